From an optimization exercise on the open Yosys and OpenROAD flow, aimed at small area; shortcuts taken in it are not production practice.
RTL that was checked went through simulation tests only; none was proved equivalent to the original.
Order is by start time. A run may have started before the one above it ended, and the first run may already hold edits.
Not every run is shown, and edits may drop behaviour that the tests do not exercise.
No functional check of the RTL was part of runs 2, 14 and 16.

--- flow/run.sh ---
#!/bin/bash
# synth_recipe.tcl (not shown) runs the flow's synth.tcl, then flattens the netlist and writes it again
# the make line also repeats each setting of config.mk as NAME=value (left out here)
make -C /OpenROAD-flow-scripts/flow DESIGN_CONFIG=/design/flow/config.mk WORK_HOME=/design/flow/orfs CLKGATE_MAP_FILE= SYNTH_SCRIPT=/design/flow/synth_recipe.tcl finish
--- flow/config.mk ---
export PLATFORM = sky130hd
export DESIGN_NAME = filter
export DESIGN_NICKNAME = filter
export VERILOG_FILES = /design/flow/design.v
export SDC_FILE = /design/flow/constraint.sdc
export NUM_CORES = 4
export LEC_CHECK = 0
export CAP_MARGIN = 20
export CORE_MARGIN = 2
export CORE_UTILIZATION = 40
export SLEW_MARGIN = 20
--- flow/constraint.sdc ---
create_clock -name core_clock -period 14.0 [get_ports {clk}]
set_input_delay 2.8000 -clock core_clock [delete_from_list [all_inputs] [get_ports {clk}]]
set_output_delay 2.8000 -clock core_clock [all_outputs]
set_load 0.01 [all_outputs]
--- flow/design.v ---
module dff #(
    parameter DATA_WIDTH = 33
) (
    input clk,
    input rst_n,
    input [DATA_WIDTH-1:0] d,
    output reg [DATA_WIDTH-1:0] q
);
always @(posedge clk or negedge rst_n) begin
    if (!rst_n) begin
        q <= 0;
    end else begin
        q <= d;
    end
end
endmodule
module filter #(
    parameter DATA_WIDTH = 16
) 
(
    input                               clk,
    input                               rst_n,
    input   signed [DATA_WIDTH-1:0]     FilterIn,
    input                               ValidIn,
    output reg signed [32:0]           data_out,
    output reg                         ValidOut
);
localparam signed [16:0] h1     =   17'b00000001010110111; 
localparam signed [16:0] h2     =   17'b00000000011111101;
localparam signed [16:0] h3     =   17'b11111101100110010;
localparam signed [16:0] h4     =   17'b11111010111110110;
localparam signed [16:0] h5     =   17'b11111100100110101;
localparam signed [16:0] h6     =   17'b00000101000001001;
localparam signed [16:0] h7     =   17'b00010010100001000;
localparam signed [16:0] h8     =   17'b00011111001011110;
localparam signed [16:0] h9     =   17'b00100100010111110;
localparam signed [16:0] h10    =   17'b00011111001011110;
localparam signed [16:0] h11    =   17'b00010010100001000;
localparam signed [16:0] h12    =   17'b00000101000001001;
localparam signed [16:0] h13    =   17'b11111100100110101;
localparam signed [16:0] h14    =   17'b11111010111110110;
localparam signed [16:0] h15    =   17'b11111101100110010; 
localparam signed [16:0] h16    =   17'b00000000011111101;
localparam signed [16:0] h17    =   17'b00000001010110111;
reg signed [15:0] data_in_0;
wire signed [15:0] data_in_delay_0_0;
wire signed [32:0] data_in_delay_1;
wire signed [32:0] data_in_delay_2;
wire signed [32:0] data_in_delay_3;
wire signed [32:0] data_in_delay_4;
wire signed [32:0] data_in_delay_5;
wire signed [32:0] data_in_delay_6;
wire signed [32:0] data_in_delay_7;
wire signed [32:0] data_in_delay_8;
wire signed [32:0] data_in_delay_9;
wire signed [32:0] data_in_delay_10;
wire signed [32:0] data_in_delay_11;
wire signed [32:0] data_in_delay_12;
wire signed [32:0] data_in_delay_13;
wire signed [32:0] data_in_delay_14;
wire signed [32:0] data_in_delay_15;
wire signed [32:0] data_in_delay_16;
wire signed [32:0] mul1;
wire signed [32:0] mul2;
wire signed [32:0] mul3;    
wire signed [32:0] mul4;
wire signed [32:0] mul5;
wire signed [32:0] mul6;    
wire signed [32:0] mul7;
wire signed [32:0] mul8;
wire signed [32:0] mul9;
wire signed [32:0] mul10;
wire signed [32:0] mul11;
wire signed [32:0] mul12;
wire signed [32:0] mul13;
wire signed [32:0] mul14;
wire signed [32:0] mul15;
wire signed [32:0] mul16;
wire signed [32:0] mul17;
wire signed [32:0] add1;
wire signed [32:0] add2;
wire signed [32:0] add3;
wire signed [32:0] add4;
wire signed [32:0] add5;
wire signed [32:0] add6;
wire signed [32:0] add7;
wire signed [32:0] add8;
wire signed [32:0] add9;
wire signed [32:0] add10;
wire signed [32:0] add11;
wire signed [32:0] add12;
wire signed [32:0] add13;
wire signed [32:0] add14;
wire signed [32:0] add15;
wire signed [32:0] add16;
reg [4:0] num_taps_and_delay;
always @(*) begin
    if (ValidIn) begin
        data_in_0 = FilterIn;
    end else begin
        data_in_0 = 0;
    end
end
always @(posedge clk or negedge rst_n) begin
    if (!rst_n) begin
        ValidOut <= 0;
        data_out <= 0;
        num_taps_and_delay <= 0;
    end else if (ValidIn) begin
        ValidOut <= 1;
        data_out <= add16;
        num_taps_and_delay <= 5'd17;
    end else if (num_taps_and_delay > 1) begin
        num_taps_and_delay <= num_taps_and_delay - 1;
        ValidOut <= 1;
        data_out <= add16;
    end else begin
        ValidOut <= 0;
        data_out <= 0;
    end
end
dff dff_0 (.clk(clk), .rst_n(rst_n), .d(mul1), .q(data_in_delay_1));
dff dff_1 (.clk(clk), .rst_n(rst_n), .d(add1), .q(data_in_delay_2));
dff dff_2 (.clk(clk), .rst_n(rst_n), .d(add2), .q(data_in_delay_3));
dff dff_3 (.clk(clk), .rst_n(rst_n), .d(add3), .q(data_in_delay_4));
dff dff_4 (.clk(clk), .rst_n(rst_n), .d(add4), .q(data_in_delay_5));
dff dff_5 (.clk(clk), .rst_n(rst_n), .d(add5), .q(data_in_delay_6));
dff dff_6 (.clk(clk), .rst_n(rst_n), .d(add6), .q(data_in_delay_7));
dff dff_7 (.clk(clk), .rst_n(rst_n), .d(add7), .q(data_in_delay_8));
dff dff_8 (.clk(clk), .rst_n(rst_n), .d(add8), .q(data_in_delay_9));
dff dff_9 (.clk(clk), .rst_n(rst_n), .d(add9), .q(data_in_delay_10));
dff dff_10 (.clk(clk), .rst_n(rst_n), .d(add10), .q(data_in_delay_11));
dff dff_11 (.clk(clk), .rst_n(rst_n), .d(add11), .q(data_in_delay_12));
dff dff_12 (.clk(clk), .rst_n(rst_n), .d(add12), .q(data_in_delay_13));
dff dff_13 (.clk(clk), .rst_n(rst_n), .d(add13), .q(data_in_delay_14));
dff dff_14 (.clk(clk), .rst_n(rst_n), .d(add14), .q(data_in_delay_15));
dff dff_15 (.clk(clk), .rst_n(rst_n), .d(add15), .q(data_in_delay_16));
assign mul1     = data_in_0 * h17; 
assign mul2     = data_in_0 * h16;
assign mul3     = data_in_0 * h15;
assign mul4     = data_in_0 * h14;
assign mul5     = data_in_0 * h13;
assign mul6     = data_in_0 * h12; 
assign mul7     = data_in_0 * h11;
assign mul8     = data_in_0 * h10;
assign mul9     = data_in_0 * h9;
assign mul10    = data_in_0 * h8;
assign mul11    = data_in_0 * h7; 
assign mul12    = data_in_0 * h6;
assign mul13    = data_in_0 * h5;
assign mul14    = data_in_0 * h4;
assign mul15    = data_in_0 * h3;
assign mul16    = data_in_0 * h2;
assign mul17    = data_in_0 * h1;
assign add1 = data_in_delay_1 + mul2;
assign add2 = data_in_delay_2 + mul3;
assign add3 = data_in_delay_3 + mul4;
assign add4 = data_in_delay_4 + mul5;
assign add5 = data_in_delay_5 + mul6;
assign add6 = data_in_delay_6 + mul7;
assign add7 = data_in_delay_7 + mul8;
assign add8 = data_in_delay_8 + mul9;
assign add9 = data_in_delay_9 + mul10;
assign add10 = data_in_delay_10 + mul11;
assign add11 = data_in_delay_11 + mul12;
assign add12 = data_in_delay_12 + mul13;
assign add13 = data_in_delay_13 + mul14;
assign add14 = data_in_delay_14 + mul15;
assign add15 = data_in_delay_15 + mul16;
assign add16 = data_in_delay_16 + mul17;
endmodule
==> results.cfg, run 1 <==
[clock_tree]
cts_tree = built
cts_buffer_depth = 3
root_buffer = clkbuf_16
cts_setup_buffers = 0
clk_latency_ns = 0.71
cts.clk_slew.worst_paths_ns = 0.06
cts.sinks = 556
cts_resized = 0
cts_buffers = 72
htreeDepth = 3
holdBufCountCts = 0

[die]
die_w_um = 410
rows = 148
coreArea_um2 = 163000
ios = 53
dieArea_um2 = 168000
start_util_pct = 40.4
die_h_um = 410

[routing]
routed_wirelength_mm = 230
first_iter_violations = 3882
drc = 0
via_per_inst = 5.52
wl_met1_mm = 102
wl_per_cell_um = 24.3
drtPass1Iterations = 6
ant_nets = 0
route.vias.total = 52300
routed-wl-met2_mm = 106
topRoutingLayerUsed = met5
route.met3.wl_mm = 10.5

[final_layout]
area_growth_pct = 9.16
fillers = 15800
multi_input_area_um2 = 47800
nets = 8763
drive_gt1_share_pct = 4.06
regArea_um2 = 13900

[synthesis]
syn_nets = 8641
netlist_area_um2 = 65800
synth-seq-cells = 556
ys.warnings.count = 2
yosys_most_used_dff = dfrtp_1
async_reset_ff_share_pct = 100
yosys.area_share.xor_xnor_pct = 10.4
synth_fa_ha_area_share_pct = 34.3
ys_seq_area_share_pct = 21.1
syn_avg_cell_area_um2 = 9.25
synth_top_family_by_area = adder cells
synth_cell_types = 95
synth.area.top_cells = dfrtp_1, ha_1, fa_1, xnor2_1, inv_1
synthSimpleGateAreaFrac_pct = 10.2
synth-edff-count = 0
synthCells = 7120
synth_mux_area_share_pct = 0.184
yosys.area.top_type = dfrtp_1
synth_common_cells = inv_1, ha_1, xnor2_1
synth_most_common_cell = inv_1
synth_compound_area_share_pct = 17.5
synth_top_area_share_pct = 21.1

[timing]
fin_skew_ns = 0.0453
slew_viol_final = 0
hold_violations = 0
min_period_ns = 11.90
max_freq_ghz = 0.0841
rsz0062_at_grt = no
relSlewSlack_pct = 24.7
fin_tns_setup_ns = 0
finalCritPeriodShare_pct = 85.0
setup_viol = 0
tightest_slew_ns = 1.13

[critical_path]
start_kind = input port
path_buf_inv = 9
cp_data_required_time_ns = 14.62
critical-path-top-delay-family = adder cells
crit_fanout = 9
crit_path_top_delay_cell = clkdlybuf4s50_1
crit_path_max_incr_delay_ns = 0.67
crit_top_cell = inv_1
arrival_ns = 12.51
cp-end-kind = flop
critPathKind = input port to flop

[job]
timing.max_cap.violations = 0

[placed_design]
numPortBuffers = 52
gp_congestion = 1.02
hpwl_mm = 190

[global_route]
grt_pass1_wl_mm = 342
grt_max_degree = 152
grt_pass1_vias = 53500
grt_use_total_pct = 27.3
overflow = 0
antenna_found_initial = 7

[run_status]
outcome = complete, no violations

[hold_path]
hp-class = flop to flop
-- layout by cell type (no fill, tap or decap), types with 27 or more instances in the layout --
cell type / instances
dfrtp_1: 556
buf_4: 83
a21oi_1: 554
and2_1: 48
nor2b_1: 72
nor3_1: 95
a21o_1: 309
o21ai_0: 284
o211ai_1: 30
nand2_1: 348
and3_1: 90
o21a_1: 88
inv_1: 1000
a21boi_0: 28
clkbuf_16: 74
nand3_1: 112
a31oi_1: 53
nor2_1: 412
fa_1: 504
nand4_1: 40
ha_1: 998
xnor2_1: 592
clkdlybuf4s50_1: 48
xor2_1: 183
a211oi_1: 41
nand2b_1: 94
o31ai_1: 27
o21bai_1: 98
-- flip-flops by register name, indices dropped and copies added (netlist names) --
| register | cells |
|---|---|
| num_taps_and_delay | 5 |
| dff_7.q | 33 |
| ValidOut | 1 |
| dff_15.q | 33 |
| dff_11.q | 33 |
| dff_2.q | 33 |
| dff_3.q | 33 |
| data_out | 33 |
| dff_5.q | 33 |
| dff_12.q | 33 |
| dff_0.q | 27 |
| dff_14.q | 33 |
| dff_4.q | 33 |
| dff_6.q | 33 |
| dff_9.q | 33 |
| dff_10.q | 33 |
| dff_8.q | 33 |
| dff_1.q | 28 |
| dff_13.q | 33 |
-- kinds of logic after synthesis --
kind of cell	count (synthesis)
AOI/OAI and AO/OA	1769
adders and majority gates	1502
and+or+nand+nor	1405
buffers and inverters	1098
xor gates and xnor gates	778
DFF	556
muxes	12
-- final timing paths --
path / slack, ns / start / cells past startpoint / end
max: 2.10 / FilterIn[10] / 34 / dff_8.q[29]$_DFF_PN0_
max reg2reg: 9.97 / dff_8.q[1]$_DFF_PN0_ / 13 / dff_9.q[31]$_DFF_PN0_
min: 0.34 / dff_9.q[0]$_DFF_PN0_ / 0 / dff_10.q[0]$_DFF_PN0_
max in group asynchronous: 9.72 / rst_n / 3 / dff_10.q[14]$_DFF_PN0_
min reg2reg: 0.34 / dff_9.q[0]$_DFF_PN0_ / 0 / dff_10.q[0]$_DFF_PN0_
min in group asynchronous: 2.08 / rst_n / 1 / ValidOut$_DFF_PN0_
-- area by class of cell --
class,count,share of cell area (%)
inverter,1010,5.27
timing repair buffer,136,1.63
sequential,556,19.4
clock buffer,91,2.75
clock inverter,39,0.721
antenna,3,0.0104
multi-input combinational,5466,66.5
tap,2175,3.79
-- metrics by stage --
stage          instance area [um^2]  instances  utilization [%]  hold slack [ns]  setup slack [ns]
2_1_floorplan                 65800       7120                -            0.331             0.271
3_3_place_gp                  69400       9343             42.5            0.332              1.61
3_5_place_dp                  69400       9343             42.5            0.335              1.58
4_1_cts                       71900       9473             44.1            0.329              2.25
5_1_grt                       71900       9474             44.1            0.348              1.84
6_report                      71900       9476             44.1            0.338              2.10
-- routing by layer --
layer | track usage (%) | up-vias
li1 | - | 24500
met1 | 36.4 | 25900
met2 | 44.9 | 1438
met3 | 3.00 | 355
met4 | 12.0 | 2
met5 | 0 | -
Power of run 1 is not shown: default switching activity piles up to over one toggle a cycle in this logic, so the estimate is an artifact.
==> inputs of run 2 (changes only) <==
==> flow/design.v (replaced) <==
module dff #(
    parameter DATA_WIDTH = 33
) (
    input clk,
    input rst_n,
    input [DATA_WIDTH-1:0] d,
    output reg [DATA_WIDTH-1:0] q
);
always @(posedge clk or negedge rst_n) begin
    if (!rst_n) begin
        q <= 0;
    end else begin
        q <= d;
    end
end
endmodule
module filter #(
    parameter DATA_WIDTH = 16
)
(
    input                               clk,
    input                               rst_n,
    input   signed [DATA_WIDTH-1:0]     FilterIn,
    input                               ValidIn,
    output      signed [32:0]           data_out,
    output                              ValidOut
);
wire [15:0] xin = ValidIn ? FilterIn : 16'd0;
reg [15:0] d1;
reg [15:0] d2;
reg [15:0] d3;
reg [15:0] d4;
reg [15:0] d5;
reg [15:0] d6;
reg [15:0] d7;
reg [15:0] d8;
reg [15:0] d9;
reg [15:0] d10;
reg [15:0] d11;
reg [15:0] d12;
reg [15:0] d13;
reg [15:0] d14;
reg [15:0] d15;
reg [15:0] d16;
reg [4:0] cnt;
reg [13:0] lo_q;
reg [29:0] up_q;
assign ValidOut = |cnt;
always @(posedge clk or negedge rst_n) begin
    if (!rst_n) begin
        cnt <= 5'd0;
        d1 <= 16'd0;
        d2 <= 16'd0;
        d3 <= 16'd0;
        d4 <= 16'd0;
        d5 <= 16'd0;
        d6 <= 16'd0;
        d7 <= 16'd0;
        d8 <= 16'd0;
        d9 <= 16'd0;
        d10 <= 16'd0;
        d11 <= 16'd0;
        d12 <= 16'd0;
        d13 <= 16'd0;
        d14 <= 16'd0;
        d15 <= 16'd0;
        d16 <= 16'd0;
    end else begin
        cnt <= ValidIn ? 5'd17 : (cnt != 5'd0 ? cnt - 5'd1 : 5'd0);
        d1 <= xin;
        d2 <= d1;
        d3 <= d2;
        d4 <= d3;
        d5 <= d4;
        d6 <= d5;
        d7 <= d6;
        d8 <= d7;
        d9 <= d8;
        d10 <= d9;
        d11 <= d10;
        d12 <= d11;
        d13 <= d12;
        d14 <= d13;
        d15 <= d14;
        d16 <= d15;
    end
end
wire c2, c4, c6, c8, c10, c12, c14, c16, c18, c20, c22, c24, c26, c28, c30, c33, c35, c37, c39, c41, c43, c45, c47, c49, c51, c53, c55, c57, c59, c61, c63, c66, c68, c70, c72, c74, c76, c78, c80, c82, c84, c86, c88, c90, c92, c94, c96, c99, c101, c103, c105, c107, c109, c111, c113, c115, c117, c119, c121, c123, c125, c127, c129, c132, c134, c136, c138, c140, c142, c144, c146, c148, c150, c152, c154, c156, c158, c160, c162, c165, c167, c169, c171, c173, c175, c177, c179, c181, c183, c185, c187, c189, c191, c193, c195, c198, c200, c202, c204, c206, c208, c210, c212, c214, c216, c218, c220, c222, c224, c226, c228, c231, c233, c235, c237, c239, c241, c243, c245, c247, c249, c251, c253, c255, c257, c259, c261, c264, c266, c269, c271, c273, c275, c277, c280, c282, c284, c286, c288, c290, c292, c295, c297, c299, c301, c303, c305, c307, c309, c311, c313, c316, c318, c320, c322, c324, c326, c328, c330, c332, c334, c336, c338, c340, c343, c345, c347, c349, c351, c353, c355, c357, c359, c361, c363, c365, c367, c369, c371, c373, c375, c377, c379, c381, c383, c385, c387, c389, c391, c393, c395, c397, c399, c401, c403, c405, c407, c409, c411, c413, c415, c417, c419, c421, c423, c425, c427, c429, c431, c433, c435, c437, c439, c441, c443, c445, c447, c449, c451, c453, c455, c457, c459, c461, c463, c465, c467, c469, c471, c473, c475, c477, c479, c481, c483, c485, c487, c490, c492, c494, c496, c498, c500, c502, c504, c506, c508, c510, c512, c514, c516, c518, c520, c522, c524, c526, c528, c530, c532, c534, c536, c538, c540, c542, c545, c547, c549, c551, c553, c555, c557, c559, c561, c563, c565, c567, c569, c571, c573, c575, c577, c579, c581, c583, c585, c587, c589, c591, c593, c595, c597, c599, c601, c603, c606, c608, c610, c612, c614, c616, c618, c620, c622, c624, c626, c628, c630, c632, c634, c636, c638, c640, c642, c644, c646, c648, c650, c652, c654, c656, c658, c660, c662, c664, c666, c668, c670, c672, c675, c677, c679, c681, c683, c685, c687, c689, c691, c693, c695, c697, c699, c701, c703, c705, c707, c709, c711, c713, c715, c717, c719, c721, c723, c725, c727, c729, c731, c733, c735, c737, c739, c741, c743, c745, c748, c750, c752, c754, c756, c758, c760, c762, c764, c766, c768, c770, c772, c774, c776, c778, c780, c782, c784, c786, c788, c790, c792, c794, c796, c798, c800, c802, c804, c806, c808, c810, c812, c814, c816, c818, c820, c823, c825, c827, c829, c831, c833, c835, c837, c839, c841, c843, c845, c847, c849, c851, c853, c855, c857, c859, c861, c863, c865, c867, c869, c871, c873, c875, c877, c879, c881, c883, c885, c887, c889, c891, c893, c895, c897, c899, c901, c903, c905, c907, c909, c911, c913, c915, c917, c919, c921, c923, c925, c927, c929, c931, c933, c935, c937, c939, c941, c943, c945, c947, c949, c951, c953, c955, c957, c959, c961, c963, c965, c967, c969, c971, c973, c975, c978, c980, c982, c984, c986, c988, c990, c992, c994, c996, c998, c1000, c1002, c1004, c1006, c1008, c1010, c1012, c1014, c1016, c1018, c1020, c1022, c1024, c1026, c1028, c1030, c1032, c1034, c1036, c1038, c1040, c1042, c1044, c1046, c1048, c1050, c1052, c1054, c1056, c1059, c1061, c1063, c1065, c1067, c1069, c1071, c1073, c1075, c1077, c1079, c1081, c1083, c1085, c1087, c1089, c1091, c1093, c1095, c1097, c1099, c1101, c1103, c1105, c1107, c1109, c1111, c1113, c1115, c1117, c1119, c1121, c1123, c1125, c1127, c1129, c1131, c1133, c1135, c1137, c1139, c1141, c1143, c1145, c1147, c1149, c1151, c1153, c1155, c1157, c1159, c1161, c1163, c1165, c1167, c1169, c1171, c1173, c1175, c1177, c1179, c1181, c1183, c1185, c1187, c1189, c1191, c1193, c1195, c1197, c1199, c1201, c1204, c1206, c1208, c1210, c1212, c1214, c1216, c1218, c1220, c1222, c1224, c1226, c1228, c1230, c1232, c1234, c1236, c1238, c1240, c1242, c1244, c1246, c1248, c1250, c1252, c1254, c1256, c1258, c1260, c1262, c1264, c1266, c1268, c1271, c1273, c1275, c1277, c1279, c1281, c1283, c1285, c1287, c1289, c1291, c1293, c1295, c1297, c1299, c1301, c1303, c1305, c1307, c1309, c1311, c1313, c1315, c1317, c1319, c1321, c1323, c1325, c1327, c1329, c1331, c1333, c1335, c1337, c1339, c1341, c1343, c1345, c1347, c1349, c1351, c1353, c1355, c1357, c1359, c1361, c1363, c1365, c1367, c1369, c1371, c1373, c1375, c1377, c1379, c1381, c1384, c1386, c1388, c1390, c1392, c1394, c1396, c1398, c1400, c1402, c1404, c1406, c1408, c1410, c1412, c1414, c1416, c1418, c1420, c1422, c1424, c1426, c1428, c1430, c1433, c1435, c1437, c1439, c1441, c1443, c1445, c1447, c1449, c1451, c1453, c1455, c1457, c1459, c1461, c1463, c1465, c1467, c1469, c1471, c1473, c1475, c1477, c1479, c1481, c1483, c1485, c1487, c1489, c1491, c1493, c1495, c1497, c1499, c1501, c1503, c1505, c1507, c1509, c1511, c1513, c1515, c1517, c1519, c1521, c1523, c1525, c1527, c1529, c1531, c1533, c1535, c1537, c1539, c1541, c1543, c1545, c1548, c1550, c1552, c1554, c1556, c1558, c1560, c1562, c1564, c1566, c1568, c1570, c1572, c1574, c1576, c1578, c1580, c1582, c1584, c1586, c1588, c1590, c1592, c1594, c1596, c1598, c1601, c1603, c1605, c1608, c1610, c1613, c1616, c1618, c1621, c1624, c1627, c1629, c1631, c1633, c1635, c1637, c1639, c1642, c1644, c1646, c1649, c1651, c1653, c1656, c1658, c1661, c1664, c1667, c1670, c1673, c1676, c1679, c1682, c1685, c1688, i31, i64, i97, i130, i163, i196, i229, i262, i267, i278, i293, i314, i341, i488, i543, i604, i673, i746, i821, i976, i1057, i1202, i1269, i1382, i1431, i1546, i1599, i1606, i1611, i1614, i1619, i1622, i1625, i1640, i1647, i1654, i1659, i1662, i1665, i1668, i1671, i1674, i1677, i1680, i1683, i1686, s1, s3, s5, s7, s9, s11, s13, s15, s17, s19, s21, s23, s25, s27, s29, s32, s34, s36, s38, s40, s42, s44, s46, s48, s50, s52, s54, s56, s58, s60, s62, s65, s67, s69, s71, s73, s75, s77, s79, s81, s83, s85, s87, s89, s91, s93, s95, s98, s100, s102, s104, s106, s108, s110, s112, s114, s116, s118, s120, s122, s124, s126, s128, s131, s133, s135, s137, s139, s141, s143, s145, s147, s149, s151, s153, s155, s157, s159, s161, s164, s166, s168, s170, s172, s174, s176, s178, s180, s182, s184, s186, s188, s190, s192, s194, s197, s199, s201, s203, s205, s207, s209, s211, s213, s215, s217, s219, s221, s223, s225, s227, s230, s232, s234, s236, s238, s240, s242, s244, s246, s248, s250, s252, s254, s256, s258, s260, s263, s265, s268, s270, s272, s274, s276, s279, s281, s283, s285, s287, s289, s291, s294, s296, s298, s300, s302, s304, s306, s308, s310, s312, s315, s317, s319, s321, s323, s325, s327, s329, s331, s333, s335, s337, s339, s342, s344, s346, s348, s350, s352, s354, s356, s358, s360, s362, s364, s366, s368, s370, s372, s374, s376, s378, s380, s382, s384, s386, s388, s390, s392, s394, s396, s398, s400, s402, s404, s406, s408, s410, s412, s414, s416, s418, s420, s422, s424, s426, s428, s430, s432, s434, s436, s438, s440, s442, s444, s446, s448, s450, s452, s454, s456, s458, s460, s462, s464, s466, s468, s470, s472, s474, s476, s478, s480, s482, s484, s486, s489, s491, s493, s495, s497, s499, s501, s503, s505, s507, s509, s511, s513, s515, s517, s519, s521, s523, s525, s527, s529, s531, s533, s535, s537, s539, s541, s544, s546, s548, s550, s552, s554, s556, s558, s560, s562, s564, s566, s568, s570, s572, s574, s576, s578, s580, s582, s584, s586, s588, s590, s592, s594, s596, s598, s600, s602, s605, s607, s609, s611, s613, s615, s617, s619, s621, s623, s625, s627, s629, s631, s633, s635, s637, s639, s641, s643, s645, s647, s649, s651, s653, s655, s657, s659, s661, s663, s665, s667, s669, s671, s674, s676, s678, s680, s682, s684, s686, s688, s690, s692, s694, s696, s698, s700, s702, s704, s706, s708, s710, s712, s714, s716, s718, s720, s722, s724, s726, s728, s730, s732, s734, s736, s738, s740, s742, s744, s747, s749, s751, s753, s755, s757, s759, s761, s763, s765, s767, s769, s771, s773, s775, s777, s779, s781, s783, s785, s787, s789, s791, s793, s795, s797, s799, s801, s803, s805, s807, s809, s811, s813, s815, s817, s819, s822, s824, s826, s828, s830, s832, s834, s836, s838, s840, s842, s844, s846, s848, s850, s852, s854, s856, s858, s860, s862, s864, s866, s868, s870, s872, s874, s876, s878, s880, s882, s884, s886, s888, s890, s892, s894, s896, s898, s900, s902, s904, s906, s908, s910, s912, s914, s916, s918, s920, s922, s924, s926, s928, s930, s932, s934, s936, s938, s940, s942, s944, s946, s948, s950, s952, s954, s956, s958, s960, s962, s964, s966, s968, s970, s972, s974, s977, s979, s981, s983, s985, s987, s989, s991, s993, s995, s997, s999, s1001, s1003, s1005, s1007, s1009, s1011, s1013, s1015, s1017, s1019, s1021, s1023, s1025, s1027, s1029, s1031, s1033, s1035, s1037, s1039, s1041, s1043, s1045, s1047, s1049, s1051, s1053, s1055, s1058, s1060, s1062, s1064, s1066, s1068, s1070, s1072, s1074, s1076, s1078, s1080, s1082, s1084, s1086, s1088, s1090, s1092, s1094, s1096, s1098, s1100, s1102, s1104, s1106, s1108, s1110, s1112, s1114, s1116, s1118, s1120, s1122, s1124, s1126, s1128, s1130, s1132, s1134, s1136, s1138, s1140, s1142, s1144, s1146, s1148, s1150, s1152, s1154, s1156, s1158, s1160, s1162, s1164, s1166, s1168, s1170, s1172, s1174, s1176, s1178, s1180, s1182, s1184, s1186, s1188, s1190, s1192, s1194, s1196, s1198, s1200, s1203, s1205, s1207, s1209, s1211, s1213, s1215, s1217, s1219, s1221, s1223, s1225, s1227, s1229, s1231, s1233, s1235, s1237, s1239, s1241, s1243, s1245, s1247, s1249, s1251, s1253, s1255, s1257, s1259, s1261, s1263, s1265, s1267, s1270, s1272, s1274, s1276, s1278, s1280, s1282, s1284, s1286, s1288, s1290, s1292, s1294, s1296, s1298, s1300, s1302, s1304, s1306, s1308, s1310, s1312, s1314, s1316, s1318, s1320, s1322, s1324, s1326, s1328, s1330, s1332, s1334, s1336, s1338, s1340, s1342, s1344, s1346, s1348, s1350, s1352, s1354, s1356, s1358, s1360, s1362, s1364, s1366, s1368, s1370, s1372, s1374, s1376, s1378, s1380, s1383, s1385, s1387, s1389, s1391, s1393, s1395, s1397, s1399, s1401, s1403, s1405, s1407, s1409, s1411, s1413, s1415, s1417, s1419, s1421, s1423, s1425, s1427, s1429, s1432, s1434, s1436, s1438, s1440, s1442, s1444, s1446, s1448, s1450, s1452, s1454, s1456, s1458, s1460, s1462, s1464, s1466, s1468, s1470, s1472, s1474, s1476, s1478, s1480, s1482, s1484, s1486, s1488, s1490, s1492, s1494, s1496, s1498, s1500, s1502, s1504, s1506, s1508, s1510, s1512, s1514, s1516, s1518, s1520, s1522, s1524, s1526, s1528, s1530, s1532, s1534, s1536, s1538, s1540, s1542, s1544, s1547, s1549, s1551, s1553, s1555, s1557, s1559, s1561, s1563, s1565, s1567, s1569, s1571, s1573, s1575, s1577, s1579, s1581, s1583, s1585, s1587, s1589, s1591, s1593, s1595, s1597, s1600, s1602, s1604, s1607, s1609, s1612, s1615, s1617, s1620, s1623, s1626, s1628, s1630, s1632, s1634, s1636, s1638, s1641, s1643, s1645, s1648, s1650, s1652, s1655, s1657, s1660, s1663, s1666, s1669, s1672, s1675, s1678, s1681, s1684, s1687;
ha us1 (.a(xin[0]), .b(d16[0]), .s(s1), .co(c2));
fa us3 (.a(xin[1]), .b(d16[1]), .c(c2), .s(s3), .co(c4));
fa us5 (.a(xin[2]), .b(d16[2]), .c(c4), .s(s5), .co(c6));
fa us7 (.a(xin[3]), .b(d16[3]), .c(c6), .s(s7), .co(c8));
fa us9 (.a(xin[4]), .b(d16[4]), .c(c8), .s(s9), .co(c10));
fa us11 (.a(xin[5]), .b(d16[5]), .c(c10), .s(s11), .co(c12));
fa us13 (.a(xin[6]), .b(d16[6]), .c(c12), .s(s13), .co(c14));
fa us15 (.a(xin[7]), .b(d16[7]), .c(c14), .s(s15), .co(c16));
fa us17 (.a(xin[8]), .b(d16[8]), .c(c16), .s(s17), .co(c18));
fa us19 (.a(xin[9]), .b(d16[9]), .c(c18), .s(s19), .co(c20));
fa us21 (.a(xin[10]), .b(d16[10]), .c(c20), .s(s21), .co(c22));
fa us23 (.a(xin[11]), .b(d16[11]), .c(c22), .s(s23), .co(c24));
fa us25 (.a(xin[12]), .b(d16[12]), .c(c24), .s(s25), .co(c26));
fa us27 (.a(xin[13]), .b(d16[13]), .c(c26), .s(s27), .co(c28));
fa us29 (.a(xin[14]), .b(d16[14]), .c(c28), .s(s29), .co(c30));
assign i31 = ~c30;
fa us32 (.a(xin[15]), .b(d16[15]), .c(i31), .s(s32), .co(c33));
ha us34 (.a(d1[0]), .b(d15[0]), .s(s34), .co(c35));
fa us36 (.a(d1[1]), .b(d15[1]), .c(c35), .s(s36), .co(c37));
fa us38 (.a(d1[2]), .b(d15[2]), .c(c37), .s(s38), .co(c39));
fa us40 (.a(d1[3]), .b(d15[3]), .c(c39), .s(s40), .co(c41));
fa us42 (.a(d1[4]), .b(d15[4]), .c(c41), .s(s42), .co(c43));
fa us44 (.a(d1[5]), .b(d15[5]), .c(c43), .s(s44), .co(c45));
fa us46 (.a(d1[6]), .b(d15[6]), .c(c45), .s(s46), .co(c47));
fa us48 (.a(d1[7]), .b(d15[7]), .c(c47), .s(s48), .co(c49));
fa us50 (.a(d1[8]), .b(d15[8]), .c(c49), .s(s50), .co(c51));
fa us52 (.a(d1[9]), .b(d15[9]), .c(c51), .s(s52), .co(c53));
fa us54 (.a(d1[10]), .b(d15[10]), .c(c53), .s(s54), .co(c55));
fa us56 (.a(d1[11]), .b(d15[11]), .c(c55), .s(s56), .co(c57));
fa us58 (.a(d1[12]), .b(d15[12]), .c(c57), .s(s58), .co(c59));
fa us60 (.a(d1[13]), .b(d15[13]), .c(c59), .s(s60), .co(c61));
fa us62 (.a(d1[14]), .b(d15[14]), .c(c61), .s(s62), .co(c63));
assign i64 = ~c63;
fa us65 (.a(d1[15]), .b(d15[15]), .c(i64), .s(s65), .co(c66));
ha us67 (.a(d2[0]), .b(d14[0]), .s(s67), .co(c68));
fa us69 (.a(d2[1]), .b(d14[1]), .c(c68), .s(s69), .co(c70));
fa us71 (.a(d2[2]), .b(d14[2]), .c(c70), .s(s71), .co(c72));
fa us73 (.a(d2[3]), .b(d14[3]), .c(c72), .s(s73), .co(c74));
fa us75 (.a(d2[4]), .b(d14[4]), .c(c74), .s(s75), .co(c76));
fa us77 (.a(d2[5]), .b(d14[5]), .c(c76), .s(s77), .co(c78));
fa us79 (.a(d2[6]), .b(d14[6]), .c(c78), .s(s79), .co(c80));
fa us81 (.a(d2[7]), .b(d14[7]), .c(c80), .s(s81), .co(c82));
fa us83 (.a(d2[8]), .b(d14[8]), .c(c82), .s(s83), .co(c84));
fa us85 (.a(d2[9]), .b(d14[9]), .c(c84), .s(s85), .co(c86));
fa us87 (.a(d2[10]), .b(d14[10]), .c(c86), .s(s87), .co(c88));
fa us89 (.a(d2[11]), .b(d14[11]), .c(c88), .s(s89), .co(c90));
fa us91 (.a(d2[12]), .b(d14[12]), .c(c90), .s(s91), .co(c92));
fa us93 (.a(d2[13]), .b(d14[13]), .c(c92), .s(s93), .co(c94));
fa us95 (.a(d2[14]), .b(d14[14]), .c(c94), .s(s95), .co(c96));
assign i97 = ~c96;
fa us98 (.a(d2[15]), .b(d14[15]), .c(i97), .s(s98), .co(c99));
ha us100 (.a(d3[0]), .b(d13[0]), .s(s100), .co(c101));
fa us102 (.a(d3[1]), .b(d13[1]), .c(c101), .s(s102), .co(c103));
fa us104 (.a(d3[2]), .b(d13[2]), .c(c103), .s(s104), .co(c105));
fa us106 (.a(d3[3]), .b(d13[3]), .c(c105), .s(s106), .co(c107));
fa us108 (.a(d3[4]), .b(d13[4]), .c(c107), .s(s108), .co(c109));
fa us110 (.a(d3[5]), .b(d13[5]), .c(c109), .s(s110), .co(c111));
fa us112 (.a(d3[6]), .b(d13[6]), .c(c111), .s(s112), .co(c113));
fa us114 (.a(d3[7]), .b(d13[7]), .c(c113), .s(s114), .co(c115));
fa us116 (.a(d3[8]), .b(d13[8]), .c(c115), .s(s116), .co(c117));
fa us118 (.a(d3[9]), .b(d13[9]), .c(c117), .s(s118), .co(c119));
fa us120 (.a(d3[10]), .b(d13[10]), .c(c119), .s(s120), .co(c121));
fa us122 (.a(d3[11]), .b(d13[11]), .c(c121), .s(s122), .co(c123));
fa us124 (.a(d3[12]), .b(d13[12]), .c(c123), .s(s124), .co(c125));
fa us126 (.a(d3[13]), .b(d13[13]), .c(c125), .s(s126), .co(c127));
fa us128 (.a(d3[14]), .b(d13[14]), .c(c127), .s(s128), .co(c129));
assign i130 = ~c129;
fa us131 (.a(d3[15]), .b(d13[15]), .c(i130), .s(s131), .co(c132));
ha us133 (.a(d4[0]), .b(d12[0]), .s(s133), .co(c134));
fa us135 (.a(d4[1]), .b(d12[1]), .c(c134), .s(s135), .co(c136));
fa us137 (.a(d4[2]), .b(d12[2]), .c(c136), .s(s137), .co(c138));
fa us139 (.a(d4[3]), .b(d12[3]), .c(c138), .s(s139), .co(c140));
fa us141 (.a(d4[4]), .b(d12[4]), .c(c140), .s(s141), .co(c142));
fa us143 (.a(d4[5]), .b(d12[5]), .c(c142), .s(s143), .co(c144));
fa us145 (.a(d4[6]), .b(d12[6]), .c(c144), .s(s145), .co(c146));
fa us147 (.a(d4[7]), .b(d12[7]), .c(c146), .s(s147), .co(c148));
fa us149 (.a(d4[8]), .b(d12[8]), .c(c148), .s(s149), .co(c150));
fa us151 (.a(d4[9]), .b(d12[9]), .c(c150), .s(s151), .co(c152));
fa us153 (.a(d4[10]), .b(d12[10]), .c(c152), .s(s153), .co(c154));
fa us155 (.a(d4[11]), .b(d12[11]), .c(c154), .s(s155), .co(c156));
fa us157 (.a(d4[12]), .b(d12[12]), .c(c156), .s(s157), .co(c158));
fa us159 (.a(d4[13]), .b(d12[13]), .c(c158), .s(s159), .co(c160));
fa us161 (.a(d4[14]), .b(d12[14]), .c(c160), .s(s161), .co(c162));
assign i163 = ~c162;
fa us164 (.a(d4[15]), .b(d12[15]), .c(i163), .s(s164), .co(c165));
ha us166 (.a(d5[0]), .b(d11[0]), .s(s166), .co(c167));
fa us168 (.a(d5[1]), .b(d11[1]), .c(c167), .s(s168), .co(c169));
fa us170 (.a(d5[2]), .b(d11[2]), .c(c169), .s(s170), .co(c171));
fa us172 (.a(d5[3]), .b(d11[3]), .c(c171), .s(s172), .co(c173));
fa us174 (.a(d5[4]), .b(d11[4]), .c(c173), .s(s174), .co(c175));
fa us176 (.a(d5[5]), .b(d11[5]), .c(c175), .s(s176), .co(c177));
fa us178 (.a(d5[6]), .b(d11[6]), .c(c177), .s(s178), .co(c179));
fa us180 (.a(d5[7]), .b(d11[7]), .c(c179), .s(s180), .co(c181));
fa us182 (.a(d5[8]), .b(d11[8]), .c(c181), .s(s182), .co(c183));
fa us184 (.a(d5[9]), .b(d11[9]), .c(c183), .s(s184), .co(c185));
fa us186 (.a(d5[10]), .b(d11[10]), .c(c185), .s(s186), .co(c187));
fa us188 (.a(d5[11]), .b(d11[11]), .c(c187), .s(s188), .co(c189));
fa us190 (.a(d5[12]), .b(d11[12]), .c(c189), .s(s190), .co(c191));
fa us192 (.a(d5[13]), .b(d11[13]), .c(c191), .s(s192), .co(c193));
fa us194 (.a(d5[14]), .b(d11[14]), .c(c193), .s(s194), .co(c195));
assign i196 = ~c195;
fa us197 (.a(d5[15]), .b(d11[15]), .c(i196), .s(s197), .co(c198));
ha us199 (.a(d6[0]), .b(d10[0]), .s(s199), .co(c200));
fa us201 (.a(d6[1]), .b(d10[1]), .c(c200), .s(s201), .co(c202));
fa us203 (.a(d6[2]), .b(d10[2]), .c(c202), .s(s203), .co(c204));
fa us205 (.a(d6[3]), .b(d10[3]), .c(c204), .s(s205), .co(c206));
fa us207 (.a(d6[4]), .b(d10[4]), .c(c206), .s(s207), .co(c208));
fa us209 (.a(d6[5]), .b(d10[5]), .c(c208), .s(s209), .co(c210));
fa us211 (.a(d6[6]), .b(d10[6]), .c(c210), .s(s211), .co(c212));
fa us213 (.a(d6[7]), .b(d10[7]), .c(c212), .s(s213), .co(c214));
fa us215 (.a(d6[8]), .b(d10[8]), .c(c214), .s(s215), .co(c216));
fa us217 (.a(d6[9]), .b(d10[9]), .c(c216), .s(s217), .co(c218));
fa us219 (.a(d6[10]), .b(d10[10]), .c(c218), .s(s219), .co(c220));
fa us221 (.a(d6[11]), .b(d10[11]), .c(c220), .s(s221), .co(c222));
fa us223 (.a(d6[12]), .b(d10[12]), .c(c222), .s(s223), .co(c224));
fa us225 (.a(d6[13]), .b(d10[13]), .c(c224), .s(s225), .co(c226));
fa us227 (.a(d6[14]), .b(d10[14]), .c(c226), .s(s227), .co(c228));
assign i229 = ~c228;
fa us230 (.a(d6[15]), .b(d10[15]), .c(i229), .s(s230), .co(c231));
ha us232 (.a(d7[0]), .b(d9[0]), .s(s232), .co(c233));
fa us234 (.a(d7[1]), .b(d9[1]), .c(c233), .s(s234), .co(c235));
fa us236 (.a(d7[2]), .b(d9[2]), .c(c235), .s(s236), .co(c237));
fa us238 (.a(d7[3]), .b(d9[3]), .c(c237), .s(s238), .co(c239));
fa us240 (.a(d7[4]), .b(d9[4]), .c(c239), .s(s240), .co(c241));
fa us242 (.a(d7[5]), .b(d9[5]), .c(c241), .s(s242), .co(c243));
fa us244 (.a(d7[6]), .b(d9[6]), .c(c243), .s(s244), .co(c245));
fa us246 (.a(d7[7]), .b(d9[7]), .c(c245), .s(s246), .co(c247));
fa us248 (.a(d7[8]), .b(d9[8]), .c(c247), .s(s248), .co(c249));
fa us250 (.a(d7[9]), .b(d9[9]), .c(c249), .s(s250), .co(c251));
fa us252 (.a(d7[10]), .b(d9[10]), .c(c251), .s(s252), .co(c253));
fa us254 (.a(d7[11]), .b(d9[11]), .c(c253), .s(s254), .co(c255));
fa us256 (.a(d7[12]), .b(d9[12]), .c(c255), .s(s256), .co(c257));
fa us258 (.a(d7[13]), .b(d9[13]), .c(c257), .s(s258), .co(c259));
fa us260 (.a(d7[14]), .b(d9[14]), .c(c259), .s(s260), .co(c261));
assign i262 = ~c261;
fa us263 (.a(d7[15]), .b(d9[15]), .c(i262), .s(s263), .co(c264));
fa us265 (.a(s34), .b(s133), .c(s166), .s(s265), .co(c266));
assign i267 = ~s265;
ha us268 (.a(i267), .b(s1), .s(s268), .co(c269));
ha us270 (.a(d8[0]), .b(s100), .s(s270), .co(c271));
fa us272 (.a(s67), .b(c266), .c(s36), .s(s272), .co(c273));
fa us274 (.a(s135), .b(s168), .c(s272), .s(s274), .co(c275));
fa us276 (.a(s232), .b(s270), .c(c269), .s(s276), .co(c277));
assign i278 = ~s274;
fa us279 (.a(i278), .b(s3), .c(s276), .s(s279), .co(c280));
fa us281 (.a(d8[1]), .b(s34), .c(c271), .s(s281), .co(c282));
fa us283 (.a(s102), .b(s234), .c(s281), .s(s283), .co(c284));
fa us285 (.a(s133), .b(s69), .c(c273), .s(s285), .co(c286));
fa us287 (.a(s38), .b(s137), .c(s170), .s(s287), .co(c288));
fa us289 (.a(c275), .b(s285), .c(s287), .s(s289), .co(c290));
fa us291 (.a(s283), .b(c277), .c(s5), .s(s291), .co(c292));
assign i293 = ~s289;
fa us294 (.a(i293), .b(c280), .c(s291), .s(s294), .co(c295));
ha us296 (.a(d8[2]), .b(s100), .s(s296), .co(c297));
fa us298 (.a(s166), .b(s199), .c(s135), .s(s298), .co(c299));
fa us300 (.a(s296), .b(s36), .c(c282), .s(s300), .co(c301));
fa us302 (.a(s104), .b(s236), .c(c284), .s(s302), .co(c303));
fa us304 (.a(s71), .b(s298), .c(c286), .s(s304), .co(c305));
fa us306 (.a(s40), .b(s139), .c(s172), .s(s306), .co(c307));
fa us308 (.a(c288), .b(c290), .c(s304), .s(s308), .co(c309));
fa us310 (.a(s300), .b(s302), .c(s1), .s(s310), .co(c311));
fa us312 (.a(s310), .b(s7), .c(c292), .s(s312), .co(c313));
assign i314 = ~c295;
fa us315 (.a(s306), .b(s308), .c(i314), .s(s315), .co(c316));
ha us317 (.a(d8[3]), .b(s67), .s(s317), .co(c318));
fa us319 (.a(s133), .b(c297), .c(s317), .s(s319), .co(c320));
fa us321 (.a(s168), .b(s201), .c(c299), .s(s321), .co(c322));
fa us323 (.a(s102), .b(s319), .c(s38), .s(s323), .co(c324));
fa us325 (.a(c301), .b(s106), .c(s238), .s(s325), .co(c326));
fa us327 (.a(s137), .b(s73), .c(s321), .s(s327), .co(c328));
fa us329 (.a(c305), .b(s42), .c(s141), .s(s329), .co(c330));
fa us331 (.a(s323), .b(c303), .c(s325), .s(s331), .co(c332));
fa us333 (.a(s174), .b(c307), .c(s327), .s(s333), .co(c334));
fa us335 (.a(c309), .b(s329), .c(s333), .s(s335), .co(c336));
fa us337 (.a(s331), .b(c311), .c(s3), .s(s337), .co(c338));
fa us339 (.a(s337), .b(s9), .c(c313), .s(s339), .co(c340));
assign i341 = ~s339;
fa us342 (.a(s335), .b(i341), .c(c316), .s(s342), .co(c343));
fa us344 (.a(d8[4]), .b(s232), .c(c318), .s(s344), .co(c345));
fa us346 (.a(s69), .b(s135), .c(c320), .s(s346), .co(c347));
fa us348 (.a(s344), .b(s104), .c(s346), .s(s348), .co(c349));
fa us350 (.a(s170), .b(s203), .c(c322), .s(s350), .co(c351));
fa us352 (.a(s40), .b(c324), .c(s108), .s(s352), .co(c353));
fa us354 (.a(s240), .b(c326), .c(s348), .s(s354), .co(c355));
fa us356 (.a(s139), .b(s75), .c(c328), .s(s356), .co(c357));
fa us358 (.a(s350), .b(s44), .c(s143), .s(s358), .co(c359));
fa us360 (.a(c332), .b(s352), .c(s354), .s(s360), .co(c361));
fa us362 (.a(s176), .b(c330), .c(c334), .s(s362), .co(c363));
fa us364 (.a(s356), .b(s358), .c(c336), .s(s364), .co(c365));
fa us366 (.a(s360), .b(s5), .c(c338), .s(s366), .co(c367));
fa us368 (.a(s366), .b(s11), .c(c340), .s(s368), .co(c369));
fa us370 (.a(s362), .b(s364), .c(c343), .s(s370), .co(c371));
ha us372 (.a(d8[5]), .b(d8[0]), .s(s372), .co(c373));
fa us374 (.a(s372), .b(s234), .c(c345), .s(s374), .co(c375));
fa us376 (.a(s71), .b(s137), .c(c347), .s(s376), .co(c377));
fa us378 (.a(s67), .b(s133), .c(s172), .s(s378), .co(c379));
fa us380 (.a(s374), .b(s106), .c(c349), .s(s380), .co(c381));
fa us382 (.a(s205), .b(c351), .c(s141), .s(s382), .co(c383));
fa us384 (.a(s376), .b(s42), .c(s110), .s(s384), .co(c385));
fa us386 (.a(s242), .b(c353), .c(c355), .s(s386), .co(c387));
fa us388 (.a(s378), .b(s77), .c(c357), .s(s388), .co(c389));
fa us390 (.a(s382), .b(s46), .c(s145), .s(s390), .co(c391));
fa us392 (.a(s380), .b(s384), .c(c361), .s(s392), .co(c393));
fa us394 (.a(s178), .b(c359), .c(c363), .s(s394), .co(c395));
fa us396 (.a(s386), .b(s1), .c(s392), .s(s396), .co(c397));
fa us398 (.a(s388), .b(s390), .c(c365), .s(s398), .co(c399));
fa us400 (.a(s396), .b(s7), .c(c367), .s(s400), .co(c401));
fa us402 (.a(s400), .b(s13), .c(c369), .s(s402), .co(c403));
fa us404 (.a(s394), .b(s398), .c(c371), .s(s404), .co(c405));
ha us406 (.a(d8[6]), .b(d8[1]), .s(s406), .co(c407));
fa us408 (.a(s232), .b(s69), .c(s135), .s(s408), .co(c409));
fa us410 (.a(c373), .b(s406), .c(s236), .s(s410), .co(c411));
fa us412 (.a(c375), .b(s73), .c(s139), .s(s412), .co(c413));
fa us414 (.a(s408), .b(s174), .c(s207), .s(s414), .co(c415));
fa us416 (.a(s410), .b(c377), .c(s108), .s(s416), .co(c417));
fa us418 (.a(c379), .b(s143), .c(c383), .s(s418), .co(c419));
fa us420 (.a(s412), .b(c381), .c(s44), .s(s420), .co(c421));
fa us422 (.a(s416), .b(s112), .c(s244), .s(s422), .co(c423));
fa us424 (.a(s414), .b(s79), .c(c389), .s(s424), .co(c425));
fa us426 (.a(c385), .b(c387), .c(s420), .s(s426), .co(c427));
fa us428 (.a(s418), .b(s48), .c(s147), .s(s428), .co(c429));
fa us430 (.a(s180), .b(c391), .c(c395), .s(s430), .co(c431));
fa us432 (.a(s422), .b(c393), .c(s426), .s(s432), .co(c433));
fa us434 (.a(s424), .b(s428), .c(c399), .s(s434), .co(c435));
fa us436 (.a(s3), .b(c397), .c(s432), .s(s436), .co(c437));
fa us438 (.a(s436), .b(s9), .c(c401), .s(s438), .co(c439));
fa us440 (.a(s438), .b(s15), .c(c403), .s(s440), .co(c441));
fa us442 (.a(s430), .b(s434), .c(c405), .s(s442), .co(c443));
fa us444 (.a(d8[7]), .b(d8[2]), .c(c407), .s(s444), .co(c445));
fa us446 (.a(d8[0]), .b(s34), .c(s133), .s(s446), .co(c447));
fa us448 (.a(s199), .b(s234), .c(s446), .s(s448), .co(c449));
fa us450 (.a(c409), .b(s71), .c(s137), .s(s450), .co(c451));
fa us452 (.a(s67), .b(s444), .c(s238), .s(s452), .co(c453));
fa us454 (.a(c411), .b(s75), .c(s141), .s(s454), .co(c455));
fa us456 (.a(s448), .b(s450), .c(s176), .s(s456), .co(c457));
fa us458 (.a(c413), .b(s452), .c(s110), .s(s458), .co(c459));
fa us460 (.a(s209), .b(c415), .c(s145), .s(s460), .co(c461));
fa us462 (.a(c417), .b(s454), .c(s46), .s(s462), .co(c463));
fa us464 (.a(c421), .b(s458), .c(s1), .s(s464), .co(c465));
fa us466 (.a(c419), .b(s456), .c(s81), .s(s466), .co(c467));
fa us468 (.a(s114), .b(s246), .c(c423), .s(s468), .co(c469));
fa us470 (.a(c427), .b(s462), .c(s464), .s(s470), .co(c471));
fa us472 (.a(c425), .b(s460), .c(s50), .s(s472), .co(c473));
fa us474 (.a(s149), .b(s182), .c(c429), .s(s474), .co(c475));
fa us476 (.a(s468), .b(c433), .c(s5), .s(s476), .co(c477));
fa us478 (.a(s466), .b(c431), .c(s472), .s(s478), .co(c479));
fa us480 (.a(s470), .b(c437), .c(s476), .s(s480), .co(c481));
fa us482 (.a(s474), .b(c435), .c(s478), .s(s482), .co(c483));
fa us484 (.a(s480), .b(s11), .c(c439), .s(s484), .co(c485));
fa us486 (.a(s484), .b(s17), .c(c441), .s(s486), .co(c487));
assign i488 = ~s486;
fa us489 (.a(s482), .b(i488), .c(c443), .s(s489), .co(c490));
ha us491 (.a(d8[8]), .b(d8[3]), .s(s491), .co(c492));
fa us493 (.a(s100), .b(s232), .c(s491), .s(s493), .co(c494));
fa us495 (.a(d8[1]), .b(s166), .c(c447), .s(s495), .co(c496));
fa us497 (.a(s36), .b(s135), .c(s201), .s(s497), .co(c498));
fa us499 (.a(c445), .b(s69), .c(s493), .s(s499), .co(c500));
fa us501 (.a(s236), .b(c449), .c(s495), .s(s501), .co(c502));
fa us503 (.a(s497), .b(s73), .c(s139), .s(s503), .co(c504));
fa us505 (.a(s499), .b(s240), .c(c453), .s(s505), .co(c506));
fa us507 (.a(c451), .b(s501), .c(s503), .s(s507), .co(c508));
fa us509 (.a(s77), .b(s143), .c(c455), .s(s509), .co(c510));
fa us511 (.a(s507), .b(s178), .c(s211), .s(s511), .co(c512));
fa us513 (.a(s505), .b(s112), .c(c459), .s(s513), .co(c514));
fa us515 (.a(c457), .b(s147), .c(c461), .s(s515), .co(c516));
fa us517 (.a(s509), .b(s48), .c(c463), .s(s517), .co(c518));
fa us519 (.a(s513), .b(c465), .c(s3), .s(s519), .co(c520));
fa us521 (.a(s511), .b(s83), .c(c467), .s(s521), .co(c522));
fa us523 (.a(s116), .b(s248), .c(c469), .s(s523), .co(c524));
fa us525 (.a(s515), .b(s52), .c(s151), .s(s525), .co(c526));
fa us527 (.a(s184), .b(c473), .c(c475), .s(s527), .co(c528));
fa us529 (.a(s517), .b(c471), .c(s519), .s(s529), .co(c530));
fa us531 (.a(s523), .b(s7), .c(c477), .s(s531), .co(c532));
fa us533 (.a(s521), .b(c479), .c(s525), .s(s533), .co(c534));
fa us535 (.a(s529), .b(c481), .c(s531), .s(s535), .co(c536));
fa us537 (.a(s527), .b(c483), .c(s533), .s(s537), .co(c538));
fa us539 (.a(s535), .b(s13), .c(c485), .s(s539), .co(c540));
fa us541 (.a(s539), .b(s19), .c(c487), .s(s541), .co(c542));
assign i543 = ~s541;
fa us544 (.a(s537), .b(i543), .c(c490), .s(s544), .co(c545));
fa us546 (.a(d8[9]), .b(d8[4]), .c(c492), .s(s546), .co(c547));
fa us548 (.a(d8[2]), .b(s199), .c(s168), .s(s548), .co(c549));
fa us550 (.a(s67), .b(c494), .c(s102), .s(s550), .co(c551));
fa us552 (.a(c496), .b(c498), .c(s38), .s(s552), .co(c553));
fa us554 (.a(s234), .b(s546), .c(s71), .s(s554), .co(c555));
fa us556 (.a(s137), .b(s203), .c(s548), .s(s556), .co(c557));
fa us558 (.a(s238), .b(c502), .c(s552), .s(s558), .co(c559));
fa us560 (.a(c500), .b(s550), .c(s554), .s(s560), .co(c561));
fa us562 (.a(s556), .b(s75), .c(s141), .s(s562), .co(c563));
fa us564 (.a(s560), .b(s242), .c(c506), .s(s564), .co(c565));
fa us566 (.a(c504), .b(s558), .c(c508), .s(s566), .co(c567));
fa us568 (.a(s79), .b(s145), .c(c510), .s(s568), .co(c569));
fa us570 (.a(s562), .b(s566), .c(s1), .s(s570), .co(c571));
fa us572 (.a(s180), .b(s213), .c(c512), .s(s572), .co(c573));
fa us574 (.a(s564), .b(s114), .c(c514), .s(s574), .co(c575));
fa us576 (.a(s570), .b(s149), .c(c516), .s(s576), .co(c577));
fa us578 (.a(s568), .b(s50), .c(c518), .s(s578), .co(c579));
fa us580 (.a(s574), .b(s5), .c(c520), .s(s580), .co(c581));
fa us582 (.a(s572), .b(s85), .c(c522), .s(s582), .co(c583));
fa us584 (.a(s118), .b(s250), .c(c524), .s(s584), .co(c585));
fa us586 (.a(s576), .b(s54), .c(s153), .s(s586), .co(c587));
fa us588 (.a(s186), .b(c526), .c(c528), .s(s588), .co(c589));
fa us590 (.a(s578), .b(c530), .c(s580), .s(s590), .co(c591));
fa us592 (.a(s584), .b(s9), .c(c532), .s(s592), .co(c593));
fa us594 (.a(s582), .b(c534), .c(s586), .s(s594), .co(c595));
fa us596 (.a(s590), .b(c536), .c(s592), .s(s596), .co(c597));
fa us598 (.a(s588), .b(c538), .c(s594), .s(s598), .co(c599));
fa us600 (.a(s596), .b(s15), .c(c540), .s(s600), .co(c601));
fa us602 (.a(s600), .b(s21), .c(c542), .s(s602), .co(c603));
assign i604 = ~s602;
fa us605 (.a(s598), .b(i604), .c(c545), .s(s605), .co(c606));
ha us607 (.a(d8[10]), .b(d8[5]), .s(s607), .co(c608));
fa us609 (.a(d8[3]), .b(d8[0]), .c(s166), .s(s609), .co(c610));
fa us611 (.a(s100), .b(s133), .c(s607), .s(s611), .co(c612));
fa us613 (.a(c547), .b(s69), .c(s611), .s(s613), .co(c614));
fa us615 (.a(s201), .b(s609), .c(c549), .s(s615), .co(c616));
fa us617 (.a(c551), .b(s104), .c(s236), .s(s617), .co(c618));
fa us619 (.a(s170), .b(s40), .c(s139), .s(s619), .co(c620));
fa us621 (.a(s613), .b(s73), .c(c555), .s(s621), .co(c622));
fa us623 (.a(s205), .b(c553), .c(c557), .s(s623), .co(c624));
fa us625 (.a(s615), .b(s240), .c(c559), .s(s625), .co(c626));
fa us627 (.a(s617), .b(c561), .c(s621), .s(s627), .co(c628));
fa us629 (.a(s619), .b(s623), .c(s77), .s(s629), .co(c630));
fa us631 (.a(s143), .b(c563), .c(s625), .s(s631), .co(c632));
fa us633 (.a(s627), .b(s244), .c(c565), .s(s633), .co(c634));
fa us635 (.a(c567), .b(s629), .c(s631), .s(s635), .co(c636));
fa us637 (.a(s81), .b(s147), .c(c569), .s(s637), .co(c638));
fa us639 (.a(c571), .b(s3), .c(s182), .s(s639), .co(c640));
fa us641 (.a(s215), .b(c573), .c(s635), .s(s641), .co(c642));
fa us643 (.a(s633), .b(s116), .c(c575), .s(s643), .co(c644));
fa us645 (.a(s637), .b(s52), .c(c579), .s(s645), .co(c646));
fa us647 (.a(s151), .b(c577), .c(s639), .s(s647), .co(c648));
fa us649 (.a(s643), .b(s7), .c(c581), .s(s649), .co(c650));
fa us651 (.a(s641), .b(s87), .c(c583), .s(s651), .co(c652));
fa us653 (.a(s120), .b(s252), .c(c585), .s(s653), .co(c654));
fa us655 (.a(s647), .b(s56), .c(s155), .s(s655), .co(c656));
fa us657 (.a(s188), .b(c587), .c(c589), .s(s657), .co(c658));
fa us659 (.a(s645), .b(c591), .c(s649), .s(s659), .co(c660));
fa us661 (.a(s653), .b(s11), .c(c593), .s(s661), .co(c662));
fa us663 (.a(s651), .b(c595), .c(s655), .s(s663), .co(c664));
fa us665 (.a(s659), .b(c597), .c(s661), .s(s665), .co(c666));
fa us667 (.a(s657), .b(c599), .c(s663), .s(s667), .co(c668));
fa us669 (.a(s665), .b(s17), .c(c601), .s(s669), .co(c670));
fa us671 (.a(s669), .b(s23), .c(c603), .s(s671), .co(c672));
assign i673 = ~s671;
fa us674 (.a(s667), .b(i673), .c(c606), .s(s674), .co(c675));
ha us676 (.a(d8[11]), .b(d8[6]), .s(s676), .co(c677));
fa us678 (.a(d8[4]), .b(d8[1]), .c(c610), .s(s678), .co(c679));
fa us680 (.a(c608), .b(s676), .c(c612), .s(s680), .co(c681));
fa us682 (.a(s102), .b(s135), .c(s71), .s(s682), .co(c683));
fa us684 (.a(s168), .b(s203), .c(s678), .s(s684), .co(c685));
fa us686 (.a(c614), .b(s680), .c(s106), .s(s686), .co(c687));
fa us688 (.a(s238), .b(c618), .c(s682), .s(s688), .co(c689));
fa us690 (.a(c616), .b(s172), .c(s684), .s(s690), .co(c691));
fa us692 (.a(s42), .b(s141), .c(s207), .s(s692), .co(c693));
fa us694 (.a(s75), .b(c622), .c(s686), .s(s694), .co(c695));
fa us696 (.a(c620), .b(c624), .c(s690), .s(s696), .co(c697));
fa us698 (.a(s242), .b(c626), .c(s692), .s(s698), .co(c699));
fa us700 (.a(s688), .b(c628), .c(s694), .s(s700), .co(c701));
fa us702 (.a(s696), .b(s79), .c(s145), .s(s702), .co(c703));
fa us704 (.a(c630), .b(c632), .c(s698), .s(s704), .co(c705));
fa us706 (.a(s700), .b(s246), .c(c634), .s(s706), .co(c707));
fa us708 (.a(s702), .b(c636), .c(s704), .s(s708), .co(c709));
fa us710 (.a(s83), .b(s149), .c(c638), .s(s710), .co(c711));
fa us712 (.a(s5), .b(s184), .c(s217), .s(s712), .co(c713));
fa us714 (.a(c640), .b(c642), .c(s708), .s(s714), .co(c715));
fa us716 (.a(s706), .b(s118), .c(c644), .s(s716), .co(c717));
fa us718 (.a(s710), .b(s54), .c(c646), .s(s718), .co(c719));
fa us720 (.a(s153), .b(c648), .c(s712), .s(s720), .co(c721));
fa us722 (.a(s716), .b(s9), .c(c650), .s(s722), .co(c723));
fa us724 (.a(s714), .b(s89), .c(c652), .s(s724), .co(c725));
fa us726 (.a(s122), .b(s254), .c(c654), .s(s726), .co(c727));
fa us728 (.a(s720), .b(s58), .c(s157), .s(s728), .co(c729));
fa us730 (.a(s190), .b(c656), .c(c658), .s(s730), .co(c731));
fa us732 (.a(s718), .b(c660), .c(s722), .s(s732), .co(c733));
fa us734 (.a(s726), .b(s13), .c(c662), .s(s734), .co(c735));
fa us736 (.a(s724), .b(c664), .c(s728), .s(s736), .co(c737));
fa us738 (.a(s732), .b(c666), .c(s734), .s(s738), .co(c739));
fa us740 (.a(s730), .b(c668), .c(s736), .s(s740), .co(c741));
fa us742 (.a(s738), .b(s19), .c(c670), .s(s742), .co(c743));
fa us744 (.a(s742), .b(s25), .c(c672), .s(s744), .co(c745));
assign i746 = ~s744;
fa us747 (.a(s740), .b(i746), .c(c675), .s(s747), .co(c748));
fa us749 (.a(d8[12]), .b(d8[7]), .c(c677), .s(s749), .co(c750));
fa us751 (.a(d8[5]), .b(d8[2]), .c(s199), .s(s751), .co(c752));
fa us753 (.a(s751), .b(c679), .c(s170), .s(s753), .co(c754));
fa us755 (.a(s749), .b(c681), .c(s104), .s(s755), .co(c756));
fa us757 (.a(s137), .b(s73), .c(c683), .s(s757), .co(c758));
fa us759 (.a(s205), .b(c685), .c(s753), .s(s759), .co(c760));
fa us761 (.a(s755), .b(s108), .c(s240), .s(s761), .co(c762));
fa us763 (.a(c687), .b(c689), .c(s757), .s(s763), .co(c764));
fa us765 (.a(s174), .b(c691), .c(s759), .s(s765), .co(c766));
fa us767 (.a(s44), .b(s143), .c(s209), .s(s767), .co(c768));
fa us769 (.a(s77), .b(c695), .c(s761), .s(s769), .co(c770));
fa us771 (.a(c693), .b(c697), .c(s765), .s(s771), .co(c772));
fa us773 (.a(s244), .b(c699), .c(s767), .s(s773), .co(c774));
fa us775 (.a(s763), .b(c701), .c(s769), .s(s775), .co(c776));
fa us777 (.a(s81), .b(s147), .c(c703), .s(s777), .co(c778));
fa us779 (.a(s771), .b(c705), .c(s773), .s(s779), .co(c780));
fa us781 (.a(s775), .b(s248), .c(c707), .s(s781), .co(c782));
fa us783 (.a(s777), .b(c709), .c(s779), .s(s783), .co(c784));
fa us785 (.a(s85), .b(s151), .c(c711), .s(s785), .co(c786));
fa us787 (.a(s7), .b(s186), .c(s219), .s(s787), .co(c788));
fa us789 (.a(c713), .b(c715), .c(s783), .s(s789), .co(c790));
fa us791 (.a(s781), .b(s120), .c(c717), .s(s791), .co(c792));
fa us793 (.a(s785), .b(s56), .c(c719), .s(s793), .co(c794));
fa us795 (.a(s155), .b(c721), .c(s787), .s(s795), .co(c796));
fa us797 (.a(s791), .b(s11), .c(c723), .s(s797), .co(c798));
fa us799 (.a(s789), .b(s91), .c(c725), .s(s799), .co(c800));
fa us801 (.a(s124), .b(s256), .c(c727), .s(s801), .co(c802));
fa us803 (.a(s795), .b(s60), .c(s159), .s(s803), .co(c804));
fa us805 (.a(s192), .b(c729), .c(c731), .s(s805), .co(c806));
fa us807 (.a(s793), .b(c733), .c(s797), .s(s807), .co(c808));
fa us809 (.a(s801), .b(s15), .c(c735), .s(s809), .co(c810));
fa us811 (.a(s799), .b(c737), .c(s803), .s(s811), .co(c812));
fa us813 (.a(s807), .b(c739), .c(s809), .s(s813), .co(c814));
fa us815 (.a(s805), .b(c741), .c(s811), .s(s815), .co(c816));
fa us817 (.a(s813), .b(s21), .c(c743), .s(s817), .co(c818));
fa us819 (.a(s817), .b(s27), .c(c745), .s(s819), .co(c820));
assign i821 = ~s819;
fa us822 (.a(s815), .b(i821), .c(c748), .s(s822), .co(c823));
fa us824 (.a(d8[6]), .b(d8[3]), .c(d8[0]), .s(s824), .co(c825));
fa us826 (.a(d8[13]), .b(d8[8]), .c(c750), .s(s826), .co(c827));
fa us828 (.a(s232), .b(s824), .c(c752), .s(s828), .co(c829));
fa us830 (.a(s201), .b(s828), .c(s172), .s(s830), .co(c831));
fa us832 (.a(s826), .b(s106), .c(s139), .s(s832), .co(c833));
fa us834 (.a(c756), .b(s75), .c(c758), .s(s834), .co(c835));
fa us836 (.a(c754), .b(s207), .c(c760), .s(s836), .co(c837));
fa us838 (.a(s832), .b(s110), .c(s242), .s(s838), .co(c839));
fa us840 (.a(c762), .b(c764), .c(s834), .s(s840), .co(c841));
fa us842 (.a(s830), .b(s176), .c(c766), .s(s842), .co(c843));
fa us844 (.a(s836), .b(s46), .c(s145), .s(s844), .co(c845));
fa us846 (.a(s79), .b(c770), .c(s838), .s(s846), .co(c847));
fa us848 (.a(s211), .b(c768), .c(c772), .s(s848), .co(c849));
fa us850 (.a(s842), .b(s246), .c(c774), .s(s850), .co(c851));
fa us852 (.a(s840), .b(c776), .c(s846), .s(s852), .co(c853));
fa us854 (.a(s844), .b(s83), .c(s149), .s(s854), .co(c855));
fa us856 (.a(c778), .b(s848), .c(c780), .s(s856), .co(c857));
fa us858 (.a(s852), .b(s250), .c(c782), .s(s858), .co(c859));
fa us860 (.a(s850), .b(s854), .c(c784), .s(s860), .co(c861));
fa us862 (.a(s87), .b(s153), .c(c786), .s(s862), .co(c863));
fa us864 (.a(s856), .b(s9), .c(s188), .s(s864), .co(c865));
fa us866 (.a(s221), .b(c788), .c(c790), .s(s866), .co(c867));
fa us868 (.a(s858), .b(s122), .c(c792), .s(s868), .co(c869));
fa us870 (.a(s862), .b(s58), .c(c794), .s(s870), .co(c871));
fa us872 (.a(s860), .b(s157), .c(c796), .s(s872), .co(c873));
fa us874 (.a(s868), .b(s13), .c(c798), .s(s874), .co(c875));
fa us876 (.a(s864), .b(s866), .c(s93), .s(s876), .co(c877));
fa us878 (.a(s126), .b(s258), .c(c802), .s(s878), .co(c879));
fa us880 (.a(c800), .b(s872), .c(s62), .s(s880), .co(c881));
fa us882 (.a(s161), .b(s194), .c(c804), .s(s882), .co(c883));
fa us884 (.a(s870), .b(c808), .c(s874), .s(s884), .co(c885));
fa us886 (.a(s878), .b(s17), .c(c810), .s(s886), .co(c887));
fa us888 (.a(c806), .b(s876), .c(c812), .s(s888), .co(c889));
fa us890 (.a(s884), .b(c814), .c(s886), .s(s890), .co(c891));
fa us892 (.a(s880), .b(s882), .c(c816), .s(s892), .co(c893));
fa us894 (.a(s890), .b(s23), .c(c818), .s(s894), .co(c895));
fa us896 (.a(s894), .b(s29), .c(c820), .s(s896), .co(c897));
fa us898 (.a(s888), .b(s892), .c(c823), .s(s898), .co(c899));
fa us900 (.a(d8[7]), .b(d8[4]), .c(d8[1]), .s(s900), .co(c901));
fa us902 (.a(c825), .b(s900), .c(s234), .s(s902), .co(c903));
fa us904 (.a(d8[14]), .b(d8[9]), .c(c827), .s(s904), .co(c905));
fa us906 (.a(c829), .b(s203), .c(s902), .s(s906), .co(c907));
fa us908 (.a(s906), .b(s174), .c(c831), .s(s908), .co(c909));
fa us910 (.a(s904), .b(s108), .c(s141), .s(s910), .co(c911));
fa us912 (.a(c833), .b(s77), .c(c835), .s(s912), .co(c913));
fa us914 (.a(s209), .b(c837), .c(s908), .s(s914), .co(c915));
fa us916 (.a(s910), .b(s112), .c(s244), .s(s916), .co(c917));
fa us918 (.a(c839), .b(c841), .c(s912), .s(s918), .co(c919));
fa us920 (.a(s178), .b(c843), .c(s914), .s(s920), .co(c921));
fa us922 (.a(s48), .b(s147), .c(s213), .s(s922), .co(c923));
fa us924 (.a(s81), .b(c847), .c(s916), .s(s924), .co(c925));
fa us926 (.a(c845), .b(c849), .c(s920), .s(s926), .co(c927));
fa us928 (.a(s248), .b(c851), .c(s922), .s(s928), .co(c929));
fa us930 (.a(s918), .b(c853), .c(s924), .s(s930), .co(c931));
fa us932 (.a(s85), .b(s151), .c(c855), .s(s932), .co(c933));
fa us934 (.a(s926), .b(s928), .c(c857), .s(s934), .co(c935));
fa us936 (.a(s930), .b(s252), .c(c859), .s(s936), .co(c937));
fa us938 (.a(s932), .b(c861), .c(s934), .s(s938), .co(c939));
fa us940 (.a(s89), .b(s155), .c(c863), .s(s940), .co(c941));
fa us942 (.a(s11), .b(s190), .c(s223), .s(s942), .co(c943));
fa us944 (.a(c865), .b(c867), .c(s938), .s(s944), .co(c945));
fa us946 (.a(s936), .b(s124), .c(c869), .s(s946), .co(c947));
fa us948 (.a(s940), .b(s60), .c(c871), .s(s948), .co(c949));
fa us950 (.a(s159), .b(c873), .c(s942), .s(s950), .co(c951));
fa us952 (.a(s946), .b(s15), .c(c875), .s(s952), .co(c953));
fa us954 (.a(s944), .b(s95), .c(c877), .s(s954), .co(c955));
fa us956 (.a(s128), .b(s260), .c(c879), .s(s956), .co(c957));
fa us958 (.a(s950), .b(c881), .c(c883), .s(s958), .co(c959));
fa us960 (.a(s948), .b(c885), .c(s952), .s(s960), .co(c961));
fa us962 (.a(s65), .b(s164), .c(s197), .s(s962), .co(c963));
fa us964 (.a(s956), .b(s19), .c(c887), .s(s964), .co(c965));
fa us966 (.a(s954), .b(c889), .c(s958), .s(s966), .co(c967));
fa us968 (.a(s960), .b(s962), .c(c891), .s(s968), .co(c969));
fa us970 (.a(s964), .b(s968), .c(s25), .s(s970), .co(c971));
fa us972 (.a(c895), .b(s970), .c(c897), .s(s972), .co(c973));
fa us974 (.a(c893), .b(s966), .c(s32), .s(s974), .co(c975));
assign i976 = ~s972;
fa us977 (.a(i976), .b(c899), .c(s974), .s(s977), .co(c978));
fa us979 (.a(d8[15]), .b(d8[8]), .c(d8[5]), .s(s979), .co(c980));
fa us981 (.a(d8[2]), .b(c901), .c(s979), .s(s981), .co(c982));
fa us983 (.a(s981), .b(c903), .c(s236), .s(s983), .co(c984));
ha us985 (.a(d8[10]), .b(c905), .s(s985), .co(c986));
fa us987 (.a(s205), .b(c907), .c(s983), .s(s987), .co(c988));
fa us989 (.a(s987), .b(s176), .c(c909), .s(s989), .co(c990));
fa us991 (.a(s985), .b(s110), .c(s143), .s(s991), .co(c992));
fa us993 (.a(c911), .b(s79), .c(c913), .s(s993), .co(c994));
fa us995 (.a(s211), .b(c915), .c(s989), .s(s995), .co(c996));
fa us997 (.a(s991), .b(s114), .c(s246), .s(s997), .co(c998));
fa us999 (.a(c917), .b(c919), .c(s993), .s(s999), .co(c1000));
fa us1001 (.a(s180), .b(c921), .c(s995), .s(s1001), .co(c1002));
fa us1003 (.a(s50), .b(s149), .c(s215), .s(s1003), .co(c1004));
fa us1005 (.a(s83), .b(c925), .c(s997), .s(s1005), .co(c1006));
fa us1007 (.a(c923), .b(c927), .c(s1001), .s(s1007), .co(c1008));
fa us1009 (.a(s250), .b(s1003), .c(c929), .s(s1009), .co(c1010));
fa us1011 (.a(s999), .b(s1005), .c(c931), .s(s1011), .co(c1012));
fa us1013 (.a(s87), .b(s153), .c(c933), .s(s1013), .co(c1014));
fa us1015 (.a(s1007), .b(s1009), .c(c935), .s(s1015), .co(c1016));
fa us1017 (.a(s1011), .b(s254), .c(c937), .s(s1017), .co(c1018));
fa us1019 (.a(s1013), .b(c939), .c(s1015), .s(s1019), .co(c1020));
fa us1021 (.a(s91), .b(s157), .c(c941), .s(s1021), .co(c1022));
fa us1023 (.a(s13), .b(s192), .c(s225), .s(s1023), .co(c1024));
fa us1025 (.a(c943), .b(c945), .c(s1019), .s(s1025), .co(c1026));
fa us1027 (.a(s1017), .b(s126), .c(c947), .s(s1027), .co(c1028));
fa us1029 (.a(s1021), .b(s62), .c(c949), .s(s1029), .co(c1030));
fa us1031 (.a(s161), .b(c951), .c(s1023), .s(s1031), .co(c1032));
fa us1033 (.a(s1027), .b(s17), .c(c953), .s(s1033), .co(c1034));
fa us1035 (.a(c66), .b(c165), .c(c198), .s(s1035), .co(c1036));
fa us1037 (.a(s1025), .b(c955), .c(s131), .s(s1037), .co(c1038));
fa us1039 (.a(c957), .b(s98), .c(s1029), .s(s1039), .co(c1040));
fa us1041 (.a(s263), .b(s1031), .c(c959), .s(s1041), .co(c1042));
fa us1043 (.a(c961), .b(s1033), .c(c963), .s(s1043), .co(c1044));
fa us1045 (.a(s1035), .b(s1039), .c(s21), .s(s1045), .co(c1046));
fa us1047 (.a(s1037), .b(c967), .c(s1041), .s(s1047), .co(c1048));
fa us1049 (.a(c965), .b(s1043), .c(c969), .s(s1049), .co(c1050));
fa us1051 (.a(s1045), .b(s1049), .c(s27), .s(s1051), .co(c1052));
fa us1053 (.a(c971), .b(s1051), .c(c973), .s(s1053), .co(c1054));
fa us1055 (.a(s1047), .b(c33), .c(c975), .s(s1055), .co(c1056));
assign i1057 = ~s1053;
fa us1058 (.a(i1057), .b(c978), .c(s1055), .s(s1058), .co(c1059));
fa us1060 (.a(d8[9]), .b(d8[6]), .c(d8[3]), .s(s1060), .co(c1061));
fa us1062 (.a(c980), .b(s1060), .c(c982), .s(s1062), .co(c1063));
fa us1064 (.a(s1062), .b(s238), .c(c984), .s(s1064), .co(c1065));
fa us1066 (.a(s207), .b(c988), .c(s1064), .s(s1066), .co(c1067));
fa us1068 (.a(s1066), .b(s178), .c(c990), .s(s1068), .co(c1069));
fa us1070 (.a(d8[11]), .b(c986), .c(s112), .s(s1070), .co(c1071));
fa us1072 (.a(s145), .b(c992), .c(s81), .s(s1072), .co(c1073));
fa us1074 (.a(s213), .b(c996), .c(s1068), .s(s1074), .co(c1075));
fa us1076 (.a(c994), .b(s1070), .c(s116), .s(s1076), .co(c1077));
fa us1078 (.a(s248), .b(c998), .c(c1000), .s(s1078), .co(c1079));
fa us1080 (.a(s182), .b(c1002), .c(s1074), .s(s1080), .co(c1081));
fa us1082 (.a(s52), .b(s151), .c(s217), .s(s1082), .co(c1083));
fa us1084 (.a(s1072), .b(s85), .c(s1076), .s(s1084), .co(c1085));
fa us1086 (.a(c1004), .b(c1008), .c(s1080), .s(s1086), .co(c1087));
fa us1088 (.a(s252), .b(s1082), .c(c1010), .s(s1088), .co(c1089));
fa us1090 (.a(c1006), .b(s1078), .c(s1084), .s(s1090), .co(c1091));
fa us1092 (.a(s89), .b(s155), .c(c1014), .s(s1092), .co(c1093));
fa us1094 (.a(s1086), .b(s1088), .c(c1016), .s(s1094), .co(c1095));
fa us1096 (.a(c1012), .b(s1090), .c(s256), .s(s1096), .co(c1097));
fa us1098 (.a(s1092), .b(c1020), .c(s1094), .s(s1098), .co(c1099));
fa us1100 (.a(c1018), .b(s93), .c(s159), .s(s1100), .co(c1101));
fa us1102 (.a(s15), .b(s194), .c(s227), .s(s1102), .co(c1103));
fa us1104 (.a(c1024), .b(c1026), .c(s1098), .s(s1104), .co(c1105));
fa us1106 (.a(c1022), .b(s1096), .c(s128), .s(s1106), .co(c1107));
fa us1108 (.a(c1028), .b(s1100), .c(c99), .s(s1108), .co(c1109));
fa us1110 (.a(c132), .b(c264), .c(s65), .s(s1110), .co(c1111));
fa us1112 (.a(c1032), .b(s1102), .c(s1104), .s(s1112), .co(c1113));
fa us1114 (.a(c1030), .b(s164), .c(s1106), .s(s1114), .co(c1115));
fa us1116 (.a(s19), .b(c1034), .c(c1036), .s(s1116), .co(c1117));
fa us1118 (.a(c1038), .b(s1110), .c(s1112), .s(s1118), .co(c1119));
fa us1120 (.a(s1108), .b(c1040), .c(s1114), .s(s1120), .co(c1121));
fa us1122 (.a(c1044), .b(s1116), .c(s1120), .s(s1122), .co(c1123));
fa us1124 (.a(c1042), .b(s1118), .c(c1048), .s(s1124), .co(c1125));
fa us1126 (.a(s23), .b(c1046), .c(s1122), .s(s1126), .co(c1127));
fa us1128 (.a(c1050), .b(s1126), .c(s29), .s(s1128), .co(c1129));
fa us1130 (.a(c1052), .b(s1128), .c(c1054), .s(s1130), .co(c1131));
fa us1132 (.a(s1124), .b(c1056), .c(c1059), .s(s1132), .co(c1133));
fa us1134 (.a(d8[10]), .b(d8[7]), .c(d8[4]), .s(s1134), .co(c1135));
fa us1136 (.a(c1061), .b(s1134), .c(c1063), .s(s1136), .co(c1137));
fa us1138 (.a(s1136), .b(s240), .c(c1065), .s(s1138), .co(c1139));
fa us1140 (.a(s209), .b(c1067), .c(s1138), .s(s1140), .co(c1141));
fa us1142 (.a(s1140), .b(s180), .c(c1069), .s(s1142), .co(c1143));
ha us1144 (.a(d8[12]), .b(s114), .s(s1144), .co(c1145));
fa us1146 (.a(s147), .b(c1071), .c(s1144), .s(s1146), .co(c1147));
fa us1148 (.a(s215), .b(c1075), .c(s1142), .s(s1148), .co(c1149));
fa us1150 (.a(s83), .b(c1073), .c(s118), .s(s1150), .co(c1151));
fa us1152 (.a(s250), .b(c1077), .c(s1146), .s(s1152), .co(c1153));
fa us1154 (.a(s184), .b(s1148), .c(c1081), .s(s1154), .co(c1155));
fa us1156 (.a(s54), .b(s153), .c(s219), .s(s1156), .co(c1157));
fa us1158 (.a(c1079), .b(s87), .c(c1085), .s(s1158), .co(c1159));
fa us1160 (.a(c1083), .b(c1087), .c(s1154), .s(s1160), .co(c1161));
fa us1162 (.a(s254), .b(s1156), .c(c1089), .s(s1162), .co(c1163));
fa us1164 (.a(s1150), .b(s1152), .c(c1091), .s(s1164), .co(c1165));
fa us1166 (.a(s91), .b(s157), .c(c1093), .s(s1166), .co(c1167));
fa us1168 (.a(s1160), .b(s1162), .c(c1095), .s(s1168), .co(c1169));
fa us1170 (.a(s1158), .b(s1164), .c(s258), .s(s1170), .co(c1171));
fa us1172 (.a(s1166), .b(c1099), .c(s1168), .s(s1172), .co(c1173));
fa us1174 (.a(c1097), .b(s95), .c(s161), .s(s1174), .co(c1175));
fa us1176 (.a(c1101), .b(s1170), .c(c165), .s(s1176), .co(c1177));
fa us1178 (.a(s17), .b(c66), .c(c1103), .s(s1178), .co(c1179));
fa us1180 (.a(c1105), .b(s1172), .c(s131), .s(s1180), .co(c1181));
fa us1182 (.a(c1107), .b(s197), .c(s230), .s(s1182), .co(c1183));
fa us1184 (.a(s1174), .b(c1109), .c(s1176), .s(s1184), .co(c1185));
fa us1186 (.a(c1111), .b(c1113), .c(s1178), .s(s1186), .co(c1187));
fa us1188 (.a(c1115), .b(s1182), .c(s21), .s(s1188), .co(c1189));
fa us1190 (.a(s1180), .b(c1119), .c(s1186), .s(s1190), .co(c1191));
fa us1192 (.a(c1117), .b(s1184), .c(c1121), .s(s1192), .co(c1193));
fa us1194 (.a(s1188), .b(c1123), .c(s1192), .s(s1194), .co(c1195));
fa us1196 (.a(s25), .b(c1127), .c(s1194), .s(s1196), .co(c1197));
fa us1198 (.a(s1190), .b(c1125), .c(s32), .s(s1198), .co(c1199));
fa us1200 (.a(s1196), .b(c1129), .c(c1131), .s(s1200), .co(c1201));
assign i1202 = ~s1200;
fa us1203 (.a(s1198), .b(i1202), .c(c1133), .s(s1203), .co(c1204));
fa us1205 (.a(d8[11]), .b(d8[8]), .c(d8[5]), .s(s1205), .co(c1206));
fa us1207 (.a(c1135), .b(s1205), .c(c1137), .s(s1207), .co(c1208));
fa us1209 (.a(s1207), .b(s242), .c(c1139), .s(s1209), .co(c1210));
fa us1211 (.a(s211), .b(c1141), .c(s1209), .s(s1211), .co(c1212));
ha us1213 (.a(d8[13]), .b(c1145), .s(s1213), .co(c1214));
fa us1215 (.a(s1211), .b(s182), .c(c1143), .s(s1215), .co(c1216));
fa us1217 (.a(s116), .b(s149), .c(s1213), .s(s1217), .co(c1218));
fa us1219 (.a(s217), .b(s1215), .c(c1149), .s(s1219), .co(c1220));
fa us1221 (.a(c1147), .b(s85), .c(s1217), .s(s1221), .co(c1222));
fa us1223 (.a(s120), .b(s252), .c(c1151), .s(s1223), .co(c1224));
fa us1225 (.a(s186), .b(s1219), .c(c1155), .s(s1225), .co(c1226));
fa us1227 (.a(s56), .b(s155), .c(s221), .s(s1227), .co(c1228));
fa us1229 (.a(c1153), .b(s1221), .c(s89), .s(s1229), .co(c1230));
fa us1231 (.a(c1157), .b(c1161), .c(s1225), .s(s1231), .co(c1232));
fa us1233 (.a(c1159), .b(s1223), .c(s1229), .s(s1233), .co(c1234));
fa us1235 (.a(s256), .b(s1227), .c(c1163), .s(s1235), .co(c1236));
fa us1237 (.a(s93), .b(s159), .c(c1167), .s(s1237), .co(c1238));
fa us1239 (.a(s1231), .b(s1235), .c(c1169), .s(s1239), .co(c1240));
fa us1241 (.a(c1165), .b(s1233), .c(s260), .s(s1241), .co(c1242));
fa us1243 (.a(s1237), .b(c1173), .c(s1239), .s(s1243), .co(c1244));
fa us1245 (.a(c1171), .b(c198), .c(c231), .s(s1245), .co(c1246));
fa us1247 (.a(c132), .b(s98), .c(s164), .s(s1247), .co(c1248));
fa us1249 (.a(c1175), .b(s1241), .c(c1177), .s(s1249), .co(c1250));
fa us1251 (.a(s19), .b(c1179), .c(s1243), .s(s1251), .co(c1252));
fa us1253 (.a(c1183), .b(s1245), .c(c1185), .s(s1253), .co(c1254));
fa us1255 (.a(c1181), .b(s1247), .c(c1187), .s(s1255), .co(c1256));
fa us1257 (.a(s1249), .b(s23), .c(c1189), .s(s1257), .co(c1258));
fa us1259 (.a(s1251), .b(c1191), .c(s1255), .s(s1259), .co(c1260));
fa us1261 (.a(s1253), .b(c1193), .c(s1257), .s(s1261), .co(c1262));
fa us1263 (.a(c1195), .b(s27), .c(s1261), .s(s1263), .co(c1264));
fa us1265 (.a(s1259), .b(c33), .c(c1199), .s(s1265), .co(c1266));
fa us1267 (.a(c1197), .b(s1263), .c(c1201), .s(s1267), .co(c1268));
assign i1269 = ~s1267;
fa us1270 (.a(s1265), .b(i1269), .c(c1204), .s(s1270), .co(c1271));
fa us1272 (.a(d8[12]), .b(d8[9]), .c(d8[6]), .s(s1272), .co(c1273));
fa us1274 (.a(c1206), .b(s1272), .c(c1208), .s(s1274), .co(c1275));
fa us1276 (.a(s1274), .b(s244), .c(c1210), .s(s1276), .co(c1277));
fa us1278 (.a(s213), .b(c1212), .c(s1276), .s(s1278), .co(c1279));
fa us1280 (.a(s1278), .b(s184), .c(c1216), .s(s1280), .co(c1281));
fa us1282 (.a(d8[14]), .b(c1214), .c(s118), .s(s1282), .co(c1283));
fa us1284 (.a(s151), .b(c1218), .c(s87), .s(s1284), .co(c1285));
fa us1286 (.a(s219), .b(s1280), .c(c1220), .s(s1286), .co(c1287));
fa us1288 (.a(s1282), .b(c1222), .c(s122), .s(s1288), .co(c1289));
fa us1290 (.a(s254), .b(c1224), .c(s1284), .s(s1290), .co(c1291));
fa us1292 (.a(s188), .b(s1286), .c(c1226), .s(s1292), .co(c1293));
fa us1294 (.a(s58), .b(s157), .c(s223), .s(s1294), .co(c1295));
fa us1296 (.a(s91), .b(c1230), .c(s1288), .s(s1296), .co(c1297));
fa us1298 (.a(c1228), .b(c1232), .c(s1292), .s(s1298), .co(c1299));
fa us1300 (.a(s258), .b(s1294), .c(c1236), .s(s1300), .co(c1301));
fa us1302 (.a(s1290), .b(c1234), .c(s1296), .s(s1302), .co(c1303));
fa us1304 (.a(s95), .b(s161), .c(c1238), .s(s1304), .co(c1305));
fa us1306 (.a(s1298), .b(s1300), .c(c1240), .s(s1306), .co(c1307));
fa us1308 (.a(c99), .b(c165), .c(s263), .s(s1308), .co(c1309));
fa us1310 (.a(s1304), .b(c1244), .c(s1306), .s(s1310), .co(c1311));
fa us1312 (.a(s1302), .b(c1242), .c(c1246), .s(s1312), .co(c1313));
fa us1314 (.a(c1248), .b(s1308), .c(s21), .s(s1314), .co(c1315));
fa us1316 (.a(c1252), .b(s1310), .c(s1314), .s(s1316), .co(c1317));
fa us1318 (.a(c1250), .b(s1312), .c(c1254), .s(s1318), .co(c1319));
fa us1320 (.a(s25), .b(c1258), .c(s1318), .s(s1320), .co(c1321));
fa us1322 (.a(c1256), .b(s1316), .c(c1260), .s(s1322), .co(c1323));
fa us1324 (.a(c1262), .b(s1320), .c(s29), .s(s1324), .co(c1325));
fa us1326 (.a(c1264), .b(s1324), .c(c1268), .s(s1326), .co(c1327));
fa us1328 (.a(s1322), .b(c1266), .c(c1271), .s(s1328), .co(c1329));
fa us1330 (.a(d8[15]), .b(d8[13]), .c(d8[10]), .s(s1330), .co(c1331));
fa us1332 (.a(d8[7]), .b(c1273), .c(s1330), .s(s1332), .co(c1333));
fa us1334 (.a(s1332), .b(c1275), .c(s246), .s(s1334), .co(c1335));
fa us1336 (.a(c1277), .b(s215), .c(c1279), .s(s1336), .co(c1337));
fa us1338 (.a(s1334), .b(s1336), .c(s186), .s(s1338), .co(c1339));
ha us1340 (.a(s120), .b(s153), .s(s1340), .co(c1341));
fa us1342 (.a(c1283), .b(s1340), .c(s89), .s(s1342), .co(c1343));
fa us1344 (.a(c1281), .b(s221), .c(s1338), .s(s1344), .co(c1345));
fa us1346 (.a(c1285), .b(s124), .c(s256), .s(s1346), .co(c1347));
fa us1348 (.a(c1289), .b(c1291), .c(s1342), .s(s1348), .co(c1349));
fa us1350 (.a(c1287), .b(s190), .c(s1344), .s(s1350), .co(c1351));
fa us1352 (.a(c1293), .b(s60), .c(s159), .s(s1352), .co(c1353));
fa us1354 (.a(s93), .b(c1297), .c(s1346), .s(s1354), .co(c1355));
fa us1356 (.a(s225), .b(c1295), .c(s1350), .s(s1356), .co(c1357));
fa us1358 (.a(c1299), .b(s260), .c(s1352), .s(s1358), .co(c1359));
fa us1360 (.a(s1348), .b(c1303), .c(s1354), .s(s1360), .co(c1361));
fa us1362 (.a(c1301), .b(c264), .c(s1356), .s(s1362), .co(c1363));
fa us1364 (.a(c1305), .b(s1358), .c(c1307), .s(s1364), .co(c1365));
fa us1366 (.a(s98), .b(s164), .c(s1360), .s(s1366), .co(c1367));
fa us1368 (.a(c1309), .b(s1362), .c(c1311), .s(s1368), .co(c1369));
fa us1370 (.a(s1364), .b(s23), .c(c1315), .s(s1370), .co(c1371));
fa us1372 (.a(s1368), .b(c1317), .c(s1370), .s(s1372), .co(c1373));
fa us1374 (.a(c1313), .b(s1366), .c(c1319), .s(s1374), .co(c1375));
fa us1376 (.a(s27), .b(c1321), .c(s1374), .s(s1376), .co(c1377));
fa us1378 (.a(s1372), .b(c1323), .c(s32), .s(s1378), .co(c1379));
fa us1380 (.a(s1376), .b(c1325), .c(c1327), .s(s1380), .co(c1381));
assign i1382 = ~s1380;
fa us1383 (.a(s1378), .b(i1382), .c(c1329), .s(s1383), .co(c1384));
fa us1385 (.a(d8[14]), .b(d8[11]), .c(d8[8]), .s(s1385), .co(c1386));
fa us1387 (.a(c1331), .b(s1385), .c(c1333), .s(s1387), .co(c1388));
fa us1389 (.a(s1387), .b(s248), .c(c1335), .s(s1389), .co(c1390));
fa us1391 (.a(s217), .b(s1389), .c(c1337), .s(s1391), .co(c1392));
fa us1393 (.a(s1391), .b(s188), .c(c1339), .s(s1393), .co(c1394));
fa us1395 (.a(c1341), .b(s122), .c(s155), .s(s1395), .co(c1396));
fa us1397 (.a(s223), .b(c1345), .c(s1393), .s(s1397), .co(c1398));
fa us1399 (.a(s91), .b(c1343), .c(s1395), .s(s1399), .co(c1400));
fa us1401 (.a(s126), .b(s258), .c(c1347), .s(s1401), .co(c1402));
fa us1403 (.a(s192), .b(c1351), .c(s1397), .s(s1403), .co(c1404));
fa us1405 (.a(s62), .b(s161), .c(s227), .s(s1405), .co(c1406));
fa us1407 (.a(c1349), .b(s1399), .c(s95), .s(s1407), .co(c1408));
fa us1409 (.a(c1353), .b(c1357), .c(s1403), .s(s1409), .co(c1410));
fa us1411 (.a(c1355), .b(s1401), .c(c99), .s(s1411), .co(c1412));
fa us1413 (.a(c165), .b(s263), .c(s1407), .s(s1413), .co(c1414));
fa us1415 (.a(c1359), .b(s1405), .c(c1363), .s(s1415), .co(c1416));
fa us1417 (.a(c1361), .b(s1411), .c(s1413), .s(s1417), .co(c1418));
fa us1419 (.a(s1409), .b(c1365), .c(s1415), .s(s1419), .co(c1420));
fa us1421 (.a(c1369), .b(s1419), .c(s25), .s(s1421), .co(c1422));
fa us1423 (.a(c1371), .b(c1373), .c(s1421), .s(s1423), .co(c1424));
fa us1425 (.a(c1367), .b(s1417), .c(c1375), .s(s1425), .co(c1426));
fa us1427 (.a(s29), .b(c1377), .c(s1425), .s(s1427), .co(c1428));
fa us1429 (.a(s1423), .b(c33), .c(c1379), .s(s1429), .co(c1430));
assign i1431 = ~s1429;
fa us1432 (.a(s1427), .b(i1431), .c(c1381), .s(s1432), .co(c1433));
fa us1434 (.a(d8[12]), .b(d8[9]), .c(c1386), .s(s1434), .co(c1435));
fa us1436 (.a(s1434), .b(c1388), .c(s250), .s(s1436), .co(c1437));
fa us1438 (.a(c1390), .b(s219), .c(s1436), .s(s1438), .co(c1439));
fa us1440 (.a(c1392), .b(s1438), .c(s190), .s(s1440), .co(c1441));
ha us1442 (.a(d8[15]), .b(s124), .s(s1442), .co(c1443));
fa us1444 (.a(s157), .b(c1396), .c(s1442), .s(s1444), .co(c1445));
fa us1446 (.a(c1394), .b(s225), .c(c1398), .s(s1446), .co(c1447));
fa us1448 (.a(s93), .b(c1400), .c(s1444), .s(s1448), .co(c1449));
fa us1450 (.a(s128), .b(s260), .c(c1402), .s(s1450), .co(c1451));
fa us1452 (.a(s1440), .b(s194), .c(c1404), .s(s1452), .co(c1453));
fa us1454 (.a(s1446), .b(c1406), .c(s98), .s(s1454), .co(c1455));
fa us1456 (.a(c264), .b(c1408), .c(s65), .s(s1456), .co(c1457));
fa us1458 (.a(s164), .b(s230), .c(s1448), .s(s1458), .co(c1459));
fa us1460 (.a(s1450), .b(c1412), .c(c1414), .s(s1460), .co(c1461));
fa us1462 (.a(c1410), .b(s1452), .c(s1454), .s(s1462), .co(c1463));
fa us1464 (.a(s1456), .b(s1458), .c(c1418), .s(s1464), .co(c1465));
fa us1466 (.a(c1416), .b(s1462), .c(c1420), .s(s1466), .co(c1467));
fa us1468 (.a(s1466), .b(s27), .c(c1422), .s(s1468), .co(c1469));
fa us1470 (.a(s1460), .b(s1464), .c(c1426), .s(s1470), .co(c1471));
fa us1472 (.a(c1424), .b(s1468), .c(s32), .s(s1472), .co(c1473));
fa us1474 (.a(c1428), .b(s1470), .c(c1433), .s(s1474), .co(c1475));
ha us1476 (.a(s1472), .b(c1430), .s(s1476), .co(c1477));
fa us1478 (.a(d8[13]), .b(d8[10]), .c(c1435), .s(s1478), .co(c1479));
fa us1480 (.a(s1478), .b(s252), .c(c1437), .s(s1480), .co(c1481));
fa us1482 (.a(s221), .b(c1439), .c(s1480), .s(s1482), .co(c1483));
fa us1484 (.a(s1482), .b(s192), .c(c1441), .s(s1484), .co(c1485));
fa us1486 (.a(c1443), .b(s126), .c(s159), .s(s1486), .co(c1487));
fa us1488 (.a(s227), .b(c1447), .c(s1484), .s(s1488), .co(c1489));
fa us1490 (.a(c1445), .b(s95), .c(s1486), .s(s1490), .co(c1491));
fa us1492 (.a(c66), .b(c165), .c(c231), .s(s1492), .co(c1493));
fa us1494 (.a(c99), .b(s131), .c(s263), .s(s1494), .co(c1495));
fa us1496 (.a(c1449), .b(c1451), .c(s197), .s(s1496), .co(c1497));
fa us1498 (.a(c1453), .b(s1488), .c(c1455), .s(s1498), .co(c1499));
fa us1500 (.a(s1490), .b(c1457), .c(s1492), .s(s1500), .co(c1501));
fa us1502 (.a(c1459), .b(s1496), .c(c1461), .s(s1502), .co(c1503));
fa us1504 (.a(s1494), .b(c1463), .c(s1498), .s(s1504), .co(c1505));
fa us1506 (.a(s1500), .b(c1465), .c(s1502), .s(s1506), .co(c1507));
fa us1508 (.a(s1504), .b(c1467), .c(s29), .s(s1508), .co(c1509));
fa us1510 (.a(c1469), .b(c33), .c(s1508), .s(s1510), .co(c1511));
fa us1512 (.a(c1473), .b(s1510), .c(c1477), .s(s1512), .co(c1513));
fa us1514 (.a(s1506), .b(c1471), .c(c1475), .s(s1514), .co(c1515));
fa us1516 (.a(d8[14]), .b(d8[11]), .c(c1479), .s(s1516), .co(c1517));
fa us1518 (.a(s1516), .b(s254), .c(c1481), .s(s1518), .co(c1519));
fa us1520 (.a(s223), .b(c1483), .c(s1518), .s(s1520), .co(c1521));
fa us1522 (.a(s1520), .b(s194), .c(c1485), .s(s1522), .co(c1523));
ha us1524 (.a(s128), .b(s161), .s(s1524), .co(c1525));
fa us1526 (.a(c1487), .b(s1524), .c(c198), .s(s1526), .co(c1527));
fa us1528 (.a(c132), .b(c264), .c(s98), .s(s1528), .co(c1529));
fa us1530 (.a(s230), .b(c1491), .c(c1493), .s(s1530), .co(c1531));
fa us1532 (.a(c1489), .b(s1522), .c(c1495), .s(s1532), .co(c1533));
fa us1534 (.a(c1497), .b(s1526), .c(c1501), .s(s1534), .co(c1535));
fa us1536 (.a(s1528), .b(c1499), .c(s1532), .s(s1536), .co(c1537));
fa us1538 (.a(s1530), .b(c1503), .c(s1534), .s(s1538), .co(c1539));
fa us1540 (.a(c1505), .b(s1536), .c(c1509), .s(s1540), .co(c1541));
fa us1542 (.a(c1507), .b(s1538), .c(s32), .s(s1542), .co(c1543));
fa us1544 (.a(c1511), .b(s1540), .c(c1513), .s(s1544), .co(c1545));
assign i1546 = ~s1544;
fa us1547 (.a(s1542), .b(i1546), .c(c1515), .s(s1547), .co(c1548));
fa us1549 (.a(d8[12]), .b(c1517), .c(s256), .s(s1549), .co(c1550));
fa us1551 (.a(c1519), .b(s225), .c(c1521), .s(s1551), .co(c1552));
fa us1553 (.a(s1549), .b(s1551), .c(c99), .s(s1553), .co(c1554));
fa us1555 (.a(d8[15]), .b(c1525), .c(c231), .s(s1555), .co(c1556));
fa us1557 (.a(c1523), .b(s131), .c(s164), .s(s1557), .co(c1558));
fa us1559 (.a(s197), .b(c1527), .c(s1555), .s(s1559), .co(c1560));
fa us1561 (.a(c1529), .b(s1553), .c(s1557), .s(s1561), .co(c1562));
fa us1563 (.a(c1531), .b(s1559), .c(c1535), .s(s1563), .co(c1564));
fa us1565 (.a(c1533), .b(s1561), .c(c1537), .s(s1565), .co(c1566));
fa us1567 (.a(c1539), .b(s1563), .c(c33), .s(s1567), .co(c1568));
fa us1569 (.a(s1565), .b(c1541), .c(c1545), .s(s1569), .co(c1570));
fa us1571 (.a(c1543), .b(s1567), .c(c1548), .s(s1571), .co(c1572));
fa us1573 (.a(d8[13]), .b(s258), .c(c1550), .s(s1573), .co(c1574));
fa us1575 (.a(s227), .b(c1552), .c(s1573), .s(s1575), .co(c1576));
fa us1577 (.a(c132), .b(c165), .c(s1575), .s(s1577), .co(c1578));
ha us1579 (.a(c198), .b(c1556), .s(s1579), .co(c1580));
fa us1581 (.a(c1554), .b(c1558), .c(s1577), .s(s1581), .co(c1582));
fa us1583 (.a(s1579), .b(c1560), .c(c1564), .s(s1583), .co(c1584));
fa us1585 (.a(c1562), .b(s1581), .c(c1566), .s(s1585), .co(c1586));
fa us1587 (.a(s1583), .b(c1568), .c(c1572), .s(s1587), .co(c1588));
ha us1589 (.a(s1585), .b(c1570), .s(s1589), .co(c1590));
fa us1591 (.a(d8[14]), .b(s260), .c(c1574), .s(s1591), .co(c1592));
fa us1593 (.a(c1576), .b(s1591), .c(c1578), .s(s1593), .co(c1594));
fa us1595 (.a(s230), .b(c1580), .c(c1584), .s(s1595), .co(c1596));
fa us1597 (.a(c1582), .b(s1593), .c(c1586), .s(s1597), .co(c1598));
assign i1599 = ~s1595;
fa us1600 (.a(i1599), .b(s1597), .c(c1590), .s(s1600), .co(c1601));
fa us1602 (.a(d8[15]), .b(c231), .c(s263), .s(s1602), .co(c1603));
fa us1604 (.a(c1592), .b(c1594), .c(c1598), .s(s1604), .co(c1605));
assign i1606 = ~s1604;
fa us1607 (.a(s1602), .b(c1596), .c(i1606), .s(s1607), .co(c1608));
ha us1609 (.a(c264), .b(c1603), .s(s1609), .co(c1610));
assign i1611 = ~c1605;
fa us1612 (.a(s1609), .b(i1611), .c(c1608), .s(s1612), .co(c1613));
assign i1614 = ~s312;
ha us1615 (.a(i1614), .b(s315), .s(s1615), .co(c1616));
ha us1617 (.a(s342), .b(c1616), .s(s1617), .co(c1618));
assign i1619 = ~s368;
fa us1620 (.a(i1619), .b(s370), .c(c1618), .s(s1620), .co(c1621));
assign i1622 = ~s402;
fa us1623 (.a(i1622), .b(s404), .c(c1621), .s(s1623), .co(c1624));
assign i1625 = ~s440;
fa us1626 (.a(i1625), .b(s442), .c(c1624), .s(s1626), .co(c1627));
ha us1628 (.a(s489), .b(c1627), .s(s1628), .co(c1629));
ha us1630 (.a(s544), .b(c1629), .s(s1630), .co(c1631));
ha us1632 (.a(s605), .b(c1631), .s(s1632), .co(c1633));
ha us1634 (.a(s674), .b(c1633), .s(s1634), .co(c1635));
ha us1636 (.a(s747), .b(c1635), .s(s1636), .co(c1637));
ha us1638 (.a(s822), .b(c1637), .s(s1638), .co(c1639));
assign i1640 = ~up_q[1];
fa us1641 (.a(i1640), .b(up_q[2]), .c(up_q[0]), .s(s1641), .co(c1642));
ha us1643 (.a(up_q[3]), .b(c1642), .s(s1643), .co(c1644));
ha us1645 (.a(up_q[4]), .b(c1644), .s(s1645), .co(c1646));
assign i1647 = ~up_q[5];
fa us1648 (.a(i1647), .b(up_q[6]), .c(c1646), .s(s1648), .co(c1649));
ha us1650 (.a(up_q[7]), .b(c1649), .s(s1650), .co(c1651));
ha us1652 (.a(up_q[8]), .b(c1651), .s(s1652), .co(c1653));
assign i1654 = ~up_q[9];
fa us1655 (.a(i1654), .b(up_q[10]), .c(c1653), .s(s1655), .co(c1656));
ha us1657 (.a(up_q[11]), .b(c1656), .s(s1657), .co(c1658));
assign i1659 = ~up_q[13];
fa us1660 (.a(up_q[12]), .b(i1659), .c(c1658), .s(s1660), .co(c1661));
assign i1662 = ~up_q[14];
fa us1663 (.a(i1662), .b(up_q[15]), .c(c1661), .s(s1663), .co(c1664));
assign i1665 = ~up_q[17];
fa us1666 (.a(up_q[16]), .b(i1665), .c(c1664), .s(s1666), .co(c1667));
assign i1668 = ~up_q[18];
ha us1669 (.a(i1668), .b(c1667), .s(s1669), .co(c1670));
assign i1671 = ~up_q[20];
fa us1672 (.a(up_q[19]), .b(i1671), .c(c1670), .s(s1672), .co(c1673));
assign i1674 = ~up_q[21];
fa us1675 (.a(i1674), .b(up_q[22]), .c(c1673), .s(s1675), .co(c1676));
assign i1677 = ~up_q[23];
fa us1678 (.a(i1677), .b(up_q[24]), .c(c1676), .s(s1678), .co(c1679));
assign i1680 = ~up_q[26];
fa us1681 (.a(up_q[25]), .b(i1680), .c(c1679), .s(s1681), .co(c1682));
assign i1683 = ~up_q[27];
ha us1684 (.a(i1683), .b(c1682), .s(s1684), .co(c1685));
assign i1686 = ~c1685;
fa us1687 (.a(up_q[28]), .b(up_q[29]), .c(i1686), .s(s1687), .co(c1688));
always @(posedge clk) begin
    lo_q[0] <= s268;
    lo_q[1] <= s279;
    lo_q[2] <= s294;
    lo_q[3] <= s1615;
    lo_q[4] <= s1617;
    lo_q[5] <= s1620;
    lo_q[6] <= s1623;
    lo_q[7] <= s1626;
    lo_q[8] <= s1628;
    lo_q[9] <= s1630;
    lo_q[10] <= s1632;
    lo_q[11] <= s1634;
    lo_q[12] <= s1636;
    lo_q[13] <= s1638;
    up_q[0] <= c1639;
    up_q[1] <= s896;
    up_q[2] <= s898;
    up_q[3] <= s977;
    up_q[4] <= s1058;
    up_q[5] <= s1130;
    up_q[6] <= s1132;
    up_q[7] <= s1203;
    up_q[8] <= s1270;
    up_q[9] <= s1326;
    up_q[10] <= s1328;
    up_q[11] <= s1383;
    up_q[12] <= c1384;
    up_q[13] <= s1432;
    up_q[14] <= s1474;
    up_q[15] <= s1476;
    up_q[16] <= s1512;
    up_q[17] <= s1514;
    up_q[18] <= s1547;
    up_q[19] <= s1569;
    up_q[20] <= s1571;
    up_q[21] <= s1587;
    up_q[22] <= s1589;
    up_q[23] <= c1588;
    up_q[24] <= s1600;
    up_q[25] <= c1601;
    up_q[26] <= s1607;
    up_q[27] <= s1612;
    up_q[28] <= c1610;
    up_q[29] <= c1613;
end
assign data_out = {c1688, ~s1687, s1684, s1681, s1678, s1675, s1672, s1669, s1666, s1663, s1660, s1657, s1655, s1652, s1650, s1648, s1645, s1643, s1641, lo_q[13], lo_q[12], lo_q[11], lo_q[10], lo_q[9], lo_q[8], lo_q[7], lo_q[6], lo_q[5], lo_q[4], lo_q[3], ~lo_q[2], ~lo_q[1], ~lo_q[0]};
endmodule
module fa (input a, input b, input c, output s, output co);
assign s = a ^ b ^ c;
assign co = (a & b) | (a & c) | (b & c);
endmodule
module ha (input a, input b, output s, output co);
assign s = a ^ b;
assign co = a & b;
endmodule
--- a/flow/config.mk
+++ b/flow/config.mk
@@ -9,3 +9,5 @@
 export CORE_MARGIN = 2
 export CORE_UTILIZATION = 40
 export SLEW_MARGIN = 20
+export SYNTH_HIERARCHICAL = 1
+export SYNTH_MINIMUM_KEEP_SIZE = 0
==> run 2 against run 1 <==
  * Still clean on timing, DRC and antenna
  * First-iteration DRC count shrank 80%
  * Core utilization grew 2.1 points
  * Cell area shrank 61%
  * Area after synthesis shrank 63%
  * Cell count shrank 77%
  * Clock-buffer cell count shrank 46
  * Clock skew grew 0.0014 ns
  * Worst setup slack lost 1.9 ns
  * Register-to-register slack lost 9.6 ns
  * Worst hold slack gained 0.043 ns
  * Largest cell class unchanged
==> results.cfg, run 2 <==
[run_status]
outcome = complete, no violations

[global_route]
grt_pass1_wl_mm = 91.4
overflow = 0
grt_use_total_pct = 20.9
grt_pass1_vias = 14100
antenna_found_initial = 0
grt_max_degree = 167

[critical_path]
cp_data_required_time_ns = 14.45
r2r-end = up_q[21]$_DFF_P_
crit_top_cell = fa_1
reg2reg_slack_ns = 0.33
start_kind = input port
crit_path_max_incr_delay_ns = 0.48
ff2ff_path_depth = 32
cp.depth = 31
critPathKind = input port to flop
cp-startpoint = ValidIn
crit_path_top_delay_cell = fa_1
crit_fanout = 7
path_buf_inv = 3
endpoint = up_q[21]$_DFF_P_
arrival_ns = 14.21
timing.rr.start = d7[0]$_DFF_PN0_
critical-path-top-delay-family = adder cells
cp-end-kind = flop

[final_layout]
area_growth_pct = 14.8
num_antenna_cells = 0
final_area_um2 = 27700
layout_commonest_cell = fa_1
drive_gt1_share_pct = 15.0
largest_reg_flops = 30
nets = 2251
top_register = up_q
layout_common_cells = fa_1, dfrtp_1, buf_4

[synthesis]
yosys_most_used_dff = dfrtp_1
syn_nets = 2078
synthCells = 1237
async_reset_ff_share_pct = 85.6
synth_common_cells = fa_1, dfrtp_1, inv_1
syn_avg_cell_area_um2 = 19.5
synth_compound_area_share_pct = 0.124
yosys.area.top_type = fa_1
synth_most_common_cell = fa_1
ys.warnings.count = 7
synth_cell_types = 17
synth-edff-count = 0
synth_top_family_by_area = adder cells
netlist_area_um2 = 24100
yosys.area_share.xor_xnor_pct = 0.0363
ys_seq_area_share_pct = 30.7
synthSimpleGateAreaFrac_pct = 0.560
synth-seq-cells = 305
synth_top_area_share_pct = 64.6
synth.area.top_cells = fa_1, dfrtp_1, dfxtp_1, ha_1, buf_4
synth_mux_area_share_pct = 0
synth_fa_ha_area_share_pct = 66.8

[timing]
hold_violations = 0
fin_skew_ns = 0.0468
rsz0062_at_grt = no
finalCritPeriodShare_pct = 98.2
max_freq_ghz = 0.0727
min_period_ns = 13.75
relSlewSlack_pct = 31.2
tightest_slew_ns = 1.03
setup_viol = 0
slew_viol_final = 0

[job]
timing.max_cap.violations = 0

[routing]
first_iter_violations = 758
wl_per_cell_um = 27.2
drtPass1Iterations = 4
route.vias.total = 11000
drc = 0
via_per_inst = 4.94
ant_nets = 0
routed_wirelength_mm = 60.4

[die]
coreArea_um2 = 60000
dieArea_um2 = 62300
start_util_pct = 40.2
die_h_um = 250
die_w_um = 250
ios = 53
rows = 90

[clock_tree]
clk_latency_ns = 0.59
cts_tree = built
cts_setup_buffers = 0
cts.clk_slew.worst_paths_ns = 0.07
root_buffer = clkbuf_16
cts_buffer_depth = 3
cts_buffers = 37
cts.sinks = 305
htreeDepth = 2

[hold_path]
hp-class = flop to flop

[placed_design]
place_area_um2 = 26400
hpwl_mm = 54.3
numPortBuffers = 52
gp_congestion = 0.910
-- run 2: repair_timing --
item                       CTS  global route
cloned                       0             0
hold endpoints to repair     0             0
pin swaps                    1             4
resized for setup            4            10
hold buffers                 0             0
setup endpoints to repair    2             2
-- run 2: how the worst min path moves through the flow --
stage	from	end	slack, ns	depth (start not counted)
6_report	d15[6]$_DFF_PN0_	d16[6]$_DFF_PN0_	0.38	0
3_3_place_gp	d13[0]$_DFF_PN0_	d14[0]$_DFF_PN0_	0.36	0
5_1_grt	d9[0]$_DFF_PN0_	d10[0]$_DFF_PN0_	0.40	0
3_5_place_dp	d8[13]$_DFF_PN0_	d9[13]$_DFF_PN0_	0.37	0
4_1_cts	d11[7]$_DFF_PN0_	d12[7]$_DFF_PN0_	0.39	0
2_1_floorplan	d9[0]$_DFF_PN0_	d10[0]$_DFF_PN0_	0.36	0
-- run 2: layout make-up --
class | instances | area (um^2)
clock buffers | 45 | 996
clock inverters | 22 | 329
fillers | 5071 | 32300
inverters | 53 | 199
multi-input cells | 848 | 16400
flip-flops and latches | 305 | 7410
well taps | 782 | 978
repair buffers | 165 | 1400
-- run 2: cell families (layout without fill, tap and decap cells) --
family / Yosys count / count (layout)
flip-flops: 305 / 305
buffers and inverters: 84 / 285
XOR/XNOR: 1 / 1
AND/OR/NAND/NOR: 21 / 21
AO/OA/AOI/OAI: 4 / 4
adder cells (fa/ha/maj): 822 / 822
-- run 2: worst register-to-register path: cells and delay by family, from the launching register on --
kind	cells	cell delay (ns)
adder cells (fa/ha/maj)	32	13.18
flip-flops	1	0.39
-- run 2: through the flow --
step / instances / worst slack [ns] / util [%] / hold slack [ns] / TNS (ns)
after global placement: 2153 / -0.727 / 43.9 / 0.364 / -1.85
after detailed placement: 2153 / -0.798 / 43.9 / 0.368 / -2.09
after CTS: 2220 / 0.0230 / 46.1 / 0.387 / 0
after floorplan: 1237 / 0.0386 / - / 0.357 / 0
after global routing: 2220 / 0.00881 / 46.2 / 0.402 / 0
final: 2220 / 0.248 / 46.2 / 0.382 / 0
-- run 2: modules after synthesis (local to each module, per instance) --
module / copies in the design / cells inside
fa: 779 / 1
filter: 1 / 416
ha: 42 / 1
-- run 2: layer usage --
layer / track usage, % / wire, um
met1: 31.0 / 27100
met2: 31.1 / 27800
met3: 5.62 / 4260
met4: 4.89 / 1270
met5: 0 / 0
Power of run 2 is left out for the same reason.
==> run 3: too many edits to list; what changed since run 2 <==
flow/design.v: 1011 -> 951 lines; modules unchanged: 3
  filter: edited, 987 -> 927 lines, shown in part
==> module filter as of run 3, first 71 of 927 lines <==
module filter #(
    parameter DATA_WIDTH = 16
)
(
    input                               clk,
    input                               rst_n,
    input   signed [DATA_WIDTH-1:0]     FilterIn,
    input                               ValidIn,
    output      signed [32:0]           data_out,
    output                              ValidOut
);
wire [15:0] xin = ValidIn ? FilterIn : 16'd0;
reg [15:0] d1;
reg [15:0] d2;
reg [15:0] d3;
reg [15:0] d4;
reg [15:0] d5;
reg [15:0] d6;
reg [15:0] d7;
reg [15:0] d8;
reg [15:0] d9;
reg [15:0] d10;
reg [15:0] d11;
reg [15:0] d12;
reg [15:0] d13;
reg [15:0] d14;
reg [15:0] d15;
reg [15:0] d16;
reg [4:0] cnt;
reg [13:0] lo_q;
reg [36:0] up_q;
assign ValidOut = |cnt;
always @(posedge clk or negedge rst_n) begin
    if (!rst_n) begin
        cnt <= 5'd0;
        d1 <= 16'd0;
        d2 <= 16'd0;
        d3 <= 16'd0;
        d4 <= 16'd0;
        d5 <= 16'd0;
        d6 <= 16'd0;
        d7 <= 16'd0;
        d8 <= 16'd0;
        d9 <= 16'd0;
        d10 <= 16'd0;
        d11 <= 16'd0;
        d12 <= 16'd0;
        d13 <= 16'd0;
        d14 <= 16'd0;
        d15 <= 16'd0;
        d16 <= 16'd0;
    end else begin
        cnt <= ValidIn ? 5'd17 : (cnt != 5'd0 ? cnt - 5'd1 : 5'd0);
        d1 <= xin;
        d2 <= d1;
        d3 <= d2;
        d4 <= d3;
        d5 <= d4;
        d6 <= d5;
        d7 <= d6;
        d8 <= d7;
        d9 <= d8;
        d10 <= d9;
        d11 <= d10;
        d12 <= d11;
        d13 <= d12;
        d14 <= d13;
        d15 <= d14;
        d16 <= d15;
    end
end
--- a/flow/config.mk
+++ b/flow/config.mk
@@ -7,7 +7,9 @@
 export LEC_CHECK = 0
 export CAP_MARGIN = 20
 export CORE_MARGIN = 2
-export CORE_UTILIZATION = 40
+export CORE_UTILIZATION = 65
+export CTS_BUF_LIST = sky130_fd_sc_hd__clkbuf_4 sky130_fd_sc_hd__clkbuf_8
+export GPL_TIMING_DRIVEN = 0
 export SLEW_MARGIN = 20
 export SYNTH_HIERARCHICAL = 1
 export SYNTH_MINIMUM_KEEP_SIZE = 0
==> run 3 against run 2 <==
  * Synthesized cell count decreased by 5.7%
  * Worst setup slack improved by 1.3 ns
  * Die area decreased by 44%
  * Cell count decreased by 21%
  * Register-to-register slack improved by 1.2 ns
  * Wire length decreased by 22%
  * Maximum frequency increased by 11%
  * Critical path depth decreased by 2
  * Global-route usage increased by 9.4 points
  * Clock skew decreased by 0.0087 ns
  * Flip-flop and latch count increased by 7
==> results.cfg, run 3 <==
[final_layout]
top_register = up_q
nets = 1979
drive_gt1_share_pct = 9.60
layout_commonest_cell = fa_1
finalNonFillerCells = 1755
layout_common_cells = fa_1, dfrtp_1, inv_1
final_area_um2 = 24000
largest_reg_flops = 37
num_antenna_cells = 0
area_growth_pct = 10.7

[routing]
first_iter_violations = 700
drtPass1Iterations = 6
routed-wl-met2_mm = 21.4
via_per_inst = 5.54
route.vias.total = 9721
ant_nets = 0
wl_met1_mm = 20.6
routed_wirelength_mm = 47.3
drc = 0
route.met3.wl_mm = 4.66
wl_per_cell_um = 27.0
topRoutingLayerUsed = met4

[critical_path]
cp-startpoint = d2[0]$_DFF_PN0_
arrival_ns = 12.93
crit_fanout = 2
crit_path_top_delay_cell = fa_1
critPathKind = flop to flop
start_kind = flop
crit_path_max_incr_delay_ns = 0.59
crit_top_cell = fa_1
endpoint = up_q[22]$_DFF_P_
r2r-end = up_q[22]$_DFF_P_
ff2ff_path_depth = 29
reg2reg_slack_ns = 1.57
cp-end-kind = flop
cp_data_required_time_ns = 14.50
timing.rr.start = d2[0]$_DFF_PN0_

[global_route]
grt_pass1_wl_mm = 73.1
grt_pass1_vias = 12100
grt_use_total_pct = 30.3
antenna_found_initial = 0
grt_max_degree = 97
overflow = 0

[synthesis]
synth_common_cells = fa_1, dfrtp_1, inv_1
synth_cell_types = 21
synth_top_area_share_pct = 57.6
ys.warnings.count = 7
synth-seq-cells = 312
synth-edff-count = 0
syn_avg_cell_area_um2 = 18.6
synthCells = 1167
yosys.area.top_type = fa_1
syn_nets = 1872
synth.area.top_cells = fa_1, dfrtp_1, dfxtp_1, ha_1, inv_1
synth_most_common_cell = fa_1
yosys_most_used_dff = dfrtp_1
ys_seq_area_share_pct = 34.8
netlist_area_um2 = 21700
async_reset_ff_share_pct = 83.7

[clock_tree]
cts_setup_buffers = 0
holdBufCountCts = 0
cts_buffer_depth = 3
cts_buffers = 50
cts.clk_slew.worst_paths_ns = 0.06
cts.sinks = 312
cts_tree = built
htreeDepth = 2
cts_resized = 0
clk_latency_ns = 0.65
root_buffer = clkbuf_8

[placed_design]
hpwl_mm = 41.0
gp_congestion = 0.925
place_inst = 1664
place_area_um2 = 22800
numPortBuffers = 52

[die]
start_util_pct = 66.3
dieArea_um2 = 34800
die_h_um = 187
rows = 66
ios = 53
die_w_um = 187
coreArea_um2 = 32700

[hold_path]
hp-class = flop to flop
min_from = d7[0]$_DFF_PN0_

[timing]
slew_viol_final = 0
rsz0062_at_grt = no
setup_viol = 0
tightest_slew_ns = 0.811
fin_skew_ns = 0.0381
hold_violations = 0
finalCritPeriodShare_pct = 88.8
min_period_ns = 12.43
relSlewSlack_pct = 45.9
max_freq_ghz = 0.0804

[run_status]
outcome = complete, no violations

[job]
timing.max_cap.violations = 0
## run 3: changes by cell type in the layout (fill, tap and decap cells not counted), sizes merged, moves of 3 or more
cell / change
ha: +20
bufinv: -3
clkbuf: +35
dfxtp: +7
clkinv: -3
fa: -156
mux2: +8
inv: +58
buf: -91
## run 3: routing by layer
| layer | up-vias | GRT usage (%) |
|---|---|---|
| met5 | - | 0 |
| met4 | 0 | 5.53 |
| met1 | 5658 | 46.9 |
| met2 | 285 | 43.1 |
| li1 | 3732 | - |
| met3 | 46 | 11.1 |
## run 3: worst max-delay path, delay by kind of cell, from the launching register on
family / cells / cell delay [ns]
DFF: 1 / 0.38
buffers and inverters: 1 / 0.07
adders and majority gates: 28 / 11.83
## run 3: how the worst min path moves through the flow
| stage | end | slack (ns) | depth (start not counted) |
|---|---|---|---|
| finish | d8[0]$_DFF_PN0_ | 0.38 | 0 |
| CTS | d6[10]$_DFF_PN0_ | 0.38 | 0 |
| floorplan | d10[0]$_DFF_PN0_ | 0.36 | 0 |
| detailed placement | d2[0]$_DFF_PN0_ | 0.37 | 0 |
| global route | d6[10]$_DFF_PN0_ | 0.39 | 0 |
| global placement | d2[0]$_DFF_PN0_ | 0.36 | 0 |
## run 3: stage by stage
step	setup TNS (ns)	hold WS, ns	util (%)	setup WS [ns]
3_5_place_dp	0	0.365	69.8	1.20
2_1_floorplan	0	0.357	-	2.32
4_1_cts	0	0.380	73.3	1.49
3_3_place_gp	-34.35	0.365	69.6	-0.160
5_1_grt	0	0.388	73.3	1.15
6_report	0	0.381	73.3	1.57
## run 3: logic make-up (layout without fill, tap and decap cells)
kind of cell | after synthesis | count (layout) | share of synthesized area (%)
compound gates | 4 | 4 | 0.162
xor+xnor | 1 | 1 | 0.0404
fa+ha+maj | 686 | 686 | 61.2
buf+inv | 134 | 280 | 2.64
flops | 312 | 312 | 34.8
mux | 9 | 9 | 0.462
simple gates | 21 | 21 | 0.658
## run 3: area by class of cell
type                       count  area [um^2]
buffer                        21          148
multi-input combinational    721        13600
sequential                   312         7550
fill                        2087         8720
timing repair buffer          55          592
tap                          442          553
clock buffer                  78          967
inverter                     113          424
clock inverter                13          193
## run 3: per-module statistics from Yosys (local to each module, per instance)
| module | flops+latches | times used | cell area, um^2 |
|---|---|---|---|
| ha | 0 | 61 | 12.5 |
| fa | 0 | 623 | 20.0 |
| filter | 312 | 1 | 8440 |
Power of run 3 is left out for the same reason.
==> inputs of run 4 (changes only) <==
--- a/flow/config.mk
+++ b/flow/config.mk
@@ -7,8 +7,7 @@
 export LEC_CHECK = 0
 export CAP_MARGIN = 20
 export CORE_MARGIN = 2
-export CORE_UTILIZATION = 65
-export CTS_BUF_LIST = sky130_fd_sc_hd__clkbuf_4 sky130_fd_sc_hd__clkbuf_8
+export CORE_UTILIZATION = 40
 export GPL_TIMING_DRIVEN = 0
 export SLEW_MARGIN = 20
 export SYNTH_HIERARCHICAL = 1
==> run 4 against run 3 <==
  * Still clean on timing, DRC and antenna
  * Cell area is 1.5% higher
  * Global-route usage is 12 points lower
  * Worst hold slack better by 0.00077 ns
  * Wire length is 0.20% higher
  * Area after synthesis stayed put
  * Cell count is 13% higher
  * Sequential share of layout area is 0.47 points lower
  * Critical path depth stayed put
  * Register-to-register slack worse by 0.04 ns
  * First-iteration DRC count is 6.4% lower
  * Core utilization is 28 points lower
==> results.cfg, run 4 <==
[placed_design]
hpwl_mm = 41.9
place_inst = 1918
gp_congestion = 0.891
pre_cts_ws_ns = 0.885
numPortBuffers = 52

[timing]
max_freq_ghz = 0.0802
final.setup.worst_slack_ns = 1.53
finalCritPeriodShare_pct = 89.1
relSlewSlack_pct = 48.9
fin_skew_ns = 0.0448
min_period_ns = 12.47
tightest_slew_ns = 0.765
slew_viol_final = 0
rsz0062_at_grt = no
hold_violations = 0
setup_viol = 0

[clock_tree]
cts_buffer_depth = 3
holdBufCountCts = 0
cts.clk_slew.worst_paths_ns = 0.07
htreeDepth = 2
cts_resized = 0
cts_tree = built
root_buffer = clkbuf_16
cts_setup_buffers = 0
cts.sinks = 312
clk_latency_ns = 0.56
cts_buffers = 35

[synthesis]
syn_avg_cell_area_um2 = 18.6
synth_mux_area_share_pct = 0.462
yosys.area_share.xor_xnor_pct = 0.0404
syn_nets = 1872
async_reset_ff_share_pct = 83.7
synth_cell_types = 21
synth-edff-count = 0
yosys.area.top_type = fa_1
ys.warnings.count = 7
netlist_area_um2 = 21700
synth_fa_ha_area_share_pct = 61.2
synth_common_cells = fa_1, dfrtp_1, inv_1
ys_seq_area_share_pct = 34.8
synth_most_common_cell = fa_1
synth_compound_area_share_pct = 0.162
synth_top_area_share_pct = 57.6
synthCells = 1167
synth-seq-cells = 312
synth.area.top_cells = fa_1, dfrtp_1, dfxtp_1, ha_1, inv_1
synth_top_family_by_area = adder cells
yosys_most_used_dff = dfrtp_1
synthSimpleGateAreaFrac_pct = 0.658

[routing]
drc = 0
via_per_inst = 4.71
route.vias.total = 9327
wl_per_cell_um = 23.9
drtPass1Iterations = 4
routed_wirelength_mm = 47.4
first_iter_violations = 655
ant_nets = 0

[run_status]
outcome = complete, no violations

[final_layout]
largest_reg_flops = 37
layout_commonest_cell = fa_1
fillers = 4604
num_antenna_cells = 0
finalNonFillerCells = 1981
layout_common_cells = fa_1, dfrtp_1, inv_1
nets = 1964
top_register = up_q
drive_gt1_share_pct = 7.24
area_growth_pct = 12.3

[critical_path]
arrival_ns = 12.90
cp_data_required_time_ns = 14.43
crit_path_max_incr_delay_ns = 0.58
start_kind = flop
reg2reg_slack_ns = 1.53
critPathKind = flop to flop
crit_path_top_delay_cell = fa_1
cp.depth = 29
r2r-end = up_q[22]$_DFF_P_
ff2ff_path_depth = 29
crit_top_cell = fa_1
critical-path-top-delay-family = adder cells
timing.rr.start = d2[0]$_DFF_PN0_
crit_fanout = 2
path_buf_inv = 1
cp-end-kind = flop

[hold_path]
min_from = d3[0]$_DFF_PN0_
worstHoldPathCells = 0
holdPathEnd = d4[0]$_DFF_PN0_
hp-class = flop to flop

[global_route]
grt_pass1_vias = 11900
overflow = 0
antenna_found_initial = 0
grt_use_total_pct = 18.2
grt_max_degree = 111
grt_pass1_wl_mm = 72.0

[die]
die_w_um = 237
rows = 85
dieArea_um2 = 56100
start_util_pct = 40.3
ios = 53
coreArea_um2 = 53700
die_h_um = 237

[job]
timing.max_cap.violations = 0
==> run 4: cell types whose count changed in the layout (fill, tap and decap cells not counted), moves of 2 or more <==
cell and change:
clkinv_4 +2, clkbuf_1 +5, clkbuf_4 -17, clkbuf_8 -53, inv_6 +3, clkbuf_16 +35
==> run 4: per-module statistics from Yosys, one instance, submodules excluded <==
module | copies in the design | area, um^2 | flops+latches | cells inside
ha | 61 | 12.5 | 0 | 1
filter | 1 | 8440 | 312 | 483
fa | 623 | 20.0 | 0 | 1
==> run 4: worst reg2reg max path: cells and delay by family (launching register included) <==
kind	cells	cell delay, ns
adders and majority gates	28	11.87
DFF	1	0.40
buffers and inverters	1	0.06
==> run 4: layout make-up <==
class,instances,area [um^2],share of cell area (%)
plain buffers,21,148,0.606
clock inverters,15,200,0.822
flip-flops and latches,312,7550,31.0
clock buffers,48,1000,4.13
repair buffers,55,596,2.45
well taps,696,871,3.58
multi-input cells,721,13600,55.7
inverters,113,424,1.74
==> run 4: worst max path at each step <==
stage                          from                 to  slack [ns]
global route        d1[0]$_DFF_PN0_   up_q[22]$_DFF_P_        1.20
global placement              rst_n  d16[15]$_DFF_PN0_       -0.05
detailed placement          ValidIn   up_q[22]$_DFF_P_        0.88
floorplan                   ValidIn   up_q[22]$_DFF_P_        2.32
CTS                 d2[0]$_DFF_PN0_   up_q[22]$_DFF_P_        1.43
finish              d2[0]$_DFF_PN0_   up_q[22]$_DFF_P_        1.53
==> run 4: kinds of logic after synthesis <==
logic type | Yosys count
DFF | 312
AOI/OAI and AO/OA | 4
adders and majority gates | 686
and+or+nand+nor | 21
muxes | 9
buffers and inverters | 134
xor gates and xnor gates | 1
==> run 4: per-stage QoR <==
stage	hold WS (ns)	cell area, um^2	TNS, ns	utilization [%]
2_1_floorplan	0.357	21700	0	-
3_3_place_gp	0.363	23100	-5.65	42.9
3_5_place_dp	0.373	23100	0	43.1
4_1_cts	0.384	24300	0	45.3
5_1_grt	0.395	24300	0	45.3
6_report	0.382	24300	0	45.3
==> run 4: metal layers <==
metal | track usage, % | up-vias | part of all wire, %
met4 | 3.59 | 0 | 1.4
met5 | 0 | - | 0
met3 | 3.57 | 39 | 6.6
met1 | 27.1 | 5421 | 44
li1 | - | 3691 | -
met2 | 28.2 | 176 | 48
Power of run 4 is left out for the same reason.
==> inputs of run 5 (changes only) <==
--- a/flow/config.mk
+++ b/flow/config.mk
@@ -7,7 +7,9 @@
 export LEC_CHECK = 0
 export CAP_MARGIN = 20
 export CORE_MARGIN = 2
-export CORE_UTILIZATION = 40
+export CORE_UTILIZATION = 65
+export CTS_CLUSTER_DIAMETER = 100
+export CTS_CLUSTER_SIZE = 26
 export GPL_TIMING_DRIVEN = 0
 export SLEW_MARGIN = 20
 export SYNTH_HIERARCHICAL = 1
==> run 5 against run 4 <==
  * Largest cell class unchanged
  * Synthesized cell count unchanged
  * Global-route usage up 11 points
  * Worst setup slack better by 0.036 ns
  * Critical endpoint unchanged
  * First-iteration DRC count up 6.4%
==> results.cfg, run 5 <==
[global_route]
grt_pass1_wl_mm = 71.4
grt_max_degree = 97
grt_use_total_pct = 29.3
grt_pass1_vias = 11800
antenna_found_initial = 0
overflow = 0

[critical_path]
arrival_ns = 12.83
crit_fanout = 2
timing.rr.start = d2[0]$_DFF_PN0_
crit_top_cell = fa_1
cp-startpoint = d2[0]$_DFF_PN0_
crit_path_top_delay_cell = fa_1
crit_path_max_incr_delay_ns = 0.58
critical-path-top-delay-family = adder cells
path_buf_inv = 1
critPathKind = flop to flop
start_kind = flop
cp_data_required_time_ns = 14.40
cp-end-kind = flop

[clock_tree]
cts.sinks = 312
htreeDepth = 1
cts_buffers = 17
cts_tree = built
cts_buffer_depth = 3
cts_resized = 0
cts.clk_slew.worst_paths_ns = 0.10
cts_setup_buffers = 0
holdBufCountCts = 0
clk_latency_ns = 0.53
root_buffer = clkbuf_16

[synthesis]
synth_most_common_cell = fa_1
synth-edff-count = 0
ys.warnings.count = 7
synth.area.top_cells = fa_1, dfrtp_1, dfxtp_1, ha_1, inv_1
syn_avg_cell_area_um2 = 18.6
yosys_most_used_dff = dfrtp_1
synth_top_area_share_pct = 57.6
synthCells = 1167
synth_cell_types = 21
syn_nets = 1872
ys_seq_area_share_pct = 34.8
yosys.area.top_type = fa_1
synth_common_cells = fa_1, dfrtp_1, inv_1
netlist_area_um2 = 21700
async_reset_ff_share_pct = 83.7
synth-seq-cells = 312

[die]
coreArea_um2 = 32700
die_w_um = 187
start_util_pct = 66.3
die_h_um = 187
ios = 53
dieArea_um2 = 34800
rows = 66

[final_layout]
nets = 1946
drive_gt1_share_pct = 4.65
top_register = up_q
multi_input_area_um2 = 13600
layout_common_cells = fa_1, dfrtp_1, inv_1
layout_commonest_cell = fa_1
num_antenna_cells = 0
largest_reg_flops = 37
fillers = 2153
regArea_um2 = 7550
area_growth_pct = 7.73

[routing]
wl_per_cell_um = 27.3
drtPass1Iterations = 4
via_per_inst = 5.61
drc = 0
ant_nets = 0
first_iter_violations = 697
routed_wirelength_mm = 46.1
route.vias.total = 9478

[timing]
final.setup.worst_slack_ns = 1.57
rsz0062_at_grt = no
setup_viol = 0
slew_viol_final = 0
fin_skew_ns = 0.0272
min_period_ns = 12.43
finalCritPeriodShare_pct = 88.8
tightest_slew_ns = 0.799
relSlewSlack_pct = 46.7
hold_violations = 0
max_freq_ghz = 0.0804

[placed_design]
hpwl_mm = 41.0
pre_cts_ws_ns = 1.20
gp_congestion = 0.925
numPortBuffers = 52

[hold_path]
min_from = d7[0]$_DFF_PN0_
hp-class = flop to flop

[job]
timing.max_cap.violations = 0

[run_status]
outcome = complete, no violations
run 5: cell counts after synthesis:
No cell type changed its count.
run 5: per-stage QoR:
stage,hold slack (ns),util (%),cells,setup TNS (ns),cell area [um^2]
2_1_floorplan,0.357,-,1167,0,21700
5_1_grt,0.407,71.4,1689,0,23300
3_3_place_gp,0.365,69.6,1661,-34.35,22700
4_1_cts,0.391,71.4,1689,0,23300
3_5_place_dp,0.365,69.8,1664,0,22800
6_report,0.390,71.4,1689,0,23300
run 5: cell families (layout without fill, tap and decap cells):
| logic type | count (synthesis) | count (layout) | share of synthesized area, % |
|---|---|---|---|
| DFF | 312 | 312 | 34.8 |
| muxes | 9 | 9 | 0.462 |
| xor gates and xnor gates | 1 | 1 | 0.0404 |
| buffers and inverters | 134 | 214 | 2.64 |
| AOI/OAI and AO/OA | 4 | 4 | 0.162 |
| adders and majority gates | 686 | 686 | 61.2 |
| and+or+nand+nor | 21 | 21 | 0.658 |
run 5: layer usage:
layer	vias to the layer above	wire, um	track usage [%]
li1	3631	-	-
met1	5545	20600	46.9
met2	264	20800	42.3
met3	38	4110	8.93
met4	0	618	4.06
met5	-	0	0
run 5: final cells by class:
type / count / share of cell area (%)
sequential: 312 / 32.4
timing repair buffer: 55 / 2.54
buffer: 21 / 0.632
clock buffer: 19 / 1.85
multi-input combinational: 721 / 58.0
tap: 442 / 2.37
inverter: 113 / 1.82
clock inverter: 6 / 0.397
run 5: final timing paths:
kind,to,slack [ns],cells after the start
max,up_q[22]$_DFF_P_,1.57,29
min,d8[0]$_DFF_PN0_,0.39,0
max reg2reg,up_q[22]$_DFF_P_,1.57,29
min reg2reg,d8[0]$_DFF_PN0_,0.39,0
max in group asynchronous,d4[15]$_DFF_PN0_,10.93,2
min in group asynchronous,cnt[1]$_DFF_PN0_,2.22,1
run 5: worst reg2reg max path, delay by kind of cell, from the launching register on:
family / cells / cell delay [ns]
flops: 1 / 0.40
fa+ha+maj: 28 / 11.84
buf+inv: 1 / 0.07
run 5: per-module statistics from Yosys, one instance, submodules excluded:
module  times used  cells  area, um^2
ha              61      1        12.5
filter           1    483        8440
fa             623      1        20.0
Power of run 5 is left out for the same reason.
## Run 6: large edit since run 5, in outline
flow/design.v: 951 -> 924 lines; modules unchanged: 3
  filter: edited, 927 -> 900 lines, shown in part
==> module filter as of run 6, first 71 of 900 lines <==
module filter #(
    parameter DATA_WIDTH = 16
)
(
    input                               clk,
    input                               rst_n,
    input   signed [DATA_WIDTH-1:0]     FilterIn,
    input                               ValidIn,
    output      signed [32:0]           data_out,
    output                              ValidOut
);
wire [15:0] xin = ValidIn ? FilterIn : 16'd0;
reg [15:0] d1;
reg [15:0] d2;
reg [15:0] d3;
reg [15:0] d4;
reg [15:0] d5;
reg [15:0] d6;
reg [15:0] d7;
reg [15:0] d8;
reg [15:0] d9;
reg [15:0] d10;
reg [15:0] d11;
reg [15:0] d12;
reg [15:0] d13;
reg [15:0] d14;
reg [15:0] d15;
reg [15:0] d16;
reg [4:0] cnt;
reg [19:0] lo_q;
reg [24:0] up_q;
assign ValidOut = |cnt;
always @(posedge clk or negedge rst_n) begin
    if (!rst_n) begin
        cnt <= 5'd0;
        d1 <= 16'd0;
        d2 <= 16'd0;
        d3 <= 16'd0;
        d4 <= 16'd0;
        d5 <= 16'd0;
        d6 <= 16'd0;
        d7 <= 16'd0;
        d8 <= 16'd0;
        d9 <= 16'd0;
        d10 <= 16'd0;
        d11 <= 16'd0;
        d12 <= 16'd0;
        d13 <= 16'd0;
        d14 <= 16'd0;
        d15 <= 16'd0;
        d16 <= 16'd0;
    end else begin
        cnt <= ValidIn ? 5'd17 : (cnt != 5'd0 ? cnt - 5'd1 : 5'd0);
        d1 <= xin;
        d2 <= d1;
        d3 <= d2;
        d4 <= d3;
        d5 <= d4;
        d6 <= d5;
        d7 <= d6;
        d8 <= d7;
        d9 <= d8;
        d10 <= d9;
        d11 <= d10;
        d12 <= d11;
        d13 <= d12;
        d14 <= d13;
        d15 <= d14;
        d16 <= d15;
    end
end
--- a/flow/config.mk
+++ b/flow/config.mk
@@ -8,8 +8,8 @@
 export CAP_MARGIN = 20
 export CORE_MARGIN = 2
 export CORE_UTILIZATION = 65
-export CTS_CLUSTER_DIAMETER = 100
-export CTS_CLUSTER_SIZE = 26
+export CTS_CLUSTER_DIAMETER = 120
+export CTS_CLUSTER_SIZE = 32
 export GPL_TIMING_DRIVEN = 0
 export SLEW_MARGIN = 20
 export SYNTH_HIERARCHICAL = 1
==> run 6 against run 5 <==
  * Register-to-register slack worse by 0.69 ns
  * Worst hold slack improved by 0.0072 ns
  * Critical path type is now input port to flop
  * Sequential share of layout area up 0.27 points
  * Synthesized cell count fell by 3.2%
  * Area after synthesis shrank 2.1%
  * Critical endpoint is now up_q[10]$_DFF_P_
  * Worst setup slack worse by 0.92 ns
  * Cell area down 2.4%
  * Clock-buffer cell count is 4 lower
  * Via count down 3.7%
  * Still clean
  * Cell count fell by 2.6%
  * Wire length is 2.4% lower
  * Flip-flop and latch count shrank 6
==> results.cfg, run 6 <==
[synthesis]
synth.area.top_cells = fa_1, dfrtp_1, dfxtp_1, ha_1, inv_1
synth-seq-cells = 306
ys.warnings.count = 7
yosys.area.top_type = fa_1
syn_avg_cell_area_um2 = 18.8
syn_nets = 1827
synth_cell_types = 17
synth-edff-count = 0
synthCells = 1130
yosys_most_used_dff = dfrtp_1
ys_seq_area_share_pct = 35.0
netlist_area_um2 = 21200
synth_common_cells = fa_1, dfrtp_1, inv_1
synth_most_common_cell = fa_1
async_reset_ff_share_pct = 85.3
synth_top_area_share_pct = 58.2

[hold_path]
holdPathEnd = d2[0]$_DFF_PN0_
hp-class = flop to flop
worstHoldPathCells = 0
min_from = d1[0]$_DFF_PN0_

[critical_path]
ff2ff_path_depth = 29
cp-end-kind = flop
reg2reg_slack_ns = 0.88
start_kind = input port
arrival_ns = 13.74
crit_path_max_incr_delay_ns = 0.63
timing.rr.start = d7[0]$_DFF_PN0_
r2r-end = up_q[10]$_DFF_P_
critPathKind = input port to flop
crit_path_top_delay_cell = fa_1
crit_top_cell = fa_1
crit_fanout = 10
cp_data_required_time_ns = 14.38

[global_route]
antenna_found_initial = 0
grt_pass1_wl_mm = 68.8
grt_max_degree = 109
overflow = 0
grt_use_total_pct = 29.6
grt_pass1_vias = 11300

[timing]
relSlewSlack_pct = 47.7
max_freq_ghz = 0.0749
slew_viol_final = 0
setup_viol = 0
rsz0062_at_grt = no
hold_slack_ns = 0.398
min_period_ns = 13.35
tightest_slew_ns = 0.774
finalCritPeriodShare_pct = 95.4
hold_violations = 0
fin_skew_ns = 0.0314

[final_layout]
num_antenna_cells = 0
multi_input_area_um2 = 13300
nets = 1897
layout_common_cells = fa_1, dfrtp_1, inv_1
drive_gt1_share_pct = 2.91
top_regs = up_q (25), lo_q (20)
layout_commonest_cell = fa_1
largest_reg_flops = 25
fillers = 2174
top_register = up_q
area_growth_pct = 7.38
regArea_um2 = 7430

[clock_tree]
cts_setup_buffers = 0
clk_latency_ns = 0.52
holdBufCountCts = 0
cts.clk_slew.worst_paths_ns = 0.11
cts.sinks = 306
root_buffer = clkbuf_16
cts_tree = built
cts_resized = 0
htreeDepth = 1
cts_buffers = 14
cts_buffer_depth = 3

[die]
start_util_pct = 65.5
coreArea_um2 = 32400
rows = 66
die_w_um = 185
ios = 53
dieArea_um2 = 34100
die_h_um = 185

[routing]
first_iter_violations = 731
ant_nets = 0
routed_wirelength_mm = 45.0
route.vias.total = 9130
via_per_inst = 5.55
wl_per_cell_um = 27.4
drtPass1Iterations = 5
drc = 0

[placed_design]
numPortBuffers = 52
gp_congestion = 0.932
hpwl_mm = 39.9

[run_status]
outcome = complete, no violations

[job]
timing.max_cap.violations = 0
[run 6: changes by cell type after synthesis, sizes merged]
cell,previous run,this run
ha,63,61
buf,19,12
mux2,8,0
fa,623,617
inv,113,106
and2,15,16
nand2,1,0
mux2i,1,0
dfxtp,51,45
[run 6: layout make-up]
cell class	instances	area share (%)
buffer	14	0.428
clock buffer	15	1.65
clock inverter	4	0.247
inverter	106	1.75
multi-input combinational	704	58.3
sequential	306	32.6
tap	442	2.43
timing repair buffer	54	2.55
[run 6: kinds of logic after synthesis]
kind of cell / after synthesis / share of synthesized area [%]
simple gates: 21 / 0.637
buf+inv: 120 / 2.34
flops: 306 / 35.0
compound gates: 4 / 0.142
xor+xnor: 1 / 0.0413
fa+ha+maj: 678 / 61.8
[run 6: worst max path at each step]
| stage | slack [ns] | cells after the start | end | startpoint |
|---|---|---|---|---|
| detailed placement | 0.07 | 29 | up_q[10]$_DFF_P_ | ValidIn |
| floorplan | 1.46 | 28 | up_q[10]$_DFF_P_ | ValidIn |
| global placement | -0.18 | 1 | d15[15]$_DFF_PN0_ | rst_n |
| CTS | 0.58 | 29 | up_q[10]$_DFF_P_ | ValidIn |
| global route | 0.25 | 29 | up_q[10]$_DFF_P_ | ValidIn |
| finish | 0.65 | 29 | up_q[10]$_DFF_P_ | ValidIn |
[run 6: metrics by stage]
stage | util (%) | instances | setup WS, ns | cell area (um^2) | TNS, ns
finish | 70.4 | 1645 | 0.645 | 22800 | 0
global route | 70.4 | 1645 | 0.249 | 22800 | 0
CTS | 70.4 | 1645 | 0.584 | 22800 | 0
detailed placement | 69.0 | 1626 | 0.0686 | 22400 | 0
global placement | 68.9 | 1624 | -0.183 | 22300 | -37.33
floorplan | - | 1130 | 1.46 | 21200 | 0
[run 6: worst max-delay path, delay by kind of cell]
kind | cells | cell delay, ns
buffers and inverters | 4 | 0.80
AND/OR/NAND/NOR | 1 | 0.21
adder cells (fa/ha/maj) | 24 | 9.91
[run 6: Yosys stat by module (local to each module, per instance)]
| module | cells inside | flops+latches |
|---|---|---|
| filter | 453 | 306 |
| ha | 1 | 0 |
| fa | 1 | 0 |
[run 6: metal layers]
layer  global-route usage [%]  vias to the layer above  wire length [um]  share of wire, %
met4                     4.16                        0               570               1.3
met3                     8.56                       41              3840               8.5
met1                     47.9                     5336             20300                45
li1                         -                     3511                 -                 -
met2                     42.3                      242             20300                45
met5                        0                        -                 0                 0
Power of run 6 is left out for the same reason.
==> inputs of run 7 (changes only) <==
--- a/flow/config.mk
+++ b/flow/config.mk
@@ -8,8 +8,8 @@
 export CAP_MARGIN = 20
 export CORE_MARGIN = 2
 export CORE_UTILIZATION = 65
-export CTS_CLUSTER_DIAMETER = 120
-export CTS_CLUSTER_SIZE = 32
+export CTS_CLUSTER_DIAMETER = 100
+export CTS_CLUSTER_SIZE = 26
 export GPL_TIMING_DRIVEN = 0
 export SLEW_MARGIN = 20
 export SYNTH_HIERARCHICAL = 1
==> run 7 against run 6 <==
  * Critical path type unchanged
  * Maximum frequency is 0.21% higher
  * Sequential share of layout area is 0.073 points lower
  * Wire length hardly changed
  * Cell area is 0.23% higher
  * Still clean
  * Clock-buffer cell count is 1 higher
  * Worst hold slack worse by 0.00074 ns
  * Core utilization is 0.16 points higher
==> results.cfg, run 7 <==
[synthesis]
synthCells = 1130
synth_top_area_share_pct = 58.2
synth-seq-cells = 306
ys.warnings.count = 7
async_reset_ff_share_pct = 85.3
synth_common_cells = fa_1, dfrtp_1, inv_1
synth.area.top_cells = fa_1, dfrtp_1, dfxtp_1, ha_1, inv_1
yosys_most_used_dff = dfrtp_1
syn_avg_cell_area_um2 = 18.8
syn_nets = 1827
netlist_area_um2 = 21200
ys_seq_area_share_pct = 35.0
synth_cell_types = 17
yosys.area.top_type = fa_1
synth-edff-count = 0
synth_most_common_cell = fa_1

[timing]
setup_viol = 0
rsz0062_at_grt = no
min_period_ns = 13.33
relSlewSlack_pct = 47.7
slew_viol_final = 0
fin_skew_ns = 0.0177
max_freq_ghz = 0.0750
finalCritPeriodShare_pct = 95.2
tightest_slew_ns = 0.774
hold_violations = 0
fin_tns_setup_ns = 0

[critical_path]
arrival_ns = 13.74
reg2reg_slack_ns = 0.89
r2r-end = up_q[10]$_DFF_P_
ff2ff_path_depth = 29
cp_data_required_time_ns = 14.41
critPathKind = input port to flop
crit_fanout = 10
timing.rr.start = d7[0]$_DFF_PN0_
crit_path_max_incr_delay_ns = 0.63
crit_path_top_delay_cell = fa_1
start_kind = input port
cp-end-kind = flop
crit_top_cell = fa_1

[global_route]
grt_pass1_vias = 11300
overflow = 0
grtUsageMet1_pct = 48.3
grt_use_total_pct = 29.5
grt_busiest_layer = met1
met3_usage_pct = 8.65
grt_pass1_wl_mm = 68.6
antenna_found_initial = 0
grt_max_degree = 109
grtUsageMet2_pct = 41.5

[die]
rows = 66
die_h_um = 185
die_w_um = 185
dieArea_um2 = 34100
coreArea_um2 = 32400
ios = 53
start_util_pct = 65.5

[placed_design]
gp_congestion = 0.932
place_area_um2 = 22400
numPortBuffers = 52
place_inst = 1626
hpwl_mm = 39.9

[final_layout]
num_antenna_cells = 0
largest_reg_flops = 25
area_growth_pct = 7.62
final_core_util_pct = 70.5
layout_commonest_cell = fa_1
finalNonFillerCells = 1648
fillers = 2167
nets = 1899
layout_common_cells = fa_1, dfrtp_1, inv_1
top_register = up_q
final_area_um2 = 22800
top_regs = up_q (25), lo_q (20)
drive_gt1_share_pct = 3.15

[clock_tree]
cts_setup_buffers = 0
cts.clk_slew.worst_paths_ns = 0.09
cts_tree = built
cts.sinks = 306
clk_latency_ns = 0.53
htreeDepth = 1
cts_buffers = 16
holdBufCountCts = 0
root_buffer = clkbuf_16
cts_buffer_depth = 3
cts_resized = 0

[routing]
route.vias.total = 9171
routed_wirelength_mm = 45.0
first_iter_violations = 617
drc = 0
ant_nets = 0
wl_per_cell_um = 27.3
via_per_inst = 5.56
drtPass1Iterations = 5

[hold_path]
hp-class = flop to flop
min_from = d1[0]$_DFF_PN0_
worstHoldPathCells = 0
holdPathEnd = d2[0]$_DFF_PN0_

[run_status]
outcome = complete, no violations

[job]
timing.max_cap.violations = 0
[run 7: how the worst max path moves through the flow]
stage | from | cells past startpoint | slack [ns] | end
finish | ValidIn | 29 | 0.67 | up_q[10]$_DFF_P_
CTS | ValidIn | 29 | 0.62 | up_q[10]$_DFF_P_
floorplan | ValidIn | 28 | 1.46 | up_q[10]$_DFF_P_
global route | ValidIn | 29 | 0.30 | up_q[10]$_DFF_P_
detailed placement | ValidIn | 29 | 0.07 | up_q[10]$_DFF_P_
global placement | rst_n | 1 | -0.18 | d15[15]$_DFF_PN0_
[run 7: routing by layer]
metal / up-vias / part of all wire, %
met3: 38 / 8.9
met2: 261 / 45
met5: - / 0
met1: 5352 / 45
li1: 3520 / -
met4: 0 / 1.5
[run 7: cell families after synthesis]
group | count (synthesis) | share of synthesized area (%)
adders and majority gates | 678 | 61.8
DFF | 306 | 35.0
xor gates and xnor gates | 1 | 0.0413
and+or+nand+nor | 21 | 0.637
AOI/OAI and AO/OA | 4 | 0.142
buffers and inverters | 120 | 2.34
[run 7: critical path, delay by kind of cell]
| kind | cells | cell delay [ns] |
|---|---|---|
| adders and majority gates | 24 | 9.91 |
| buffers and inverters | 4 | 0.80 |
| and+or+nand+nor | 1 | 0.21 |
[run 7: final cells by class]
cell class / instances / area [um^2] / share of cell area (%)
inverters: 106 / 398 / 1.74
multi-input cells: 704 / 13300 / 58.2
clock inverters: 6 / 82.6 / 0.362
clock buffers: 16 / 400 / 1.75
flip-flops and latches: 306 / 7430 / 32.5
well taps: 442 / 553 / 2.42
repair buffers: 54 / 581 / 2.54
plain buffers: 14 / 97.6 / 0.427
[run 7: Yosys stat by module (local to each module, per instance)]
module | flip-flops and latches | area [um^2] | cells inside | copies in the design
filter | 306 | 8110 | 453 | 1
ha | 0 | 12.5 | 1 | 60
fa | 0 | 20.0 | 1 | 617
[run 7: stage by stage]
| stage | worst slack (ns) | hold slack [ns] |
|---|---|---|
| after floorplan | 1.46 | 0.357 |
| after global placement | -0.183 | 0.367 |
| after detailed placement | 0.0686 | 0.375 |
| after CTS | 0.621 | 0.396 |
| after global routing | 0.305 | 0.406 |
| final | 0.673 | 0.397 |
Power of run 7 is left out for the same reason.
## Run 8: large edit since run 7, in outline
flow/design.v: 924 -> 924 lines; modules unchanged: 3
  filter: edited, 900 -> 900 lines, shown in part
==> module filter as of run 8, first 71 of 900 lines <==
module filter #(
    parameter DATA_WIDTH = 16
)
(
    input                               clk,
    input                               rst_n,
    input   signed [DATA_WIDTH-1:0]     FilterIn,
    input                               ValidIn,
    output      signed [32:0]           data_out,
    output                              ValidOut
);
wire [15:0] xin = ValidIn ? FilterIn : 16'd0;
reg [15:0] d1;
reg [15:0] d2;
reg [15:0] d3;
reg [15:0] d4;
reg [15:0] d5;
reg [15:0] d6;
reg [15:0] d7;
reg [15:0] d8;
reg [15:0] d9;
reg [15:0] d10;
reg [15:0] d11;
reg [15:0] d12;
reg [15:0] d13;
reg [15:0] d14;
reg [15:0] d15;
reg [15:0] d16;
reg [4:0] cnt;
reg [19:0] lo_q;
reg [26:0] up_q;
assign ValidOut = |cnt;
always @(posedge clk or negedge rst_n) begin
    if (!rst_n) begin
        cnt <= 5'd0;
        d1 <= 16'd0;
        d2 <= 16'd0;
        d3 <= 16'd0;
        d4 <= 16'd0;
        d5 <= 16'd0;
        d6 <= 16'd0;
        d7 <= 16'd0;
        d8 <= 16'd0;
        d9 <= 16'd0;
        d10 <= 16'd0;
        d11 <= 16'd0;
        d12 <= 16'd0;
        d13 <= 16'd0;
        d14 <= 16'd0;
        d15 <= 16'd0;
        d16 <= 16'd0;
    end else begin
        cnt <= ValidIn ? 5'd17 : (cnt != 5'd0 ? cnt - 5'd1 : 5'd0);
        d1 <= xin;
        d2 <= d1;
        d3 <= d2;
        d4 <= d3;
        d5 <= d4;
        d6 <= d5;
        d7 <= d6;
        d8 <= d7;
        d9 <= d8;
        d10 <= d9;
        d11 <= d10;
        d12 <= d11;
        d13 <= d12;
        d14 <= d13;
        d15 <= d14;
        d16 <= d15;
    end
end
==> run 8 against run 7 <==
  * Still clean on timing, DRC and antenna
  * Cell count shrank 2.1%
  * Global-route usage shrank 0.82 points
  * Worst hold slack lost 0.0090 ns
  * Non-clock buffer count grew 1
  * First-iteration DRC count grew 5.2%
  * Critical endpoint is now up_q[19]$_DFF_P_
==> results.cfg, run 8 <==
[run_status]
outcome = complete, no violations

[synthesis]
syn_nets = 1789
yosys.area.top_type = fa_1
synthCells = 1130
ys_seq_area_share_pct = 36.3
synth_cell_types = 17
synth-edff-count = 0
synth_common_cells = fa_1, dfrtp_1, inv_1
syn_avg_cell_area_um2 = 18.2
async_reset_ff_share_pct = 84.7
synth.area.top_cells = fa_1, dfrtp_1, dfxtp_1, ha_1, inv_1
ys.warnings.count = 7
synth_most_common_cell = fa_1
yosys_most_used_dff = dfrtp_1
netlist_area_um2 = 20600
synth_top_area_share_pct = 55.4
synth-seq-cells = 308

[placed_design]
numPortBuffers = 52
hpwl_mm = 38.4
place_inst = 1586
gp_congestion = 0.911

[routing]
via_per_inst = 5.57
wl_per_cell_um = 26.5
first_iter_violations = 649
drc = 0
route.vias.total = 8990
ant_nets = 0
drtPass1Iterations = 7
routed_wirelength_mm = 42.8

[final_layout]
num_antenna_cells = 0
top_regs = up_q (27), lo_q (20)
top_register = up_q
drive_gt1_share_pct = 3.05
finalNonFillerCells = 1614
largest_reg_flops = 27
nets = 1861
layout_commonest_cell = fa_1
area_growth_pct = 7.67
layout_common_cells = fa_1, dfrtp_1, inv_1

[hold_path]
worstHoldPathCells = 0
hp-class = flop to flop

[timing]
finalCritPeriodShare_pct = 97.3
slew_viol_final = 0
setup_viol = 0
hold_slack_ns = 0.388
hold_violations = 0
fin_skew_ns = 0.0183
tightest_slew_ns = 0.789
rsz0062_at_grt = no
relSlewSlack_pct = 46.7
max_freq_ghz = 0.0734
min_period_ns = 13.62

[global_route]
grt_use_total_pct = 28.7
overflow = 0
grt_pass1_vias = 10800
grt_max_degree = 107
grt_pass1_wl_mm = 66.2
antenna_found_initial = 0

[critical_path]
cp-end-kind = flop
crit_path_max_incr_delay_ns = 0.83
ff2ff_path_depth = 33
crit_path_top_delay_cell = fa_1
arrival_ns = 14.01
cp_data_required_time_ns = 14.39
crit_fanout = 10
critPathKind = input port to flop
start_kind = input port
crit_top_cell = fa_1

[clock_tree]
cts_buffer_depth = 3
holdBufCountCts = 0
htreeDepth = 1
root_buffer = clkbuf_16
cts_tree = built
clk_latency_ns = 0.52
cts_buffers = 16
cts.sinks = 308
cts_resized = 0
cts.clk_slew.worst_paths_ns = 0.09
cts_setup_buffers = 0

[die]
dieArea_um2 = 33100
die_h_um = 182
die_w_um = 182
ios = 53
coreArea_um2 = 31300
start_util_pct = 65.7
rows = 65

[job]
timing.max_cap.violations = 0
[run 8: cell types whose count changed in the layout (fill, tap and decap cells not counted), moves of 2 or more]
cell / previous run / this run
fa_1: 617 / 569
dfxtp_1: 45 / 47
clkinvlp_4: 2 / 0
ha_1: 61 / 71
inv_1: 106 / 141
clkbuf_1: 2 / 10
[run 8: metrics by stage]
step	area, um^2	setup TNS [ns]	setup slack [ns]	utilization (%)
global placement	21600	-144.78	-0.607	68.9
floorplan	20600	0	1.35	-
global route	22100	0	0.00507	70.7
CTS	22100	0	0.389	70.7
finish	22100	0	0.378	70.7
detailed placement	21600	-0.138	-0.138	69.1
[run 8: worst max-delay path: cells and delay by family]
family	cells	cell delay [ns]
simple gates	1	0.25
fa+ha+maj	24	10.08
buf+inv	4	0.87
[run 8: path summary, 6_finish.rpt]
kind	to	from	slack, ns
worst min-delay path	d8[0]$_DFF_PN0_	d7[0]$_DFF_PN0_	0.39
min in group asynchronous	d8[15]$_DFF_PN0_	rst_n	2.20
worst max-delay path	up_q[19]$_DFF_P_	ValidIn	0.38
max in group asynchronous	d8[1]$_DFF_PN0_	rst_n	10.41
worst max register to register	up_q[19]$_DFF_P_	d4[0]$_DFF_PN0_	1.12
worst min register to register	d8[0]$_DFF_PN0_	d7[0]$_DFF_PN0_	0.39
[run 8: Yosys stat by module, one instance, submodules excluded]
| module | cells inside | flops+latches |
|---|---|---|
| filter | 491 | 308 |
| fa | 1 | 0 |
| ha | 1 | 0 |
[run 8: cell families after synthesis]
group | Yosys count | synth area share (%)
compound gates | 4 | 0.146
xor+xnor | 1 | 0.0426
fa+ha+maj | 640 | 59.7
buf+inv | 156 | 3.09
flops | 308 | 36.3
simple gates | 21 | 0.657
[run 8: layout make-up]
| class | instances | area (um^2) |
|---|---|---|
| plain buffers | 15 | 105 |
| clock buffers | 25 | 455 |
| clock inverters | 3 | 37.5 |
| fillers | 2022 | 9180 |
| inverters | 141 | 529 |
| multi-input cells | 666 | 12500 |
| flip-flops and latches | 308 | 7470 |
| well taps | 402 | 503 |
| repair buffers | 54 | 581 |
[run 8: per-layer routing]
metal | vias to the layer above | global-route usage [%] | wire length (um)
met1 | 5136 | 47.3 | 19600
li1 | 3503 | - | -
met2 | 318 | 39.4 | 18400
met5 | - | 0 | 0
met3 | 33 | 9.43 | 4320
met4 | 0 | 4.06 | 505
Power of run 8 is left out for the same reason.
==> inputs of run 9 (changes only) <==
==> flow/flow/run.sh (new file) <==
#!/bin/bash
export BUFFER_PORTS_ARGS="-buffer_cell sky130_fd_sc_hd__buf_1"
export PRE_GLOBAL_PLACE_TCL="$PWD/flow/pre_gpl.tcl"
bash standard.sh > standard.log 2>&1
==> flow/flow/pre_gpl.tcl (new file) <==
remove_buffers
==> flow/standard.sh (new file) <==
#!/bin/bash
# synth_recipe.tcl (not shown) runs the flow's synth.tcl, then flattens the netlist and writes it again
# the make line also repeats each setting of config.mk as NAME=value (left out here)
make -C /OpenROAD-flow-scripts/flow DESIGN_CONFIG=/design/flow/config.mk WORK_HOME=/design/flow/orfs CLKGATE_MAP_FILE= SYNTH_SCRIPT=/design/flow/synth_recipe.tcl "${@:-finish}"
removed: flow/run.sh
==> run 9 against run 8 <==
  * Still clean on timing, DRC and antenna
  * Global-route usage grew 0.13 points
  * Clock skew grew 0.013 ns
  * First-iteration DRC count grew 5.5%
  * Worst setup slack gained 0.27 ns
  * Synthesized cell count is the same
  * Clock-buffer cell count is the same
  * Wire length grew 0.96%
  * Via count shrank 0.29%
  * Cell area shrank 1.1%
  * Area after synthesis is the same
  * Critical path type unchanged
==> results.cfg, run 9 <==
[critical_path]
cp-end-kind = flop
start_kind = input port
crit_fanout = 21
cp_data_required_time_ns = 14.39
arrival_ns = 13.74
critPathKind = input port to flop

[timing]
rsz0062_at_grt = no
setup_viol = 0
max_freq_ghz = 0.0749
hold_violations = 0
finalCritPeriodShare_pct = 95.3
slew_viol_final = 0
tightest_slew_ns = 0.890
relSlewSlack_pct = 40.7
fin_skew_ns = 0.0308
fin_tns_setup_ns = 0
min_period_ns = 13.35

[synthesis]
yosys.area.top_type = fa_1
synthCells = 1130
synth_compound_area_share_pct = 0.146
synth_mux_area_share_pct = 0
synth_top_area_share_pct = 55.4
synth.area.top_cells = fa_1, dfrtp_1, dfxtp_1, ha_1, inv_1
syn_nets = 1789
ys_seq_area_share_pct = 36.3
async_reset_ff_share_pct = 84.7
synth-seq-cells = 308
netlist_area_um2 = 20600
yosys_most_used_dff = dfrtp_1
yosys.area_share.xor_xnor_pct = 0.0426
syn_avg_cell_area_um2 = 18.2
synth-edff-count = 0
synth_most_common_cell = fa_1
synthSimpleGateAreaFrac_pct = 0.657
synth_top_family_by_area = adder cells
synth_fa_ha_area_share_pct = 59.7
ys.warnings.count = 7
synth_cell_types = 17
synth_common_cells = fa_1, dfrtp_1, inv_1

[final_layout]
nets = 1853
largest_reg_flops = 27
layout_commonest_cell = fa_1
num_antenna_cells = 0
layout_common_cells = fa_1, dfrtp_1, inv_1
top_register = up_q
top_regs = up_q (27), lo_q (20)
area_growth_pct = 6.46
drive_gt1_share_pct = 2.66

[die]
dieArea_um2 = 33100
die_h_um = 182
coreArea_um2 = 31300
start_util_pct = 65.7
ios = 53
rows = 65
die_w_um = 182

[hold_path]
hp-class = flop to flop

[clock_tree]
cts.sinks = 308
cts_setup_buffers = 0
cts_resized = 0
cts.clk_slew.worst_paths_ns = 0.09
clk_latency_ns = 0.52
cts_tree = built
holdBufCountCts = 0
root_buffer = clkbuf_16
cts_buffers = 16
htreeDepth = 1
cts_buffer_depth = 3

[global_route]
grt_busiest_layer = met1
grt_pass1_wl_mm = 66.3
overflow = 0
antenna_found_initial = 0
grt_pass1_vias = 10700
grt_max_degree = 35
grtUsageMet1_pct = 47.8
met3_usage_pct = 8.66
grt_use_total_pct = 28.8
grtUsageMet2_pct = 39.7

[routing]
via_per_inst = 5.58
drc = 0
wl_per_cell_um = 26.9
route.vias.total = 8964
first_iter_violations = 685
routed_wirelength_mm = 43.2
drtPass1Iterations = 5
ant_nets = 0

[run_status]
outcome = complete, no violations

[placed_design]
hpwl_mm = 38.9
numPortBuffers = 52
gp_congestion = 0.907

[job]
timing.max_cap.violations = 0
==> run 9: cell counts after synthesis <==
Identical to the previous run, type by type.
==> run 9: cells by family (layout without fill, tap and decap cells) <==
kind of cell | count (synthesis) | in the layout
adders and majority gates | 640 | 640
and+or+nand+nor | 21 | 21
buffers and inverters | 156 | 230
AOI/OAI and AO/OA | 4 | 4
DFF | 308 | 308
xor gates and xnor gates | 1 | 1
==> run 9: per-stage QoR <==
step                      cells  hold slack [ns]  utilization, %  setup WS (ns)  instance area [um^2]
after floorplan            1130            0.357               -           1.35                 20600
after global placement     1569            0.365            67.6          -2.31                 21200
after detailed placement   1578            0.367            68.2         0.0653                 21300
after CTS                  1606            0.389            69.9          0.591                 21900
after global routing       1606            0.403            69.9          0.238                 21900
final                      1606            0.386            69.9          0.651                 21900
==> run 9: layout make-up <==
cell class,instances,area (um^2)
repair buffers,61,384
clock inverters,3,80.1
flip-flops and latches,308,7470
well taps,402,503
fillers,2065,9420
multi-input cells,666,12500
inverters,141,529
clock buffers,25,465
==> run 9: final timing paths <==
kind,startpoint,to,slack [ns],cells after the start
max,ValidIn,up_q[19]$_DFF_P_,0.65,28
min,d1[0]$_DFF_PN0_,d2[0]$_DFF_PN0_,0.39,0
max reg2reg,d4[0]$_DFF_PN0_,up_q[19]$_DFF_P_,0.97,33
min reg2reg,d1[0]$_DFF_PN0_,d2[0]$_DFF_PN0_,0.39,0
max in group asynchronous,rst_n,d9[1]$_DFF_PN0_,10.20,8
min in group asynchronous,rst_n,d9[15]$_DFF_PN0_,2.23,2
==> run 9: critical path: stages <==
cell    delay, ns
buf_1        0.37
and2_1       0.32
ha_1         0.22
fa_1         0.40
fa_1         0.44
fa_1         0.41
fa_1         0.40
fa_1         0.40
fa_1         0.40
fa_1         0.41
fa_1         0.41
fa_1         0.41
fa_1         0.41
fa_1         0.40
fa_1         0.41
fa_1         0.75
fa_1         0.57
fa_1         0.48
fa_1         0.40
fa_1         0.39
fa_1         0.39
fa_1         0.52
fa_1         0.44
fa_1         0.39
inv_1        0.07
fa_1         0.40
inv_1        0.06
ha_1         0.24
==> run 9: Yosys stat by module, one instance, submodules excluded <==
module  flops+latches  copies in the design  area, um^2
filter            308                     1        8290
fa                  0                   569        20.0
ha                  0                    70        12.5
==> run 9: metal layers <==
| metal | share of wire (%) | wire, um |
|---|---|---|
| met1 | 47 | 20100 |
| met2 | 43 | 18500 |
| met3 | 9.2 | 3980 |
| met4 | 1.5 | 650 |
| met5 | 0 | 0 |
Power of run 9 is left out for the same reason.
==> inputs of run 10 (changes only) <==
==> flow/flow/run.sh (replaced) <==
#!/bin/bash
export BUFFER_PORTS_ARGS="-buffer_cell sky130_fd_sc_hd__buf_1"
export PRE_GLOBAL_PLACE_TCL="$PWD/flow/pre_gpl.tcl"
export CTS_ARGS="-sink_clustering_enable -repair_clock_nets -sink_clustering_size 26 -sink_clustering_max_diameter 100 -dont_use_dummy_load"
bash standard.sh > standard.log 2>&1
==> run 10 against run 9 <==
  * Sequential share of layout area rose by 0.23 points
  * First-iteration DRC count fell by 2.6%
  * Worst hold slack improved by 0.0021 ns
  * Cell area fell by 0.66%
  * Non-clock buffer count did not move
  * Critical endpoint unchanged
  * Critical path depth did not move
  * Synthesized cell count did not move
  * Die area did not move
  * Worst setup slack got worse by 0.0064 ns
  * Cell count fell by 0.75%
  * Wire length fell by 0.31%
  * Register-to-register slack improved by 0.03 ns
==> results.cfg, run 10 <==
[run_status]
outcome = complete, no violations

[critical_path]
arrival_ns = 13.74
critPathKind = input port to flop
cp-end-kind = flop
crit_fanout = 21
crit_top_cell = fa_1
crit_path_top_delay_cell = fa_1
start_kind = input port
crit_path_max_incr_delay_ns = 0.81
cp_data_required_time_ns = 14.39

[synthesis]
synth_cell_types = 17
synth_top_family_by_area = adder cells
synth_top_area_share_pct = 55.4
synth_mux_area_share_pct = 0
syn_avg_cell_area_um2 = 18.2
synth.area.top_cells = fa_1, dfrtp_1, dfxtp_1, ha_1, inv_1
synth_most_common_cell = fa_1
yosys.area.top_type = fa_1
ys.warnings.count = 7
synth_compound_area_share_pct = 0.146
synth-seq-cells = 308
syn_nets = 1789
async_reset_ff_share_pct = 84.7
synthSimpleGateAreaFrac_pct = 0.657
synth_common_cells = fa_1, dfrtp_1, inv_1
synth-edff-count = 0
ys_seq_area_share_pct = 36.3
synthCells = 1130
netlist_area_um2 = 20600
yosys.area_share.xor_xnor_pct = 0.0426
synth_fa_ha_area_share_pct = 59.7
yosys_most_used_dff = dfrtp_1

[die]
rows = 65
die_w_um = 182
coreArea_um2 = 31300
die_h_um = 182
dieArea_um2 = 33100
ios = 53
start_util_pct = 65.7

[timing]
relSlewSlack_pct = 39.0
finalCritPeriodShare_pct = 95.4
slew_viol_final = 0
hold_slack_ns = 0.388
tightest_slew_ns = 0.915
rsz0062_at_grt = no
max_freq_ghz = 0.0749
fin_tns_setup_ns = 0
hold_violations = 0
min_period_ns = 13.36
fin_skew_ns = 0.0630
setup_viol = 0

[global_route]
grt_use_total_pct = 28.7
grt_pass1_vias = 10600
grtUsageMet2_pct = 39.6
grt_max_degree = 35
grt_busiest_layer = met1
met3_usage_pct = 8.86
grt_pass1_wl_mm = 66.1
overflow = 0
grtUsageMet1_pct = 47.5
antenna_found_initial = 0

[routing]
drtPass1Iterations = 5
wl_per_cell_um = 27.0
via_per_inst = 5.62
routed_wirelength_mm = 43.1
ant_nets = 0
first_iter_violations = 667
drc = 0
route.vias.total = 8957

[final_layout]
top_regs = up_q (27), lo_q (20)
area_growth_pct = 5.75
num_antenna_cells = 0
nets = 1853
layout_commonest_cell = fa_1
drive_gt1_share_pct = 2.27
layout_common_cells = fa_1, dfrtp_1, inv_1
top_register = up_q
largest_reg_flops = 27
final_area_um2 = 21700

[placed_design]
gp_congestion = 0.907
place_area_um2 = 21300
hpwl_mm = 38.9
numPortBuffers = 52

[job]
timing.max_cap.violations = 0

[clock_tree]
cts.clk_slew.worst_paths_ns = 0.09
cts_buffer_depth = 3
cts.sinks = 308
cts_setup_buffers = 0
holdBufCountCts = 0
root_buffer = clkbuf_16
cts_tree = built
cts_buffers = 16
htreeDepth = 1
clk_latency_ns = 0.52
cts_resized = 0

[hold_path]
hp-class = flop to flop
[run 10: cell counts after synthesis]
No cell type changed its count.
[run 10: cell families (layout without fill, tap and decap cells)]
logic type / after synthesis / count (layout)
AND/OR/NAND/NOR: 21 / 21
adder cells (fa/ha/maj): 640 / 640
XOR/XNOR: 1 / 1
flip-flops: 308 / 308
buffers and inverters: 156 / 218
AO/OA/AOI/OAI: 4 / 4
[run 10: through the flow]
stage / worst slack [ns] / cells / util, %
4_1_cts: 0.585 / 1594 / 69.4
3_5_place_dp: 0.0653 / 1578 / 68.2
3_3_place_gp: -2.31 / 1569 / 67.6
2_1_floorplan: 1.35 / 1130 / -
6_report: 0.645 / 1594 / 69.4
5_1_grt: 0.242 / 1594 / 69.4
[run 10: cell type report]
cell class              instances  area, um^2
inverters                     141         529
fillers                      2076        9570
flip-flops and latches        308        7470
clock buffers                  16         400
multi-input cells             666       12500
repair buffers                 61         384
well taps                     402         503
[run 10: metal layers]
layer  wire length, um  up-vias
li1                  -     3474
met1             20100     5159
met2             18400      283
met3              3890       41
met4               674        0
met5                 0        -
[run 10: worst max-delay path: cells and delay by family]
family | cells | cell delay [ns]
buffers and inverters | 3 | 0.51
AND/OR/NAND/NOR | 1 | 0.32
adder cells (fa/ha/maj) | 24 | 10.09
[run 10: worst paths after layout]
path | to | start | slack [ns] | cells past startpoint
max | up_q[19]$_DFF_P_ | ValidIn | 0.64 | 28
min | d2[0]$_DFF_PN0_ | d1[0]$_DFF_PN0_ | 0.39 | 0
min in group asynchronous | d9[15]$_DFF_PN0_ | rst_n | 2.24 | 2
max reg2reg | up_q[19]$_DFF_P_ | d4[0]$_DFF_PN0_ | 1.00 | 33
min reg2reg | d2[0]$_DFF_PN0_ | d1[0]$_DFF_PN0_ | 0.39 | 0
max in group asynchronous | d9[1]$_DFF_PN0_ | rst_n | 10.18 | 8
[run 10: modules after synthesis, one instance, submodules excluded]
| module | cell area, um^2 | flip-flops and latches |
|---|---|---|
| filter | 8290 | 308 |
| ha | 12.5 | 0 |
| fa | 20.0 | 0 |
Power of run 10 is left out for the same reason.
==> inputs of run 11 (changes only) <==
==> flow/flow/run.sh (replaced) <==
#!/bin/bash
export BUFFER_PORTS_ARGS="-buffer_cell sky130_fd_sc_hd__buf_1"
export PRE_GLOBAL_PLACE_TCL="$PWD/flow/pre_gpl.tcl"
bash standard.sh > standard.log 2>&1
--- a/flow/config.mk
+++ b/flow/config.mk
@@ -8,8 +8,9 @@
 export CAP_MARGIN = 20
 export CORE_MARGIN = 2
 export CORE_UTILIZATION = 65
-export CTS_CLUSTER_DIAMETER = 100
-export CTS_CLUSTER_SIZE = 26
+export CTS_BUF_LIST = sky130_fd_sc_hd__clkbuf_8
+export CTS_CLUSTER_DIAMETER = 80
+export CTS_CLUSTER_SIZE = 15
 export GPL_TIMING_DRIVEN = 0
 export SLEW_MARGIN = 20
 export SYNTH_HIERARCHICAL = 1
==> run 11 against run 10 <==
  * Maximum frequency increased by 1.0%
  * Area after synthesis is the same
  * Clock-buffer cell count up 9
  * Worst setup slack improved by 0.14 ns
  * Sequential share of layout area about the same
  * Flip-flop and latch count is the same
  * Cell area rose by 0.13%
  * Synthesized cell count stayed put
==> results.cfg, run 11 <==
[critical_path]
critPathKind = input port to flop
cp_data_required_time_ns = 14.52
crit_fanout = 21
ff2ff_path_depth = 33
start_kind = input port
cp-end-kind = flop
arrival_ns = 13.74
timing.rr.start = d4[0]$_DFF_PN0_
path_buf_inv = 3
crit_top_cell = fa_1
r2r-end = up_q[19]$_DFF_P_
crit_path_top_delay_cell = fa_1
critical-path-top-delay-family = adder cells
crit_path_max_incr_delay_ns = 0.80
reg2reg_slack_ns = 1.03

[synthesis]
async_reset_ff_share_pct = 84.7
synth_most_common_cell = fa_1
ys.warnings.count = 7
synth-edff-count = 0
synth_top_area_share_pct = 55.4
yosys_most_used_dff = dfrtp_1
synth_cell_types = 17
synthCells = 1130
yosys.area.top_type = fa_1
ys_seq_area_share_pct = 36.3
netlist_area_um2 = 20600
syn_nets = 1789
synth.area.top_cells = fa_1, dfrtp_1, dfxtp_1, ha_1, inv_1
synth-seq-cells = 308
synth_common_cells = fa_1, dfrtp_1, inv_1
syn_avg_cell_area_um2 = 18.2

[timing]
min_period_ns = 13.22
fin_tns_setup_ns = 0
fin_skew_ns = 0.0652
hold_slack_ns = 0.354
max_freq_ghz = 0.0756
relSlewSlack_pct = 36.6
finalCritPeriodShare_pct = 94.4
rsz0062_at_grt = no
setup_viol = 0
hold_violations = 0
tightest_slew_ns = 0.951
slew_viol_final = 0

[clock_tree]
cts_resized = 0
cts.clk_slew.worst_paths_ns = 0.10
htreeDepth = 1
holdBufCountCts = 0
cts.sinks = 308
root_buffer = clkbuf_8
cts_setup_buffers = 0
cts_buffers = 25
cts_buffer_depth = 3
clk_latency_ns = 0.65
cts_tree = built

[global_route]
grt_use_total_pct = 29.0
grt_pass1_vias = 10700
overflow = 0
antenna_found_initial = 0
grt_pass1_wl_mm = 66.4
grt_max_degree = 35

[placed_design]
numPortBuffers = 52
gp_congestion = 0.907
hpwl_mm = 38.9

[final_layout]
final_core_util_pct = 69.5
num_antenna_cells = 0
top_register = up_q
drive_gt1_share_pct = 3.31
largest_reg_flops = 27
area_growth_pct = 5.89
layout_commonest_cell = fa_1
top_regs = up_q (27), lo_q (20)
layout_common_cells = fa_1, dfrtp_1, inv_1
nets = 1862

[die]
die_h_um = 182
dieArea_um2 = 33100
ios = 53
coreArea_um2 = 31300
rows = 65
start_util_pct = 65.7
die_w_um = 182

[hold_path]
holdPathEnd = d5[2]$_DFF_PN0_
worstHoldPathCells = 0
hp-class = flop to flop
min_from = d4[2]$_DFF_PN0_

[routing]
first_iter_violations = 634
route.vias.total = 8970
drc = 0
ant_nets = 0
via_per_inst = 5.56
drtPass1Iterations = 5
routed_wirelength_mm = 43.2
wl_per_cell_um = 26.8

[job]
timing.max_cap.violations = 0

[run_status]
outcome = complete, no violations
## run 11: cell counts after synthesis
No cell type changed its count.
## run 11: modules after synthesis (local to each module, per instance)
module / flops+latches / cells
filter: 308 / 491
fa: 0 / 1
ha: 0 / 1
## run 11: how the worst max path moves through the flow
stage | startpoint | cells past startpoint | to
3_5_place_dp | ValidIn | 28 | up_q[19]$_DFF_P_
6_report | ValidIn | 28 | up_q[19]$_DFF_P_
3_3_place_gp | rst_n | 1 | d10[1]$_DFF_PN0_
5_1_grt | ValidIn | 28 | up_q[19]$_DFF_P_
2_1_floorplan | ValidIn | 28 | up_q[19]$_DFF_P_
4_1_cts | ValidIn | 28 | up_q[19]$_DFF_P_
## run 11: final cells by class
cell class | count | area [um^2]
inverter | 141 | 529
clock buffer | 25 | 344
tap | 402 | 503
clock inverter | 9 | 85.1
sequential | 308 | 7470
fill | 2071 | 9540
timing repair buffer | 61 | 384
multi-input combinational | 666 | 12500
## run 11: logic make-up after synthesis
kind of cell | Yosys count | synth area share [%]
xor gates and xnor gates | 1 | 0.0426
buffers and inverters | 156 | 3.09
AOI/OAI and AO/OA | 4 | 0.146
adders and majority gates | 640 | 59.7
DFF | 308 | 36.3
and+or+nand+nor | 21 | 0.657
## run 11: metrics by stage
| stage | std cells | instance area (um^2) | worst slack, ns |
|---|---|---|---|
| floorplan | 1130 | 20600 | 1.35 |
| global placement | 1569 | 21200 | -2.31 |
| detailed placement | 1578 | 21300 | 0.0653 |
| CTS | 1612 | 21800 | 0.749 |
| global route | 1612 | 21800 | 0.408 |
| finish | 1612 | 21800 | 0.780 |
## run 11: per-layer routing
layer | vias to the layer above | track usage, % | routed length, um
met5 | - | 0 | 0
met4 | 0 | 4.55 | 737
met3 | 45 | 10.0 | 4130
met2 | 290 | 39.5 | 18300
met1 | 5137 | 47.6 | 20100
li1 | 3498 | - | -
Power of run 11 is left out for the same reason.
==> inputs of run 12 (changes only) <==
==> flow/flow/run.sh (replaced) <==
#!/bin/bash
export BUFFER_PORTS_ARGS="-buffer_cell sky130_fd_sc_hd__buf_1"
export PRE_GLOBAL_PLACE_TCL="$PWD/flow/pre_gpl.tcl"
export CTS_ARGS="-sink_clustering_enable -repair_clock_nets -sink_clustering_size 26 -sink_clustering_max_diameter 100 -dont_use_dummy_load"
bash standard.sh > standard.log 2>&1
==> flow/config.mk (replaced) <==
export PLATFORM = sky130hd
export DESIGN_NAME = filter
export DESIGN_NICKNAME = filter
export VERILOG_FILES = /design/flow/design.v
export SDC_FILE = /design/flow/constraint.sdc
export NUM_CORES = 4
export LEC_CHECK = 0
export CAP_MARGIN = 5
export CORE_MARGIN = 2
export CORE_UTILIZATION = 65
export CTS_CLUSTER_DIAMETER = 100
export CTS_CLUSTER_SIZE = 26
export GPL_TIMING_DRIVEN = 0
export SLEW_MARGIN = 5
export SYNTH_HIERARCHICAL = 1
export SYNTH_MINIMUM_KEEP_SIZE = 0
==> run 12 against run 11 <==
  * Wire length decreased by 0.46%
  * Maximum frequency is 1.6% lower
  * Global-route usage is 0.36 points lower
  * Non-clock buffer count shrank 2
  * Worst hold slack improved by 0.034 ns
  * Critical path depth unchanged
  * Highest routed layer unchanged
==> results.cfg, run 12 <==
[placed_design]
gp_congestion = 0.907
hpwl_mm = 38.8
numPortBuffers = 52

[final_layout]
largest_reg_flops = 27
top_regs = up_q (27), lo_q (20)
drive_gt1_share_pct = 2.10
layout_commonest_cell = fa_1
area_growth_pct = 5.52
nets = 1851
num_antenna_cells = 0
top_register = up_q
layout_common_cells = fa_1, dfrtp_1, inv_1
fillers = 2068

[routing]
drc = 0
drtPass1Iterations = 5
first_iter_violations = 621
routed_wirelength_mm = 43.0
wl_per_cell_um = 27.0
via_per_inst = 5.58
route.vias.total = 8877
ant_nets = 0

[timing]
rsz0062_at_grt = no
hold_violations = 0
tightest_slew_ns = 0.916
relSlewSlack_pct = 39.0
setup_viol = 0
min_period_ns = 13.44
fin_skew_ns = 0.0635
max_freq_ghz = 0.0744
fin_tns_setup_ns = 0
finalCritPeriodShare_pct = 96.0
slew_viol_final = 0

[critical_path]
critPathKind = input port to flop
crit_fanout = 21
cp_data_required_time_ns = 14.35
timing.rr.start = d4[0]$_DFF_PN0_
critical-path-top-delay-family = adder cells
ff2ff_path_depth = 33
cp-end-kind = flop
start_kind = input port
arrival_ns = 13.79
path_buf_inv = 3
r2r-end = up_q[19]$_DFF_P_
crit_path_top_delay_cell = fa_1
crit_top_cell = fa_1
crit_path_max_incr_delay_ns = 0.83
reg2reg_slack_ns = 1.02

[global_route]
grt_use_total_pct = 28.6
grt_max_degree = 42
grt_pass1_wl_mm = 65.7
grt_pass1_vias = 10500
overflow = 0
antenna_found_initial = 0

[hold_path]
min_from = d5[0]$_DFF_PN0_
hp-class = flop to flop
worstHoldPathCells = 0
holdPathEnd = d6[0]$_DFF_PN0_

[synthesis]
syn_nets = 1789
yosys.area.top_type = fa_1
synth-edff-count = 0
synth_top_area_share_pct = 55.4
ys.warnings.count = 7
syn_avg_cell_area_um2 = 18.2
synth_common_cells = fa_1, dfrtp_1, inv_1
synth.area.top_cells = fa_1, dfrtp_1, dfxtp_1, ha_1, inv_1
synth-seq-cells = 308
async_reset_ff_share_pct = 84.7
netlist_area_um2 = 20600
synthCells = 1130
synth_cell_types = 17
yosys_most_used_dff = dfrtp_1
ys_seq_area_share_pct = 36.3
synth_most_common_cell = fa_1

[die]
dieArea_um2 = 33100
die_w_um = 182
start_util_pct = 65.7
ios = 53
coreArea_um2 = 31300
rows = 65
die_h_um = 182

[clock_tree]
cts.clk_slew.worst_paths_ns = 0.10
cts_buffer_depth = 3
root_buffer = clkbuf_16
cts_tree = built
clk_latency_ns = 0.53
cts_buffers = 16
holdBufCountCts = 0
cts_setup_buffers = 0
cts_resized = 0
cts.sinks = 308
htreeDepth = 1

[run_status]
outcome = complete, no violations

[job]
timing.max_cap.violations = 0
==> run 12: cell counts after synthesis <==
No cell type changed its count.
==> run 12: final cells by class <==
cell class / instances / area (um^2) / share of cell area [%]
timing repair buffer: 59 / 337 / 1.55
inverter: 141 / 529 / 2.44
clock buffer: 16 / 400 / 1.85
sequential: 308 / 7470 / 34.4
tap: 402 / 503 / 2.32
multi-input combinational: 666 / 12500 / 57.4
==> run 12: worst max path at each step <==
stage | from | to | slack (ns) | depth (start not counted)
floorplan | ValidIn | up_q[19]$_DFF_P_ | 1.35 | 28
global placement | rst_n | d10[1]$_DFF_PN0_ | -2.31 | 1
detailed placement | ValidIn | up_q[19]$_DFF_P_ | 0.08 | 28
CTS | ValidIn | up_q[19]$_DFF_P_ | 0.55 | 28
global route | ValidIn | up_q[19]$_DFF_P_ | 0.28 | 28
finish | ValidIn | up_q[19]$_DFF_P_ | 0.56 | 28
==> run 12: per-module statistics from Yosys, one instance, submodules excluded <==
module | cells inside | times used | area, um^2 | flops+latches
fa | 1 | 569 | 20.0 | 0
ha | 1 | 70 | 12.5 | 0
filter | 491 | 1 | 8290 | 308
==> run 12: per-stage QoR <==
step	setup WS, ns	util, %	cell area [um^2]	hold slack [ns]	cells
2_1_floorplan	1.35	-	20600	0.357	1130
3_3_place_gp	-2.31	67.6	21200	0.365	1569
3_5_place_dp	0.0755	68.0	21300	0.366	1576
4_1_cts	0.553	69.3	21700	0.390	1592
5_1_grt	0.280	69.3	21700	0.401	1592
6_report	0.559	69.3	21700	0.388	1592
==> run 12: metal layers <==
layer  part of all wire (%)  up-vias  track usage, %
met1                     47     5110            47.9
met4                    1.7        0            4.48
li1                       -     3466               -
met2                     43      268            39.3
met3                    8.2       33            8.36
met5                      0        -               0
==> run 12: kinds of logic after synthesis <==
group,Yosys count,synth area share [%]
AOI/OAI and AO/OA,4,0.146
DFF,308,36.3
xor gates and xnor gates,1,0.0426
and+or+nand+nor,21,0.657
buffers and inverters,156,3.09
adders and majority gates,640,59.7
==> run 12: worst register-to-register path, delay by kind of cell, from the launching register on <==
kind	cells	cell delay (ns)
buffers and inverters	4	0.30
adders and majority gates	29	12.15
DFF	1	0.39
Power of run 12 is left out for the same reason.
==> inputs of run 13 (changes only) <==
==> flow/flow/run.sh (replaced) <==
#!/bin/bash
export BUFFER_PORTS_ARGS="-buffer_cell sky130_fd_sc_hd__buf_1"
export PRE_GLOBAL_PLACE_TCL="$PWD/flow/pre_gpl.tcl"
export CTS_ARGS="-sink_clustering_enable -repair_clock_nets -sink_clustering_size 18 -sink_clustering_max_diameter 90 -buf_list sky130_fd_sc_hd__clkbuf_8 -dont_use_dummy_load"
bash standard.sh > standard.log 2>&1
--- a/flow/config.mk
+++ b/flow/config.mk
@@ -5,12 +5,12 @@
 export SDC_FILE = /design/flow/constraint.sdc
 export NUM_CORES = 4
 export LEC_CHECK = 0
-export CAP_MARGIN = 5
+export CAP_MARGIN = 20
 export CORE_MARGIN = 2
 export CORE_UTILIZATION = 65
 export CTS_CLUSTER_DIAMETER = 100
 export CTS_CLUSTER_SIZE = 26
 export GPL_TIMING_DRIVEN = 0
-export SLEW_MARGIN = 5
+export SLEW_MARGIN = 20
 export SYNTH_HIERARCHICAL = 1
 export SYNTH_MINIMUM_KEEP_SIZE = 0
==> run 13 against run 12 <==
  * Clock skew hardly changed
  * Critical endpoint unchanged
  * Via count is 0.30% higher
  * Still clean on timing, DRC and antenna
  * Register-to-register slack worse by 0.02 ns
  * Clock-buffer cell count is 5 higher
  * Critical path type unchanged
  * Synthesized cell count stayed put
  * Cell area is 0.29% lower
  * Die area stayed put
==> results.cfg, run 13 <==
[timing]
hold_violations = 0
final.setup.worst_slack_ns = 0.755
tightest_slew_ns = 0.882
max_freq_ghz = 0.0755
fin_skew_ns = 0.0636
rsz0062_at_grt = no
setup_viol = 0
finalCritPeriodShare_pct = 94.6
relSlewSlack_pct = 41.2
min_period_ns = 13.24
slew_viol_final = 0

[critical_path]
crit_path_max_incr_delay_ns = 0.75
r2r-end = up_q[19]$_DFF_P_
critical-path-top-delay-family = adder cells
critPathKind = input port to flop
cp.depth = 28
crit_top_cell = fa_1
reg2reg_slack_ns = 1.00
start_kind = input port
cp-startpoint = ValidIn
crit_path_top_delay_cell = fa_1
ff2ff_path_depth = 33
arrival_ns = 13.72
crit_fanout = 21
cp_data_required_time_ns = 14.47
cp-end-kind = flop
timing.rr.start = d12[0]$_DFF_PN0_
path_buf_inv = 3
endpoint = up_q[19]$_DFF_P_

[global_route]
grt_use_total_pct = 28.7
overflow = 0
grt_max_degree = 35
antenna_found_initial = 0
grt_pass1_vias = 10600
grt_pass1_wl_mm = 65.9

[routing]
drc = 0
drtPass1Iterations = 5
via_per_inst = 5.57
wl_per_cell_um = 27.0
routed_wirelength_mm = 43.1
route.vias.total = 8904
first_iter_violations = 555
ant_nets = 0

[placed_design]
pre_cts_ws_ns = 0.0653
numPortBuffers = 52
place_inst = 1578
place_area_um2 = 21300
gp_congestion = 0.907
hpwl_mm = 38.9

[die]
die_w_um = 182
die_h_um = 182
coreArea_um2 = 31300
ios = 53
rows = 65
dieArea_um2 = 33100
start_util_pct = 65.7

[final_layout]
layout_common_cells = fa_1, dfrtp_1, inv_1
top_register = up_q
final_area_um2 = 21600
drive_gt1_share_pct = 2.67
area_growth_pct = 5.21
top_regs = up_q (27), lo_q (20)
finalNonFillerCells = 1599
nets = 1858
layout_commonest_cell = fa_1
largest_reg_flops = 27
num_antenna_cells = 0
final_core_util_pct = 69.1

[clock_tree]
cts_tree = built
cts_setup_buffers = 0
cts_resized = 0
root_buffer = clkbuf_8
htreeDepth = 1
holdBufCountCts = 0
cts.clk_slew.worst_paths_ns = 0.10
cts.sinks = 308
cts_buffers = 21
cts_buffer_depth = 3
clk_latency_ns = 0.59

[synthesis]
yosys_most_used_dff = dfrtp_1
syn_nets = 1789
synth_cell_types = 17
synth-seq-cells = 308
synth_common_cells = fa_1, dfrtp_1, inv_1
yosys.area.top_type = fa_1
synth.area.top_cells = fa_1, dfrtp_1, dfxtp_1, ha_1, inv_1
ys_seq_area_share_pct = 36.3
synth_top_area_share_pct = 55.4
synth-edff-count = 0
synthCells = 1130
syn_avg_cell_area_um2 = 18.2
ys.warnings.count = 7
async_reset_ff_share_pct = 84.7
netlist_area_um2 = 20600
synth_most_common_cell = fa_1

[run_status]
outcome = complete, no violations

[job]
timing.max_cap.violations = 0

[hold_path]
hp-class = flop to flop
min_from = d3[14]$_DFF_PN0_
run 13: cell count changes in the layout (fill, tap and decap cells not counted):
cell and delta:
clkbuf_16 -16, buf_12 +1, buf_16 +1, clkbuf_8 +21
run 13: cell type report:
cell class / instances / area (um^2)
Multi-Input combinational cell: 666 / 12500
Fill cell: 2084 / 9680
Sequential cell: 308 / 7470
Inverter: 141 / 529
Tap cell: 402 / 503
Timing Repair Buffer: 61 / 384
Clock buffer: 21 / 289
run 13: worst reg2reg max path: cells and delay by family, from the launching register on:
family,cells,cell delay (ns)
buffers and inverters,4,0.29
adder cells (fa/ha/maj),29,12.14
flip-flops,1,0.41
run 13: kinds of logic (layout without fill, tap and decap cells):
family | Yosys count | after routing | share of synthesized area [%]
AO/OA/AOI/OAI | 4 | 4 | 0.146
buffers and inverters | 156 | 223 | 3.09
XOR/XNOR | 1 | 1 | 0.0426
adder cells (fa/ha/maj) | 640 | 640 | 59.7
flip-flops | 308 | 308 | 36.3
AND/OR/NAND/NOR | 21 | 21 | 0.657
run 13: modules after synthesis (local to each module, per instance):
| module | flip-flops and latches | cells |
|---|---|---|
| filter | 308 | 491 |
| ha | 0 | 1 |
| fa | 0 | 1 |
run 13: through the flow:
step           hold slack [ns]  TNS [ns]
2_1_floorplan            0.357         0
6_report                 0.355         0
5_1_grt                  0.361         0
3_5_place_dp             0.367         0
4_1_cts                  0.361         0
3_3_place_gp             0.365   -591.75
run 13: layer usage:
layer / GRT usage (%) / wire, um
met1: 47.6 / 20200
met2: 38.9 / 18200
met3: 8.92 / 3770
met4: 5.77 / 964
met5: 0 / 0
run 13: how the worst min path moves through the flow:
stage	end	slack [ns]	cells after the start
final	d4[14]$_DFF_PN0_	0.36	0
after global routing	d4[14]$_DFF_PN0_	0.36	0
after CTS	d4[14]$_DFF_PN0_	0.36	0
after detailed placement	d6[0]$_DFF_PN0_	0.37	0
after global placement	d5[0]$_DFF_PN0_	0.36	0
after floorplan	d10[0]$_DFF_PN0_	0.36	0
Power of run 13 is left out for the same reason.
--- run 14: outline of the changes from run 13 ---
flow/design.v: 924 -> 921 lines; modules unchanged: 3
  filter: edited, 900 -> 897 lines, shown in part
==> module filter as of run 14, first 56 of 897 lines <==
module filter #(
    parameter DATA_WIDTH = 16
)
(
    input                               clk,
    input                               rst_n,
    input   signed [DATA_WIDTH-1:0]     FilterIn,
    input                               ValidIn,
    output      signed [32:0]           data_out,
    output                              ValidOut
);
wire [15:0] xin = ValidIn ? FilterIn : 16'd0;
reg [15:0] d1;
reg [15:0] d2;
reg [15:0] d3;
reg [15:0] d4;
reg [15:0] d5;
reg [15:0] d6;
reg [15:0] d7;
reg [15:0] d8;
reg [15:0] d9;
reg [15:0] d10;
reg [15:0] d11;
reg [15:0] d12;
reg [15:0] d13;
reg [15:0] d14;
reg [15:0] d15;
reg [15:0] d16;
reg [4:0] cnt;
reg [19:0] lo_q;
reg [26:0] up_q;
assign ValidOut = |cnt;
always @(posedge clk or negedge rst_n) begin
    if (!rst_n) cnt <= 5'd0;
    else cnt <= ValidIn ? 5'd17 : (cnt != 5'd0 ? cnt - 5'd1 : 5'd0);
end
wire [15:0] rmask = {16{rst_n}};
wire [15:0] rset = ~rmask;
always @(posedge clk) begin
    d1 <= ~(xin & rmask);
    d2 <= ~(d1 | rset);
    d3 <= ~(d2 & rmask);
    d4 <= ~(d3 | rset);
    d5 <= ~(d4 & rmask);
    d6 <= ~(d5 | rset);
    d7 <= ~(d6 & rmask);
    d8 <= ~(d7 | rset);
    d9 <= ~(d8 & rmask);
    d10 <= ~(d9 | rset);
    d11 <= ~(d10 & rmask);
    d12 <= ~(d11 | rset);
    d13 <= ~(d12 & rmask);
    d14 <= ~(d13 | rset);
    d15 <= ~(d14 & rmask);
    d16 <= ~(d15 | rset);
end
==> flow/config.mk (replaced) <==
export PLATFORM = sky130hd
export DESIGN_NAME = filter
export DESIGN_NICKNAME = filter
export VERILOG_FILES = /design/flow/design.v
export SDC_FILE = /design/flow/constraint.sdc
export NUM_CORES = 4
export LEC_CHECK = 0
export ABC_AREA = 1
export CAP_MARGIN = 5
export CORE_MARGIN = 2
export CORE_UTILIZATION = 65
export GPL_TIMING_DRIVEN = 0
export SLEW_MARGIN = 5
export SYNTH_HIERARCHICAL = 1
export SYNTH_MINIMUM_KEEP_SIZE = 0
==> run 14 against run 13 <==
  * Worst hold slack improved by 0.048 ns
  * Still clean
  * Via count increased by 14%
  * Flip-flop and latch count unchanged
  * Non-clock buffer count decreased by 5
  * Worst setup slack got worse by 0.20 ns
  * Sequential share of layout area decreased by 5.5 points
  * Register-to-register slack got worse by 0.20 ns
  * Cell count increased by 18%
  * Clock-buffer cell count unchanged
==> results.cfg, run 14 <==
[run_status]
outcome = complete, no violations

[synthesis]
synth-edff-count = 0
yosys_most_used_dff = dfxtp_1
synth_top_area_share_pct = 55.7
yosys.area.top_type = fa_1
synth-seq-cells = 308
synth_cell_types = 12
synth_most_common_cell = fa_1
syn_avg_cell_area_um2 = 14.1
async_reset_ff_share_pct = 1.62
synthCells = 1452
ys.warnings.count = 7
synth.area.top_cells = fa_1, dfxtp_1, ha_1, inv_1, nand2_1
syn_nets = 2111
synth_common_cells = fa_1, dfxtp_1, inv_1
ys_seq_area_share_pct = 30.3
netlist_area_um2 = 20500

[timing]
fin_tns_setup_ns = 0
finalCritPeriodShare_pct = 96.0
max_freq_ghz = 0.0744
hold_slack_ns = 0.403
min_period_ns = 13.45
setup_viol = 0
tightest_slew_ns = 0.527
fin_skew_ns = 0.0605
slew_viol_final = 0
hold_violations = 0
rsz0062_at_grt = no
relSlewSlack_pct = 64.8

[die]
rows = 64
coreArea_um2 = 30800
ios = 53
dieArea_um2 = 32900
start_util_pct = 66.4
die_w_um = 181
die_h_um = 181

[critical_path]
start_kind = input port
ff2ff_path_depth = 32
timing.rr.start = d4[0]$_DFF_P_
critPathKind = input port to flop
cp_data_required_time_ns = 14.46
crit_path_top_delay_cell = fa_1
endpoint = up_q[19]$_DFF_P_
crit_path_max_incr_delay_ns = 0.81
crit_top_cell = fa_1
reg2reg_slack_ns = 0.80
arrival_ns = 13.91
cp-startpoint = ValidIn
crit_fanout = 17
r2r-end = up_q[19]$_DFF_P_
cp-end-kind = flop

[routing]
drc = 0
wl_per_cell_um = 23.5
ant_nets = 0
wl_met1_mm = 20.6
first_iter_violations = 733
drtPass1Iterations = 7
route.met3.wl_mm = 4.87
routed_wirelength_mm = 44.2
topRoutingLayerUsed = met4
routed-wl-met2_mm = 18.3
via_per_inst = 5.41
route.vias.total = 10200

[clock_tree]
cts.clk_slew.worst_paths_ns = 0.12
cts_buffer_depth = 3
cts_tree = built
cts.sinks = 308
cts_resized = 0
root_buffer = clkbuf_8
clk_latency_ns = 0.58
holdBufCountCts = 0
htreeDepth = 1
cts_setup_buffers = 0
cts_buffers = 21

[global_route]
overflow = 0
grt_pass1_vias = 11700
antenna_found_initial = 0
grt_pass1_wl_mm = 68.9
grt_use_total_pct = 29.3
grt_max_degree = 102

[placed_design]
hpwl_mm = 38.9
gp_congestion = 0.930
numPortBuffers = 52

[final_layout]
area_growth_pct = 4.07
fillers = 2182
layout_common_cells = fa_1, dfxtp_1, inv_1
top_register = up_q
drive_gt1_share_pct = 2.09
largest_reg_flops = 27
top_regs = up_q (27), lo_q (20)
layout_commonest_cell = fa_1
final_core_util_pct = 69.1
regArea_um2 = 6190
num_antenna_cells = 0
nets = 2147
multi_input_area_um2 = 13400

[hold_path]
worstHoldPathCells = 1
hp-class = flop to flop

[job]
timing.max_cap.violations = 0
run 14: cell families after synthesis:
| logic type | count (synthesis) | share of synthesized area [%] |
|---|---|---|
| fa+ha+maj | 640 | 60.0 |
| flops | 308 | 30.3 |
| simple gates | 287 | 5.28 |
| buf+inv | 215 | 4.38 |
| compound gates | 1 | 0.0244 |
| xor+xnor | 1 | 0.0428 |
run 14: per-module statistics from Yosys (local to each module, per instance):
module | flip-flops and latches | times used | cells inside | cell area, um^2
fa | 0 | 569 | 1 | 20.0
filter | 308 | 1 | 813 | 8190
ha | 0 | 70 | 1 | 12.5
run 14: worst min-delay path by stage:
| stage | from | to | slack, ns |
|---|---|---|---|
| floorplan | d10[0]$_DFF_P_ | d11[0]$_DFF_P_ | 0.37 |
| global placement | d6[0]$_DFF_P_ | d7[0]$_DFF_P_ | 0.38 |
| detailed placement | d2[0]$_DFF_P_ | d3[0]$_DFF_P_ | 0.38 |
| CTS | d2[10]$_DFF_P_ | d3[10]$_DFF_P_ | 0.39 |
| global route | d10[0]$_DFF_P_ | d11[0]$_DFF_P_ | 0.43 |
| finish | d2[15]$_DFF_P_ | d3[15]$_DFF_P_ | 0.40 |
run 14: final cells by class:
type                       count  share of cell area, %
clock buffer                  21                   1.36
tap                          396                   2.33
inverter                     172                   3.06
sequential                   308                   29.1
multi-input combinational    929                   62.8
timing repair buffer          56                   1.34
run 14: metal layers:
| layer | vias to the layer above | track usage [%] |
|---|---|---|
| met5 | - | 0 |
| met2 | 335 | 39.8 |
| li1 | 4306 | - |
| met3 | 34 | 10.8 |
| met1 | 5504 | 47.3 |
| met4 | 0 | 3.74 |
run 14: stage by stage:
stage | instance area, um^2 | instances | setup WS (ns)
6_report | 21300 | 1882 | 0.554
5_1_grt | 21300 | 1882 | 0.246
4_1_cts | 21300 | 1882 | 0.331
3_5_place_dp | 21000 | 1861 | -0.264
3_3_place_gp | 20900 | 1857 | -0.181
2_1_floorplan | 20500 | 1452 | 0.920
run 14: worst max-delay path, delay by kind of cell:
| family | cells | cell delay, ns |
|---|---|---|
| buffers and inverters | 4 | 0.40 |
| adder cells (fa/ha/maj) | 25 | 10.58 |
| AND/OR/NAND/NOR | 1 | 0.13 |
Power of run 14 is not shown: the default activity estimate is doubtful for this run.
==> inputs of run 15 (changes only) <==
==> flow/design.v: back to that of run 8 <==
--- a/flow/config.mk
+++ b/flow/config.mk
@@ -5,7 +5,6 @@
 export SDC_FILE = /design/flow/constraint.sdc
 export NUM_CORES = 4
 export LEC_CHECK = 0
-export ABC_AREA = 1
 export CAP_MARGIN = 5
 export CORE_MARGIN = 2
 export CORE_UTILIZATION = 65
==> run 15 against run 14 <==
  * Still clean
  * Worst setup slack better by 0.18 ns
  * Register-to-register slack gained 0.28 ns
  * Non-clock buffer count is 3 higher
  * Cell area up 1.4%
  * Synthesized cell count decreased by 22%
  * Global-route usage decreased by 0.50 points
  * Cell count decreased by 15%
  * Critical path type unchanged
  * Largest cell class unchanged
  * Highest routed layer unchanged
==> results.cfg, run 15 <==
[run_status]
outcome = complete, no violations

[final_layout]
multi_input_area_um2 = 12500
regArea_um2 = 7470
largest_reg_flops = 27
fillers = 2093
area_growth_pct = 4.98
final_area_um2 = 21600
top_register = up_q
layout_commonest_cell = fa_1
drive_gt1_share_pct = 2.51
nets = 1856
top_regs = up_q (27), lo_q (20)
num_antenna_cells = 0
final_core_util_pct = 68.9
layout_common_cells = fa_1, dfrtp_1, inv_1

[global_route]
grt_max_degree = 42
grt_pass1_wl_mm = 66.0
grt_pass1_vias = 10500
grt_use_total_pct = 28.8
antenna_found_initial = 0
overflow = 0

[critical_path]
ff2ff_path_depth = 33
crit_path_max_incr_delay_ns = 0.81
arrival_ns = 13.76
cp_data_required_time_ns = 14.50
crit_top_cell = fa_1
crit_fanout = 21
r2r-end = up_q[19]$_DFF_P_
cp-end-kind = flop
timing.rr.start = d12[0]$_DFF_PN0_
critPathKind = input port to flop
crit_path_top_delay_cell = fa_1
reg2reg_slack_ns = 1.08
start_kind = input port

[routing]
wl_per_cell_um = 27.0
drtPass1Iterations = 5
ant_nets = 0
first_iter_violations = 608
drc = 0
route.vias.total = 8949
routed_wirelength_mm = 43.1
via_per_inst = 5.60

[clock_tree]
cts_setup_buffers = 0
cts.sinks = 308
clk_latency_ns = 0.60
cts.clk_slew.worst_paths_ns = 0.11
cts_resized = 0
cts_buffer_depth = 3
htreeDepth = 1
cts_buffers = 21
cts_tree = built
holdBufCountCts = 0
root_buffer = clkbuf_8

[die]
dieArea_um2 = 33100
start_util_pct = 65.7
rows = 65
ios = 53
coreArea_um2 = 31300
die_h_um = 182
die_w_um = 182

[timing]
fin_skew_ns = 0.0952
tightest_slew_ns = 0.916
max_freq_ghz = 0.0754
setup_viol = 0
min_period_ns = 13.26
relSlewSlack_pct = 38.9
rsz0062_at_grt = no
slew_viol_final = 0
fin_tns_setup_ns = 0
hold_violations = 0
finalCritPeriodShare_pct = 94.7

[synthesis]
synth_most_common_cell = fa_1
synth-seq-cells = 308
syn_avg_cell_area_um2 = 18.2
yosys.area.top_type = fa_1
synth_common_cells = fa_1, dfrtp_1, inv_1
yosys_most_used_dff = dfrtp_1
synth.area.top_cells = fa_1, dfrtp_1, dfxtp_1, ha_1, inv_1
synthCells = 1130
synth_cell_types = 17
syn_nets = 1789
async_reset_ff_share_pct = 84.7
synth_top_area_share_pct = 55.4
netlist_area_um2 = 20600
ys.warnings.count = 7
synth-edff-count = 0
ys_seq_area_share_pct = 36.3

[placed_design]
hpwl_mm = 38.8
numPortBuffers = 52
gp_congestion = 0.907
place_area_um2 = 21300

[hold_path]
holdPathEnd = d2[14]$_DFF_PN0_
min_from = d1[14]$_DFF_PN0_
worstHoldPathCells = 0
hp-class = flop to flop

[job]
timing.max_cap.violations = 0
-- run 15: cell types whose count changed in the layout (fill, tap and decap cells not counted), sizes merged, moves of 2 or more --
cell | before | now
dfxtp | 303 | 47
nand2 | 152 | 0
nor2 | 133 | 0
dfrtp | 5 | 261
and2 | 0 | 16
nor3 | 0 | 2
inv | 172 | 141
buf | 55 | 59
nand3 | 2 | 0
-- run 15: Yosys stat by module, one instance, submodules excluded --
module,cells,copies in the design
filter,491,1
ha,1,70
fa,1,569
-- run 15: worst max path at each step --
stage	end	cells after the start	slack (ns)	from
detailed placement	up_q[19]$_DFF_P_	28	0.08	ValidIn
CTS	up_q[19]$_DFF_P_	28	0.74	ValidIn
finish	up_q[19]$_DFF_P_	28	0.74	ValidIn
global placement	d10[1]$_DFF_PN0_	1	-2.31	rst_n
floorplan	up_q[19]$_DFF_P_	28	1.35	ValidIn
global route	up_q[19]$_DFF_P_	28	0.45	ValidIn
-- run 15: cell type report --
class | instances | area share (%)
clock buffers | 21 | 1.34
inverters | 141 | 2.45
multi-input cells | 666 | 57.7
flip-flops and latches | 308 | 34.6
well taps | 402 | 2.33
repair buffers | 59 | 1.56
-- run 15: metrics by stage --
step | hold WS [ns] | instances | setup WS, ns
2_1_floorplan | 0.357 | 1130 | 1.35
3_3_place_gp | 0.365 | 1569 | -2.31
3_5_place_dp | 0.366 | 1576 | 0.0755
4_1_cts | 0.346 | 1597 | 0.743
5_1_grt | 0.339 | 1597 | 0.453
6_report | 0.344 | 1597 | 0.739
-- run 15: critical path, delay by kind of cell --
kind | cells | cell delay [ns]
and+or+nand+nor | 1 | 0.32
adders and majority gates | 24 | 10.09
buffers and inverters | 3 | 0.52
-- run 15: metal layers --
| metal | global-route usage [%] | vias up | routed length (um) |
|---|---|---|---|
| li1 | - | 3474 | - |
| met1 | 48.0 | 5144 | 20400 |
| met2 | 39.1 | 291 | 18200 |
| met3 | 8.76 | 40 | 3680 |
| met4 | 5.19 | 0 | 794 |
| met5 | 0 | - | 0 |
-- run 15: cells by family after synthesis --
group,synth area share [%]
fa+ha+maj,59.7
flops,36.3
buf+inv,3.09
simple gates,0.657
compound gates,0.146
xor+xnor,0.0426
Power of run 15 is not shown: default switching activity piles up to over one toggle a cycle in this logic, so the estimate is an artifact.
==> inputs of run 16 (changes only) <==
==> flow/design.v (replaced) <==
module dff #(
    parameter DATA_WIDTH = 33
) (
    input clk,
    input rst_n,
    input [DATA_WIDTH-1:0] d,
    output reg [DATA_WIDTH-1:0] q
);
always @(posedge clk or negedge rst_n) begin
    if (!rst_n) begin
        q <= 0;
    end else begin
        q <= d;
    end
end
endmodule
module filter #(
    parameter DATA_WIDTH = 16
)
(
    input                               clk,
    input                               rst_n,
    input   signed [DATA_WIDTH-1:0]     FilterIn,
    input                               ValidIn,
    output      signed [32:0]           data_out,
    output                              ValidOut
);
wire [15:0] xin = ValidIn ? FilterIn : 16'd0;
reg [15:0] d1;
reg [15:0] d2;
reg [15:0] d3;
reg [15:0] d4;
reg [15:0] d5;
reg [15:0] d6;
reg [15:0] d7;
reg [15:0] d8;
reg [15:0] d9;
reg [15:0] d10;
reg [15:0] d11;
reg [15:0] d12;
reg [15:0] d13;
reg [15:0] d14;
reg [15:0] d15;
reg [15:0] d16;
reg [4:0] cnt;
reg [19:0] lo_q;
reg [25:0] up_q;
assign ValidOut = |cnt;
always @(posedge clk or negedge rst_n) begin
    if (!rst_n) begin
        cnt <= 5'd0;
        d1 <= 16'd0;
        d2 <= 16'd0;
        d3 <= 16'd0;
        d4 <= 16'd0;
        d5 <= 16'd0;
        d6 <= 16'd0;
        d7 <= 16'd0;
        d8 <= 16'd0;
        d9 <= 16'd0;
        d10 <= 16'd0;
        d11 <= 16'd0;
        d12 <= 16'd0;
        d13 <= 16'd0;
        d14 <= 16'd0;
        d15 <= 16'd0;
        d16 <= 16'd0;
    end else begin
        cnt <= ValidIn ? 5'd17 : (cnt != 5'd0 ? cnt - 5'd1 : 5'd0);
        d1 <= xin;
        d2 <= d1;
        d3 <= d2;
        d4 <= d3;
        d5 <= d4;
        d6 <= d5;
        d7 <= d6;
        d8 <= d7;
        d9 <= d8;
        d10 <= d9;
        d11 <= d10;
        d12 <= d11;
        d13 <= d12;
        d14 <= d13;
        d15 <= d14;
        d16 <= d15;
    end
end
wire c2, c4, c6, c8, c10, c12, c14, c16, c18, c20, c22, c24, c26, c28, c30, c33, c35, c37, c39, c41, c43, c45, c47, c49, c51, c53, c55, c57, c59, c61, c63, c66, c68, c70, c72, c74, c76, c78, c80, c82, c84, c86, c88, c90, c92, c94, c96, c99, c101, c103, c105, c107, c109, c111, c113, c115, c117, c119, c121, c123, c125, c127, c129, c132, c134, c136, c138, c140, c142, c144, c146, c148, c150, c152, c154, c156, c158, c160, c162, c165, c167, c169, c171, c173, c175, c177, c179, c181, c183, c185, c187, c189, c191, c193, c195, c198, c200, c202, c204, c206, c208, c210, c212, c214, c216, c218, c220, c222, c224, c226, c228, c231, c233, c235, c237, c239, c241, c243, c245, c247, c249, c251, c253, c255, c257, c259, c261, c264, c267, c270, c273, c276, c279, c282, c285, c288, c291, c294, c297, c300, c303, c306, c309, c312, c315, c318, c321, c324, c327, c330, c333, c336, c339, c342, c345, c348, c351, c354, c356, c360, c362, c364, c367, c370, c373, c376, c379, c382, c385, c388, c391, c394, c397, c400, c403, c406, c408, c411, c413, c415, c417, c419, c421, c423, c425, c427, c429, c431, c433, c435, c437, c439, c441, c443, c446, c448, c451, c454, c456, c458, c460, c462, c464, c466, c468, c470, c472, c474, c476, c478, c480, c482, c484, c487, c489, c491, c493, c495, c497, c499, c501, c503, c505, c507, c509, c511, c513, c515, c518, c521, c523, c525, c527, c529, c531, c533, c535, c537, c539, c541, c543, c545, c547, c549, c551, c553, c555, c557, c559, c562, c565, c568, c571, c574, c577, c580, c583, c586, c589, c592, c595, c598, c601, c604, c607, c610, c612, c614, c618, c620, c622, c624, c626, c628, c630, c632, c634, c636, c638, c640, c642, c645, c647, c649, c652, c655, c658, c660, c662, c664, c666, c668, c670, c672, c675, c678, c680, c682, c684, c686, c688, c690, c693, c695, c697, c699, c701, c703, c705, c707, c710, c712, c714, c716, c718, c720, c722, c724, c727, c729, c731, c733, c735, c737, c739, c741, c743, c746, c749, c751, c753, c755, c757, c759, c761, c763, c765, c767, c769, c772, c774, c776, c778, c780, c782, c784, c786, c788, c790, c792, c794, c797, c799, c801, c803, c805, c807, c809, c811, c813, c815, c817, c819, c822, c825, c827, c829, c831, c833, c835, c837, c839, c841, c843, c845, c847, c849, c851, c853, c855, c857, c859, c861, c863, c865, c867, c869, c871, c873, c875, c877, c879, c881, c883, c885, c887, c889, c891, c893, c895, c897, c899, c901, c903, c905, c907, c909, c911, c913, c915, c917, c919, c921, c923, c925, c927, c929, c931, c933, c935, c937, c939, c941, c943, c946, c948, c950, c952, c954, c956, c958, c960, c962, c964, c966, c968, c970, c972, c974, c976, c979, c982, c984, c986, c988, c990, c992, c994, c996, c998, c1000, c1002, c1004, c1006, c1008, c1010, c1012, c1014, c1016, c1018, c1020, c1022, c1024, c1026, c1028, c1030, c1032, c1034, c1036, c1038, c1040, c1042, c1044, c1046, c1049, c1052, c1054, c1056, c1058, c1060, c1062, c1064, c1066, c1068, c1070, c1072, c1074, c1076, c1078, c1080, c1083, c1086, c1088, c1090, c1092, c1094, c1096, c1098, c1100, c1102, c1104, c1106, c1108, c1110, c1112, c1115, c1118, c1120, c1122, c1124, c1126, c1128, c1130, c1132, c1134, c1136, c1138, c1140, c1142, c1145, c1148, c1150, c1152, c1154, c1156, c1158, c1160, c1162, c1164, c1166, c1168, c1170, c1172, c1175, c1177, c1179, c1181, c1183, c1185, c1187, c1189, c1191, c1193, c1195, c1198, c1201, c1203, c1205, c1207, c1209, c1211, c1213, c1215, c1217, c1219, c1221, c1224, c1226, c1228, c1230, c1232, c1234, c1236, c1238, c1240, c1242, c1244, c1246, c1248, c1250, c1252, c1254, c1256, c1259, c1261, c1263, c1265, c1267, c1269, c1271, c1274, c1276, c1278, c1280, c1282, c1284, c1286, c1289, c1291, c1293, c1295, c1297, c1299, c1301, c1303, c1305, c1308, c1310, c1312, c1315, c1317, c1320, c1322, c1325, c1328, c1331, c1334, c1336, c1339, c1341, c1343, c1345, c1347, c1350, c1353, c1356, c1358, c1360, c1363, c1365, c1367, c1369, c1371, c1373, c1375, c1377, c1380, c1382, c1385, c1388, c1391, c1394, c1397, c1400, c1403, c1407, i31, i64, i97, i130, i163, i196, i229, i262, i265, i268, i271, i274, i277, i280, i283, i286, i289, i292, i295, i298, i301, i304, i307, i310, i313, i316, i319, i322, i325, i328, i331, i334, i337, i340, i343, i346, i349, i352, i357, i358, i365, i368, i371, i374, i377, i380, i383, i386, i389, i392, i395, i398, i401, i404, i409, i444, i449, i452, i485, i516, i519, i560, i563, i566, i569, i572, i575, i578, i581, i584, i587, i590, i593, i596, i599, i602, i605, i608, i615, i616, i643, i650, i653, i656, i673, i676, i691, i708, i725, i744, i747, i770, i795, i820, i823, i944, i977, i980, i1047, i1050, i1081, i1084, i1113, i1116, i1143, i1146, i1173, i1196, i1199, i1222, i1257, i1272, i1287, i1306, i1313, i1318, i1323, i1326, i1329, i1332, i1337, i1348, i1351, i1354, i1361, i1378, i1383, i1386, i1389, i1392, i1395, i1398, i1401, i1404, i1405, s1, s3, s5, s7, s9, s11, s13, s15, s17, s19, s21, s23, s25, s27, s29, s32, s34, s36, s38, s40, s42, s44, s46, s48, s50, s52, s54, s56, s58, s60, s62, s65, s67, s69, s71, s73, s75, s77, s79, s81, s83, s85, s87, s89, s91, s93, s95, s98, s100, s102, s104, s106, s108, s110, s112, s114, s116, s118, s120, s122, s124, s126, s128, s131, s133, s135, s137, s139, s141, s143, s145, s147, s149, s151, s153, s155, s157, s159, s161, s164, s166, s168, s170, s172, s174, s176, s178, s180, s182, s184, s186, s188, s190, s192, s194, s197, s199, s201, s203, s205, s207, s209, s211, s213, s215, s217, s219, s221, s223, s225, s227, s230, s232, s234, s236, s238, s240, s242, s244, s246, s248, s250, s252, s254, s256, s258, s260, s263, s266, s269, s272, s275, s278, s281, s284, s287, s290, s293, s296, s299, s302, s305, s308, s311, s314, s317, s320, s323, s326, s329, s332, s335, s338, s341, s344, s347, s350, s353, s355, s359, s361, s363, s366, s369, s372, s375, s378, s381, s384, s387, s390, s393, s396, s399, s402, s405, s407, s410, s412, s414, s416, s418, s420, s422, s424, s426, s428, s430, s432, s434, s436, s438, s440, s442, s445, s447, s450, s453, s455, s457, s459, s461, s463, s465, s467, s469, s471, s473, s475, s477, s479, s481, s483, s486, s488, s490, s492, s494, s496, s498, s500, s502, s504, s506, s508, s510, s512, s514, s517, s520, s522, s524, s526, s528, s530, s532, s534, s536, s538, s540, s542, s544, s546, s548, s550, s552, s554, s556, s558, s561, s564, s567, s570, s573, s576, s579, s582, s585, s588, s591, s594, s597, s600, s603, s606, s609, s611, s613, s617, s619, s621, s623, s625, s627, s629, s631, s633, s635, s637, s639, s641, s644, s646, s648, s651, s654, s657, s659, s661, s663, s665, s667, s669, s671, s674, s677, s679, s681, s683, s685, s687, s689, s692, s694, s696, s698, s700, s702, s704, s706, s709, s711, s713, s715, s717, s719, s721, s723, s726, s728, s730, s732, s734, s736, s738, s740, s742, s745, s748, s750, s752, s754, s756, s758, s760, s762, s764, s766, s768, s771, s773, s775, s777, s779, s781, s783, s785, s787, s789, s791, s793, s796, s798, s800, s802, s804, s806, s808, s810, s812, s814, s816, s818, s821, s824, s826, s828, s830, s832, s834, s836, s838, s840, s842, s844, s846, s848, s850, s852, s854, s856, s858, s860, s862, s864, s866, s868, s870, s872, s874, s876, s878, s880, s882, s884, s886, s888, s890, s892, s894, s896, s898, s900, s902, s904, s906, s908, s910, s912, s914, s916, s918, s920, s922, s924, s926, s928, s930, s932, s934, s936, s938, s940, s942, s945, s947, s949, s951, s953, s955, s957, s959, s961, s963, s965, s967, s969, s971, s973, s975, s978, s981, s983, s985, s987, s989, s991, s993, s995, s997, s999, s1001, s1003, s1005, s1007, s1009, s1011, s1013, s1015, s1017, s1019, s1021, s1023, s1025, s1027, s1029, s1031, s1033, s1035, s1037, s1039, s1041, s1043, s1045, s1048, s1051, s1053, s1055, s1057, s1059, s1061, s1063, s1065, s1067, s1069, s1071, s1073, s1075, s1077, s1079, s1082, s1085, s1087, s1089, s1091, s1093, s1095, s1097, s1099, s1101, s1103, s1105, s1107, s1109, s1111, s1114, s1117, s1119, s1121, s1123, s1125, s1127, s1129, s1131, s1133, s1135, s1137, s1139, s1141, s1144, s1147, s1149, s1151, s1153, s1155, s1157, s1159, s1161, s1163, s1165, s1167, s1169, s1171, s1174, s1176, s1178, s1180, s1182, s1184, s1186, s1188, s1190, s1192, s1194, s1197, s1200, s1202, s1204, s1206, s1208, s1210, s1212, s1214, s1216, s1218, s1220, s1223, s1225, s1227, s1229, s1231, s1233, s1235, s1237, s1239, s1241, s1243, s1245, s1247, s1249, s1251, s1253, s1255, s1258, s1260, s1262, s1264, s1266, s1268, s1270, s1273, s1275, s1277, s1279, s1281, s1283, s1285, s1288, s1290, s1292, s1294, s1296, s1298, s1300, s1302, s1304, s1307, s1309, s1311, s1314, s1316, s1319, s1321, s1324, s1327, s1330, s1333, s1335, s1338, s1340, s1342, s1344, s1346, s1349, s1352, s1355, s1357, s1359, s1362, s1364, s1366, s1368, s1370, s1372, s1374, s1376, s1379, s1381, s1384, s1387, s1390, s1393, s1396, s1399, s1402, s1406;
ha us1 (.a(xin[0]), .b(d16[0]), .s(s1), .co(c2));
fa us3 (.a(xin[1]), .b(d16[1]), .c(c2), .s(s3), .co(c4));
fa us5 (.a(xin[2]), .b(d16[2]), .c(c4), .s(s5), .co(c6));
fa us7 (.a(xin[3]), .b(d16[3]), .c(c6), .s(s7), .co(c8));
fa us9 (.a(xin[4]), .b(d16[4]), .c(c8), .s(s9), .co(c10));
fa us11 (.a(xin[5]), .b(d16[5]), .c(c10), .s(s11), .co(c12));
fa us13 (.a(xin[6]), .b(d16[6]), .c(c12), .s(s13), .co(c14));
fa us15 (.a(xin[7]), .b(d16[7]), .c(c14), .s(s15), .co(c16));
fa us17 (.a(xin[8]), .b(d16[8]), .c(c16), .s(s17), .co(c18));
fa us19 (.a(xin[9]), .b(d16[9]), .c(c18), .s(s19), .co(c20));
fa us21 (.a(xin[10]), .b(d16[10]), .c(c20), .s(s21), .co(c22));
fa us23 (.a(xin[11]), .b(d16[11]), .c(c22), .s(s23), .co(c24));
fa us25 (.a(xin[12]), .b(d16[12]), .c(c24), .s(s25), .co(c26));
fa us27 (.a(xin[13]), .b(d16[13]), .c(c26), .s(s27), .co(c28));
fa us29 (.a(xin[14]), .b(d16[14]), .c(c28), .s(s29), .co(c30));
assign i31 = ~c30;
fa us32 (.a(xin[15]), .b(d16[15]), .c(i31), .s(s32), .co(c33));
ha us34 (.a(d1[0]), .b(d15[0]), .s(s34), .co(c35));
fa us36 (.a(d1[1]), .b(d15[1]), .c(c35), .s(s36), .co(c37));
fa us38 (.a(d1[2]), .b(d15[2]), .c(c37), .s(s38), .co(c39));
fa us40 (.a(d1[3]), .b(d15[3]), .c(c39), .s(s40), .co(c41));
fa us42 (.a(d1[4]), .b(d15[4]), .c(c41), .s(s42), .co(c43));
fa us44 (.a(d1[5]), .b(d15[5]), .c(c43), .s(s44), .co(c45));
fa us46 (.a(d1[6]), .b(d15[6]), .c(c45), .s(s46), .co(c47));
fa us48 (.a(d1[7]), .b(d15[7]), .c(c47), .s(s48), .co(c49));
fa us50 (.a(d1[8]), .b(d15[8]), .c(c49), .s(s50), .co(c51));
fa us52 (.a(d1[9]), .b(d15[9]), .c(c51), .s(s52), .co(c53));
fa us54 (.a(d1[10]), .b(d15[10]), .c(c53), .s(s54), .co(c55));
fa us56 (.a(d1[11]), .b(d15[11]), .c(c55), .s(s56), .co(c57));
fa us58 (.a(d1[12]), .b(d15[12]), .c(c57), .s(s58), .co(c59));
fa us60 (.a(d1[13]), .b(d15[13]), .c(c59), .s(s60), .co(c61));
fa us62 (.a(d1[14]), .b(d15[14]), .c(c61), .s(s62), .co(c63));
assign i64 = ~c63;
fa us65 (.a(d1[15]), .b(d15[15]), .c(i64), .s(s65), .co(c66));
ha us67 (.a(d2[0]), .b(d14[0]), .s(s67), .co(c68));
fa us69 (.a(d2[1]), .b(d14[1]), .c(c68), .s(s69), .co(c70));
fa us71 (.a(d2[2]), .b(d14[2]), .c(c70), .s(s71), .co(c72));
fa us73 (.a(d2[3]), .b(d14[3]), .c(c72), .s(s73), .co(c74));
fa us75 (.a(d2[4]), .b(d14[4]), .c(c74), .s(s75), .co(c76));
fa us77 (.a(d2[5]), .b(d14[5]), .c(c76), .s(s77), .co(c78));
fa us79 (.a(d2[6]), .b(d14[6]), .c(c78), .s(s79), .co(c80));
fa us81 (.a(d2[7]), .b(d14[7]), .c(c80), .s(s81), .co(c82));
fa us83 (.a(d2[8]), .b(d14[8]), .c(c82), .s(s83), .co(c84));
fa us85 (.a(d2[9]), .b(d14[9]), .c(c84), .s(s85), .co(c86));
fa us87 (.a(d2[10]), .b(d14[10]), .c(c86), .s(s87), .co(c88));
fa us89 (.a(d2[11]), .b(d14[11]), .c(c88), .s(s89), .co(c90));
fa us91 (.a(d2[12]), .b(d14[12]), .c(c90), .s(s91), .co(c92));
fa us93 (.a(d2[13]), .b(d14[13]), .c(c92), .s(s93), .co(c94));
fa us95 (.a(d2[14]), .b(d14[14]), .c(c94), .s(s95), .co(c96));
assign i97 = ~c96;
fa us98 (.a(d2[15]), .b(d14[15]), .c(i97), .s(s98), .co(c99));
ha us100 (.a(d3[0]), .b(d13[0]), .s(s100), .co(c101));
fa us102 (.a(d3[1]), .b(d13[1]), .c(c101), .s(s102), .co(c103));
fa us104 (.a(d3[2]), .b(d13[2]), .c(c103), .s(s104), .co(c105));
fa us106 (.a(d3[3]), .b(d13[3]), .c(c105), .s(s106), .co(c107));
fa us108 (.a(d3[4]), .b(d13[4]), .c(c107), .s(s108), .co(c109));
fa us110 (.a(d3[5]), .b(d13[5]), .c(c109), .s(s110), .co(c111));
fa us112 (.a(d3[6]), .b(d13[6]), .c(c111), .s(s112), .co(c113));
fa us114 (.a(d3[7]), .b(d13[7]), .c(c113), .s(s114), .co(c115));
fa us116 (.a(d3[8]), .b(d13[8]), .c(c115), .s(s116), .co(c117));
fa us118 (.a(d3[9]), .b(d13[9]), .c(c117), .s(s118), .co(c119));
fa us120 (.a(d3[10]), .b(d13[10]), .c(c119), .s(s120), .co(c121));
fa us122 (.a(d3[11]), .b(d13[11]), .c(c121), .s(s122), .co(c123));
fa us124 (.a(d3[12]), .b(d13[12]), .c(c123), .s(s124), .co(c125));
fa us126 (.a(d3[13]), .b(d13[13]), .c(c125), .s(s126), .co(c127));
fa us128 (.a(d3[14]), .b(d13[14]), .c(c127), .s(s128), .co(c129));
assign i130 = ~c129;
fa us131 (.a(d3[15]), .b(d13[15]), .c(i130), .s(s131), .co(c132));
ha us133 (.a(d4[0]), .b(d12[0]), .s(s133), .co(c134));
fa us135 (.a(d4[1]), .b(d12[1]), .c(c134), .s(s135), .co(c136));
fa us137 (.a(d4[2]), .b(d12[2]), .c(c136), .s(s137), .co(c138));
fa us139 (.a(d4[3]), .b(d12[3]), .c(c138), .s(s139), .co(c140));
fa us141 (.a(d4[4]), .b(d12[4]), .c(c140), .s(s141), .co(c142));
fa us143 (.a(d4[5]), .b(d12[5]), .c(c142), .s(s143), .co(c144));
fa us145 (.a(d4[6]), .b(d12[6]), .c(c144), .s(s145), .co(c146));
fa us147 (.a(d4[7]), .b(d12[7]), .c(c146), .s(s147), .co(c148));
fa us149 (.a(d4[8]), .b(d12[8]), .c(c148), .s(s149), .co(c150));
fa us151 (.a(d4[9]), .b(d12[9]), .c(c150), .s(s151), .co(c152));
fa us153 (.a(d4[10]), .b(d12[10]), .c(c152), .s(s153), .co(c154));
fa us155 (.a(d4[11]), .b(d12[11]), .c(c154), .s(s155), .co(c156));
fa us157 (.a(d4[12]), .b(d12[12]), .c(c156), .s(s157), .co(c158));
fa us159 (.a(d4[13]), .b(d12[13]), .c(c158), .s(s159), .co(c160));
fa us161 (.a(d4[14]), .b(d12[14]), .c(c160), .s(s161), .co(c162));
assign i163 = ~c162;
fa us164 (.a(d4[15]), .b(d12[15]), .c(i163), .s(s164), .co(c165));
ha us166 (.a(d5[0]), .b(d11[0]), .s(s166), .co(c167));
fa us168 (.a(d5[1]), .b(d11[1]), .c(c167), .s(s168), .co(c169));
fa us170 (.a(d5[2]), .b(d11[2]), .c(c169), .s(s170), .co(c171));
fa us172 (.a(d5[3]), .b(d11[3]), .c(c171), .s(s172), .co(c173));
fa us174 (.a(d5[4]), .b(d11[4]), .c(c173), .s(s174), .co(c175));
fa us176 (.a(d5[5]), .b(d11[5]), .c(c175), .s(s176), .co(c177));
fa us178 (.a(d5[6]), .b(d11[6]), .c(c177), .s(s178), .co(c179));
fa us180 (.a(d5[7]), .b(d11[7]), .c(c179), .s(s180), .co(c181));
fa us182 (.a(d5[8]), .b(d11[8]), .c(c181), .s(s182), .co(c183));
fa us184 (.a(d5[9]), .b(d11[9]), .c(c183), .s(s184), .co(c185));
fa us186 (.a(d5[10]), .b(d11[10]), .c(c185), .s(s186), .co(c187));
fa us188 (.a(d5[11]), .b(d11[11]), .c(c187), .s(s188), .co(c189));
fa us190 (.a(d5[12]), .b(d11[12]), .c(c189), .s(s190), .co(c191));
fa us192 (.a(d5[13]), .b(d11[13]), .c(c191), .s(s192), .co(c193));
fa us194 (.a(d5[14]), .b(d11[14]), .c(c193), .s(s194), .co(c195));
assign i196 = ~c195;
fa us197 (.a(d5[15]), .b(d11[15]), .c(i196), .s(s197), .co(c198));
ha us199 (.a(d6[0]), .b(d10[0]), .s(s199), .co(c200));
fa us201 (.a(d6[1]), .b(d10[1]), .c(c200), .s(s201), .co(c202));
fa us203 (.a(d6[2]), .b(d10[2]), .c(c202), .s(s203), .co(c204));
fa us205 (.a(d6[3]), .b(d10[3]), .c(c204), .s(s205), .co(c206));
fa us207 (.a(d6[4]), .b(d10[4]), .c(c206), .s(s207), .co(c208));
fa us209 (.a(d6[5]), .b(d10[5]), .c(c208), .s(s209), .co(c210));
fa us211 (.a(d6[6]), .b(d10[6]), .c(c210), .s(s211), .co(c212));
fa us213 (.a(d6[7]), .b(d10[7]), .c(c212), .s(s213), .co(c214));
fa us215 (.a(d6[8]), .b(d10[8]), .c(c214), .s(s215), .co(c216));
fa us217 (.a(d6[9]), .b(d10[9]), .c(c216), .s(s217), .co(c218));
fa us219 (.a(d6[10]), .b(d10[10]), .c(c218), .s(s219), .co(c220));
fa us221 (.a(d6[11]), .b(d10[11]), .c(c220), .s(s221), .co(c222));
fa us223 (.a(d6[12]), .b(d10[12]), .c(c222), .s(s223), .co(c224));
fa us225 (.a(d6[13]), .b(d10[13]), .c(c224), .s(s225), .co(c226));
fa us227 (.a(d6[14]), .b(d10[14]), .c(c226), .s(s227), .co(c228));
assign i229 = ~c228;
fa us230 (.a(d6[15]), .b(d10[15]), .c(i229), .s(s230), .co(c231));
ha us232 (.a(d7[0]), .b(d9[0]), .s(s232), .co(c233));
fa us234 (.a(d7[1]), .b(d9[1]), .c(c233), .s(s234), .co(c235));
fa us236 (.a(d7[2]), .b(d9[2]), .c(c235), .s(s236), .co(c237));
fa us238 (.a(d7[3]), .b(d9[3]), .c(c237), .s(s238), .co(c239));
fa us240 (.a(d7[4]), .b(d9[4]), .c(c239), .s(s240), .co(c241));
fa us242 (.a(d7[5]), .b(d9[5]), .c(c241), .s(s242), .co(c243));
fa us244 (.a(d7[6]), .b(d9[6]), .c(c243), .s(s244), .co(c245));
fa us246 (.a(d7[7]), .b(d9[7]), .c(c245), .s(s246), .co(c247));
fa us248 (.a(d7[8]), .b(d9[8]), .c(c247), .s(s248), .co(c249));
fa us250 (.a(d7[9]), .b(d9[9]), .c(c249), .s(s250), .co(c251));
fa us252 (.a(d7[10]), .b(d9[10]), .c(c251), .s(s252), .co(c253));
fa us254 (.a(d7[11]), .b(d9[11]), .c(c253), .s(s254), .co(c255));
fa us256 (.a(d7[12]), .b(d9[12]), .c(c255), .s(s256), .co(c257));
fa us258 (.a(d7[13]), .b(d9[13]), .c(c257), .s(s258), .co(c259));
fa us260 (.a(d7[14]), .b(d9[14]), .c(c259), .s(s260), .co(c261));
assign i262 = ~c261;
fa us263 (.a(d7[15]), .b(d9[15]), .c(i262), .s(s263), .co(c264));
assign i265 = ~s166;
ha us266 (.a(s100), .b(i265), .s(s266), .co(c267));
assign i268 = ~s168;
fa us269 (.a(s102), .b(i268), .c(c267), .s(s269), .co(c270));
assign i271 = ~s170;
fa us272 (.a(s104), .b(i271), .c(c270), .s(s272), .co(c273));
assign i274 = ~s172;
fa us275 (.a(s106), .b(i274), .c(c273), .s(s275), .co(c276));
assign i277 = ~s174;
fa us278 (.a(s108), .b(i277), .c(c276), .s(s278), .co(c279));
assign i280 = ~s176;
fa us281 (.a(s110), .b(i280), .c(c279), .s(s281), .co(c282));
assign i283 = ~s178;
fa us284 (.a(s112), .b(i283), .c(c282), .s(s284), .co(c285));
assign i286 = ~s180;
fa us287 (.a(s114), .b(i286), .c(c285), .s(s287), .co(c288));
assign i289 = ~s182;
fa us290 (.a(s116), .b(i289), .c(c288), .s(s290), .co(c291));
assign i292 = ~s184;
fa us293 (.a(s118), .b(i292), .c(c291), .s(s293), .co(c294));
assign i295 = ~s186;
fa us296 (.a(s120), .b(i295), .c(c294), .s(s296), .co(c297));
assign i298 = ~s188;
fa us299 (.a(s122), .b(i298), .c(c297), .s(s299), .co(c300));
assign i301 = ~s190;
fa us302 (.a(s124), .b(i301), .c(c300), .s(s302), .co(c303));
assign i304 = ~s192;
fa us305 (.a(s126), .b(i304), .c(c303), .s(s305), .co(c306));
assign i307 = ~s194;
fa us308 (.a(s128), .b(i307), .c(c306), .s(s308), .co(c309));
assign i310 = ~s131;
fa us311 (.a(i310), .b(s197), .c(c309), .s(s311), .co(c312));
assign i313 = ~c132;
fa us314 (.a(i313), .b(c198), .c(c312), .s(s314), .co(c315));
assign i316 = ~s232;
ha us317 (.a(s139), .b(i316), .s(s317), .co(c318));
assign i319 = ~s234;
fa us320 (.a(s141), .b(i319), .c(c318), .s(s320), .co(c321));
assign i322 = ~s236;
fa us323 (.a(s143), .b(i322), .c(c321), .s(s323), .co(c324));
assign i325 = ~s238;
fa us326 (.a(s145), .b(i325), .c(c324), .s(s326), .co(c327));
assign i328 = ~s240;
fa us329 (.a(s147), .b(i328), .c(c327), .s(s329), .co(c330));
assign i331 = ~s242;
fa us332 (.a(s149), .b(i331), .c(c330), .s(s332), .co(c333));
assign i334 = ~s244;
fa us335 (.a(s151), .b(i334), .c(c333), .s(s335), .co(c336));
assign i337 = ~s246;
fa us338 (.a(s153), .b(i337), .c(c336), .s(s338), .co(c339));
assign i340 = ~s248;
fa us341 (.a(s155), .b(i340), .c(c339), .s(s341), .co(c342));
assign i343 = ~s250;
fa us344 (.a(s157), .b(i343), .c(c342), .s(s344), .co(c345));
assign i346 = ~s252;
fa us347 (.a(s159), .b(i346), .c(c345), .s(s347), .co(c348));
assign i349 = ~s254;
fa us350 (.a(s161), .b(i349), .c(c348), .s(s350), .co(c351));
assign i352 = ~c351;
fa us353 (.a(s164), .b(s256), .c(i352), .s(s353), .co(c354));
fa us355 (.a(c165), .b(s258), .c(c354), .s(s355), .co(c356));
assign i357 = ~s260;
assign i358 = ~c356;
ha us359 (.a(i357), .b(i358), .s(s359), .co(c360));
ha us361 (.a(s263), .b(c360), .s(s361), .co(c362));
ha us363 (.a(c264), .b(c362), .s(s363), .co(c364));
assign i365 = ~s67;
ha us366 (.a(s137), .b(i365), .s(s366), .co(c367));
assign i368 = ~s69;
fa us369 (.a(s317), .b(i368), .c(c367), .s(s369), .co(c370));
assign i371 = ~s71;
fa us372 (.a(s320), .b(i371), .c(c370), .s(s372), .co(c373));
assign i374 = ~s73;
fa us375 (.a(s323), .b(i374), .c(c373), .s(s375), .co(c376));
assign i377 = ~s75;
fa us378 (.a(s326), .b(i377), .c(c376), .s(s378), .co(c379));
assign i380 = ~s77;
fa us381 (.a(s329), .b(i380), .c(c379), .s(s381), .co(c382));
assign i383 = ~s79;
fa us384 (.a(s332), .b(i383), .c(c382), .s(s384), .co(c385));
assign i386 = ~s81;
fa us387 (.a(s335), .b(i386), .c(c385), .s(s387), .co(c388));
assign i389 = ~s83;
fa us390 (.a(s338), .b(i389), .c(c388), .s(s390), .co(c391));
assign i392 = ~s85;
fa us393 (.a(s341), .b(i392), .c(c391), .s(s393), .co(c394));
assign i395 = ~s87;
fa us396 (.a(s344), .b(i395), .c(c394), .s(s396), .co(c397));
assign i398 = ~s89;
fa us399 (.a(s347), .b(i398), .c(c397), .s(s399), .co(c400));
assign i401 = ~s91;
fa us402 (.a(s350), .b(i401), .c(c400), .s(s402), .co(c403));
assign i404 = ~c403;
fa us405 (.a(s353), .b(s93), .c(i404), .s(s405), .co(c406));
fa us407 (.a(s355), .b(s95), .c(c406), .s(s407), .co(c408));
assign i409 = ~c408;
fa us410 (.a(s359), .b(s98), .c(i409), .s(s410), .co(c411));
fa us412 (.a(s361), .b(c99), .c(c411), .s(s412), .co(c413));
ha us414 (.a(s363), .b(c413), .s(s414), .co(c415));
ha us416 (.a(c364), .b(c415), .s(s416), .co(c417));
ha us418 (.a(d8[2]), .b(s1), .s(s418), .co(c419));
fa us420 (.a(d8[3]), .b(s3), .c(c419), .s(s420), .co(c421));
fa us422 (.a(d8[4]), .b(s5), .c(c421), .s(s422), .co(c423));
fa us424 (.a(d8[5]), .b(s7), .c(c423), .s(s424), .co(c425));
fa us426 (.a(d8[6]), .b(s9), .c(c425), .s(s426), .co(c427));
fa us428 (.a(d8[7]), .b(s11), .c(c427), .s(s428), .co(c429));
fa us430 (.a(d8[8]), .b(s13), .c(c429), .s(s430), .co(c431));
fa us432 (.a(d8[9]), .b(s15), .c(c431), .s(s432), .co(c433));
fa us434 (.a(d8[10]), .b(s17), .c(c433), .s(s434), .co(c435));
fa us436 (.a(d8[11]), .b(s19), .c(c435), .s(s436), .co(c437));
fa us438 (.a(d8[12]), .b(s21), .c(c437), .s(s438), .co(c439));
fa us440 (.a(d8[13]), .b(s23), .c(c439), .s(s440), .co(c441));
fa us442 (.a(d8[14]), .b(s25), .c(c441), .s(s442), .co(c443));
assign i444 = ~d8[15];
fa us445 (.a(i444), .b(s27), .c(c443), .s(s445), .co(c446));
ha us447 (.a(s29), .b(c446), .s(s447), .co(c448));
assign i449 = ~s32;
ha us450 (.a(i449), .b(c448), .s(s450), .co(c451));
assign i452 = ~c33;
ha us453 (.a(i452), .b(c451), .s(s453), .co(c454));
ha us455 (.a(s34), .b(s133), .s(s455), .co(c456));
fa us457 (.a(s36), .b(s135), .c(c456), .s(s457), .co(c458));
fa us459 (.a(s38), .b(s137), .c(c458), .s(s459), .co(c460));
fa us461 (.a(s40), .b(s139), .c(c460), .s(s461), .co(c462));
fa us463 (.a(s42), .b(s141), .c(c462), .s(s463), .co(c464));
fa us465 (.a(s44), .b(s143), .c(c464), .s(s465), .co(c466));
fa us467 (.a(s46), .b(s145), .c(c466), .s(s467), .co(c468));
fa us469 (.a(s48), .b(s147), .c(c468), .s(s469), .co(c470));
fa us471 (.a(s50), .b(s149), .c(c470), .s(s471), .co(c472));
fa us473 (.a(s52), .b(s151), .c(c472), .s(s473), .co(c474));
fa us475 (.a(s54), .b(s153), .c(c474), .s(s475), .co(c476));
fa us477 (.a(s56), .b(s155), .c(c476), .s(s477), .co(c478));
fa us479 (.a(s58), .b(s157), .c(c478), .s(s479), .co(c480));
fa us481 (.a(s60), .b(s159), .c(c480), .s(s481), .co(c482));
fa us483 (.a(s62), .b(s161), .c(c482), .s(s483), .co(c484));
assign i485 = ~c484;
fa us486 (.a(s65), .b(s164), .c(i485), .s(s486), .co(c487));
fa us488 (.a(c66), .b(c165), .c(c487), .s(s488), .co(c489));
ha us490 (.a(s366), .b(d8[0]), .s(s490), .co(c491));
fa us492 (.a(s369), .b(d8[1]), .c(c491), .s(s492), .co(c493));
fa us494 (.a(s372), .b(s418), .c(c493), .s(s494), .co(c495));
fa us496 (.a(s375), .b(s420), .c(c495), .s(s496), .co(c497));
fa us498 (.a(s378), .b(s422), .c(c497), .s(s498), .co(c499));
fa us500 (.a(s381), .b(s424), .c(c499), .s(s500), .co(c501));
fa us502 (.a(s384), .b(s426), .c(c501), .s(s502), .co(c503));
fa us504 (.a(s387), .b(s428), .c(c503), .s(s504), .co(c505));
fa us506 (.a(s390), .b(s430), .c(c505), .s(s506), .co(c507));
fa us508 (.a(s393), .b(s432), .c(c507), .s(s508), .co(c509));
fa us510 (.a(s396), .b(s434), .c(c509), .s(s510), .co(c511));
fa us512 (.a(s399), .b(s436), .c(c511), .s(s512), .co(c513));
fa us514 (.a(s402), .b(s438), .c(c513), .s(s514), .co(c515));
assign i516 = ~s405;
fa us517 (.a(i516), .b(s440), .c(c515), .s(s517), .co(c518));
assign i519 = ~s407;
fa us520 (.a(i519), .b(s442), .c(c518), .s(s520), .co(c521));
fa us522 (.a(s410), .b(s445), .c(c521), .s(s522), .co(c523));
fa us524 (.a(s412), .b(s447), .c(c523), .s(s524), .co(c525));
fa us526 (.a(s414), .b(s450), .c(c525), .s(s526), .co(c527));
fa us528 (.a(s416), .b(s453), .c(c527), .s(s528), .co(c529));
fa us530 (.a(c417), .b(c454), .c(c529), .s(s530), .co(c531));
ha us532 (.a(s201), .b(d8[0]), .s(s532), .co(c533));
fa us534 (.a(s203), .b(d8[1]), .c(c533), .s(s534), .co(c535));
fa us536 (.a(s205), .b(d8[2]), .c(c535), .s(s536), .co(c537));
fa us538 (.a(s207), .b(d8[3]), .c(c537), .s(s538), .co(c539));
fa us540 (.a(s209), .b(d8[4]), .c(c539), .s(s540), .co(c541));
fa us542 (.a(s211), .b(d8[5]), .c(c541), .s(s542), .co(c543));
fa us544 (.a(s213), .b(d8[6]), .c(c543), .s(s544), .co(c545));
fa us546 (.a(s215), .b(d8[7]), .c(c545), .s(s546), .co(c547));
fa us548 (.a(s217), .b(d8[8]), .c(c547), .s(s548), .co(c549));
fa us550 (.a(s219), .b(d8[9]), .c(c549), .s(s550), .co(c551));
fa us552 (.a(s221), .b(d8[10]), .c(c551), .s(s552), .co(c553));
fa us554 (.a(s223), .b(d8[11]), .c(c553), .s(s554), .co(c555));
fa us556 (.a(s225), .b(d8[12]), .c(c555), .s(s556), .co(c557));
fa us558 (.a(s227), .b(d8[13]), .c(c557), .s(s558), .co(c559));
assign i560 = ~s230;
fa us561 (.a(i560), .b(d8[14]), .c(c559), .s(s561), .co(c562));
assign i563 = ~c562;
fa us564 (.a(c231), .b(d8[15]), .c(i563), .s(s564), .co(c565));
assign i566 = ~s266;
ha us567 (.a(s457), .b(i566), .s(s567), .co(c568));
assign i569 = ~s269;
fa us570 (.a(s459), .b(i569), .c(c568), .s(s570), .co(c571));
assign i572 = ~s272;
fa us573 (.a(s461), .b(i572), .c(c571), .s(s573), .co(c574));
assign i575 = ~s275;
fa us576 (.a(s463), .b(i575), .c(c574), .s(s576), .co(c577));
assign i578 = ~s278;
fa us579 (.a(s465), .b(i578), .c(c577), .s(s579), .co(c580));
assign i581 = ~s281;
fa us582 (.a(s467), .b(i581), .c(c580), .s(s582), .co(c583));
assign i584 = ~s284;
fa us585 (.a(s469), .b(i584), .c(c583), .s(s585), .co(c586));
assign i587 = ~s287;
fa us588 (.a(s471), .b(i587), .c(c586), .s(s588), .co(c589));
assign i590 = ~s290;
fa us591 (.a(s473), .b(i590), .c(c589), .s(s591), .co(c592));
assign i593 = ~s293;
fa us594 (.a(s475), .b(i593), .c(c592), .s(s594), .co(c595));
assign i596 = ~s296;
fa us597 (.a(s477), .b(i596), .c(c595), .s(s597), .co(c598));
assign i599 = ~s299;
fa us600 (.a(s479), .b(i599), .c(c598), .s(s600), .co(c601));
assign i602 = ~s302;
fa us603 (.a(s481), .b(i602), .c(c601), .s(s603), .co(c604));
assign i605 = ~s305;
fa us606 (.a(s483), .b(i605), .c(c604), .s(s606), .co(c607));
assign i608 = ~c607;
fa us609 (.a(s486), .b(s308), .c(i608), .s(s609), .co(c610));
fa us611 (.a(s488), .b(s311), .c(c610), .s(s611), .co(c612));
fa us613 (.a(c489), .b(s314), .c(c612), .s(s613), .co(c614));
assign i615 = ~c315;
assign i616 = ~c614;
ha us617 (.a(i615), .b(i616), .s(s617), .co(c618));
ha us619 (.a(s573), .b(i566), .s(s619), .co(c620));
fa us621 (.a(s576), .b(i569), .c(c620), .s(s621), .co(c622));
fa us623 (.a(s579), .b(i572), .c(c622), .s(s623), .co(c624));
fa us625 (.a(s582), .b(i575), .c(c624), .s(s625), .co(c626));
fa us627 (.a(s585), .b(i578), .c(c626), .s(s627), .co(c628));
fa us629 (.a(s588), .b(i581), .c(c628), .s(s629), .co(c630));
fa us631 (.a(s591), .b(i584), .c(c630), .s(s631), .co(c632));
fa us633 (.a(s594), .b(i587), .c(c632), .s(s633), .co(c634));
fa us635 (.a(s597), .b(i590), .c(c634), .s(s635), .co(c636));
fa us637 (.a(s600), .b(i593), .c(c636), .s(s637), .co(c638));
fa us639 (.a(s603), .b(i596), .c(c638), .s(s639), .co(c640));
fa us641 (.a(s606), .b(i599), .c(c640), .s(s641), .co(c642));
assign i643 = ~c642;
fa us644 (.a(s609), .b(s302), .c(i643), .s(s644), .co(c645));
fa us646 (.a(s611), .b(s305), .c(c645), .s(s646), .co(c647));
fa us648 (.a(s613), .b(s308), .c(c647), .s(s648), .co(c649));
assign i650 = ~s617;
fa us651 (.a(i650), .b(s311), .c(c649), .s(s651), .co(c652));
assign i653 = ~c618;
fa us654 (.a(i653), .b(s314), .c(c652), .s(s654), .co(c655));
assign i656 = ~c655;
ha us657 (.a(i615), .b(i656), .s(s657), .co(c658));
ha us659 (.a(i265), .b(s455), .s(s659), .co(c660));
ha us661 (.a(d8[0]), .b(s232), .s(s661), .co(c662));
fa us663 (.a(s67), .b(c660), .c(s567), .s(s663), .co(c664));
fa us665 (.a(s661), .b(s168), .c(s3), .s(s665), .co(c666));
fa us667 (.a(d8[1]), .b(s34), .c(c662), .s(s667), .co(c668));
fa us669 (.a(s234), .b(s667), .c(s170), .s(s669), .co(c670));
fa us671 (.a(s133), .b(s69), .c(c664), .s(s671), .co(c672));
assign i673 = ~s669;
fa us674 (.a(i673), .b(s570), .c(s671), .s(s674), .co(c675));
assign i676 = ~c666;
ha us677 (.a(i676), .b(s674), .s(s677), .co(c678));
ha us679 (.a(s36), .b(c668), .s(s679), .co(c680));
fa us681 (.a(s199), .b(s135), .c(s71), .s(s681), .co(c682));
fa us683 (.a(s236), .b(s679), .c(s172), .s(s683), .co(c684));
fa us685 (.a(s681), .b(c672), .c(s619), .s(s685), .co(c686));
fa us687 (.a(c670), .b(s683), .c(s418), .s(s687), .co(c688));
fa us689 (.a(c675), .b(s685), .c(c678), .s(s689), .co(c690));
assign i691 = ~s687;
ha us692 (.a(i691), .b(s689), .s(s692), .co(c693));
fa us694 (.a(s133), .b(s38), .c(c680), .s(s694), .co(c695));
fa us696 (.a(s201), .b(s366), .c(s73), .s(s696), .co(c697));
fa us698 (.a(s238), .b(s694), .c(s174), .s(s698), .co(c699));
fa us700 (.a(c682), .b(s696), .c(c686), .s(s700), .co(c701));
fa us702 (.a(c684), .b(s698), .c(c688), .s(s702), .co(c703));
fa us704 (.a(s621), .b(s700), .c(c690), .s(s704), .co(c705));
fa us706 (.a(s420), .b(s702), .c(s9), .s(s706), .co(c707));
assign i708 = ~s706;
ha us709 (.a(s704), .b(i708), .s(s709), .co(c710));
fa us711 (.a(s135), .b(s40), .c(c695), .s(s711), .co(c712));
fa us713 (.a(s203), .b(s75), .c(c697), .s(s713), .co(c714));
fa us715 (.a(s240), .b(s711), .c(s176), .s(s715), .co(c716));
fa us717 (.a(s369), .b(s713), .c(c701), .s(s717), .co(c718));
fa us719 (.a(c699), .b(s715), .c(c703), .s(s719), .co(c720));
fa us721 (.a(s623), .b(s717), .c(c705), .s(s721), .co(c722));
fa us723 (.a(s422), .b(s719), .c(s11), .s(s723), .co(c724));
assign i725 = ~c707;
fa us726 (.a(i725), .b(c710), .c(s721), .s(s726), .co(c727));
ha us728 (.a(s490), .b(s42), .s(s728), .co(c729));
fa us730 (.a(s133), .b(s205), .c(s77), .s(s730), .co(c731));
fa us732 (.a(c712), .b(s728), .c(s242), .s(s732), .co(c733));
fa us734 (.a(s178), .b(c716), .c(s732), .s(s734), .co(c735));
fa us736 (.a(c714), .b(s730), .c(s372), .s(s736), .co(c737));
fa us738 (.a(s736), .b(c718), .c(s625), .s(s738), .co(c739));
fa us740 (.a(s1), .b(s734), .c(c720), .s(s740), .co(c741));
fa us742 (.a(s424), .b(s740), .c(s13), .s(s742), .co(c743));
assign i744 = ~c724;
fa us745 (.a(s738), .b(c722), .c(i744), .s(s745), .co(c746));
assign i747 = ~s742;
ha us748 (.a(i747), .b(s745), .s(s748), .co(c749));
ha us750 (.a(c729), .b(s44), .s(s750), .co(c751));
fa us752 (.a(s135), .b(s207), .c(s79), .s(s752), .co(c753));
fa us754 (.a(s750), .b(s244), .c(c733), .s(s754), .co(c755));
fa us756 (.a(s492), .b(s180), .c(c735), .s(s756), .co(c757));
fa us758 (.a(c731), .b(s752), .c(s375), .s(s758), .co(c759));
fa us760 (.a(s754), .b(s3), .c(s756), .s(s760), .co(c761));
fa us762 (.a(c737), .b(s758), .c(s627), .s(s762), .co(c763));
fa us764 (.a(s760), .b(c741), .c(s426), .s(s764), .co(c765));
fa us766 (.a(s764), .b(s15), .c(c743), .s(s766), .co(c767));
fa us768 (.a(c739), .b(s762), .c(c746), .s(s768), .co(c769));
assign i770 = ~s766;
ha us771 (.a(i770), .b(s768), .s(s771), .co(c772));
fa us773 (.a(s199), .b(s455), .c(s490), .s(s773), .co(c774));
fa us775 (.a(s773), .b(s209), .c(s81), .s(s775), .co(c776));
fa us777 (.a(c751), .b(s46), .c(s246), .s(s777), .co(c778));
fa us779 (.a(c755), .b(s182), .c(c757), .s(s779), .co(c780));
fa us781 (.a(c753), .b(s775), .c(s378), .s(s781), .co(c782));
fa us783 (.a(s777), .b(s494), .c(s5), .s(s783), .co(c784));
fa us785 (.a(s779), .b(c761), .c(s783), .s(s785), .co(c786));
fa us787 (.a(c759), .b(s781), .c(s629), .s(s787), .co(c788));
fa us789 (.a(s785), .b(s428), .c(c765), .s(s789), .co(c790));
fa us791 (.a(s789), .b(s17), .c(c767), .s(s791), .co(c792));
fa us793 (.a(c763), .b(s787), .c(c769), .s(s793), .co(c794));
assign i795 = ~s791;
ha us796 (.a(i795), .b(s793), .s(s796), .co(c797));
fa us798 (.a(s201), .b(s567), .c(c774), .s(s798), .co(c799));
fa us800 (.a(s798), .b(s211), .c(s492), .s(s800), .co(c801));
fa us802 (.a(s800), .b(s83), .c(c776), .s(s802), .co(c803));
ha us804 (.a(s48), .b(s248), .s(s804), .co(c805));
fa us806 (.a(c778), .b(s804), .c(s184), .s(s806), .co(c807));
fa us808 (.a(s802), .b(s381), .c(c782), .s(s808), .co(c809));
fa us810 (.a(c780), .b(s7), .c(c784), .s(s810), .co(c811));
fa us812 (.a(s496), .b(s806), .c(c786), .s(s812), .co(c813));
fa us814 (.a(s808), .b(s631), .c(c788), .s(s814), .co(c815));
fa us816 (.a(s810), .b(s812), .c(s430), .s(s816), .co(c817));
fa us818 (.a(c790), .b(s816), .c(s19), .s(s818), .co(c819));
assign i820 = ~c792;
fa us821 (.a(s814), .b(i820), .c(c794), .s(s821), .co(c822));
assign i823 = ~s818;
ha us824 (.a(i823), .b(s821), .s(s824), .co(c825));
fa us826 (.a(s199), .b(s203), .c(s570), .s(s826), .co(c827));
fa us828 (.a(c799), .b(s826), .c(s213), .s(s828), .co(c829));
ha us830 (.a(s67), .b(s50), .s(s830), .co(c831));
fa us832 (.a(c801), .b(s828), .c(s494), .s(s832), .co(c833));
fa us834 (.a(c805), .b(s830), .c(s250), .s(s834), .co(c835));
fa us836 (.a(s85), .b(c803), .c(s832), .s(s836), .co(c837));
fa us838 (.a(s186), .b(c807), .c(s834), .s(s838), .co(c839));
fa us840 (.a(s384), .b(c809), .c(s836), .s(s840), .co(c841));
fa us842 (.a(s9), .b(c811), .c(s498), .s(s842), .co(c843));
fa us844 (.a(s838), .b(c813), .c(s842), .s(s844), .co(c845));
fa us846 (.a(s840), .b(s633), .c(c815), .s(s846), .co(c847));
fa us848 (.a(s844), .b(s432), .c(c817), .s(s848), .co(c849));
fa us850 (.a(s848), .b(s21), .c(c819), .s(s850), .co(c851));
fa us852 (.a(s846), .b(c822), .c(c825), .s(s852), .co(c853));
ha us854 (.a(s133), .b(s69), .s(s854), .co(c855));
fa us856 (.a(s532), .b(s205), .c(c827), .s(s856), .co(c857));
fa us858 (.a(s619), .b(s856), .c(s215), .s(s858), .co(c859));
fa us860 (.a(s854), .b(c831), .c(s52), .s(s860), .co(c861));
fa us862 (.a(c829), .b(s858), .c(c833), .s(s862), .co(c863));
fa us864 (.a(s252), .b(c835), .c(s860), .s(s864), .co(c865));
fa us866 (.a(s87), .b(s496), .c(c837), .s(s866), .co(c867));
fa us868 (.a(s188), .b(c839), .c(s864), .s(s868), .co(c869));
fa us870 (.a(s862), .b(s387), .c(c841), .s(s870), .co(c871));
fa us872 (.a(s11), .b(s500), .c(c843), .s(s872), .co(c873));
fa us874 (.a(s868), .b(c845), .c(s872), .s(s874), .co(c875));
fa us876 (.a(s866), .b(s870), .c(s635), .s(s876), .co(c877));
fa us878 (.a(s874), .b(s434), .c(c849), .s(s878), .co(c879));
fa us880 (.a(s878), .b(s23), .c(c851), .s(s880), .co(c881));
fa us882 (.a(c847), .b(s876), .c(c853), .s(s882), .co(c883));
fa us884 (.a(s135), .b(c855), .c(s71), .s(s884), .co(c885));
fa us886 (.a(s534), .b(s207), .c(c857), .s(s886), .co(c887));
fa us888 (.a(s886), .b(s621), .c(s217), .s(s888), .co(c889));
fa us890 (.a(s884), .b(s54), .c(c861), .s(s890), .co(c891));
fa us892 (.a(c859), .b(s888), .c(c863), .s(s892), .co(c893));
fa us894 (.a(s254), .b(c865), .c(s890), .s(s894), .co(c895));
fa us896 (.a(s89), .b(s498), .c(c867), .s(s896), .co(c897));
fa us898 (.a(s190), .b(c869), .c(s894), .s(s898), .co(c899));
fa us900 (.a(s892), .b(s390), .c(c871), .s(s900), .co(c901));
fa us902 (.a(s13), .b(s502), .c(c873), .s(s902), .co(c903));
fa us904 (.a(s898), .b(c875), .c(s902), .s(s904), .co(c905));
fa us906 (.a(s896), .b(s900), .c(s637), .s(s906), .co(c907));
fa us908 (.a(s904), .b(s436), .c(c879), .s(s908), .co(c909));
fa us910 (.a(s908), .b(s25), .c(c881), .s(s910), .co(c911));
fa us912 (.a(c877), .b(s906), .c(c883), .s(s912), .co(c913));
fa us914 (.a(s137), .b(s73), .c(c885), .s(s914), .co(c915));
fa us916 (.a(s199), .b(s536), .c(s209), .s(s916), .co(c917));
fa us918 (.a(s916), .b(c887), .c(s623), .s(s918), .co(c919));
fa us920 (.a(s219), .b(c889), .c(s918), .s(s920), .co(c921));
fa us922 (.a(s914), .b(s56), .c(c891), .s(s922), .co(c923));
fa us924 (.a(s920), .b(c893), .c(s91), .s(s924), .co(c925));
fa us926 (.a(s256), .b(c895), .c(s922), .s(s926), .co(c927));
fa us928 (.a(s500), .b(c897), .c(s924), .s(s928), .co(c929));
fa us930 (.a(s192), .b(c899), .c(s926), .s(s930), .co(c931));
fa us932 (.a(s15), .b(s504), .c(c903), .s(s932), .co(c933));
fa us934 (.a(s393), .b(c901), .c(s928), .s(s934), .co(c935));
fa us936 (.a(s930), .b(c905), .c(s932), .s(s936), .co(c937));
fa us938 (.a(s934), .b(s639), .c(c907), .s(s938), .co(c939));
fa us940 (.a(s936), .b(s438), .c(c909), .s(s940), .co(c941));
fa us942 (.a(s940), .b(s27), .c(c911), .s(s942), .co(c943));
assign i944 = ~s942;
ha us945 (.a(s938), .b(i944), .s(s945), .co(c946));
ha us947 (.a(s317), .b(s75), .s(s947), .co(c948));
fa us949 (.a(s532), .b(s538), .c(s211), .s(s949), .co(c950));
fa us951 (.a(c917), .b(s949), .c(s625), .s(s951), .co(c952));
fa us953 (.a(c919), .b(s221), .c(c921), .s(s953), .co(c954));
fa us955 (.a(c915), .b(s947), .c(s58), .s(s955), .co(c956));
fa us957 (.a(s951), .b(s953), .c(s93), .s(s957), .co(c958));
fa us959 (.a(c923), .b(s258), .c(c927), .s(s959), .co(c960));
fa us961 (.a(c925), .b(s502), .c(c929), .s(s961), .co(c962));
fa us963 (.a(s955), .b(s194), .c(c931), .s(s963), .co(c964));
fa us965 (.a(s959), .b(s17), .c(s506), .s(s965), .co(c966));
fa us967 (.a(s957), .b(s396), .c(c935), .s(s967), .co(c968));
fa us969 (.a(c933), .b(s963), .c(c937), .s(s969), .co(c970));
fa us971 (.a(s961), .b(s967), .c(s641), .s(s971), .co(c972));
fa us973 (.a(s965), .b(s969), .c(s440), .s(s973), .co(c974));
fa us975 (.a(c941), .b(s973), .c(s29), .s(s975), .co(c976));
assign i977 = ~c943;
fa us978 (.a(c939), .b(s971), .c(i977), .s(s978), .co(c979));
assign i980 = ~s975;
ha us981 (.a(i980), .b(s978), .s(s981), .co(c982));
ha us983 (.a(c948), .b(s77), .s(s983), .co(c984));
fa us985 (.a(s534), .b(s540), .c(s213), .s(s985), .co(c986));
fa us987 (.a(c950), .b(s985), .c(s627), .s(s987), .co(c988));
fa us989 (.a(c952), .b(s223), .c(c954), .s(s989), .co(c990));
fa us991 (.a(s320), .b(s983), .c(s60), .s(s991), .co(c992));
fa us993 (.a(s987), .b(s989), .c(s95), .s(s993), .co(c994));
fa us995 (.a(c956), .b(s260), .c(c960), .s(s995), .co(c996));
fa us997 (.a(c958), .b(s504), .c(s197), .s(s997), .co(c998));
fa us999 (.a(s991), .b(c964), .c(s995), .s(s999), .co(c1000));
fa us1001 (.a(c962), .b(s993), .c(s399), .s(s1001), .co(c1002));
fa us1003 (.a(s19), .b(s508), .c(c966), .s(s1003), .co(c1004));
fa us1005 (.a(s997), .b(c968), .c(s1001), .s(s1005), .co(c1006));
fa us1007 (.a(s999), .b(c970), .c(s1003), .s(s1007), .co(c1008));
fa us1009 (.a(s1007), .b(s644), .c(s442), .s(s1009), .co(c1010));
fa us1011 (.a(c974), .b(s1009), .c(c976), .s(s1011), .co(c1012));
fa us1013 (.a(s1005), .b(c972), .c(s32), .s(s1013), .co(c1014));
fa us1015 (.a(c979), .b(c982), .c(s1013), .s(s1015), .co(c1016));
fa us1017 (.a(c984), .b(s79), .c(s323), .s(s1017), .co(c1018));
fa us1019 (.a(s536), .b(s542), .c(s215), .s(s1019), .co(c1020));
fa us1021 (.a(c986), .b(s1019), .c(s629), .s(s1021), .co(c1022));
fa us1023 (.a(c988), .b(s225), .c(c990), .s(s1023), .co(c1024));
fa us1025 (.a(s1017), .b(s62), .c(c992), .s(s1025), .co(c1026));
fa us1027 (.a(s1021), .b(s1023), .c(c198), .s(s1027), .co(c1028));
fa us1029 (.a(c994), .b(s263), .c(s506), .s(s1029), .co(c1030));
fa us1031 (.a(s98), .b(c996), .c(s1025), .s(s1031), .co(c1032));
fa us1033 (.a(c998), .b(s1027), .c(s1029), .s(s1033), .co(c1034));
fa us1035 (.a(c1000), .b(s1031), .c(s21), .s(s1035), .co(c1036));
fa us1037 (.a(s402), .b(c1002), .c(s1033), .s(s1037), .co(c1038));
fa us1039 (.a(s510), .b(c1004), .c(s1035), .s(s1039), .co(c1040));
fa us1041 (.a(c1008), .b(s1039), .c(s646), .s(s1041), .co(c1042));
fa us1043 (.a(s445), .b(c1010), .c(s1041), .s(s1043), .co(c1044));
fa us1045 (.a(c1006), .b(s1037), .c(c33), .s(s1045), .co(c1046));
assign i1047 = ~c1014;
fa us1048 (.a(s1043), .b(c1012), .c(i1047), .s(s1048), .co(c1049));
assign i1050 = ~s1048;
ha us1051 (.a(s1045), .b(i1050), .s(s1051), .co(c1052));
fa us1053 (.a(s81), .b(s326), .c(c1018), .s(s1053), .co(c1054));
fa us1055 (.a(s538), .b(s544), .c(s217), .s(s1055), .co(c1056));
fa us1057 (.a(c1020), .b(s1055), .c(s631), .s(s1057), .co(c1058));
fa us1059 (.a(c1022), .b(s227), .c(c1024), .s(s1059), .co(c1060));
fa us1061 (.a(s1053), .b(c99), .c(c1026), .s(s1061), .co(c1062));
fa us1063 (.a(s1057), .b(c264), .c(s65), .s(s1063), .co(c1064));
fa us1065 (.a(s1059), .b(c1028), .c(s508), .s(s1065), .co(c1066));
fa us1067 (.a(c1030), .b(s1063), .c(c1034), .s(s1067), .co(c1068));
fa us1069 (.a(c1032), .b(s1061), .c(s405), .s(s1069), .co(c1070));
fa us1071 (.a(s23), .b(c1036), .c(s512), .s(s1071), .co(c1072));
fa us1073 (.a(s1065), .b(c1038), .c(s1067), .s(s1073), .co(c1074));
fa us1075 (.a(s1069), .b(c1040), .c(s1071), .s(s1075), .co(c1076));
fa us1077 (.a(s1075), .b(s648), .c(c1042), .s(s1077), .co(c1078));
fa us1079 (.a(s447), .b(c1044), .c(s1077), .s(s1079), .co(c1080));
assign i1081 = ~s1079;
fa us1082 (.a(s1073), .b(c1046), .c(i1081), .s(s1082), .co(c1083));
assign i1084 = ~c1049;
ha us1085 (.a(i1084), .b(s1082), .s(s1085), .co(c1086));
ha us1087 (.a(s83), .b(s329), .s(s1087), .co(c1088));
fa us1089 (.a(s540), .b(s546), .c(s219), .s(s1089), .co(c1090));
fa us1091 (.a(c1056), .b(s1089), .c(s633), .s(s1091), .co(c1092));
fa us1093 (.a(c1058), .b(c66), .c(c1060), .s(s1093), .co(c1094));
fa us1095 (.a(c1054), .b(s1087), .c(s230), .s(s1095), .co(c1096));
fa us1097 (.a(s1091), .b(c1064), .c(s1093), .s(s1097), .co(c1098));
fa us1099 (.a(s510), .b(c1066), .c(s1097), .s(s1099), .co(c1100));
fa us1101 (.a(c1062), .b(s1095), .c(c1070), .s(s1101), .co(c1102));
fa us1103 (.a(s407), .b(s25), .c(s514), .s(s1103), .co(c1104));
fa us1105 (.a(c1068), .b(s1099), .c(c1074), .s(s1105), .co(c1106));
fa us1107 (.a(c1072), .b(s1101), .c(c1076), .s(s1107), .co(c1108));
fa us1109 (.a(s1103), .b(s1107), .c(s651), .s(s1109), .co(c1110));
fa us1111 (.a(c1078), .b(s450), .c(c1080), .s(s1111), .co(c1112));
assign i1113 = ~s1105;
fa us1114 (.a(i1113), .b(s1109), .c(s1111), .s(s1114), .co(c1115));
assign i1116 = ~s1114;
ha us1117 (.a(c1083), .b(i1116), .s(s1117), .co(c1118));
ha us1119 (.a(c1088), .b(s85), .s(s1119), .co(c1120));
fa us1121 (.a(s542), .b(s548), .c(s221), .s(s1121), .co(c1122));
fa us1123 (.a(c1090), .b(s1121), .c(s635), .s(s1123), .co(c1124));
fa us1125 (.a(s332), .b(s1119), .c(c231), .s(s1125), .co(c1126));
fa us1127 (.a(c1092), .b(c1094), .c(s1123), .s(s1127), .co(c1128));
fa us1129 (.a(c1098), .b(s1127), .c(s512), .s(s1129), .co(c1130));
fa us1131 (.a(c1096), .b(s1125), .c(c1102), .s(s1131), .co(c1132));
fa us1133 (.a(c1100), .b(s1129), .c(s410), .s(s1133), .co(c1134));
fa us1135 (.a(s27), .b(s517), .c(c1104), .s(s1135), .co(c1136));
fa us1137 (.a(s1131), .b(c1108), .c(s1135), .s(s1137), .co(c1138));
fa us1139 (.a(s1137), .b(s654), .c(c1110), .s(s1139), .co(c1140));
fa us1141 (.a(s453), .b(c1112), .c(s1139), .s(s1141), .co(c1142));
assign i1143 = ~c1115;
fa us1144 (.a(c1106), .b(s1133), .c(i1143), .s(s1144), .co(c1145));
assign i1146 = ~s1141;
ha us1147 (.a(i1146), .b(s1144), .s(s1147), .co(c1148));
ha us1149 (.a(c1120), .b(s87), .s(s1149), .co(c1150));
fa us1151 (.a(s544), .b(s550), .c(s223), .s(s1151), .co(c1152));
fa us1153 (.a(c1122), .b(s1151), .c(s637), .s(s1153), .co(c1154));
fa us1155 (.a(s335), .b(s1149), .c(c1126), .s(s1155), .co(c1156));
fa us1157 (.a(c1124), .b(c1128), .c(s1153), .s(s1157), .co(c1158));
fa us1159 (.a(s1157), .b(s514), .c(c1130), .s(s1159), .co(c1160));
fa us1161 (.a(s1155), .b(c1132), .c(s29), .s(s1161), .co(c1162));
fa us1163 (.a(s1159), .b(s412), .c(c1134), .s(s1163), .co(c1164));
fa us1165 (.a(s520), .b(c1136), .c(s1161), .s(s1165), .co(c1166));
fa us1167 (.a(c1138), .b(s1165), .c(c454), .s(s1167), .co(c1168));
fa us1169 (.a(c1140), .b(s1167), .c(c1142), .s(s1169), .co(c1170));
fa us1171 (.a(s1163), .b(s657), .c(c1145), .s(s1171), .co(c1172));
assign i1173 = ~s1169;
ha us1174 (.a(i1173), .b(s1171), .s(s1174), .co(c1175));
ha us1176 (.a(c1150), .b(s89), .s(s1176), .co(c1177));
fa us1178 (.a(s546), .b(s552), .c(s225), .s(s1178), .co(c1179));
fa us1180 (.a(c1152), .b(s1178), .c(s639), .s(s1180), .co(c1181));
fa us1182 (.a(s338), .b(s1176), .c(c1156), .s(s1182), .co(c1183));
fa us1184 (.a(c1154), .b(c1158), .c(s1180), .s(s1184), .co(c1185));
fa us1186 (.a(s1184), .b(s517), .c(c1160), .s(s1186), .co(c1187));
fa us1188 (.a(s414), .b(s1186), .c(c1164), .s(s1188), .co(c1189));
fa us1190 (.a(s1182), .b(c1162), .c(s522), .s(s1190), .co(c1191));
fa us1192 (.a(s32), .b(s1188), .c(c658), .s(s1192), .co(c1193));
fa us1194 (.a(c1166), .b(s1190), .c(c1168), .s(s1194), .co(c1195));
assign i1196 = ~s1192;
fa us1197 (.a(i1196), .b(s1194), .c(c1170), .s(s1197), .co(c1198));
assign i1199 = ~s1197;
ha us1200 (.a(c1172), .b(i1199), .s(s1200), .co(c1201));
ha us1202 (.a(c1177), .b(s91), .s(s1202), .co(c1203));
fa us1204 (.a(s548), .b(s554), .c(s227), .s(s1204), .co(c1205));
fa us1206 (.a(c1179), .b(s1204), .c(s641), .s(s1206), .co(c1207));
fa us1208 (.a(s341), .b(s1202), .c(c1183), .s(s1208), .co(c1209));
fa us1210 (.a(c1181), .b(c1185), .c(s1206), .s(s1210), .co(c1211));
fa us1212 (.a(s1210), .b(s520), .c(c1187), .s(s1212), .co(c1213));
fa us1214 (.a(c33), .b(s416), .c(s1212), .s(s1214), .co(c1215));
fa us1216 (.a(s1208), .b(s524), .c(c1191), .s(s1216), .co(c1217));
fa us1218 (.a(c1189), .b(s1214), .c(c1193), .s(s1218), .co(c1219));
fa us1220 (.a(s1216), .b(c1195), .c(c1198), .s(s1220), .co(c1221));
assign i1222 = ~s1220;
ha us1223 (.a(s1218), .b(i1222), .s(s1223), .co(c1224));
fa us1225 (.a(c1203), .b(s93), .c(s344), .s(s1225), .co(c1226));
fa us1227 (.a(s550), .b(s556), .c(c1205), .s(s1227), .co(c1228));
fa us1229 (.a(s1225), .b(s230), .c(s644), .s(s1229), .co(c1230));
fa us1231 (.a(s1227), .b(c1207), .c(c1211), .s(s1231), .co(c1232));
fa us1233 (.a(s1231), .b(c417), .c(s522), .s(s1233), .co(c1234));
fa us1235 (.a(c1213), .b(c1215), .c(s1233), .s(s1235), .co(c1236));
fa us1237 (.a(c1209), .b(s1229), .c(s526), .s(s1237), .co(c1238));
fa us1239 (.a(c1217), .b(s1237), .c(c1221), .s(s1239), .co(c1240));
fa us1241 (.a(s1235), .b(c1219), .c(c1224), .s(s1241), .co(c1242));
fa us1243 (.a(s95), .b(s347), .c(c1226), .s(s1243), .co(c1244));
fa us1245 (.a(s552), .b(s558), .c(c1228), .s(s1245), .co(c1246));
fa us1247 (.a(c231), .b(s1243), .c(s646), .s(s1247), .co(c1248));
fa us1249 (.a(s1245), .b(c1232), .c(s524), .s(s1249), .co(c1250));
fa us1251 (.a(c1234), .b(c1236), .c(s1249), .s(s1251), .co(c1252));
fa us1253 (.a(c1230), .b(s1247), .c(s528), .s(s1253), .co(c1254));
fa us1255 (.a(c1238), .b(s1253), .c(c1240), .s(s1255), .co(c1256));
assign i1257 = ~s1255;
ha us1258 (.a(s1251), .b(i1257), .s(s1258), .co(c1259));
ha us1260 (.a(s350), .b(c1244), .s(s1260), .co(c1261));
fa us1262 (.a(s554), .b(s98), .c(s561), .s(s1262), .co(c1263));
fa us1264 (.a(s1260), .b(s648), .c(c1248), .s(s1264), .co(c1265));
fa us1266 (.a(c1246), .b(s1262), .c(s526), .s(s1266), .co(c1267));
fa us1268 (.a(c1250), .b(c1252), .c(s1266), .s(s1268), .co(c1269));
fa us1270 (.a(s1264), .b(s530), .c(c1254), .s(s1270), .co(c1271));
assign i1272 = ~s1268;
fa us1273 (.a(i1272), .b(s1270), .c(c1256), .s(s1273), .co(c1274));
fa us1275 (.a(s556), .b(c99), .c(s353), .s(s1275), .co(c1276));
ha us1277 (.a(c1261), .b(s564), .s(s1277), .co(c1278));
fa us1279 (.a(s1277), .b(s651), .c(c1265), .s(s1279), .co(c1280));
fa us1281 (.a(c1263), .b(s1275), .c(s528), .s(s1281), .co(c1282));
fa us1283 (.a(c1267), .b(c1269), .c(s1281), .s(s1283), .co(c1284));
fa us1285 (.a(s1279), .b(c531), .c(c1271), .s(s1285), .co(c1286));
assign i1287 = ~s1285;
ha us1288 (.a(s1283), .b(i1287), .s(s1288), .co(c1289));
fa us1290 (.a(s558), .b(s355), .c(c1276), .s(s1290), .co(c1291));
fa us1292 (.a(c565), .b(c1278), .c(s654), .s(s1292), .co(c1293));
fa us1294 (.a(s1290), .b(s530), .c(c1282), .s(s1294), .co(c1295));
fa us1296 (.a(c1280), .b(s1292), .c(c1286), .s(s1296), .co(c1297));
fa us1298 (.a(c1284), .b(s1294), .c(c1289), .s(s1298), .co(c1299));
fa us1300 (.a(s561), .b(c1291), .c(s657), .s(s1300), .co(c1301));
ha us1302 (.a(s359), .b(c1293), .s(s1302), .co(c1303));
fa us1304 (.a(s1300), .b(c531), .c(c1295), .s(s1304), .co(c1305));
assign i1306 = ~s1304;
fa us1307 (.a(s1302), .b(i1306), .c(c1297), .s(s1307), .co(c1308));
fa us1309 (.a(s564), .b(s361), .c(c1303), .s(s1309), .co(c1310));
fa us1311 (.a(c658), .b(c1301), .c(c1305), .s(s1311), .co(c1312));
assign i1313 = ~s1309;
ha us1314 (.a(i1313), .b(s1311), .s(s1314), .co(c1315));
ha us1316 (.a(c565), .b(s363), .s(s1316), .co(c1317));
assign i1318 = ~c1312;
fa us1319 (.a(s1316), .b(c1310), .c(i1318), .s(s1319), .co(c1320));
ha us1321 (.a(c364), .b(c1317), .s(s1321), .co(c1322));
assign i1323 = ~s1;
ha us1324 (.a(s659), .b(i1323), .s(s1324), .co(c1325));
assign i1326 = ~s665;
fa us1327 (.a(s663), .b(i1326), .c(c1325), .s(s1327), .co(c1328));
assign i1329 = ~s5;
fa us1330 (.a(s677), .b(i1329), .c(c1328), .s(s1330), .co(c1331));
assign i1332 = ~s7;
fa us1333 (.a(s692), .b(i1332), .c(c1331), .s(s1333), .co(c1334));
fa us1335 (.a(s709), .b(c693), .c(c1334), .s(s1335), .co(c1336));
assign i1337 = ~s723;
fa us1338 (.a(i1337), .b(s726), .c(c1336), .s(s1338), .co(c1339));
fa us1340 (.a(s748), .b(c727), .c(c1339), .s(s1340), .co(c1341));
fa us1342 (.a(s771), .b(c749), .c(c1341), .s(s1342), .co(c1343));
fa us1344 (.a(s796), .b(c772), .c(c1343), .s(s1344), .co(c1345));
fa us1346 (.a(s824), .b(c797), .c(c1345), .s(s1346), .co(c1347));
assign i1348 = ~s850;
fa us1349 (.a(i1348), .b(s852), .c(c1347), .s(s1349), .co(c1350));
assign i1351 = ~s880;
fa us1352 (.a(i1351), .b(s882), .c(c1350), .s(s1352), .co(c1353));
assign i1354 = ~s910;
fa us1355 (.a(i1354), .b(s912), .c(c1353), .s(s1355), .co(c1356));
fa us1357 (.a(s945), .b(c913), .c(c1356), .s(s1357), .co(c1358));
fa us1359 (.a(s981), .b(c946), .c(c1358), .s(s1359), .co(c1360));
assign i1361 = ~s1011;
fa us1362 (.a(i1361), .b(s1015), .c(c1360), .s(s1362), .co(c1363));
fa us1364 (.a(s1051), .b(c1016), .c(c1363), .s(s1364), .co(c1365));
fa us1366 (.a(s1085), .b(c1052), .c(c1365), .s(s1366), .co(c1367));
fa us1368 (.a(s1117), .b(c1086), .c(c1367), .s(s1368), .co(c1369));
fa us1370 (.a(s1147), .b(c1118), .c(c1369), .s(s1370), .co(c1371));
fa us1372 (.a(up_q[1]), .b(up_q[2]), .c(up_q[0]), .s(s1372), .co(c1373));
fa us1374 (.a(up_q[3]), .b(up_q[4]), .c(c1373), .s(s1374), .co(c1375));
fa us1376 (.a(up_q[5]), .b(up_q[6]), .c(c1375), .s(s1376), .co(c1377));
assign i1378 = ~up_q[7];
fa us1379 (.a(i1378), .b(up_q[8]), .c(c1377), .s(s1379), .co(c1380));
fa us1381 (.a(up_q[9]), .b(up_q[10]), .c(c1380), .s(s1381), .co(c1382));
assign i1383 = ~up_q[12];
fa us1384 (.a(up_q[11]), .b(i1383), .c(c1382), .s(s1384), .co(c1385));
assign i1386 = ~up_q[14];
fa us1387 (.a(up_q[13]), .b(i1386), .c(c1385), .s(s1387), .co(c1388));
assign i1389 = ~up_q[15];
fa us1390 (.a(i1389), .b(up_q[16]), .c(c1388), .s(s1390), .co(c1391));
assign i1392 = ~up_q[18];
fa us1393 (.a(up_q[17]), .b(i1392), .c(c1391), .s(s1393), .co(c1394));
assign i1395 = ~up_q[20];
fa us1396 (.a(up_q[19]), .b(i1395), .c(c1394), .s(s1396), .co(c1397));
assign i1398 = ~up_q[22];
fa us1399 (.a(up_q[21]), .b(i1398), .c(c1397), .s(s1399), .co(c1400));
assign i1401 = ~c1400;
fa us1402 (.a(up_q[23]), .b(up_q[24]), .c(i1401), .s(s1402), .co(c1403));
assign i1404 = ~up_q[25];
assign i1405 = ~c1403;
ha us1406 (.a(i1404), .b(i1405), .s(s1406), .co(c1407));
always @(posedge clk) begin
    lo_q[0] <= s1324;
    lo_q[1] <= s1327;
    lo_q[2] <= s1330;
    lo_q[3] <= s1333;
    lo_q[4] <= s1335;
    lo_q[5] <= s1338;
    lo_q[6] <= s1340;
    lo_q[7] <= s1342;
    lo_q[8] <= s1344;
    lo_q[9] <= s1346;
    lo_q[10] <= s1349;
    lo_q[11] <= s1352;
    lo_q[12] <= s1355;
    lo_q[13] <= s1357;
    lo_q[14] <= s1359;
    lo_q[15] <= s1362;
    lo_q[16] <= s1364;
    lo_q[17] <= s1366;
    lo_q[18] <= s1368;
    lo_q[19] <= s1370;
    up_q[0] <= c1371;
    up_q[1] <= s1174;
    up_q[2] <= c1148;
    up_q[3] <= s1200;
    up_q[4] <= c1175;
    up_q[5] <= s1223;
    up_q[6] <= c1201;
    up_q[7] <= s1239;
    up_q[8] <= s1241;
    up_q[9] <= s1258;
    up_q[10] <= c1242;
    up_q[11] <= c1259;
    up_q[12] <= s1273;
    up_q[13] <= s1288;
    up_q[14] <= c1274;
    up_q[15] <= s1296;
    up_q[16] <= s1298;
    up_q[17] <= c1299;
    up_q[18] <= s1307;
    up_q[19] <= s1314;
    up_q[20] <= c1308;
    up_q[21] <= c1315;
    up_q[22] <= s1319;
    up_q[23] <= c1320;
    up_q[24] <= s1321;
    up_q[25] <= c1322;
end
assign data_out = {s1406, ~s1402, s1399, s1396, s1393, s1390, s1387, s1384, s1381, s1379, s1376, s1374, s1372, lo_q[19], lo_q[18], lo_q[17], lo_q[16], lo_q[15], lo_q[14], lo_q[13], lo_q[12], lo_q[11], lo_q[10], lo_q[9], lo_q[8], lo_q[7], lo_q[6], lo_q[5], lo_q[4], lo_q[3], lo_q[2], lo_q[1], lo_q[0]};
endmodule
module fa (input a, input b, input c, output s, output co);
assign s = a ^ b ^ c;
assign co = (a & b) | (a & c) | (b & c);
endmodule
module ha (input a, input b, output s, output co);
assign s = a ^ b;
assign co = a & b;
endmodule
==> run 16 against run 15 <==
  * Maximum frequency is 3.1% lower
  * Via count shrank 0.49%
  * Critical path depth decreased by 1
  * Wire length decreased by 1.1%
  * Register-to-register slack got worse by 0.73 ns
  * Worst setup slack got worse by 0.42 ns
  * Critical path type unchanged
  * Largest cell class unchanged
==> results.cfg, run 16 <==
[global_route]
grt_busiest_layer = met1
met3_usage_pct = 8.62
grtUsageMet1_pct = 48.2
overflow = 0
grt_max_degree = 41
grtUsageMet2_pct = 38.9
antenna_found_initial = 0
grt_pass1_vias = 10500
grt_use_total_pct = 28.5
grt_pass1_wl_mm = 65.6

[final_layout]
num_antenna_cells = 0
top_register = up_q
drive_gt1_share_pct = 4.61
largest_reg_flops = 26
final_area_um2 = 21600
layout_commonest_cell = fa_1
top_regs = up_q (26), lo_q (20)
finalNonFillerCells = 1589
nets = 1851
layout_common_cells = fa_1, dfrtp_1, inv_1
area_growth_pct = 5.40

[timing]
finalCritPeriodShare_pct = 97.8
tightest_slew_ns = 0.996
hold_violations = 0
fin_skew_ns = 0.0405
slew_viol_final = 0
setup_viol = 0
rsz0062_at_grt = no
max_freq_ghz = 0.0731
relSlewSlack_pct = 33.6
min_period_ns = 13.69
fin_tns_setup_ns = 0

[clock_tree]
cts_buffers = 21
clk_latency_ns = 0.58
cts.sinks = 307
cts_buffer_depth = 3
holdBufCountCts = 0
root_buffer = clkbuf_8
cts.clk_slew.worst_paths_ns = 0.11
cts_tree = built
htreeDepth = 1

[synthesis]
synth-edff-count = 0
synth_cell_types = 17
netlist_area_um2 = 20500
syn_avg_cell_area_um2 = 18.2
synth-seq-cells = 307
synth_fa_ha_area_share_pct = 59.7
synth_common_cells = fa_1, dfrtp_1, inv_1
yosys_most_used_dff = dfrtp_1
syn_nets = 1779
async_reset_ff_share_pct = 85.0
synth_top_family_by_area = adder cells
synth_compound_area_share_pct = 0.147
ys.warnings.count = 7
synthSimpleGateAreaFrac_pct = 0.660
yosys.area_share.xor_xnor_pct = 0.0428
yosys.area.top_type = fa_1
synth_top_area_share_pct = 55.5
ys_seq_area_share_pct = 36.4
synthCells = 1123
synth.area.top_cells = fa_1, dfrtp_1, dfxtp_1, ha_1, inv_1
synth_mux_area_share_pct = 0
synth_most_common_cell = fa_1

[run_status]
outcome = complete, no violations

[critical_path]
critPathKind = input port to flop
cp_data_required_time_ns = 14.46
start_kind = input port
arrival_ns = 14.15
crit_fanout = 21
cp-end-kind = flop

[routing]
first_iter_violations = 662
routed_wirelength_mm = 42.6
drtPass1Iterations = 5
route.vias.total = 8905
drc = 0
wl_per_cell_um = 26.8
ant_nets = 0
via_per_inst = 5.60

[die]
die_h_um = 182
dieArea_um2 = 32900
coreArea_um2 = 30800
start_util_pct = 66.4
ios = 53
rows = 64
die_w_um = 182

[placed_design]
place_area_um2 = 21200
numPortBuffers = 52
place_inst = 1564
gp_congestion = 0.939
hpwl_mm = 38.1

[hold_path]
hp-class = flop to flop

[job]
timing.max_cap.violations = 0
## run 16: cell type report
class                      instances  area [um^2]
clock buffer                      21          289
fill                            2040         9240
inverter                         139          522
multi-input combinational        663        12500
sequential                       307         7450
tap                              396          495
timing repair buffer              63          367
## run 16: cells by family after synthesis
family,Yosys count
flip-flops,307
AO/OA/AOI/OAI,4
buffers and inverters,153
XOR/XNOR,1
AND/OR/NAND/NOR,21
adder cells (fa/ha/maj),637
## run 16: worst paths after layout
| path | start | to | slack [ns] | cells after the start |
|---|---|---|---|---|
| min reg2reg | d3[14]$_DFF_PN0_ | d4[14]$_DFF_PN0_ | 0.36 | 0 |
| min in group asynchronous | rst_n | d9[15]$_DFF_PN0_ | 2.18 | 2 |
| min | d3[14]$_DFF_PN0_ | d4[14]$_DFF_PN0_ | 0.36 | 0 |
| max | ValidIn | up_q[12]$_DFF_P_ | 0.31 | 27 |
| max in group asynchronous | rst_n | d11[1]$_DFF_PN0_ | 10.54 | 6 |
| max reg2reg | d12[0]$_DFF_PN0_ | up_q[12]$_DFF_P_ | 0.35 | 32 |
## run 16: worst max-delay path, cell delays in order
cell    delay, ns
buf_1        0.41
and2_1       0.32
ha_1         0.21
fa_1         0.41
fa_1         0.45
fa_1         0.40
fa_1         0.39
fa_1         0.41
fa_1         0.41
fa_1         0.41
fa_1         0.41
fa_1         0.40
fa_1         0.40
fa_1         0.40
fa_1         0.81
fa_1         0.58
fa_1         0.44
fa_1         0.43
fa_1         0.42
fa_2         0.39
fa_1         0.42
fa_1         0.38
fa_1         0.40
fa_1         0.39
fa_1         0.40
fa_1         0.40
fa_1         0.43
## run 16: repair_timing
item                                    CTS  global route
endpoints found under the setup margin    0             4
gates resized for setup                   0            21
setup buffers                             0             4
hold endpoints to repair                  0             0
## run 16: through the flow
stage	hold slack, ns	utilization [%]	setup WS [ns]
3_3_place_gp	0.365	68.4	-2.39
2_1_floorplan	0.357	-	0.955
3_5_place_dp	0.368	68.8	-0.382
5_1_grt	0.394	70.0	0.00946
6_report	0.364	70.0	0.315
4_1_cts	0.371	69.7	0.147
## run 16: modules after synthesis (local to each module, per instance)
| module | cells inside | area (um^2) | copies in the design | flip-flops and latches |
|---|---|---|---|---|
| ha | 1 | 12.5 | 68 | 0 |
| fa | 1 | 20.0 | 568 | 0 |
| filter | 487 | 8260 | 1 | 307 |
## run 16: layer usage
metal  part of all wire (%)  vias to the layer above
met5                      0                        -
met4                    1.2                        0
met3                     10                       32
met2                     43                      328
met1                     46                     5073
li1                       -                     3472
Power of run 16 is left out for the same reason.
==> inputs of run 17 (changes only) <==
==> flow/design.v (replaced) <==
module dff #(
    parameter DATA_WIDTH = 33
) (
    input clk,
    input rst_n,
    input [DATA_WIDTH-1:0] d,
    output reg [DATA_WIDTH-1:0] q
);
always @(posedge clk or negedge rst_n) begin
    if (!rst_n) begin
        q <= 0;
    end else begin
        q <= d;
    end
end
endmodule
module filter #(
    parameter DATA_WIDTH = 16
)
(
    input                               clk,
    input                               rst_n,
    input   signed [DATA_WIDTH-1:0]     FilterIn,
    input                               ValidIn,
    output      signed [32:0]           data_out,
    output                              ValidOut
);
wire [15:0] xin = ValidIn ? FilterIn : 16'd0;
reg [15:0] d1;
reg [15:0] d2;
reg [15:0] d3;
reg [15:0] d4;
reg [15:0] d5;
reg [15:0] d6;
reg [15:0] d7;
reg [15:0] d8;
reg [15:0] d9;
reg [15:0] d10;
reg [15:0] d11;
reg [15:0] d12;
reg [15:0] d13;
reg [15:0] d14;
reg [15:0] d15;
reg [15:0] d16;
reg [4:0] cnt;
reg [19:0] lo_q;
reg [25:0] up_q;
assign ValidOut = |cnt;
always @(posedge clk or negedge rst_n) begin
    if (!rst_n) cnt <= 5'd0;
    else cnt <= ValidIn ? 5'd17 : (cnt != 5'd0 ? cnt - 5'd1 : 5'd0);
end
wire [15:0] rmask = {16{rst_n}};
wire [15:0] rset = ~rmask;
always @(posedge clk) begin
    d1 <= ~(xin & rmask);
    d2 <= ~(d1 | rset);
    d3 <= ~(d2 & rmask);
    d4 <= ~(d3 | rset);
    d5 <= ~(d4 & rmask);
    d6 <= ~(d5 | rset);
    d7 <= ~(d6 & rmask);
    d8 <= ~(d7 | rset);
    d9 <= ~(d8 & rmask);
    d10 <= ~(d9 | rset);
    d11 <= ~(d10 & rmask);
    d12 <= ~(d11 | rset);
    d13 <= ~(d12 & rmask);
    d14 <= ~(d13 | rset);
    d15 <= ~(d14 & rmask);
    d16 <= ~(d15 | rset);
end
wire c2, c4, c6, c8, c10, c12, c14, c16, c18, c20, c22, c24, c26, c28, c30, c33, c37, c40, c42, c44, c46, c48, c50, c52, c54, c56, c58, c60, c62, c64, c66, c69, c71, c73, c75, c77, c79, c81, c83, c85, c87, c89, c91, c93, c95, c97, c99, c102, c106, c109, c111, c113, c115, c117, c119, c121, c123, c125, c127, c129, c131, c133, c135, c138, c140, c142, c144, c146, c148, c150, c152, c154, c156, c158, c160, c162, c164, c166, c168, c171, c175, c178, c180, c182, c184, c186, c188, c190, c192, c194, c196, c198, c200, c202, c204, c207, c209, c211, c213, c215, c217, c219, c221, c223, c225, c227, c229, c231, c233, c235, c237, c240, c244, c247, c249, c251, c253, c255, c257, c259, c261, c263, c265, c267, c269, c271, c273, c276, c279, c282, c285, c288, c291, c294, c297, c300, c303, c306, c309, c312, c315, c318, c321, c324, c327, c330, c332, c334, c336, c338, c340, c342, c344, c346, c348, c350, c352, c355, c358, c360, c363, c366, c369, c372, c375, c378, c381, c384, c387, c390, c393, c396, c399, c402, c405, c408, c411, c414, c417, c420, c423, c426, c429, c432, c435, c438, c441, c444, c447, c450, c453, c456, c459, c462, c464, c466, c468, c471, c474, c477, c480, c483, c486, c489, c492, c495, c498, c501, c504, c507, c510, c512, c514, c516, c518, c520, c522, c524, c526, c528, c530, c532, c534, c536, c538, c540, c542, c544, c546, c548, c550, c552, c554, c556, c558, c560, c562, c564, c566, c568, c570, c572, c574, c576, c579, c582, c584, c586, c588, c590, c592, c594, c596, c598, c600, c602, c604, c606, c608, c610, c612, c614, c617, c619, c621, c623, c625, c627, c629, c631, c633, c635, c637, c639, c641, c643, c646, c649, c651, c653, c655, c657, c659, c661, c663, c665, c668, c670, c672, c674, c676, c679, c681, c683, c685, c687, c689, c692, c694, c696, c698, c700, c702, c704, c706, c708, c710, c712, c714, c716, c718, c720, c723, c725, c727, c729, c731, c733, c735, c737, c739, c742, c744, c746, c748, c750, c752, c754, c756, c758, c761, c764, c766, c768, c770, c772, c774, c776, c778, c780, c782, c784, c787, c790, c792, c794, c796, c798, c800, c802, c804, c806, c808, c810, c812, c815, c817, c819, c821, c823, c825, c827, c829, c831, c833, c835, c837, c839, c842, c844, c846, c848, c850, c852, c854, c856, c858, c860, c862, c864, c866, c868, c870, c872, c874, c876, c878, c880, c882, c884, c886, c888, c890, c892, c894, c896, c899, c902, c904, c906, c908, c910, c912, c914, c916, c918, c920, c922, c924, c926, c928, c930, c933, c936, c938, c940, c942, c944, c946, c948, c950, c952, c954, c956, c958, c960, c962, c964, c966, c968, c971, c973, c975, c977, c979, c981, c983, c985, c987, c989, c991, c993, c995, c997, c999, c1001, c1003, c1005, c1007, c1009, c1011, c1013, c1015, c1017, c1019, c1021, c1023, c1025, c1027, c1029, c1031, c1033, c1035, c1038, c1041, c1043, c1045, c1047, c1049, c1051, c1053, c1055, c1057, c1059, c1061, c1063, c1065, c1067, c1069, c1071, c1074, c1076, c1078, c1080, c1082, c1084, c1086, c1088, c1090, c1092, c1094, c1096, c1098, c1100, c1102, c1104, c1106, c1108, c1110, c1112, c1114, c1116, c1118, c1120, c1122, c1124, c1126, c1128, c1131, c1134, c1136, c1138, c1140, c1142, c1144, c1146, c1148, c1150, c1152, c1154, c1156, c1158, c1161, c1163, c1165, c1167, c1169, c1171, c1173, c1175, c1177, c1179, c1181, c1183, c1186, c1188, c1190, c1192, c1194, c1196, c1198, c1200, c1202, c1204, c1206, c1209, c1211, c1213, c1215, c1217, c1219, c1221, c1223, c1225, c1228, c1231, c1233, c1235, c1237, c1239, c1241, c1243, c1245, c1247, c1250, c1253, c1255, c1257, c1259, c1261, c1263, c1265, c1267, c1269, c1272, c1274, c1276, c1278, c1280, c1282, c1284, c1286, c1289, c1291, c1293, c1295, c1297, c1299, c1302, c1304, c1306, c1308, c1310, c1312, c1314, c1316, c1320, c1322, c1324, c1326, c1328, c1331, c1334, c1337, c1340, c1342, c1344, c1347, c1350, c1353, c1355, c1357, c1359, c1362, c1364, c1367, c1370, c1373, c1375, c1378, c1381, c1383, c1385, c1387, c1390, c1393, c1396, c1399, c1402, c1405, c1408, i31, i34, i35, i38, i67, i100, i103, i104, i107, i136, i169, i172, i173, i176, i205, i238, i241, i242, i245, i274, i277, i280, i283, i286, i289, i292, i295, i298, i301, i304, i307, i310, i313, i316, i319, i322, i325, i328, i353, i356, i361, i364, i367, i370, i373, i376, i379, i382, i385, i388, i391, i394, i397, i400, i403, i406, i409, i412, i415, i418, i421, i424, i427, i430, i433, i436, i439, i442, i445, i448, i451, i454, i457, i460, i469, i472, i475, i478, i481, i484, i487, i490, i493, i496, i499, i502, i505, i508, i577, i580, i615, i644, i647, i666, i677, i690, i721, i740, i759, i762, i785, i788, i813, i840, i897, i900, i931, i934, i969, i1036, i1039, i1072, i1129, i1132, i1159, i1184, i1207, i1226, i1229, i1248, i1251, i1270, i1287, i1300, i1317, i1318, i1329, i1332, i1335, i1338, i1345, i1348, i1351, i1360, i1365, i1368, i1371, i1376, i1379, i1388, i1391, i1394, i1397, i1400, i1403, i1406, s1, s3, s5, s7, s9, s11, s13, s15, s17, s19, s21, s23, s25, s27, s29, s32, s36, s39, s41, s43, s45, s47, s49, s51, s53, s55, s57, s59, s61, s63, s65, s68, s70, s72, s74, s76, s78, s80, s82, s84, s86, s88, s90, s92, s94, s96, s98, s101, s105, s108, s110, s112, s114, s116, s118, s120, s122, s124, s126, s128, s130, s132, s134, s137, s139, s141, s143, s145, s147, s149, s151, s153, s155, s157, s159, s161, s163, s165, s167, s170, s174, s177, s179, s181, s183, s185, s187, s189, s191, s193, s195, s197, s199, s201, s203, s206, s208, s210, s212, s214, s216, s218, s220, s222, s224, s226, s228, s230, s232, s234, s236, s239, s243, s246, s248, s250, s252, s254, s256, s258, s260, s262, s264, s266, s268, s270, s272, s275, s278, s281, s284, s287, s290, s293, s296, s299, s302, s305, s308, s311, s314, s317, s320, s323, s326, s329, s331, s333, s335, s337, s339, s341, s343, s345, s347, s349, s351, s354, s357, s359, s362, s365, s368, s371, s374, s377, s380, s383, s386, s389, s392, s395, s398, s401, s404, s407, s410, s413, s416, s419, s422, s425, s428, s431, s434, s437, s440, s443, s446, s449, s452, s455, s458, s461, s463, s465, s467, s470, s473, s476, s479, s482, s485, s488, s491, s494, s497, s500, s503, s506, s509, s511, s513, s515, s517, s519, s521, s523, s525, s527, s529, s531, s533, s535, s537, s539, s541, s543, s545, s547, s549, s551, s553, s555, s557, s559, s561, s563, s565, s567, s569, s571, s573, s575, s578, s581, s583, s585, s587, s589, s591, s593, s595, s597, s599, s601, s603, s605, s607, s609, s611, s613, s616, s618, s620, s622, s624, s626, s628, s630, s632, s634, s636, s638, s640, s642, s645, s648, s650, s652, s654, s656, s658, s660, s662, s664, s667, s669, s671, s673, s675, s678, s680, s682, s684, s686, s688, s691, s693, s695, s697, s699, s701, s703, s705, s707, s709, s711, s713, s715, s717, s719, s722, s724, s726, s728, s730, s732, s734, s736, s738, s741, s743, s745, s747, s749, s751, s753, s755, s757, s760, s763, s765, s767, s769, s771, s773, s775, s777, s779, s781, s783, s786, s789, s791, s793, s795, s797, s799, s801, s803, s805, s807, s809, s811, s814, s816, s818, s820, s822, s824, s826, s828, s830, s832, s834, s836, s838, s841, s843, s845, s847, s849, s851, s853, s855, s857, s859, s861, s863, s865, s867, s869, s871, s873, s875, s877, s879, s881, s883, s885, s887, s889, s891, s893, s895, s898, s901, s903, s905, s907, s909, s911, s913, s915, s917, s919, s921, s923, s925, s927, s929, s932, s935, s937, s939, s941, s943, s945, s947, s949, s951, s953, s955, s957, s959, s961, s963, s965, s967, s970, s972, s974, s976, s978, s980, s982, s984, s986, s988, s990, s992, s994, s996, s998, s1000, s1002, s1004, s1006, s1008, s1010, s1012, s1014, s1016, s1018, s1020, s1022, s1024, s1026, s1028, s1030, s1032, s1034, s1037, s1040, s1042, s1044, s1046, s1048, s1050, s1052, s1054, s1056, s1058, s1060, s1062, s1064, s1066, s1068, s1070, s1073, s1075, s1077, s1079, s1081, s1083, s1085, s1087, s1089, s1091, s1093, s1095, s1097, s1099, s1101, s1103, s1105, s1107, s1109, s1111, s1113, s1115, s1117, s1119, s1121, s1123, s1125, s1127, s1130, s1133, s1135, s1137, s1139, s1141, s1143, s1145, s1147, s1149, s1151, s1153, s1155, s1157, s1160, s1162, s1164, s1166, s1168, s1170, s1172, s1174, s1176, s1178, s1180, s1182, s1185, s1187, s1189, s1191, s1193, s1195, s1197, s1199, s1201, s1203, s1205, s1208, s1210, s1212, s1214, s1216, s1218, s1220, s1222, s1224, s1227, s1230, s1232, s1234, s1236, s1238, s1240, s1242, s1244, s1246, s1249, s1252, s1254, s1256, s1258, s1260, s1262, s1264, s1266, s1268, s1271, s1273, s1275, s1277, s1279, s1281, s1283, s1285, s1288, s1290, s1292, s1294, s1296, s1298, s1301, s1303, s1305, s1307, s1309, s1311, s1313, s1315, s1319, s1321, s1323, s1325, s1327, s1330, s1333, s1336, s1339, s1341, s1343, s1346, s1349, s1352, s1354, s1356, s1358, s1361, s1363, s1366, s1369, s1372, s1374, s1377, s1380, s1382, s1384, s1386, s1389, s1392, s1395, s1398, s1401, s1404, s1407;
ha us1 (.a(xin[0]), .b(d16[0]), .s(s1), .co(c2));
fa us3 (.a(xin[1]), .b(d16[1]), .c(c2), .s(s3), .co(c4));
fa us5 (.a(xin[2]), .b(d16[2]), .c(c4), .s(s5), .co(c6));
fa us7 (.a(xin[3]), .b(d16[3]), .c(c6), .s(s7), .co(c8));
fa us9 (.a(xin[4]), .b(d16[4]), .c(c8), .s(s9), .co(c10));
fa us11 (.a(xin[5]), .b(d16[5]), .c(c10), .s(s11), .co(c12));
fa us13 (.a(xin[6]), .b(d16[6]), .c(c12), .s(s13), .co(c14));
fa us15 (.a(xin[7]), .b(d16[7]), .c(c14), .s(s15), .co(c16));
fa us17 (.a(xin[8]), .b(d16[8]), .c(c16), .s(s17), .co(c18));
fa us19 (.a(xin[9]), .b(d16[9]), .c(c18), .s(s19), .co(c20));
fa us21 (.a(xin[10]), .b(d16[10]), .c(c20), .s(s21), .co(c22));
fa us23 (.a(xin[11]), .b(d16[11]), .c(c22), .s(s23), .co(c24));
fa us25 (.a(xin[12]), .b(d16[12]), .c(c24), .s(s25), .co(c26));
fa us27 (.a(xin[13]), .b(d16[13]), .c(c26), .s(s27), .co(c28));
fa us29 (.a(xin[14]), .b(d16[14]), .c(c28), .s(s29), .co(c30));
assign i31 = ~c30;
fa us32 (.a(xin[15]), .b(d16[15]), .c(i31), .s(s32), .co(c33));
assign i34 = ~d1[0];
assign i35 = ~d15[0];
ha us36 (.a(i34), .b(i35), .s(s36), .co(c37));
assign i38 = ~c37;
fa us39 (.a(d1[1]), .b(d15[1]), .c(i38), .s(s39), .co(c40));
fa us41 (.a(d1[2]), .b(d15[2]), .c(c40), .s(s41), .co(c42));
fa us43 (.a(d1[3]), .b(d15[3]), .c(c42), .s(s43), .co(c44));
fa us45 (.a(d1[4]), .b(d15[4]), .c(c44), .s(s45), .co(c46));
fa us47 (.a(d1[5]), .b(d15[5]), .c(c46), .s(s47), .co(c48));
fa us49 (.a(d1[6]), .b(d15[6]), .c(c48), .s(s49), .co(c50));
fa us51 (.a(d1[7]), .b(d15[7]), .c(c50), .s(s51), .co(c52));
fa us53 (.a(d1[8]), .b(d15[8]), .c(c52), .s(s53), .co(c54));
fa us55 (.a(d1[9]), .b(d15[9]), .c(c54), .s(s55), .co(c56));
fa us57 (.a(d1[10]), .b(d15[10]), .c(c56), .s(s57), .co(c58));
fa us59 (.a(d1[11]), .b(d15[11]), .c(c58), .s(s59), .co(c60));
fa us61 (.a(d1[12]), .b(d15[12]), .c(c60), .s(s61), .co(c62));
fa us63 (.a(d1[13]), .b(d15[13]), .c(c62), .s(s63), .co(c64));
fa us65 (.a(d1[14]), .b(d15[14]), .c(c64), .s(s65), .co(c66));
assign i67 = ~c66;
fa us68 (.a(d1[15]), .b(d15[15]), .c(i67), .s(s68), .co(c69));
ha us70 (.a(d2[0]), .b(d14[0]), .s(s70), .co(c71));
fa us72 (.a(d2[1]), .b(d14[1]), .c(c71), .s(s72), .co(c73));
fa us74 (.a(d2[2]), .b(d14[2]), .c(c73), .s(s74), .co(c75));
fa us76 (.a(d2[3]), .b(d14[3]), .c(c75), .s(s76), .co(c77));
fa us78 (.a(d2[4]), .b(d14[4]), .c(c77), .s(s78), .co(c79));
fa us80 (.a(d2[5]), .b(d14[5]), .c(c79), .s(s80), .co(c81));
fa us82 (.a(d2[6]), .b(d14[6]), .c(c81), .s(s82), .co(c83));
fa us84 (.a(d2[7]), .b(d14[7]), .c(c83), .s(s84), .co(c85));
fa us86 (.a(d2[8]), .b(d14[8]), .c(c85), .s(s86), .co(c87));
fa us88 (.a(d2[9]), .b(d14[9]), .c(c87), .s(s88), .co(c89));
fa us90 (.a(d2[10]), .b(d14[10]), .c(c89), .s(s90), .co(c91));
fa us92 (.a(d2[11]), .b(d14[11]), .c(c91), .s(s92), .co(c93));
fa us94 (.a(d2[12]), .b(d14[12]), .c(c93), .s(s94), .co(c95));
fa us96 (.a(d2[13]), .b(d14[13]), .c(c95), .s(s96), .co(c97));
fa us98 (.a(d2[14]), .b(d14[14]), .c(c97), .s(s98), .co(c99));
assign i100 = ~c99;
fa us101 (.a(d2[15]), .b(d14[15]), .c(i100), .s(s101), .co(c102));
assign i103 = ~d3[0];
assign i104 = ~d13[0];
ha us105 (.a(i103), .b(i104), .s(s105), .co(c106));
assign i107 = ~c106;
fa us108 (.a(d3[1]), .b(d13[1]), .c(i107), .s(s108), .co(c109));
fa us110 (.a(d3[2]), .b(d13[2]), .c(c109), .s(s110), .co(c111));
fa us112 (.a(d3[3]), .b(d13[3]), .c(c111), .s(s112), .co(c113));
fa us114 (.a(d3[4]), .b(d13[4]), .c(c113), .s(s114), .co(c115));
fa us116 (.a(d3[5]), .b(d13[5]), .c(c115), .s(s116), .co(c117));
fa us118 (.a(d3[6]), .b(d13[6]), .c(c117), .s(s118), .co(c119));
fa us120 (.a(d3[7]), .b(d13[7]), .c(c119), .s(s120), .co(c121));
fa us122 (.a(d3[8]), .b(d13[8]), .c(c121), .s(s122), .co(c123));
fa us124 (.a(d3[9]), .b(d13[9]), .c(c123), .s(s124), .co(c125));
fa us126 (.a(d3[10]), .b(d13[10]), .c(c125), .s(s126), .co(c127));
fa us128 (.a(d3[11]), .b(d13[11]), .c(c127), .s(s128), .co(c129));
fa us130 (.a(d3[12]), .b(d13[12]), .c(c129), .s(s130), .co(c131));
fa us132 (.a(d3[13]), .b(d13[13]), .c(c131), .s(s132), .co(c133));
fa us134 (.a(d3[14]), .b(d13[14]), .c(c133), .s(s134), .co(c135));
assign i136 = ~c135;
fa us137 (.a(d3[15]), .b(d13[15]), .c(i136), .s(s137), .co(c138));
ha us139 (.a(d4[0]), .b(d12[0]), .s(s139), .co(c140));
fa us141 (.a(d4[1]), .b(d12[1]), .c(c140), .s(s141), .co(c142));
fa us143 (.a(d4[2]), .b(d12[2]), .c(c142), .s(s143), .co(c144));
fa us145 (.a(d4[3]), .b(d12[3]), .c(c144), .s(s145), .co(c146));
fa us147 (.a(d4[4]), .b(d12[4]), .c(c146), .s(s147), .co(c148));
fa us149 (.a(d4[5]), .b(d12[5]), .c(c148), .s(s149), .co(c150));
fa us151 (.a(d4[6]), .b(d12[6]), .c(c150), .s(s151), .co(c152));
fa us153 (.a(d4[7]), .b(d12[7]), .c(c152), .s(s153), .co(c154));
fa us155 (.a(d4[8]), .b(d12[8]), .c(c154), .s(s155), .co(c156));
fa us157 (.a(d4[9]), .b(d12[9]), .c(c156), .s(s157), .co(c158));
fa us159 (.a(d4[10]), .b(d12[10]), .c(c158), .s(s159), .co(c160));
fa us161 (.a(d4[11]), .b(d12[11]), .c(c160), .s(s161), .co(c162));
fa us163 (.a(d4[12]), .b(d12[12]), .c(c162), .s(s163), .co(c164));
fa us165 (.a(d4[13]), .b(d12[13]), .c(c164), .s(s165), .co(c166));
fa us167 (.a(d4[14]), .b(d12[14]), .c(c166), .s(s167), .co(c168));
assign i169 = ~c168;
fa us170 (.a(d4[15]), .b(d12[15]), .c(i169), .s(s170), .co(c171));
assign i172 = ~d5[0];
assign i173 = ~d11[0];
ha us174 (.a(i172), .b(i173), .s(s174), .co(c175));
assign i176 = ~c175;
fa us177 (.a(d5[1]), .b(d11[1]), .c(i176), .s(s177), .co(c178));
fa us179 (.a(d5[2]), .b(d11[2]), .c(c178), .s(s179), .co(c180));
fa us181 (.a(d5[3]), .b(d11[3]), .c(c180), .s(s181), .co(c182));
fa us183 (.a(d5[4]), .b(d11[4]), .c(c182), .s(s183), .co(c184));
fa us185 (.a(d5[5]), .b(d11[5]), .c(c184), .s(s185), .co(c186));
fa us187 (.a(d5[6]), .b(d11[6]), .c(c186), .s(s187), .co(c188));
fa us189 (.a(d5[7]), .b(d11[7]), .c(c188), .s(s189), .co(c190));
fa us191 (.a(d5[8]), .b(d11[8]), .c(c190), .s(s191), .co(c192));
fa us193 (.a(d5[9]), .b(d11[9]), .c(c192), .s(s193), .co(c194));
fa us195 (.a(d5[10]), .b(d11[10]), .c(c194), .s(s195), .co(c196));
fa us197 (.a(d5[11]), .b(d11[11]), .c(c196), .s(s197), .co(c198));
fa us199 (.a(d5[12]), .b(d11[12]), .c(c198), .s(s199), .co(c200));
fa us201 (.a(d5[13]), .b(d11[13]), .c(c200), .s(s201), .co(c202));
fa us203 (.a(d5[14]), .b(d11[14]), .c(c202), .s(s203), .co(c204));
assign i205 = ~c204;
fa us206 (.a(d5[15]), .b(d11[15]), .c(i205), .s(s206), .co(c207));
ha us208 (.a(d6[0]), .b(d10[0]), .s(s208), .co(c209));
fa us210 (.a(d6[1]), .b(d10[1]), .c(c209), .s(s210), .co(c211));
fa us212 (.a(d6[2]), .b(d10[2]), .c(c211), .s(s212), .co(c213));
fa us214 (.a(d6[3]), .b(d10[3]), .c(c213), .s(s214), .co(c215));
fa us216 (.a(d6[4]), .b(d10[4]), .c(c215), .s(s216), .co(c217));
fa us218 (.a(d6[5]), .b(d10[5]), .c(c217), .s(s218), .co(c219));
fa us220 (.a(d6[6]), .b(d10[6]), .c(c219), .s(s220), .co(c221));
fa us222 (.a(d6[7]), .b(d10[7]), .c(c221), .s(s222), .co(c223));
fa us224 (.a(d6[8]), .b(d10[8]), .c(c223), .s(s224), .co(c225));
fa us226 (.a(d6[9]), .b(d10[9]), .c(c225), .s(s226), .co(c227));
fa us228 (.a(d6[10]), .b(d10[10]), .c(c227), .s(s228), .co(c229));
fa us230 (.a(d6[11]), .b(d10[11]), .c(c229), .s(s230), .co(c231));
fa us232 (.a(d6[12]), .b(d10[12]), .c(c231), .s(s232), .co(c233));
fa us234 (.a(d6[13]), .b(d10[13]), .c(c233), .s(s234), .co(c235));
fa us236 (.a(d6[14]), .b(d10[14]), .c(c235), .s(s236), .co(c237));
assign i238 = ~c237;
fa us239 (.a(d6[15]), .b(d10[15]), .c(i238), .s(s239), .co(c240));
assign i241 = ~d7[0];
assign i242 = ~d9[0];
ha us243 (.a(i241), .b(i242), .s(s243), .co(c244));
assign i245 = ~c244;
fa us246 (.a(d7[1]), .b(d9[1]), .c(i245), .s(s246), .co(c247));
fa us248 (.a(d7[2]), .b(d9[2]), .c(c247), .s(s248), .co(c249));
fa us250 (.a(d7[3]), .b(d9[3]), .c(c249), .s(s250), .co(c251));
fa us252 (.a(d7[4]), .b(d9[4]), .c(c251), .s(s252), .co(c253));
fa us254 (.a(d7[5]), .b(d9[5]), .c(c253), .s(s254), .co(c255));
fa us256 (.a(d7[6]), .b(d9[6]), .c(c255), .s(s256), .co(c257));
fa us258 (.a(d7[7]), .b(d9[7]), .c(c257), .s(s258), .co(c259));
fa us260 (.a(d7[8]), .b(d9[8]), .c(c259), .s(s260), .co(c261));
fa us262 (.a(d7[9]), .b(d9[9]), .c(c261), .s(s262), .co(c263));
fa us264 (.a(d7[10]), .b(d9[10]), .c(c263), .s(s264), .co(c265));
fa us266 (.a(d7[11]), .b(d9[11]), .c(c265), .s(s266), .co(c267));
fa us268 (.a(d7[12]), .b(d9[12]), .c(c267), .s(s268), .co(c269));
fa us270 (.a(d7[13]), .b(d9[13]), .c(c269), .s(s270), .co(c271));
fa us272 (.a(d7[14]), .b(d9[14]), .c(c271), .s(s272), .co(c273));
assign i274 = ~c273;
fa us275 (.a(d7[15]), .b(d9[15]), .c(i274), .s(s275), .co(c276));
assign i277 = ~s174;
ha us278 (.a(s105), .b(i277), .s(s278), .co(c279));
assign i280 = ~s108;
fa us281 (.a(i280), .b(s177), .c(c279), .s(s281), .co(c282));
assign i283 = ~s110;
fa us284 (.a(i283), .b(s179), .c(c282), .s(s284), .co(c285));
assign i286 = ~s112;
fa us287 (.a(i286), .b(s181), .c(c285), .s(s287), .co(c288));
assign i289 = ~s114;
fa us290 (.a(i289), .b(s183), .c(c288), .s(s290), .co(c291));
assign i292 = ~s116;
fa us293 (.a(i292), .b(s185), .c(c291), .s(s293), .co(c294));
assign i295 = ~s118;
fa us296 (.a(i295), .b(s187), .c(c294), .s(s296), .co(c297));
assign i298 = ~s120;
fa us299 (.a(i298), .b(s189), .c(c297), .s(s299), .co(c300));
assign i301 = ~s122;
fa us302 (.a(i301), .b(s191), .c(c300), .s(s302), .co(c303));
assign i304 = ~s124;
fa us305 (.a(i304), .b(s193), .c(c303), .s(s305), .co(c306));
assign i307 = ~s126;
fa us308 (.a(i307), .b(s195), .c(c306), .s(s308), .co(c309));
assign i310 = ~s128;
fa us311 (.a(i310), .b(s197), .c(c309), .s(s311), .co(c312));
assign i313 = ~s130;
fa us314 (.a(i313), .b(s199), .c(c312), .s(s314), .co(c315));
assign i316 = ~s132;
fa us317 (.a(i316), .b(s201), .c(c315), .s(s317), .co(c318));
assign i319 = ~s134;
fa us320 (.a(i319), .b(s203), .c(c318), .s(s320), .co(c321));
assign i322 = ~s206;
fa us323 (.a(s137), .b(i322), .c(c321), .s(s323), .co(c324));
assign i325 = ~c207;
fa us326 (.a(c138), .b(i325), .c(c324), .s(s326), .co(c327));
assign i328 = ~s243;
ha us329 (.a(s145), .b(i328), .s(s329), .co(c330));
fa us331 (.a(s147), .b(s246), .c(c330), .s(s331), .co(c332));
fa us333 (.a(s149), .b(s248), .c(c332), .s(s333), .co(c334));
fa us335 (.a(s151), .b(s250), .c(c334), .s(s335), .co(c336));
fa us337 (.a(s153), .b(s252), .c(c336), .s(s337), .co(c338));
fa us339 (.a(s155), .b(s254), .c(c338), .s(s339), .co(c340));
fa us341 (.a(s157), .b(s256), .c(c340), .s(s341), .co(c342));
fa us343 (.a(s159), .b(s258), .c(c342), .s(s343), .co(c344));
fa us345 (.a(s161), .b(s260), .c(c344), .s(s345), .co(c346));
fa us347 (.a(s163), .b(s262), .c(c346), .s(s347), .co(c348));
fa us349 (.a(s165), .b(s264), .c(c348), .s(s349), .co(c350));
fa us351 (.a(s167), .b(s266), .c(c350), .s(s351), .co(c352));
assign i353 = ~s170;
fa us354 (.a(i353), .b(s268), .c(c352), .s(s354), .co(c355));
assign i356 = ~c171;
fa us357 (.a(i356), .b(s270), .c(c355), .s(s357), .co(c358));
ha us359 (.a(s272), .b(c358), .s(s359), .co(c360));
assign i361 = ~s275;
ha us362 (.a(i361), .b(c360), .s(s362), .co(c363));
assign i364 = ~c276;
ha us365 (.a(i364), .b(c363), .s(s365), .co(c366));
assign i367 = ~d8[0];
ha us368 (.a(s70), .b(i367), .s(s368), .co(c369));
assign i370 = ~d8[1];
fa us371 (.a(s72), .b(i370), .c(c369), .s(s371), .co(c372));
assign i373 = ~d8[2];
fa us374 (.a(s74), .b(i373), .c(c372), .s(s374), .co(c375));
assign i376 = ~d8[3];
fa us377 (.a(s76), .b(i376), .c(c375), .s(s377), .co(c378));
assign i379 = ~d8[4];
fa us380 (.a(s78), .b(i379), .c(c378), .s(s380), .co(c381));
assign i382 = ~d8[5];
fa us383 (.a(s80), .b(i382), .c(c381), .s(s383), .co(c384));
assign i385 = ~d8[6];
fa us386 (.a(s82), .b(i385), .c(c384), .s(s386), .co(c387));
assign i388 = ~d8[7];
fa us389 (.a(s84), .b(i388), .c(c387), .s(s389), .co(c390));
assign i391 = ~d8[8];
fa us392 (.a(s86), .b(i391), .c(c390), .s(s392), .co(c393));
assign i394 = ~d8[9];
fa us395 (.a(s88), .b(i394), .c(c393), .s(s395), .co(c396));
assign i397 = ~d8[10];
fa us398 (.a(s90), .b(i397), .c(c396), .s(s398), .co(c399));
assign i400 = ~d8[11];
fa us401 (.a(s92), .b(i400), .c(c399), .s(s401), .co(c402));
assign i403 = ~d8[12];
fa us404 (.a(s94), .b(i403), .c(c402), .s(s404), .co(c405));
assign i406 = ~d8[13];
fa us407 (.a(s96), .b(i406), .c(c405), .s(s407), .co(c408));
assign i409 = ~d8[14];
fa us410 (.a(s98), .b(i409), .c(c408), .s(s410), .co(c411));
assign i412 = ~s101;
fa us413 (.a(i412), .b(d8[15]), .c(c411), .s(s413), .co(c414));
assign i415 = ~c102;
ha us416 (.a(i415), .b(c414), .s(s416), .co(c417));
assign i418 = ~s1;
ha us419 (.a(s374), .b(i418), .s(s419), .co(c420));
assign i421 = ~s3;
fa us422 (.a(s377), .b(i421), .c(c420), .s(s422), .co(c423));
assign i424 = ~s5;
fa us425 (.a(s380), .b(i424), .c(c423), .s(s425), .co(c426));
assign i427 = ~s7;
fa us428 (.a(s383), .b(i427), .c(c426), .s(s428), .co(c429));
assign i430 = ~s9;
fa us431 (.a(s386), .b(i430), .c(c429), .s(s431), .co(c432));
assign i433 = ~s11;
fa us434 (.a(s389), .b(i433), .c(c432), .s(s434), .co(c435));
assign i436 = ~s13;
fa us437 (.a(s392), .b(i436), .c(c435), .s(s437), .co(c438));
assign i439 = ~s15;
fa us440 (.a(s395), .b(i439), .c(c438), .s(s440), .co(c441));
assign i442 = ~s17;
fa us443 (.a(s398), .b(i442), .c(c441), .s(s443), .co(c444));
assign i445 = ~s19;
fa us446 (.a(s401), .b(i445), .c(c444), .s(s446), .co(c447));
assign i448 = ~s21;
fa us449 (.a(s404), .b(i448), .c(c447), .s(s449), .co(c450));
assign i451 = ~s23;
fa us452 (.a(s407), .b(i451), .c(c450), .s(s452), .co(c453));
assign i454 = ~s25;
fa us455 (.a(s410), .b(i454), .c(c453), .s(s455), .co(c456));
assign i457 = ~s27;
fa us458 (.a(s413), .b(i457), .c(c456), .s(s458), .co(c459));
assign i460 = ~s29;
fa us461 (.a(s416), .b(i460), .c(c459), .s(s461), .co(c462));
fa us463 (.a(c417), .b(s32), .c(c462), .s(s463), .co(c464));
ha us465 (.a(c33), .b(c464), .s(s465), .co(c466));
ha us467 (.a(s36), .b(s139), .s(s467), .co(c468));
assign i469 = ~s39;
fa us470 (.a(i469), .b(s141), .c(c468), .s(s470), .co(c471));
assign i472 = ~s41;
fa us473 (.a(i472), .b(s143), .c(c471), .s(s473), .co(c474));
assign i475 = ~s43;
fa us476 (.a(i475), .b(s145), .c(c474), .s(s476), .co(c477));
assign i478 = ~s45;
fa us479 (.a(i478), .b(s147), .c(c477), .s(s479), .co(c480));
assign i481 = ~s47;
fa us482 (.a(i481), .b(s149), .c(c480), .s(s482), .co(c483));
assign i484 = ~s49;
fa us485 (.a(i484), .b(s151), .c(c483), .s(s485), .co(c486));
assign i487 = ~s51;
fa us488 (.a(i487), .b(s153), .c(c486), .s(s488), .co(c489));
assign i490 = ~s53;
fa us491 (.a(i490), .b(s155), .c(c489), .s(s491), .co(c492));
assign i493 = ~s55;
fa us494 (.a(i493), .b(s157), .c(c492), .s(s494), .co(c495));
assign i496 = ~s57;
fa us497 (.a(i496), .b(s159), .c(c495), .s(s497), .co(c498));
assign i499 = ~s59;
fa us500 (.a(i499), .b(s161), .c(c498), .s(s500), .co(c501));
assign i502 = ~s61;
fa us503 (.a(i502), .b(s163), .c(c501), .s(s503), .co(c504));
assign i505 = ~s63;
fa us506 (.a(i505), .b(s165), .c(c504), .s(s506), .co(c507));
assign i508 = ~s65;
fa us509 (.a(i508), .b(s167), .c(c507), .s(s509), .co(c510));
fa us511 (.a(s68), .b(i353), .c(c510), .s(s511), .co(c512));
fa us513 (.a(c69), .b(i356), .c(c512), .s(s513), .co(c514));
ha us515 (.a(s281), .b(s70), .s(s515), .co(c516));
fa us517 (.a(s284), .b(s72), .c(c516), .s(s517), .co(c518));
fa us519 (.a(s287), .b(s74), .c(c518), .s(s519), .co(c520));
fa us521 (.a(s290), .b(s76), .c(c520), .s(s521), .co(c522));
fa us523 (.a(s293), .b(s78), .c(c522), .s(s523), .co(c524));
fa us525 (.a(s296), .b(s80), .c(c524), .s(s525), .co(c526));
fa us527 (.a(s299), .b(s82), .c(c526), .s(s527), .co(c528));
fa us529 (.a(s302), .b(s84), .c(c528), .s(s529), .co(c530));
fa us531 (.a(s305), .b(s86), .c(c530), .s(s531), .co(c532));
fa us533 (.a(s308), .b(s88), .c(c532), .s(s533), .co(c534));
fa us535 (.a(s311), .b(s90), .c(c534), .s(s535), .co(c536));
fa us537 (.a(s314), .b(s92), .c(c536), .s(s537), .co(c538));
fa us539 (.a(s317), .b(s94), .c(c538), .s(s539), .co(c540));
fa us541 (.a(s320), .b(s96), .c(c540), .s(s541), .co(c542));
fa us543 (.a(s323), .b(s98), .c(c542), .s(s543), .co(c544));
fa us545 (.a(s326), .b(i412), .c(c544), .s(s545), .co(c546));
fa us547 (.a(c327), .b(i415), .c(c546), .s(s547), .co(c548));
ha us549 (.a(s210), .b(d8[0]), .s(s549), .co(c550));
fa us551 (.a(s212), .b(d8[1]), .c(c550), .s(s551), .co(c552));
fa us553 (.a(s214), .b(d8[2]), .c(c552), .s(s553), .co(c554));
fa us555 (.a(s216), .b(d8[3]), .c(c554), .s(s555), .co(c556));
fa us557 (.a(s218), .b(d8[4]), .c(c556), .s(s557), .co(c558));
fa us559 (.a(s220), .b(d8[5]), .c(c558), .s(s559), .co(c560));
fa us561 (.a(s222), .b(d8[6]), .c(c560), .s(s561), .co(c562));
fa us563 (.a(s224), .b(d8[7]), .c(c562), .s(s563), .co(c564));
fa us565 (.a(s226), .b(d8[8]), .c(c564), .s(s565), .co(c566));
fa us567 (.a(s228), .b(d8[9]), .c(c566), .s(s567), .co(c568));
fa us569 (.a(s230), .b(d8[10]), .c(c568), .s(s569), .co(c570));
fa us571 (.a(s232), .b(d8[11]), .c(c570), .s(s571), .co(c572));
fa us573 (.a(s234), .b(d8[12]), .c(c572), .s(s573), .co(c574));
fa us575 (.a(s236), .b(d8[13]), .c(c574), .s(s575), .co(c576));
assign i577 = ~s239;
fa us578 (.a(i577), .b(d8[14]), .c(c576), .s(s578), .co(c579));
assign i580 = ~c579;
fa us581 (.a(c240), .b(d8[15]), .c(i580), .s(s581), .co(c582));
ha us583 (.a(s419), .b(s208), .s(s583), .co(c584));
fa us585 (.a(s422), .b(s210), .c(c584), .s(s585), .co(c586));
fa us587 (.a(s425), .b(s212), .c(c586), .s(s587), .co(c588));
fa us589 (.a(s428), .b(s214), .c(c588), .s(s589), .co(c590));
fa us591 (.a(s431), .b(s216), .c(c590), .s(s591), .co(c592));
fa us593 (.a(s434), .b(s218), .c(c592), .s(s593), .co(c594));
fa us595 (.a(s437), .b(s220), .c(c594), .s(s595), .co(c596));
fa us597 (.a(s440), .b(s222), .c(c596), .s(s597), .co(c598));
fa us599 (.a(s443), .b(s224), .c(c598), .s(s599), .co(c600));
fa us601 (.a(s446), .b(s226), .c(c600), .s(s601), .co(c602));
fa us603 (.a(s449), .b(s228), .c(c602), .s(s603), .co(c604));
fa us605 (.a(s452), .b(s230), .c(c604), .s(s605), .co(c606));
fa us607 (.a(s455), .b(s232), .c(c606), .s(s607), .co(c608));
fa us609 (.a(s458), .b(s234), .c(c608), .s(s609), .co(c610));
fa us611 (.a(s461), .b(s236), .c(c610), .s(s611), .co(c612));
fa us613 (.a(s463), .b(i577), .c(c612), .s(s613), .co(c614));
assign i615 = ~c240;
fa us616 (.a(s465), .b(i615), .c(c614), .s(s616), .co(c617));
ha us618 (.a(c466), .b(c617), .s(s618), .co(c619));
ha us620 (.a(s7), .b(s278), .s(s620), .co(c621));
fa us622 (.a(s9), .b(s515), .c(c621), .s(s622), .co(c623));
fa us624 (.a(s11), .b(s517), .c(c623), .s(s624), .co(c625));
fa us626 (.a(s13), .b(s519), .c(c625), .s(s626), .co(c627));
fa us628 (.a(s15), .b(s521), .c(c627), .s(s628), .co(c629));
fa us630 (.a(s17), .b(s523), .c(c629), .s(s630), .co(c631));
fa us632 (.a(s19), .b(s525), .c(c631), .s(s632), .co(c633));
fa us634 (.a(s21), .b(s527), .c(c633), .s(s634), .co(c635));
fa us636 (.a(s23), .b(s529), .c(c635), .s(s636), .co(c637));
fa us638 (.a(s25), .b(s531), .c(c637), .s(s638), .co(c639));
fa us640 (.a(s27), .b(s533), .c(c639), .s(s640), .co(c641));
fa us642 (.a(s29), .b(s535), .c(c641), .s(s642), .co(c643));
assign i644 = ~s32;
fa us645 (.a(i644), .b(s537), .c(c643), .s(s645), .co(c646));
assign i647 = ~c33;
fa us648 (.a(i647), .b(s539), .c(c646), .s(s648), .co(c649));
ha us650 (.a(s541), .b(c649), .s(s650), .co(c651));
ha us652 (.a(s543), .b(c651), .s(s652), .co(c653));
ha us654 (.a(s545), .b(c653), .s(s654), .co(c655));
ha us656 (.a(s547), .b(c655), .s(s656), .co(c657));
ha us658 (.a(c548), .b(c657), .s(s658), .co(c659));
ha us660 (.a(i277), .b(s467), .s(s660), .co(c661));
ha us662 (.a(s243), .b(s278), .s(s662), .co(c663));
fa us664 (.a(s368), .b(s177), .c(c661), .s(s664), .co(c665));
assign i666 = ~s662;
fa us667 (.a(i666), .b(s664), .c(s470), .s(s667), .co(c668));
fa us669 (.a(s139), .b(s246), .c(s371), .s(s669), .co(c670));
fa us671 (.a(s36), .b(c663), .c(s281), .s(s671), .co(c672));
fa us673 (.a(s179), .b(c665), .c(s669), .s(s673), .co(c674));
fa us675 (.a(s473), .b(c668), .c(s673), .s(s675), .co(c676));
assign i677 = ~s671;
ha us678 (.a(i677), .b(s675), .s(s678), .co(c679));
fa us680 (.a(s141), .b(s39), .c(s248), .s(s680), .co(c681));
fa us682 (.a(c670), .b(s181), .c(s680), .s(s682), .co(c683));
ha us684 (.a(s284), .b(c672), .s(s684), .co(c685));
fa us686 (.a(c674), .b(s476), .c(s682), .s(s686), .co(c687));
fa us688 (.a(c676), .b(s686), .c(c679), .s(s688), .co(c689));
assign i690 = ~s684;
fa us691 (.a(i690), .b(s688), .c(s583), .s(s691), .co(c692));
fa us693 (.a(s143), .b(s41), .c(s250), .s(s693), .co(c694));
ha us695 (.a(s139), .b(c685), .s(s695), .co(c696));
fa us697 (.a(c681), .b(s183), .c(c683), .s(s697), .co(c698));
fa us699 (.a(s693), .b(s479), .c(c687), .s(s699), .co(c700));
fa us701 (.a(s697), .b(s699), .c(c689), .s(s701), .co(c702));
fa us703 (.a(s701), .b(c692), .c(s585), .s(s703), .co(c704));
fa us705 (.a(s287), .b(s695), .c(s622), .s(s705), .co(c706));
fa us707 (.a(s43), .b(s329), .c(s252), .s(s707), .co(c708));
ha us709 (.a(s141), .b(c696), .s(s709), .co(c710));
fa us711 (.a(c694), .b(s185), .c(c698), .s(s711), .co(c712));
fa us713 (.a(s707), .b(s482), .c(c700), .s(s713), .co(c714));
fa us715 (.a(s711), .b(s713), .c(c702), .s(s715), .co(c716));
fa us717 (.a(s715), .b(s587), .c(c704), .s(s717), .co(c718));
fa us719 (.a(s290), .b(s709), .c(c706), .s(s719), .co(c720));
assign i721 = ~s719;
ha us722 (.a(s717), .b(i721), .s(s722), .co(c723));
fa us724 (.a(s139), .b(s368), .c(s45), .s(s724), .co(c725));
fa us726 (.a(s331), .b(s254), .c(c708), .s(s726), .co(c727));
fa us728 (.a(s143), .b(c710), .c(s1), .s(s728), .co(c729));
fa us730 (.a(s724), .b(s187), .c(c712), .s(s730), .co(c731));
fa us732 (.a(s726), .b(s485), .c(c714), .s(s732), .co(c733));
fa us734 (.a(s730), .b(s732), .c(c716), .s(s734), .co(c735));
fa us736 (.a(s734), .b(s589), .c(c718), .s(s736), .co(c737));
fa us738 (.a(s293), .b(s728), .c(s626), .s(s738), .co(c739));
assign i740 = ~c720;
fa us741 (.a(s736), .b(i740), .c(c723), .s(s741), .co(c742));
fa us743 (.a(s141), .b(s371), .c(s47), .s(s743), .co(c744));
fa us745 (.a(c725), .b(s333), .c(s256), .s(s745), .co(c746));
fa us747 (.a(c727), .b(s743), .c(s189), .s(s747), .co(c748));
fa us749 (.a(s329), .b(c729), .c(s3), .s(s749), .co(c750));
fa us751 (.a(c731), .b(s745), .c(s747), .s(s751), .co(c752));
fa us753 (.a(s488), .b(c733), .c(s751), .s(s753), .co(c754));
fa us755 (.a(c735), .b(s753), .c(s591), .s(s755), .co(c756));
fa us757 (.a(s296), .b(s749), .c(s628), .s(s757), .co(c758));
assign i759 = ~c739;
fa us760 (.a(c737), .b(s755), .c(i759), .s(s760), .co(c761));
assign i762 = ~s757;
ha us763 (.a(i762), .b(s760), .s(s763), .co(c764));
ha us765 (.a(s368), .b(s331), .s(s765), .co(c766));
fa us767 (.a(s467), .b(s143), .c(s49), .s(s767), .co(c768));
fa us769 (.a(c744), .b(s335), .c(s258), .s(s769), .co(c770));
fa us771 (.a(c746), .b(s767), .c(s583), .s(s771), .co(c772));
fa us773 (.a(s191), .b(c748), .c(s769), .s(s773), .co(c774));
fa us775 (.a(s765), .b(s5), .c(c750), .s(s775), .co(c776));
fa us777 (.a(s771), .b(c752), .c(s491), .s(s777), .co(c778));
fa us779 (.a(s773), .b(c754), .c(s777), .s(s779), .co(c780));
fa us781 (.a(s779), .b(s593), .c(c756), .s(s781), .co(c782));
fa us783 (.a(s299), .b(s775), .c(s630), .s(s783), .co(c784));
assign i785 = ~c758;
fa us786 (.a(s781), .b(i785), .c(c761), .s(s786), .co(c787));
assign i788 = ~s783;
ha us789 (.a(i788), .b(s786), .s(s789), .co(c790));
fa us791 (.a(s371), .b(c766), .c(s333), .s(s791), .co(c792));
fa us793 (.a(s470), .b(s329), .c(s51), .s(s793), .co(c794));
fa us795 (.a(c768), .b(s337), .c(s260), .s(s795), .co(c796));
fa us797 (.a(c770), .b(s793), .c(c772), .s(s797), .co(c798));
fa us799 (.a(s193), .b(c774), .c(s795), .s(s799), .co(c800));
fa us801 (.a(s791), .b(c776), .c(s302), .s(s801), .co(c802));
fa us803 (.a(s585), .b(s797), .c(s494), .s(s803), .co(c804));
fa us805 (.a(c778), .b(s799), .c(c780), .s(s805), .co(c806));
fa us807 (.a(s803), .b(s805), .c(s595), .s(s807), .co(c808));
fa us809 (.a(s620), .b(s801), .c(s632), .s(s809), .co(c810));
fa us811 (.a(c782), .b(s807), .c(c787), .s(s811), .co(c812));
assign i813 = ~c790;
fa us814 (.a(c784), .b(i813), .c(s809), .s(s814), .co(c815));
fa us816 (.a(s208), .b(s473), .c(s331), .s(s816), .co(c817));
ha us818 (.a(s335), .b(c792), .s(s818), .co(c819));
fa us820 (.a(s816), .b(s53), .c(c794), .s(s820), .co(c821));
fa us822 (.a(s339), .b(s262), .c(c796), .s(s822), .co(c823));
fa us824 (.a(s820), .b(c798), .c(s195), .s(s824), .co(c825));
fa us826 (.a(s419), .b(s818), .c(s305), .s(s826), .co(c827));
fa us828 (.a(c800), .b(s822), .c(s587), .s(s828), .co(c829));
fa us830 (.a(s824), .b(s497), .c(c804), .s(s830), .co(c831));
fa us832 (.a(c802), .b(s622), .c(s826), .s(s832), .co(c833));
fa us834 (.a(s828), .b(c806), .c(s830), .s(s834), .co(c835));
fa us836 (.a(s834), .b(s597), .c(c808), .s(s836), .co(c837));
fa us838 (.a(s832), .b(s634), .c(c810), .s(s838), .co(c839));
assign i840 = ~s838;
fa us841 (.a(s836), .b(c812), .c(i840), .s(s841), .co(c842));
fa us843 (.a(s549), .b(s476), .c(s333), .s(s843), .co(c844));
fa us845 (.a(s139), .b(s278), .c(c819), .s(s845), .co(c846));
fa us847 (.a(s337), .b(s845), .c(s422), .s(s847), .co(c848));
fa us849 (.a(c817), .b(s843), .c(s55), .s(s849), .co(c850));
fa us851 (.a(c821), .b(s341), .c(s264), .s(s851), .co(c852));
fa us853 (.a(c823), .b(s849), .c(s197), .s(s853), .co(c854));
fa us855 (.a(s847), .b(s308), .c(c827), .s(s855), .co(c856));
fa us857 (.a(c825), .b(s851), .c(s589), .s(s857), .co(c858));
fa us859 (.a(c829), .b(s853), .c(s500), .s(s859), .co(c860));
fa us861 (.a(s624), .b(c833), .c(s855), .s(s861), .co(c862));
fa us863 (.a(c831), .b(s857), .c(c835), .s(s863), .co(c864));
fa us865 (.a(s859), .b(s863), .c(s599), .s(s865), .co(c866));
fa us867 (.a(s861), .b(s636), .c(c839), .s(s867), .co(c868));
fa us869 (.a(c837), .b(s865), .c(c842), .s(s869), .co(c870));
fa us871 (.a(s551), .b(s479), .c(s335), .s(s871), .co(c872));
fa us873 (.a(s141), .b(s281), .c(c846), .s(s873), .co(c874));
fa us875 (.a(s339), .b(s873), .c(s425), .s(s875), .co(c876));
fa us877 (.a(c844), .b(s871), .c(s57), .s(s877), .co(c878));
fa us879 (.a(c850), .b(s343), .c(s266), .s(s879), .co(c880));
fa us881 (.a(c852), .b(s877), .c(s199), .s(s881), .co(c882));
fa us883 (.a(c848), .b(s875), .c(s311), .s(s883), .co(c884));
fa us885 (.a(c854), .b(s879), .c(s591), .s(s885), .co(c886));
fa us887 (.a(c858), .b(s881), .c(s503), .s(s887), .co(c888));
fa us889 (.a(c856), .b(s626), .c(c862), .s(s889), .co(c890));
fa us891 (.a(c860), .b(s885), .c(c864), .s(s891), .co(c892));
fa us893 (.a(s887), .b(s891), .c(s601), .s(s893), .co(c894));
fa us895 (.a(s883), .b(s889), .c(s638), .s(s895), .co(c896));
assign i897 = ~c868;
fa us898 (.a(c866), .b(s893), .c(i897), .s(s898), .co(c899));
assign i900 = ~s895;
ha us901 (.a(i900), .b(s898), .s(s901), .co(c902));
fa us903 (.a(s208), .b(s553), .c(s482), .s(s903), .co(c904));
fa us905 (.a(s903), .b(s337), .c(c872), .s(s905), .co(c906));
fa us907 (.a(s143), .b(s284), .c(c874), .s(s907), .co(c908));
fa us909 (.a(s341), .b(s907), .c(s428), .s(s909), .co(c910));
fa us911 (.a(s905), .b(s59), .c(c878), .s(s911), .co(c912));
fa us913 (.a(s345), .b(s268), .c(c880), .s(s913), .co(c914));
fa us915 (.a(s911), .b(s201), .c(c882), .s(s915), .co(c916));
fa us917 (.a(c876), .b(s909), .c(s314), .s(s917), .co(c918));
fa us919 (.a(s913), .b(s593), .c(c886), .s(s919), .co(c920));
fa us921 (.a(s915), .b(s506), .c(c888), .s(s921), .co(c922));
fa us923 (.a(c884), .b(s628), .c(c890), .s(s923), .co(c924));
fa us925 (.a(s919), .b(c892), .c(s921), .s(s925), .co(c926));
fa us927 (.a(s925), .b(s603), .c(c894), .s(s927), .co(c928));
fa us929 (.a(s917), .b(s923), .c(s640), .s(s929), .co(c930));
assign i931 = ~c896;
fa us932 (.a(s927), .b(i931), .c(c899), .s(s932), .co(c933));
assign i934 = ~s929;
ha us935 (.a(i934), .b(s932), .s(s935), .co(c936));
ha us937 (.a(s329), .b(s287), .s(s937), .co(c938));
fa us939 (.a(s549), .b(s555), .c(s485), .s(s939), .co(c940));
fa us941 (.a(c904), .b(s939), .c(s339), .s(s941), .co(c942));
fa us943 (.a(s937), .b(c908), .c(s343), .s(s943), .co(c944));
fa us945 (.a(c906), .b(s941), .c(s61), .s(s945), .co(c946));
fa us947 (.a(s431), .b(c910), .c(s943), .s(s947), .co(c948));
fa us949 (.a(c912), .b(s347), .c(s270), .s(s949), .co(c950));
fa us951 (.a(c914), .b(s945), .c(s203), .s(s951), .co(c952));
fa us953 (.a(s947), .b(s317), .c(c918), .s(s953), .co(c954));
fa us955 (.a(c916), .b(s949), .c(s595), .s(s955), .co(c956));
fa us957 (.a(c920), .b(s951), .c(s509), .s(s957), .co(c958));
fa us959 (.a(s630), .b(c924), .c(s953), .s(s959), .co(c960));
fa us961 (.a(c922), .b(s955), .c(c926), .s(s961), .co(c962));
fa us963 (.a(s957), .b(s961), .c(s605), .s(s963), .co(c964));
fa us965 (.a(s959), .b(s642), .c(c930), .s(s965), .co(c966));
fa us967 (.a(c928), .b(s963), .c(c933), .s(s967), .co(c968));
assign i969 = ~s965;
ha us970 (.a(i969), .b(s967), .s(s970), .co(c971));
ha us972 (.a(s331), .b(c938), .s(s972), .co(c973));
fa us974 (.a(s551), .b(s557), .c(s488), .s(s974), .co(c975));
fa us976 (.a(c940), .b(s974), .c(s341), .s(s976), .co(c977));
fa us978 (.a(s290), .b(s972), .c(s345), .s(s978), .co(c979));
fa us980 (.a(c942), .b(s976), .c(s63), .s(s980), .co(c981));
fa us982 (.a(c944), .b(s434), .c(c948), .s(s982), .co(c983));
fa us984 (.a(c946), .b(s349), .c(s272), .s(s984), .co(c985));
fa us986 (.a(c950), .b(s980), .c(c952), .s(s986), .co(c987));
fa us988 (.a(s978), .b(s982), .c(s206), .s(s988), .co(c989));
fa us990 (.a(s984), .b(s597), .c(c956), .s(s990), .co(c991));
fa us992 (.a(s986), .b(s511), .c(c958), .s(s992), .co(c993));
fa us994 (.a(s320), .b(c954), .c(s988), .s(s994), .co(c995));
fa us996 (.a(s990), .b(c962), .c(s992), .s(s996), .co(c997));
fa us998 (.a(s632), .b(c960), .c(s994), .s(s998), .co(c999));
fa us1000 (.a(s996), .b(s607), .c(c964), .s(s1000), .co(c1001));
fa us1002 (.a(s998), .b(c966), .c(s645), .s(s1002), .co(c1003));
fa us1004 (.a(s1000), .b(c968), .c(c971), .s(s1004), .co(c1005));
fa us1006 (.a(c973), .b(s333), .c(s293), .s(s1006), .co(c1007));
fa us1008 (.a(s553), .b(s559), .c(s491), .s(s1008), .co(c1009));
fa us1010 (.a(c975), .b(s1008), .c(s343), .s(s1010), .co(c1011));
fa us1012 (.a(s1006), .b(s347), .c(c979), .s(s1012), .co(c1013));
fa us1014 (.a(c977), .b(s1010), .c(s65), .s(s1014), .co(c1015));
fa us1016 (.a(s437), .b(c983), .c(s1012), .s(s1016), .co(c1017));
fa us1018 (.a(c981), .b(s351), .c(c985), .s(s1018), .co(c1019));
fa us1020 (.a(c207), .b(s275), .c(s1016), .s(s1020), .co(c1021));
fa us1022 (.a(s1014), .b(c987), .c(s1018), .s(s1022), .co(c1023));
fa us1024 (.a(c989), .b(s1020), .c(s323), .s(s1024), .co(c1025));
fa us1026 (.a(s599), .b(c991), .c(s513), .s(s1026), .co(c1027));
fa us1028 (.a(c995), .b(s634), .c(s1024), .s(s1028), .co(c1029));
fa us1030 (.a(c993), .b(s1022), .c(c997), .s(s1030), .co(c1031));
fa us1032 (.a(s1026), .b(s1030), .c(s609), .s(s1032), .co(c1033));
fa us1034 (.a(c999), .b(s1028), .c(s648), .s(s1034), .co(c1035));
assign i1036 = ~c1003;
fa us1037 (.a(c1001), .b(s1032), .c(i1036), .s(s1037), .co(c1038));
assign i1039 = ~s1034;
ha us1040 (.a(i1039), .b(s1037), .s(s1040), .co(c1041));
fa us1042 (.a(s335), .b(s296), .c(c1007), .s(s1042), .co(c1043));
fa us1044 (.a(s555), .b(s561), .c(s494), .s(s1044), .co(c1045));
fa us1046 (.a(c1009), .b(s1044), .c(s345), .s(s1046), .co(c1047));
fa us1048 (.a(s1042), .b(s349), .c(c1013), .s(s1048), .co(c1049));
fa us1050 (.a(c1011), .b(s1046), .c(c1015), .s(s1050), .co(c1051));
fa us1052 (.a(s440), .b(c276), .c(c1017), .s(s1052), .co(c1053));
fa us1054 (.a(c1019), .b(s354), .c(s1050), .s(s1054), .co(c1055));
fa us1056 (.a(s1048), .b(s68), .c(c1021), .s(s1056), .co(c1057));
fa us1058 (.a(c514), .b(c1023), .c(s1054), .s(s1058), .co(c1059));
fa us1060 (.a(s1052), .b(s1056), .c(s326), .s(s1060), .co(c1061));
fa us1062 (.a(s601), .b(c1027), .c(s1058), .s(s1062), .co(c1063));
fa us1064 (.a(c1025), .b(s636), .c(c1029), .s(s1064), .co(c1065));
fa us1066 (.a(c1031), .b(s1062), .c(s611), .s(s1066), .co(c1067));
fa us1068 (.a(s1060), .b(s1064), .c(s650), .s(s1068), .co(c1069));
fa us1070 (.a(c1033), .b(s1066), .c(c1038), .s(s1070), .co(c1071));
assign i1072 = ~c1041;
fa us1073 (.a(c1035), .b(s1068), .c(i1072), .s(s1073), .co(c1074));
ha us1075 (.a(s337), .b(s299), .s(s1075), .co(c1076));
fa us1077 (.a(s557), .b(s563), .c(s497), .s(s1077), .co(c1078));
fa us1079 (.a(c1045), .b(s1077), .c(s347), .s(s1079), .co(c1080));
fa us1081 (.a(c1043), .b(s1075), .c(s351), .s(s1081), .co(c1082));
fa us1083 (.a(c1049), .b(c69), .c(s443), .s(s1083), .co(c1084));
fa us1085 (.a(c1047), .b(s1079), .c(c1051), .s(s1085), .co(c1086));
fa us1087 (.a(c1053), .b(s1081), .c(s1083), .s(s1087), .co(c1088));
fa us1089 (.a(s357), .b(c1055), .c(s1085), .s(s1089), .co(c1090));
fa us1091 (.a(c1057), .b(c327), .c(s1087), .s(s1091), .co(c1092));
fa us1093 (.a(c1059), .b(s1089), .c(s603), .s(s1093), .co(c1094));
fa us1095 (.a(c1061), .b(s1091), .c(s638), .s(s1095), .co(c1096));
fa us1097 (.a(c1063), .b(s1093), .c(s613), .s(s1097), .co(c1098));
fa us1099 (.a(c1065), .b(s1095), .c(s652), .s(s1099), .co(c1100));
fa us1101 (.a(c1067), .b(s1097), .c(c1071), .s(s1101), .co(c1102));
fa us1103 (.a(c1069), .b(s1099), .c(c1074), .s(s1103), .co(c1104));
ha us1105 (.a(s339), .b(c1076), .s(s1105), .co(c1106));
fa us1107 (.a(s559), .b(s565), .c(s500), .s(s1107), .co(c1108));
fa us1109 (.a(c1078), .b(s1107), .c(s349), .s(s1109), .co(c1110));
fa us1111 (.a(s302), .b(s1105), .c(c1082), .s(s1111), .co(c1112));
fa us1113 (.a(s354), .b(s446), .c(c1084), .s(s1113), .co(c1114));
fa us1115 (.a(c1080), .b(s1109), .c(c1086), .s(s1115), .co(c1116));
fa us1117 (.a(s1111), .b(c1088), .c(s1113), .s(s1117), .co(c1118));
fa us1119 (.a(s359), .b(c1090), .c(s1115), .s(s1119), .co(c1120));
fa us1121 (.a(s1119), .b(s605), .c(c1094), .s(s1121), .co(c1122));
fa us1123 (.a(c1092), .b(s1117), .c(s640), .s(s1123), .co(c1124));
fa us1125 (.a(s1121), .b(s616), .c(c1098), .s(s1125), .co(c1126));
fa us1127 (.a(c1096), .b(s1123), .c(s654), .s(s1127), .co(c1128));
assign i1129 = ~s1125;
fa us1130 (.a(c1100), .b(i1129), .c(s1127), .s(s1130), .co(c1131));
assign i1132 = ~s1130;
ha us1133 (.a(c1102), .b(i1132), .s(s1133), .co(c1134));
fa us1135 (.a(c1106), .b(s341), .c(s305), .s(s1135), .co(c1136));
fa us1137 (.a(s561), .b(s567), .c(s503), .s(s1137), .co(c1138));
fa us1139 (.a(c1108), .b(s1137), .c(s351), .s(s1139), .co(c1140));
fa us1141 (.a(s1135), .b(c1112), .c(s357), .s(s1141), .co(c1142));
fa us1143 (.a(c1110), .b(s1139), .c(c1116), .s(s1143), .co(c1144));
fa us1145 (.a(s449), .b(c1114), .c(s1141), .s(s1145), .co(c1146));
fa us1147 (.a(s362), .b(c1120), .c(s1143), .s(s1147), .co(c1148));
fa us1149 (.a(s1147), .b(s607), .c(c1122), .s(s1149), .co(c1150));
fa us1151 (.a(c1118), .b(s1145), .c(s642), .s(s1151), .co(c1152));
fa us1153 (.a(s1149), .b(s618), .c(c1126), .s(s1153), .co(c1154));
fa us1155 (.a(c1124), .b(s1151), .c(s656), .s(s1155), .co(c1156));
fa us1157 (.a(c1128), .b(s1155), .c(c1131), .s(s1157), .co(c1158));
assign i1159 = ~s1157;
ha us1160 (.a(s1153), .b(i1159), .s(s1160), .co(c1161));
fa us1162 (.a(s343), .b(s308), .c(c1136), .s(s1162), .co(c1163));
fa us1164 (.a(s563), .b(s569), .c(s506), .s(s1164), .co(c1165));
fa us1166 (.a(c1138), .b(s1164), .c(c1140), .s(s1166), .co(c1167));
fa us1168 (.a(s1162), .b(s359), .c(c1142), .s(s1168), .co(c1169));
fa us1170 (.a(s354), .b(s1166), .c(s365), .s(s1170), .co(c1171));
fa us1172 (.a(s452), .b(c1146), .c(s1168), .s(s1172), .co(c1173));
fa us1174 (.a(c1144), .b(c1148), .c(s1170), .s(s1174), .co(c1175));
fa us1176 (.a(s1174), .b(s609), .c(c1150), .s(s1176), .co(c1177));
fa us1178 (.a(s1172), .b(c1152), .c(s645), .s(s1178), .co(c1179));
fa us1180 (.a(s1176), .b(c619), .c(c1154), .s(s1180), .co(c1181));
fa us1182 (.a(s1178), .b(s658), .c(c1156), .s(s1182), .co(c1183));
assign i1184 = ~s1180;
fa us1185 (.a(i1184), .b(s1182), .c(c1158), .s(s1185), .co(c1186));
fa us1187 (.a(s345), .b(s311), .c(c1163), .s(s1187), .co(c1188));
fa us1189 (.a(s565), .b(s571), .c(s509), .s(s1189), .co(c1190));
fa us1191 (.a(c1165), .b(s1189), .c(c1167), .s(s1191), .co(c1192));
fa us1193 (.a(s357), .b(s1191), .c(c366), .s(s1193), .co(c1194));
fa us1195 (.a(s1187), .b(s362), .c(c1169), .s(s1195), .co(c1196));
fa us1197 (.a(s455), .b(c1173), .c(s1195), .s(s1197), .co(c1198));
fa us1199 (.a(c1171), .b(s1193), .c(c1175), .s(s1199), .co(c1200));
fa us1201 (.a(s1199), .b(s611), .c(c1177), .s(s1201), .co(c1202));
fa us1203 (.a(s1197), .b(s648), .c(c1179), .s(s1203), .co(c1204));
fa us1205 (.a(s1203), .b(c659), .c(c1183), .s(s1205), .co(c1206));
assign i1207 = ~s1205;
fa us1208 (.a(s1201), .b(c1181), .c(i1207), .s(s1208), .co(c1209));
fa us1210 (.a(s347), .b(s314), .c(c1188), .s(s1210), .co(c1211));
fa us1212 (.a(s567), .b(s573), .c(s511), .s(s1212), .co(c1213));
fa us1214 (.a(c1190), .b(s1212), .c(s359), .s(s1214), .co(c1215));
fa us1216 (.a(c1192), .b(s1214), .c(c1194), .s(s1216), .co(c1217));
fa us1218 (.a(s1210), .b(s365), .c(c1196), .s(s1218), .co(c1219));
fa us1220 (.a(s458), .b(c1198), .c(s1218), .s(s1220), .co(c1221));
fa us1222 (.a(s1216), .b(c1200), .c(s613), .s(s1222), .co(c1223));
fa us1224 (.a(s1220), .b(s650), .c(c1204), .s(s1224), .co(c1225));
assign i1226 = ~s1224;
fa us1227 (.a(c1202), .b(s1222), .c(i1226), .s(s1227), .co(c1228));
assign i1229 = ~c1206;
ha us1230 (.a(i1229), .b(s1227), .s(s1230), .co(c1231));
ha us1232 (.a(s349), .b(s317), .s(s1232), .co(c1233));
fa us1234 (.a(s569), .b(s575), .c(s513), .s(s1234), .co(c1235));
fa us1236 (.a(c1213), .b(s362), .c(s1234), .s(s1236), .co(c1237));
fa us1238 (.a(c1211), .b(s1232), .c(c366), .s(s1238), .co(c1239));
fa us1240 (.a(c1215), .b(s1236), .c(c1217), .s(s1240), .co(c1241));
fa us1242 (.a(s1238), .b(c1219), .c(s461), .s(s1242), .co(c1243));
fa us1244 (.a(s1240), .b(s616), .c(c1223), .s(s1244), .co(c1245));
fa us1246 (.a(c1221), .b(s1242), .c(s652), .s(s1246), .co(c1247));
assign i1248 = ~s1244;
fa us1249 (.a(c1225), .b(i1248), .c(s1246), .s(s1249), .co(c1250));
assign i1251 = ~s1249;
ha us1252 (.a(c1228), .b(i1251), .s(s1252), .co(c1253));
fa us1254 (.a(s351), .b(c1233), .c(s320), .s(s1254), .co(c1255));
fa us1256 (.a(s571), .b(s578), .c(c514), .s(s1256), .co(c1257));
fa us1258 (.a(c1235), .b(s1256), .c(s365), .s(s1258), .co(c1259));
fa us1260 (.a(c1237), .b(s1258), .c(c1241), .s(s1260), .co(c1261));
fa us1262 (.a(s1254), .b(c1239), .c(s463), .s(s1262), .co(c1263));
fa us1264 (.a(c1243), .b(s1262), .c(s654), .s(s1264), .co(c1265));
fa us1266 (.a(s1260), .b(s618), .c(c1245), .s(s1266), .co(c1267));
fa us1268 (.a(c1247), .b(s1264), .c(c1250), .s(s1268), .co(c1269));
assign i1270 = ~s1268;
ha us1271 (.a(s1266), .b(i1270), .s(s1271), .co(c1272));
ha us1273 (.a(s354), .b(c1255), .s(s1273), .co(c1274));
fa us1275 (.a(s323), .b(s1273), .c(s581), .s(s1275), .co(c1276));
fa us1277 (.a(s573), .b(c1257), .c(c366), .s(s1277), .co(c1278));
fa us1279 (.a(c1259), .b(s1277), .c(c1261), .s(s1279), .co(c1280));
fa us1281 (.a(s1275), .b(s465), .c(c1263), .s(s1281), .co(c1282));
fa us1283 (.a(s1281), .b(s656), .c(c1265), .s(s1283), .co(c1284));
fa us1285 (.a(s1279), .b(c619), .c(c1267), .s(s1285), .co(c1286));
assign i1287 = ~s1285;
fa us1288 (.a(s1283), .b(i1287), .c(c1269), .s(s1288), .co(c1289));
fa us1290 (.a(c1274), .b(c582), .c(s357), .s(s1290), .co(c1291));
fa us1292 (.a(s326), .b(c1276), .c(s1290), .s(s1292), .co(c1293));
fa us1294 (.a(s575), .b(c1278), .c(c1280), .s(s1294), .co(c1295));
fa us1296 (.a(s1292), .b(c466), .c(c1282), .s(s1296), .co(c1297));
fa us1298 (.a(s1296), .b(s658), .c(c1284), .s(s1298), .co(c1299));
assign i1300 = ~s1298;
fa us1301 (.a(s1294), .b(c1286), .c(i1300), .s(s1301), .co(c1302));
fa us1303 (.a(c327), .b(s359), .c(c1291), .s(s1303), .co(c1304));
fa us1305 (.a(c1293), .b(s1303), .c(c1297), .s(s1305), .co(c1306));
fa us1307 (.a(c659), .b(s1305), .c(c1299), .s(s1307), .co(c1308));
fa us1309 (.a(s578), .b(c1295), .c(c1302), .s(s1309), .co(c1310));
fa us1311 (.a(s581), .b(s362), .c(c1304), .s(s1311), .co(c1312));
fa us1313 (.a(s1311), .b(c1306), .c(c1308), .s(s1313), .co(c1314));
ha us1315 (.a(c582), .b(s365), .s(s1315), .co(c1316));
assign i1317 = ~c1312;
assign i1318 = ~s1315;
ha us1319 (.a(i1317), .b(i1318), .s(s1319), .co(c1320));
ha us1321 (.a(c366), .b(c1316), .s(s1321), .co(c1322));
ha us1323 (.a(s660), .b(i418), .s(s1323), .co(c1324));
fa us1325 (.a(i421), .b(s667), .c(c1324), .s(s1325), .co(c1326));
fa us1327 (.a(s678), .b(i424), .c(c1326), .s(s1327), .co(c1328));
assign i1329 = ~s620;
fa us1330 (.a(i1329), .b(s691), .c(c1328), .s(s1330), .co(c1331));
assign i1332 = ~s705;
fa us1333 (.a(s703), .b(i1332), .c(c1331), .s(s1333), .co(c1334));
assign i1335 = ~s624;
fa us1336 (.a(s722), .b(i1335), .c(c1334), .s(s1336), .co(c1337));
assign i1338 = ~s738;
fa us1339 (.a(i1338), .b(s741), .c(c1337), .s(s1339), .co(c1340));
fa us1341 (.a(s763), .b(c742), .c(c1340), .s(s1341), .co(c1342));
fa us1343 (.a(s789), .b(c764), .c(c1342), .s(s1343), .co(c1344));
assign i1345 = ~s814;
fa us1346 (.a(s811), .b(i1345), .c(c1344), .s(s1346), .co(c1347));
assign i1348 = ~c815;
fa us1349 (.a(i1348), .b(s841), .c(c1347), .s(s1349), .co(c1350));
assign i1351 = ~s867;
fa us1352 (.a(i1351), .b(s869), .c(c1350), .s(s1352), .co(c1353));
fa us1354 (.a(s901), .b(c870), .c(c1353), .s(s1354), .co(c1355));
fa us1356 (.a(s935), .b(c902), .c(c1355), .s(s1356), .co(c1357));
fa us1358 (.a(s970), .b(c936), .c(c1357), .s(s1358), .co(c1359));
assign i1360 = ~s1002;
fa us1361 (.a(i1360), .b(s1004), .c(c1359), .s(s1361), .co(c1362));
fa us1363 (.a(s1040), .b(c1005), .c(c1362), .s(s1363), .co(c1364));
assign i1365 = ~s1073;
fa us1366 (.a(s1070), .b(i1365), .c(c1364), .s(s1366), .co(c1367));
assign i1368 = ~s1103;
fa us1369 (.a(s1101), .b(i1368), .c(c1367), .s(s1369), .co(c1370));
assign i1371 = ~c1104;
fa us1372 (.a(s1133), .b(i1371), .c(c1370), .s(s1372), .co(c1373));
fa us1374 (.a(up_q[1]), .b(up_q[2]), .c(up_q[0]), .s(s1374), .co(c1375));
assign i1376 = ~up_q[4];
fa us1377 (.a(up_q[3]), .b(i1376), .c(c1375), .s(s1377), .co(c1378));
assign i1379 = ~up_q[5];
fa us1380 (.a(i1379), .b(up_q[6]), .c(c1378), .s(s1380), .co(c1381));
fa us1382 (.a(up_q[7]), .b(up_q[8]), .c(c1381), .s(s1382), .co(c1383));
fa us1384 (.a(up_q[9]), .b(up_q[10]), .c(c1383), .s(s1384), .co(c1385));
fa us1386 (.a(up_q[11]), .b(up_q[12]), .c(c1385), .s(s1386), .co(c1387));
assign i1388 = ~up_q[14];
fa us1389 (.a(up_q[13]), .b(i1388), .c(c1387), .s(s1389), .co(c1390));
assign i1391 = ~up_q[15];
fa us1392 (.a(i1391), .b(up_q[16]), .c(c1390), .s(s1392), .co(c1393));
assign i1394 = ~up_q[17];
fa us1395 (.a(i1394), .b(up_q[18]), .c(c1393), .s(s1395), .co(c1396));
assign i1397 = ~up_q[20];
fa us1398 (.a(up_q[19]), .b(i1397), .c(c1396), .s(s1398), .co(c1399));
assign i1400 = ~up_q[22];
fa us1401 (.a(up_q[21]), .b(i1400), .c(c1399), .s(s1401), .co(c1402));
assign i1403 = ~up_q[24];
fa us1404 (.a(up_q[23]), .b(i1403), .c(c1402), .s(s1404), .co(c1405));
assign i1406 = ~up_q[25];
ha us1407 (.a(i1406), .b(c1405), .s(s1407), .co(c1408));
always @(posedge clk) begin
    lo_q[0] <= s1323;
    lo_q[1] <= s1325;
    lo_q[2] <= s1327;
    lo_q[3] <= s1330;
    lo_q[4] <= s1333;
    lo_q[5] <= s1336;
    lo_q[6] <= s1339;
    lo_q[7] <= s1341;
    lo_q[8] <= s1343;
    lo_q[9] <= s1346;
    lo_q[10] <= s1349;
    lo_q[11] <= s1352;
    lo_q[12] <= s1354;
    lo_q[13] <= s1356;
    lo_q[14] <= s1358;
    lo_q[15] <= s1361;
    lo_q[16] <= s1363;
    lo_q[17] <= s1366;
    lo_q[18] <= s1369;
    lo_q[19] <= s1372;
    up_q[0] <= c1373;
    up_q[1] <= s1160;
    up_q[2] <= c1134;
    up_q[3] <= c1161;
    up_q[4] <= s1185;
    up_q[5] <= c1186;
    up_q[6] <= s1208;
    up_q[7] <= s1230;
    up_q[8] <= c1209;
    up_q[9] <= s1252;
    up_q[10] <= c1231;
    up_q[11] <= s1271;
    up_q[12] <= c1253;
    up_q[13] <= c1272;
    up_q[14] <= s1288;
    up_q[15] <= c1289;
    up_q[16] <= s1301;
    up_q[17] <= s1307;
    up_q[18] <= s1309;
    up_q[19] <= c1310;
    up_q[20] <= s1313;
    up_q[21] <= s1319;
    up_q[22] <= c1314;
    up_q[23] <= c1320;
    up_q[24] <= s1321;
    up_q[25] <= c1322;
end
assign data_out = {s1407, s1404, s1401, s1398, s1395, s1392, s1389, s1386, s1384, s1382, s1380, s1377, s1374, lo_q[19], lo_q[18], lo_q[17], lo_q[16], lo_q[15], lo_q[14], lo_q[13], lo_q[12], lo_q[11], lo_q[10], lo_q[9], lo_q[8], lo_q[7], lo_q[6], lo_q[5], lo_q[4], lo_q[3], lo_q[2], lo_q[1], lo_q[0]};
endmodule
module fa (input a, input b, input c, output s, output co);
assign s = a ^ b ^ c;
assign co = (a & b) | (a & c) | (b & c);
endmodule
module ha (input a, input b, output s, output co);
assign s = a ^ b;
assign co = a & b;
endmodule
--- a/flow/config.mk
+++ b/flow/config.mk
@@ -5,6 +5,7 @@
 export SDC_FILE = /design/flow/constraint.sdc
 export NUM_CORES = 4
 export LEC_CHECK = 0
+export ABC_AREA = 1
 export CAP_MARGIN = 5
 export CORE_MARGIN = 2
 export CORE_UTILIZATION = 65
==> run 17 against run 16 <==
  * Still clean
  * Worst setup slack better by 0.38 ns
  * Register-to-register slack better by 1.0 ns
  * Worst hold slack better by 0.0098 ns
  * Cell area is 1.9% lower
==> results.cfg, run 17 <==
[hold_path]
min_from = d1[15]$_DFF_P_
hp-class = flop to flop

[routing]
via_per_inst = 5.49
drtPass1Iterations = 5
drc = 0
ant_nets = 0
route.vias.total = 10300
first_iter_violations = 716
wl_per_cell_um = 24.0
routed_wirelength_mm = 44.9

[die]
die_w_um = 181
dieArea_um2 = 32700
start_util_pct = 66.3
die_h_um = 181
rows = 64
coreArea_um2 = 30700
ios = 53

[critical_path]
cp_data_required_time_ns = 14.49
arrival_ns = 13.79
crit_fanout = 17
critPathKind = input port to flop
cp-startpoint = ValidIn
reg2reg_slack_ns = 1.40
timing.rr.start = d12[0]$_DFF_P_
start_kind = input port
cp-end-kind = flop

[final_layout]
top_regs = up_q (26), lo_q (20)
nets = 2127
top_register = up_q
area_growth_pct = 4.11
num_antenna_cells = 0
final_area_um2 = 21200
layout_common_cells = fa_1, dfxtp_1, inv_1
layout_commonest_cell = fa_1
largest_reg_flops = 26
drive_gt1_share_pct = 1.90

[timing]
min_period_ns = 13.31
hold_slack_ns = 0.374
finalCritPeriodShare_pct = 95.1
setup_viol = 0
slew_viol_final = 0
tightest_slew_ns = 0.685
relSlewSlack_pct = 54.3
fin_skew_ns = 0.0633
max_freq_ghz = 0.0751
hold_violations = 0
rsz0062_at_grt = no
fin_tns_setup_ns = 0
final.setup.worst_slack_ns = 0.691

[global_route]
grt_max_degree = 100
overflow = 0
grt_use_total_pct = 29.4
grt_pass1_wl_mm = 68.7
antenna_found_initial = 0
grt_pass1_vias = 11800

[placed_design]
numPortBuffers = 52
gp_congestion = 0.912
hpwl_mm = 39.5
pre_cts_ws_ns = 0.0239
place_area_um2 = 20900

[synthesis]
ys_seq_area_share_pct = 30.3
synth_common_cells = fa_1, dfxtp_1, inv_1
synth_most_common_cell = fa_1
yosys.area.top_type = fa_1
ys.warnings.count = 7
synth.area.top_cells = fa_1, dfxtp_1, ha_1, inv_1, nand2_1
syn_avg_cell_area_um2 = 14.1
synth-edff-count = 0
netlist_area_um2 = 20300
synth_top_area_share_pct = 56.3
async_reset_ff_share_pct = 1.63
syn_nets = 2090
synthCells = 1439
yosys_most_used_dff = dfxtp_1
synth_cell_types = 12
synth-seq-cells = 307

[clock_tree]
cts.clk_slew.worst_paths_ns = 0.11
holdBufCountCts = 0
cts.sinks = 307
cts_resized = 0
cts_buffers = 22
clk_latency_ns = 0.60
htreeDepth = 1
cts_tree = built
cts_setup_buffers = 0
cts_buffer_depth = 3
root_buffer = clkbuf_8

[run_status]
outcome = complete, no violations

[job]
timing.max_cap.violations = 0
run 17: critical path, cell delays in order:
cell and delay (ns):
buf_1 0.30, nand2_1 0.14, inv_1 0.07, ha_1 0.20, fa_1 0.72, inv_1 0.18
fa_1 0.44, fa_1 0.43, fa_1 0.41, fa_1 0.55, fa_1 0.49, fa_1 0.42
fa_1 0.39, fa_1 0.39, fa_1 0.41, fa_1 0.39, fa_1 0.40, fa_1 0.40
fa_1 0.41, fa_1 0.40, fa_1 0.39, fa_1 0.39, fa_1 0.55, fa_1 0.45
fa_1 0.39, fa_1 0.41, fa_1 0.42, fa_1 0.45
run 17: final timing paths:
path                                    end  cells past startpoint
min in group asynchronous  cnt[3]$_DFF_PN0_                      1
min reg2reg                  d2[15]$_DFF_P_                      1
min                          d2[15]$_DFF_P_                      1
max reg2reg                up_q[18]$_DFF_P_                     29
max                        up_q[18]$_DFF_P_                     28
max in group asynchronous  cnt[2]$_DFF_PN0_                      2
run 17: per-module statistics from Yosys, one instance, submodules excluded:
module  cell area (um^2)  cells inside  flops+latches
filter              8160           808            307
fa                  20.0             1              0
ha                  12.5             1              0
run 17: logic make-up after synthesis:
| group | share of synthesized area, % |
|---|---|
| AOI/OAI and AO/OA | 0.0246 |
| xor gates and xnor gates | 0.0431 |
| adders and majority gates | 60.0 |
| buffers and inverters | 4.33 |
| DFF | 30.3 |
| and+or+nand+nor | 5.31 |
run 17: per-stage QoR:
| step | instances | util (%) |
|---|---|---|
| finish | 1870 | 69.1 |
| global route | 1870 | 69.1 |
| CTS | 1870 | 69.1 |
| detailed placement | 1848 | 68.1 |
| global placement | 1844 | 67.8 |
| floorplan | 1439 | - |
run 17: metal layers:
metal | global-route usage [%] | up-vias | wire length (um)
met3 | 7.22 | 62 | 4250
met5 | 0 | - | 0
li1 | - | 4264 | -
met4 | 6.16 | 0 | 1040
met2 | 41.3 | 373 | 19100
met1 | 47.5 | 5564 | 20500
run 17: final cells by class:
class,instances,area (um^2)
inverters,168,636
well taps,396,495
clock buffers,22,303
flip-flops and latches,307,6170
fillers,2225,9490
multi-input cells,921,13300
repair buffers,56,284
Power of run 17 is not shown: the default activity estimate is doubtful for this run.
==> inputs of run 18 (changes only) <==
--- a/flow/config.mk
+++ b/flow/config.mk
@@ -8,7 +8,7 @@
 export ABC_AREA = 1
 export CAP_MARGIN = 5
 export CORE_MARGIN = 2
-export CORE_UTILIZATION = 65
+export CORE_UTILIZATION = 55
 export GPL_TIMING_DRIVEN = 0
 export SLEW_MARGIN = 5
 export SYNTH_HIERARCHICAL = 1
==> run 18 against run 17 <==
  * Register-to-register slack improved by 0.06 ns
  * Via count decreased by 2.7%
  * Cell count increased by 3.9%
  * Cell area increased by 0.43%
  * Die area increased by 18%
  * Worst setup slack got worse by 0.0093 ns
  * Area after synthesis unchanged
  * Worst hold slack improved by 0.029 ns
  * Maximum frequency about the same
  * Wire length increased by 2.7%
  * Core utilization decreased by 11 points
  * Clock-buffer cell count unchanged
  * Largest cell class unchanged
==> results.cfg, run 18 <==
[global_route]
antenna_found_initial = 0
overflow = 0
grt_use_total_pct = 25.6
grt_max_degree = 81
grt_pass1_vias = 11500
grt_pass1_wl_mm = 69.7

[synthesis]
synth_cell_types = 12
synthCells = 1439
yosys.area.top_type = fa_1
synth_top_area_share_pct = 56.3
async_reset_ff_share_pct = 1.63
syn_nets = 2090
syn_avg_cell_area_um2 = 14.1
synth_common_cells = fa_1, dfxtp_1, inv_1
synth-edff-count = 0
yosys_most_used_dff = dfxtp_1
ys_seq_area_share_pct = 30.3
netlist_area_um2 = 20300
synth.area.top_cells = fa_1, dfxtp_1, ha_1, inv_1, nand2_1
synth-seq-cells = 307
ys.warnings.count = 7
synth_most_common_cell = fa_1

[timing]
rsz0062_at_grt = no
setup_viol = 0
min_period_ns = 13.32
fin_skew_ns = 0.0673
final.setup.worst_slack_ns = 0.682
tightest_slew_ns = 0.762
hold_violations = 0
finalCritPeriodShare_pct = 95.1
slew_viol_final = 0
max_freq_ghz = 0.0751
relSlewSlack_pct = 49.2

[hold_path]
holdPathEnd = d3[0]$_DFF_P_
worstHoldPathCells = 1
hp-class = flop to flop
min_from = d2[0]$_DFF_P_

[routing]
topRoutingLayerUsed = met4
routed-wl-met2_mm = 19.7
wl_per_cell_um = 23.7
drtPass1Iterations = 5
via_per_inst = 5.14
route.vias.total = 9990
ant_nets = 0
drc = 0
first_iter_violations = 752
routed_wirelength_mm = 46.1
wl_met1_mm = 22.2
route.met3.wl_mm = 3.30

[die]
die_w_um = 196
start_util_pct = 55.7
rows = 70
coreArea_um2 = 36500
ios = 53
die_h_um = 196
dieArea_um2 = 38500

[critical_path]
start_kind = input port
cp_data_required_time_ns = 14.48
cp-end-kind = flop
crit_fanout = 17
r2r-end = up_q[18]$_DFF_P_
cp-startpoint = ValidIn
timing.rr.start = d12[0]$_DFF_P_
arrival_ns = 13.80
reg2reg_slack_ns = 1.46
critPathKind = input port to flop
ff2ff_path_depth = 29

[placed_design]
numPortBuffers = 52
pre_cts_ws_ns = -0.00893
gp_congestion = 0.914
place_area_um2 = 21000
place_inst = 1920
hpwl_mm = 40.4

[final_layout]
layout_common_cells = fa_1, dfxtp_1, inv_1
nets = 2127
final_core_util_pct = 58.2
layout_commonest_cell = fa_1
final_area_um2 = 21300
area_growth_pct = 4.56
top_register = up_q
drive_gt1_share_pct = 1.90
finalNonFillerCells = 1942
num_antenna_cells = 0
top_regs = up_q (26), lo_q (20)
largest_reg_flops = 26
fillers = 2954

[clock_tree]
cts_tree = built
root_buffer = clkbuf_8
clk_latency_ns = 0.61
cts_buffers = 22
cts.sinks = 307
htreeDepth = 1
cts_setup_buffers = 0
cts.clk_slew.worst_paths_ns = 0.11
cts_resized = 0
cts_buffer_depth = 3
holdBufCountCts = 0

[job]
timing.max_cap.violations = 0

[run_status]
outcome = complete, no violations
## run 18: how the worst max path moves through the flow
stage / slack, ns / endpoint / depth (start not counted)
floorplan: 1.23 / up_q[18]$_DFF_P_ / 28
global placement: -0.44 / d6[1]$_DFF_P_ / 3
detailed placement: -0.009 / up_q[18]$_DFF_P_ / 28
CTS: 0.66 / up_q[18]$_DFF_P_ / 28
global route: 0.26 / up_q[18]$_DFF_P_ / 28
finish: 0.68 / up_q[18]$_DFF_P_ / 28
## run 18: cell families after synthesis
kind of cell	Yosys count	share of synthesized area (%)
fa+ha+maj	632	60.0
flops	307	30.3
simple gates	287	5.31
compound gates	1	0.0246
buf+inv	211	4.33
xor+xnor	1	0.0431
## run 18: stage by stage
step                      hold WS, ns   TNS, ns
after floorplan                 0.370         0
after global routing            0.412         0
after global placement          0.386    -53.08
final                           0.404         0
after CTS                       0.395         0
after detailed placement        0.383  -0.00893
## run 18: final cells by class
type / count / area [um^2] / area share [%]
clock buffer: 22 / 303 / 1.42
inverter: 168 / 636 / 2.99
multi-input combinational: 921 / 13300 / 62.5
tap: 468 / 586 / 2.75
timing repair buffer: 56 / 284 / 1.34
sequential: 307 / 6170 / 29.0
## run 18: critical path, cell delays in order
cell	delay (ns)
buf_1	0.32
nand2_1	0.16
inv_1	0.08
ha_1	0.21
fa_1	0.39
fa_1	0.73
inv_1	0.18
fa_1	0.47
fa_1	0.56
fa_1	0.49
fa_1	0.41
fa_1	0.40
fa_1	0.40
fa_1	0.39
fa_1	0.40
fa_1	0.39
fa_1	0.41
fa_1	0.39
fa_1	0.39
fa_1	0.40
fa_1	0.40
fa_1	0.39
fa_1	0.55
fa_1	0.44
fa_1	0.39
fa_1	0.39
fa_1	0.41
fa_1	0.43
## run 18: routing by layer
metal  track usage (%)  vias up
met5                 0        -
met4              5.27        0
met3              5.10       57
met2              36.4      278
met1              41.4     5390
li1                  -     4265
## run 18: modules after synthesis, one instance, submodules excluded
| module | flops+latches | cells inside | times used |
|---|---|---|---|
| filter | 307 | 808 | 1 |
| fa | 0 | 1 | 572 |
| ha | 0 | 1 | 59 |
Power of run 18 is not shown: the default activity estimate is doubtful for this run.
==> inputs of run 19 (changes only) <==
--- a/flow/config.mk
+++ b/flow/config.mk
@@ -8,7 +8,7 @@
 export ABC_AREA = 1
 export CAP_MARGIN = 5
 export CORE_MARGIN = 2
-export CORE_UTILIZATION = 55
+export CORE_UTILIZATION = 72
 export GPL_TIMING_DRIVEN = 0
 export SLEW_MARGIN = 5
 export SYNTH_HIERARCHICAL = 1
==> run 19 against run 18 <==
  * Still clean on timing, DRC and antenna
  * Cell count down 4.6%
  * Non-clock buffer count is the same
  * Core utilization is 18 points higher
  * Worst hold slack got worse by 0.026 ns
  * Cell area shrank 0.47%
  * Critical path depth unchanged
  * Critical endpoint unchanged
  * Highest routed layer unchanged
==> results.cfg, run 19 <==
[run_status]
outcome = complete, no violations

[die]
ios = 53
rows = 61
coreArea_um2 = 27800
die_h_um = 172
die_w_um = 172
dieArea_um2 = 29600
start_util_pct = 73.2

[clock_tree]
holdBufCountCts = 0
clk_latency_ns = 0.60
cts_tree = built
cts_resized = 0
cts_buffer_depth = 3
htreeDepth = 1
cts_setup_buffers = 0
root_buffer = clkbuf_8
cts_buffers = 22
cts.sinks = 307
cts.clk_slew.worst_paths_ns = 0.11

[synthesis]
yosys_most_used_dff = dfxtp_1
ys.warnings.count = 7
ys_seq_area_share_pct = 30.3
syn_avg_cell_area_um2 = 14.1
synth-edff-count = 0
synth_top_area_share_pct = 56.3
synth.area.top_cells = fa_1, dfxtp_1, ha_1, inv_1, nand2_1
yosys.area.top_type = fa_1
synth-seq-cells = 307
async_reset_ff_share_pct = 1.63
syn_nets = 2090
synthCells = 1439
synth_cell_types = 12
synth_common_cells = fa_1, dfxtp_1, inv_1
netlist_area_um2 = 20300
synth_most_common_cell = fa_1

[final_layout]
top_regs = up_q (26), lo_q (20)
fillers = 1776
nets = 2127
final_area_um2 = 21200
finalNonFillerCells = 1852
layout_common_cells = fa_1, dfxtp_1, inv_1
top_register = up_q
layout_commonest_cell = fa_1
largest_reg_flops = 26
drive_gt1_share_pct = 1.90
num_antenna_cells = 0
area_growth_pct = 4.06

[global_route]
overflow = 0
grt_use_total_pct = 33.3
antenna_found_initial = 0
grt_max_degree = 83
grt_pass1_vias = 11900
grt_pass1_wl_mm = 68.2

[placed_design]
hpwl_mm = 39.3
place_area_um2 = 20900
place_inst = 1830
pre_cts_ws_ns = -0.0233
gp_congestion = 0.948
numPortBuffers = 52

[critical_path]
path_buf_inv = 3
crit_fanout = 17
arrival_ns = 13.83
cp-end-kind = flop
cp_data_required_time_ns = 14.49
crit_path_max_incr_delay_ns = 0.72
critPathKind = input port to flop
critical-path-top-delay-family = adder cells
crit_path_top_delay_cell = fa_1
crit_top_cell = fa_1
start_kind = input port

[routing]
via_per_inst = 5.52
route.vias.total = 10200
routed_wirelength_mm = 44.5
ant_nets = 0
drtPass1Iterations = 5
first_iter_violations = 703
wl_per_cell_um = 24.0
drc = 0

[timing]
final.setup.worst_slack_ns = 0.661
fin_skew_ns = 0.0945
slew_viol_final = 0
hold_violations = 0
rsz0062_at_grt = no
tightest_slew_ns = 0.834
setup_viol = 0
max_freq_ghz = 0.0750
relSlewSlack_pct = 44.4
min_period_ns = 13.34
finalCritPeriodShare_pct = 95.3

[hold_path]
hp-class = flop to flop

[job]
timing.max_cap.violations = 0
## run 19: worst paths after layout
check / startpoint / end / slack, ns / cells after the start
max reg2reg: d4[0]$_DFF_P_ / up_q[18]$_DFF_P_ / 1.36 / 29
min in group asynchronous: rst_n / cnt[1]$_DFF_PN0_ / 2.29 / 1
max: ValidIn / up_q[18]$_DFF_P_ / 0.66 / 28
min: d2[15]$_DFF_P_ / d3[15]$_DFF_P_ / 0.38 / 1
max in group asynchronous: rst_n / cnt[3]$_DFF_PN0_ / 11.05 / 2
min reg2reg: d2[15]$_DFF_P_ / d3[15]$_DFF_P_ / 0.38 / 1
## run 19: per-stage QoR
stage | hold WS (ns) | setup TNS [ns] | utilization (%)
final | 0.378 | 0 | 76.2
after global routing | 0.394 | 0 | 76.2
after CTS | 0.383 | 0 | 76.2
after detailed placement | 0.388 | -0.0233 | 75.1
after global placement | 0.379 | 0 | 74.7
after floorplan | 0.370 | 0 | -
## run 19: logic make-up (layout without fill, tap and decap cells)
| family | Yosys count | after routing | synth area share (%) |
|---|---|---|---|
| buffers and inverters | 211 | 246 | 4.33 |
| xor gates and xnor gates | 1 | 1 | 0.0431 |
| DFF | 307 | 307 | 30.3 |
| and+or+nand+nor | 287 | 287 | 5.31 |
| adders and majority gates | 632 | 632 | 60.0 |
| AOI/OAI and AO/OA | 1 | 1 | 0.0246 |
## run 19: cell type report
cell class / count / area (um^2) / area share (%)
well taps: 378 / 473 / 2.23
inverters: 168 / 633 / 2.99
clock buffers: 22 / 303 / 1.43
flip-flops and latches: 307 / 6170 / 29.1
multi-input cells: 921 / 13300 / 62.8
repair buffers: 56 / 299 / 1.41
## run 19: modules after synthesis (local to each module, per instance)
module,area [um^2],cells inside,flip-flops and latches,times used
filter,8160,808,307,1
fa,20.0,1,0,572
ha,12.5,1,0,59
## run 19: per-layer routing
layer | routed length [um] | track usage (%) | vias up
met4 | 856 | 6.25 | 0
met3 | 5280 | 13.3 | 52
met2 | 19800 | 48.4 | 396
met1 | 18500 | 49.3 | 5512
li1 | - | - | 4261
met5 | 0 | 0 | -
Power of run 19 is not shown: the default activity estimate is doubtful for this run.
==> inputs of run 20 (changes only) <==
==> flow/flow/run.sh (replaced) <==
#!/bin/bash
export BUFFER_PORTS_ARGS="-buffer_cell sky130_fd_sc_hd__buf_1"
export PRE_GLOBAL_PLACE_TCL="$PWD/flow/pre_gpl.tcl"
export CTS_ARGS="-sink_clustering_enable -repair_clock_nets -sink_clustering_size 28 -sink_clustering_max_diameter 110 -buf_list sky130_fd_sc_hd__clkbuf_16 -dont_use_dummy_load"
bash standard.sh > standard.log 2>&1
--- a/flow/config.mk
+++ b/flow/config.mk
@@ -8,7 +8,7 @@
 export ABC_AREA = 1
 export CAP_MARGIN = 5
 export CORE_MARGIN = 2
-export CORE_UTILIZATION = 72
+export CORE_UTILIZATION = 65
 export GPL_TIMING_DRIVEN = 0
 export SLEW_MARGIN = 5
 export SYNTH_HIERARCHICAL = 1
==> run 20 against run 19 <==
  * Maximum frequency fell by 0.74%
  * Still clean
  * Highest routed layer unchanged
  * Core utilization is 6.8 points lower
  * Critical endpoint unchanged
  * Worst setup slack got worse by 0.099 ns
  * Critical path type unchanged
  * Clock-buffer cell count is 6 lower
==> results.cfg, run 20 <==
[critical_path]
crit_path_top_delay_cell = fa_1
crit_top_cell = fa_1
critical-path-top-delay-family = adder cells
r2r-end = up_q[18]$_DFF_P_
crit_fanout = 17
timing.rr.start = d12[0]$_DFF_P_
reg2reg_slack_ns = 1.32
critPathKind = input port to flop
start_kind = input port
path_buf_inv = 3
cp_data_required_time_ns = 14.36
ff2ff_path_depth = 29
crit_path_max_incr_delay_ns = 0.72
cp-startpoint = ValidIn
arrival_ns = 13.79
cp-end-kind = flop

[clock_tree]
cts_setup_buffers = 0
cts.sinks = 307
clk_latency_ns = 0.52
cts_buffers = 16
cts.clk_slew.worst_paths_ns = 0.10
root_buffer = clkbuf_16
htreeDepth = 1
holdBufCountCts = 0
cts_buffer_depth = 3
cts_resized = 0
cts_tree = built

[global_route]
antenna_found_initial = 0
overflow = 0
grt_pass1_vias = 11800
grt_max_degree = 100
grt_pass1_wl_mm = 68.3
grt_use_total_pct = 29.2

[hold_path]
worstHoldPathCells = 1
holdPathEnd = d5[0]$_DFF_P_
hp-class = flop to flop
min_from = d4[0]$_DFF_P_

[synthesis]
synth-edff-count = 0
synth_cell_types = 12
yosys.area.top_type = fa_1
ys_seq_area_share_pct = 30.3
async_reset_ff_share_pct = 1.63
netlist_area_um2 = 20300
yosys_most_used_dff = dfxtp_1
synthCells = 1439
synth_most_common_cell = fa_1
synth.area.top_cells = fa_1, dfxtp_1, ha_1, inv_1, nand2_1
synth-seq-cells = 307
syn_avg_cell_area_um2 = 14.1
synth_common_cells = fa_1, dfxtp_1, inv_1
synth_top_area_share_pct = 56.3
syn_nets = 2090
ys.warnings.count = 7

[routing]
route.vias.total = 10200
first_iter_violations = 694
wl_per_cell_um = 24.1
via_per_inst = 5.49
ant_nets = 0
routed_wirelength_mm = 44.8
drtPass1Iterations = 5
drc = 0

[placed_design]
gp_congestion = 0.912
hpwl_mm = 39.5
numPortBuffers = 52

[final_layout]
largest_reg_flops = 26
num_antenna_cells = 0
nets = 2121
drive_gt1_share_pct = 1.50
layout_common_cells = fa_1, dfxtp_1, inv_1
top_register = up_q
top_regs = up_q (26), lo_q (20)
layout_commonest_cell = fa_1
area_growth_pct = 4.59
fillers = 2193

[timing]
slew_viol_final = 0
rsz0062_at_grt = no
max_freq_ghz = 0.0744
tightest_slew_ns = 0.684
hold_violations = 0
relSlewSlack_pct = 54.4
fin_tns_setup_ns = 0
fin_skew_ns = 0.0530
setup_viol = 0
finalCritPeriodShare_pct = 96.0
min_period_ns = 13.44

[job]
timing.max_cap.violations = 0

[run_status]
outcome = complete, no violations

[die]
start_util_pct = 66.3
dieArea_um2 = 32700
ios = 53
rows = 64
die_h_um = 181
die_w_um = 181
coreArea_um2 = 30700
## run 20: cell count changes in the layout (fill, tap and decap cells not counted)
cell	delta
buf_12	+2
buf_16	-2
clkbuf_16	+16
clkbuf_8	-22
inv_4	-1
inv_6	+1
## run 20: final cells by class
class | instances | area [um^2] | share of cell area (%)
inverter | 168 | 636 | 2.99
clock buffer | 16 | 400 | 1.88
sequential | 307 | 6170 | 29.0
multi-input combinational | 921 | 13300 | 62.5
tap | 396 | 495 | 2.33
timing repair buffer | 56 | 284 | 1.33
## run 20: routing by layer
metal | part of all wire (%) | wire length, um | vias to the layer above | global-route usage [%]
met1 | 46 | 20800 | 5583 | 47.8
met3 | 8.9 | 3970 | 49 | 6.31
met2 | 43 | 19200 | 341 | 41.4
li1 | - | - | 4253 | -
met4 | 1.9 | 865 | 0 | 5.48
met5 | 0 | 0 | - | 0
## run 20: stage by stage
step | cells | area [um^2] | setup WS [ns] | hold WS (ns) | util, %
4_1_cts | 1864 | 21300 | 0.516 | 0.400 | 69.4
3_3_place_gp | 1844 | 20800 | 0.0628 | 0.378 | 67.8
5_1_grt | 1864 | 21300 | 0.198 | 0.415 | 69.4
6_report | 1864 | 21300 | 0.561 | 0.401 | 69.4
3_5_place_dp | 1848 | 20900 | 0.0239 | 0.378 | 68.1
2_1_floorplan | 1439 | 20300 | 1.23 | 0.370 | -
## run 20: worst register-to-register path, delay by kind of cell, from the launching register on
| kind | cells | cell delay, ns |
|---|---|---|
| adders and majority gates | 29 | 12.20 |
| DFF | 1 | 0.34 |
## run 20: worst max path at each step
stage	endpoint	slack [ns]	cells past startpoint
final	up_q[18]$_DFF_P_	0.56	28
after global routing	up_q[18]$_DFF_P_	0.20	28
after CTS	up_q[18]$_DFF_P_	0.52	28
after detailed placement	up_q[18]$_DFF_P_	0.02	28
after global placement	up_q[18]$_DFF_P_	0.06	28
after floorplan	up_q[18]$_DFF_P_	1.23	28
## run 20: logic make-up after synthesis
kind of cell,Yosys count,share of synthesized area [%]
simple gates,287,5.31
fa+ha+maj,632,60.0
compound gates,1,0.0246
xor+xnor,1,0.0431
flops,307,30.3
buf+inv,211,4.33
## run 20: modules after synthesis, one instance, submodules excluded
| module | area (um^2) | times used |
|---|---|---|
| ha | 12.5 | 59 |
| fa | 20.0 | 572 |
| filter | 8160 | 1 |
Power of run 20 is not shown: the default activity estimate is doubtful for this run.
==> inputs of run 21 (changes only) <==
==> flow/flow/run.sh (replaced) <==
#!/bin/bash
export BUFFER_PORTS_ARGS="-buffer_cell sky130_fd_sc_hd__buf_1"
export PRE_GLOBAL_PLACE_TCL="$PWD/flow/pre_gpl.tcl"
export CTS_ARGS="-sink_clustering_enable -repair_clock_nets -sink_clustering_size 32 -sink_clustering_max_diameter 110 -buf_list sky130_fd_sc_hd__clkbuf_16 -dont_use_dummy_load"
bash standard.sh > standard.log 2>&1
==> run 21 against run 20 <==
  * Global-route usage grew 0.11 points
  * First-iteration DRC count grew 16%
  * Synthesized cell count is the same
  * Via count shrank 0.40%
  * Non-clock buffer count is the same
  * Clock skew is essentially flat
  * Cell count is essentially flat
  * Area after synthesis is the same
  * Wire length grew 0.25%
==> results.cfg, run 21 <==
[run_status]
outcome = complete, no violations

[synthesis]
synth-seq-cells = 307
yosys_most_used_dff = dfxtp_1
synth_cell_types = 12
syn_avg_cell_area_um2 = 14.1
synth_common_cells = fa_1, dfxtp_1, inv_1
async_reset_ff_share_pct = 1.63
synth_most_common_cell = fa_1
synth-edff-count = 0
ys_seq_area_share_pct = 30.3
synthCells = 1439
synth_top_area_share_pct = 56.3
syn_nets = 2090
synth.area.top_cells = fa_1, dfxtp_1, ha_1, inv_1, nand2_1
ys.warnings.count = 7
netlist_area_um2 = 20300
yosys.area.top_type = fa_1

[clock_tree]
cts_resized = 0
cts.sinks = 307
cts_buffer_depth = 3
cts_setup_buffers = 0
clk_latency_ns = 0.52
cts.clk_slew.worst_paths_ns = 0.11
cts_tree = built
holdBufCountCts = 0
root_buffer = clkbuf_16
htreeDepth = 1
cts_buffers = 15

[final_layout]
num_antenna_cells = 0
final_core_util_pct = 69.3
nets = 2120
top_register = up_q
regArea_um2 = 6170
layout_common_cells = fa_1, dfxtp_1, inv_1
layout_commonest_cell = fa_1
area_growth_pct = 4.47
fillers = 2208
top_regs = up_q (26), lo_q (20)
drive_gt1_share_pct = 1.43
multi_input_area_um2 = 13300
largest_reg_flops = 26
finalNonFillerCells = 1863

[timing]
setup_viol = 0
relSlewSlack_pct = 53.9
rsz0062_at_grt = no
fin_tns_setup_ns = 0
hold_violations = 0
slew_viol_final = 0
fin_skew_ns = 0.0533
max_freq_ghz = 0.0745
finalCritPeriodShare_pct = 95.9
min_period_ns = 13.42
tightest_slew_ns = 0.691

[routing]
wl_per_cell_um = 24.1
first_iter_violations = 803
drtPass1Iterations = 6
route.vias.total = 10200
ant_nets = 0
via_per_inst = 5.47
drc = 0
routed_wirelength_mm = 45.0

[placed_design]
hpwl_mm = 39.5
place_inst = 1848
numPortBuffers = 52
gp_congestion = 0.912

[global_route]
grtUsageMet1_pct = 47.5
antenna_found_initial = 0
grt_pass1_wl_mm = 68.5
grt_max_degree = 100
grt_use_total_pct = 29.3
grt_pass1_vias = 11800
met3_usage_pct = 6.79
grt_busiest_layer = met1
grtUsageMet2_pct = 41.6
overflow = 0

[critical_path]
cp-startpoint = ValidIn
crit_fanout = 17
critPathKind = input port to flop
timing.rr.start = d12[0]$_DFF_P_
arrival_ns = 13.78
cp_data_required_time_ns = 14.35
cp-end-kind = flop
start_kind = input port

[die]
coreArea_um2 = 30700
dieArea_um2 = 32700
start_util_pct = 66.3
ios = 53
die_h_um = 181
die_w_um = 181
rows = 64

[job]
timing.max_cap.violations = 0

[hold_path]
hp-class = flop to flop
min_from = d10[14]$_DFF_P_
==> run 21: changes by cell type in the layout (fill, tap and decap cells not counted) <==
cell / delta
clkbuf_16: -1
==> run 21: routing by layer <==
metal | vias to the layer above | wire length, um | part of all wire (%)
met5 | - | 0 | 0
met4 | 0 | 894 | 2.0
met2 | 367 | 19300 | 43
met3 | 53 | 4260 | 9.5
met1 | 5510 | 20500 | 46
li1 | 4255 | - | -
==> run 21: layout make-up <==
class	count	area share [%]
clock buffers	15	1.77
multi-input cells	921	62.5
inverters	168	2.99
well taps	396	2.33
repair buffers	56	1.34
flip-flops and latches	307	29.0
==> run 21: logic make-up (layout without fill, tap and decap cells) <==
kind of cell	count (synthesis)	after routing	share of synthesized area [%]
AND/OR/NAND/NOR	287	287	5.31
AO/OA/AOI/OAI	1	1	0.0246
XOR/XNOR	1	1	0.0431
buffers and inverters	211	239	4.33
flip-flops	307	307	30.3
adder cells (fa/ha/maj)	632	632	60.0
==> run 21: per-module statistics from Yosys (local to each module, per instance) <==
module	times used	flip-flops and latches	cells
filter	1	307	808
fa	572	0	1
ha	59	0	1
==> run 21: worst paths after layout <==
| path | endpoint | slack [ns] | cells after the start |
|---|---|---|---|
| min in group asynchronous | cnt[3]$_DFF_PN0_ | 2.25 | 1 |
| setup reg to reg | up_q[18]$_DFF_P_ | 1.31 | 29 |
| hold / removal | d11[14]$_DFF_P_ | 0.39 | 1 |
| hold reg to reg | d11[14]$_DFF_P_ | 0.39 | 1 |
| setup / recovery | up_q[18]$_DFF_P_ | 0.58 | 28 |
| max in group asynchronous | cnt[2]$_DFF_PN0_ | 11.20 | 2 |
==> run 21: per-stage QoR <==
step	setup slack, ns	area [um^2]	hold WS, ns
finish	0.578	21300	0.390
global route	0.218	21300	0.401
global placement	0.0628	20800	0.378
CTS	0.516	21300	0.393
floorplan	1.23	20300	0.370
detailed placement	0.0239	20900	0.378
==> run 21: worst max-delay path, cell delays in order <==
cell,delay [ns]
buf_1,0.30
nand2_1,0.14
inv_1,0.07
ha_1,0.20
fa_1,0.38
fa_1,0.72
inv_1,0.18
fa_1,0.46
fa_1,0.41
fa_1,0.55
fa_1,0.49
fa_1,0.42
fa_1,0.39
fa_1,0.40
fa_1,0.41
fa_1,0.39
fa_1,0.40
fa_1,0.40
fa_1,0.41
fa_1,0.40
fa_1,0.39
fa_1,0.39
fa_1,0.55
fa_1,0.45
fa_1,0.39
fa_1,0.41
fa_1,0.42
fa_1,0.46
Power of run 21 is not shown: the default activity estimate is doubtful for this run.

[port drivers added, routing unchanged]
No port has a modelled driver above. Below, the same layouts with a new extraction and two added sets of constraints. Step 1 assumes that a clkbuf_16 drives the clock port and a buf_2 every other input. Step 2 times the ports against the registers' clock, not the clock port: input delays grow and output delays shrink by t, the midpoint of the rising clock arrivals with the driver on. Slacks: ideal ports / drivers / drivers and shift; pairs: ideal ports / drivers.
run	t, ns	slack for setup (ns)	hold slack, ns
run 1	0.768	2.103 / 2.089 / 1.321	0.338 / 0.338 / 0.338
run 2	0.625	0.248 / 0.284 / -0.341	0.382 / 0.382 / 0.382
run 3	0.679	1.569 / 1.569 / 1.267	0.381 / 0.381 / 0.381
run 4	0.594	1.533 / 1.533 / 1.027	0.382 / 0.382 / 0.382
run 5	0.568	1.569 / 1.569 / 1.237	0.390 / 0.390 / 0.390
run 6	0.566	0.645 / 0.671 / 0.105	0.398 / 0.398 / 0.398
run 7	0.581	0.673 / 0.699 / 0.118	0.397 / 0.397 / 0.397
run 8	0.563	0.378 / 0.412 / -0.151	0.388 / 0.388 / 0.388
run 9	0.556	0.651 / 0.684 / 0.128	0.386 / 0.386 / 0.386
run 10	0.541	0.645 / 0.679 / 0.137	0.388 / 0.388 / 0.388
run 11	0.660	0.780 / 0.812 / 0.152	0.354 / 0.354 / 0.354
run 12	0.550	0.559 / 0.594 / 0.044	0.388 / 0.388 / 0.388
run 13	0.617	0.755 / 0.787 / 0.169	0.355 / 0.355 / 0.355
run 14	0.607	0.554 / 0.585 / -0.021	0.403 / 0.403 / 0.403
run 15	0.606	0.739 / 0.768 / 0.162	0.344 / 0.344 / 0.344
run 16	0.611	0.315 / 0.348 / -0.263	0.364 / 0.364 / 0.364
run 17	0.617	0.691 / 0.721 / 0.104	0.374 / 0.374 / 0.374
run 18	0.625	0.682 / 0.715 / 0.089	0.404 / 0.404 / 0.404
run 19	0.608	0.661 / 0.693 / 0.086	0.378 / 0.378 / 0.378
run 20	0.546	0.561 / 0.595 / 0.049	0.401 / 0.401 / 0.401
run 21	0.545	0.578 / 0.613 / 0.067	0.390 / 0.390 / 0.390
Met with ideal ports but missed after step 2: setup timing in run 2, run 8, run 14 and run 16. The setup slack of run 1, which loses most, moves by -0.014 ns with the drivers and by -0.782 ns with both steps.
